This design comes from an exercise in tuning for small area and a short achievable clock period on the open sky130 flow, not from production work. RTL that was checked went through simulation tests only; none was proved equivalent to the original. Runs are listed by start time; runs that overlapped did not see each other's results, and the first one shown may already differ from the original design. The series may have gaps, and a smaller design here may also do less where the tests do not look. For run 16, only the layout was checked, not whether the RTL still works.

==> flow/constraint.sdc <==
create_clock -name core_clock -period 18.0 [get_ports {clk}]
set_input_delay 3.6000 -clock core_clock [delete_from_list [all_inputs] [get_ports {clk}]]
set_output_delay 3.6000 -clock core_clock [all_outputs]
set_load 0.01 [all_outputs]
==> flow/config.mk <==
export PLATFORM = sky130hd
export DESIGN_NAME = FirSymmetry
export DESIGN_NICKNAME = FirSymmetry
export VERILOG_FILES = /design/flow/design.v
export SDC_FILE = /design/flow/constraint.sdc
export NUM_CORES = 4
export LEC_CHECK = 0
export CAP_MARGIN = 20
export CORE_MARGIN = 2
export CORE_UTILIZATION = 40
export SLEW_MARGIN = 20
export SYNTH_HIERARCHICAL = 1
==> flow/run.sh <==
#!/bin/bash
# synth_recipe.tcl (not shown) runs the flow's synth.tcl, then flattens the netlist and writes it again
# the make line also repeats each setting of config.mk as NAME=value (left out here)
make -C /OpenROAD-flow-scripts/flow DESIGN_CONFIG=/design/flow/config.mk WORK_HOME=/design/flow/orfs CLKGATE_MAP_FILE= SYNTH_SCRIPT=/design/flow/synth_recipe.tcl finish
==> flow/design.v <==
module FirSymmetry (
  input               io_input_valid,
  output              io_input_ready,
  input      [7:0]    io_input_payload,
  output              io_output_valid,
  input               io_output_ready,
  output     [21:0]   io_output_payload,
  input               clk,
  input               reset
);
  reg [871:0] win;
  reg [17:0] y;
  reg [6:0] run;
  reg full;
  wire s1;
  wire c2;
  wire s3;
  wire c4;
  wire s5;
  wire c6;
  wire s7;
  wire c8;
  wire s9;
  wire c10;
  wire s11;
  wire c12;
  wire s13;
  wire c14;
  wire s15;
  wire c16;
  wire s17;
  wire c18;
  wire s19;
  wire c20;
  wire s21;
  wire c22;
  wire s23;
  wire c24;
  wire s25;
  wire c26;
  wire s27;
  wire c28;
  wire s29;
  wire c30;
  wire s31;
  wire c32;
  wire s33;
  wire c34;
  wire s35;
  wire c36;
  wire s37;
  wire c38;
  wire s39;
  wire c40;
  wire s41;
  wire c42;
  wire s43;
  wire c44;
  wire s45;
  wire c46;
  wire s47;
  wire c48;
  wire s49;
  wire c50;
  wire s51;
  wire c52;
  wire s53;
  wire c54;
  wire s55;
  wire c56;
  wire s57;
  wire c58;
  wire s59;
  wire c60;
  wire s61;
  wire c62;
  wire s63;
  wire c64;
  wire s65;
  wire c66;
  wire s67;
  wire c68;
  wire s69;
  wire c70;
  wire s71;
  wire c72;
  wire s73;
  wire c74;
  wire s75;
  wire c76;
  wire s77;
  wire c78;
  wire s79;
  wire c80;
  wire s81;
  wire c82;
  wire s83;
  wire c84;
  wire s85;
  wire c86;
  wire s87;
  wire c88;
  wire s89;
  wire c90;
  wire s91;
  wire c92;
  wire s93;
  wire c94;
  wire s95;
  wire c96;
  wire s97;
  wire c98;
  wire s99;
  wire c100;
  wire s101;
  wire c102;
  wire s103;
  wire c104;
  wire s105;
  wire c106;
  wire s107;
  wire c108;
  wire s109;
  wire c110;
  wire s111;
  wire c112;
  wire s113;
  wire c114;
  wire s115;
  wire c116;
  wire s117;
  wire c118;
  wire s119;
  wire c120;
  wire s121;
  wire c122;
  wire s123;
  wire c124;
  wire s125;
  wire c126;
  wire s127;
  wire c128;
  wire s129;
  wire c130;
  wire s131;
  wire c132;
  wire s133;
  wire c134;
  wire s135;
  wire c136;
  wire s137;
  wire c138;
  wire s139;
  wire c140;
  wire s141;
  wire c142;
  wire s143;
  wire c144;
  wire s145;
  wire c146;
  wire s147;
  wire c148;
  wire s149;
  wire c150;
  wire s151;
  wire c152;
  wire s153;
  wire c154;
  wire s155;
  wire c156;
  wire s157;
  wire c158;
  wire s159;
  wire c160;
  wire s161;
  wire c162;
  wire s163;
  wire c164;
  wire s165;
  wire c166;
  wire s167;
  wire c168;
  wire s169;
  wire c170;
  wire s171;
  wire c172;
  wire s173;
  wire c174;
  wire s175;
  wire c176;
  wire s177;
  wire c178;
  wire s179;
  wire c180;
  wire s181;
  wire c182;
  wire s183;
  wire c184;
  wire s185;
  wire c186;
  wire s187;
  wire c188;
  wire s189;
  wire c190;
  wire s191;
  wire c192;
  wire s193;
  wire c194;
  wire s195;
  wire c196;
  wire s197;
  wire c198;
  wire s199;
  wire c200;
  wire s201;
  wire c202;
  wire s203;
  wire c204;
  wire s205;
  wire c206;
  wire s207;
  wire c208;
  wire s209;
  wire c210;
  wire s211;
  wire c212;
  wire s213;
  wire c214;
  wire s215;
  wire c216;
  wire s217;
  wire c218;
  wire s219;
  wire c220;
  wire s221;
  wire c222;
  wire s223;
  wire c224;
  wire s225;
  wire c226;
  wire s227;
  wire c228;
  wire s229;
  wire c230;
  wire s231;
  wire c232;
  wire s233;
  wire c234;
  wire s235;
  wire c236;
  wire s237;
  wire c238;
  wire s239;
  wire c240;
  wire s241;
  wire c242;
  wire s243;
  wire c244;
  wire s245;
  wire c246;
  wire s247;
  wire c248;
  wire s249;
  wire c250;
  wire s251;
  wire c252;
  wire s253;
  wire c254;
  wire s255;
  wire c256;
  wire s257;
  wire c258;
  wire s259;
  wire c260;
  wire s261;
  wire c262;
  wire s263;
  wire c264;
  wire s265;
  wire c266;
  wire s267;
  wire c268;
  wire s269;
  wire c270;
  wire s271;
  wire c272;
  wire s273;
  wire c274;
  wire s275;
  wire c276;
  wire s277;
  wire c278;
  wire s279;
  wire c280;
  wire s281;
  wire c282;
  wire s283;
  wire c284;
  wire s285;
  wire c286;
  wire s287;
  wire c288;
  wire s289;
  wire c290;
  wire s291;
  wire c292;
  wire s293;
  wire c294;
  wire s295;
  wire c296;
  wire s297;
  wire c298;
  wire s299;
  wire c300;
  wire s301;
  wire c302;
  wire s303;
  wire c304;
  wire s305;
  wire c306;
  wire s307;
  wire c308;
  wire s309;
  wire c310;
  wire s311;
  wire c312;
  wire s313;
  wire c314;
  wire s315;
  wire c316;
  wire s317;
  wire c318;
  wire s319;
  wire c320;
  wire s321;
  wire c322;
  wire s323;
  wire c324;
  wire s325;
  wire c326;
  wire s327;
  wire c328;
  wire s329;
  wire c330;
  wire s331;
  wire c332;
  wire s333;
  wire c334;
  wire s335;
  wire c336;
  wire s337;
  wire c338;
  wire s339;
  wire c340;
  wire s341;
  wire c342;
  wire s343;
  wire c344;
  wire s345;
  wire c346;
  wire s347;
  wire c348;
  wire s349;
  wire c350;
  wire s351;
  wire c352;
  wire s353;
  wire c354;
  wire s355;
  wire c356;
  wire s357;
  wire c358;
  wire s359;
  wire c360;
  wire s361;
  wire c362;
  wire s363;
  wire c364;
  wire s365;
  wire c366;
  wire s367;
  wire c368;
  wire s369;
  wire c370;
  wire s371;
  wire c372;
  wire s373;
  wire c374;
  wire s375;
  wire c376;
  wire s377;
  wire c378;
  wire s379;
  wire c380;
  wire s381;
  wire c382;
  wire s383;
  wire c384;
  wire s385;
  wire c386;
  wire s387;
  wire c388;
  wire s389;
  wire c390;
  wire s391;
  wire c392;
  wire s393;
  wire c394;
  wire s395;
  wire c396;
  wire s397;
  wire c398;
  wire s399;
  wire c400;
  wire s401;
  wire c402;
  wire s403;
  wire c404;
  wire s405;
  wire c406;
  wire s407;
  wire c408;
  wire s409;
  wire c410;
  wire s411;
  wire c412;
  wire s413;
  wire c414;
  wire s415;
  wire c416;
  wire s417;
  wire c418;
  wire s419;
  wire c420;
  wire s421;
  wire c422;
  wire s423;
  wire c424;
  wire s425;
  wire c426;
  wire s427;
  wire c428;
  wire s429;
  wire c430;
  wire s431;
  wire c432;
  wire s433;
  wire c434;
  wire s435;
  wire c436;
  wire s437;
  wire c438;
  wire s439;
  wire c440;
  wire s441;
  wire c442;
  wire s443;
  wire c444;
  wire s445;
  wire c446;
  wire s447;
  wire c448;
  wire s449;
  wire c450;
  wire s451;
  wire c452;
  wire s453;
  wire c454;
  wire s455;
  wire c456;
  wire s457;
  wire c458;
  wire s459;
  wire c460;
  wire s461;
  wire c462;
  wire s463;
  wire c464;
  wire s465;
  wire c466;
  wire s467;
  wire c468;
  wire s469;
  wire c470;
  wire s471;
  wire c472;
  wire s473;
  wire c474;
  wire s475;
  wire c476;
  wire s477;
  wire c478;
  wire s479;
  wire c480;
  wire s481;
  wire c482;
  wire s483;
  wire c484;
  wire s485;
  wire c486;
  wire s487;
  wire c488;
  wire s489;
  wire c490;
  wire s491;
  wire c492;
  wire s493;
  wire c494;
  wire s495;
  wire c496;
  wire s497;
  wire c498;
  wire s499;
  wire c500;
  wire s501;
  wire c502;
  wire s503;
  wire c504;
  wire s505;
  wire c506;
  wire s507;
  wire c508;
  wire s509;
  wire c510;
  wire s511;
  wire c512;
  wire s513;
  wire c514;
  wire s515;
  wire c516;
  wire s517;
  wire c518;
  wire s519;
  wire c520;
  wire s521;
  wire c522;
  wire s523;
  wire c524;
  wire s525;
  wire c526;
  wire s527;
  wire c528;
  wire s529;
  wire c530;
  wire s531;
  wire c532;
  wire s533;
  wire c534;
  wire s535;
  wire c536;
  wire s537;
  wire c538;
  wire s539;
  wire c540;
  wire s541;
  wire c542;
  wire s543;
  wire c544;
  wire s545;
  wire c546;
  wire s547;
  wire c548;
  wire s549;
  wire c550;
  wire s551;
  wire c552;
  wire s553;
  wire c554;
  wire s555;
  wire c556;
  wire s557;
  wire c558;
  wire s559;
  wire c560;
  wire s561;
  wire c562;
  wire s563;
  wire c564;
  wire s565;
  wire c566;
  wire s567;
  wire c568;
  wire s569;
  wire c570;
  wire s571;
  wire c572;
  wire s573;
  wire c574;
  wire s575;
  wire c576;
  wire s577;
  wire c578;
  wire s579;
  wire c580;
  wire s581;
  wire c582;
  wire s583;
  wire c584;
  wire s585;
  wire c586;
  wire s587;
  wire c588;
  wire s589;
  wire c590;
  wire s591;
  wire c592;
  wire s593;
  wire c594;
  wire s595;
  wire c596;
  wire s597;
  wire c598;
  wire s599;
  wire c600;
  wire s601;
  wire c602;
  wire s603;
  wire c604;
  wire s605;
  wire c606;
  wire s607;
  wire c608;
  wire s609;
  wire c610;
  wire s611;
  wire c612;
  wire s613;
  wire c614;
  wire s615;
  wire c616;
  wire s617;
  wire c618;
  wire s619;
  wire c620;
  wire s621;
  wire c622;
  wire s623;
  wire c624;
  wire s625;
  wire c626;
  wire s627;
  wire c628;
  wire s629;
  wire c630;
  wire s631;
  wire c632;
  wire s633;
  wire c634;
  wire s635;
  wire c636;
  wire s637;
  wire c638;
  wire s639;
  wire c640;
  wire s641;
  wire c642;
  wire s643;
  wire c644;
  wire s645;
  wire c646;
  wire s647;
  wire c648;
  wire s649;
  wire c650;
  wire s651;
  wire c652;
  wire s653;
  wire c654;
  wire s655;
  wire c656;
  wire s657;
  wire c658;
  wire s659;
  wire c660;
  wire s661;
  wire c662;
  wire s663;
  wire c664;
  wire s665;
  wire c666;
  wire s667;
  wire c668;
  wire s669;
  wire c670;
  wire s671;
  wire c672;
  wire s673;
  wire c674;
  wire s675;
  wire c676;
  wire s677;
  wire c678;
  wire s679;
  wire c680;
  wire s681;
  wire c682;
  wire s683;
  wire c684;
  wire s685;
  wire c686;
  wire s687;
  wire c688;
  wire s689;
  wire c690;
  wire s691;
  wire c692;
  wire s693;
  wire c694;
  wire s695;
  wire c696;
  wire s697;
  wire c698;
  wire s699;
  wire c700;
  wire s701;
  wire c702;
  wire s703;
  wire c704;
  wire s705;
  wire c706;
  wire s707;
  wire c708;
  wire s709;
  wire c710;
  wire s711;
  wire c712;
  wire s713;
  wire c714;
  wire s715;
  wire c716;
  wire s717;
  wire c718;
  wire s719;
  wire c720;
  wire s721;
  wire c722;
  wire s723;
  wire c724;
  wire s725;
  wire c726;
  wire s727;
  wire c728;
  wire s729;
  wire c730;
  wire s731;
  wire c732;
  wire s733;
  wire c734;
  wire s735;
  wire c736;
  wire s737;
  wire c738;
  wire s739;
  wire c740;
  wire s741;
  wire c742;
  wire s743;
  wire c744;
  wire s745;
  wire c746;
  wire s747;
  wire c748;
  wire s749;
  wire c750;
  wire s751;
  wire c752;
  wire s753;
  wire c754;
  wire s755;
  wire c756;
  wire s757;
  wire c758;
  wire s759;
  wire c760;
  wire s761;
  wire c762;
  wire s763;
  wire c764;
  wire s765;
  wire c766;
  wire s767;
  wire c768;
  wire s769;
  wire c770;
  wire s771;
  wire c772;
  wire s773;
  wire c774;
  wire s775;
  wire c776;
  wire s777;
  wire c778;
  wire s779;
  wire c780;
  wire s781;
  wire c782;
  wire s783;
  wire c784;
  wire s785;
  wire c786;
  wire s787;
  wire c788;
  wire s789;
  wire c790;
  wire s791;
  wire c792;
  wire s793;
  wire c794;
  wire s795;
  wire c796;
  wire s797;
  wire c798;
  wire s799;
  wire c800;
  wire s801;
  wire c802;
  wire s803;
  wire c804;
  wire s805;
  wire c806;
  wire s807;
  wire c808;
  wire s809;
  wire c810;
  wire s811;
  wire c812;
  wire s813;
  wire c814;
  wire s815;
  wire c816;
  wire s817;
  wire c818;
  wire s819;
  wire c820;
  wire s821;
  wire c822;
  wire s823;
  wire c824;
  wire s825;
  wire c826;
  wire s827;
  wire c828;
  wire s829;
  wire c830;
  wire s831;
  wire c832;
  wire s833;
  wire c834;
  wire s835;
  wire c836;
  wire s837;
  wire c838;
  wire s839;
  wire c840;
  wire s841;
  wire c842;
  wire s843;
  wire c844;
  wire s845;
  wire c846;
  wire s847;
  wire c848;
  wire s849;
  wire c850;
  wire s851;
  wire c852;
  wire s853;
  wire c854;
  wire s855;
  wire c856;
  wire s857;
  wire c858;
  wire s859;
  wire c860;
  wire s861;
  wire c862;
  wire s863;
  wire c864;
  wire s865;
  wire c866;
  wire s867;
  wire c868;
  wire s869;
  wire c870;
  wire s871;
  wire c872;
  wire s873;
  wire c874;
  wire s875;
  wire c876;
  wire s877;
  wire c878;
  wire s879;
  wire c880;
  wire s881;
  wire c882;
  wire s883;
  wire c884;
  wire s885;
  wire c886;
  wire s887;
  wire c888;
  wire s889;
  wire c890;
  wire s891;
  wire c892;
  wire s893;
  wire c894;
  wire s895;
  wire c896;
  wire s897;
  wire c898;
  wire s899;
  wire c900;
  wire s901;
  wire c902;
  wire s903;
  wire c904;
  wire s905;
  wire c906;
  wire s907;
  wire c908;
  wire s909;
  wire c910;
  wire s911;
  wire c912;
  wire s913;
  wire c914;
  wire s915;
  wire c916;
  wire s917;
  wire c918;
  wire s919;
  wire c920;
  wire s921;
  wire c922;
  wire s923;
  wire c924;
  wire s925;
  wire c926;
  wire s927;
  wire c928;
  wire s929;
  wire c930;
  wire s931;
  wire c932;
  wire s933;
  wire c934;
  wire s935;
  wire c936;
  wire s937;
  wire c938;
  wire s939;
  wire c940;
  wire s941;
  wire c942;
  wire s943;
  wire c944;
  wire s945;
  wire c946;
  wire s947;
  wire c948;
  wire s949;
  wire c950;
  wire s951;
  wire c952;
  wire s953;
  wire c954;
  wire s955;
  wire c956;
  wire s957;
  wire c958;
  wire s959;
  wire c960;
  wire s961;
  wire c962;
  wire s963;
  wire c964;
  wire s965;
  wire c966;
  wire s967;
  wire c968;
  wire s969;
  wire c970;
  wire s971;
  wire c972;
  wire s973;
  wire c974;
  wire s975;
  wire c976;
  wire s977;
  wire c978;
  wire s979;
  wire c980;
  wire s981;
  wire c982;
  wire s983;
  wire c984;
  wire s985;
  wire c986;
  wire s987;
  wire c988;
  wire s989;
  wire c990;
  wire s991;
  wire c992;
  wire n993;
  wire n994;
  wire n995;
  wire n996;
  wire n997;
  wire n998;
  wire n999;
  wire n1000;
  wire n1001;
  wire n1002;
  wire n1003;
  wire n1004;
  wire n1005;
  wire n1006;
  wire n1007;
  wire n1008;
  wire n1009;
  wire n1010;
  wire n1011;
  wire n1012;
  wire n1013;
  wire n1014;
  wire n1015;
  wire n1016;
  wire n1017;
  wire n1018;
  wire n1019;
  wire n1020;
  wire n1021;
  wire n1022;
  wire n1023;
  wire n1024;
  wire n1025;
  wire s1026;
  wire c1027;
  wire s1028;
  wire c1029;
  wire s1030;
  wire c1031;
  wire s1032;
  wire c1033;
  wire s1034;
  wire c1035;
  wire s1036;
  wire c1037;
  wire s1038;
  wire c1039;
  wire s1040;
  wire c1041;
  wire s1042;
  wire c1043;
  wire s1044;
  wire c1045;
  wire s1046;
  wire c1047;
  wire s1048;
  wire c1049;
  wire s1050;
  wire c1051;
  wire s1052;
  wire c1053;
  wire s1054;
  wire c1055;
  wire s1056;
  wire c1057;
  wire s1058;
  wire c1059;
  wire s1060;
  wire c1061;
  wire s1062;
  wire c1063;
  wire s1064;
  wire c1065;
  wire s1066;
  wire c1067;
  wire s1068;
  wire c1069;
  wire s1070;
  wire c1071;
  wire s1072;
  wire c1073;
  wire s1074;
  wire c1075;
  wire s1076;
  wire c1077;
  wire s1078;
  wire c1079;
  wire s1080;
  wire c1081;
  wire s1082;
  wire c1083;
  wire s1084;
  wire c1085;
  wire s1086;
  wire c1087;
  wire s1088;
  wire c1089;
  wire s1090;
  wire c1091;
  wire s1092;
  wire c1093;
  wire s1094;
  wire c1095;
  wire s1096;
  wire c1097;
  wire s1098;
  wire c1099;
  wire s1100;
  wire c1101;
  wire s1102;
  wire c1103;
  wire s1104;
  wire c1105;
  wire s1106;
  wire c1107;
  wire s1108;
  wire c1109;
  wire s1110;
  wire c1111;
  wire s1112;
  wire c1113;
  wire s1114;
  wire c1115;
  wire s1116;
  wire c1117;
  wire s1118;
  wire c1119;
  wire s1120;
  wire c1121;
  wire s1122;
  wire c1123;
  wire s1124;
  wire c1125;
  wire s1126;
  wire c1127;
  wire s1128;
  wire c1129;
  wire s1130;
  wire c1131;
  wire s1132;
  wire c1133;
  wire s1134;
  wire c1135;
  wire s1136;
  wire c1137;
  wire s1138;
  wire c1139;
  wire s1140;
  wire c1141;
  wire s1142;
  wire c1143;
  wire s1144;
  wire c1145;
  wire s1146;
  wire c1147;
  wire s1148;
  wire c1149;
  wire s1150;
  wire c1151;
  wire s1152;
  wire c1153;
  wire s1154;
  wire c1155;
  wire s1156;
  wire c1157;
  wire s1158;
  wire c1159;
  wire s1160;
  wire c1161;
  wire s1162;
  wire c1163;
  wire s1164;
  wire c1165;
  wire s1166;
  wire c1167;
  wire s1168;
  wire c1169;
  wire s1170;
  wire c1171;
  wire s1172;
  wire c1173;
  wire s1174;
  wire c1175;
  wire s1176;
  wire c1177;
  wire s1178;
  wire c1179;
  wire s1180;
  wire c1181;
  wire s1182;
  wire c1183;
  wire s1184;
  wire c1185;
  wire s1186;
  wire c1187;
  wire s1188;
  wire c1189;
  wire s1190;
  wire c1191;
  wire s1192;
  wire c1193;
  wire s1194;
  wire c1195;
  wire s1196;
  wire c1197;
  wire s1198;
  wire c1199;
  wire s1200;
  wire c1201;
  wire s1202;
  wire c1203;
  wire s1204;
  wire c1205;
  wire s1206;
  wire c1207;
  wire s1208;
  wire c1209;
  wire s1210;
  wire c1211;
  wire s1212;
  wire c1213;
  wire s1214;
  wire c1215;
  wire s1216;
  wire c1217;
  wire s1218;
  wire c1219;
  wire s1220;
  wire c1221;
  wire s1222;
  wire c1223;
  wire s1224;
  wire c1225;
  wire s1226;
  wire c1227;
  wire s1228;
  wire c1229;
  wire s1230;
  wire c1231;
  wire s1232;
  wire c1233;
  wire s1234;
  wire c1235;
  wire s1236;
  wire c1237;
  wire s1238;
  wire c1239;
  wire s1240;
  wire c1241;
  wire s1242;
  wire c1243;
  wire s1244;
  wire c1245;
  wire s1246;
  wire c1247;
  wire s1248;
  wire c1249;
  wire s1250;
  wire c1251;
  wire s1252;
  wire c1253;
  wire s1254;
  wire c1255;
  wire s1256;
  wire c1257;
  wire s1258;
  wire c1259;
  wire s1260;
  wire c1261;
  wire s1262;
  wire c1263;
  wire s1264;
  wire c1265;
  wire s1266;
  wire c1267;
  wire s1268;
  wire c1269;
  wire s1270;
  wire c1271;
  wire s1272;
  wire c1273;
  wire s1274;
  wire c1275;
  wire s1276;
  wire c1277;
  wire s1278;
  wire c1279;
  wire s1280;
  wire c1281;
  wire s1282;
  wire c1283;
  wire s1284;
  wire c1285;
  wire s1286;
  wire c1287;
  wire s1288;
  wire c1289;
  wire s1290;
  wire c1291;
  wire s1292;
  wire c1293;
  wire s1294;
  wire c1295;
  wire s1296;
  wire c1297;
  wire s1298;
  wire c1299;
  wire s1300;
  wire c1301;
  wire s1302;
  wire c1303;
  wire s1304;
  wire c1305;
  wire s1306;
  wire c1307;
  wire s1308;
  wire c1309;
  wire s1310;
  wire c1311;
  wire s1312;
  wire c1313;
  wire s1314;
  wire c1315;
  wire s1316;
  wire c1317;
  wire s1318;
  wire c1319;
  wire s1320;
  wire c1321;
  wire s1322;
  wire c1323;
  wire s1324;
  wire c1325;
  wire s1326;
  wire c1327;
  wire s1328;
  wire c1329;
  wire s1330;
  wire c1331;
  wire s1332;
  wire c1333;
  wire s1334;
  wire c1335;
  wire s1336;
  wire c1337;
  wire s1338;
  wire c1339;
  wire s1340;
  wire c1341;
  wire s1342;
  wire c1343;
  wire s1344;
  wire c1345;
  wire s1346;
  wire c1347;
  wire s1348;
  wire c1349;
  wire s1350;
  wire c1351;
  wire s1352;
  wire c1353;
  wire s1354;
  wire c1355;
  wire s1356;
  wire c1357;
  wire s1358;
  wire c1359;
  wire s1360;
  wire c1361;
  wire s1362;
  wire c1363;
  wire s1364;
  wire c1365;
  wire s1366;
  wire c1367;
  wire s1368;
  wire c1369;
  wire s1370;
  wire c1371;
  wire s1372;
  wire c1373;
  wire s1374;
  wire c1375;
  wire s1376;
  wire c1377;
  wire s1378;
  wire c1379;
  wire s1380;
  wire c1381;
  wire s1382;
  wire c1383;
  wire s1384;
  wire c1385;
  wire s1386;
  wire c1387;
  wire s1388;
  wire c1389;
  wire s1390;
  wire c1391;
  wire s1392;
  wire c1393;
  wire s1394;
  wire c1395;
  wire s1396;
  wire c1397;
  wire s1398;
  wire c1399;
  wire s1400;
  wire c1401;
  wire s1402;
  wire c1403;
  wire s1404;
  wire c1405;
  wire s1406;
  wire c1407;
  wire s1408;
  wire c1409;
  wire s1410;
  wire c1411;
  wire s1412;
  wire c1413;
  wire s1414;
  wire c1415;
  wire s1416;
  wire c1417;
  wire s1418;
  wire c1419;
  wire s1420;
  wire c1421;
  wire s1422;
  wire c1423;
  wire s1424;
  wire c1425;
  wire s1426;
  wire c1427;
  wire s1428;
  wire c1429;
  wire s1430;
  wire c1431;
  wire s1432;
  wire c1433;
  wire s1434;
  wire c1435;
  wire s1436;
  wire c1437;
  wire s1438;
  wire c1439;
  wire s1440;
  wire c1441;
  wire s1442;
  wire c1443;
  wire s1444;
  wire c1445;
  wire s1446;
  wire c1447;
  wire s1448;
  wire c1449;
  wire s1450;
  wire c1451;
  wire s1452;
  wire c1453;
  wire s1454;
  wire c1455;
  wire s1456;
  wire c1457;
  wire s1458;
  wire c1459;
  wire s1460;
  wire c1461;
  wire s1462;
  wire c1463;
  wire s1464;
  wire c1465;
  wire s1466;
  wire c1467;
  wire s1468;
  wire c1469;
  wire s1470;
  wire c1471;
  wire s1472;
  wire c1473;
  wire s1474;
  wire c1475;
  wire s1476;
  wire c1477;
  wire s1478;
  wire c1479;
  wire s1480;
  wire c1481;
  wire s1482;
  wire c1483;
  wire s1484;
  wire c1485;
  wire s1486;
  wire c1487;
  wire s1488;
  wire c1489;
  wire s1490;
  wire c1491;
  wire s1492;
  wire c1493;
  wire s1494;
  wire c1495;
  wire s1496;
  wire c1497;
  wire s1498;
  wire c1499;
  wire s1500;
  wire c1501;
  wire s1502;
  wire c1503;
  wire s1504;
  wire c1505;
  wire s1506;
  wire c1507;
  wire s1508;
  wire c1509;
  wire s1510;
  wire c1511;
  wire s1512;
  wire c1513;
  wire s1514;
  wire c1515;
  wire s1516;
  wire c1517;
  wire s1518;
  wire c1519;
  wire s1520;
  wire c1521;
  wire s1522;
  wire c1523;
  wire s1524;
  wire c1525;
  wire s1526;
  wire c1527;
  wire s1528;
  wire c1529;
  wire s1530;
  wire c1531;
  wire s1532;
  wire c1533;
  wire s1534;
  wire c1535;
  wire s1536;
  wire c1537;
  wire s1538;
  wire c1539;
  wire s1540;
  wire c1541;
  wire s1542;
  wire c1543;
  wire s1544;
  wire c1545;
  wire s1546;
  wire c1547;
  wire s1548;
  wire c1549;
  wire s1550;
  wire c1551;
  wire s1552;
  wire c1553;
  wire s1554;
  wire c1555;
  wire s1556;
  wire c1557;
  wire s1558;
  wire c1559;
  wire s1560;
  wire c1561;
  wire s1562;
  wire c1563;
  wire s1564;
  wire c1565;
  wire s1566;
  wire c1567;
  wire s1568;
  wire c1569;
  wire s1570;
  wire c1571;
  wire s1572;
  wire c1573;
  wire s1574;
  wire c1575;
  wire s1576;
  wire c1577;
  wire s1578;
  wire c1579;
  wire s1580;
  wire c1581;
  wire s1582;
  wire c1583;
  wire s1584;
  wire c1585;
  wire s1586;
  wire c1587;
  wire s1588;
  wire c1589;
  wire s1590;
  wire c1591;
  wire s1592;
  wire c1593;
  wire s1594;
  wire c1595;
  wire s1596;
  wire c1597;
  wire s1598;
  wire c1599;
  wire s1600;
  wire c1601;
  wire s1602;
  wire c1603;
  wire s1604;
  wire c1605;
  wire s1606;
  wire c1607;
  wire s1608;
  wire c1609;
  wire s1610;
  wire c1611;
  wire s1612;
  wire c1613;
  wire s1614;
  wire c1615;
  wire s1616;
  wire c1617;
  wire s1618;
  wire c1619;
  wire s1620;
  wire c1621;
  wire s1622;
  wire c1623;
  wire s1624;
  wire c1625;
  wire s1626;
  wire c1627;
  wire s1628;
  wire c1629;
  wire s1630;
  wire c1631;
  wire s1632;
  wire c1633;
  wire s1634;
  wire c1635;
  wire s1636;
  wire c1637;
  wire s1638;
  wire c1639;
  wire s1640;
  wire c1641;
  wire s1642;
  wire c1643;
  wire s1644;
  wire c1645;
  wire s1646;
  wire c1647;
  wire s1648;
  wire c1649;
  wire s1650;
  wire c1651;
  wire s1652;
  wire c1653;
  wire s1654;
  wire c1655;
  wire s1656;
  wire c1657;
  wire s1658;
  wire c1659;
  wire s1660;
  wire c1661;
  wire s1662;
  wire c1663;
  wire s1664;
  wire c1665;
  wire s1666;
  wire c1667;
  wire s1668;
  wire c1669;
  wire s1670;
  wire c1671;
  wire s1672;
  wire c1673;
  wire s1674;
  wire c1675;
  wire s1676;
  wire c1677;
  wire s1678;
  wire c1679;
  wire s1680;
  wire c1681;
  wire s1682;
  wire c1683;
  wire s1684;
  wire c1685;
  wire s1686;
  wire c1687;
  wire s1688;
  wire c1689;
  wire s1690;
  wire c1691;
  wire s1692;
  wire c1693;
  wire s1694;
  wire c1695;
  wire s1696;
  wire c1697;
  wire s1698;
  wire c1699;
  wire s1700;
  wire c1701;
  wire s1702;
  wire c1703;
  wire s1704;
  wire c1705;
  wire s1706;
  wire c1707;
  wire s1708;
  wire c1709;
  wire s1710;
  wire c1711;
  wire s1712;
  wire c1713;
  wire s1714;
  wire c1715;
  wire s1716;
  wire c1717;
  wire s1718;
  wire c1719;
  wire s1720;
  wire c1721;
  wire s1722;
  wire c1723;
  wire s1724;
  wire c1725;
  wire s1726;
  wire c1727;
  wire s1728;
  wire c1729;
  wire s1730;
  wire c1731;
  wire s1732;
  wire c1733;
  wire s1734;
  wire c1735;
  wire s1736;
  wire c1737;
  wire s1738;
  wire c1739;
  wire s1740;
  wire c1741;
  wire s1742;
  wire c1743;
  wire s1744;
  wire c1745;
  wire s1746;
  wire c1747;
  wire s1748;
  wire c1749;
  wire s1750;
  wire c1751;
  wire s1752;
  wire c1753;
  wire s1754;
  wire c1755;
  wire s1756;
  wire c1757;
  wire s1758;
  wire c1759;
  wire s1760;
  wire c1761;
  wire s1762;
  wire c1763;
  wire s1764;
  wire c1765;
  wire s1766;
  wire c1767;
  wire s1768;
  wire c1769;
  wire s1770;
  wire c1771;
  wire s1772;
  wire c1773;
  wire s1774;
  wire c1775;
  wire s1776;
  wire c1777;
  wire s1778;
  wire c1779;
  wire s1780;
  wire c1781;
  wire s1782;
  wire c1783;
  wire s1784;
  wire c1785;
  wire s1786;
  wire c1787;
  wire s1788;
  wire c1789;
  wire s1790;
  wire c1791;
  wire s1792;
  wire c1793;
  wire s1794;
  wire c1795;
  wire s1796;
  wire c1797;
  wire s1798;
  wire c1799;
  wire s1800;
  wire c1801;
  wire s1802;
  wire c1803;
  wire s1804;
  wire c1805;
  wire s1806;
  wire c1807;
  wire s1808;
  wire c1809;
  wire s1810;
  wire c1811;
  wire s1812;
  wire c1813;
  wire s1814;
  wire c1815;
  wire s1816;
  wire c1817;
  wire s1818;
  wire c1819;
  wire s1820;
  wire c1821;
  wire s1822;
  wire c1823;
  wire s1824;
  wire c1825;
  wire s1826;
  wire c1827;
  wire s1828;
  wire c1829;
  wire s1830;
  wire c1831;
  wire s1832;
  wire c1833;
  wire s1834;
  wire c1835;
  wire s1836;
  wire c1837;
  wire s1838;
  wire c1839;
  wire s1840;
  wire c1841;
  wire s1842;
  wire c1843;
  wire s1844;
  wire c1845;
  wire s1846;
  wire c1847;
  wire s1848;
  wire c1849;
  wire s1850;
  wire c1851;
  wire s1852;
  wire c1853;
  wire s1854;
  wire c1855;
  wire s1856;
  wire c1857;
  wire s1858;
  wire c1859;
  wire s1860;
  wire c1861;
  wire s1862;
  wire c1863;
  wire s1864;
  wire c1865;
  wire s1866;
  wire c1867;
  wire s1868;
  wire c1869;
  wire s1870;
  wire c1871;
  wire s1872;
  wire c1873;
  wire s1874;
  wire c1875;
  wire s1876;
  wire c1877;
  wire s1878;
  wire c1879;
  wire s1880;
  wire c1881;
  wire s1882;
  wire c1883;
  wire s1884;
  wire c1885;
  wire s1886;
  wire c1887;
  wire s1888;
  wire c1889;
  wire s1890;
  wire c1891;
  wire s1892;
  wire c1893;
  wire s1894;
  wire c1895;
  wire s1896;
  wire c1897;
  wire s1898;
  wire c1899;
  wire s1900;
  wire c1901;
  wire s1902;
  wire c1903;
  wire s1904;
  wire c1905;
  wire s1906;
  wire c1907;
  wire s1908;
  wire c1909;
  wire s1910;
  wire c1911;
  wire s1912;
  wire c1913;
  wire s1914;
  wire c1915;
  wire s1916;
  wire c1917;
  wire s1918;
  wire c1919;
  wire s1920;
  wire c1921;
  wire s1922;
  wire c1923;
  wire s1924;
  wire c1925;
  wire s1926;
  wire c1927;
  wire s1928;
  wire c1929;
  wire s1930;
  wire c1931;
  wire s1932;
  wire c1933;
  wire s1934;
  wire c1935;
  wire s1936;
  wire c1937;
  wire s1938;
  wire c1939;
  wire s1940;
  wire c1941;
  wire s1942;
  wire c1943;
  wire s1944;
  wire c1945;
  wire s1946;
  wire c1947;
  wire s1948;
  wire c1949;
  wire s1950;
  wire c1951;
  wire s1952;
  wire c1953;
  wire s1954;
  wire c1955;
  wire s1956;
  wire c1957;
  wire s1958;
  wire c1959;
  wire s1960;
  wire c1961;
  wire s1962;
  wire c1963;
  wire s1964;
  wire c1965;
  wire s1966;
  wire c1967;
  wire s1968;
  wire c1969;
  wire s1970;
  wire c1971;
  wire s1972;
  wire c1973;
  wire s1974;
  wire c1975;
  wire s1976;
  wire c1977;
  wire s1978;
  wire c1979;
  wire s1980;
  wire c1981;
  wire s1982;
  wire c1983;
  wire s1984;
  wire c1985;
  wire s1986;
  wire c1987;
  wire s1988;
  wire c1989;
  wire s1990;
  wire c1991;
  wire s1992;
  wire c1993;
  wire s1994;
  wire c1995;
  wire s1996;
  wire c1997;
  wire s1998;
  wire c1999;
  wire s2000;
  wire c2001;
  wire s2002;
  wire c2003;
  wire s2004;
  wire c2005;
  wire s2006;
  wire c2007;
  wire s2008;
  wire c2009;
  wire s2010;
  wire c2011;
  wire s2012;
  wire c2013;
  wire s2014;
  wire c2015;
  wire s2016;
  wire c2017;
  wire s2018;
  wire c2019;
  wire s2020;
  wire c2021;
  wire s2022;
  wire c2023;
  wire s2024;
  wire c2025;
  wire s2026;
  wire c2027;
  wire s2028;
  wire c2029;
  wire s2030;
  wire c2031;
  wire s2032;
  wire c2033;
  wire s2034;
  wire c2035;
  wire s2036;
  wire c2037;
  wire s2038;
  wire c2039;
  wire s2040;
  wire c2041;
  wire s2042;
  wire c2043;
  wire s2044;
  wire c2045;
  wire s2046;
  wire c2047;
  wire s2048;
  wire c2049;
  wire s2050;
  wire c2051;
  wire s2052;
  wire c2053;
  wire s2054;
  wire c2055;
  wire s2056;
  wire c2057;
  wire s2058;
  wire c2059;
  wire s2060;
  wire c2061;
  wire s2062;
  wire c2063;
  wire s2064;
  wire c2065;
  wire s2066;
  wire c2067;
  wire s2068;
  wire c2069;
  wire s2070;
  wire c2071;
  wire s2072;
  wire c2073;
  wire s2074;
  wire c2075;
  wire s2076;
  wire c2077;
  wire s2078;
  wire c2079;
  wire s2080;
  wire c2081;
  wire s2082;
  wire c2083;
  wire s2084;
  wire c2085;
  wire s2086;
  wire c2087;
  wire s2088;
  wire c2089;
  wire s2090;
  wire c2091;
  wire s2092;
  wire c2093;
  wire s2094;
  wire c2095;
  wire s2096;
  wire c2097;
  wire s2098;
  wire c2099;
  wire s2100;
  wire c2101;
  wire s2102;
  wire c2103;
  wire s2104;
  wire c2105;
  wire s2106;
  wire c2107;
  wire s2108;
  wire c2109;
  wire s2110;
  wire c2111;
  wire s2112;
  wire c2113;
  wire s2114;
  wire c2115;
  wire s2116;
  wire c2117;
  wire s2118;
  wire c2119;
  wire s2120;
  wire c2121;
  wire s2122;
  wire c2123;
  wire s2124;
  wire c2125;
  wire s2126;
  wire c2127;
  wire s2128;
  wire c2129;
  wire s2130;
  wire c2131;
  wire s2132;
  wire c2133;
  wire s2134;
  wire c2135;
  wire s2136;
  wire c2137;
  wire s2138;
  wire c2139;
  wire s2140;
  wire c2141;
  wire s2142;
  wire c2143;
  wire s2144;
  wire c2145;
  wire s2146;
  wire c2147;
  wire s2148;
  wire c2149;
  wire s2150;
  wire c2151;
  wire s2152;
  wire c2153;
  wire s2154;
  wire c2155;
  wire s2156;
  wire c2157;
  wire s2158;
  wire c2159;
  wire s2160;
  wire c2161;
  wire s2162;
  wire c2163;
  wire s2164;
  wire c2165;
  wire s2166;
  wire c2167;
  wire s2168;
  wire c2169;
  wire s2170;
  wire c2171;
  wire s2172;
  wire c2173;
  wire s2174;
  wire c2175;
  wire s2176;
  wire c2177;
  wire s2178;
  wire c2179;
  wire s2180;
  wire c2181;
  wire s2182;
  wire c2183;
  wire s2184;
  wire c2185;
  wire s2186;
  wire c2187;
  wire s2188;
  wire c2189;
  wire s2190;
  wire c2191;
  wire s2192;
  wire c2193;
  wire s2194;
  wire c2195;
  wire s2196;
  wire c2197;
  wire s2198;
  wire c2199;
  wire s2200;
  wire c2201;
  wire s2202;
  wire c2203;
  reg [35:0] sc;
  wire [17:0] y_next;
  wire s2204;
  wire c2205;
  wire s2206;
  wire c2207;
  wire s2208;
  wire c2209;
  wire s2210;
  wire c2211;
  wire s2212;
  wire c2213;
  wire s2214;
  wire c2215;
  wire s2216;
  wire c2217;
  wire s2218;
  wire c2219;
  wire s2220;
  wire c2221;
  wire s2222;
  wire c2223;
  wire s2224;
  wire c2225;
  wire s2226;
  wire c2227;
  wire s2228;
  wire c2229;
  wire s2230;
  wire c2231;
  wire s2232;
  wire c2233;
  wire s2234;
  wire c2235;
  wire s2236;
  wire c2237;
  wire s2238;
  wire c2239;
  fa u_s1 (.a(win[104]), .b(win[112]), .c(win[120]), .s(s1), .co(c2));
  fa u_s3 (.a(win[192]), .b(win[248]), .c(win[256]), .s(s3), .co(c4));
  fa u_s5 (.a(win[272]), .b(win[288]), .c(win[304]), .s(s5), .co(c6));
  fa u_s7 (.a(win[320]), .b(win[416]), .c(win[440]), .s(s7), .co(c8));
  fa u_s9 (.a(win[528]), .b(win[552]), .c(win[648]), .s(s9), .co(c10));
  fa u_s11 (.a(win[664]), .b(win[680]), .c(win[696]), .s(s11), .co(c12));
  fa u_s13 (.a(win[712]), .b(win[720]), .c(win[776]), .s(s13), .co(c14));
  fa u_s15 (.a(win[848]), .b(win[856]), .c(win[864]), .s(s15), .co(c16));
  fa u_s17 (.a(s1), .b(s3), .c(s5), .s(s17), .co(c18));
  fa u_s19 (.a(s7), .b(s9), .c(s11), .s(s19), .co(c20));
  fa u_s21 (.a(s13), .b(s15), .c(s17), .s(s21), .co(c22));
  fa u_s23 (.a(win[105]), .b(win[113]), .c(win[121]), .s(s23), .co(c24));
  fa u_s25 (.a(win[193]), .b(win[200]), .c(win[208]), .s(s25), .co(c26));
  fa u_s27 (.a(win[216]), .b(win[224]), .c(win[249]), .s(s27), .co(c28));
  fa u_s29 (.a(win[257]), .b(win[273]), .c(win[289]), .s(s29), .co(c30));
  fa u_s31 (.a(win[305]), .b(win[321]), .c(win[328]), .s(s31), .co(c32));
  fa u_s33 (.a(win[417]), .b(win[441]), .c(win[464]), .s(s33), .co(c34));
  fa u_s35 (.a(win[504]), .b(win[529]), .c(win[553]), .s(s35), .co(c36));
  fa u_s37 (.a(win[640]), .b(win[649]), .c(win[665]), .s(s37), .co(c38));
  fa u_s39 (.a(win[681]), .b(win[697]), .c(win[713]), .s(s39), .co(c40));
  fa u_s41 (.a(win[721]), .b(win[744]), .c(win[752]), .s(s41), .co(c42));
  fa u_s43 (.a(win[760]), .b(win[768]), .c(win[777]), .s(s43), .co(c44));
  fa u_s45 (.a(win[849]), .b(win[857]), .c(win[865]), .s(s45), .co(c46));
  fa u_s47 (.a(c2), .b(c4), .c(c6), .s(s47), .co(c48));
  fa u_s49 (.a(c8), .b(c10), .c(c12), .s(s49), .co(c50));
  fa u_s51 (.a(c14), .b(c16), .c(s23), .s(s51), .co(c52));
  fa u_s53 (.a(s25), .b(s27), .c(s29), .s(s53), .co(c54));
  fa u_s55 (.a(s31), .b(s33), .c(s35), .s(s55), .co(c56));
  fa u_s57 (.a(s37), .b(s39), .c(s41), .s(s57), .co(c58));
  fa u_s59 (.a(s43), .b(s45), .c(c18), .s(s59), .co(c60));
  fa u_s61 (.a(c20), .b(s47), .c(s49), .s(s61), .co(c62));
  fa u_s63 (.a(s51), .b(s53), .c(s55), .s(s63), .co(c64));
  fa u_s65 (.a(s57), .b(c22), .c(s59), .s(s65), .co(c66));
  ha u_s67 (.a(s61), .b(s63), .s(s67), .co(c68));
  fa u_s69 (.a(win[106]), .b(win[114]), .c(win[122]), .s(s69), .co(c70));
  fa u_s71 (.a(win[194]), .b(win[201]), .c(win[209]), .s(s71), .co(c72));
  fa u_s73 (.a(win[217]), .b(win[225]), .c(win[250]), .s(s73), .co(c74));
  fa u_s75 (.a(win[258]), .b(win[274]), .c(win[290]), .s(s75), .co(c76));
  fa u_s77 (.a(win[296]), .b(win[306]), .c(win[304]), .s(s77), .co(c78));
  fa u_s79 (.a(win[322]), .b(win[320]), .c(win[329]), .s(s79), .co(c80));
  fa u_s81 (.a(win[418]), .b(win[432]), .c(win[442]), .s(s81), .co(c82));
  fa u_s83 (.a(win[440]), .b(win[448]), .c(win[456]), .s(s83), .co(c84));
  fa u_s85 (.a(win[465]), .b(win[505]), .c(win[512]), .s(s85), .co(c86));
  fa u_s87 (.a(win[520]), .b(win[530]), .c(win[528]), .s(s87), .co(c88));
  fa u_s89 (.a(win[536]), .b(win[554]), .c(win[641]), .s(s89), .co(c90));
  fa u_s91 (.a(win[650]), .b(win[648]), .c(win[666]), .s(s91), .co(c92));
  fa u_s93 (.a(win[664]), .b(win[672]), .c(win[682]), .s(s93), .co(c94));
  fa u_s95 (.a(win[698]), .b(win[714]), .c(win[722]), .s(s95), .co(c96));
  fa u_s97 (.a(win[745]), .b(win[753]), .c(win[761]), .s(s97), .co(c98));
  fa u_s99 (.a(win[769]), .b(win[778]), .c(win[850]), .s(s99), .co(c100));
  fa u_s101 (.a(win[858]), .b(win[866]), .c(c24), .s(s101), .co(c102));
  fa u_s103 (.a(c26), .b(c28), .c(c30), .s(s103), .co(c104));
  fa u_s105 (.a(c32), .b(c34), .c(c36), .s(s105), .co(c106));
  fa u_s107 (.a(c38), .b(c40), .c(c42), .s(s107), .co(c108));
  fa u_s109 (.a(c44), .b(c46), .c(s69), .s(s109), .co(c110));
  fa u_s111 (.a(s71), .b(s73), .c(s75), .s(s111), .co(c112));
  fa u_s113 (.a(s77), .b(s79), .c(s81), .s(s113), .co(c114));
  fa u_s115 (.a(s83), .b(s85), .c(s87), .s(s115), .co(c116));
  fa u_s117 (.a(s89), .b(s91), .c(s93), .s(s117), .co(c118));
  fa u_s119 (.a(s95), .b(s97), .c(s99), .s(s119), .co(c120));
  fa u_s121 (.a(c48), .b(c50), .c(c52), .s(s121), .co(c122));
  fa u_s123 (.a(c54), .b(c56), .c(c58), .s(s123), .co(c124));
  fa u_s125 (.a(s101), .b(s103), .c(s105), .s(s125), .co(c126));
  fa u_s127 (.a(s107), .b(s109), .c(s111), .s(s127), .co(c128));
  fa u_s129 (.a(s113), .b(s115), .c(s117), .s(s129), .co(c130));
  fa u_s131 (.a(s119), .b(c60), .c(c62), .s(s131), .co(c132));
  fa u_s133 (.a(c64), .b(s121), .c(s123), .s(s133), .co(c134));
  fa u_s135 (.a(s125), .b(s127), .c(s129), .s(s135), .co(c136));
  fa u_s137 (.a(c68), .b(s131), .c(c66), .s(s137), .co(c138));
  ha u_s139 (.a(s133), .b(s135), .s(s139), .co(c140));
  fa u_s141 (.a(win[107]), .b(win[115]), .c(win[123]), .s(s141), .co(c142));
  fa u_s143 (.a(win[195]), .b(win[202]), .c(win[210]), .s(s143), .co(c144));
  fa u_s145 (.a(win[218]), .b(win[226]), .c(win[251]), .s(s145), .co(c146));
  fa u_s147 (.a(win[259]), .b(win[275]), .c(win[291]), .s(s147), .co(c148));
  fa u_s149 (.a(win[297]), .b(win[307]), .c(win[305]), .s(s149), .co(c150));
  fa u_s151 (.a(win[312]), .b(win[323]), .c(win[321]), .s(s151), .co(c152));
  fa u_s153 (.a(win[330]), .b(win[392]), .c(win[419]), .s(s153), .co(c154));
  fa u_s155 (.a(win[433]), .b(win[443]), .c(win[441]), .s(s155), .co(c156));
  fa u_s157 (.a(win[449]), .b(win[457]), .c(win[466]), .s(s157), .co(c158));
  fa u_s159 (.a(win[506]), .b(win[513]), .c(win[521]), .s(s159), .co(c160));
  fa u_s161 (.a(win[531]), .b(win[529]), .c(win[537]), .s(s161), .co(c162));
  fa u_s163 (.a(win[555]), .b(win[576]), .c(win[642]), .s(s163), .co(c164));
  fa u_s165 (.a(win[651]), .b(win[649]), .c(win[656]), .s(s165), .co(c166));
  fa u_s167 (.a(win[667]), .b(win[665]), .c(win[673]), .s(s167), .co(c168));
  fa u_s169 (.a(win[683]), .b(win[699]), .c(win[715]), .s(s169), .co(c170));
  fa u_s171 (.a(win[723]), .b(win[746]), .c(win[754]), .s(s171), .co(c172));
  fa u_s173 (.a(win[762]), .b(win[770]), .c(win[779]), .s(s173), .co(c174));
  fa u_s175 (.a(win[851]), .b(win[859]), .c(win[867]), .s(s175), .co(c176));
  fa u_s177 (.a(c70), .b(c72), .c(c74), .s(s177), .co(c178));
  fa u_s179 (.a(c76), .b(c78), .c(c80), .s(s179), .co(c180));
  fa u_s181 (.a(c82), .b(c84), .c(c86), .s(s181), .co(c182));
  fa u_s183 (.a(c88), .b(c90), .c(c92), .s(s183), .co(c184));
  fa u_s185 (.a(c94), .b(c96), .c(c98), .s(s185), .co(c186));
  fa u_s187 (.a(c100), .b(s141), .c(s143), .s(s187), .co(c188));
  fa u_s189 (.a(s145), .b(s147), .c(s149), .s(s189), .co(c190));
  fa u_s191 (.a(s151), .b(s153), .c(s155), .s(s191), .co(c192));
  fa u_s193 (.a(s157), .b(s159), .c(s161), .s(s193), .co(c194));
  fa u_s195 (.a(s163), .b(s165), .c(s167), .s(s195), .co(c196));
  fa u_s197 (.a(s169), .b(s171), .c(s173), .s(s197), .co(c198));
  fa u_s199 (.a(s175), .b(c102), .c(c104), .s(s199), .co(c200));
  fa u_s201 (.a(c106), .b(c108), .c(c110), .s(s201), .co(c202));
  fa u_s203 (.a(c112), .b(c114), .c(c116), .s(s203), .co(c204));
  fa u_s205 (.a(c118), .b(c120), .c(s177), .s(s205), .co(c206));
  fa u_s207 (.a(s179), .b(s181), .c(s183), .s(s207), .co(c208));
  fa u_s209 (.a(s185), .b(s187), .c(s189), .s(s209), .co(c210));
  fa u_s211 (.a(s191), .b(s193), .c(s195), .s(s211), .co(c212));
  fa u_s213 (.a(s197), .b(c122), .c(c124), .s(s213), .co(c214));
  fa u_s215 (.a(c126), .b(s199), .c(c128), .s(s215), .co(c216));
  fa u_s217 (.a(c130), .b(s201), .c(s203), .s(s217), .co(c218));
  fa u_s219 (.a(s205), .b(s207), .c(s209), .s(s219), .co(c220));
  fa u_s221 (.a(s211), .b(c132), .c(s213), .s(s221), .co(c222));
  fa u_s223 (.a(c134), .b(c136), .c(s215), .s(s223), .co(c224));
  fa u_s225 (.a(s217), .b(s219), .c(c138), .s(s225), .co(c226));
  fa u_s227 (.a(c140), .b(s221), .c(s223), .s(s227), .co(c228));
  fa u_s229 (.a(win[108]), .b(win[116]), .c(win[124]), .s(s229), .co(c230));
  fa u_s231 (.a(win[196]), .b(win[203]), .c(win[211]), .s(s231), .co(c232));
  fa u_s233 (.a(win[219]), .b(win[227]), .c(win[252]), .s(s233), .co(c234));
  fa u_s235 (.a(win[260]), .b(win[276]), .c(win[292]), .s(s235), .co(c236));
  fa u_s237 (.a(win[298]), .b(win[308]), .c(win[306]), .s(s237), .co(c238));
  fa u_s239 (.a(win[313]), .b(win[324]), .c(win[322]), .s(s239), .co(c240));
  fa u_s241 (.a(win[331]), .b(win[393]), .c(win[400]), .s(s241), .co(c242));
  fa u_s243 (.a(win[408]), .b(win[420]), .c(win[416]), .s(s243), .co(c244));
  fa u_s245 (.a(win[424]), .b(win[434]), .c(win[444]), .s(s245), .co(c246));
  fa u_s247 (.a(win[442]), .b(win[450]), .c(win[458]), .s(s247), .co(c248));
  fa u_s249 (.a(win[456]), .b(win[467]), .c(win[507]), .s(s249), .co(c250));
  fa u_s251 (.a(win[514]), .b(win[512]), .c(win[522]), .s(s251), .co(c252));
  fa u_s253 (.a(win[532]), .b(win[530]), .c(win[538]), .s(s253), .co(c254));
  fa u_s255 (.a(win[544]), .b(win[556]), .c(win[552]), .s(s255), .co(c256));
  fa u_s257 (.a(win[560]), .b(win[568]), .c(win[577]), .s(s257), .co(c258));
  fa u_s259 (.a(win[643]), .b(win[652]), .c(win[650]), .s(s259), .co(c260));
  fa u_s261 (.a(win[657]), .b(win[668]), .c(win[666]), .s(s261), .co(c262));
  fa u_s263 (.a(win[674]), .b(win[684]), .c(win[700]), .s(s263), .co(c264));
  fa u_s265 (.a(win[716]), .b(win[724]), .c(win[747]), .s(s265), .co(c266));
  fa u_s267 (.a(win[755]), .b(win[763]), .c(win[771]), .s(s267), .co(c268));
  fa u_s269 (.a(win[780]), .b(win[852]), .c(win[860]), .s(s269), .co(c270));
  fa u_s271 (.a(win[868]), .b(c142), .c(c144), .s(s271), .co(c272));
  fa u_s273 (.a(c146), .b(c148), .c(c150), .s(s273), .co(c274));
  fa u_s275 (.a(c152), .b(c154), .c(c156), .s(s275), .co(c276));
  fa u_s277 (.a(c158), .b(c160), .c(c162), .s(s277), .co(c278));
  fa u_s279 (.a(c164), .b(c166), .c(c168), .s(s279), .co(c280));
  fa u_s281 (.a(c170), .b(c172), .c(c174), .s(s281), .co(c282));
  fa u_s283 (.a(c176), .b(s229), .c(s231), .s(s283), .co(c284));
  fa u_s285 (.a(s233), .b(s235), .c(s237), .s(s285), .co(c286));
  fa u_s287 (.a(s239), .b(s241), .c(s243), .s(s287), .co(c288));
  fa u_s289 (.a(s245), .b(s247), .c(s249), .s(s289), .co(c290));
  fa u_s291 (.a(s251), .b(s253), .c(s255), .s(s291), .co(c292));
  fa u_s293 (.a(s257), .b(s259), .c(s261), .s(s293), .co(c294));
  fa u_s295 (.a(s263), .b(s265), .c(s267), .s(s295), .co(c296));
  fa u_s297 (.a(s269), .b(c178), .c(c180), .s(s297), .co(c298));
  fa u_s299 (.a(c182), .b(c184), .c(c186), .s(s299), .co(c300));
  fa u_s301 (.a(c188), .b(c190), .c(c192), .s(s301), .co(c302));
  fa u_s303 (.a(c194), .b(c196), .c(c198), .s(s303), .co(c304));
  fa u_s305 (.a(s271), .b(s273), .c(s275), .s(s305), .co(c306));
  fa u_s307 (.a(s277), .b(s279), .c(s281), .s(s307), .co(c308));
  fa u_s309 (.a(s283), .b(s285), .c(s287), .s(s309), .co(c310));
  fa u_s311 (.a(s289), .b(s291), .c(s293), .s(s311), .co(c312));
  fa u_s313 (.a(s295), .b(c200), .c(c202), .s(s313), .co(c314));
  fa u_s315 (.a(c204), .b(c206), .c(c208), .s(s315), .co(c316));
  fa u_s317 (.a(s297), .b(s299), .c(c210), .s(s317), .co(c318));
  fa u_s319 (.a(c212), .b(s301), .c(s303), .s(s319), .co(c320));
  fa u_s321 (.a(s305), .b(s307), .c(s309), .s(s321), .co(c322));
  fa u_s323 (.a(s311), .b(c214), .c(s313), .s(s323), .co(c324));
  fa u_s325 (.a(s315), .b(c216), .c(c218), .s(s325), .co(c326));
  fa u_s327 (.a(c220), .b(s317), .c(s319), .s(s327), .co(c328));
  fa u_s329 (.a(s321), .b(c222), .c(c224), .s(s329), .co(c330));
  fa u_s331 (.a(s323), .b(s325), .c(s327), .s(s331), .co(c332));
  fa u_s333 (.a(c226), .b(c228), .c(s329), .s(s333), .co(c334));
  fa u_s335 (.a(win[109]), .b(win[117]), .c(win[125]), .s(s335), .co(c336));
  fa u_s337 (.a(win[197]), .b(win[204]), .c(win[212]), .s(s337), .co(c338));
  fa u_s339 (.a(win[220]), .b(win[228]), .c(win[253]), .s(s339), .co(c340));
  fa u_s341 (.a(win[261]), .b(win[277]), .c(win[293]), .s(s341), .co(c342));
  fa u_s343 (.a(win[299]), .b(win[309]), .c(win[307]), .s(s343), .co(c344));
  fa u_s345 (.a(win[314]), .b(win[325]), .c(win[323]), .s(s345), .co(c346));
  fa u_s347 (.a(win[332]), .b(win[394]), .c(win[401]), .s(s347), .co(c348));
  fa u_s349 (.a(win[409]), .b(win[421]), .c(win[417]), .s(s349), .co(c350));
  fa u_s351 (.a(win[425]), .b(win[435]), .c(win[445]), .s(s351), .co(c352));
  fa u_s353 (.a(win[443]), .b(win[451]), .c(win[459]), .s(s353), .co(c354));
  fa u_s355 (.a(win[457]), .b(win[468]), .c(win[508]), .s(s355), .co(c356));
  fa u_s357 (.a(win[515]), .b(win[513]), .c(win[523]), .s(s357), .co(c358));
  fa u_s359 (.a(win[533]), .b(win[531]), .c(win[539]), .s(s359), .co(c360));
  fa u_s361 (.a(win[545]), .b(win[557]), .c(win[553]), .s(s361), .co(c362));
  fa u_s363 (.a(win[561]), .b(win[569]), .c(win[578]), .s(s363), .co(c364));
  fa u_s365 (.a(win[644]), .b(win[653]), .c(win[651]), .s(s365), .co(c366));
  fa u_s367 (.a(win[658]), .b(win[669]), .c(win[667]), .s(s367), .co(c368));
  fa u_s369 (.a(win[675]), .b(win[685]), .c(win[701]), .s(s369), .co(c370));
  fa u_s371 (.a(win[717]), .b(win[725]), .c(win[748]), .s(s371), .co(c372));
  fa u_s373 (.a(win[756]), .b(win[764]), .c(win[772]), .s(s373), .co(c374));
  fa u_s375 (.a(win[781]), .b(win[853]), .c(win[861]), .s(s375), .co(c376));
  fa u_s377 (.a(win[869]), .b(c230), .c(c232), .s(s377), .co(c378));
  fa u_s379 (.a(c234), .b(c236), .c(c238), .s(s379), .co(c380));
  fa u_s381 (.a(c240), .b(c242), .c(c244), .s(s381), .co(c382));
  fa u_s383 (.a(c246), .b(c248), .c(c250), .s(s383), .co(c384));
  fa u_s385 (.a(c252), .b(c254), .c(c256), .s(s385), .co(c386));
  fa u_s387 (.a(c258), .b(c260), .c(c262), .s(s387), .co(c388));
  fa u_s389 (.a(c264), .b(c266), .c(c268), .s(s389), .co(c390));
  fa u_s391 (.a(c270), .b(s335), .c(s337), .s(s391), .co(c392));
  fa u_s393 (.a(s339), .b(s341), .c(s343), .s(s393), .co(c394));
  fa u_s395 (.a(s345), .b(s347), .c(s349), .s(s395), .co(c396));
  fa u_s397 (.a(s351), .b(s353), .c(s355), .s(s397), .co(c398));
  fa u_s399 (.a(s357), .b(s359), .c(s361), .s(s399), .co(c400));
  fa u_s401 (.a(s363), .b(s365), .c(s367), .s(s401), .co(c402));
  fa u_s403 (.a(s369), .b(s371), .c(s373), .s(s403), .co(c404));
  fa u_s405 (.a(s375), .b(c272), .c(c274), .s(s405), .co(c406));
  fa u_s407 (.a(c276), .b(c278), .c(c280), .s(s407), .co(c408));
  fa u_s409 (.a(c282), .b(c284), .c(c286), .s(s409), .co(c410));
  fa u_s411 (.a(c288), .b(c290), .c(c292), .s(s411), .co(c412));
  fa u_s413 (.a(c294), .b(c296), .c(s377), .s(s413), .co(c414));
  fa u_s415 (.a(s379), .b(s381), .c(s383), .s(s415), .co(c416));
  fa u_s417 (.a(s385), .b(s387), .c(s389), .s(s417), .co(c418));
  fa u_s419 (.a(s391), .b(s393), .c(s395), .s(s419), .co(c420));
  fa u_s421 (.a(s397), .b(s399), .c(s401), .s(s421), .co(c422));
  fa u_s423 (.a(s403), .b(c298), .c(c300), .s(s423), .co(c424));
  fa u_s425 (.a(c302), .b(c304), .c(c306), .s(s425), .co(c426));
  fa u_s427 (.a(c308), .b(s405), .c(s407), .s(s427), .co(c428));
  fa u_s429 (.a(c310), .b(c312), .c(s409), .s(s429), .co(c430));
  fa u_s431 (.a(s411), .b(s413), .c(s415), .s(s431), .co(c432));
  fa u_s433 (.a(s417), .b(s419), .c(s421), .s(s433), .co(c434));
  fa u_s435 (.a(c314), .b(c316), .c(s423), .s(s435), .co(c436));
  fa u_s437 (.a(s425), .b(s427), .c(c318), .s(s437), .co(c438));
  fa u_s439 (.a(c320), .b(c322), .c(s429), .s(s439), .co(c440));
  fa u_s441 (.a(s431), .b(s433), .c(c324), .s(s441), .co(c442));
  fa u_s443 (.a(s435), .b(c326), .c(c328), .s(s443), .co(c444));
  fa u_s445 (.a(s437), .b(s439), .c(s441), .s(s445), .co(c446));
  fa u_s447 (.a(c330), .b(c332), .c(s443), .s(s447), .co(c448));
  ha u_s449 (.a(s445), .b(c334), .s(s449), .co(c450));
  fa u_s451 (.a(win[110]), .b(win[118]), .c(win[126]), .s(s451), .co(c452));
  fa u_s453 (.a(win[198]), .b(win[205]), .c(win[213]), .s(s453), .co(c454));
  fa u_s455 (.a(win[221]), .b(win[229]), .c(win[254]), .s(s455), .co(c456));
  fa u_s457 (.a(win[262]), .b(win[278]), .c(win[294]), .s(s457), .co(c458));
  fa u_s459 (.a(win[300]), .b(win[310]), .c(win[308]), .s(s459), .co(c460));
  fa u_s461 (.a(win[315]), .b(win[326]), .c(win[324]), .s(s461), .co(c462));
  fa u_s463 (.a(win[333]), .b(win[395]), .c(win[402]), .s(s463), .co(c464));
  fa u_s465 (.a(win[410]), .b(win[422]), .c(win[418]), .s(s465), .co(c466));
  fa u_s467 (.a(win[426]), .b(win[436]), .c(win[446]), .s(s467), .co(c468));
  fa u_s469 (.a(win[444]), .b(win[452]), .c(win[460]), .s(s469), .co(c470));
  fa u_s471 (.a(win[458]), .b(win[469]), .c(win[509]), .s(s471), .co(c472));
  fa u_s473 (.a(win[516]), .b(win[514]), .c(win[524]), .s(s473), .co(c474));
  fa u_s475 (.a(win[534]), .b(win[532]), .c(win[540]), .s(s475), .co(c476));
  fa u_s477 (.a(win[546]), .b(win[558]), .c(win[554]), .s(s477), .co(c478));
  fa u_s479 (.a(win[562]), .b(win[570]), .c(win[579]), .s(s479), .co(c480));
  fa u_s481 (.a(win[645]), .b(win[654]), .c(win[652]), .s(s481), .co(c482));
  fa u_s483 (.a(win[659]), .b(win[670]), .c(win[668]), .s(s483), .co(c484));
  fa u_s485 (.a(win[676]), .b(win[686]), .c(win[702]), .s(s485), .co(c486));
  fa u_s487 (.a(win[718]), .b(win[726]), .c(win[749]), .s(s487), .co(c488));
  fa u_s489 (.a(win[757]), .b(win[765]), .c(win[773]), .s(s489), .co(c490));
  fa u_s491 (.a(win[782]), .b(win[854]), .c(win[862]), .s(s491), .co(c492));
  fa u_s493 (.a(win[870]), .b(c336), .c(c338), .s(s493), .co(c494));
  fa u_s495 (.a(c340), .b(c342), .c(c344), .s(s495), .co(c496));
  fa u_s497 (.a(c346), .b(c348), .c(c350), .s(s497), .co(c498));
  fa u_s499 (.a(c352), .b(c354), .c(c356), .s(s499), .co(c500));
  fa u_s501 (.a(c358), .b(c360), .c(c362), .s(s501), .co(c502));
  fa u_s503 (.a(c364), .b(c366), .c(c368), .s(s503), .co(c504));
  fa u_s505 (.a(c370), .b(c372), .c(c374), .s(s505), .co(c506));
  fa u_s507 (.a(c376), .b(s451), .c(s453), .s(s507), .co(c508));
  fa u_s509 (.a(s455), .b(s457), .c(s459), .s(s509), .co(c510));
  fa u_s511 (.a(s461), .b(s463), .c(s465), .s(s511), .co(c512));
  fa u_s513 (.a(s467), .b(s469), .c(s471), .s(s513), .co(c514));
  fa u_s515 (.a(s473), .b(s475), .c(s477), .s(s515), .co(c516));
  fa u_s517 (.a(s479), .b(s481), .c(s483), .s(s517), .co(c518));
  fa u_s519 (.a(s485), .b(s487), .c(s489), .s(s519), .co(c520));
  fa u_s521 (.a(s491), .b(c378), .c(c380), .s(s521), .co(c522));
  fa u_s523 (.a(c382), .b(c384), .c(c386), .s(s523), .co(c524));
  fa u_s525 (.a(c388), .b(c390), .c(c392), .s(s525), .co(c526));
  fa u_s527 (.a(c394), .b(c396), .c(c398), .s(s527), .co(c528));
  fa u_s529 (.a(c400), .b(c402), .c(c404), .s(s529), .co(c530));
  fa u_s531 (.a(s493), .b(s495), .c(s497), .s(s531), .co(c532));
  fa u_s533 (.a(s499), .b(s501), .c(s503), .s(s533), .co(c534));
  fa u_s535 (.a(s505), .b(s507), .c(s509), .s(s535), .co(c536));
  fa u_s537 (.a(s511), .b(s513), .c(s515), .s(s537), .co(c538));
  fa u_s539 (.a(s517), .b(s519), .c(c406), .s(s539), .co(c540));
  fa u_s541 (.a(c408), .b(c410), .c(c412), .s(s541), .co(c542));
  fa u_s543 (.a(c414), .b(c416), .c(c418), .s(s543), .co(c544));
  fa u_s545 (.a(s521), .b(s523), .c(c420), .s(s545), .co(c546));
  fa u_s547 (.a(c422), .b(s525), .c(s527), .s(s547), .co(c548));
  fa u_s549 (.a(s529), .b(s531), .c(s533), .s(s549), .co(c550));
  fa u_s551 (.a(c424), .b(s535), .c(s537), .s(s551), .co(c552));
  fa u_s553 (.a(c426), .b(c428), .c(s539), .s(s553), .co(c554));
  fa u_s555 (.a(s541), .b(s543), .c(c430), .s(s555), .co(c556));
  fa u_s557 (.a(c432), .b(c434), .c(s545), .s(s557), .co(c558));
  fa u_s559 (.a(s547), .b(s549), .c(c436), .s(s559), .co(c560));
  fa u_s561 (.a(s551), .b(s553), .c(c438), .s(s561), .co(c562));
  fa u_s563 (.a(c440), .b(s555), .c(s557), .s(s563), .co(c564));
  fa u_s565 (.a(c442), .b(s559), .c(c444), .s(s565), .co(c566));
  fa u_s567 (.a(s561), .b(s563), .c(c446), .s(s567), .co(c568));
  fa u_s569 (.a(c448), .b(s565), .c(c450), .s(s569), .co(c570));
  fa u_s571 (.a(win[151]), .b(win[159]), .c(win[167]), .s(s571), .co(c572));
  fa u_s573 (.a(win[175]), .b(win[183]), .c(win[206]), .s(s573), .co(c574));
  fa u_s575 (.a(win[214]), .b(win[222]), .c(win[230]), .s(s575), .co(c576));
  fa u_s577 (.a(win[247]), .b(win[287]), .c(win[303]), .s(s577), .co(c578));
  fa u_s579 (.a(win[301]), .b(win[309]), .c(win[316]), .s(s579), .co(c580));
  fa u_s581 (.a(win[325]), .b(win[334]), .c(win[343]), .s(s581), .co(c582));
  fa u_s583 (.a(win[351]), .b(win[367]), .c(win[383]), .s(s583), .co(c584));
  fa u_s585 (.a(win[396]), .b(win[403]), .c(win[411]), .s(s585), .co(c586));
  fa u_s587 (.a(win[419]), .b(win[427]), .c(win[439]), .s(s587), .co(c588));
  fa u_s589 (.a(win[437]), .b(win[445]), .c(win[453]), .s(s589), .co(c590));
  fa u_s591 (.a(win[463]), .b(win[461]), .c(win[459]), .s(s591), .co(c592));
  fa u_s593 (.a(win[470]), .b(win[487]), .c(win[495]), .s(s593), .co(c594));
  fa u_s595 (.a(win[510]), .b(win[519]), .c(win[517]), .s(s595), .co(c596));
  fa u_s597 (.a(win[515]), .b(win[525]), .c(win[533]), .s(s597), .co(c598));
  fa u_s599 (.a(win[543]), .b(win[541]), .c(win[547]), .s(s599), .co(c600));
  fa u_s601 (.a(win[555]), .b(win[563]), .c(win[571]), .s(s601), .co(c602));
  fa u_s603 (.a(win[580]), .b(win[599]), .c(win[615]), .s(s603), .co(c604));
  fa u_s605 (.a(win[631]), .b(win[639]), .c(win[646]), .s(s605), .co(c606));
  fa u_s607 (.a(win[653]), .b(win[660]), .c(win[669]), .s(s607), .co(c608));
  fa u_s609 (.a(win[679]), .b(win[677]), .c(win[695]), .s(s609), .co(c610));
  fa u_s611 (.a(win[735]), .b(win[750]), .c(win[758]), .s(s611), .co(c612));
  fa u_s613 (.a(win[766]), .b(win[774]), .c(win[799]), .s(s613), .co(c614));
  fa u_s615 (.a(win[807]), .b(win[815]), .c(win[823]), .s(s615), .co(c616));
  fa u_s617 (.a(win[831]), .b(c452), .c(c454), .s(s617), .co(c618));
  fa u_s619 (.a(c456), .b(c458), .c(c460), .s(s619), .co(c620));
  fa u_s621 (.a(c462), .b(c464), .c(c466), .s(s621), .co(c622));
  fa u_s623 (.a(c468), .b(c470), .c(c472), .s(s623), .co(c624));
  fa u_s625 (.a(c474), .b(c476), .c(c478), .s(s625), .co(c626));
  fa u_s627 (.a(c480), .b(c482), .c(c484), .s(s627), .co(c628));
  fa u_s629 (.a(c486), .b(c488), .c(c490), .s(s629), .co(c630));
  fa u_s631 (.a(c492), .b(s571), .c(s573), .s(s631), .co(c632));
  fa u_s633 (.a(s575), .b(s577), .c(s579), .s(s633), .co(c634));
  fa u_s635 (.a(s581), .b(s583), .c(s585), .s(s635), .co(c636));
  fa u_s637 (.a(s587), .b(s589), .c(s591), .s(s637), .co(c638));
  fa u_s639 (.a(s593), .b(s595), .c(s597), .s(s639), .co(c640));
  fa u_s641 (.a(s599), .b(s601), .c(s603), .s(s641), .co(c642));
  fa u_s643 (.a(s605), .b(s607), .c(s609), .s(s643), .co(c644));
  fa u_s645 (.a(s611), .b(s613), .c(s615), .s(s645), .co(c646));
  fa u_s647 (.a(c494), .b(c496), .c(c498), .s(s647), .co(c648));
  fa u_s649 (.a(c500), .b(c502), .c(c504), .s(s649), .co(c650));
  fa u_s651 (.a(c506), .b(c508), .c(c510), .s(s651), .co(c652));
  fa u_s653 (.a(c512), .b(c514), .c(c516), .s(s653), .co(c654));
  fa u_s655 (.a(c518), .b(c520), .c(s617), .s(s655), .co(c656));
  fa u_s657 (.a(s619), .b(s621), .c(s623), .s(s657), .co(c658));
  fa u_s659 (.a(s625), .b(s627), .c(s629), .s(s659), .co(c660));
  fa u_s661 (.a(s631), .b(s633), .c(s635), .s(s661), .co(c662));
  fa u_s663 (.a(s637), .b(s639), .c(s641), .s(s663), .co(c664));
  fa u_s665 (.a(s643), .b(s645), .c(c522), .s(s665), .co(c666));
  fa u_s667 (.a(c524), .b(c526), .c(c528), .s(s667), .co(c668));
  fa u_s669 (.a(c530), .b(c532), .c(c534), .s(s669), .co(c670));
  fa u_s671 (.a(s647), .b(s649), .c(c536), .s(s671), .co(c672));
  fa u_s673 (.a(c538), .b(s651), .c(s653), .s(s673), .co(c674));
  fa u_s675 (.a(s655), .b(s657), .c(s659), .s(s675), .co(c676));
  fa u_s677 (.a(c540), .b(s661), .c(s663), .s(s677), .co(c678));
  fa u_s679 (.a(c542), .b(c544), .c(s665), .s(s679), .co(c680));
  fa u_s681 (.a(s667), .b(s669), .c(c546), .s(s681), .co(c682));
  fa u_s683 (.a(c548), .b(c550), .c(c552), .s(s683), .co(c684));
  fa u_s685 (.a(s671), .b(s673), .c(s675), .s(s685), .co(c686));
  fa u_s687 (.a(c554), .b(s677), .c(s679), .s(s687), .co(c688));
  fa u_s689 (.a(c556), .b(c558), .c(s681), .s(s689), .co(c690));
  fa u_s691 (.a(c560), .b(s683), .c(s685), .s(s691), .co(c692));
  fa u_s693 (.a(c562), .b(s687), .c(c564), .s(s693), .co(c694));
  fa u_s695 (.a(s689), .b(s691), .c(c566), .s(s695), .co(c696));
  fa u_s697 (.a(s693), .b(c568), .c(s695), .s(s697), .co(c698));
  fa u_s699 (.a(win[302]), .b(win[310]), .c(win[319]), .s(s699), .co(c700));
  fa u_s701 (.a(win[317]), .b(win[326]), .c(win[399]), .s(s701), .co(c702));
  fa u_s703 (.a(win[397]), .b(win[404]), .c(win[412]), .s(s703), .co(c704));
  fa u_s705 (.a(win[420]), .b(win[428]), .c(win[438]), .s(s705), .co(c706));
  fa u_s707 (.a(win[446]), .b(win[454]), .c(win[462]), .s(s707), .co(c708));
  fa u_s709 (.a(win[460]), .b(win[479]), .c(win[503]), .s(s709), .co(c710));
  fa u_s711 (.a(win[518]), .b(win[516]), .c(win[526]), .s(s711), .co(c712));
  fa u_s713 (.a(win[534]), .b(win[542]), .c(win[548]), .s(s713), .co(c714));
  fa u_s715 (.a(win[556]), .b(win[564]), .c(win[572]), .s(s715), .co(c716));
  fa u_s717 (.a(win[583]), .b(win[581]), .c(win[654]), .s(s717), .co(c718));
  fa u_s719 (.a(win[663]), .b(win[661]), .c(win[670]), .s(s719), .co(c720));
  fa u_s721 (.a(win[678]), .b(c572), .c(c574), .s(s721), .co(c722));
  fa u_s723 (.a(c576), .b(c578), .c(c580), .s(s723), .co(c724));
  fa u_s725 (.a(c582), .b(c584), .c(c586), .s(s725), .co(c726));
  fa u_s727 (.a(c588), .b(c590), .c(c592), .s(s727), .co(c728));
  fa u_s729 (.a(c594), .b(c596), .c(c598), .s(s729), .co(c730));
  fa u_s731 (.a(c600), .b(c602), .c(c604), .s(s731), .co(c732));
  fa u_s733 (.a(c606), .b(c608), .c(c610), .s(s733), .co(c734));
  fa u_s735 (.a(c612), .b(c614), .c(c616), .s(s735), .co(c736));
  fa u_s737 (.a(s699), .b(s701), .c(s703), .s(s737), .co(c738));
  fa u_s739 (.a(s705), .b(s707), .c(s709), .s(s739), .co(c740));
  fa u_s741 (.a(s711), .b(s713), .c(s715), .s(s741), .co(c742));
  fa u_s743 (.a(s717), .b(s719), .c(c618), .s(s743), .co(c744));
  fa u_s745 (.a(c620), .b(c622), .c(c624), .s(s745), .co(c746));
  fa u_s747 (.a(c626), .b(c628), .c(c630), .s(s747), .co(c748));
  fa u_s749 (.a(c632), .b(c634), .c(c636), .s(s749), .co(c750));
  fa u_s751 (.a(c638), .b(c640), .c(c642), .s(s751), .co(c752));
  fa u_s753 (.a(c644), .b(c646), .c(s721), .s(s753), .co(c754));
  fa u_s755 (.a(s723), .b(s725), .c(s727), .s(s755), .co(c756));
  fa u_s757 (.a(s729), .b(s731), .c(s733), .s(s757), .co(c758));
  fa u_s759 (.a(s735), .b(s737), .c(s739), .s(s759), .co(c760));
  fa u_s761 (.a(s741), .b(c648), .c(c650), .s(s761), .co(c762));
  fa u_s763 (.a(c652), .b(c654), .c(c656), .s(s763), .co(c764));
  fa u_s765 (.a(c658), .b(c660), .c(s743), .s(s765), .co(c766));
  fa u_s767 (.a(s745), .b(s747), .c(c662), .s(s767), .co(c768));
  fa u_s769 (.a(c664), .b(s749), .c(s751), .s(s769), .co(c770));
  fa u_s771 (.a(s753), .b(s755), .c(s757), .s(s771), .co(c772));
  fa u_s773 (.a(c666), .b(s759), .c(c668), .s(s773), .co(c774));
  fa u_s775 (.a(c670), .b(s761), .c(s763), .s(s775), .co(c776));
  fa u_s777 (.a(s765), .b(c672), .c(c674), .s(s777), .co(c778));
  fa u_s779 (.a(c676), .b(c678), .c(s767), .s(s779), .co(c780));
  fa u_s781 (.a(s769), .b(s771), .c(c680), .s(s781), .co(c782));
  fa u_s783 (.a(s773), .b(c682), .c(c684), .s(s783), .co(c784));
  fa u_s785 (.a(c686), .b(s775), .c(s777), .s(s785), .co(c786));
  fa u_s787 (.a(s779), .b(c688), .c(s781), .s(s787), .co(c788));
  fa u_s789 (.a(c690), .b(c692), .c(s783), .s(s789), .co(c790));
  fa u_s791 (.a(s785), .b(s787), .c(c694), .s(s791), .co(c792));
  fa u_s793 (.a(s789), .b(c696), .c(s791), .s(s793), .co(c794));
  fa u_s795 (.a(win[255]), .b(win[263]), .c(win[271]), .s(s795), .co(c796));
  fa u_s797 (.a(win[279]), .b(win[318]), .c(win[351]), .s(s797), .co(c798));
  fa u_s799 (.a(win[383]), .b(win[398]), .c(win[407]), .s(s799), .co(c800));
  fa u_s801 (.a(win[405]), .b(win[413]), .c(win[421]), .s(s801), .co(c802));
  fa u_s803 (.a(win[431]), .b(win[429]), .c(win[461]), .s(s803), .co(c804));
  fa u_s805 (.a(win[517]), .b(win[551]), .c(win[549]), .s(s805), .co(c806));
  fa u_s807 (.a(win[557]), .b(win[565]), .c(win[575]), .s(s807), .co(c808));
  fa u_s809 (.a(win[573]), .b(win[582]), .c(win[599]), .s(s809), .co(c810));
  fa u_s811 (.a(win[631]), .b(win[662]), .c(win[703]), .s(s811), .co(c812));
  fa u_s813 (.a(win[711]), .b(win[719]), .c(win[727]), .s(s813), .co(c814));
  fa u_s815 (.a(c700), .b(c702), .c(c704), .s(s815), .co(c816));
  fa u_s817 (.a(c706), .b(c708), .c(c710), .s(s817), .co(c818));
  fa u_s819 (.a(c712), .b(c714), .c(c716), .s(s819), .co(c820));
  fa u_s821 (.a(c718), .b(c720), .c(s795), .s(s821), .co(c822));
  fa u_s823 (.a(s797), .b(s799), .c(s801), .s(s823), .co(c824));
  fa u_s825 (.a(s803), .b(s805), .c(s807), .s(s825), .co(c826));
  fa u_s827 (.a(s809), .b(s811), .c(s813), .s(s827), .co(c828));
  fa u_s829 (.a(c722), .b(c724), .c(c726), .s(s829), .co(c830));
  fa u_s831 (.a(c728), .b(c730), .c(c732), .s(s831), .co(c832));
  fa u_s833 (.a(c734), .b(c736), .c(c738), .s(s833), .co(c834));
  fa u_s835 (.a(c740), .b(c742), .c(s815), .s(s835), .co(c836));
  fa u_s837 (.a(s817), .b(s819), .c(s821), .s(s837), .co(c838));
  fa u_s839 (.a(s823), .b(s825), .c(s827), .s(s839), .co(c840));
  fa u_s841 (.a(c744), .b(c746), .c(c748), .s(s841), .co(c842));
  fa u_s843 (.a(c750), .b(c752), .c(c754), .s(s843), .co(c844));
  fa u_s845 (.a(c756), .b(c758), .c(s829), .s(s845), .co(c846));
  fa u_s847 (.a(s831), .b(c760), .c(s833), .s(s847), .co(c848));
  fa u_s849 (.a(s835), .b(c762), .c(s837), .s(s849), .co(c850));
  fa u_s851 (.a(s839), .b(c764), .c(c766), .s(s851), .co(c852));
  fa u_s853 (.a(s841), .b(s843), .c(s845), .s(s853), .co(c854));
  fa u_s855 (.a(c768), .b(c770), .c(c772), .s(s855), .co(c856));
  fa u_s857 (.a(s847), .b(c774), .c(s849), .s(s857), .co(c858));
  fa u_s859 (.a(c776), .b(s851), .c(c778), .s(s859), .co(c860));
  fa u_s861 (.a(c780), .b(s853), .c(s855), .s(s861), .co(c862));
  fa u_s863 (.a(c782), .b(s857), .c(c784), .s(s863), .co(c864));
  fa u_s865 (.a(c786), .b(s859), .c(s861), .s(s865), .co(c866));
  fa u_s867 (.a(c788), .b(c790), .c(s863), .s(s867), .co(c868));
  fa u_s869 (.a(s865), .b(c792), .c(s867), .s(s869), .co(c870));
  fa u_s871 (.a(win[359]), .b(win[367]), .c(win[375]), .s(s871), .co(c872));
  fa u_s873 (.a(win[406]), .b(win[414]), .c(win[422]), .s(s873), .co(c874));
  fa u_s875 (.a(win[430]), .b(win[462]), .c(win[479]), .s(s875), .co(c876));
  fa u_s877 (.a(win[503]), .b(win[518]), .c(win[550]), .s(s877), .co(c878));
  fa u_s879 (.a(win[558]), .b(win[566]), .c(win[574]), .s(s879), .co(c880));
  fa u_s881 (.a(win[607]), .b(win[615]), .c(win[623]), .s(s881), .co(c882));
  fa u_s883 (.a(c796), .b(c798), .c(c800), .s(s883), .co(c884));
  fa u_s885 (.a(c802), .b(c804), .c(c806), .s(s885), .co(c886));
  fa u_s887 (.a(c808), .b(c810), .c(c812), .s(s887), .co(c888));
  fa u_s889 (.a(c814), .b(s871), .c(s873), .s(s889), .co(c890));
  fa u_s891 (.a(s875), .b(s877), .c(s879), .s(s891), .co(c892));
  fa u_s893 (.a(s881), .b(c816), .c(c818), .s(s893), .co(c894));
  fa u_s895 (.a(c820), .b(c822), .c(c824), .s(s895), .co(c896));
  fa u_s897 (.a(c826), .b(c828), .c(s883), .s(s897), .co(c898));
  fa u_s899 (.a(s885), .b(s887), .c(s889), .s(s899), .co(c900));
  fa u_s901 (.a(s891), .b(c830), .c(c832), .s(s901), .co(c902));
  fa u_s903 (.a(c834), .b(c836), .c(s893), .s(s903), .co(c904));
  fa u_s905 (.a(c838), .b(c840), .c(s895), .s(s905), .co(c906));
  fa u_s907 (.a(s897), .b(c842), .c(s899), .s(s907), .co(c908));
  fa u_s909 (.a(c844), .b(c846), .c(s901), .s(s909), .co(c910));
  fa u_s911 (.a(s903), .b(c848), .c(c850), .s(s911), .co(c912));
  fa u_s913 (.a(s905), .b(c852), .c(s907), .s(s913), .co(c914));
  fa u_s915 (.a(c854), .b(s909), .c(c856), .s(s915), .co(c916));
  fa u_s917 (.a(c858), .b(s911), .c(c860), .s(s917), .co(c918));
  fa u_s919 (.a(s913), .b(c862), .c(s915), .s(s919), .co(c920));
  fa u_s921 (.a(c864), .b(s917), .c(c866), .s(s921), .co(c922));
  fa u_s923 (.a(s919), .b(c868), .c(s921), .s(s923), .co(c924));
  fa u_s925 (.a(win[447]), .b(win[487]), .c(win[495]), .s(s925), .co(c926));
  fa u_s927 (.a(win[535]), .b(c872), .c(c874), .s(s927), .co(c928));
  fa u_s929 (.a(c876), .b(c878), .c(c880), .s(s929), .co(c930));
  fa u_s931 (.a(c882), .b(s925), .c(c884), .s(s931), .co(c932));
  fa u_s933 (.a(c886), .b(c888), .c(c890), .s(s933), .co(c934));
  fa u_s935 (.a(c892), .b(s927), .c(s929), .s(s935), .co(c936));
  fa u_s937 (.a(c894), .b(c896), .c(c898), .s(s937), .co(c938));
  fa u_s939 (.a(s931), .b(c900), .c(s933), .s(s939), .co(c940));
  fa u_s941 (.a(s935), .b(c902), .c(c904), .s(s941), .co(c942));
  fa u_s943 (.a(s937), .b(c906), .c(c908), .s(s943), .co(c944));
  fa u_s945 (.a(s939), .b(c910), .c(s941), .s(s945), .co(c946));
  fa u_s947 (.a(c912), .b(c914), .c(s943), .s(s947), .co(c948));
  fa u_s949 (.a(c916), .b(s945), .c(c918), .s(s949), .co(c950));
  fa u_s951 (.a(s947), .b(c920), .c(s949), .s(s951), .co(c952));
  ha u_s953 (.a(c922), .b(s951), .s(s953), .co(c954));
  fa u_s955 (.a(win[455]), .b(win[527]), .c(c926), .s(s955), .co(c956));
  fa u_s957 (.a(c928), .b(c930), .c(s955), .s(s957), .co(c958));
  fa u_s959 (.a(c932), .b(c934), .c(c936), .s(s959), .co(c960));
  fa u_s961 (.a(s957), .b(c938), .c(s959), .s(s961), .co(c962));
  fa u_s963 (.a(c940), .b(c942), .c(c944), .s(s963), .co(c964));
  fa u_s965 (.a(s961), .b(c946), .c(c948), .s(s965), .co(c966));
  fa u_s967 (.a(s963), .b(c950), .c(s965), .s(s967), .co(c968));
  ha u_s969 (.a(c952), .b(s967), .s(s969), .co(c970));
  fa u_s971 (.a(win[463]), .b(win[471]), .c(win[479]), .s(s971), .co(c972));
  fa u_s973 (.a(win[487]), .b(win[495]), .c(win[503]), .s(s973), .co(c974));
  fa u_s975 (.a(win[511]), .b(win[519]), .c(s971), .s(s975), .co(c976));
  fa u_s977 (.a(s973), .b(c956), .c(s975), .s(s977), .co(c978));
  fa u_s979 (.a(c958), .b(s977), .c(c960), .s(s979), .co(c980));
  fa u_s981 (.a(c962), .b(s979), .c(c964), .s(s981), .co(c982));
  fa u_s983 (.a(c966), .b(s981), .c(c968), .s(s983), .co(c984));
  fa u_s985 (.a(c972), .b(c974), .c(c976), .s(s985), .co(c986));
  fa u_s987 (.a(c978), .b(s985), .c(c980), .s(s987), .co(c988));
  ha u_s989 (.a(s987), .b(c982), .s(s989), .co(c990));
  ha u_s991 (.a(c986), .b(c988), .s(s991), .co(c992));
  assign n993 = ~s19;
  assign n994 = ~s21;
  assign n995 = ~s67;
  assign n996 = ~s65;
  assign n997 = ~s137;
  assign n998 = ~s139;
  assign n999 = ~s225;
  assign n1000 = ~s227;
  assign n1001 = ~s331;
  assign n1002 = ~s333;
  assign n1003 = ~s447;
  assign n1004 = ~s449;
  assign n1005 = ~s567;
  assign n1006 = ~s569;
  assign n1007 = ~c570;
  assign n1008 = ~s697;
  assign n1009 = ~c698;
  assign n1010 = ~s793;
  assign n1011 = ~c794;
  assign n1012 = ~s869;
  assign n1013 = ~c870;
  assign n1014 = ~s923;
  assign n1015 = ~c924;
  assign n1016 = ~s953;
  assign n1017 = ~c954;
  assign n1018 = ~s969;
  assign n1019 = ~c970;
  assign n1020 = ~s983;
  assign n1021 = ~s989;
  assign n1022 = ~c984;
  assign n1023 = ~s991;
  assign n1024 = ~c990;
  assign n1025 = ~c992;
  fa u_s1026 (.a(win[144]), .b(win[152]), .c(win[160]), .s(s1026), .co(c1027));
  fa u_s1028 (.a(win[168]), .b(win[176]), .c(win[240]), .s(s1028), .co(c1029));
  fa u_s1030 (.a(win[280]), .b(win[296]), .c(win[336]), .s(s1030), .co(c1031));
  fa u_s1032 (.a(win[344]), .b(win[360]), .c(win[376]), .s(s1032), .co(c1033));
  fa u_s1034 (.a(win[432]), .b(win[456]), .c(win[480]), .s(s1034), .co(c1035));
  fa u_s1036 (.a(win[488]), .b(win[512]), .c(win[536]), .s(s1036), .co(c1037));
  fa u_s1038 (.a(win[592]), .b(win[608]), .c(win[624]), .s(s1038), .co(c1039));
  fa u_s1040 (.a(win[632]), .b(win[672]), .c(win[688]), .s(s1040), .co(c1041));
  fa u_s1042 (.a(win[728]), .b(win[792]), .c(win[800]), .s(s1042), .co(c1043));
  fa u_s1044 (.a(win[808]), .b(win[816]), .c(win[824]), .s(s1044), .co(c1045));
  fa u_s1046 (.a(s1026), .b(s1028), .c(s1030), .s(s1046), .co(c1047));
  fa u_s1048 (.a(s1032), .b(s1034), .c(s1036), .s(s1048), .co(c1049));
  fa u_s1050 (.a(s1038), .b(s1040), .c(s1042), .s(s1050), .co(c1051));
  fa u_s1052 (.a(s1044), .b(s1046), .c(s1048), .s(s1052), .co(c1053));
  fa u_s1054 (.a(s1050), .b(n993), .c(s1052), .s(s1054), .co(c1055));
  fa u_s1056 (.a(win[145]), .b(win[153]), .c(win[161]), .s(s1056), .co(c1057));
  fa u_s1058 (.a(win[169]), .b(win[177]), .c(win[241]), .s(s1058), .co(c1059));
  fa u_s1060 (.a(win[281]), .b(win[297]), .c(win[312]), .s(s1060), .co(c1061));
  fa u_s1062 (.a(win[337]), .b(win[345]), .c(win[361]), .s(s1062), .co(c1063));
  fa u_s1064 (.a(win[377]), .b(win[392]), .c(win[433]), .s(s1064), .co(c1065));
  fa u_s1066 (.a(win[457]), .b(win[472]), .c(win[481]), .s(s1066), .co(c1067));
  fa u_s1068 (.a(win[489]), .b(win[496]), .c(win[513]), .s(s1068), .co(c1069));
  fa u_s1070 (.a(win[537]), .b(win[576]), .c(win[593]), .s(s1070), .co(c1071));
  fa u_s1072 (.a(win[609]), .b(win[625]), .c(win[633]), .s(s1072), .co(c1073));
  fa u_s1074 (.a(win[656]), .b(win[673]), .c(win[689]), .s(s1074), .co(c1075));
  fa u_s1076 (.a(win[729]), .b(win[793]), .c(win[801]), .s(s1076), .co(c1077));
  fa u_s1078 (.a(win[809]), .b(win[817]), .c(win[825]), .s(s1078), .co(c1079));
  assign s1080 = ~(c1027 ^ c1029);
  assign c1081 = c1027 | c1029;
  fa u_s1082 (.a(c1031), .b(c1033), .c(c1035), .s(s1082), .co(c1083));
  fa u_s1084 (.a(c1037), .b(c1039), .c(c1041), .s(s1084), .co(c1085));
  fa u_s1086 (.a(c1043), .b(c1045), .c(s1056), .s(s1086), .co(c1087));
  fa u_s1088 (.a(s1058), .b(s1060), .c(s1062), .s(s1088), .co(c1089));
  fa u_s1090 (.a(s1064), .b(s1066), .c(s1068), .s(s1090), .co(c1091));
  fa u_s1092 (.a(s1070), .b(s1072), .c(s1074), .s(s1092), .co(c1093));
  fa u_s1094 (.a(s1076), .b(s1078), .c(c1047), .s(s1094), .co(c1095));
  fa u_s1096 (.a(c1049), .b(c1051), .c(s1080), .s(s1096), .co(c1097));
  fa u_s1098 (.a(s1082), .b(s1084), .c(s1086), .s(s1098), .co(c1099));
  fa u_s1100 (.a(s1088), .b(s1090), .c(s1092), .s(s1100), .co(c1101));
  fa u_s1102 (.a(c1053), .b(s1094), .c(s1096), .s(s1102), .co(c1103));
  fa u_s1104 (.a(s1098), .b(s1100), .c(c1055), .s(s1104), .co(c1105));
  fa u_s1106 (.a(s1102), .b(n995), .c(n996), .s(s1106), .co(c1107));
  fa u_s1108 (.a(win[146]), .b(win[154]), .c(win[162]), .s(s1108), .co(c1109));
  fa u_s1110 (.a(win[170]), .b(win[178]), .c(win[242]), .s(s1110), .co(c1111));
  fa u_s1112 (.a(win[248]), .b(win[256]), .c(win[264]), .s(s1112), .co(c1113));
  fa u_s1114 (.a(win[272]), .b(win[282]), .c(win[298]), .s(s1114), .co(c1115));
  fa u_s1116 (.a(win[313]), .b(win[338]), .c(win[346]), .s(s1116), .co(c1117));
  fa u_s1118 (.a(win[344]), .b(win[362]), .c(win[378]), .s(s1118), .co(c1119));
  fa u_s1120 (.a(win[376]), .b(win[393]), .c(win[400]), .s(s1120), .co(c1121));
  fa u_s1122 (.a(win[424]), .b(win[434]), .c(win[458]), .s(s1122), .co(c1123));
  fa u_s1124 (.a(win[473]), .b(win[482]), .c(win[490]), .s(s1124), .co(c1125));
  fa u_s1126 (.a(win[497]), .b(win[514]), .c(win[538]), .s(s1126), .co(c1127));
  fa u_s1128 (.a(win[544]), .b(win[568]), .c(win[577]), .s(s1128), .co(c1129));
  fa u_s1130 (.a(win[594]), .b(win[592]), .c(win[610]), .s(s1130), .co(c1131));
  fa u_s1132 (.a(win[626]), .b(win[624]), .c(win[634]), .s(s1132), .co(c1133));
  fa u_s1134 (.a(win[657]), .b(win[674]), .c(win[690]), .s(s1134), .co(c1135));
  fa u_s1136 (.a(win[696]), .b(win[704]), .c(win[712]), .s(s1136), .co(c1137));
  fa u_s1138 (.a(win[720]), .b(win[730]), .c(win[794]), .s(s1138), .co(c1139));
  fa u_s1140 (.a(win[802]), .b(win[810]), .c(win[818]), .s(s1140), .co(c1141));
  fa u_s1142 (.a(win[826]), .b(c1057), .c(c1059), .s(s1142), .co(c1143));
  fa u_s1144 (.a(c1061), .b(c1063), .c(c1065), .s(s1144), .co(c1145));
  fa u_s1146 (.a(c1067), .b(c1069), .c(c1071), .s(s1146), .co(c1147));
  fa u_s1148 (.a(c1073), .b(c1075), .c(c1077), .s(s1148), .co(c1149));
  fa u_s1150 (.a(c1079), .b(s1108), .c(s1110), .s(s1150), .co(c1151));
  fa u_s1152 (.a(s1112), .b(s1114), .c(s1116), .s(s1152), .co(c1153));
  fa u_s1154 (.a(s1118), .b(s1120), .c(s1122), .s(s1154), .co(c1155));
  fa u_s1156 (.a(s1124), .b(s1126), .c(s1128), .s(s1156), .co(c1157));
  fa u_s1158 (.a(s1130), .b(s1132), .c(s1134), .s(s1158), .co(c1159));
  fa u_s1160 (.a(s1136), .b(s1138), .c(s1140), .s(s1160), .co(c1161));
  fa u_s1162 (.a(c1081), .b(c1083), .c(c1085), .s(s1162), .co(c1163));
  fa u_s1164 (.a(c1087), .b(c1089), .c(c1091), .s(s1164), .co(c1165));
  fa u_s1166 (.a(c1093), .b(s1142), .c(s1144), .s(s1166), .co(c1167));
  fa u_s1168 (.a(s1146), .b(s1148), .c(s1150), .s(s1168), .co(c1169));
  fa u_s1170 (.a(s1152), .b(s1154), .c(s1156), .s(s1170), .co(c1171));
  fa u_s1172 (.a(s1158), .b(s1160), .c(c1095), .s(s1172), .co(c1173));
  fa u_s1174 (.a(c1097), .b(s1162), .c(c1099), .s(s1174), .co(c1175));
  fa u_s1176 (.a(c1101), .b(s1164), .c(s1166), .s(s1176), .co(c1177));
  fa u_s1178 (.a(s1168), .b(s1170), .c(s1172), .s(s1178), .co(c1179));
  fa u_s1180 (.a(c1103), .b(s1174), .c(s1176), .s(s1180), .co(c1181));
  fa u_s1182 (.a(c1105), .b(s1178), .c(n997), .s(s1182), .co(c1183));
  fa u_s1184 (.a(c1107), .b(s1180), .c(n998), .s(s1184), .co(c1185));
  fa u_s1186 (.a(win[147]), .b(win[155]), .c(win[163]), .s(s1186), .co(c1187));
  fa u_s1188 (.a(win[171]), .b(win[179]), .c(win[243]), .s(s1188), .co(c1189));
  fa u_s1190 (.a(win[249]), .b(win[257]), .c(win[265]), .s(s1190), .co(c1191));
  fa u_s1192 (.a(win[273]), .b(win[283]), .c(win[299]), .s(s1192), .co(c1193));
  fa u_s1194 (.a(win[314]), .b(win[339]), .c(win[347]), .s(s1194), .co(c1195));
  fa u_s1196 (.a(win[345]), .b(win[352]), .c(win[363]), .s(s1196), .co(c1197));
  fa u_s1198 (.a(win[360]), .b(win[368]), .c(win[379]), .s(s1198), .co(c1199));
  fa u_s1200 (.a(win[377]), .b(win[394]), .c(win[401]), .s(s1200), .co(c1201));
  fa u_s1202 (.a(win[425]), .b(win[435]), .c(win[459]), .s(s1202), .co(c1203));
  fa u_s1204 (.a(win[474]), .b(win[472]), .c(win[483]), .s(s1204), .co(c1205));
  fa u_s1206 (.a(win[491]), .b(win[498]), .c(win[496]), .s(s1206), .co(c1207));
  fa u_s1208 (.a(win[515]), .b(win[539]), .c(win[545]), .s(s1208), .co(c1209));
  fa u_s1210 (.a(win[569]), .b(win[578]), .c(win[595]), .s(s1210), .co(c1211));
  fa u_s1212 (.a(win[593]), .b(win[600]), .c(win[611]), .s(s1212), .co(c1213));
  fa u_s1214 (.a(win[608]), .b(win[616]), .c(win[627]), .s(s1214), .co(c1215));
  fa u_s1216 (.a(win[625]), .b(win[635]), .c(win[658]), .s(s1216), .co(c1217));
  fa u_s1218 (.a(win[675]), .b(win[691]), .c(win[697]), .s(s1218), .co(c1219));
  fa u_s1220 (.a(win[705]), .b(win[713]), .c(win[721]), .s(s1220), .co(c1221));
  fa u_s1222 (.a(win[731]), .b(win[795]), .c(win[803]), .s(s1222), .co(c1223));
  fa u_s1224 (.a(win[811]), .b(win[819]), .c(win[827]), .s(s1224), .co(c1225));
  fa u_s1226 (.a(c1109), .b(c1111), .c(c1113), .s(s1226), .co(c1227));
  fa u_s1228 (.a(c1115), .b(c1117), .c(c1119), .s(s1228), .co(c1229));
  fa u_s1230 (.a(c1121), .b(c1123), .c(c1125), .s(s1230), .co(c1231));
  fa u_s1232 (.a(c1127), .b(c1129), .c(c1131), .s(s1232), .co(c1233));
  fa u_s1234 (.a(c1133), .b(c1135), .c(c1137), .s(s1234), .co(c1235));
  fa u_s1236 (.a(c1139), .b(c1141), .c(s1186), .s(s1236), .co(c1237));
  fa u_s1238 (.a(s1188), .b(s1190), .c(s1192), .s(s1238), .co(c1239));
  fa u_s1240 (.a(s1194), .b(s1196), .c(s1198), .s(s1240), .co(c1241));
  fa u_s1242 (.a(s1200), .b(s1202), .c(s1204), .s(s1242), .co(c1243));
  fa u_s1244 (.a(s1206), .b(s1208), .c(s1210), .s(s1244), .co(c1245));
  fa u_s1246 (.a(s1212), .b(s1214), .c(s1216), .s(s1246), .co(c1247));
  fa u_s1248 (.a(s1218), .b(s1220), .c(s1222), .s(s1248), .co(c1249));
  fa u_s1250 (.a(s1224), .b(c1143), .c(c1145), .s(s1250), .co(c1251));
  fa u_s1252 (.a(c1147), .b(c1149), .c(c1151), .s(s1252), .co(c1253));
  fa u_s1254 (.a(c1153), .b(c1155), .c(c1157), .s(s1254), .co(c1255));
  fa u_s1256 (.a(c1159), .b(c1161), .c(s1226), .s(s1256), .co(c1257));
  fa u_s1258 (.a(s1228), .b(s1230), .c(s1232), .s(s1258), .co(c1259));
  fa u_s1260 (.a(s1234), .b(s1236), .c(s1238), .s(s1260), .co(c1261));
  fa u_s1262 (.a(s1240), .b(s1242), .c(s1244), .s(s1262), .co(c1263));
  fa u_s1264 (.a(s1246), .b(s1248), .c(c1163), .s(s1264), .co(c1265));
  fa u_s1266 (.a(c1165), .b(c1167), .c(s1250), .s(s1266), .co(c1267));
  fa u_s1268 (.a(c1169), .b(c1171), .c(s1252), .s(s1268), .co(c1269));
  fa u_s1270 (.a(s1254), .b(s1256), .c(s1258), .s(s1270), .co(c1271));
  fa u_s1272 (.a(s1260), .b(s1262), .c(c1173), .s(s1272), .co(c1273));
  fa u_s1274 (.a(s1264), .b(s1266), .c(c1175), .s(s1274), .co(c1275));
  fa u_s1276 (.a(c1177), .b(s1268), .c(s1270), .s(s1276), .co(c1277));
  fa u_s1278 (.a(c1179), .b(s1272), .c(c1181), .s(s1278), .co(c1279));
  fa u_s1280 (.a(s1274), .b(s1276), .c(n999), .s(s1280), .co(c1281));
  fa u_s1282 (.a(c1183), .b(s1278), .c(c1185), .s(s1282), .co(c1283));
  ha u_s1284 (.a(n1000), .b(s1280), .s(s1284), .co(c1285));
  fa u_s1286 (.a(win[148]), .b(win[156]), .c(win[164]), .s(s1286), .co(c1287));
  fa u_s1288 (.a(win[172]), .b(win[180]), .c(win[244]), .s(s1288), .co(c1289));
  fa u_s1290 (.a(win[250]), .b(win[258]), .c(win[266]), .s(s1290), .co(c1291));
  fa u_s1292 (.a(win[274]), .b(win[284]), .c(win[300]), .s(s1292), .co(c1293));
  fa u_s1294 (.a(win[315]), .b(win[340]), .c(win[348]), .s(s1294), .co(c1295));
  fa u_s1296 (.a(win[346]), .b(win[353]), .c(win[364]), .s(s1296), .co(c1297));
  fa u_s1298 (.a(win[361]), .b(win[369]), .c(win[380]), .s(s1298), .co(c1299));
  fa u_s1300 (.a(win[378]), .b(win[395]), .c(win[402]), .s(s1300), .co(c1301));
  fa u_s1302 (.a(win[426]), .b(win[436]), .c(win[440]), .s(s1302), .co(c1303));
  fa u_s1304 (.a(win[460]), .b(win[475]), .c(win[473]), .s(s1304), .co(c1305));
  fa u_s1306 (.a(win[484]), .b(win[480]), .c(win[492]), .s(s1306), .co(c1307));
  fa u_s1308 (.a(win[488]), .b(win[499]), .c(win[497]), .s(s1308), .co(c1309));
  fa u_s1310 (.a(win[516]), .b(win[528]), .c(win[540]), .s(s1310), .co(c1311));
  fa u_s1312 (.a(win[546]), .b(win[570]), .c(win[579]), .s(s1312), .co(c1313));
  fa u_s1314 (.a(win[596]), .b(win[594]), .c(win[601]), .s(s1314), .co(c1315));
  fa u_s1316 (.a(win[612]), .b(win[609]), .c(win[617]), .s(s1316), .co(c1317));
  fa u_s1318 (.a(win[628]), .b(win[626]), .c(win[636]), .s(s1318), .co(c1319));
  fa u_s1320 (.a(win[659]), .b(win[676]), .c(win[692]), .s(s1320), .co(c1321));
  fa u_s1322 (.a(win[698]), .b(win[706]), .c(win[714]), .s(s1322), .co(c1323));
  fa u_s1324 (.a(win[722]), .b(win[732]), .c(win[796]), .s(s1324), .co(c1325));
  fa u_s1326 (.a(win[804]), .b(win[812]), .c(win[820]), .s(s1326), .co(c1327));
  fa u_s1328 (.a(win[828]), .b(c1187), .c(c1189), .s(s1328), .co(c1329));
  fa u_s1330 (.a(c1191), .b(c1193), .c(c1195), .s(s1330), .co(c1331));
  fa u_s1332 (.a(c1197), .b(c1199), .c(c1201), .s(s1332), .co(c1333));
  fa u_s1334 (.a(c1203), .b(c1205), .c(c1207), .s(s1334), .co(c1335));
  fa u_s1336 (.a(c1209), .b(c1211), .c(c1213), .s(s1336), .co(c1337));
  fa u_s1338 (.a(c1215), .b(c1217), .c(c1219), .s(s1338), .co(c1339));
  fa u_s1340 (.a(c1221), .b(c1223), .c(c1225), .s(s1340), .co(c1341));
  fa u_s1342 (.a(s1286), .b(s1288), .c(s1290), .s(s1342), .co(c1343));
  fa u_s1344 (.a(s1292), .b(s1294), .c(s1296), .s(s1344), .co(c1345));
  fa u_s1346 (.a(s1298), .b(s1300), .c(s1302), .s(s1346), .co(c1347));
  fa u_s1348 (.a(s1304), .b(s1306), .c(s1308), .s(s1348), .co(c1349));
  fa u_s1350 (.a(s1310), .b(s1312), .c(s1314), .s(s1350), .co(c1351));
  fa u_s1352 (.a(s1316), .b(s1318), .c(s1320), .s(s1352), .co(c1353));
  fa u_s1354 (.a(s1322), .b(s1324), .c(s1326), .s(s1354), .co(c1355));
  fa u_s1356 (.a(c1227), .b(c1229), .c(c1231), .s(s1356), .co(c1357));
  fa u_s1358 (.a(c1233), .b(c1235), .c(c1237), .s(s1358), .co(c1359));
  fa u_s1360 (.a(c1239), .b(c1241), .c(c1243), .s(s1360), .co(c1361));
  fa u_s1362 (.a(c1245), .b(c1247), .c(c1249), .s(s1362), .co(c1363));
  fa u_s1364 (.a(s1328), .b(s1330), .c(s1332), .s(s1364), .co(c1365));
  fa u_s1366 (.a(s1334), .b(s1336), .c(s1338), .s(s1366), .co(c1367));
  fa u_s1368 (.a(s1340), .b(s1342), .c(s1344), .s(s1368), .co(c1369));
  fa u_s1370 (.a(s1346), .b(s1348), .c(s1350), .s(s1370), .co(c1371));
  fa u_s1372 (.a(s1352), .b(s1354), .c(c1251), .s(s1372), .co(c1373));
  fa u_s1374 (.a(c1253), .b(c1255), .c(c1257), .s(s1374), .co(c1375));
  fa u_s1376 (.a(c1259), .b(s1356), .c(c1261), .s(s1376), .co(c1377));
  fa u_s1378 (.a(c1263), .b(s1358), .c(s1360), .s(s1378), .co(c1379));
  fa u_s1380 (.a(s1362), .b(s1364), .c(s1366), .s(s1380), .co(c1381));
  fa u_s1382 (.a(c1265), .b(s1368), .c(s1370), .s(s1382), .co(c1383));
  fa u_s1384 (.a(c1267), .b(s1372), .c(s1374), .s(s1384), .co(c1385));
  fa u_s1386 (.a(c1269), .b(c1271), .c(s1376), .s(s1386), .co(c1387));
  fa u_s1388 (.a(s1378), .b(s1380), .c(c1273), .s(s1388), .co(c1389));
  fa u_s1390 (.a(s1382), .b(c1275), .c(c1277), .s(s1390), .co(c1391));
  fa u_s1392 (.a(s1384), .b(s1386), .c(s1388), .s(s1392), .co(c1393));
  fa u_s1394 (.a(c1279), .b(s1390), .c(s1392), .s(s1394), .co(c1395));
  fa u_s1396 (.a(n1001), .b(c1281), .c(c1283), .s(s1396), .co(c1397));
  fa u_s1398 (.a(n1002), .b(c1285), .c(s1394), .s(s1398), .co(c1399));
  fa u_s1400 (.a(win[149]), .b(win[157]), .c(win[165]), .s(s1400), .co(c1401));
  fa u_s1402 (.a(win[173]), .b(win[181]), .c(win[245]), .s(s1402), .co(c1403));
  fa u_s1404 (.a(win[251]), .b(win[259]), .c(win[267]), .s(s1404), .co(c1405));
  fa u_s1406 (.a(win[275]), .b(win[285]), .c(win[301]), .s(s1406), .co(c1407));
  fa u_s1408 (.a(win[316]), .b(win[341]), .c(win[349]), .s(s1408), .co(c1409));
  fa u_s1410 (.a(win[347]), .b(win[354]), .c(win[365]), .s(s1410), .co(c1411));
  fa u_s1412 (.a(win[362]), .b(win[370]), .c(win[381]), .s(s1412), .co(c1413));
  fa u_s1414 (.a(win[379]), .b(win[396]), .c(win[403]), .s(s1414), .co(c1415));
  fa u_s1416 (.a(win[427]), .b(win[437]), .c(win[441]), .s(s1416), .co(c1417));
  fa u_s1418 (.a(win[448]), .b(win[461]), .c(win[476]), .s(s1418), .co(c1419));
  fa u_s1420 (.a(win[474]), .b(win[485]), .c(win[481]), .s(s1420), .co(c1421));
  fa u_s1422 (.a(win[493]), .b(win[489]), .c(win[500]), .s(s1422), .co(c1423));
  fa u_s1424 (.a(win[498]), .b(win[517]), .c(win[520]), .s(s1424), .co(c1425));
  fa u_s1426 (.a(win[529]), .b(win[541]), .c(win[547]), .s(s1426), .co(c1427));
  fa u_s1428 (.a(win[571]), .b(win[580]), .c(win[597]), .s(s1428), .co(c1429));
  fa u_s1430 (.a(win[595]), .b(win[602]), .c(win[613]), .s(s1430), .co(c1431));
  fa u_s1432 (.a(win[610]), .b(win[618]), .c(win[629]), .s(s1432), .co(c1433));
  fa u_s1434 (.a(win[627]), .b(win[637]), .c(win[660]), .s(s1434), .co(c1435));
  fa u_s1436 (.a(win[677]), .b(win[693]), .c(win[699]), .s(s1436), .co(c1437));
  fa u_s1438 (.a(win[707]), .b(win[715]), .c(win[723]), .s(s1438), .co(c1439));
  fa u_s1440 (.a(win[733]), .b(win[797]), .c(win[805]), .s(s1440), .co(c1441));
  fa u_s1442 (.a(win[813]), .b(win[821]), .c(win[829]), .s(s1442), .co(c1443));
  fa u_s1444 (.a(c1287), .b(c1289), .c(c1291), .s(s1444), .co(c1445));
  fa u_s1446 (.a(c1293), .b(c1295), .c(c1297), .s(s1446), .co(c1447));
  fa u_s1448 (.a(c1299), .b(c1301), .c(c1303), .s(s1448), .co(c1449));
  fa u_s1450 (.a(c1305), .b(c1307), .c(c1309), .s(s1450), .co(c1451));
  fa u_s1452 (.a(c1311), .b(c1313), .c(c1315), .s(s1452), .co(c1453));
  fa u_s1454 (.a(c1317), .b(c1319), .c(c1321), .s(s1454), .co(c1455));
  fa u_s1456 (.a(c1323), .b(c1325), .c(c1327), .s(s1456), .co(c1457));
  fa u_s1458 (.a(s1400), .b(s1402), .c(s1404), .s(s1458), .co(c1459));
  fa u_s1460 (.a(s1406), .b(s1408), .c(s1410), .s(s1460), .co(c1461));
  fa u_s1462 (.a(s1412), .b(s1414), .c(s1416), .s(s1462), .co(c1463));
  fa u_s1464 (.a(s1418), .b(s1420), .c(s1422), .s(s1464), .co(c1465));
  fa u_s1466 (.a(s1424), .b(s1426), .c(s1428), .s(s1466), .co(c1467));
  fa u_s1468 (.a(s1430), .b(s1432), .c(s1434), .s(s1468), .co(c1469));
  fa u_s1470 (.a(s1436), .b(s1438), .c(s1440), .s(s1470), .co(c1471));
  fa u_s1472 (.a(s1442), .b(c1329), .c(c1331), .s(s1472), .co(c1473));
  fa u_s1474 (.a(c1333), .b(c1335), .c(c1337), .s(s1474), .co(c1475));
  fa u_s1476 (.a(c1339), .b(c1341), .c(c1343), .s(s1476), .co(c1477));
  fa u_s1478 (.a(c1345), .b(c1347), .c(c1349), .s(s1478), .co(c1479));
  fa u_s1480 (.a(c1351), .b(c1353), .c(c1355), .s(s1480), .co(c1481));
  fa u_s1482 (.a(s1444), .b(s1446), .c(s1448), .s(s1482), .co(c1483));
  fa u_s1484 (.a(s1450), .b(s1452), .c(s1454), .s(s1484), .co(c1485));
  fa u_s1486 (.a(s1456), .b(s1458), .c(s1460), .s(s1486), .co(c1487));
  fa u_s1488 (.a(s1462), .b(s1464), .c(s1466), .s(s1488), .co(c1489));
  fa u_s1490 (.a(s1468), .b(s1470), .c(c1357), .s(s1490), .co(c1491));
  fa u_s1492 (.a(c1359), .b(c1361), .c(c1363), .s(s1492), .co(c1493));
  fa u_s1494 (.a(c1365), .b(c1367), .c(s1472), .s(s1494), .co(c1495));
  fa u_s1496 (.a(s1474), .b(c1369), .c(c1371), .s(s1496), .co(c1497));
  fa u_s1498 (.a(s1476), .b(s1478), .c(s1480), .s(s1498), .co(c1499));
  fa u_s1500 (.a(s1482), .b(s1484), .c(c1373), .s(s1500), .co(c1501));
  fa u_s1502 (.a(s1486), .b(s1488), .c(c1375), .s(s1502), .co(c1503));
  fa u_s1504 (.a(s1490), .b(s1492), .c(s1494), .s(s1504), .co(c1505));
  fa u_s1506 (.a(c1377), .b(c1379), .c(c1381), .s(s1506), .co(c1507));
  fa u_s1508 (.a(c1383), .b(s1496), .c(s1498), .s(s1508), .co(c1509));
  fa u_s1510 (.a(s1500), .b(c1385), .c(s1502), .s(s1510), .co(c1511));
  fa u_s1512 (.a(c1387), .b(s1504), .c(s1506), .s(s1512), .co(c1513));
  fa u_s1514 (.a(c1389), .b(s1508), .c(s1510), .s(s1514), .co(c1515));
  fa u_s1516 (.a(c1391), .b(s1512), .c(c1393), .s(s1516), .co(c1517));
  fa u_s1518 (.a(s1514), .b(c1395), .c(s1516), .s(s1518), .co(c1519));
  fa u_s1520 (.a(n1003), .b(n1004), .c(c1397), .s(s1520), .co(c1521));
  ha u_s1522 (.a(c1399), .b(s1518), .s(s1522), .co(c1523));
  fa u_s1524 (.a(win[150]), .b(win[158]), .c(win[166]), .s(s1524), .co(c1525));
  fa u_s1526 (.a(win[174]), .b(win[182]), .c(win[246]), .s(s1526), .co(c1527));
  fa u_s1528 (.a(win[252]), .b(win[260]), .c(win[268]), .s(s1528), .co(c1529));
  fa u_s1530 (.a(win[276]), .b(win[286]), .c(win[302]), .s(s1530), .co(c1531));
  fa u_s1532 (.a(win[317]), .b(win[342]), .c(win[350]), .s(s1532), .co(c1533));
  fa u_s1534 (.a(win[348]), .b(win[355]), .c(win[366]), .s(s1534), .co(c1535));
  fa u_s1536 (.a(win[363]), .b(win[371]), .c(win[382]), .s(s1536), .co(c1537));
  fa u_s1538 (.a(win[380]), .b(win[397]), .c(win[404]), .s(s1538), .co(c1539));
  fa u_s1540 (.a(win[428]), .b(win[438]), .c(win[442]), .s(s1540), .co(c1541));
  fa u_s1542 (.a(win[449]), .b(win[462]), .c(win[456]), .s(s1542), .co(c1543));
  fa u_s1544 (.a(win[464]), .b(win[477]), .c(win[475]), .s(s1544), .co(c1545));
  fa u_s1546 (.a(win[472]), .b(win[486]), .c(win[482]), .s(s1546), .co(c1547));
  fa u_s1548 (.a(win[480]), .b(win[494]), .c(win[490]), .s(s1548), .co(c1549));
  fa u_s1550 (.a(win[488]), .b(win[501]), .c(win[499]), .s(s1550), .co(c1551));
  fa u_s1552 (.a(win[496]), .b(win[504]), .c(win[518]), .s(s1552), .co(c1553));
  fa u_s1554 (.a(win[512]), .b(win[521]), .c(win[530]), .s(s1554), .co(c1555));
  fa u_s1556 (.a(win[542]), .b(win[548]), .c(win[572]), .s(s1556), .co(c1557));
  fa u_s1558 (.a(win[581]), .b(win[598]), .c(win[596]), .s(s1558), .co(c1559));
  fa u_s1560 (.a(win[603]), .b(win[614]), .c(win[611]), .s(s1560), .co(c1561));
  fa u_s1562 (.a(win[619]), .b(win[630]), .c(win[628]), .s(s1562), .co(c1563));
  fa u_s1564 (.a(win[638]), .b(win[661]), .c(win[678]), .s(s1564), .co(c1565));
  fa u_s1566 (.a(win[694]), .b(win[700]), .c(win[708]), .s(s1566), .co(c1567));
  fa u_s1568 (.a(win[716]), .b(win[724]), .c(win[734]), .s(s1568), .co(c1569));
  fa u_s1570 (.a(win[798]), .b(win[806]), .c(win[814]), .s(s1570), .co(c1571));
  fa u_s1572 (.a(win[822]), .b(win[830]), .c(c1401), .s(s1572), .co(c1573));
  fa u_s1574 (.a(c1403), .b(c1405), .c(c1407), .s(s1574), .co(c1575));
  fa u_s1576 (.a(c1409), .b(c1411), .c(c1413), .s(s1576), .co(c1577));
  fa u_s1578 (.a(c1415), .b(c1417), .c(c1419), .s(s1578), .co(c1579));
  fa u_s1580 (.a(c1421), .b(c1423), .c(c1425), .s(s1580), .co(c1581));
  fa u_s1582 (.a(c1427), .b(c1429), .c(c1431), .s(s1582), .co(c1583));
  fa u_s1584 (.a(c1433), .b(c1435), .c(c1437), .s(s1584), .co(c1585));
  fa u_s1586 (.a(c1439), .b(c1441), .c(c1443), .s(s1586), .co(c1587));
  fa u_s1588 (.a(s1524), .b(s1526), .c(s1528), .s(s1588), .co(c1589));
  fa u_s1590 (.a(s1530), .b(s1532), .c(s1534), .s(s1590), .co(c1591));
  fa u_s1592 (.a(s1536), .b(s1538), .c(s1540), .s(s1592), .co(c1593));
  fa u_s1594 (.a(s1542), .b(s1544), .c(s1546), .s(s1594), .co(c1595));
  fa u_s1596 (.a(s1548), .b(s1550), .c(s1552), .s(s1596), .co(c1597));
  fa u_s1598 (.a(s1554), .b(s1556), .c(s1558), .s(s1598), .co(c1599));
  fa u_s1600 (.a(s1560), .b(s1562), .c(s1564), .s(s1600), .co(c1601));
  fa u_s1602 (.a(s1566), .b(s1568), .c(s1570), .s(s1602), .co(c1603));
  fa u_s1604 (.a(c1445), .b(c1447), .c(c1449), .s(s1604), .co(c1605));
  fa u_s1606 (.a(c1451), .b(c1453), .c(c1455), .s(s1606), .co(c1607));
  fa u_s1608 (.a(c1457), .b(c1459), .c(c1461), .s(s1608), .co(c1609));
  fa u_s1610 (.a(c1463), .b(c1465), .c(c1467), .s(s1610), .co(c1611));
  fa u_s1612 (.a(c1469), .b(c1471), .c(s1572), .s(s1612), .co(c1613));
  fa u_s1614 (.a(s1574), .b(s1576), .c(s1578), .s(s1614), .co(c1615));
  fa u_s1616 (.a(s1580), .b(s1582), .c(s1584), .s(s1616), .co(c1617));
  fa u_s1618 (.a(s1586), .b(s1588), .c(s1590), .s(s1618), .co(c1619));
  fa u_s1620 (.a(s1592), .b(s1594), .c(s1596), .s(s1620), .co(c1621));
  fa u_s1622 (.a(s1598), .b(s1600), .c(s1602), .s(s1622), .co(c1623));
  fa u_s1624 (.a(c1473), .b(c1475), .c(c1477), .s(s1624), .co(c1625));
  fa u_s1626 (.a(c1479), .b(c1481), .c(c1483), .s(s1626), .co(c1627));
  fa u_s1628 (.a(c1485), .b(s1604), .c(s1606), .s(s1628), .co(c1629));
  fa u_s1630 (.a(c1487), .b(c1489), .c(s1608), .s(s1630), .co(c1631));
  fa u_s1632 (.a(s1610), .b(s1612), .c(s1614), .s(s1632), .co(c1633));
  fa u_s1634 (.a(s1616), .b(c1491), .c(s1618), .s(s1634), .co(c1635));
  fa u_s1636 (.a(s1620), .b(s1622), .c(c1493), .s(s1636), .co(c1637));
  fa u_s1638 (.a(c1495), .b(s1624), .c(s1626), .s(s1638), .co(c1639));
  fa u_s1640 (.a(s1628), .b(c1497), .c(c1499), .s(s1640), .co(c1641));
  fa u_s1642 (.a(c1501), .b(s1630), .c(s1632), .s(s1642), .co(c1643));
  fa u_s1644 (.a(c1503), .b(s1634), .c(c1505), .s(s1644), .co(c1645));
  fa u_s1646 (.a(s1636), .b(c1507), .c(c1509), .s(s1646), .co(c1647));
  fa u_s1648 (.a(s1638), .b(s1640), .c(s1642), .s(s1648), .co(c1649));
  fa u_s1650 (.a(c1511), .b(s1644), .c(c1513), .s(s1650), .co(c1651));
  fa u_s1652 (.a(s1646), .b(s1648), .c(c1515), .s(s1652), .co(c1653));
  fa u_s1654 (.a(s1650), .b(c1517), .c(s1652), .s(s1654), .co(c1655));
  fa u_s1656 (.a(n1005), .b(c1519), .c(c1521), .s(s1656), .co(c1657));
  fa u_s1658 (.a(n1006), .b(s1654), .c(c1523), .s(s1658), .co(c1659));
  fa u_s1660 (.a(win[111]), .b(win[119]), .c(win[127]), .s(s1660), .co(c1661));
  fa u_s1662 (.a(win[199]), .b(win[255]), .c(win[253]), .s(s1662), .co(c1663));
  fa u_s1664 (.a(win[263]), .b(win[261]), .c(win[269]), .s(s1664), .co(c1665));
  fa u_s1666 (.a(win[279]), .b(win[277]), .c(win[295]), .s(s1666), .co(c1667));
  fa u_s1668 (.a(win[311]), .b(win[318]), .c(win[327]), .s(s1668), .co(c1669));
  fa u_s1670 (.a(win[349]), .b(win[356]), .c(win[364]), .s(s1670), .co(c1671));
  fa u_s1672 (.a(win[372]), .b(win[381]), .c(win[398]), .s(s1672), .co(c1673));
  fa u_s1674 (.a(win[405]), .b(win[423]), .c(win[429]), .s(s1674), .co(c1675));
  fa u_s1676 (.a(win[447]), .b(win[443]), .c(win[450]), .s(s1676), .co(c1677));
  fa u_s1678 (.a(win[457]), .b(win[465]), .c(win[478]), .s(s1678), .co(c1679));
  fa u_s1680 (.a(win[476]), .b(win[473]), .c(win[483]), .s(s1680), .co(c1681));
  fa u_s1682 (.a(win[481]), .b(win[491]), .c(win[489]), .s(s1682), .co(c1683));
  fa u_s1684 (.a(win[502]), .b(win[500]), .c(win[497]), .s(s1684), .co(c1685));
  fa u_s1686 (.a(win[505]), .b(win[513]), .c(win[522]), .s(s1686), .co(c1687));
  fa u_s1688 (.a(win[535]), .b(win[531]), .c(win[549]), .s(s1688), .co(c1689));
  fa u_s1690 (.a(win[559]), .b(win[573]), .c(win[582]), .s(s1690), .co(c1691));
  fa u_s1692 (.a(win[597]), .b(win[604]), .c(win[612]), .s(s1692), .co(c1693));
  fa u_s1694 (.a(win[620]), .b(win[629]), .c(win[655]), .s(s1694), .co(c1695));
  fa u_s1696 (.a(win[662]), .b(win[671]), .c(win[687]), .s(s1696), .co(c1697));
  fa u_s1698 (.a(win[703]), .b(win[701]), .c(win[709]), .s(s1698), .co(c1699));
  fa u_s1700 (.a(win[719]), .b(win[717]), .c(win[727]), .s(s1700), .co(c1701));
  fa u_s1702 (.a(win[725]), .b(win[783]), .c(win[855]), .s(s1702), .co(c1703));
  fa u_s1704 (.a(win[863]), .b(win[871]), .c(c1525), .s(s1704), .co(c1705));
  fa u_s1706 (.a(c1527), .b(c1529), .c(c1531), .s(s1706), .co(c1707));
  fa u_s1708 (.a(c1533), .b(c1535), .c(c1537), .s(s1708), .co(c1709));
  fa u_s1710 (.a(c1539), .b(c1541), .c(c1543), .s(s1710), .co(c1711));
  fa u_s1712 (.a(c1545), .b(c1547), .c(c1549), .s(s1712), .co(c1713));
  fa u_s1714 (.a(c1551), .b(c1553), .c(c1555), .s(s1714), .co(c1715));
  fa u_s1716 (.a(c1557), .b(c1559), .c(c1561), .s(s1716), .co(c1717));
  fa u_s1718 (.a(c1563), .b(c1565), .c(c1567), .s(s1718), .co(c1719));
  fa u_s1720 (.a(c1569), .b(c1571), .c(s1660), .s(s1720), .co(c1721));
  fa u_s1722 (.a(s1662), .b(s1664), .c(s1666), .s(s1722), .co(c1723));
  fa u_s1724 (.a(s1668), .b(s1670), .c(s1672), .s(s1724), .co(c1725));
  fa u_s1726 (.a(s1674), .b(s1676), .c(s1678), .s(s1726), .co(c1727));
  fa u_s1728 (.a(s1680), .b(s1682), .c(s1684), .s(s1728), .co(c1729));
  fa u_s1730 (.a(s1686), .b(s1688), .c(s1690), .s(s1730), .co(c1731));
  fa u_s1732 (.a(s1692), .b(s1694), .c(s1696), .s(s1732), .co(c1733));
  fa u_s1734 (.a(s1698), .b(s1700), .c(s1702), .s(s1734), .co(c1735));
  fa u_s1736 (.a(c1573), .b(c1575), .c(c1577), .s(s1736), .co(c1737));
  fa u_s1738 (.a(c1579), .b(c1581), .c(c1583), .s(s1738), .co(c1739));
  fa u_s1740 (.a(c1585), .b(c1587), .c(c1589), .s(s1740), .co(c1741));
  fa u_s1742 (.a(c1591), .b(c1593), .c(c1595), .s(s1742), .co(c1743));
  fa u_s1744 (.a(c1597), .b(c1599), .c(c1601), .s(s1744), .co(c1745));
  fa u_s1746 (.a(c1603), .b(s1704), .c(s1706), .s(s1746), .co(c1747));
  fa u_s1748 (.a(s1708), .b(s1710), .c(s1712), .s(s1748), .co(c1749));
  fa u_s1750 (.a(s1714), .b(s1716), .c(s1718), .s(s1750), .co(c1751));
  fa u_s1752 (.a(s1720), .b(s1722), .c(s1724), .s(s1752), .co(c1753));
  fa u_s1754 (.a(s1726), .b(s1728), .c(s1730), .s(s1754), .co(c1755));
  fa u_s1756 (.a(s1732), .b(s1734), .c(c1605), .s(s1756), .co(c1757));
  fa u_s1758 (.a(c1607), .b(c1609), .c(c1611), .s(s1758), .co(c1759));
  fa u_s1760 (.a(c1613), .b(c1615), .c(c1617), .s(s1760), .co(c1761));
  fa u_s1762 (.a(s1736), .b(s1738), .c(c1619), .s(s1762), .co(c1763));
  fa u_s1764 (.a(c1621), .b(c1623), .c(s1740), .s(s1764), .co(c1765));
  fa u_s1766 (.a(s1742), .b(s1744), .c(s1746), .s(s1766), .co(c1767));
  fa u_s1768 (.a(s1748), .b(s1750), .c(s1752), .s(s1768), .co(c1769));
  fa u_s1770 (.a(s1754), .b(c1625), .c(c1627), .s(s1770), .co(c1771));
  fa u_s1772 (.a(c1629), .b(s1756), .c(s1758), .s(s1772), .co(c1773));
  fa u_s1774 (.a(s1760), .b(c1631), .c(c1633), .s(s1774), .co(c1775));
  fa u_s1776 (.a(c1635), .b(s1762), .c(s1764), .s(s1776), .co(c1777));
  fa u_s1778 (.a(s1766), .b(c1637), .c(s1768), .s(s1778), .co(c1779));
  fa u_s1780 (.a(c1639), .b(s1770), .c(c1641), .s(s1780), .co(c1781));
  fa u_s1782 (.a(c1643), .b(s1772), .c(s1774), .s(s1782), .co(c1783));
  fa u_s1784 (.a(s1776), .b(c1645), .c(s1778), .s(s1784), .co(c1785));
  fa u_s1786 (.a(c1647), .b(s1780), .c(c1649), .s(s1786), .co(c1787));
  fa u_s1788 (.a(s1782), .b(c1651), .c(s1784), .s(s1788), .co(c1789));
  fa u_s1790 (.a(s1786), .b(c1653), .c(s1788), .s(s1790), .co(c1791));
  fa u_s1792 (.a(n1007), .b(c1655), .c(n1008), .s(s1792), .co(c1793));
  fa u_s1794 (.a(s1790), .b(c1657), .c(c1659), .s(s1794), .co(c1795));
  fa u_s1796 (.a(win[207]), .b(win[215]), .c(win[223]), .s(s1796), .co(c1797));
  fa u_s1798 (.a(win[231]), .b(win[254]), .c(win[262]), .s(s1798), .co(c1799));
  fa u_s1800 (.a(win[270]), .b(win[278]), .c(win[335]), .s(s1800), .co(c1801));
  fa u_s1802 (.a(win[350]), .b(win[357]), .c(win[365]), .s(s1802), .co(c1803));
  fa u_s1804 (.a(win[373]), .b(win[382]), .c(win[406]), .s(s1804), .co(c1805));
  fa u_s1806 (.a(win[430]), .b(win[444]), .c(win[451]), .s(s1806), .co(c1807));
  fa u_s1808 (.a(win[458]), .b(win[471]), .c(win[466]), .s(s1808), .co(c1809));
  fa u_s1810 (.a(win[477]), .b(win[474]), .c(win[484]), .s(s1810), .co(c1811));
  fa u_s1812 (.a(win[482]), .b(win[492]), .c(win[490]), .s(s1812), .co(c1813));
  fa u_s1814 (.a(win[501]), .b(win[498]), .c(win[511]), .s(s1814), .co(c1815));
  fa u_s1816 (.a(win[506]), .b(win[514]), .c(win[523]), .s(s1816), .co(c1817));
  fa u_s1818 (.a(win[532]), .b(win[550]), .c(win[574]), .s(s1818), .co(c1819));
  fa u_s1820 (.a(win[598]), .b(win[605]), .c(win[613]), .s(s1820), .co(c1821));
  fa u_s1822 (.a(win[621]), .b(win[630]), .c(win[647]), .s(s1822), .co(c1823));
  fa u_s1824 (.a(win[702]), .b(win[710]), .c(win[718]), .s(s1824), .co(c1825));
  fa u_s1826 (.a(win[726]), .b(win[751]), .c(win[759]), .s(s1826), .co(c1827));
  fa u_s1828 (.a(win[767]), .b(win[775]), .c(c1661), .s(s1828), .co(c1829));
  fa u_s1830 (.a(c1663), .b(c1665), .c(c1667), .s(s1830), .co(c1831));
  fa u_s1832 (.a(c1669), .b(c1671), .c(c1673), .s(s1832), .co(c1833));
  fa u_s1834 (.a(c1675), .b(c1677), .c(c1679), .s(s1834), .co(c1835));
  fa u_s1836 (.a(c1681), .b(c1683), .c(c1685), .s(s1836), .co(c1837));
  fa u_s1838 (.a(c1687), .b(c1689), .c(c1691), .s(s1838), .co(c1839));
  fa u_s1840 (.a(c1693), .b(c1695), .c(c1697), .s(s1840), .co(c1841));
  fa u_s1842 (.a(c1699), .b(c1701), .c(c1703), .s(s1842), .co(c1843));
  fa u_s1844 (.a(s1796), .b(s1798), .c(s1800), .s(s1844), .co(c1845));
  fa u_s1846 (.a(s1802), .b(s1804), .c(s1806), .s(s1846), .co(c1847));
  fa u_s1848 (.a(s1808), .b(s1810), .c(s1812), .s(s1848), .co(c1849));
  fa u_s1850 (.a(s1814), .b(s1816), .c(s1818), .s(s1850), .co(c1851));
  fa u_s1852 (.a(s1820), .b(s1822), .c(s1824), .s(s1852), .co(c1853));
  fa u_s1854 (.a(s1826), .b(c1705), .c(c1707), .s(s1854), .co(c1855));
  fa u_s1856 (.a(c1709), .b(c1711), .c(c1713), .s(s1856), .co(c1857));
  fa u_s1858 (.a(c1715), .b(c1717), .c(c1719), .s(s1858), .co(c1859));
  fa u_s1860 (.a(c1721), .b(c1723), .c(c1725), .s(s1860), .co(c1861));
  fa u_s1862 (.a(c1727), .b(c1729), .c(c1731), .s(s1862), .co(c1863));
  fa u_s1864 (.a(c1733), .b(c1735), .c(s1828), .s(s1864), .co(c1865));
  fa u_s1866 (.a(s1830), .b(s1832), .c(s1834), .s(s1866), .co(c1867));
  fa u_s1868 (.a(s1836), .b(s1838), .c(s1840), .s(s1868), .co(c1869));
  fa u_s1870 (.a(s1842), .b(s1844), .c(s1846), .s(s1870), .co(c1871));
  fa u_s1872 (.a(s1848), .b(s1850), .c(s1852), .s(s1872), .co(c1873));
  fa u_s1874 (.a(c1737), .b(c1739), .c(c1741), .s(s1874), .co(c1875));
  fa u_s1876 (.a(c1743), .b(c1745), .c(c1747), .s(s1876), .co(c1877));
  fa u_s1878 (.a(c1749), .b(c1751), .c(s1854), .s(s1878), .co(c1879));
  fa u_s1880 (.a(s1856), .b(s1858), .c(c1753), .s(s1880), .co(c1881));
  fa u_s1882 (.a(c1755), .b(s1860), .c(s1862), .s(s1882), .co(c1883));
  fa u_s1884 (.a(s1864), .b(s1866), .c(s1868), .s(s1884), .co(c1885));
  fa u_s1886 (.a(c1757), .b(s1870), .c(s1872), .s(s1886), .co(c1887));
  fa u_s1888 (.a(c1759), .b(c1761), .c(s1874), .s(s1888), .co(c1889));
  fa u_s1890 (.a(s1876), .b(s1878), .c(c1763), .s(s1890), .co(c1891));
  fa u_s1892 (.a(c1765), .b(c1767), .c(c1769), .s(s1892), .co(c1893));
  fa u_s1894 (.a(s1880), .b(s1882), .c(s1884), .s(s1894), .co(c1895));
  fa u_s1896 (.a(c1771), .b(s1886), .c(c1773), .s(s1896), .co(c1897));
  fa u_s1898 (.a(c1775), .b(c1777), .c(s1888), .s(s1898), .co(c1899));
  fa u_s1900 (.a(s1890), .b(c1779), .c(s1892), .s(s1900), .co(c1901));
  fa u_s1902 (.a(s1894), .b(c1781), .c(s1896), .s(s1902), .co(c1903));
  fa u_s1904 (.a(c1783), .b(s1898), .c(c1785), .s(s1904), .co(c1905));
  fa u_s1906 (.a(s1900), .b(s1902), .c(c1787), .s(s1906), .co(c1907));
  fa u_s1908 (.a(c1789), .b(s1904), .c(s1906), .s(s1908), .co(c1909));
  fa u_s1910 (.a(c1791), .b(n1009), .c(s1908), .s(s1910), .co(c1911));
  fa u_s1912 (.a(n1010), .b(c1793), .c(s1910), .s(s1912), .co(c1913));
  fa u_s1914 (.a(win[303]), .b(win[311]), .c(win[327]), .s(s1914), .co(c1915));
  fa u_s1916 (.a(win[358]), .b(win[366]), .c(win[374]), .s(s1916), .co(c1917));
  fa u_s1918 (.a(win[439]), .b(win[447]), .c(win[445]), .s(s1918), .co(c1919));
  fa u_s1920 (.a(win[455]), .b(win[452]), .c(win[463]), .s(s1920), .co(c1921));
  fa u_s1922 (.a(win[459]), .b(win[467]), .c(win[478]), .s(s1922), .co(c1923));
  fa u_s1924 (.a(win[475]), .b(win[485]), .c(win[483]), .s(s1924), .co(c1925));
  fa u_s1926 (.a(win[493]), .b(win[491]), .c(win[502]), .s(s1926), .co(c1927));
  fa u_s1928 (.a(win[499]), .b(win[507]), .c(win[519]), .s(s1928), .co(c1929));
  fa u_s1930 (.a(win[515]), .b(win[527]), .c(win[524]), .s(s1930), .co(c1931));
  fa u_s1932 (.a(win[535]), .b(win[533]), .c(win[543]), .s(s1932), .co(c1933));
  fa u_s1934 (.a(win[606]), .b(win[614]), .c(win[622]), .s(s1934), .co(c1935));
  fa u_s1936 (.a(win[655]), .b(win[671]), .c(win[679]), .s(s1936), .co(c1937));
  fa u_s1938 (.a(c1797), .b(c1799), .c(c1801), .s(s1938), .co(c1939));
  fa u_s1940 (.a(c1803), .b(c1805), .c(c1807), .s(s1940), .co(c1941));
  fa u_s1942 (.a(c1809), .b(c1811), .c(c1813), .s(s1942), .co(c1943));
  fa u_s1944 (.a(c1815), .b(c1817), .c(c1819), .s(s1944), .co(c1945));
  fa u_s1946 (.a(c1821), .b(c1823), .c(c1825), .s(s1946), .co(c1947));
  fa u_s1948 (.a(c1827), .b(s1914), .c(s1916), .s(s1948), .co(c1949));
  fa u_s1950 (.a(s1918), .b(s1920), .c(s1922), .s(s1950), .co(c1951));
  fa u_s1952 (.a(s1924), .b(s1926), .c(s1928), .s(s1952), .co(c1953));
  fa u_s1954 (.a(s1930), .b(s1932), .c(s1934), .s(s1954), .co(c1955));
  fa u_s1956 (.a(s1936), .b(c1829), .c(c1831), .s(s1956), .co(c1957));
  fa u_s1958 (.a(c1833), .b(c1835), .c(c1837), .s(s1958), .co(c1959));
  fa u_s1960 (.a(c1839), .b(c1841), .c(c1843), .s(s1960), .co(c1961));
  fa u_s1962 (.a(c1845), .b(c1847), .c(c1849), .s(s1962), .co(c1963));
  fa u_s1964 (.a(c1851), .b(c1853), .c(s1938), .s(s1964), .co(c1965));
  fa u_s1966 (.a(s1940), .b(s1942), .c(s1944), .s(s1966), .co(c1967));
  fa u_s1968 (.a(s1946), .b(s1948), .c(s1950), .s(s1968), .co(c1969));
  fa u_s1970 (.a(s1952), .b(s1954), .c(c1855), .s(s1970), .co(c1971));
  fa u_s1972 (.a(c1857), .b(c1859), .c(c1861), .s(s1972), .co(c1973));
  fa u_s1974 (.a(c1863), .b(c1865), .c(c1867), .s(s1974), .co(c1975));
  fa u_s1976 (.a(c1869), .b(s1956), .c(s1958), .s(s1976), .co(c1977));
  fa u_s1978 (.a(s1960), .b(c1871), .c(c1873), .s(s1978), .co(c1979));
  fa u_s1980 (.a(s1962), .b(s1964), .c(s1966), .s(s1980), .co(c1981));
  fa u_s1982 (.a(s1968), .b(c1875), .c(c1877), .s(s1982), .co(c1983));
  fa u_s1984 (.a(c1879), .b(s1970), .c(s1972), .s(s1984), .co(c1985));
  fa u_s1986 (.a(s1974), .b(s1976), .c(c1881), .s(s1986), .co(c1987));
  fa u_s1988 (.a(c1883), .b(c1885), .c(c1887), .s(s1988), .co(c1989));
  fa u_s1990 (.a(s1978), .b(s1980), .c(c1889), .s(s1990), .co(c1991));
  fa u_s1992 (.a(s1982), .b(c1891), .c(c1893), .s(s1992), .co(c1993));
  fa u_s1994 (.a(c1895), .b(s1984), .c(s1986), .s(s1994), .co(c1995));
  fa u_s1996 (.a(s1988), .b(c1897), .c(s1990), .s(s1996), .co(c1997));
  fa u_s1998 (.a(c1899), .b(c1901), .c(s1992), .s(s1998), .co(c1999));
  fa u_s2000 (.a(s1994), .b(c1903), .c(s1996), .s(s2000), .co(c2001));
  fa u_s2002 (.a(c1905), .b(s1998), .c(c1907), .s(s2002), .co(c2003));
  fa u_s2004 (.a(s2000), .b(c1909), .c(s2002), .s(s2004), .co(c2005));
  fa u_s2006 (.a(n1011), .b(n1012), .c(c1911), .s(s2006), .co(c2007));
  ha u_s2008 (.a(s2004), .b(c1913), .s(s2008), .co(c2009));
  fa u_s2010 (.a(win[319]), .b(win[399]), .c(win[446]), .s(s2010), .co(c2011));
  fa u_s2012 (.a(win[453]), .b(win[460]), .c(win[468]), .s(s2012), .co(c2013));
  fa u_s2014 (.a(win[476]), .b(win[486]), .c(win[484]), .s(s2014), .co(c2015));
  fa u_s2016 (.a(win[494]), .b(win[492]), .c(win[500]), .s(s2016), .co(c2017));
  fa u_s2018 (.a(win[508]), .b(win[516]), .c(win[525]), .s(s2018), .co(c2019));
  fa u_s2020 (.a(win[534]), .b(win[583]), .c(win[663]), .s(s2020), .co(c2021));
  fa u_s2022 (.a(c1915), .b(c1917), .c(c1919), .s(s2022), .co(c2023));
  fa u_s2024 (.a(c1921), .b(c1923), .c(c1925), .s(s2024), .co(c2025));
  fa u_s2026 (.a(c1927), .b(c1929), .c(c1931), .s(s2026), .co(c2027));
  fa u_s2028 (.a(c1933), .b(c1935), .c(c1937), .s(s2028), .co(c2029));
  fa u_s2030 (.a(s2010), .b(s2012), .c(s2014), .s(s2030), .co(c2031));
  fa u_s2032 (.a(s2016), .b(s2018), .c(s2020), .s(s2032), .co(c2033));
  fa u_s2034 (.a(c1939), .b(c1941), .c(c1943), .s(s2034), .co(c2035));
  fa u_s2036 (.a(c1945), .b(c1947), .c(c1949), .s(s2036), .co(c2037));
  fa u_s2038 (.a(c1951), .b(c1953), .c(c1955), .s(s2038), .co(c2039));
  fa u_s2040 (.a(s2022), .b(s2024), .c(s2026), .s(s2040), .co(c2041));
  fa u_s2042 (.a(s2028), .b(s2030), .c(s2032), .s(s2042), .co(c2043));
  fa u_s2044 (.a(c1957), .b(c1959), .c(c1961), .s(s2044), .co(c2045));
  fa u_s2046 (.a(c1963), .b(c1965), .c(c1967), .s(s2046), .co(c2047));
  fa u_s2048 (.a(s2034), .b(c1969), .c(s2036), .s(s2048), .co(c2049));
  fa u_s2050 (.a(s2038), .b(s2040), .c(c1971), .s(s2050), .co(c2051));
  fa u_s2052 (.a(s2042), .b(c1973), .c(c1975), .s(s2052), .co(c2053));
  fa u_s2054 (.a(c1977), .b(s2044), .c(s2046), .s(s2054), .co(c2055));
  fa u_s2056 (.a(c1979), .b(c1981), .c(s2048), .s(s2056), .co(c2057));
  fa u_s2058 (.a(c1983), .b(s2050), .c(c1985), .s(s2058), .co(c2059));
  fa u_s2060 (.a(s2052), .b(c1987), .c(c1989), .s(s2060), .co(c2061));
  fa u_s2062 (.a(s2054), .b(s2056), .c(c1991), .s(s2062), .co(c2063));
  fa u_s2064 (.a(s2058), .b(c1993), .c(c1995), .s(s2064), .co(c2065));
  fa u_s2066 (.a(s2060), .b(c1997), .c(s2062), .s(s2066), .co(c2067));
  fa u_s2068 (.a(c1999), .b(s2064), .c(c2001), .s(s2068), .co(c2069));
  fa u_s2070 (.a(s2066), .b(c2003), .c(s2068), .s(s2070), .co(c2071));
  fa u_s2072 (.a(n1013), .b(n1014), .c(c2005), .s(s2072), .co(c2073));
  fa u_s2074 (.a(s2070), .b(c2007), .c(s2072), .s(s2074), .co(c2075));
  fa u_s2076 (.a(win[407]), .b(win[415]), .c(win[423]), .s(s2076), .co(c2077));
  fa u_s2078 (.a(win[431]), .b(win[454]), .c(win[463]), .s(s2078), .co(c2079));
  fa u_s2080 (.a(win[461]), .b(win[469]), .c(win[477]), .s(s2080), .co(c2081));
  fa u_s2082 (.a(win[485]), .b(win[493]), .c(win[501]), .s(s2082), .co(c2083));
  fa u_s2084 (.a(win[509]), .b(win[519]), .c(win[517]), .s(s2084), .co(c2085));
  fa u_s2086 (.a(win[526]), .b(win[551]), .c(win[559]), .s(s2086), .co(c2087));
  fa u_s2088 (.a(win[567]), .b(win[575]), .c(c2011), .s(s2088), .co(c2089));
  fa u_s2090 (.a(c2013), .b(c2015), .c(c2017), .s(s2090), .co(c2091));
  fa u_s2092 (.a(c2019), .b(c2021), .c(s2076), .s(s2092), .co(c2093));
  fa u_s2094 (.a(s2078), .b(s2080), .c(s2082), .s(s2094), .co(c2095));
  fa u_s2096 (.a(s2084), .b(s2086), .c(c2023), .s(s2096), .co(c2097));
  fa u_s2098 (.a(c2025), .b(c2027), .c(c2029), .s(s2098), .co(c2099));
  fa u_s2100 (.a(c2031), .b(c2033), .c(s2088), .s(s2100), .co(c2101));
  fa u_s2102 (.a(s2090), .b(s2092), .c(s2094), .s(s2102), .co(c2103));
  fa u_s2104 (.a(c2035), .b(c2037), .c(c2039), .s(s2104), .co(c2105));
  fa u_s2106 (.a(c2041), .b(s2096), .c(s2098), .s(s2106), .co(c2107));
  fa u_s2108 (.a(c2043), .b(s2100), .c(c2045), .s(s2108), .co(c2109));
  fa u_s2110 (.a(s2102), .b(c2047), .c(s2104), .s(s2110), .co(c2111));
  fa u_s2112 (.a(s2106), .b(c2049), .c(c2051), .s(s2112), .co(c2113));
  fa u_s2114 (.a(c2053), .b(s2108), .c(c2055), .s(s2114), .co(c2115));
  fa u_s2116 (.a(c2057), .b(s2110), .c(s2112), .s(s2116), .co(c2117));
  fa u_s2118 (.a(c2059), .b(s2114), .c(c2061), .s(s2118), .co(c2119));
  fa u_s2120 (.a(c2063), .b(s2116), .c(c2065), .s(s2120), .co(c2121));
  fa u_s2122 (.a(s2118), .b(c2067), .c(s2120), .s(s2122), .co(c2123));
  fa u_s2124 (.a(c2069), .b(s2122), .c(n1015), .s(s2124), .co(c2125));
  fa u_s2126 (.a(n1016), .b(c2071), .c(s2124), .s(s2126), .co(c2127));
  ha u_s2128 (.a(c2073), .b(s2126), .s(s2128), .co(c2129));
  fa u_s2130 (.a(win[462]), .b(win[470]), .c(win[478]), .s(s2130), .co(c2131));
  fa u_s2132 (.a(win[486]), .b(win[494]), .c(win[502]), .s(s2132), .co(c2133));
  fa u_s2134 (.a(win[510]), .b(win[518]), .c(c2077), .s(s2134), .co(c2135));
  fa u_s2136 (.a(c2079), .b(c2081), .c(c2083), .s(s2136), .co(c2137));
  fa u_s2138 (.a(c2085), .b(c2087), .c(s2130), .s(s2138), .co(c2139));
  fa u_s2140 (.a(s2132), .b(c2089), .c(c2091), .s(s2140), .co(c2141));
  fa u_s2142 (.a(c2093), .b(c2095), .c(s2134), .s(s2142), .co(c2143));
  fa u_s2144 (.a(s2136), .b(s2138), .c(c2097), .s(s2144), .co(c2145));
  fa u_s2146 (.a(c2099), .b(c2101), .c(s2140), .s(s2146), .co(c2147));
  fa u_s2148 (.a(c2103), .b(s2142), .c(c2105), .s(s2148), .co(c2149));
  fa u_s2150 (.a(c2107), .b(s2144), .c(s2146), .s(s2150), .co(c2151));
  fa u_s2152 (.a(c2109), .b(c2111), .c(s2148), .s(s2152), .co(c2153));
  fa u_s2154 (.a(c2113), .b(s2150), .c(c2115), .s(s2154), .co(c2155));
  fa u_s2156 (.a(s2152), .b(c2117), .c(s2154), .s(s2156), .co(c2157));
  fa u_s2158 (.a(c2119), .b(c2121), .c(s2156), .s(s2158), .co(c2159));
  fa u_s2160 (.a(c2123), .b(s2158), .c(n1017), .s(s2160), .co(c2161));
  fa u_s2162 (.a(n1018), .b(c2125), .c(s2160), .s(s2162), .co(c2163));
  ha u_s2164 (.a(c2127), .b(s2162), .s(s2164), .co(c2165));
  fa u_s2166 (.a(c2131), .b(c2133), .c(c2135), .s(s2166), .co(c2167));
  fa u_s2168 (.a(c2137), .b(c2139), .c(c2141), .s(s2168), .co(c2169));
  fa u_s2170 (.a(c2143), .b(s2166), .c(c2145), .s(s2170), .co(c2171));
  fa u_s2172 (.a(c2147), .b(s2168), .c(c2149), .s(s2172), .co(c2173));
  fa u_s2174 (.a(s2170), .b(c2151), .c(c2153), .s(s2174), .co(c2175));
  fa u_s2176 (.a(s2172), .b(c2155), .c(s2174), .s(s2176), .co(c2177));
  fa u_s2178 (.a(c2157), .b(s2176), .c(c2159), .s(s2178), .co(c2179));
  fa u_s2180 (.a(n1019), .b(n1020), .c(s2178), .s(s2180), .co(c2181));
  fa u_s2182 (.a(c2161), .b(s2180), .c(c2163), .s(s2182), .co(c2183));
  fa u_s2184 (.a(c2167), .b(c2169), .c(c2171), .s(s2184), .co(c2185));
  fa u_s2186 (.a(c2173), .b(s2184), .c(c2175), .s(s2186), .co(c2187));
  fa u_s2188 (.a(c2177), .b(s2186), .c(n1021), .s(s2188), .co(c2189));
  fa u_s2190 (.a(s2188), .b(n1022), .c(c2179), .s(s2190), .co(c2191));
  ha u_s2192 (.a(c2181), .b(s2190), .s(s2192), .co(c2193));
  fa u_s2194 (.a(c2185), .b(n1023), .c(c2187), .s(s2194), .co(c2195));
  fa u_s2196 (.a(n1024), .b(s2194), .c(c2189), .s(s2196), .co(c2197));
  ha u_s2198 (.a(s2196), .b(c2191), .s(s2198), .co(c2199));
  assign s2200 = ~(n1025 ^ c2195);
  assign c2201 = n1025 | c2195;
  ha u_s2202 (.a(s2200), .b(c2197), .s(s2202), .co(c2203));
  ha u_s2204 (.a(sc[0]), .b(sc[1]), .s(s2204), .co(c2205));
  fa u_s2206 (.a(sc[2]), .b(sc[3]), .c(c2205), .s(s2206), .co(c2207));
  fa u_s2208 (.a(sc[4]), .b(sc[5]), .c(c2207), .s(s2208), .co(c2209));
  fa u_s2210 (.a(sc[6]), .b(sc[7]), .c(c2209), .s(s2210), .co(c2211));
  fa u_s2212 (.a(sc[8]), .b(sc[9]), .c(c2211), .s(s2212), .co(c2213));
  fa u_s2214 (.a(sc[10]), .b(sc[11]), .c(c2213), .s(s2214), .co(c2215));
  fa u_s2216 (.a(sc[12]), .b(sc[13]), .c(c2215), .s(s2216), .co(c2217));
  fa u_s2218 (.a(sc[14]), .b(sc[15]), .c(c2217), .s(s2218), .co(c2219));
  fa u_s2220 (.a(sc[16]), .b(sc[17]), .c(c2219), .s(s2220), .co(c2221));
  fa u_s2222 (.a(sc[18]), .b(sc[19]), .c(c2221), .s(s2222), .co(c2223));
  fa u_s2224 (.a(sc[20]), .b(sc[21]), .c(c2223), .s(s2224), .co(c2225));
  fa u_s2226 (.a(sc[22]), .b(sc[23]), .c(c2225), .s(s2226), .co(c2227));
  fa u_s2228 (.a(sc[24]), .b(sc[25]), .c(c2227), .s(s2228), .co(c2229));
  fa u_s2230 (.a(sc[26]), .b(sc[27]), .c(c2229), .s(s2230), .co(c2231));
  fa u_s2232 (.a(sc[28]), .b(sc[29]), .c(c2231), .s(s2232), .co(c2233));
  fa u_s2234 (.a(sc[30]), .b(sc[31]), .c(c2233), .s(s2234), .co(c2235));
  fa u_s2236 (.a(sc[32]), .b(sc[33]), .c(c2235), .s(s2236), .co(c2237));
  fa u_s2238 (.a(sc[34]), .b(sc[35]), .c(c2237), .s(s2238), .co(c2239));
  assign y_next = {s2238, s2236, s2234, s2232, s2230, s2228, s2226, s2224, s2222, s2220, s2218, s2216, s2214, s2212, s2210, s2208, s2206, s2204};
  assign io_input_ready = io_output_ready;
  assign io_output_valid = io_input_valid & io_output_ready & full & ~reset;
  assign io_output_payload = {{4{y[17]}}, y};
  always @(posedge clk) begin
    if (io_output_ready) begin
      win <= {win[863:0], io_input_payload};
      sc <= {c2203, c2201, c2199, s2202, c2193, s2198, c2183, s2192, s2182, c2165, s2164, c2129, s2128, c2075, s2074, c2009, s2008, s2006, s1912, c1795, s1794, s1792, s1658, s1656, s1522, s1520, s1398, s1396, s1284, s1282, s1184, s1182, s1106, s1104, s1054, n994};
      y <= y_next;
    end
  end
  always @(posedge clk or posedge reset) begin
    if (reset) begin
      run <= 7'd0;
      full <= 1'b0;
    end else if (io_output_ready) begin
      run <= io_input_valid ? run + 7'd1 : 7'd0;
      full <= io_input_valid & (full | (run == 7'd126));
    end
  end
endmodule
module fa (input a, input b, input c, output s, output co);
  assign s = a ^ b ^ c;
  assign co = (a & b) | (a & c) | (b & c);
endmodule
module ha (input a, input b, output s, output co);
  assign s = a ^ b;
  assign co = a & b;
endmodule
==> out/metrics.cfg, run 1 <==
[status]
run_status=complete, no violations

[synth]
postSynthRegisterBits=934
main_combinational_cell_family_by_area_after_synthesis=adder cells
netlist_area_mm2=0.0504
yosys-top-cells-area=sky130_fd_sc_hd__edfxtp_1 (55%), sky130_fd_sc_hd__fa_1 (43%), sky130_fd_sc_hd__ha_1 (0.50%)
syn_avg_cell_area_um2=23.8
synth_xor_area_frac=0.000174
flip_flop_cell_with_the_highest_count_after_synthesis=sky130_fd_sc_hd__edfxtp_1
yosysSeqAreaShare=0.556
netlist.top_cell.by_area=sky130_fd_sc_hd__edfxtp_1
synthesis.yosys.warnings=7
post_synth_mux_area_share=0
yosys.area_share.adder=0.436
synth_top_area_frac=0.552
netlist_instances=2119
simple_logic_cell_fraction_of_the_synthesized_area=0.00204
synth_async_sr_flop_share=0.00857
synth_cell_type_count=24
synth_compound_gate_area_share=0.00137
number_of_enable_flip_flop_cells_after_synthesis=926
syn-num-nets=3236

[cts]
clock_path_buffers=3
h-tree-depth=3
cts_tree=done
cts-resized-gates=0
clk_pin_slew_ns=0.06
cts.repair_timing.setup_buffer_count=0
cts_made_buffers=104
cts.sinks=934
clock_latency_of_the_later_clocked_register_in_the_worst_skew_pair_ns=0.71
cts.root.buffer_cell=sky130_fd_sc_hd__clkbuf_16
cts_hold_buf=0

[worst_setup_path]
critPathKind=in2out
cp-end-kind=output pin
crit_path_top_delay_cell=sky130_fd_sc_hd__buf_4
cp_slowest_stage_delay_ns=0.72
setup.worst_path.start_class=input port
rr_worst_depth=18
data_arrival_time_of_the_worst_path_ns=5.46
timing.critical_path.cells=buf_8, buf_4, clkdlybuf4s50_1
critical_path.top_delay_family=buffers and inverters
crit_path_max_fanout=90
req_time_crit_path_ns=14.40
worstSetupPathDepth=3
worstPathBufferInverterCount=3

[placement]
port-buffer-count=35
dpl.hpwl_um=111000
placed_cells_incl_taps=3809
place.gp.congestion=0.925
dpl-instance-area_mm2=0.0528

[final_layout]
fillers=10503
final_design_area_no_fill_mm2=0.0560
layout.cells.non_filler=3999
area_delta_synth_final_pct=11.2
num_antenna_cells=0
design.final.nets=3382
layout-drive-gt1-share=0.0677

[floorplan]
fp-row-count=130
die_span_y_um=359
die-area_mm2=0.129
fp.dieW_um=359
num_ports=36
core_mm2=0.125
floorplan.initialDensity=0.402

[grt]
track_usage=0.215
grt_antenna_before_repair=2
grt_start_max_net_pins=166
grt_pass1_wl_um=188000
grt_pass1_vias=23725
grt.overflow.total=0

[route]
post-route-drc-count=0
vias_per_cell=5.13
totalWireLength_um=133000
drt_first_iter_violations=1920
drt_first_pass_iters=5
routed_wirelength_normalized_by_instance_count_um=33.2
antenna_violating_nets_remaining=0
via_total_after_detailed_routing=20513

[timing]
max-slew-margin-rel=0.275
tns_ns=0
largest_clock_skew_in_the_final_design_ns=0.0359
timing_max_transition_violations_final=0
report.final.setup_viol=0
period_minus_slack_ns=9.06
ratio_of_final_minimum_period_to_clock_period=0.503
clock.fmax_mhz=110
grt_setup_unrepaired=false
slew_at_the_pin_with_the_worst_max_slew_slack_ns=1.09
whs_ns=0.392
timing_hold_violations_final=0

[flow_run]
timing.max_cap.violations=0

[hold_path]
worstHoldPathType=reg2reg
min_path_cells=0

## modules after synthesis (local to each module, per instance)
module       cells  area, µm²
FirSymmetry   1018      28400
ha               1       12.5
fa               1       20.0
## stage by stage
stage	worst slack [ns]	utilization
after floorplan	10.26	-
after global placement	8.89	0.422
after detailed placement	8.83	0.422
after CTS	8.84	0.447
after global routing	8.76	0.447
final	8.94	0.447
## sequential cells by signal, summed over array words and instances, names as in the netlist
signal / flops
run: 7
win: 872
y: 18
sc: 36
full: 1
## path summary, 6_finish.rpt
check                                  startpoint                  to  slack (ns)
min in group asynchronous                   reset  run[0]$_DFFE_PP0P_        3.19
worst max-delay path              io_output_ready      io_input_ready        8.94
worst max register to register    sc[0]$_DFFE_PP_     y[17]$_DFFE_PP_       10.21
max in group asynchronous                   reset  run[1]$_DFFE_PP0P_       14.57
worst min-delay path            win[59]$_DFFE_PP_   win[67]$_DFFE_PP_        0.39
worst min register to register  win[59]$_DFFE_PP_   win[67]$_DFFE_PP_        0.39
## routing by layer
layer / GRT usage / wire, µm / part of all wire / vias up
met5: 0 / 0 / 0 / -
met4: 0.0817 / 5620 / 0.042 / 0
met3: 0.0334 / 6230 / 0.047 / 175
met2: 0.351 / 66600 / 0.50 / 649
met1: 0.294 / 54300 / 0.41 / 11988
li1: - / - / - / 7701
## final cells by class
cell class / instances / area (µm²) / area share
clock buffer: 131 / 2730 / 0.0488
inverter: 44 / 165 / 0.00295
clock inverter: 59 / 462 / 0.00824
sequential: 934 / 28000 / 0.500
multi-input combinational: 1135 / 22200 / 0.395
timing repair buffer: 46 / 450 / 0.00804
tap: 1650 / 2060 / 0.0368
## kinds of logic (layout without fill, tap and decap cells)
| logic type | Yosys count | after routing |
|---|---|---|
| buffers and inverters | 50 | 280 |
| flip-flops | 934 | 934 |
| adder cells (fa/ha/maj) | 1105 | 1105 |
| AND/OR/NAND/NOR | 19 | 19 |
| AO/OA/AOI/OAI | 10 | 10 |
| XOR/XNOR | 1 | 1 |
## cell usage in the layout (no fill, tap or decap), types with 2 or more instances in the layout
| cell type | count |
|---|---|
| sky130_fd_sc_hd__clkbuf_8 | 3 |
| sky130_fd_sc_hd__nand3_1 | 5 |
| sky130_fd_sc_hd__fa_1 | 1085 |
| sky130_fd_sc_hd__dfrtp_1 | 8 |
| sky130_fd_sc_hd__edfxtp_1 | 926 |
| sky130_fd_sc_hd__clkinvlp_4 | 9 |
| sky130_fd_sc_hd__nand2_1 | 5 |
| sky130_fd_sc_hd__ha_1 | 20 |
| sky130_fd_sc_hd__buf_4 | 10 |
| sky130_fd_sc_hd__inv_1 | 44 |
| sky130_fd_sc_hd__nor2_1 | 2 |
| sky130_fd_sc_hd__clkdlybuf4s50_1 | 34 |
| sky130_fd_sc_hd__clkinv_2 | 19 |
| sky130_fd_sc_hd__clkinv_1 | 20 |
| sky130_fd_sc_hd__o21ai_0 | 3 |
| sky130_fd_sc_hd__clkbuf_1 | 24 |
| sky130_fd_sc_hd__bufinv_16 | 5 |
| sky130_fd_sc_hd__inv_6 | 4 |
| sky130_fd_sc_hd__clkbuf_16 | 104 |
| sky130_fd_sc_hd__nand2b_1 | 2 |
## cells in the mapped netlist (2+ instances only)
library cell,instances
sky130_fd_sc_hd__fa_1,1085
sky130_fd_sc_hd__edfxtp_1,926
sky130_fd_sc_hd__buf_4,6
sky130_fd_sc_hd__nand3_1,5
sky130_fd_sc_hd__nor2_1,2
sky130_fd_sc_hd__o21ai_0,3
sky130_fd_sc_hd__inv_1,44
sky130_fd_sc_hd__ha_1,20
sky130_fd_sc_hd__nand2_1,5
sky130_fd_sc_hd__nand2b_1,2
sky130_fd_sc_hd__dfrtp_1,8
Power of run 1 is left out: the tool's default activity adds up to more than one toggle a clock period on the data nets, which glitch-free logic cannot reach.
==> run 2: changes to the inputs <==
--- a/flow/design.v
+++ b/flow/design.v
@@ -9,5 +9,5 @@
   input               reset
 );
-  reg [871:0] win;
+  reg [879:0] win;
   reg [17:0] y;
   reg [6:0] run;
@@ -2216,65 +2216,28 @@
   wire s2202;
   wire c2203;
-  reg [35:0] sc;
   wire [17:0] y_next;
-  wire s2204;
-  wire c2205;
-  wire s2206;
-  wire c2207;
-  wire s2208;
-  wire c2209;
-  wire s2210;
-  wire c2211;
-  wire s2212;
-  wire c2213;
-  wire s2214;
-  wire c2215;
-  wire s2216;
-  wire c2217;
-  wire s2218;
-  wire c2219;
-  wire s2220;
-  wire c2221;
-  wire s2222;
-  wire c2223;
-  wire s2224;
-  wire c2225;
-  wire s2226;
-  wire c2227;
-  wire s2228;
-  wire c2229;
-  wire s2230;
-  wire c2231;
-  wire s2232;
-  wire c2233;
-  wire s2234;
-  wire c2235;
-  wire s2236;
-  wire c2237;
-  wire s2238;
-  wire c2239;
-  fa u_s1 (.a(win[104]), .b(win[112]), .c(win[120]), .s(s1), .co(c2));
-  fa u_s3 (.a(win[192]), .b(win[248]), .c(win[256]), .s(s3), .co(c4));
-  fa u_s5 (.a(win[272]), .b(win[288]), .c(win[304]), .s(s5), .co(c6));
-  fa u_s7 (.a(win[320]), .b(win[416]), .c(win[440]), .s(s7), .co(c8));
-  fa u_s9 (.a(win[528]), .b(win[552]), .c(win[648]), .s(s9), .co(c10));
-  fa u_s11 (.a(win[664]), .b(win[680]), .c(win[696]), .s(s11), .co(c12));
-  fa u_s13 (.a(win[712]), .b(win[720]), .c(win[776]), .s(s13), .co(c14));
-  fa u_s15 (.a(win[848]), .b(win[856]), .c(win[864]), .s(s15), .co(c16));
+  fa u_s1 (.a(win[112]), .b(win[120]), .c(win[128]), .s(s1), .co(c2));
+  fa u_s3 (.a(win[200]), .b(win[256]), .c(win[264]), .s(s3), .co(c4));
+  fa u_s5 (.a(win[280]), .b(win[296]), .c(win[312]), .s(s5), .co(c6));
+  fa u_s7 (.a(win[328]), .b(win[424]), .c(win[448]), .s(s7), .co(c8));
+  fa u_s9 (.a(win[536]), .b(win[560]), .c(win[656]), .s(s9), .co(c10));
+  fa u_s11 (.a(win[672]), .b(win[688]), .c(win[704]), .s(s11), .co(c12));
+  fa u_s13 (.a(win[720]), .b(win[728]), .c(win[784]), .s(s13), .co(c14));
+  fa u_s15 (.a(win[856]), .b(win[864]), .c(win[872]), .s(s15), .co(c16));
   fa u_s17 (.a(s1), .b(s3), .c(s5), .s(s17), .co(c18));
   fa u_s19 (.a(s7), .b(s9), .c(s11), .s(s19), .co(c20));
   fa u_s21 (.a(s13), .b(s15), .c(s17), .s(s21), .co(c22));
-  fa u_s23 (.a(win[105]), .b(win[113]), .c(win[121]), .s(s23), .co(c24));
-  fa u_s25 (.a(win[193]), .b(win[200]), .c(win[208]), .s(s25), .co(c26));
-  fa u_s27 (.a(win[216]), .b(win[224]), .c(win[249]), .s(s27), .co(c28));
-  fa u_s29 (.a(win[257]), .b(win[273]), .c(win[289]), .s(s29), .co(c30));
-  fa u_s31 (.a(win[305]), .b(win[321]), .c(win[328]), .s(s31), .co(c32));
-  fa u_s33 (.a(win[417]), .b(win[441]), .c(win[464]), .s(s33), .co(c34));
-  fa u_s35 (.a(win[504]), .b(win[529]), .c(win[553]), .s(s35), .co(c36));
-  fa u_s37 (.a(win[640]), .b(win[649]), .c(win[665]), .s(s37), .co(c38));
-  fa u_s39 (.a(win[681]), .b(win[697]), .c(win[713]), .s(s39), .co(c40));
-  fa u_s41 (.a(win[721]), .b(win[744]), .c(win[752]), .s(s41), .co(c42));
-  fa u_s43 (.a(win[760]), .b(win[768]), .c(win[777]), .s(s43), .co(c44));
-  fa u_s45 (.a(win[849]), .b(win[857]), .c(win[865]), .s(s45), .co(c46));
+  fa u_s23 (.a(win[113]), .b(win[121]), .c(win[129]), .s(s23), .co(c24));
+  fa u_s25 (.a(win[201]), .b(win[208]), .c(win[216]), .s(s25), .co(c26));
+  fa u_s27 (.a(win[224]), .b(win[232]), .c(win[257]), .s(s27), .co(c28));
+  fa u_s29 (.a(win[265]), .b(win[281]), .c(win[297]), .s(s29), .co(c30));
+  fa u_s31 (.a(win[313]), .b(win[329]), .c(win[336]), .s(s31), .co(c32));
+  fa u_s33 (.a(win[425]), .b(win[449]), .c(win[472]), .s(s33), .co(c34));
+  fa u_s35 (.a(win[512]), .b(win[537]), .c(win[561]), .s(s35), .co(c36));
+  fa u_s37 (.a(win[648]), .b(win[657]), .c(win[673]), .s(s37), .co(c38));
+  fa u_s39 (.a(win[689]), .b(win[705]), .c(win[721]), .s(s39), .co(c40));
+  fa u_s41 (.a(win[729]), .b(win[752]), .c(win[760]), .s(s41), .co(c42));
+  fa u_s43 (.a(win[768]), .b(win[776]), .c(win[785]), .s(s43), .co(c44));
+  fa u_s45 (.a(win[857]), .b(win[865]), .c(win[873]), .s(s45), .co(c46));
   fa u_s47 (.a(c2), .b(c4), .c(c6), .s(s47), .co(c48));
   fa u_s49 (.a(c8), .b(c10), .c(c12), .s(s49), .co(c50));
@@ -2288,21 +2251,21 @@
   fa u_s65 (.a(s57), .b(c22), .c(s59), .s(s65), .co(c66));
   ha u_s67 (.a(s61), .b(s63), .s(s67), .co(c68));
-  fa u_s69 (.a(win[106]), .b(win[114]), .c(win[122]), .s(s69), .co(c70));
-  fa u_s71 (.a(win[194]), .b(win[201]), .c(win[209]), .s(s71), .co(c72));
-  fa u_s73 (.a(win[217]), .b(win[225]), .c(win[250]), .s(s73), .co(c74));
-  fa u_s75 (.a(win[258]), .b(win[274]), .c(win[290]), .s(s75), .co(c76));
-  fa u_s77 (.a(win[296]), .b(win[306]), .c(win[304]), .s(s77), .co(c78));
-  fa u_s79 (.a(win[322]), .b(win[320]), .c(win[329]), .s(s79), .co(c80));
-  fa u_s81 (.a(win[418]), .b(win[432]), .c(win[442]), .s(s81), .co(c82));
-  fa u_s83 (.a(win[440]), .b(win[448]), .c(win[456]), .s(s83), .co(c84));
-  fa u_s85 (.a(win[465]), .b(win[505]), .c(win[512]), .s(s85), .co(c86));
-  fa u_s87 (.a(win[520]), .b(win[530]), .c(win[528]), .s(s87), .co(c88));
-  fa u_s89 (.a(win[536]), .b(win[554]), .c(win[641]), .s(s89), .co(c90));
-  fa u_s91 (.a(win[650]), .b(win[648]), .c(win[666]), .s(s91), .co(c92));
-  fa u_s93 (.a(win[664]), .b(win[672]), .c(win[682]), .s(s93), .co(c94));
-  fa u_s95 (.a(win[698]), .b(win[714]), .c(win[722]), .s(s95), .co(c96));
-  fa u_s97 (.a(win[745]), .b(win[753]), .c(win[761]), .s(s97), .co(c98));
-  fa u_s99 (.a(win[769]), .b(win[778]), .c(win[850]), .s(s99), .co(c100));
-  fa u_s101 (.a(win[858]), .b(win[866]), .c(c24), .s(s101), .co(c102));
+  fa u_s69 (.a(win[114]), .b(win[122]), .c(win[130]), .s(s69), .co(c70));
+  fa u_s71 (.a(win[202]), .b(win[209]), .c(win[217]), .s(s71), .co(c72));
+  fa u_s73 (.a(win[225]), .b(win[233]), .c(win[258]), .s(s73), .co(c74));
+  fa u_s75 (.a(win[266]), .b(win[282]), .c(win[298]), .s(s75), .co(c76));
+  fa u_s77 (.a(win[304]), .b(win[314]), .c(win[312]), .s(s77), .co(c78));
+  fa u_s79 (.a(win[330]), .b(win[328]), .c(win[337]), .s(s79), .co(c80));
+  fa u_s81 (.a(win[426]), .b(win[440]), .c(win[450]), .s(s81), .co(c82));
+  fa u_s83 (.a(win[448]), .b(win[456]), .c(win[464]), .s(s83), .co(c84));
+  fa u_s85 (.a(win[473]), .b(win[513]), .c(win[520]), .s(s85), .co(c86));
+  fa u_s87 (.a(win[528]), .b(win[538]), .c(win[536]), .s(s87), .co(c88));
+  fa u_s89 (.a(win[544]), .b(win[562]), .c(win[649]), .s(s89), .co(c90));
+  fa u_s91 (.a(win[658]), .b(win[656]), .c(win[674]), .s(s91), .co(c92));
+  fa u_s93 (.a(win[672]), .b(win[680]), .c(win[690]), .s(s93), .co(c94));
+  fa u_s95 (.a(win[706]), .b(win[722]), .c(win[730]), .s(s95), .co(c96));
+  fa u_s97 (.a(win[753]), .b(win[761]), .c(win[769]), .s(s97), .co(c98));
+  fa u_s99 (.a(win[777]), .b(win[786]), .c(win[858]), .s(s99), .co(c100));
+  fa u_s101 (.a(win[866]), .b(win[874]), .c(c24), .s(s101), .co(c102));
   fa u_s103 (.a(c26), .b(c28), .c(c30), .s(s103), .co(c104));
   fa u_s105 (.a(c32), .b(c34), .c(c36), .s(s105), .co(c106));
@@ -2324,22 +2287,22 @@
   fa u_s137 (.a(c68), .b(s131), .c(c66), .s(s137), .co(c138));
   ha u_s139 (.a(s133), .b(s135), .s(s139), .co(c140));
-  fa u_s141 (.a(win[107]), .b(win[115]), .c(win[123]), .s(s141), .co(c142));
-  fa u_s143 (.a(win[195]), .b(win[202]), .c(win[210]), .s(s143), .co(c144));
-  fa u_s145 (.a(win[218]), .b(win[226]), .c(win[251]), .s(s145), .co(c146));
-  fa u_s147 (.a(win[259]), .b(win[275]), .c(win[291]), .s(s147), .co(c148));
-  fa u_s149 (.a(win[297]), .b(win[307]), .c(win[305]), .s(s149), .co(c150));
-  fa u_s151 (.a(win[312]), .b(win[323]), .c(win[321]), .s(s151), .co(c152));
-  fa u_s153 (.a(win[330]), .b(win[392]), .c(win[419]), .s(s153), .co(c154));
-  fa u_s155 (.a(win[433]), .b(win[443]), .c(win[441]), .s(s155), .co(c156));
-  fa u_s157 (.a(win[449]), .b(win[457]), .c(win[466]), .s(s157), .co(c158));
-  fa u_s159 (.a(win[506]), .b(win[513]), .c(win[521]), .s(s159), .co(c160));
-  fa u_s161 (.a(win[531]), .b(win[529]), .c(win[537]), .s(s161), .co(c162));
-  fa u_s163 (.a(win[555]), .b(win[576]), .c(win[642]), .s(s163), .co(c164));
-  fa u_s165 (.a(win[651]), .b(win[649]), .c(win[656]), .s(s165), .co(c166));
-  fa u_s167 (.a(win[667]), .b(win[665]), .c(win[673]), .s(s167), .co(c168));
-  fa u_s169 (.a(win[683]), .b(win[699]), .c(win[715]), .s(s169), .co(c170));
-  fa u_s171 (.a(win[723]), .b(win[746]), .c(win[754]), .s(s171), .co(c172));
-  fa u_s173 (.a(win[762]), .b(win[770]), .c(win[779]), .s(s173), .co(c174));
-  fa u_s175 (.a(win[851]), .b(win[859]), .c(win[867]), .s(s175), .co(c176));
+  fa u_s141 (.a(win[115]), .b(win[123]), .c(win[131]), .s(s141), .co(c142));
+  fa u_s143 (.a(win[203]), .b(win[210]), .c(win[218]), .s(s143), .co(c144));
+  fa u_s145 (.a(win[226]), .b(win[234]), .c(win[259]), .s(s145), .co(c146));
+  fa u_s147 (.a(win[267]), .b(win[283]), .c(win[299]), .s(s147), .co(c148));
+  fa u_s149 (.a(win[305]), .b(win[315]), .c(win[313]), .s(s149), .co(c150));
+  fa u_s151 (.a(win[320]), .b(win[331]), .c(win[329]), .s(s151), .co(c152));
+  fa u_s153 (.a(win[338]), .b(win[400]), .c(win[427]), .s(s153), .co(c154));
+  fa u_s155 (.a(win[441]), .b(win[451]), .c(win[449]), .s(s155), .co(c156));
+  fa u_s157 (.a(win[457]), .b(win[465]), .c(win[474]), .s(s157), .co(c158));
+  fa u_s159 (.a(win[514]), .b(win[521]), .c(win[529]), .s(s159), .co(c160));
+  fa u_s161 (.a(win[539]), .b(win[537]), .c(win[545]), .s(s161), .co(c162));
+  fa u_s163 (.a(win[563]), .b(win[584]), .c(win[650]), .s(s163), .co(c164));
+  fa u_s165 (.a(win[659]), .b(win[657]), .c(win[664]), .s(s165), .co(c166));
+  fa u_s167 (.a(win[675]), .b(win[673]), .c(win[681]), .s(s167), .co(c168));
+  fa u_s169 (.a(win[691]), .b(win[707]), .c(win[723]), .s(s169), .co(c170));
+  fa u_s171 (.a(win[731]), .b(win[754]), .c(win[762]), .s(s171), .co(c172));
+  fa u_s173 (.a(win[770]), .b(win[778]), .c(win[787]), .s(s173), .co(c174));
+  fa u_s175 (.a(win[859]), .b(win[867]), .c(win[875]), .s(s175), .co(c176));
   fa u_s177 (.a(c70), .b(c72), .c(c74), .s(s177), .co(c178));
   fa u_s179 (.a(c76), .b(c78), .c(c80), .s(s179), .co(c180));
@@ -2368,26 +2331,26 @@
   fa u_s225 (.a(s217), .b(s219), .c(c138), .s(s225), .co(c226));
   fa u_s227 (.a(c140), .b(s221), .c(s223), .s(s227), .co(c228));
-  fa u_s229 (.a(win[108]), .b(win[116]), .c(win[124]), .s(s229), .co(c230));
-  fa u_s231 (.a(win[196]), .b(win[203]), .c(win[211]), .s(s231), .co(c232));
-  fa u_s233 (.a(win[219]), .b(win[227]), .c(win[252]), .s(s233), .co(c234));
-  fa u_s235 (.a(win[260]), .b(win[276]), .c(win[292]), .s(s235), .co(c236));
-  fa u_s237 (.a(win[298]), .b(win[308]), .c(win[306]), .s(s237), .co(c238));
-  fa u_s239 (.a(win[313]), .b(win[324]), .c(win[322]), .s(s239), .co(c240));
-  fa u_s241 (.a(win[331]), .b(win[393]), .c(win[400]), .s(s241), .co(c242));
-  fa u_s243 (.a(win[408]), .b(win[420]), .c(win[416]), .s(s243), .co(c244));
-  fa u_s245 (.a(win[424]), .b(win[434]), .c(win[444]), .s(s245), .co(c246));
-  fa u_s247 (.a(win[442]), .b(win[450]), .c(win[458]), .s(s247), .co(c248));
-  fa u_s249 (.a(win[456]), .b(win[467]), .c(win[507]), .s(s249), .co(c250));
-  fa u_s251 (.a(win[514]), .b(win[512]), .c(win[522]), .s(s251), .co(c252));
-  fa u_s253 (.a(win[532]), .b(win[530]), .c(win[538]), .s(s253), .co(c254));
-  fa u_s255 (.a(win[544]), .b(win[556]), .c(win[552]), .s(s255), .co(c256));
-  fa u_s257 (.a(win[560]), .b(win[568]), .c(win[577]), .s(s257), .co(c258));
-  fa u_s259 (.a(win[643]), .b(win[652]), .c(win[650]), .s(s259), .co(c260));
-  fa u_s261 (.a(win[657]), .b(win[668]), .c(win[666]), .s(s261), .co(c262));
-  fa u_s263 (.a(win[674]), .b(win[684]), .c(win[700]), .s(s263), .co(c264));
-  fa u_s265 (.a(win[716]), .b(win[724]), .c(win[747]), .s(s265), .co(c266));
-  fa u_s267 (.a(win[755]), .b(win[763]), .c(win[771]), .s(s267), .co(c268));
-  fa u_s269 (.a(win[780]), .b(win[852]), .c(win[860]), .s(s269), .co(c270));
-  fa u_s271 (.a(win[868]), .b(c142), .c(c144), .s(s271), .co(c272));
+  fa u_s229 (.a(win[116]), .b(win[124]), .c(win[132]), .s(s229), .co(c230));
+  fa u_s231 (.a(win[204]), .b(win[211]), .c(win[219]), .s(s231), .co(c232));
+  fa u_s233 (.a(win[227]), .b(win[235]), .c(win[260]), .s(s233), .co(c234));
+  fa u_s235 (.a(win[268]), .b(win[284]), .c(win[300]), .s(s235), .co(c236));
+  fa u_s237 (.a(win[306]), .b(win[316]), .c(win[314]), .s(s237), .co(c238));
+  fa u_s239 (.a(win[321]), .b(win[332]), .c(win[330]), .s(s239), .co(c240));
+  fa u_s241 (.a(win[339]), .b(win[401]), .c(win[408]), .s(s241), .co(c242));
+  fa u_s243 (.a(win[416]), .b(win[428]), .c(win[424]), .s(s243), .co(c244));
+  fa u_s245 (.a(win[432]), .b(win[442]), .c(win[452]), .s(s245), .co(c246));
+  fa u_s247 (.a(win[450]), .b(win[458]), .c(win[466]), .s(s247), .co(c248));
+  fa u_s249 (.a(win[464]), .b(win[475]), .c(win[515]), .s(s249), .co(c250));
+  fa u_s251 (.a(win[522]), .b(win[520]), .c(win[530]), .s(s251), .co(c252));
+  fa u_s253 (.a(win[540]), .b(win[538]), .c(win[546]), .s(s253), .co(c254));
+  fa u_s255 (.a(win[552]), .b(win[564]), .c(win[560]), .s(s255), .co(c256));
+  fa u_s257 (.a(win[568]), .b(win[576]), .c(win[585]), .s(s257), .co(c258));
+  fa u_s259 (.a(win[651]), .b(win[660]), .c(win[658]), .s(s259), .co(c260));
+  fa u_s261 (.a(win[665]), .b(win[676]), .c(win[674]), .s(s261), .co(c262));
+  fa u_s263 (.a(win[682]), .b(win[692]), .c(win[708]), .s(s263), .co(c264));
+  fa u_s265 (.a(win[724]), .b(win[732]), .c(win[755]), .s(s265), .co(c266));
+  fa u_s267 (.a(win[763]), .b(win[771]), .c(win[779]), .s(s267), .co(c268));
+  fa u_s269 (.a(win[788]), .b(win[860]), .c(win[868]), .s(s269), .co(c270));
+  fa u_s271 (.a(win[876]), .b(c142), .c(c144), .s(s271), .co(c272));
   fa u_s273 (.a(c146), .b(c148), .c(c150), .s(s273), .co(c274));
   fa u_s275 (.a(c152), .b(c154), .c(c156), .s(s275), .co(c276));
@@ -2421,26 +2384,26 @@
   fa u_s331 (.a(s323), .b(s325), .c(s327), .s(s331), .co(c332));
   fa u_s333 (.a(c226), .b(c228), .c(s329), .s(s333), .co(c334));
-  fa u_s335 (.a(win[109]), .b(win[117]), .c(win[125]), .s(s335), .co(c336));
-  fa u_s337 (.a(win[197]), .b(win[204]), .c(win[212]), .s(s337), .co(c338));
-  fa u_s339 (.a(win[220]), .b(win[228]), .c(win[253]), .s(s339), .co(c340));
-  fa u_s341 (.a(win[261]), .b(win[277]), .c(win[293]), .s(s341), .co(c342));
-  fa u_s343 (.a(win[299]), .b(win[309]), .c(win[307]), .s(s343), .co(c344));
-  fa u_s345 (.a(win[314]), .b(win[325]), .c(win[323]), .s(s345), .co(c346));
-  fa u_s347 (.a(win[332]), .b(win[394]), .c(win[401]), .s(s347), .co(c348));
-  fa u_s349 (.a(win[409]), .b(win[421]), .c(win[417]), .s(s349), .co(c350));
-  fa u_s351 (.a(win[425]), .b(win[435]), .c(win[445]), .s(s351), .co(c352));
-  fa u_s353 (.a(win[443]), .b(win[451]), .c(win[459]), .s(s353), .co(c354));
-  fa u_s355 (.a(win[457]), .b(win[468]), .c(win[508]), .s(s355), .co(c356));
-  fa u_s357 (.a(win[515]), .b(win[513]), .c(win[523]), .s(s357), .co(c358));
-  fa u_s359 (.a(win[533]), .b(win[531]), .c(win[539]), .s(s359), .co(c360));
-  fa u_s361 (.a(win[545]), .b(win[557]), .c(win[553]), .s(s361), .co(c362));
-  fa u_s363 (.a(win[561]), .b(win[569]), .c(win[578]), .s(s363), .co(c364));
-  fa u_s365 (.a(win[644]), .b(win[653]), .c(win[651]), .s(s365), .co(c366));
-  fa u_s367 (.a(win[658]), .b(win[669]), .c(win[667]), .s(s367), .co(c368));
-  fa u_s369 (.a(win[675]), .b(win[685]), .c(win[701]), .s(s369), .co(c370));
-  fa u_s371 (.a(win[717]), .b(win[725]), .c(win[748]), .s(s371), .co(c372));
-  fa u_s373 (.a(win[756]), .b(win[764]), .c(win[772]), .s(s373), .co(c374));
-  fa u_s375 (.a(win[781]), .b(win[853]), .c(win[861]), .s(s375), .co(c376));
-  fa u_s377 (.a(win[869]), .b(c230), .c(c232), .s(s377), .co(c378));
+  fa u_s335 (.a(win[117]), .b(win[125]), .c(win[133]), .s(s335), .co(c336));
+  fa u_s337 (.a(win[205]), .b(win[212]), .c(win[220]), .s(s337), .co(c338));
+  fa u_s339 (.a(win[228]), .b(win[236]), .c(win[261]), .s(s339), .co(c340));
+  fa u_s341 (.a(win[269]), .b(win[285]), .c(win[301]), .s(s341), .co(c342));
+  fa u_s343 (.a(win[307]), .b(win[317]), .c(win[315]), .s(s343), .co(c344));
+  fa u_s345 (.a(win[322]), .b(win[333]), .c(win[331]), .s(s345), .co(c346));
+  fa u_s347 (.a(win[340]), .b(win[402]), .c(win[409]), .s(s347), .co(c348));
+  fa u_s349 (.a(win[417]), .b(win[429]), .c(win[425]), .s(s349), .co(c350));
+  fa u_s351 (.a(win[433]), .b(win[443]), .c(win[453]), .s(s351), .co(c352));
+  fa u_s353 (.a(win[451]), .b(win[459]), .c(win[467]), .s(s353), .co(c354));
+  fa u_s355 (.a(win[465]), .b(win[476]), .c(win[516]), .s(s355), .co(c356));
+  fa u_s357 (.a(win[523]), .b(win[521]), .c(win[531]), .s(s357), .co(c358));
+  fa u_s359 (.a(win[541]), .b(win[539]), .c(win[547]), .s(s359), .co(c360));
+  fa u_s361 (.a(win[553]), .b(win[565]), .c(win[561]), .s(s361), .co(c362));
+  fa u_s363 (.a(win[569]), .b(win[577]), .c(win[586]), .s(s363), .co(c364));
+  fa u_s365 (.a(win[652]), .b(win[661]), .c(win[659]), .s(s365), .co(c366));
+  fa u_s367 (.a(win[666]), .b(win[677]), .c(win[675]), .s(s367), .co(c368));
+  fa u_s369 (.a(win[683]), .b(win[693]), .c(win[709]), .s(s369), .co(c370));
+  fa u_s371 (.a(win[725]), .b(win[733]), .c(win[756]), .s(s371), .co(c372));
+  fa u_s373 (.a(win[764]), .b(win[772]), .c(win[780]), .s(s373), .co(c374));
+  fa u_s375 (.a(win[789]), .b(win[861]), .c(win[869]), .s(s375), .co(c376));
+  fa u_s377 (.a(win[877]), .b(c230), .c(c232), .s(s377), .co(c378));
   fa u_s379 (.a(c234), .b(c236), .c(c238), .s(s379), .co(c380));
   fa u_s381 (.a(c240), .b(c242), .c(c244), .s(s381), .co(c382));
@@ -2479,26 +2442,26 @@
   fa u_s447 (.a(c330), .b(c332), .c(s443), .s(s447), .co(c448));
   ha u_s449 (.a(s445), .b(c334), .s(s449), .co(c450));
-  fa u_s451 (.a(win[110]), .b(win[118]), .c(win[126]), .s(s451), .co(c452));
-  fa u_s453 (.a(win[198]), .b(win[205]), .c(win[213]), .s(s453), .co(c454));
-  fa u_s455 (.a(win[221]), .b(win[229]), .c(win[254]), .s(s455), .co(c456));
-  fa u_s457 (.a(win[262]), .b(win[278]), .c(win[294]), .s(s457), .co(c458));
-  fa u_s459 (.a(win[300]), .b(win[310]), .c(win[308]), .s(s459), .co(c460));
-  fa u_s461 (.a(win[315]), .b(win[326]), .c(win[324]), .s(s461), .co(c462));
-  fa u_s463 (.a(win[333]), .b(win[395]), .c(win[402]), .s(s463), .co(c464));
-  fa u_s465 (.a(win[410]), .b(win[422]), .c(win[418]), .s(s465), .co(c466));
-  fa u_s467 (.a(win[426]), .b(win[436]), .c(win[446]), .s(s467), .co(c468));
-  fa u_s469 (.a(win[444]), .b(win[452]), .c(win[460]), .s(s469), .co(c470));
-  fa u_s471 (.a(win[458]), .b(win[469]), .c(win[509]), .s(s471), .co(c472));
-  fa u_s473 (.a(win[516]), .b(win[514]), .c(win[524]), .s(s473), .co(c474));
-  fa u_s475 (.a(win[534]), .b(win[532]), .c(win[540]), .s(s475), .co(c476));
-  fa u_s477 (.a(win[546]), .b(win[558]), .c(win[554]), .s(s477), .co(c478));
-  fa u_s479 (.a(win[562]), .b(win[570]), .c(win[579]), .s(s479), .co(c480));
-  fa u_s481 (.a(win[645]), .b(win[654]), .c(win[652]), .s(s481), .co(c482));
-  fa u_s483 (.a(win[659]), .b(win[670]), .c(win[668]), .s(s483), .co(c484));
-  fa u_s485 (.a(win[676]), .b(win[686]), .c(win[702]), .s(s485), .co(c486));
-  fa u_s487 (.a(win[718]), .b(win[726]), .c(win[749]), .s(s487), .co(c488));
-  fa u_s489 (.a(win[757]), .b(win[765]), .c(win[773]), .s(s489), .co(c490));
-  fa u_s491 (.a(win[782]), .b(win[854]), .c(win[862]), .s(s491), .co(c492));
-  fa u_s493 (.a(win[870]), .b(c336), .c(c338), .s(s493), .co(c494));
+  fa u_s451 (.a(win[118]), .b(win[126]), .c(win[134]), .s(s451), .co(c452));
+  fa u_s453 (.a(win[206]), .b(win[213]), .c(win[221]), .s(s453), .co(c454));
+  fa u_s455 (.a(win[229]), .b(win[237]), .c(win[262]), .s(s455), .co(c456));
+  fa u_s457 (.a(win[270]), .b(win[286]), .c(win[302]), .s(s457), .co(c458));
+  fa u_s459 (.a(win[308]), .b(win[318]), .c(win[316]), .s(s459), .co(c460));
+  fa u_s461 (.a(win[323]), .b(win[334]), .c(win[332]), .s(s461), .co(c462));
+  fa u_s463 (.a(win[341]), .b(win[403]), .c(win[410]), .s(s463), .co(c464));
+  fa u_s465 (.a(win[418]), .b(win[430]), .c(win[426]), .s(s465), .co(c466));
+  fa u_s467 (.a(win[434]), .b(win[444]), .c(win[454]), .s(s467), .co(c468));
+  fa u_s469 (.a(win[452]), .b(win[460]), .c(win[468]), .s(s469), .co(c470));
+  fa u_s471 (.a(win[466]), .b(win[477]), .c(win[517]), .s(s471), .co(c472));
+  fa u_s473 (.a(win[524]), .b(win[522]), .c(win[532]), .s(s473), .co(c474));
+  fa u_s475 (.a(win[542]), .b(win[540]), .c(win[548]), .s(s475), .co(c476));
+  fa u_s477 (.a(win[554]), .b(win[566]), .c(win[562]), .s(s477), .co(c478));
+  fa u_s479 (.a(win[570]), .b(win[578]), .c(win[587]), .s(s479), .co(c480));
+  fa u_s481 (.a(win[653]), .b(win[662]), .c(win[660]), .s(s481), .co(c482));
+  fa u_s483 (.a(win[667]), .b(win[678]), .c(win[676]), .s(s483), .co(c484));
+  fa u_s485 (.a(win[684]), .b(win[694]), .c(win[710]), .s(s485), .co(c486));
+  fa u_s487 (.a(win[726]), .b(win[734]), .c(win[757]), .s(s487), .co(c488));
+  fa u_s489 (.a(win[765]), .b(win[773]), .c(win[781]), .s(s489), .co(c490));
+  fa u_s491 (.a(win[790]), .b(win[862]), .c(win[870]), .s(s491), .co(c492));
+  fa u_s493 (.a(win[878]), .b(c336), .c(c338), .s(s493), .co(c494));
   fa u_s495 (.a(c340), .b(c342), .c(c344), .s(s495), .co(c496));
   fa u_s497 (.a(c346), .b(c348), .c(c350), .s(s497), .co(c498));
@@ -2539,28 +2502,28 @@
   fa u_s567 (.a(s561), .b(s563), .c(c446), .s(s567), .co(c568));
   fa u_s569 (.a(c448), .b(s565), .c(c450), .s(s569), .co(c570));
-  fa u_s571 (.a(win[151]), .b(win[159]), .c(win[167]), .s(s571), .co(c572));
-  fa u_s573 (.a(win[175]), .b(win[183]), .c(win[206]), .s(s573), .co(c574));
-  fa u_s575 (.a(win[214]), .b(win[222]), .c(win[230]), .s(s575), .co(c576));
-  fa u_s577 (.a(win[247]), .b(win[287]), .c(win[303]), .s(s577), .co(c578));
-  fa u_s579 (.a(win[301]), .b(win[309]), .c(win[316]), .s(s579), .co(c580));
-  fa u_s581 (.a(win[325]), .b(win[334]), .c(win[343]), .s(s581), .co(c582));
-  fa u_s583 (.a(win[351]), .b(win[367]), .c(win[383]), .s(s583), .co(c584));
-  fa u_s585 (.a(win[396]), .b(win[403]), .c(win[411]), .s(s585), .co(c586));
-  fa u_s587 (.a(win[419]), .b(win[427]), .c(win[439]), .s(s587), .co(c588));
-  fa u_s589 (.a(win[437]), .b(win[445]), .c(win[453]), .s(s589), .co(c590));
-  fa u_s591 (.a(win[463]), .b(win[461]), .c(win[459]), .s(s591), .co(c592));
-  fa u_s593 (.a(win[470]), .b(win[487]), .c(win[495]), .s(s593), .co(c594));
-  fa u_s595 (.a(win[510]), .b(win[519]), .c(win[517]), .s(s595), .co(c596));
-  fa u_s597 (.a(win[515]), .b(win[525]), .c(win[533]), .s(s597), .co(c598));
-  fa u_s599 (.a(win[543]), .b(win[541]), .c(win[547]), .s(s599), .co(c600));
-  fa u_s601 (.a(win[555]), .b(win[563]), .c(win[571]), .s(s601), .co(c602));
-  fa u_s603 (.a(win[580]), .b(win[599]), .c(win[615]), .s(s603), .co(c604));
-  fa u_s605 (.a(win[631]), .b(win[639]), .c(win[646]), .s(s605), .co(c606));
-  fa u_s607 (.a(win[653]), .b(win[660]), .c(win[669]), .s(s607), .co(c608));
-  fa u_s609 (.a(win[679]), .b(win[677]), .c(win[695]), .s(s609), .co(c610));
-  fa u_s611 (.a(win[735]), .b(win[750]), .c(win[758]), .s(s611), .co(c612));
-  fa u_s613 (.a(win[766]), .b(win[774]), .c(win[799]), .s(s613), .co(c614));
-  fa u_s615 (.a(win[807]), .b(win[815]), .c(win[823]), .s(s615), .co(c616));
-  fa u_s617 (.a(win[831]), .b(c452), .c(c454), .s(s617), .co(c618));
+  fa u_s571 (.a(win[159]), .b(win[167]), .c(win[175]), .s(s571), .co(c572));
+  fa u_s573 (.a(win[183]), .b(win[191]), .c(win[214]), .s(s573), .co(c574));
+  fa u_s575 (.a(win[222]), .b(win[230]), .c(win[238]), .s(s575), .co(c576));
+  fa u_s577 (.a(win[255]), .b(win[295]), .c(win[311]), .s(s577), .co(c578));
+  fa u_s579 (.a(win[309]), .b(win[317]), .c(win[324]), .s(s579), .co(c580));
+  fa u_s581 (.a(win[333]), .b(win[342]), .c(win[351]), .s(s581), .co(c582));
+  fa u_s583 (.a(win[359]), .b(win[375]), .c(win[391]), .s(s583), .co(c584));
+  fa u_s585 (.a(win[404]), .b(win[411]), .c(win[419]), .s(s585), .co(c586));
+  fa u_s587 (.a(win[427]), .b(win[435]), .c(win[447]), .s(s587), .co(c588));
+  fa u_s589 (.a(win[445]), .b(win[453]), .c(win[461]), .s(s589), .co(c590));
+  fa u_s591 (.a(win[471]), .b(win[469]), .c(win[467]), .s(s591), .co(c592));
+  fa u_s593 (.a(win[478]), .b(win[495]), .c(win[503]), .s(s593), .co(c594));
+  fa u_s595 (.a(win[518]), .b(win[527]), .c(win[525]), .s(s595), .co(c596));
+  fa u_s597 (.a(win[523]), .b(win[533]), .c(win[541]), .s(s597), .co(c598));
+  fa u_s599 (.a(win[551]), .b(win[549]), .c(win[555]), .s(s599), .co(c600));
+  fa u_s601 (.a(win[563]), .b(win[571]), .c(win[579]), .s(s601), .co(c602));
+  fa u_s603 (.a(win[588]), .b(win[607]), .c(win[623]), .s(s603), .co(c604));
+  fa u_s605 (.a(win[639]), .b(win[647]), .c(win[654]), .s(s605), .co(c606));
+  fa u_s607 (.a(win[661]), .b(win[668]), .c(win[677]), .s(s607), .co(c608));
+  fa u_s609 (.a(win[687]), .b(win[685]), .c(win[703]), .s(s609), .co(c610));
+  fa u_s611 (.a(win[743]), .b(win[758]), .c(win[766]), .s(s611), .co(c612));
+  fa u_s613 (.a(win[774]), .b(win[782]), .c(win[807]), .s(s613), .co(c614));
+  fa u_s615 (.a(win[815]), .b(win[823]), .c(win[831]), .s(s615), .co(c616));
+  fa u_s617 (.a(win[839]), .b(c452), .c(c454), .s(s617), .co(c618));
   fa u_s619 (.a(c456), .b(c458), .c(c460), .s(s619), .co(c620));
   fa u_s621 (.a(c462), .b(c464), .c(c466), .s(s621), .co(c622));
@@ -2603,16 +2566,16 @@
   fa u_s695 (.a(s689), .b(s691), .c(c566), .s(s695), .co(c696));
   fa u_s697 (.a(s693), .b(c568), .c(s695), .s(s697), .co(c698));
-  fa u_s699 (.a(win[302]), .b(win[310]), .c(win[319]), .s(s699), .co(c700));
-  fa u_s701 (.a(win[317]), .b(win[326]), .c(win[399]), .s(s701), .co(c702));
-  fa u_s703 (.a(win[397]), .b(win[404]), .c(win[412]), .s(s703), .co(c704));
-  fa u_s705 (.a(win[420]), .b(win[428]), .c(win[438]), .s(s705), .co(c706));
-  fa u_s707 (.a(win[446]), .b(win[454]), .c(win[462]), .s(s707), .co(c708));
-  fa u_s709 (.a(win[460]), .b(win[479]), .c(win[503]), .s(s709), .co(c710));
-  fa u_s711 (.a(win[518]), .b(win[516]), .c(win[526]), .s(s711), .co(c712));
-  fa u_s713 (.a(win[534]), .b(win[542]), .c(win[548]), .s(s713), .co(c714));
-  fa u_s715 (.a(win[556]), .b(win[564]), .c(win[572]), .s(s715), .co(c716));
-  fa u_s717 (.a(win[583]), .b(win[581]), .c(win[654]), .s(s717), .co(c718));
-  fa u_s719 (.a(win[663]), .b(win[661]), .c(win[670]), .s(s719), .co(c720));
-  fa u_s721 (.a(win[678]), .b(c572), .c(c574), .s(s721), .co(c722));
+  fa u_s699 (.a(win[310]), .b(win[318]), .c(win[327]), .s(s699), .co(c700));
+  fa u_s701 (.a(win[325]), .b(win[334]), .c(win[407]), .s(s701), .co(c702));
+  fa u_s703 (.a(win[405]), .b(win[412]), .c(win[420]), .s(s703), .co(c704));
+  fa u_s705 (.a(win[428]), .b(win[436]), .c(win[446]), .s(s705), .co(c706));
+  fa u_s707 (.a(win[454]), .b(win[462]), .c(win[470]), .s(s707), .co(c708));
+  fa u_s709 (.a(win[468]), .b(win[487]), .c(win[511]), .s(s709), .co(c710));
+  fa u_s711 (.a(win[526]), .b(win[524]), .c(win[534]), .s(s711), .co(c712));
+  fa u_s713 (.a(win[542]), .b(win[550]), .c(win[556]), .s(s713), .co(c714));
+  fa u_s715 (.a(win[564]), .b(win[572]), .c(win[580]), .s(s715), .co(c716));
+  fa u_s717 (.a(win[591]), .b(win[589]), .c(win[662]), .s(s717), .co(c718));
+  fa u_s719 (.a(win[671]), .b(win[669]), .c(win[678]), .s(s719), .co(c720));
+  fa u_s721 (.a(win[686]), .b(c572), .c(c574), .s(s721), .co(c722));
   fa u_s723 (.a(c576), .b(c578), .c(c580), .s(s723), .co(c724));
   fa u_s725 (.a(c582), .b(c584), .c(c586), .s(s725), .co(c726));
@@ -2651,14 +2614,14 @@
   fa u_s791 (.a(s785), .b(s787), .c(c694), .s(s791), .co(c792));
   fa u_s793 (.a(s789), .b(c696), .c(s791), .s(s793), .co(c794));
-  fa u_s795 (.a(win[255]), .b(win[263]), .c(win[271]), .s(s795), .co(c796));
-  fa u_s797 (.a(win[279]), .b(win[318]), .c(win[351]), .s(s797), .co(c798));
-  fa u_s799 (.a(win[383]), .b(win[398]), .c(win[407]), .s(s799), .co(c800));
-  fa u_s801 (.a(win[405]), .b(win[413]), .c(win[421]), .s(s801), .co(c802));
-  fa u_s803 (.a(win[431]), .b(win[429]), .c(win[461]), .s(s803), .co(c804));
-  fa u_s805 (.a(win[517]), .b(win[551]), .c(win[549]), .s(s805), .co(c806));
-  fa u_s807 (.a(win[557]), .b(win[565]), .c(win[575]), .s(s807), .co(c808));
-  fa u_s809 (.a(win[573]), .b(win[582]), .c(win[599]), .s(s809), .co(c810));
-  fa u_s811 (.a(win[631]), .b(win[662]), .c(win[703]), .s(s811), .co(c812));
-  fa u_s813 (.a(win[711]), .b(win[719]), .c(win[727]), .s(s813), .co(c814));
+  fa u_s795 (.a(win[263]), .b(win[271]), .c(win[279]), .s(s795), .co(c796));
+  fa u_s797 (.a(win[287]), .b(win[326]), .c(win[359]), .s(s797), .co(c798));
+  fa u_s799 (.a(win[391]), .b(win[406]), .c(win[415]), .s(s799), .co(c800));
+  fa u_s801 (.a(win[413]), .b(win[421]), .c(win[429]), .s(s801), .co(c802));
+  fa u_s803 (.a(win[439]), .b(win[437]), .c(win[469]), .s(s803), .co(c804));
+  fa u_s805 (.a(win[525]), .b(win[559]), .c(win[557]), .s(s805), .co(c806));
+  fa u_s807 (.a(win[565]), .b(win[573]), .c(win[583]), .s(s807), .co(c808));
+  fa u_s809 (.a(win[581]), .b(win[590]), .c(win[607]), .s(s809), .co(c810));
+  fa u_s811 (.a(win[639]), .b(win[670]), .c(win[711]), .s(s811), .co(c812));
+  fa u_s813 (.a(win[719]), .b(win[727]), .c(win[735]), .s(s813), .co(c814));
   fa u_s815 (.a(c700), .b(c702), .c(c704), .s(s815), .co(c816));
   fa u_s817 (.a(c706), .b(c708), .c(c710), .s(s817), .co(c818));
@@ -2689,10 +2652,10 @@
   fa u_s867 (.a(c788), .b(c790), .c(s863), .s(s867), .co(c868));
   fa u_s869 (.a(s865), .b(c792), .c(s867), .s(s869), .co(c870));
-  fa u_s871 (.a(win[359]), .b(win[367]), .c(win[375]), .s(s871), .co(c872));
-  fa u_s873 (.a(win[406]), .b(win[414]), .c(win[422]), .s(s873), .co(c874));
-  fa u_s875 (.a(win[430]), .b(win[462]), .c(win[479]), .s(s875), .co(c876));
-  fa u_s877 (.a(win[503]), .b(win[518]), .c(win[550]), .s(s877), .co(c878));
-  fa u_s879 (.a(win[558]), .b(win[566]), .c(win[574]), .s(s879), .co(c880));
-  fa u_s881 (.a(win[607]), .b(win[615]), .c(win[623]), .s(s881), .co(c882));
+  fa u_s871 (.a(win[367]), .b(win[375]), .c(win[383]), .s(s871), .co(c872));
+  fa u_s873 (.a(win[414]), .b(win[422]), .c(win[430]), .s(s873), .co(c874));
+  fa u_s875 (.a(win[438]), .b(win[470]), .c(win[487]), .s(s875), .co(c876));
+  fa u_s877 (.a(win[511]), .b(win[526]), .c(win[558]), .s(s877), .co(c878));
+  fa u_s879 (.a(win[566]), .b(win[574]), .c(win[582]), .s(s879), .co(c880));
+  fa u_s881 (.a(win[615]), .b(win[623]), .c(win[631]), .s(s881), .co(c882));
   fa u_s883 (.a(c796), .b(c798), .c(c800), .s(s883), .co(c884));
   fa u_s885 (.a(c802), .b(c804), .c(c806), .s(s885), .co(c886));
@@ -2716,6 +2679,6 @@
   fa u_s921 (.a(c864), .b(s917), .c(c866), .s(s921), .co(c922));
   fa u_s923 (.a(s919), .b(c868), .c(s921), .s(s923), .co(c924));
-  fa u_s925 (.a(win[447]), .b(win[487]), .c(win[495]), .s(s925), .co(c926));
-  fa u_s927 (.a(win[535]), .b(c872), .c(c874), .s(s927), .co(c928));
+  fa u_s925 (.a(win[455]), .b(win[495]), .c(win[503]), .s(s925), .co(c926));
+  fa u_s927 (.a(win[543]), .b(c872), .c(c874), .s(s927), .co(c928));
   fa u_s929 (.a(c876), .b(c878), .c(c880), .s(s929), .co(c930));
   fa u_s931 (.a(c882), .b(s925), .c(c884), .s(s931), .co(c932));
@@ -2731,5 +2694,5 @@
   fa u_s951 (.a(s947), .b(c920), .c(s949), .s(s951), .co(c952));
   ha u_s953 (.a(c922), .b(s951), .s(s953), .co(c954));
-  fa u_s955 (.a(win[455]), .b(win[527]), .c(c926), .s(s955), .co(c956));
+  fa u_s955 (.a(win[463]), .b(win[535]), .c(c926), .s(s955), .co(c956));
   fa u_s957 (.a(c928), .b(c930), .c(s955), .s(s957), .co(c958));
   fa u_s959 (.a(c932), .b(c934), .c(c936), .s(s959), .co(c960));
@@ -2739,7 +2702,7 @@
   fa u_s967 (.a(s963), .b(c950), .c(s965), .s(s967), .co(c968));
   ha u_s969 (.a(c952), .b(s967), .s(s969), .co(c970));
-  fa u_s971 (.a(win[463]), .b(win[471]), .c(win[479]), .s(s971), .co(c972));
-  fa u_s973 (.a(win[487]), .b(win[495]), .c(win[503]), .s(s973), .co(c974));
-  fa u_s975 (.a(win[511]), .b(win[519]), .c(s971), .s(s975), .co(c976));
+  fa u_s971 (.a(win[471]), .b(win[479]), .c(win[487]), .s(s971), .co(c972));
+  fa u_s973 (.a(win[495]), .b(win[503]), .c(win[511]), .s(s973), .co(c974));
+  fa u_s975 (.a(win[519]), .b(win[527]), .c(s971), .s(s975), .co(c976));
   fa u_s977 (.a(s973), .b(c956), .c(s975), .s(s977), .co(c978));
   fa u_s979 (.a(c958), .b(s977), .c(c960), .s(s979), .co(c980));
@@ -2783,14 +2746,14 @@
   assign n1024 = ~c990;
   assign n1025 = ~c992;
-  fa u_s1026 (.a(win[144]), .b(win[152]), .c(win[160]), .s(s1026), .co(c1027));
-  fa u_s1028 (.a(win[168]), .b(win[176]), .c(win[240]), .s(s1028), .co(c1029));
-  fa u_s1030 (.a(win[280]), .b(win[296]), .c(win[336]), .s(s1030), .co(c1031));
-  fa u_s1032 (.a(win[344]), .b(win[360]), .c(win[376]), .s(s1032), .co(c1033));
-  fa u_s1034 (.a(win[432]), .b(win[456]), .c(win[480]), .s(s1034), .co(c1035));
-  fa u_s1036 (.a(win[488]), .b(win[512]), .c(win[536]), .s(s1036), .co(c1037));
-  fa u_s1038 (.a(win[592]), .b(win[608]), .c(win[624]), .s(s1038), .co(c1039));
-  fa u_s1040 (.a(win[632]), .b(win[672]), .c(win[688]), .s(s1040), .co(c1041));
-  fa u_s1042 (.a(win[728]), .b(win[792]), .c(win[800]), .s(s1042), .co(c1043));
-  fa u_s1044 (.a(win[808]), .b(win[816]), .c(win[824]), .s(s1044), .co(c1045));
+  fa u_s1026 (.a(win[152]), .b(win[160]), .c(win[168]), .s(s1026), .co(c1027));
+  fa u_s1028 (.a(win[176]), .b(win[184]), .c(win[248]), .s(s1028), .co(c1029));
+  fa u_s1030 (.a(win[288]), .b(win[304]), .c(win[344]), .s(s1030), .co(c1031));
+  fa u_s1032 (.a(win[352]), .b(win[368]), .c(win[384]), .s(s1032), .co(c1033));
+  fa u_s1034 (.a(win[440]), .b(win[464]), .c(win[488]), .s(s1034), .co(c1035));
+  fa u_s1036 (.a(win[496]), .b(win[520]), .c(win[544]), .s(s1036), .co(c1037));
+  fa u_s1038 (.a(win[600]), .b(win[616]), .c(win[632]), .s(s1038), .co(c1039));
+  fa u_s1040 (.a(win[640]), .b(win[680]), .c(win[696]), .s(s1040), .co(c1041));
+  fa u_s1042 (.a(win[736]), .b(win[800]), .c(win[808]), .s(s1042), .co(c1043));
+  fa u_s1044 (.a(win[816]), .b(win[824]), .c(win[832]), .s(s1044), .co(c1045));
   fa u_s1046 (.a(s1026), .b(s1028), .c(s1030), .s(s1046), .co(c1047));
   fa u_s1048 (.a(s1032), .b(s1034), .c(s1036), .s(s1048), .co(c1049));
@@ -2798,16 +2761,16 @@
   fa u_s1052 (.a(s1044), .b(s1046), .c(s1048), .s(s1052), .co(c1053));
   fa u_s1054 (.a(s1050), .b(n993), .c(s1052), .s(s1054), .co(c1055));
-  fa u_s1056 (.a(win[145]), .b(win[153]), .c(win[161]), .s(s1056), .co(c1057));
-  fa u_s1058 (.a(win[169]), .b(win[177]), .c(win[241]), .s(s1058), .co(c1059));
-  fa u_s1060 (.a(win[281]), .b(win[297]), .c(win[312]), .s(s1060), .co(c1061));
-  fa u_s1062 (.a(win[337]), .b(win[345]), .c(win[361]), .s(s1062), .co(c1063));
-  fa u_s1064 (.a(win[377]), .b(win[392]), .c(win[433]), .s(s1064), .co(c1065));
-  fa u_s1066 (.a(win[457]), .b(win[472]), .c(win[481]), .s(s1066), .co(c1067));
-  fa u_s1068 (.a(win[489]), .b(win[496]), .c(win[513]), .s(s1068), .co(c1069));
-  fa u_s1070 (.a(win[537]), .b(win[576]), .c(win[593]), .s(s1070), .co(c1071));
-  fa u_s1072 (.a(win[609]), .b(win[625]), .c(win[633]), .s(s1072), .co(c1073));
-  fa u_s1074 (.a(win[656]), .b(win[673]), .c(win[689]), .s(s1074), .co(c1075));
-  fa u_s1076 (.a(win[729]), .b(win[793]), .c(win[801]), .s(s1076), .co(c1077));
-  fa u_s1078 (.a(win[809]), .b(win[817]), .c(win[825]), .s(s1078), .co(c1079));
+  fa u_s1056 (.a(win[153]), .b(win[161]), .c(win[169]), .s(s1056), .co(c1057));
+  fa u_s1058 (.a(win[177]), .b(win[185]), .c(win[249]), .s(s1058), .co(c1059));
+  fa u_s1060 (.a(win[289]), .b(win[305]), .c(win[320]), .s(s1060), .co(c1061));
+  fa u_s1062 (.a(win[345]), .b(win[353]), .c(win[369]), .s(s1062), .co(c1063));
+  fa u_s1064 (.a(win[385]), .b(win[400]), .c(win[441]), .s(s1064), .co(c1065));
+  fa u_s1066 (.a(win[465]), .b(win[480]), .c(win[489]), .s(s1066), .co(c1067));
+  fa u_s1068 (.a(win[497]), .b(win[504]), .c(win[521]), .s(s1068), .co(c1069));
+  fa u_s1070 (.a(win[545]), .b(win[584]), .c(win[601]), .s(s1070), .co(c1071));
+  fa u_s1072 (.a(win[617]), .b(win[633]), .c(win[641]), .s(s1072), .co(c1073));
+  fa u_s1074 (.a(win[664]), .b(win[681]), .c(win[697]), .s(s1074), .co(c1075));
+  fa u_s1076 (.a(win[737]), .b(win[801]), .c(win[809]), .s(s1076), .co(c1077));
+  fa u_s1078 (.a(win[817]), .b(win[825]), .c(win[833]), .s(s1078), .co(c1079));
   assign s1080 = ~(c1027 ^ c1029);
   assign c1081 = c1027 | c1029;
@@ -2825,22 +2788,22 @@
   fa u_s1104 (.a(s1098), .b(s1100), .c(c1055), .s(s1104), .co(c1105));
   fa u_s1106 (.a(s1102), .b(n995), .c(n996), .s(s1106), .co(c1107));
-  fa u_s1108 (.a(win[146]), .b(win[154]), .c(win[162]), .s(s1108), .co(c1109));
-  fa u_s1110 (.a(win[170]), .b(win[178]), .c(win[242]), .s(s1110), .co(c1111));
-  fa u_s1112 (.a(win[248]), .b(win[256]), .c(win[264]), .s(s1112), .co(c1113));
-  fa u_s1114 (.a(win[272]), .b(win[282]), .c(win[298]), .s(s1114), .co(c1115));
-  fa u_s1116 (.a(win[313]), .b(win[338]), .c(win[346]), .s(s1116), .co(c1117));
-  fa u_s1118 (.a(win[344]), .b(win[362]), .c(win[378]), .s(s1118), .co(c1119));
-  fa u_s1120 (.a(win[376]), .b(win[393]), .c(win[400]), .s(s1120), .co(c1121));
-  fa u_s1122 (.a(win[424]), .b(win[434]), .c(win[458]), .s(s1122), .co(c1123));
-  fa u_s1124 (.a(win[473]), .b(win[482]), .c(win[490]), .s(s1124), .co(c1125));
-  fa u_s1126 (.a(win[497]), .b(win[514]), .c(win[538]), .s(s1126), .co(c1127));
-  fa u_s1128 (.a(win[544]), .b(win[568]), .c(win[577]), .s(s1128), .co(c1129));
-  fa u_s1130 (.a(win[594]), .b(win[592]), .c(win[610]), .s(s1130), .co(c1131));
-  fa u_s1132 (.a(win[626]), .b(win[624]), .c(win[634]), .s(s1132), .co(c1133));
-  fa u_s1134 (.a(win[657]), .b(win[674]), .c(win[690]), .s(s1134), .co(c1135));
-  fa u_s1136 (.a(win[696]), .b(win[704]), .c(win[712]), .s(s1136), .co(c1137));
-  fa u_s1138 (.a(win[720]), .b(win[730]), .c(win[794]), .s(s1138), .co(c1139));
-  fa u_s1140 (.a(win[802]), .b(win[810]), .c(win[818]), .s(s1140), .co(c1141));
-  fa u_s1142 (.a(win[826]), .b(c1057), .c(c1059), .s(s1142), .co(c1143));
+  fa u_s1108 (.a(win[154]), .b(win[162]), .c(win[170]), .s(s1108), .co(c1109));
+  fa u_s1110 (.a(win[178]), .b(win[186]), .c(win[250]), .s(s1110), .co(c1111));
+  fa u_s1112 (.a(win[256]), .b(win[264]), .c(win[272]), .s(s1112), .co(c1113));
+  fa u_s1114 (.a(win[280]), .b(win[290]), .c(win[306]), .s(s1114), .co(c1115));
+  fa u_s1116 (.a(win[321]), .b(win[346]), .c(win[354]), .s(s1116), .co(c1117));
+  fa u_s1118 (.a(win[352]), .b(win[370]), .c(win[386]), .s(s1118), .co(c1119));
+  fa u_s1120 (.a(win[384]), .b(win[401]), .c(win[408]), .s(s1120), .co(c1121));
+  fa u_s1122 (.a(win[432]), .b(win[442]), .c(win[466]), .s(s1122), .co(c1123));
+  fa u_s1124 (.a(win[481]), .b(win[490]), .c(win[498]), .s(s1124), .co(c1125));
+  fa u_s1126 (.a(win[505]), .b(win[522]), .c(win[546]), .s(s1126), .co(c1127));
+  fa u_s1128 (.a(win[552]), .b(win[576]), .c(win[585]), .s(s1128), .co(c1129));
+  fa u_s1130 (.a(win[602]), .b(win[600]), .c(win[618]), .s(s1130), .co(c1131));
+  fa u_s1132 (.a(win[634]), .b(win[632]), .c(win[642]), .s(s1132), .co(c1133));
+  fa u_s1134 (.a(win[665]), .b(win[682]), .c(win[698]), .s(s1134), .co(c1135));
+  fa u_s1136 (.a(win[704]), .b(win[712]), .c(win[720]), .s(s1136), .co(c1137));
+  fa u_s1138 (.a(win[728]), .b(win[738]), .c(win[802]), .s(s1138), .co(c1139));
+  fa u_s1140 (.a(win[810]), .b(win[818]), .c(win[826]), .s(s1140), .co(c1141));
+  fa u_s1142 (.a(win[834]), .b(c1057), .c(c1059), .s(s1142), .co(c1143));
   fa u_s1144 (.a(c1061), .b(c1063), .c(c1065), .s(s1144), .co(c1145));
   fa u_s1146 (.a(c1067), .b(c1069), .c(c1071), .s(s1146), .co(c1147));
@@ -2864,24 +2827,24 @@
   fa u_s1182 (.a(c1105), .b(s1178), .c(n997), .s(s1182), .co(c1183));
   fa u_s1184 (.a(c1107), .b(s1180), .c(n998), .s(s1184), .co(c1185));
-  fa u_s1186 (.a(win[147]), .b(win[155]), .c(win[163]), .s(s1186), .co(c1187));
-  fa u_s1188 (.a(win[171]), .b(win[179]), .c(win[243]), .s(s1188), .co(c1189));
-  fa u_s1190 (.a(win[249]), .b(win[257]), .c(win[265]), .s(s1190), .co(c1191));
-  fa u_s1192 (.a(win[273]), .b(win[283]), .c(win[299]), .s(s1192), .co(c1193));
-  fa u_s1194 (.a(win[314]), .b(win[339]), .c(win[347]), .s(s1194), .co(c1195));
-  fa u_s1196 (.a(win[345]), .b(win[352]), .c(win[363]), .s(s1196), .co(c1197));
-  fa u_s1198 (.a(win[360]), .b(win[368]), .c(win[379]), .s(s1198), .co(c1199));
-  fa u_s1200 (.a(win[377]), .b(win[394]), .c(win[401]), .s(s1200), .co(c1201));
-  fa u_s1202 (.a(win[425]), .b(win[435]), .c(win[459]), .s(s1202), .co(c1203));
-  fa u_s1204 (.a(win[474]), .b(win[472]), .c(win[483]), .s(s1204), .co(c1205));
-  fa u_s1206 (.a(win[491]), .b(win[498]), .c(win[496]), .s(s1206), .co(c1207));
-  fa u_s1208 (.a(win[515]), .b(win[539]), .c(win[545]), .s(s1208), .co(c1209));
-  fa u_s1210 (.a(win[569]), .b(win[578]), .c(win[595]), .s(s1210), .co(c1211));
-  fa u_s1212 (.a(win[593]), .b(win[600]), .c(win[611]), .s(s1212), .co(c1213));
-  fa u_s1214 (.a(win[608]), .b(win[616]), .c(win[627]), .s(s1214), .co(c1215));
-  fa u_s1216 (.a(win[625]), .b(win[635]), .c(win[658]), .s(s1216), .co(c1217));
-  fa u_s1218 (.a(win[675]), .b(win[691]), .c(win[697]), .s(s1218), .co(c1219));
-  fa u_s1220 (.a(win[705]), .b(win[713]), .c(win[721]), .s(s1220), .co(c1221));
-  fa u_s1222 (.a(win[731]), .b(win[795]), .c(win[803]), .s(s1222), .co(c1223));
-  fa u_s1224 (.a(win[811]), .b(win[819]), .c(win[827]), .s(s1224), .co(c1225));
+  fa u_s1186 (.a(win[155]), .b(win[163]), .c(win[171]), .s(s1186), .co(c1187));
+  fa u_s1188 (.a(win[179]), .b(win[187]), .c(win[251]), .s(s1188), .co(c1189));
+  fa u_s1190 (.a(win[257]), .b(win[265]), .c(win[273]), .s(s1190), .co(c1191));
+  fa u_s1192 (.a(win[281]), .b(win[291]), .c(win[307]), .s(s1192), .co(c1193));
+  fa u_s1194 (.a(win[322]), .b(win[347]), .c(win[355]), .s(s1194), .co(c1195));
+  fa u_s1196 (.a(win[353]), .b(win[360]), .c(win[371]), .s(s1196), .co(c1197));
+  fa u_s1198 (.a(win[368]), .b(win[376]), .c(win[387]), .s(s1198), .co(c1199));
+  fa u_s1200 (.a(win[385]), .b(win[402]), .c(win[409]), .s(s1200), .co(c1201));
+  fa u_s1202 (.a(win[433]), .b(win[443]), .c(win[467]), .s(s1202), .co(c1203));
+  fa u_s1204 (.a(win[482]), .b(win[480]), .c(win[491]), .s(s1204), .co(c1205));
+  fa u_s1206 (.a(win[499]), .b(win[506]), .c(win[504]), .s(s1206), .co(c1207));
+  fa u_s1208 (.a(win[523]), .b(win[547]), .c(win[553]), .s(s1208), .co(c1209));
+  fa u_s1210 (.a(win[577]), .b(win[586]), .c(win[603]), .s(s1210), .co(c1211));
+  fa u_s1212 (.a(win[601]), .b(win[608]), .c(win[619]), .s(s1212), .co(c1213));
+  fa u_s1214 (.a(win[616]), .b(win[624]), .c(win[635]), .s(s1214), .co(c1215));
+  fa u_s1216 (.a(win[633]), .b(win[643]), .c(win[666]), .s(s1216), .co(c1217));
+  fa u_s1218 (.a(win[683]), .b(win[699]), .c(win[705]), .s(s1218), .co(c1219));
+  fa u_s1220 (.a(win[713]), .b(win[721]), .c(win[729]), .s(s1220), .co(c1221));
+  fa u_s1222 (.a(win[739]), .b(win[803]), .c(win[811]), .s(s1222), .co(c1223));
+  fa u_s1224 (.a(win[819]), .b(win[827]), .c(win[835]), .s(s1224), .co(c1225));
   fa u_s1226 (.a(c1109), .b(c1111), .c(c1113), .s(s1226), .co(c1227));
   fa u_s1228 (.a(c1115), .b(c1117), .c(c1119), .s(s1228), .co(c1229));
@@ -2914,26 +2877,26 @@
   fa u_s1282 (.a(c1183), .b(s1278), .c(c1185), .s(s1282), .co(c1283));
   ha u_s1284 (.a(n1000), .b(s1280), .s(s1284), .co(c1285));
-  fa u_s1286 (.a(win[148]), .b(win[156]), .c(win[164]), .s(s1286), .co(c1287));
-  fa u_s1288 (.a(win[172]), .b(win[180]), .c(win[244]), .s(s1288), .co(c1289));
-  fa u_s1290 (.a(win[250]), .b(win[258]), .c(win[266]), .s(s1290), .co(c1291));
-  fa u_s1292 (.a(win[274]), .b(win[284]), .c(win[300]), .s(s1292), .co(c1293));
-  fa u_s1294 (.a(win[315]), .b(win[340]), .c(win[348]), .s(s1294), .co(c1295));
-  fa u_s1296 (.a(win[346]), .b(win[353]), .c(win[364]), .s(s1296), .co(c1297));
-  fa u_s1298 (.a(win[361]), .b(win[369]), .c(win[380]), .s(s1298), .co(c1299));
-  fa u_s1300 (.a(win[378]), .b(win[395]), .c(win[402]), .s(s1300), .co(c1301));
-  fa u_s1302 (.a(win[426]), .b(win[436]), .c(win[440]), .s(s1302), .co(c1303));
-  fa u_s1304 (.a(win[460]), .b(win[475]), .c(win[473]), .s(s1304), .co(c1305));
-  fa u_s1306 (.a(win[484]), .b(win[480]), .c(win[492]), .s(s1306), .co(c1307));
-  fa u_s1308 (.a(win[488]), .b(win[499]), .c(win[497]), .s(s1308), .co(c1309));
-  fa u_s1310 (.a(win[516]), .b(win[528]), .c(win[540]), .s(s1310), .co(c1311));
-  fa u_s1312 (.a(win[546]), .b(win[570]), .c(win[579]), .s(s1312), .co(c1313));
-  fa u_s1314 (.a(win[596]), .b(win[594]), .c(win[601]), .s(s1314), .co(c1315));
-  fa u_s1316 (.a(win[612]), .b(win[609]), .c(win[617]), .s(s1316), .co(c1317));
-  fa u_s1318 (.a(win[628]), .b(win[626]), .c(win[636]), .s(s1318), .co(c1319));
-  fa u_s1320 (.a(win[659]), .b(win[676]), .c(win[692]), .s(s1320), .co(c1321));
-  fa u_s1322 (.a(win[698]), .b(win[706]), .c(win[714]), .s(s1322), .co(c1323));
-  fa u_s1324 (.a(win[722]), .b(win[732]), .c(win[796]), .s(s1324), .co(c1325));
-  fa u_s1326 (.a(win[804]), .b(win[812]), .c(win[820]), .s(s1326), .co(c1327));
-  fa u_s1328 (.a(win[828]), .b(c1187), .c(c1189), .s(s1328), .co(c1329));
+  fa u_s1286 (.a(win[156]), .b(win[164]), .c(win[172]), .s(s1286), .co(c1287));
+  fa u_s1288 (.a(win[180]), .b(win[188]), .c(win[252]), .s(s1288), .co(c1289));
+  fa u_s1290 (.a(win[258]), .b(win[266]), .c(win[274]), .s(s1290), .co(c1291));
+  fa u_s1292 (.a(win[282]), .b(win[292]), .c(win[308]), .s(s1292), .co(c1293));
+  fa u_s1294 (.a(win[323]), .b(win[348]), .c(win[356]), .s(s1294), .co(c1295));
+  fa u_s1296 (.a(win[354]), .b(win[361]), .c(win[372]), .s(s1296), .co(c1297));
+  fa u_s1298 (.a(win[369]), .b(win[377]), .c(win[388]), .s(s1298), .co(c1299));
+  fa u_s1300 (.a(win[386]), .b(win[403]), .c(win[410]), .s(s1300), .co(c1301));
+  fa u_s1302 (.a(win[434]), .b(win[444]), .c(win[448]), .s(s1302), .co(c1303));
+  fa u_s1304 (.a(win[468]), .b(win[483]), .c(win[481]), .s(s1304), .co(c1305));
+  fa u_s1306 (.a(win[492]), .b(win[488]), .c(win[500]), .s(s1306), .co(c1307));
+  fa u_s1308 (.a(win[496]), .b(win[507]), .c(win[505]), .s(s1308), .co(c1309));
+  fa u_s1310 (.a(win[524]), .b(win[536]), .c(win[548]), .s(s1310), .co(c1311));
+  fa u_s1312 (.a(win[554]), .b(win[578]), .c(win[587]), .s(s1312), .co(c1313));
+  fa u_s1314 (.a(win[604]), .b(win[602]), .c(win[609]), .s(s1314), .co(c1315));
+  fa u_s1316 (.a(win[620]), .b(win[617]), .c(win[625]), .s(s1316), .co(c1317));
+  fa u_s1318 (.a(win[636]), .b(win[634]), .c(win[644]), .s(s1318), .co(c1319));
+  fa u_s1320 (.a(win[667]), .b(win[684]), .c(win[700]), .s(s1320), .co(c1321));
+  fa u_s1322 (.a(win[706]), .b(win[714]), .c(win[722]), .s(s1322), .co(c1323));
+  fa u_s1324 (.a(win[730]), .b(win[740]), .c(win[804]), .s(s1324), .co(c1325));
+  fa u_s1326 (.a(win[812]), .b(win[820]), .c(win[828]), .s(s1326), .co(c1327));
+  fa u_s1328 (.a(win[836]), .b(c1187), .c(c1189), .s(s1328), .co(c1329));
   fa u_s1330 (.a(c1191), .b(c1193), .c(c1195), .s(s1330), .co(c1331));
   fa u_s1332 (.a(c1197), .b(c1199), .c(c1201), .s(s1332), .co(c1333));
@@ -2971,26 +2934,26 @@
   fa u_s1396 (.a(n1001), .b(c1281), .c(c1283), .s(s1396), .co(c1397));
   fa u_s1398 (.a(n1002), .b(c1285), .c(s1394), .s(s1398), .co(c1399));
-  fa u_s1400 (.a(win[149]), .b(win[157]), .c(win[165]), .s(s1400), .co(c1401));
-  fa u_s1402 (.a(win[173]), .b(win[181]), .c(win[245]), .s(s1402), .co(c1403));
-  fa u_s1404 (.a(win[251]), .b(win[259]), .c(win[267]), .s(s1404), .co(c1405));
-  fa u_s1406 (.a(win[275]), .b(win[285]), .c(win[301]), .s(s1406), .co(c1407));
-  fa u_s1408 (.a(win[316]), .b(win[341]), .c(win[349]), .s(s1408), .co(c1409));
-  fa u_s1410 (.a(win[347]), .b(win[354]), .c(win[365]), .s(s1410), .co(c1411));
-  fa u_s1412 (.a(win[362]), .b(win[370]), .c(win[381]), .s(s1412), .co(c1413));
-  fa u_s1414 (.a(win[379]), .b(win[396]), .c(win[403]), .s(s1414), .co(c1415));
-  fa u_s1416 (.a(win[427]), .b(win[437]), .c(win[441]), .s(s1416), .co(c1417));
-  fa u_s1418 (.a(win[448]), .b(win[461]), .c(win[476]), .s(s1418), .co(c1419));
-  fa u_s1420 (.a(win[474]), .b(win[485]), .c(win[481]), .s(s1420), .co(c1421));
-  fa u_s1422 (.a(win[493]), .b(win[489]), .c(win[500]), .s(s1422), .co(c1423));
-  fa u_s1424 (.a(win[498]), .b(win[517]), .c(win[520]), .s(s1424), .co(c1425));
-  fa u_s1426 (.a(win[529]), .b(win[541]), .c(win[547]), .s(s1426), .co(c1427));
-  fa u_s1428 (.a(win[571]), .b(win[580]), .c(win[597]), .s(s1428), .co(c1429));
-  fa u_s1430 (.a(win[595]), .b(win[602]), .c(win[613]), .s(s1430), .co(c1431));
-  fa u_s1432 (.a(win[610]), .b(win[618]), .c(win[629]), .s(s1432), .co(c1433));
-  fa u_s1434 (.a(win[627]), .b(win[637]), .c(win[660]), .s(s1434), .co(c1435));
-  fa u_s1436 (.a(win[677]), .b(win[693]), .c(win[699]), .s(s1436), .co(c1437));
-  fa u_s1438 (.a(win[707]), .b(win[715]), .c(win[723]), .s(s1438), .co(c1439));
-  fa u_s1440 (.a(win[733]), .b(win[797]), .c(win[805]), .s(s1440), .co(c1441));
-  fa u_s1442 (.a(win[813]), .b(win[821]), .c(win[829]), .s(s1442), .co(c1443));
+  fa u_s1400 (.a(win[157]), .b(win[165]), .c(win[173]), .s(s1400), .co(c1401));
+  fa u_s1402 (.a(win[181]), .b(win[189]), .c(win[253]), .s(s1402), .co(c1403));
+  fa u_s1404 (.a(win[259]), .b(win[267]), .c(win[275]), .s(s1404), .co(c1405));
+  fa u_s1406 (.a(win[283]), .b(win[293]), .c(win[309]), .s(s1406), .co(c1407));
+  fa u_s1408 (.a(win[324]), .b(win[349]), .c(win[357]), .s(s1408), .co(c1409));
+  fa u_s1410 (.a(win[355]), .b(win[362]), .c(win[373]), .s(s1410), .co(c1411));
+  fa u_s1412 (.a(win[370]), .b(win[378]), .c(win[389]), .s(s1412), .co(c1413));
+  fa u_s1414 (.a(win[387]), .b(win[404]), .c(win[411]), .s(s1414), .co(c1415));
+  fa u_s1416 (.a(win[435]), .b(win[445]), .c(win[449]), .s(s1416), .co(c1417));
+  fa u_s1418 (.a(win[456]), .b(win[469]), .c(win[484]), .s(s1418), .co(c1419));
+  fa u_s1420 (.a(win[482]), .b(win[493]), .c(win[489]), .s(s1420), .co(c1421));
+  fa u_s1422 (.a(win[501]), .b(win[497]), .c(win[508]), .s(s1422), .co(c1423));
+  fa u_s1424 (.a(win[506]), .b(win[525]), .c(win[528]), .s(s1424), .co(c1425));
+  fa u_s1426 (.a(win[537]), .b(win[549]), .c(win[555]), .s(s1426), .co(c1427));
+  fa u_s1428 (.a(win[579]), .b(win[588]), .c(win[605]), .s(s1428), .co(c1429));
+  fa u_s1430 (.a(win[603]), .b(win[610]), .c(win[621]), .s(s1430), .co(c1431));
+  fa u_s1432 (.a(win[618]), .b(win[626]), .c(win[637]), .s(s1432), .co(c1433));
+  fa u_s1434 (.a(win[635]), .b(win[645]), .c(win[668]), .s(s1434), .co(c1435));
+  fa u_s1436 (.a(win[685]), .b(win[701]), .c(win[707]), .s(s1436), .co(c1437));
+  fa u_s1438 (.a(win[715]), .b(win[723]), .c(win[731]), .s(s1438), .co(c1439));
+  fa u_s1440 (.a(win[741]), .b(win[805]), .c(win[813]), .s(s1440), .co(c1441));
+  fa u_s1442 (.a(win[821]), .b(win[829]), .c(win[837]), .s(s1442), .co(c1443));
   fa u_s1444 (.a(c1287), .b(c1289), .c(c1291), .s(s1444), .co(c1445));
   fa u_s1446 (.a(c1293), .b(c1295), .c(c1297), .s(s1446), .co(c1447));
@@ -3033,29 +2996,29 @@
   fa u_s1520 (.a(n1003), .b(n1004), .c(c1397), .s(s1520), .co(c1521));
   ha u_s1522 (.a(c1399), .b(s1518), .s(s1522), .co(c1523));
-  fa u_s1524 (.a(win[150]), .b(win[158]), .c(win[166]), .s(s1524), .co(c1525));
-  fa u_s1526 (.a(win[174]), .b(win[182]), .c(win[246]), .s(s1526), .co(c1527));
-  fa u_s1528 (.a(win[252]), .b(win[260]), .c(win[268]), .s(s1528), .co(c1529));
-  fa u_s1530 (.a(win[276]), .b(win[286]), .c(win[302]), .s(s1530), .co(c1531));
-  fa u_s1532 (.a(win[317]), .b(win[342]), .c(win[350]), .s(s1532), .co(c1533));
-  fa u_s1534 (.a(win[348]), .b(win[355]), .c(win[366]), .s(s1534), .co(c1535));
-  fa u_s1536 (.a(win[363]), .b(win[371]), .c(win[382]), .s(s1536), .co(c1537));
-  fa u_s1538 (.a(win[380]), .b(win[397]), .c(win[404]), .s(s1538), .co(c1539));
-  fa u_s1540 (.a(win[428]), .b(win[438]), .c(win[442]), .s(s1540), .co(c1541));
-  fa u_s1542 (.a(win[449]), .b(win[462]), .c(win[456]), .s(s1542), .co(c1543));
-  fa u_s1544 (.a(win[464]), .b(win[477]), .c(win[475]), .s(s1544), .co(c1545));
-  fa u_s1546 (.a(win[472]), .b(win[486]), .c(win[482]), .s(s1546), .co(c1547));
-  fa u_s1548 (.a(win[480]), .b(win[494]), .c(win[490]), .s(s1548), .co(c1549));
-  fa u_s1550 (.a(win[488]), .b(win[501]), .c(win[499]), .s(s1550), .co(c1551));
-  fa u_s1552 (.a(win[496]), .b(win[504]), .c(win[518]), .s(s1552), .co(c1553));
-  fa u_s1554 (.a(win[512]), .b(win[521]), .c(win[530]), .s(s1554), .co(c1555));
-  fa u_s1556 (.a(win[542]), .b(win[548]), .c(win[572]), .s(s1556), .co(c1557));
-  fa u_s1558 (.a(win[581]), .b(win[598]), .c(win[596]), .s(s1558), .co(c1559));
-  fa u_s1560 (.a(win[603]), .b(win[614]), .c(win[611]), .s(s1560), .co(c1561));
-  fa u_s1562 (.a(win[619]), .b(win[630]), .c(win[628]), .s(s1562), .co(c1563));
-  fa u_s1564 (.a(win[638]), .b(win[661]), .c(win[678]), .s(s1564), .co(c1565));
-  fa u_s1566 (.a(win[694]), .b(win[700]), .c(win[708]), .s(s1566), .co(c1567));
-  fa u_s1568 (.a(win[716]), .b(win[724]), .c(win[734]), .s(s1568), .co(c1569));
-  fa u_s1570 (.a(win[798]), .b(win[806]), .c(win[814]), .s(s1570), .co(c1571));
-  fa u_s1572 (.a(win[822]), .b(win[830]), .c(c1401), .s(s1572), .co(c1573));
+  fa u_s1524 (.a(win[158]), .b(win[166]), .c(win[174]), .s(s1524), .co(c1525));
+  fa u_s1526 (.a(win[182]), .b(win[190]), .c(win[254]), .s(s1526), .co(c1527));
+  fa u_s1528 (.a(win[260]), .b(win[268]), .c(win[276]), .s(s1528), .co(c1529));
+  fa u_s1530 (.a(win[284]), .b(win[294]), .c(win[310]), .s(s1530), .co(c1531));
+  fa u_s1532 (.a(win[325]), .b(win[350]), .c(win[358]), .s(s1532), .co(c1533));
+  fa u_s1534 (.a(win[356]), .b(win[363]), .c(win[374]), .s(s1534), .co(c1535));
+  fa u_s1536 (.a(win[371]), .b(win[379]), .c(win[390]), .s(s1536), .co(c1537));
+  fa u_s1538 (.a(win[388]), .b(win[405]), .c(win[412]), .s(s1538), .co(c1539));
+  fa u_s1540 (.a(win[436]), .b(win[446]), .c(win[450]), .s(s1540), .co(c1541));
+  fa u_s1542 (.a(win[457]), .b(win[470]), .c(win[464]), .s(s1542), .co(c1543));
+  fa u_s1544 (.a(win[472]), .b(win[485]), .c(win[483]), .s(s1544), .co(c1545));
+  fa u_s1546 (.a(win[480]), .b(win[494]), .c(win[490]), .s(s1546), .co(c1547));
+  fa u_s1548 (.a(win[488]), .b(win[502]), .c(win[498]), .s(s1548), .co(c1549));
+  fa u_s1550 (.a(win[496]), .b(win[509]), .c(win[507]), .s(s1550), .co(c1551));
+  fa u_s1552 (.a(win[504]), .b(win[512]), .c(win[526]), .s(s1552), .co(c1553));
+  fa u_s1554 (.a(win[520]), .b(win[529]), .c(win[538]), .s(s1554), .co(c1555));
+  fa u_s1556 (.a(win[550]), .b(win[556]), .c(win[580]), .s(s1556), .co(c1557));
+  fa u_s1558 (.a(win[589]), .b(win[606]), .c(win[604]), .s(s1558), .co(c1559));
+  fa u_s1560 (.a(win[611]), .b(win[622]), .c(win[619]), .s(s1560), .co(c1561));
+  fa u_s1562 (.a(win[627]), .b(win[638]), .c(win[636]), .s(s1562), .co(c1563));
+  fa u_s1564 (.a(win[646]), .b(win[669]), .c(win[686]), .s(s1564), .co(c1565));
+  fa u_s1566 (.a(win[702]), .b(win[708]), .c(win[716]), .s(s1566), .co(c1567));
+  fa u_s1568 (.a(win[724]), .b(win[732]), .c(win[742]), .s(s1568), .co(c1569));
+  fa u_s1570 (.a(win[806]), .b(win[814]), .c(win[822]), .s(s1570), .co(c1571));
+  fa u_s1572 (.a(win[830]), .b(win[838]), .c(c1401), .s(s1572), .co(c1573));
   fa u_s1574 (.a(c1403), .b(c1405), .c(c1407), .s(s1574), .co(c1575));
   fa u_s1576 (.a(c1409), .b(c1411), .c(c1413), .s(s1576), .co(c1577));
@@ -3101,27 +3064,27 @@
   fa u_s1656 (.a(n1005), .b(c1519), .c(c1521), .s(s1656), .co(c1657));
   fa u_s1658 (.a(n1006), .b(s1654), .c(c1523), .s(s1658), .co(c1659));
-  fa u_s1660 (.a(win[111]), .b(win[119]), .c(win[127]), .s(s1660), .co(c1661));
-  fa u_s1662 (.a(win[199]), .b(win[255]), .c(win[253]), .s(s1662), .co(c1663));
-  fa u_s1664 (.a(win[263]), .b(win[261]), .c(win[269]), .s(s1664), .co(c1665));
-  fa u_s1666 (.a(win[279]), .b(win[277]), .c(win[295]), .s(s1666), .co(c1667));
-  fa u_s1668 (.a(win[311]), .b(win[318]), .c(win[327]), .s(s1668), .co(c1669));
-  fa u_s1670 (.a(win[349]), .b(win[356]), .c(win[364]), .s(s1670), .co(c1671));
-  fa u_s1672 (.a(win[372]), .b(win[381]), .c(win[398]), .s(s1672), .co(c1673));
-  fa u_s1674 (.a(win[405]), .b(win[423]), .c(win[429]), .s(s1674), .co(c1675));
-  fa u_s1676 (.a(win[447]), .b(win[443]), .c(win[450]), .s(s1676), .co(c1677));
-  fa u_s1678 (.a(win[457]), .b(win[465]), .c(win[478]), .s(s1678), .co(c1679));
-  fa u_s1680 (.a(win[476]), .b(win[473]), .c(win[483]), .s(s1680), .co(c1681));
-  fa u_s1682 (.a(win[481]), .b(win[491]), .c(win[489]), .s(s1682), .co(c1683));
-  fa u_s1684 (.a(win[502]), .b(win[500]), .c(win[497]), .s(s1684), .co(c1685));
-  fa u_s1686 (.a(win[505]), .b(win[513]), .c(win[522]), .s(s1686), .co(c1687));
-  fa u_s1688 (.a(win[535]), .b(win[531]), .c(win[549]), .s(s1688), .co(c1689));
-  fa u_s1690 (.a(win[559]), .b(win[573]), .c(win[582]), .s(s1690), .co(c1691));
-  fa u_s1692 (.a(win[597]), .b(win[604]), .c(win[612]), .s(s1692), .co(c1693));
-  fa u_s1694 (.a(win[620]), .b(win[629]), .c(win[655]), .s(s1694), .co(c1695));
-  fa u_s1696 (.a(win[662]), .b(win[671]), .c(win[687]), .s(s1696), .co(c1697));
-  fa u_s1698 (.a(win[703]), .b(win[701]), .c(win[709]), .s(s1698), .co(c1699));
-  fa u_s1700 (.a(win[719]), .b(win[717]), .c(win[727]), .s(s1700), .co(c1701));
-  fa u_s1702 (.a(win[725]), .b(win[783]), .c(win[855]), .s(s1702), .co(c1703));
-  fa u_s1704 (.a(win[863]), .b(win[871]), .c(c1525), .s(s1704), .co(c1705));
+  fa u_s1660 (.a(win[119]), .b(win[127]), .c(win[135]), .s(s1660), .co(c1661));
+  fa u_s1662 (.a(win[207]), .b(win[263]), .c(win[261]), .s(s1662), .co(c1663));
+  fa u_s1664 (.a(win[271]), .b(win[269]), .c(win[277]), .s(s1664), .co(c1665));
+  fa u_s1666 (.a(win[287]), .b(win[285]), .c(win[303]), .s(s1666), .co(c1667));
+  fa u_s1668 (.a(win[319]), .b(win[326]), .c(win[335]), .s(s1668), .co(c1669));
+  fa u_s1670 (.a(win[357]), .b(win[364]), .c(win[372]), .s(s1670), .co(c1671));
+  fa u_s1672 (.a(win[380]), .b(win[389]), .c(win[406]), .s(s1672), .co(c1673));
+  fa u_s1674 (.a(win[413]), .b(win[431]), .c(win[437]), .s(s1674), .co(c1675));
+  fa u_s1676 (.a(win[455]), .b(win[451]), .c(win[458]), .s(s1676), .co(c1677));
+  fa u_s1678 (.a(win[465]), .b(win[473]), .c(win[486]), .s(s1678), .co(c1679));
+  fa u_s1680 (.a(win[484]), .b(win[481]), .c(win[491]), .s(s1680), .co(c1681));
+  fa u_s1682 (.a(win[489]), .b(win[499]), .c(win[497]), .s(s1682), .co(c1683));
+  fa u_s1684 (.a(win[510]), .b(win[508]), .c(win[505]), .s(s1684), .co(c1685));
+  fa u_s1686 (.a(win[513]), .b(win[521]), .c(win[530]), .s(s1686), .co(c1687));
+  fa u_s1688 (.a(win[543]), .b(win[539]), .c(win[557]), .s(s1688), .co(c1689));
+  fa u_s1690 (.a(win[567]), .b(win[581]), .c(win[590]), .s(s1690), .co(c1691));
+  fa u_s1692 (.a(win[605]), .b(win[612]), .c(win[620]), .s(s1692), .co(c1693));
+  fa u_s1694 (.a(win[628]), .b(win[637]), .c(win[663]), .s(s1694), .co(c1695));
+  fa u_s1696 (.a(win[670]), .b(win[679]), .c(win[695]), .s(s1696), .co(c1697));
+  fa u_s1698 (.a(win[711]), .b(win[709]), .c(win[717]), .s(s1698), .co(c1699));
+  fa u_s1700 (.a(win[727]), .b(win[725]), .c(win[735]), .s(s1700), .co(c1701));
+  fa u_s1702 (.a(win[733]), .b(win[791]), .c(win[863]), .s(s1702), .co(c1703));
+  fa u_s1704 (.a(win[871]), .b(win[879]), .c(c1525), .s(s1704), .co(c1705));
   fa u_s1706 (.a(c1527), .b(c1529), .c(c1531), .s(s1706), .co(c1707));
   fa u_s1708 (.a(c1533), .b(c1535), .c(c1537), .s(s1708), .co(c1709));
@@ -3169,21 +3132,21 @@
   fa u_s1792 (.a(n1007), .b(c1655), .c(n1008), .s(s1792), .co(c1793));
   fa u_s1794 (.a(s1790), .b(c1657), .c(c1659), .s(s1794), .co(c1795));
-  fa u_s1796 (.a(win[207]), .b(win[215]), .c(win[223]), .s(s1796), .co(c1797));
-  fa u_s1798 (.a(win[231]), .b(win[254]), .c(win[262]), .s(s1798), .co(c1799));
-  fa u_s1800 (.a(win[270]), .b(win[278]), .c(win[335]), .s(s1800), .co(c1801));
-  fa u_s1802 (.a(win[350]), .b(win[357]), .c(win[365]), .s(s1802), .co(c1803));
-  fa u_s1804 (.a(win[373]), .b(win[382]), .c(win[406]), .s(s1804), .co(c1805));
-  fa u_s1806 (.a(win[430]), .b(win[444]), .c(win[451]), .s(s1806), .co(c1807));
-  fa u_s1808 (.a(win[458]), .b(win[471]), .c(win[466]), .s(s1808), .co(c1809));
-  fa u_s1810 (.a(win[477]), .b(win[474]), .c(win[484]), .s(s1810), .co(c1811));
-  fa u_s1812 (.a(win[482]), .b(win[492]), .c(win[490]), .s(s1812), .co(c1813));
-  fa u_s1814 (.a(win[501]), .b(win[498]), .c(win[511]), .s(s1814), .co(c1815));
-  fa u_s1816 (.a(win[506]), .b(win[514]), .c(win[523]), .s(s1816), .co(c1817));
-  fa u_s1818 (.a(win[532]), .b(win[550]), .c(win[574]), .s(s1818), .co(c1819));
-  fa u_s1820 (.a(win[598]), .b(win[605]), .c(win[613]), .s(s1820), .co(c1821));
-  fa u_s1822 (.a(win[621]), .b(win[630]), .c(win[647]), .s(s1822), .co(c1823));
-  fa u_s1824 (.a(win[702]), .b(win[710]), .c(win[718]), .s(s1824), .co(c1825));
-  fa u_s1826 (.a(win[726]), .b(win[751]), .c(win[759]), .s(s1826), .co(c1827));
-  fa u_s1828 (.a(win[767]), .b(win[775]), .c(c1661), .s(s1828), .co(c1829));
+  fa u_s1796 (.a(win[215]), .b(win[223]), .c(win[231]), .s(s1796), .co(c1797));
+  fa u_s1798 (.a(win[239]), .b(win[262]), .c(win[270]), .s(s1798), .co(c1799));
+  fa u_s1800 (.a(win[278]), .b(win[286]), .c(win[343]), .s(s1800), .co(c1801));
+  fa u_s1802 (.a(win[358]), .b(win[365]), .c(win[373]), .s(s1802), .co(c1803));
+  fa u_s1804 (.a(win[381]), .b(win[390]), .c(win[414]), .s(s1804), .co(c1805));
+  fa u_s1806 (.a(win[438]), .b(win[452]), .c(win[459]), .s(s1806), .co(c1807));
+  fa u_s1808 (.a(win[466]), .b(win[479]), .c(win[474]), .s(s1808), .co(c1809));
+  fa u_s1810 (.a(win[485]), .b(win[482]), .c(win[492]), .s(s1810), .co(c1811));
+  fa u_s1812 (.a(win[490]), .b(win[500]), .c(win[498]), .s(s1812), .co(c1813));
+  fa u_s1814 (.a(win[509]), .b(win[506]), .c(win[519]), .s(s1814), .co(c1815));
+  fa u_s1816 (.a(win[514]), .b(win[522]), .c(win[531]), .s(s1816), .co(c1817));
+  fa u_s1818 (.a(win[540]), .b(win[558]), .c(win[582]), .s(s1818), .co(c1819));
+  fa u_s1820 (.a(win[606]), .b(win[613]), .c(win[621]), .s(s1820), .co(c1821));
+  fa u_s1822 (.a(win[629]), .b(win[638]), .c(win[655]), .s(s1822), .co(c1823));
+  fa u_s1824 (.a(win[710]), .b(win[718]), .c(win[726]), .s(s1824), .co(c1825));
+  fa u_s1826 (.a(win[734]), .b(win[759]), .c(win[767]), .s(s1826), .co(c1827));
+  fa u_s1828 (.a(win[775]), .b(win[783]), .c(c1661), .s(s1828), .co(c1829));
   fa u_s1830 (.a(c1663), .b(c1665), .c(c1667), .s(s1830), .co(c1831));
   fa u_s1832 (.a(c1669), .b(c1671), .c(c1673), .s(s1832), .co(c1833));
@@ -3228,16 +3191,16 @@
   fa u_s1910 (.a(c1791), .b(n1009), .c(s1908), .s(s1910), .co(c1911));
   fa u_s1912 (.a(n1010), .b(c1793), .c(s1910), .s(s1912), .co(c1913));
-  fa u_s1914 (.a(win[303]), .b(win[311]), .c(win[327]), .s(s1914), .co(c1915));
-  fa u_s1916 (.a(win[358]), .b(win[366]), .c(win[374]), .s(s1916), .co(c1917));
-  fa u_s1918 (.a(win[439]), .b(win[447]), .c(win[445]), .s(s1918), .co(c1919));
-  fa u_s1920 (.a(win[455]), .b(win[452]), .c(win[463]), .s(s1920), .co(c1921));
-  fa u_s1922 (.a(win[459]), .b(win[467]), .c(win[478]), .s(s1922), .co(c1923));
-  fa u_s1924 (.a(win[475]), .b(win[485]), .c(win[483]), .s(s1924), .co(c1925));
-  fa u_s1926 (.a(win[493]), .b(win[491]), .c(win[502]), .s(s1926), .co(c1927));
-  fa u_s1928 (.a(win[499]), .b(win[507]), .c(win[519]), .s(s1928), .co(c1929));
-  fa u_s1930 (.a(win[515]), .b(win[527]), .c(win[524]), .s(s1930), .co(c1931));
-  fa u_s1932 (.a(win[535]), .b(win[533]), .c(win[543]), .s(s1932), .co(c1933));
-  fa u_s1934 (.a(win[606]), .b(win[614]), .c(win[622]), .s(s1934), .co(c1935));
-  fa u_s1936 (.a(win[655]), .b(win[671]), .c(win[679]), .s(s1936), .co(c1937));
+  fa u_s1914 (.a(win[311]), .b(win[319]), .c(win[335]), .s(s1914), .co(c1915));
+  fa u_s1916 (.a(win[366]), .b(win[374]), .c(win[382]), .s(s1916), .co(c1917));
+  fa u_s1918 (.a(win[447]), .b(win[455]), .c(win[453]), .s(s1918), .co(c1919));
+  fa u_s1920 (.a(win[463]), .b(win[460]), .c(win[471]), .s(s1920), .co(c1921));
+  fa u_s1922 (.a(win[467]), .b(win[475]), .c(win[486]), .s(s1922), .co(c1923));
+  fa u_s1924 (.a(win[483]), .b(win[493]), .c(win[491]), .s(s1924), .co(c1925));
+  fa u_s1926 (.a(win[501]), .b(win[499]), .c(win[510]), .s(s1926), .co(c1927));
+  fa u_s1928 (.a(win[507]), .b(win[515]), .c(win[527]), .s(s1928), .co(c1929));
+  fa u_s1930 (.a(win[523]), .b(win[535]), .c(win[532]), .s(s1930), .co(c1931));
+  fa u_s1932 (.a(win[543]), .b(win[541]), .c(win[551]), .s(s1932), .co(c1933));
+  fa u_s1934 (.a(win[614]), .b(win[622]), .c(win[630]), .s(s1934), .co(c1935));
+  fa u_s1936 (.a(win[663]), .b(win[679]), .c(win[687]), .s(s1936), .co(c1937));
   fa u_s1938 (.a(c1797), .b(c1799), .c(c1801), .s(s1938), .co(c1939));
   fa u_s1940 (.a(c1803), .b(c1805), .c(c1807), .s(s1940), .co(c1941));
@@ -3276,10 +3239,10 @@
   fa u_s2006 (.a(n1011), .b(n1012), .c(c1911), .s(s2006), .co(c2007));
   ha u_s2008 (.a(s2004), .b(c1913), .s(s2008), .co(c2009));
-  fa u_s2010 (.a(win[319]), .b(win[399]), .c(win[446]), .s(s2010), .co(c2011));
-  fa u_s2012 (.a(win[453]), .b(win[460]), .c(win[468]), .s(s2012), .co(c2013));
-  fa u_s2014 (.a(win[476]), .b(win[486]), .c(win[484]), .s(s2014), .co(c2015));
-  fa u_s2016 (.a(win[494]), .b(win[492]), .c(win[500]), .s(s2016), .co(c2017));
-  fa u_s2018 (.a(win[508]), .b(win[516]), .c(win[525]), .s(s2018), .co(c2019));
-  fa u_s2020 (.a(win[534]), .b(win[583]), .c(win[663]), .s(s2020), .co(c2021));
+  fa u_s2010 (.a(win[327]), .b(win[407]), .c(win[454]), .s(s2010), .co(c2011));
+  fa u_s2012 (.a(win[461]), .b(win[468]), .c(win[476]), .s(s2012), .co(c2013));
+  fa u_s2014 (.a(win[484]), .b(win[494]), .c(win[492]), .s(s2014), .co(c2015));
+  fa u_s2016 (.a(win[502]), .b(win[500]), .c(win[508]), .s(s2016), .co(c2017));
+  fa u_s2018 (.a(win[516]), .b(win[524]), .c(win[533]), .s(s2018), .co(c2019));
+  fa u_s2020 (.a(win[542]), .b(win[591]), .c(win[671]), .s(s2020), .co(c2021));
   fa u_s2022 (.a(c1915), .b(c1917), .c(c1919), .s(s2022), .co(c2023));
   fa u_s2024 (.a(c1921), .b(c1923), .c(c1925), .s(s2024), .co(c2025));
@@ -3309,11 +3272,11 @@
   fa u_s2072 (.a(n1013), .b(n1014), .c(c2005), .s(s2072), .co(c2073));
   fa u_s2074 (.a(s2070), .b(c2007), .c(s2072), .s(s2074), .co(c2075));
-  fa u_s2076 (.a(win[407]), .b(win[415]), .c(win[423]), .s(s2076), .co(c2077));
-  fa u_s2078 (.a(win[431]), .b(win[454]), .c(win[463]), .s(s2078), .co(c2079));
-  fa u_s2080 (.a(win[461]), .b(win[469]), .c(win[477]), .s(s2080), .co(c2081));
-  fa u_s2082 (.a(win[485]), .b(win[493]), .c(win[501]), .s(s2082), .co(c2083));
-  fa u_s2084 (.a(win[509]), .b(win[519]), .c(win[517]), .s(s2084), .co(c2085));
-  fa u_s2086 (.a(win[526]), .b(win[551]), .c(win[559]), .s(s2086), .co(c2087));
-  fa u_s2088 (.a(win[567]), .b(win[575]), .c(c2011), .s(s2088), .co(c2089));
+  fa u_s2076 (.a(win[415]), .b(win[423]), .c(win[431]), .s(s2076), .co(c2077));
+  fa u_s2078 (.a(win[439]), .b(win[462]), .c(win[471]), .s(s2078), .co(c2079));
+  fa u_s2080 (.a(win[469]), .b(win[477]), .c(win[485]), .s(s2080), .co(c2081));
+  fa u_s2082 (.a(win[493]), .b(win[501]), .c(win[509]), .s(s2082), .co(c2083));
+  fa u_s2084 (.a(win[517]), .b(win[527]), .c(win[525]), .s(s2084), .co(c2085));
+  fa u_s2086 (.a(win[534]), .b(win[559]), .c(win[567]), .s(s2086), .co(c2087));
+  fa u_s2088 (.a(win[575]), .b(win[583]), .c(c2011), .s(s2088), .co(c2089));
   fa u_s2090 (.a(c2013), .b(c2015), .c(c2017), .s(s2090), .co(c2091));
   fa u_s2092 (.a(c2019), .b(c2021), .c(s2076), .s(s2092), .co(c2093));
@@ -3336,7 +3299,7 @@
   fa u_s2126 (.a(n1016), .b(c2071), .c(s2124), .s(s2126), .co(c2127));
   ha u_s2128 (.a(c2073), .b(s2126), .s(s2128), .co(c2129));
-  fa u_s2130 (.a(win[462]), .b(win[470]), .c(win[478]), .s(s2130), .co(c2131));
-  fa u_s2132 (.a(win[486]), .b(win[494]), .c(win[502]), .s(s2132), .co(c2133));
-  fa u_s2134 (.a(win[510]), .b(win[518]), .c(c2077), .s(s2134), .co(c2135));
+  fa u_s2130 (.a(win[470]), .b(win[478]), .c(win[486]), .s(s2130), .co(c2131));
+  fa u_s2132 (.a(win[494]), .b(win[502]), .c(win[510]), .s(s2132), .co(c2133));
+  fa u_s2134 (.a(win[518]), .b(win[526]), .c(c2077), .s(s2134), .co(c2135));
   fa u_s2136 (.a(c2079), .b(c2081), .c(c2083), .s(s2136), .co(c2137));
   fa u_s2138 (.a(c2085), .b(c2087), .c(s2130), .s(s2138), .co(c2139));
@@ -3374,23 +3337,5 @@
   assign c2201 = n1025 | c2195;
   ha u_s2202 (.a(s2200), .b(c2197), .s(s2202), .co(c2203));
-  ha u_s2204 (.a(sc[0]), .b(sc[1]), .s(s2204), .co(c2205));
-  fa u_s2206 (.a(sc[2]), .b(sc[3]), .c(c2205), .s(s2206), .co(c2207));
-  fa u_s2208 (.a(sc[4]), .b(sc[5]), .c(c2207), .s(s2208), .co(c2209));
-  fa u_s2210 (.a(sc[6]), .b(sc[7]), .c(c2209), .s(s2210), .co(c2211));
-  fa u_s2212 (.a(sc[8]), .b(sc[9]), .c(c2211), .s(s2212), .co(c2213));
-  fa u_s2214 (.a(sc[10]), .b(sc[11]), .c(c2213), .s(s2214), .co(c2215));
-  fa u_s2216 (.a(sc[12]), .b(sc[13]), .c(c2215), .s(s2216), .co(c2217));
-  fa u_s2218 (.a(sc[14]), .b(sc[15]), .c(c2217), .s(s2218), .co(c2219));
-  fa u_s2220 (.a(sc[16]), .b(sc[17]), .c(c2219), .s(s2220), .co(c2221));
-  fa u_s2222 (.a(sc[18]), .b(sc[19]), .c(c2221), .s(s2222), .co(c2223));
-  fa u_s2224 (.a(sc[20]), .b(sc[21]), .c(c2223), .s(s2224), .co(c2225));
-  fa u_s2226 (.a(sc[22]), .b(sc[23]), .c(c2225), .s(s2226), .co(c2227));
-  fa u_s2228 (.a(sc[24]), .b(sc[25]), .c(c2227), .s(s2228), .co(c2229));
-  fa u_s2230 (.a(sc[26]), .b(sc[27]), .c(c2229), .s(s2230), .co(c2231));
-  fa u_s2232 (.a(sc[28]), .b(sc[29]), .c(c2231), .s(s2232), .co(c2233));
-  fa u_s2234 (.a(sc[30]), .b(sc[31]), .c(c2233), .s(s2234), .co(c2235));
-  fa u_s2236 (.a(sc[32]), .b(sc[33]), .c(c2235), .s(s2236), .co(c2237));
-  fa u_s2238 (.a(sc[34]), .b(sc[35]), .c(c2237), .s(s2238), .co(c2239));
-  assign y_next = {s2238, s2236, s2234, s2232, s2230, s2228, s2226, s2224, s2222, s2220, s2218, s2216, s2214, s2212, s2210, s2208, s2206, s2204};
+  assign y_next = {c2201, s2202, s2198, s2192, c2165, c2129, c2075, c2009, s2006, c1795, s1792, s1656, s1520, s1396, s1282, s1182, s1104, n994} + {c2203, c2199, c2193, c2183, s2182, s2164, s2128, s2074, s2008, s1912, s1794, s1658, s1522, s1398, s1284, s1184, s1106, s1054};
   assign io_input_ready = io_output_ready;
   assign io_output_valid = io_input_valid & io_output_ready & full & ~reset;
@@ -3398,6 +3343,5 @@
   always @(posedge clk) begin
     if (io_output_ready) begin
-      win <= {win[863:0], io_input_payload};
-      sc <= {c2203, c2201, c2199, s2202, c2193, s2198, c2183, s2192, s2182, c2165, s2164, c2129, s2128, c2075, s2074, c2009, s2008, s2006, s1912, c1795, s1794, s1792, s1658, s1656, s1522, s1520, s1398, s1396, s1284, s1282, s1184, s1182, s1106, s1104, s1054, n994};
+      win <= {win[871:0], io_input_payload};
       y <= y_next;
     end
==> out/metrics.cfg, run 2 <==
[synth]
synth_async_sr_flop_share=0.00883
synth_most_common_cell=sky130_fd_sc_hd__fa_1
netlist_instances=2193
number_of_enable_flip_flop_cells_after_synthesis=898
post_synth_most_frequent_cells=sky130_fd_sc_hd__fa_1 (1069), sky130_fd_sc_hd__edfxtp_1 (898), sky130_fd_sc_hd__inv_1 (52)
postSynthRegisterBits=906
synth_cell_type_count=43
synthesis.yosys.warnings=7
synth_top_area_frac=0.539
yosysSeqAreaShare=0.543
syn-num-nets=3310
netlist.top_cell.by_area=sky130_fd_sc_hd__edfxtp_1
syn_avg_cell_area_um2=22.8
flip_flop_cell_with_the_highest_count_after_synthesis=sky130_fd_sc_hd__edfxtp_1
netlist_area_mm2=0.0500
yosys-top-cells-area=sky130_fd_sc_hd__edfxtp_1 (54%), sky130_fd_sc_hd__fa_1 (43%), sky130_fd_sc_hd__ha_1 (0.90%)

[floorplan]
fp-row-count=129
die_span_y_um=358
floorplan.initialDensity=0.403
num_ports=36
core_mm2=0.124
fp.dieW_um=358
die-area_mm2=0.128

[cts]
cts.repair_timing.setup_buffer_count=0
cts_made_buffers=98
h-tree-depth=3
cts-resized-gates=0
clk_pin_slew_ns=0.06
clock_latency_of_the_later_clocked_register_in_the_worst_skew_pair_ns=0.73
cts_tree=done
cts.root.buffer_cell=sky130_fd_sc_hd__clkbuf_16
cts_hold_buf=0
clock_path_buffers=3
cts.sinks=906

[timing]
largest_clock_skew_in_the_final_design_ns=0.0370
grt_setup_unrepaired=false
ratio_of_final_minimum_period_to_clock_period=0.496
whs_ns=0.413
period_minus_slack_ns=8.92
timing_max_transition_violations_final=0
max-slew-margin-rel=0.247
report.final.setup_viol=0
clock.fmax_mhz=112
tns_ns=0
slew_at_the_pin_with_the_worst_max_slew_slack_ns=1.13
timing_hold_violations_final=0

[placement]
placed_cells_incl_taps=3866
port-buffer-count=35
place.gp.congestion=0.970
dpl.hpwl_um=113000

[grt]
grt.overflow.total=0
grt_start_max_net_pins=192
grt_pass1_wl_um=192000
grt_antenna_before_repair=3
track_usage=0.223
grt_pass1_vias=24358

[worst_setup_path]
critPathKind=in2out
setup.worst_path.start_class=input port
data_arrival_time_of_the_worst_path_ns=5.32
req_time_crit_path_ns=14.40
crit_path_max_fanout=8
cp-end-kind=output pin

[route]
post-route-drc-count=0
vias_per_cell=5.22
via_total_after_detailed_routing=21091
drt_first_iter_violations=2169
drt_first_pass_iters=6
antenna_violating_nets_remaining=0
routed_wirelength_normalized_by_instance_count_um=33.5
totalWireLength_um=135000

[final_layout]
design.final.nets=3447
register_area_mm2=0.0272
mostFrequentLayoutCell=sky130_fd_sc_hd__fa_1
top_register=win
largest_reg_flops=880
layout_common_cells=sky130_fd_sc_hd__fa_1 (1069), sky130_fd_sc_hd__edfxtp_1 (898), sky130_fd_sc_hd__clkbuf_16 (99)
multi_input_comb_area_mm2=0.0226
layout-drive-gt1-share=0.0656
share_of_the_core_filled_with_cells=0.449
area_delta_synth_final_pct=11.2
fillers=10488
reg_top3=win x880, y x18, run x7
num_antenna_cells=0
layout.cells.non_filler=4044

[hold_path]
worstHoldPathType=reg2reg

[flow_run]
timing.max_cap.violations=0

[status]
run_status=complete, no violations

[run 2: cell count changes in the layout (fill, tap and decap cells not counted), sizes merged, moves of 5 or more]
cell and delta:
xnor2 +7, nand2 +13, clkinv +5, ha +16
a21oi +12, o21ai +12, fa -16, nor2 +6
edfxtp -28, xor2 +5, clkbuf -15, inv +6
[run 2: Yosys stat by module, one instance, submodules excluded]
module | cells | area, µm² | times used | flops+latches
FirSymmetry | 1110 | 28400 | 1 | 906
fa | 1 | 20.0 | 1068 | 0
ha | 1 | 12.5 | 15 | 0
[run 2: path summary, 6_finish.rpt]
path / from / to / slack (ns) / depth (start not counted)
min: win[32]$_DFFE_PP_ / win[40]$_DFFE_PP_ / 0.41 / 0
min in group asynchronous: reset / run[1]$_DFFE_PP0P_ / 3.17 / 2
min reg2reg: win[32]$_DFFE_PP_ / win[40]$_DFFE_PP_ / 0.41 / 0
max: io_input_valid / io_output_valid / 9.08 / 4
max in group asynchronous: reset / run[5]$_DFFE_PP0P_ / 14.59 / 2
max reg2reg: win[496]$_DFFE_PP_ / y[17]$_DFFE_PP_ / 9.34 / 20
[run 2: area by class of cell]
type / instances / share of cell area
sequential: 906 / 0.489
multi-input combinational: 1228 / 0.407
clock buffer: 116 / 0.0457
tap: 1637 / 0.0368
clock inverter: 61 / 0.00995
timing repair buffer: 44 / 0.00871
inverter: 52 / 0.00351
[run 2: worst max-delay path, stage by stage]
cell,delay (ns)
sky130_fd_sc_hd__clkdlybuf4s50_1,0.64
sky130_fd_sc_hd__nand2_1,0.19
sky130_fd_sc_hd__nor3b_1,0.30
sky130_fd_sc_hd__clkdlybuf4s50_1,0.59
[run 2: logic make-up (layout without fill, tap and decap cells)]
group	after synthesis	count (layout)	share of synthesized area
flops	906	906	0.543
compound gates	60	60	0.00791
fa+ha+maj	1105	1105	0.437
buf+inv	59	273	0.00480
xor+xnor	13	13	0.00228
simple gates	50	50	0.00488
[run 2: stage by stage]
step	instance area, µm²	setup slack (ns)
2_1_floorplan	50000	10.08
3_3_place_gp	52500	9.23
3_5_place_dp	52500	9.10
4_1_cts	55600	9.08
5_1_grt	55600	9.00
6_report	55600	9.08
[run 2: metal layers]
layer / GRT usage / vias to the layer above / share of wire
met1: 0.310 / 12201 / 0.41
met2: 0.360 / 752 / 0.50
met5: 0 / - / 0
met3: 0.0351 / 175 / 0.053
met4: 0.0812 / 0 / 0.040
li1: - / 7963 / -
Power of run 2 is left out for the same reason.
==> run 3: too many edits to list; what changed since run 2 <==
flow/design.v: 3366 -> 3029 lines; modules unchanged: 2
  FirSymmetry: edited, 3358 -> 3021 lines, shown in part
==> module FirSymmetry, changes in run 3, first 117 of 2422 lines <==
@@ -9,5 +9,5 @@
   input               reset
 );
-  reg [879:0] win;
+  reg [871:0] win;
   reg [17:0] y;
   reg [6:0] run;
@@ -999,10 +999,10 @@
   wire s985;
   wire c986;
-  wire s987;
-  wire c988;
-  wire s989;
-  wire c990;
-  wire s991;
-  wire c992;
+  wire n987;
+  wire n988;
+  wire n989;
+  wire n990;
+  wire n991;
+  wire n992;
   wire n993;
   wire n994;
@@ -1030,12 +1030,12 @@
   wire n1016;
   wire n1017;
-  wire n1018;
-  wire n1019;
-  wire n1020;
-  wire n1021;
-  wire n1022;
-  wire n1023;
-  wire n1024;
-  wire n1025;
+  wire s1018;
+  wire c1019;
+  wire s1020;
+  wire c1021;
+  wire s1022;
+  wire c1023;
+  wire s1024;
+  wire c1025;
   wire s1026;
   wire c1027;
@@ -1986,1356 +1986,1018 @@
   wire s1972;
   wire c1973;
-  wire s1974;
-  wire c1975;
-  wire s1976;
-  wire c1977;
-  wire s1978;
-  wire c1979;
-  wire s1980;
-  wire c1981;
-  wire s1982;
-  wire c1983;
-  wire s1984;
-  wire c1985;
-  wire s1986;
-  wire c1987;
-  wire s1988;
-  wire c1989;
-  wire s1990;
-  wire c1991;
-  wire s1992;
-  wire c1993;
-  wire s1994;
-  wire c1995;
-  wire s1996;
-  wire c1997;
-  wire s1998;
-  wire c1999;
-  wire s2000;
-  wire c2001;
-  wire s2002;
-  wire c2003;
-  wire s2004;
-  wire c2005;
-  wire s2006;
-  wire c2007;
-  wire s2008;
-  wire c2009;
-  wire s2010;
-  wire c2011;
-  wire s2012;
-  wire c2013;
-  wire s2014;
-  wire c2015;
-  wire s2016;
-  wire c2017;
-  wire s2018;
-  wire c2019;
-  wire s2020;
-  wire c2021;
-  wire s2022;
-  wire c2023;
-  wire s2024;
-  wire c2025;
-  wire s2026;
-  wire c2027;
-  wire s2028;
-  wire c2029;
-  wire s2030;
-  wire c2031;
-  wire s2032;
-  wire c2033;
-  wire s2034;
-  wire c2035;
-  wire s2036;
-  wire c2037;
-  wire s2038;
-  wire c2039;
-  wire s2040;
-  wire c2041;
-  wire s2042;
==> out/metrics.cfg, run 3 <==
[synth]
post_synth_most_frequent_cells=sky130_fd_sc_hd__fa_1 (940), sky130_fd_sc_hd__edfxtp_1 (926), sky130_fd_sc_hd__inv_1 (82)
syn_avg_cell_area_um2=22.7
yosysSeqAreaShare=0.576
synth_most_common_cell=sky130_fd_sc_hd__fa_1
netlist_instances=2148
post_synth_mux_area_share=0.000411
synth_xor_area_frac=0.00267
synth_compound_gate_area_share=0.00800
simple_logic_cell_fraction_of_the_synthesized_area=0.00599
main_combinational_cell_family_by_area_after_synthesis=adder cells
synth_cell_type_count=45
syn-num-nets=3151
netlist_area_mm2=0.0487
number_of_enable_flip_flop_cells_after_synthesis=926
postSynthRegisterBits=934
netlist.top_cell.by_area=sky130_fd_sc_hd__edfxtp_1
synthesis.yosys.warnings=7
flip_flop_cell_with_the_highest_count_after_synthesis=sky130_fd_sc_hd__edfxtp_1
synth_top_area_frac=0.571
yosys-top-cells-area=sky130_fd_sc_hd__edfxtp_1 (57%), sky130_fd_sc_hd__fa_1 (39%), sky130_fd_sc_hd__ha_1 (1.3%)
yosys.area_share.adder=0.400
synth_async_sr_flop_share=0.00857

[worst_setup_path]
worstPathBufferInverterCount=2
data_arrival_time_of_the_worst_path_ns=5.17
cp-end-kind=output pin
crit_path_top_delay_cell=sky130_fd_sc_hd__clkdlybuf4s50_1
crit_path_max_fanout=80
critical_path.top_delay_family=buffers and inverters
worstSetupPathDepth=4
critPathKind=in2out
cp_slowest_stage_delay_ns=0.57
req_time_crit_path_ns=14.40
setup.worst_path.start_class=input port
timing.critical_path.cells=buf_8, nand2_1, nor3b_1, clkdlybuf4s50_1
rr_worst_depth=14

[placement]
port-buffer-count=35
place.gp.congestion=0.920
dpl-instance-area_mm2=0.0511
dpl.hpwl_um=99900
placed_cells_incl_taps=3797

[timing]
clock.fmax_mhz=114
timing_max_transition_violations_final=0
period_minus_slack_ns=8.77
slew_at_the_pin_with_the_worst_max_slew_slack_ns=1.08
report.final.setup_viol=0
max-slew-margin-rel=0.279
largest_clock_skew_in_the_final_design_ns=0.0353
tns_ns=0
ratio_of_final_minimum_period_to_clock_period=0.487
grt_setup_unrepaired=false
timing_hold_violations_final=0

[route]
post-route-drc-count=0
totalWireLength_um=122000
vias_per_cell=5.04
drt_first_pass_iters=5
routed_wirelength_normalized_by_instance_count_um=30.6
antenna_violating_nets_remaining=0
via_total_after_detailed_routing=20058
drt_first_iter_violations=1982

[cts]
cts.root.buffer_cell=sky130_fd_sc_hd__clkbuf_16
cts.repair_timing.setup_buffer_count=0
cts_made_buffers=100
cts_tree=done
cts.sinks=934
h-tree-depth=3
clock_latency_of_the_later_clocked_register_in_the_worst_skew_pair_ns=0.70
clk_pin_slew_ns=0.06
clock_path_buffers=3
cts-resized-gates=0
cts_hold_buf=0

[hold_path]
min_path_cells=0
worstHoldPathType=reg2reg

[floorplan]
fp-row-count=127
core_mm2=0.120
num_ports=36
die-area_mm2=0.124
floorplan.initialDensity=0.405
die_span_y_um=353
fp.dieW_um=353

[final_layout]
num_antenna_cells=0
layout.cells.non_filler=3976
top_register=win
largest_reg_flops=872
layout-drive-gt1-share=0.0639
mostFrequentLayoutCell=sky130_fd_sc_hd__fa_1
design.final.nets=3290
fillers=10064
final_design_area_no_fill_mm2=0.0542
layout_common_cells=sky130_fd_sc_hd__fa_1 (940), sky130_fd_sc_hd__edfxtp_1 (926), sky130_fd_sc_hd__clkbuf_16 (103)
reg_top3=win x872, sc x36, y x18
area_delta_synth_final_pct=11.3
share_of_the_core_filled_with_cells=0.450

[flow_run]
timing.max_cap.violations=0

[grt]
grt_pass1_wl_um=174000
grt.overflow.total=0
track_usage=0.203
grt_pass1_vias=22872
grt_antenna_before_repair=3
grt_start_max_net_pins=185

[status]
run_status=complete, no violations

run 3: cell types whose count changed after synthesis, sizes merged, moves of 3 or more:
cell and delta:
a21oi +6, and2 -3, edfxtp +28, fa -129, ha +15, inv +30, nand4 +3, nor3 +3
o22ai +3, o31a +3, o31ai -3, xnor2 +3
run 3: cells by family after synthesis:
kind of cell	after synthesis
muxes	2
AOI/OAI and AO/OA	60
adders and majority gates	991
buffers and inverters	91
DFF	934
xor gates and xnor gates	14
and+or+nand+nor	56
run 3: per-stage QoR:
step / setup WS, ns / hold slack, ns
floorplan: 10.42 / 0.400
detailed placement: 9.24 / 0.405
global route: 9.11 / 0.419
CTS: 9.23 / 0.400
global placement: 9.23 / 0.401
finish: 9.23 / 0.405
run 3: area by class of cell:
class                           count  area [µm²]  area share
Inverter                           82         308     0.00568
Clock buffer                      122        2650      0.0489
Tap cell                         1612        2020      0.0372
Clock inverter                     57         445     0.00822
Multi-Input combinational cell   1123       20300       0.375
Timing Repair Buffer               46         454     0.00838
Sequential cell                   934       28000       0.517
run 3: layer usage:
layer	wire length, µm	global-route usage	vias to the layer above
met4	5540	0.0808	0
met5	0	0	-
li1	-	-	7861
met1	50000	0.278	11340
met3	7180	0.0436	178
met2	58800	0.319	679
run 3: worst register-to-register path: stages (launching register included):
cell                       delay [ns]
sky130_fd_sc_hd__edfxtp_1        0.75
sky130_fd_sc_hd__fa_1            0.57
sky130_fd_sc_hd__fa_1            0.46
sky130_fd_sc_hd__fa_1            0.43
sky130_fd_sc_hd__fa_1            0.45
sky130_fd_sc_hd__fa_1            0.46
sky130_fd_sc_hd__fa_1            0.52
sky130_fd_sc_hd__fa_1            0.44
sky130_fd_sc_hd__fa_1            0.40
sky130_fd_sc_hd__fa_1            0.46
sky130_fd_sc_hd__fa_1            0.48
sky130_fd_sc_hd__inv_1           0.12
sky130_fd_sc_hd__fa_1            0.44
sky130_fd_sc_hd__fa_1            0.39
sky130_fd_sc_hd__fa_1            0.43
run 3: final timing paths:
kind	to	slack (ns)	start
max in group asynchronous	run[0]$_DFFE_PP0P_	14.57	reset
min	win[592]$_DFFE_PP_	0.41	win[584]$_DFFE_PP_
min reg2reg	win[592]$_DFFE_PP_	0.41	win[584]$_DFFE_PP_
max reg2reg	sc[23]$_DFFE_PP_	10.95	win[514]$_DFFE_PP_
min in group asynchronous	run[6]$_DFFE_PP0P_	3.20	reset
max	io_output_valid	9.23	io_output_ready
run 3: modules after synthesis (local to each module, per instance):
module	copies in the design	flip-flops and latches
FirSymmetry	1	934
ha	23	0
fa	939	0
Power of run 3 is left out for the same reason.
==> run 4: changes to the inputs <==
==> flow/flow/run.sh (new file) <==
#!/bin/bash
# Standard ORFS layout, but with fast port buffers (buf_2 on every input and
# output port instead of the default the resizer picks).
set -euo pipefail
export BUFFER_PORTS_ARGS="-buffer_cell sky130_fd_sc_hd__buf_2"
bash standard.sh finish > standard.log 2>&1
==> flow/standard.sh (new file) <==
#!/bin/bash
# synth_recipe.tcl (not shown) runs the flow's synth.tcl, then flattens the netlist and writes it again
# the make line also repeats each setting of config.mk as NAME=value (left out here)
make -C /OpenROAD-flow-scripts/flow DESIGN_CONFIG=/design/flow/config.mk WORK_HOME=/design/flow/orfs CLKGATE_MAP_FILE= SYNTH_SCRIPT=/design/flow/synth_recipe.tcl "${@:-finish}"
removed: flow/run.sh
==> out/metrics.cfg, run 4 <==
[worst_setup_path]
timing.critical_path.cells=buf_8, nand2_1, nor3b_1, buf_2
cp-end-kind=output pin
worstPathBufferInverterCount=2
crit_path_max_fanout=74
setup.reg_to_reg.worst_slack_ns=11.01
cp_slowest_stage_delay_ns=0.39
setup.worst_path.start_class=input port
critPathKind=in2out
req_time_crit_path_ns=14.40
worstReg2RegStart=win[514]$_DFFE_PP_
rr_worst_depth=14
critical_path.top_delay_family=buffers and inverters
crit_path_top_delay_cell=sky130_fd_sc_hd__buf_8
worst_r2r_endpoint=sc[23]$_DFFE_PP_
data_arrival_time_of_the_worst_path_ns=4.69

[synth]
synth_cell_type_count=45
number_of_enable_flip_flop_cells_after_synthesis=926
synth_async_sr_flop_share=0.00857
post_synth_most_frequent_cells=sky130_fd_sc_hd__fa_1 (940), sky130_fd_sc_hd__edfxtp_1 (926), sky130_fd_sc_hd__inv_1 (82)
syn-num-nets=3151
synth_most_common_cell=sky130_fd_sc_hd__fa_1
netlist_area_mm2=0.0487
syn_avg_cell_area_um2=22.7
synth_top_area_frac=0.571
postSynthRegisterBits=934
netlist.top_cell.by_area=sky130_fd_sc_hd__edfxtp_1
netlist_instances=2148
yosys-top-cells-area=sky130_fd_sc_hd__edfxtp_1 (57%), sky130_fd_sc_hd__fa_1 (39%), sky130_fd_sc_hd__ha_1 (1.3%)
synthesis.yosys.warnings=7
flip_flop_cell_with_the_highest_count_after_synthesis=sky130_fd_sc_hd__edfxtp_1
yosysSeqAreaShare=0.576

[grt]
grt_pass1_wl_um=174000
grt_antenna_before_repair=2
grt_start_max_net_pins=171
grt_pass1_vias=23040
grt.overflow.total=0
track_usage=0.201

[cts]
clk_pin_slew_ns=0.06
clock_latency_of_the_later_clocked_register_in_the_worst_skew_pair_ns=0.70
cts_tree=done
cts_made_buffers=100
cts.root.buffer_cell=sky130_fd_sc_hd__clkbuf_16
cts.sinks=934
clock_path_buffers=3
h-tree-depth=3
cts_hold_buf=0
cts.repair_timing.setup_buffer_count=0
cts-resized-gates=0

[final_layout]
mostFrequentLayoutCell=sky130_fd_sc_hd__fa_1
design.final.nets=3287
largest_reg_flops=872
num_antenna_cells=0
reg_top3=win x872, sc x36, y x18
area_delta_synth_final_pct=11.2
fillers=10156
top_register=win
layout-drive-gt1-share=0.0817
layout.cells.non_filler=3974
layout_common_cells=sky130_fd_sc_hd__fa_1 (940), sky130_fd_sc_hd__edfxtp_1 (926), sky130_fd_sc_hd__clkbuf_16 (101)

[timing]
ratio_of_final_minimum_period_to_clock_period=0.460
largest_clock_skew_in_the_final_design_ns=0.0311
period_minus_slack_ns=8.29
timing_max_transition_violations_final=0
report.final.setup_viol=0
layout_setup_ws_ns=9.71
grt_setup_unrepaired=false
timing_hold_violations_final=0
slew_at_the_pin_with_the_worst_max_slew_slack_ns=1.07
tns_ns=0
whs_ns=0.405
max-slew-margin-rel=0.284
clock.fmax_mhz=121

[placement]
placed_cells_incl_taps=3794
dp_slack_ns=9.68
dpl.hpwl_um=98900
place.gp.congestion=0.923
port-buffer-count=35

[hold_path]
min_path_cells=0
worstHoldPathType=reg2reg
worstHoldStart=win[43]$_DFFE_PP_
min_delay_worst_endpoint=win[51]$_DFFE_PP_

[floorplan]
floorplan.initialDensity=0.405
num_ports=36
fp-row-count=127
die_span_y_um=353
core_mm2=0.120
fp.dieW_um=353
die-area_mm2=0.124

[route]
via_total_after_detailed_routing=20178
vias_per_cell=5.08
routed_wirelength_normalized_by_instance_count_um=30.4
post-route-drc-count=0
drt_first_pass_iters=7
drt_first_iter_violations=2084
antenna_violating_nets_remaining=0
totalWireLength_um=121000

[flow_run]
timing.max_cap.violations=0

[status]
run_status=complete, no violations

[run 4: metal layers]
layer  wire, µm  up-vias  global-route usage
met3       5830      142              0.0310
met5          0        -                   0
met2      60700      581               0.329
met4       2990        0              0.0498
li1           -     7858                   -
met1      51400    11597               0.286
[run 4: how the worst max path moves through the flow]
stage / cells past startpoint / startpoint / to
final: 4 / io_output_ready / io_output_valid
after global routing: 4 / io_output_ready / io_output_valid
after CTS: 4 / io_output_ready / io_output_valid
after detailed placement: 4 / io_output_ready / io_output_valid
after global placement: 4 / io_output_ready / io_output_valid
after floorplan: 2 / io_input_valid / io_output_valid
[run 4: cell type report]
type                       count  area [µm²]  share of cell area
clock buffer                 125        2640              0.0487
clock inverter                55         566              0.0105
inverter                      82         308             0.00569
multi-input combinational   1123       20300               0.375
sequential                   934       28000               0.518
tap                         1612        2020              0.0373
timing repair buffer          43         283             0.00523
[run 4: cells by family (layout without fill, tap and decap cells)]
family / after synthesis / after routing / synth area share
flops: 934 / 934 / 0.576
xor+xnor: 14 / 14 / 0.00267
simple gates: 56 / 56 / 0.00599
fa+ha+maj: 991 / 991 / 0.400
buf+inv: 91 / 305 / 0.00756
mux: 2 / 2 / 0.000411
compound gates: 60 / 60 / 0.00800
[run 4: worst register-to-register path, stage by stage, from the launching register on]
cell	delay [ns]
sky130_fd_sc_hd__edfxtp_1	0.69
sky130_fd_sc_hd__fa_1	0.55
sky130_fd_sc_hd__fa_1	0.46
sky130_fd_sc_hd__fa_1	0.44
sky130_fd_sc_hd__fa_1	0.45
sky130_fd_sc_hd__fa_1	0.48
sky130_fd_sc_hd__fa_1	0.52
sky130_fd_sc_hd__fa_1	0.44
sky130_fd_sc_hd__fa_1	0.39
sky130_fd_sc_hd__fa_1	0.46
sky130_fd_sc_hd__fa_1	0.47
sky130_fd_sc_hd__inv_1	0.11
sky130_fd_sc_hd__fa_1	0.42
sky130_fd_sc_hd__fa_1	0.39
sky130_fd_sc_hd__fa_1	0.44
[run 4: through the flow]
stage | util | cell area [µm²]
finish | 0.450 | 54100
global route | 0.450 | 54100
CTS | 0.450 | 54100
detailed placement | 0.423 | 50900
global placement | 0.423 | 50900
floorplan | - | 48700
[run 4: per-module statistics from Yosys, one instance, submodules excluded]
module       flip-flops and latches  cell area [µm²]  cells inside
fa                                0             20.0             1
FirSymmetry                     934            29600          1186
ha                                0             12.5             1
Power of run 4 is left out for the same reason.
==> run 5: changes to the inputs <==
--- a/flow/config.mk
+++ b/flow/config.mk
@@ -8,5 +8,7 @@
 export CAP_MARGIN = 20
 export CORE_MARGIN = 2
-export CORE_UTILIZATION = 40
+export CORE_UTILIZATION = 60
+export CTS_BUF_LIST = sky130_fd_sc_hd__clkbuf_8
+export CTS_CLUSTER_SIZE = 20
 export SLEW_MARGIN = 20
 export SYNTH_HIERARCHICAL = 1
==> out/metrics.cfg, run 5 <==
[timing]
largest_clock_skew_in_the_final_design_ns=0.0366
period_minus_slack_ns=8.77
max-slew-margin-rel=0.287
grt_setup_unrepaired=false
slew_at_the_pin_with_the_worst_max_slew_slack_ns=1.07
timing_hold_violations_final=0
timing_max_transition_violations_final=0
ratio_of_final_minimum_period_to_clock_period=0.487
clock.fmax_mhz=114
report.final.setup_viol=0
tns_ns=0

[synth]
synth_xor_area_frac=0.00267
syn_avg_cell_area_um2=22.7
post_synth_mux_area_share=0.000411
main_combinational_cell_family_by_area_after_synthesis=adder cells
synth_async_sr_flop_share=0.00857
netlist_instances=2148
synth_compound_gate_area_share=0.00800
netlist_area_mm2=0.0487
number_of_enable_flip_flop_cells_after_synthesis=926
synthesis.yosys.warnings=7
yosys.area_share.adder=0.400
netlist.top_cell.by_area=sky130_fd_sc_hd__edfxtp_1
yosys-top-cells-area=sky130_fd_sc_hd__edfxtp_1 (57%), sky130_fd_sc_hd__fa_1 (39%), sky130_fd_sc_hd__ha_1 (1.3%)
synth_most_common_cell=sky130_fd_sc_hd__fa_1
syn-num-nets=3151
flip_flop_cell_with_the_highest_count_after_synthesis=sky130_fd_sc_hd__edfxtp_1
synth_cell_type_count=45
postSynthRegisterBits=934
simple_logic_cell_fraction_of_the_synthesized_area=0.00599
post_synth_most_frequent_cells=sky130_fd_sc_hd__fa_1 (940), sky130_fd_sc_hd__edfxtp_1 (926), sky130_fd_sc_hd__inv_1 (82)
synth_top_area_frac=0.571
yosysSeqAreaShare=0.576

[final_layout]
design.final.nets=3346
top_register=win
largest_reg_flops=872
fillers=5297
share_of_the_core_filled_with_cells=0.659
layout.cells.non_filler=3514
mostFrequentLayoutCell=sky130_fd_sc_hd__fa_1
area_delta_synth_final_pct=8.92
layout_common_cells=sky130_fd_sc_hd__fa_1 (940), sky130_fd_sc_hd__edfxtp_1 (926), sky130_fd_sc_hd__clkbuf_8 (159)
reg_top3=win x872, sc x36, y x18
final_design_area_no_fill_mm2=0.0530
layout-drive-gt1-share=0.0962

[flow_run]
timing.max_cap.violations=0

[worst_setup_path]
setup.reg_to_reg.worst_slack_ns=10.95
crit_path_max_fanout=89
endpoint=io_input_ready
setup.worst_path.start_class=input port
critical_path.startpoint=io_output_ready
critPathKind=in2out
req_time_crit_path_ns=14.40
rr_worst_depth=14
data_arrival_time_of_the_worst_path_ns=5.17
cp-end-kind=output pin
worst_r2r_endpoint=sc[23]$_DFFE_PP_
worstReg2RegStart=win[457]$_DFFE_PP_

[cts]
cts_made_buffers=155
cts_tree=done
cts.repair_timing.setup_buffer_count=0
cts-resized-gates=0
cts_hold_buf=0
clk_pin_slew_ns=0.06
cts.root.buffer_cell=sky130_fd_sc_hd__clkbuf_8
clock_latency_of_the_later_clocked_register_in_the_worst_skew_pair_ns=0.83
clock_path_buffers=3
cts.sinks=934
h-tree-depth=4

[grt]
grt_pass1_wl_um=170000
grt_antenna_before_repair=3
track_usage=0.307
grt.overflow.total=0
grt_pass1_vias=23124
grt_start_max_net_pins=90

[route]
drt_first_pass_iters=5
totalWireLength_um=120000
post-route-drc-count=0
vias_per_cell=5.87
antenna_violating_nets_remaining=0
routed_wirelength_normalized_by_instance_count_um=34.1
drt_first_iter_violations=1951
via_total_after_detailed_routing=20637

[floorplan]
die_span_y_um=289
floorplan.initialDensity=0.605
die-area_mm2=0.0834
fp.dieW_um=289
fp-row-count=104
num_ports=36
core_mm2=0.0804

[placement]
placed_cells_incl_taps=3246
dpl.hpwl_um=98000
port-buffer-count=35
dpl-instance-area_mm2=0.0502
place.gp.congestion=0.931

[status]
run_status=complete, no violations

[hold_path]
worstHoldPathType=reg2reg

run 5: area by class of cell:
class,count,area [µm²],area share
antenna,1,2.50,0.0000472
sequential,934,28000,0.528
clock inverter,108,606,0.0114
clock buffer,159,2190,0.0413
tap,1060,1330,0.0250
inverter,82,308,0.00581
multi-input combinational,1123,20300,0.383
timing repair buffer,47,279,0.00526
run 5: metal layers:
layer  track usage  routed length (µm)
met1         0.429               47100
met2         0.496               60800
met3        0.0480                6800
met4         0.128                5230
met5             0                   0
run 5: cells by family (layout without fill, tap and decap cells):
| family | Yosys count | in the layout |
|---|---|---|
| simple gates | 56 | 56 |
| mux | 2 | 2 |
| other cells | 0 | 1 |
| buf+inv | 91 | 396 |
| fa+ha+maj | 991 | 991 |
| flops | 934 | 934 |
| xor+xnor | 14 | 14 |
| compound gates | 60 | 60 |
run 5: Yosys stat by module, one instance, submodules excluded:
module / cells inside / flops+latches
FirSymmetry: 1186 / 934
fa: 1 / 0
ha: 1 / 0
run 5: how the worst min path moves through the flow:
stage | cells after the start | slack, ns | from | end
floorplan | 0 | 0.40 | win[92]$_DFFE_PP_ | win[100]$_DFFE_PP_
global placement | 0 | 0.40 | win[66]$_DFFE_PP_ | win[74]$_DFFE_PP_
detailed placement | 0 | 0.40 | win[133]$_DFFE_PP_ | win[141]$_DFFE_PP_
CTS | 0 | 0.38 | win[128]$_DFFE_PP_ | win[136]$_DFFE_PP_
global route | 0 | 0.39 | win[128]$_DFFE_PP_ | win[136]$_DFFE_PP_
finish | 0 | 0.39 | win[128]$_DFFE_PP_ | win[136]$_DFFE_PP_
run 5: worst max-delay path, cell delays in order:
cell and delay [ns]:
sky130_fd_sc_hd__buf_8 0.40, sky130_fd_sc_hd__buf_4 0.84, sky130_fd_sc_hd__buf_2 0.27
run 5: through the flow:
stage          hold WS (ns)  setup slack [ns]
2_1_floorplan         0.400             10.42
3_3_place_gp          0.400              9.24
3_5_place_dp          0.405              9.14
6_report              0.390              9.23
5_1_grt               0.394              9.04
4_1_cts               0.379              9.18
Power of run 5 is left out for the same reason.
==> run 6: changes to the inputs <==
==> flow/flow/run.sh (replaced) <==
#!/bin/bash
# Standard ORFS layout with three changes to how the control paths are laid out:
#  - every port buffer is a buf_2 (the resizer's default pick is a slow delay buffer),
#  - the five control pins (valid/ready/reset) are placed next to each other,
#  - before detailed placement, the shift-enable buffer tree under io_output_ready
#    is moved behind one extra buffer, so the port buffer only drives
#    io_input_ready's buffer, the io_output_valid gate and that tree buffer.
# Each step's full output is in standard.log (and ORFS's own logs under orfs/logs).
set -euo pipefail
HERE=$(pwd)
export BUFFER_PORTS_ARGS="-buffer_cell sky130_fd_sc_hd__buf_2"
export PRE_IO_PLACEMENT_TCL=$HERE/flow/io_pins.tcl
export PRE_DETAIL_PLACE_TCL=$HERE/flow/io_fix.tcl
bash standard.sh finish > standard.log 2>&1
==> flow/flow/io_fix.tcl (new file) <==
# Isolate the io_output_ready port buffer from the shift-enable buffer tree.
set block [ord::get_db_block]
proc driver_inst_of_net {net} {
  foreach it [$net getITerms] {
    if {[$it isOutputSignal]} { return [$it getInst] }
  }
  return ""
}
proc port_load_inst {port} {
  set bt [[ord::get_db_block] findBTerm $port]
  set net [$bt getNet]
  foreach it [$net getITerms] { return [$it getInst] }
}
proc port_driver_inst {port} {
  set bt [[ord::get_db_block] findBTerm $port]
  return [driver_inst_of_net [$bt getNet]]
}
set ibuf [port_load_inst io_output_ready]
set onet ""
foreach it [$ibuf getITerms] {
  if {[$it isOutputSignal]} { set onet [$it getNet] }
}
# cells in the fan-in of the io_output_valid and io_input_ready port buffers
set keep {}
foreach p {io_output_valid io_input_ready} {
  set ob [port_driver_inst $p]
  lappend keep [$ob getName]
  # walk back two levels of logic from the output buffer
  set frontier [list $ob]
  for {set lvl 0} {$lvl < 3} {incr lvl} {
    set next {}
    foreach inst $frontier {
      foreach it [$inst getITerms] {
        if {[$it isInputSignal]} {
          set n [$it getNet]
          if {$n eq "NULL" || $n eq ""} continue
          set d [driver_inst_of_net $n]
          if {$d ne "" && [$d getName] ne [$ibuf getName]} {
            lappend next $d
            lappend keep [$d getName]
          }
        }
      }
    }
    set frontier $next
  }
}
set loads {}
foreach it [$onet getITerms] {
  if {[$it isInputSignal]} {
    set inst [$it getInst]
    if {[lsearch -exact $keep [$inst getName]] < 0} {
      lappend loads "[$inst getName]/[[$it getMTerm] getName]"
    }
  }
}
puts "io_fix: [$ibuf getName] drives [llength [$onet getITerms]] pins; moving [llength $loads] behind a new buffer"
if {[llength $loads] > 0} {
  insert_buffer -buffer_cell sky130_fd_sc_hd__buf_12 -net [$onet getName] -load_pins $loads -buffer_name en_tree_root
}
==> flow/flow/io_pins.tcl (new file) <==
# keep the control pins together so the valid/ready paths stay short
set_io_pin_constraint -group -order -pin_names {io_input_valid reset io_output_valid io_input_ready io_output_ready}
--- a/flow/config.mk
+++ b/flow/config.mk
@@ -8,7 +8,5 @@
 export CAP_MARGIN = 20
 export CORE_MARGIN = 2
-export CORE_UTILIZATION = 60
-export CTS_BUF_LIST = sky130_fd_sc_hd__clkbuf_8
-export CTS_CLUSTER_SIZE = 20
+export CORE_UTILIZATION = 40
 export SLEW_MARGIN = 20
 export SYNTH_HIERARCHICAL = 1
==> out/metrics.cfg, run 6 <==
[floorplan]
floorplan.initialDensity=0.405
fp-row-count=127
die_span_y_um=353
fp.dieW_um=353
num_ports=36

[synth]
yosys-top-cells-area=sky130_fd_sc_hd__edfxtp_1 (57%), sky130_fd_sc_hd__fa_1 (39%), sky130_fd_sc_hd__ha_1 (1.3%)
flip_flop_cell_with_the_highest_count_after_synthesis=sky130_fd_sc_hd__edfxtp_1
synth_most_common_cell=sky130_fd_sc_hd__fa_1
number_of_enable_flip_flop_cells_after_synthesis=926
synth_cell_type_count=45
syn_avg_cell_area_um2=22.7
yosysSeqAreaShare=0.576
synth_async_sr_flop_share=0.00857
netlist_instances=2148
syn-num-nets=3151
postSynthRegisterBits=934
netlist.top_cell.by_area=sky130_fd_sc_hd__edfxtp_1
post_synth_most_frequent_cells=sky130_fd_sc_hd__fa_1 (940), sky130_fd_sc_hd__edfxtp_1 (926), sky130_fd_sc_hd__inv_1 (82)
netlist_area_mm2=0.0487
synthesis.yosys.warnings=7
synth_top_area_frac=0.571

[placement]
port-buffer-count=35
place.gp.congestion=0.922

[status]
toolErrorMsg=[ERROR STA-0132] pin 'win\\[353\\]$_DFFE_PP_/DE' not found.
failing_step=detailed placement
run_status=aborted with a tool error

## run 6: cell counts after synthesis
Identical to the previous run, type by type.
## run 6: worst min-delay path by stage
stage                   cells past startpoint         startpoint                 end
after floorplan                             0  win[92]$_DFFE_PP_  win[100]$_DFFE_PP_
after global placement                      0  win[33]$_DFFE_PP_   win[41]$_DFFE_PP_
## run 6: kinds of logic after synthesis
logic type,synth area share
adder cells (fa/ha/maj),0.400
multiplexers,0.000411
XOR/XNOR,0.00267
flip-flops,0.576
buffers and inverters,0.00756
AO/OA/AOI/OAI,0.00800
AND/OR/NAND/NOR,0.00599
## run 6: per-stage QoR
stage	hold WS, ns	cell area (µm²)	worst slack (ns)	instances
after global placement	0.400	50900	9.50	3796
after floorplan	0.400	48700	10.42	2148
## run 6: Yosys stat by module (local to each module, per instance)
module       cell area [µm²]  flip-flops and latches  copies in the design
fa                      20.0                       0                   939
ha                      12.5                       0                    23
FirSymmetry            29600                     934                     1
==> run 7: changes to the inputs <==
==> flow/flow/io_fix.tcl (replaced) <==
# Runs before detailed placement (PRE_DETAIL_PLACE_TCL), after the resizer has
# buffered the design.  It shortens the combinational port-to-port paths
# (io_output_ready -> io_input_ready, and the valid/ready/reset -> io_output_valid
# gate), which the flow leaves slow because they meet the 18 ns clock easily:
#  - the io_output_ready port buffer keeps only the loads on those paths; the
#    shift-enable buffer tree is moved behind one new buffer,
#  - the gates on those paths get drive strength 2, their port buffers buf_4.
set db [ord::get_db]
set block [ord::get_db_block]

proc driver_of_net {net} {
  foreach it [$net getITerms] {
    if {[$it isOutputSignal]} { return [$it getInst] }
  }
  return ""
}
proc is_seq {inst} {
  return [[$inst getMaster] isSequential]
}
proc port_net {port} {
  return [[[ord::get_db_block] findBTerm $port] getNet]
}
proc out_net {inst} {
  foreach it [$inst getITerms] {
    if {[$it isOutputSignal]} { return [$it getNet] }
  }
  return ""
}
proc upsize {inst cell} {
  set m [[ord::get_db] findMaster $cell]
  if {$m eq "NULL" || $m eq ""} { return }
  if {[[$inst getMaster] getName] eq $cell} { return }
  puts "io_fix: [$inst getName] [[$inst getMaster] getName] -> $cell"
  replace_cell [get_cells [$inst getName]] $cell
}

# port buffers
set inbuf {}
foreach p {io_input_valid io_output_ready reset} {
  foreach it [[port_net $p] getITerms] { dict set inbuf $p [$it getInst] }
}
set outbuf {}
foreach p {io_output_valid io_input_ready} {
  dict set outbuf $p [driver_of_net [port_net $p]]
}
set portbufs {}
foreach {p i} $inbuf { lappend portbufs [$i getName] }
foreach {p i} $outbuf { lappend portbufs [$i getName] }

# combinational cells between the port buffers and the two outputs
set keep {}
foreach {p ob} $outbuf {
  set frontier [list $ob]
  for {set lvl 0} {$lvl < 4} {incr lvl} {
    set next {}
    foreach inst $frontier {
      if {[lsearch -exact $portbufs [$inst getName]] >= 0 && $inst ne $ob} continue
      foreach it [$inst getITerms] {
        if {![$it isInputSignal]} continue
        set n [$it getNet]
        if {$n eq "NULL" || $n eq ""} continue
        set d [driver_of_net $n]
        if {$d eq "" || [is_seq $d]} continue
        if {[lsearch -exact $keep [$d getName]] < 0} {
          lappend keep [$d getName]
          lappend next $d
        }
      }
    }
    set frontier $next
  }
}
puts "io_fix: control path cells: $keep"

# isolate the shift-enable tree
set ibuf [dict get $inbuf io_output_ready]
set onet [out_net $ibuf]
set loads {}
set nkeep 0
foreach pin [get_pins -of_objects [get_nets [$onet getName]]] {
  if {[get_property $pin direction] ne "input"} continue
  set iname [get_full_name [get_cells -of_objects $pin]]
  if {[lsearch -exact $keep $iname] < 0 && [lsearch -exact $portbufs $iname] < 0} {
    lappend loads $pin
  } else {
    incr nkeep
  }
}
puts "io_fix: [$ibuf getName] keeps $nkeep loads, [llength $loads] move behind en_tree_root"
if {[llength $loads] > 0} {
  insert_buffer -buffer_cell sky130_fd_sc_hd__buf_12 -net [get_nets [$onet getName]] \
    -load_pins $loads -buffer_name en_tree_root
}

# sizes
foreach name $keep {
  set inst [$block findInst $name]
  if {[lsearch -exact $portbufs $name] >= 0} continue
  set mname [[$inst getMaster] getName]
  if {[regexp {^(sky130_fd_sc_hd__\w+?)_(0|1)$} $mname -> base]} {
    upsize $inst ${base}_2
  }
}
foreach p {io_input_valid reset} { upsize [dict get $inbuf $p] sky130_fd_sc_hd__buf_4 }
foreach p {io_output_valid io_input_ready} { upsize [dict get $outbuf $p] sky130_fd_sc_hd__buf_4 }
==> out/metrics.cfg, run 7 <==
[status]
run_status=complete, no violations

[timing]
largest_clock_skew_in_the_final_design_ns=0.0301
report.final.setup_viol=0
grt_setup_unrepaired=false
period_minus_slack_ns=7.74
ratio_of_final_minimum_period_to_clock_period=0.430
tns_ns=0
max-slew-margin-rel=0.301
slew_at_the_pin_with_the_worst_max_slew_slack_ns=1.05
clock.fmax_mhz=129
timing_hold_violations_final=0
timing_max_transition_violations_final=0

[synth]
synth_most_common_cell=sky130_fd_sc_hd__fa_1
synth_cell_type_count=45
yosys-top-cells-area=sky130_fd_sc_hd__edfxtp_1 (57%), sky130_fd_sc_hd__fa_1 (39%), sky130_fd_sc_hd__ha_1 (1.3%)
syn_avg_cell_area_um2=22.7
number_of_enable_flip_flop_cells_after_synthesis=926
syn-num-nets=3151
post_synth_most_frequent_cells=sky130_fd_sc_hd__fa_1 (940), sky130_fd_sc_hd__edfxtp_1 (926), sky130_fd_sc_hd__inv_1 (82)
synth_top_area_frac=0.571
netlist_instances=2148
yosysSeqAreaShare=0.576
netlist.top_cell.by_area=sky130_fd_sc_hd__edfxtp_1
synth_async_sr_flop_share=0.00857
flip_flop_cell_with_the_highest_count_after_synthesis=sky130_fd_sc_hd__edfxtp_1
synthesis.yosys.warnings=7
netlist_area_mm2=0.0487
postSynthRegisterBits=934

[cts]
clock_latency_of_the_later_clocked_register_in_the_worst_skew_pair_ns=0.70
clock_path_buffers=3
cts_made_buffers=100
cts.root.buffer_cell=sky130_fd_sc_hd__clkbuf_16
cts_tree=done
cts_hold_buf=0
cts-resized-gates=0
h-tree-depth=3
clk_pin_slew_ns=0.06
cts.repair_timing.setup_buffer_count=0
cts.sinks=934

[route]
drt_first_pass_iters=5
post-route-drc-count=0
antenna_violating_nets_remaining=0
via_total_after_detailed_routing=20124
totalWireLength_um=123000
vias_per_cell=5.05
routed_wirelength_normalized_by_instance_count_um=31.0
drt_first_iter_violations=2150

[final_layout]
area_delta_synth_final_pct=11.8
final_design_area_no_fill_mm2=0.0544
num_antenna_cells=0
mostFrequentLayoutCell=sky130_fd_sc_hd__fa_1
layout_common_cells=sky130_fd_sc_hd__fa_1 (940), sky130_fd_sc_hd__edfxtp_1 (926), sky130_fd_sc_hd__clkbuf_16 (102)
reg_top3=win x872, sc x36, y x18
top_register=win
layout-drive-gt1-share=0.0864
largest_reg_flops=872
design.final.nets=3290

[worst_setup_path]
worstReg2RegStart=win[459]$_DFFE_PP_
setup.reg_to_reg.worst_slack_ns=10.98
critPathKind=in2out
worst_r2r_endpoint=sc[27]$_DFFE_PP_
critical_path.top_delay_family=buffers and inverters
cp_slowest_stage_delay_ns=0.19
crit_path_top_delay_cell=sky130_fd_sc_hd__nor3b_2
req_time_crit_path_ns=14.40
timing.critical_path.cells=buf_4, nand2_2, nor3b_2, buf_4
crit_path_frequent_cell=sky130_fd_sc_hd__buf_4
setup.worst_path.start_class=input port
crit_path_max_fanout=6
rr_worst_depth=14
cp-end-kind=output pin
data_arrival_time_of_the_worst_path_ns=4.14
worstPathBufferInverterCount=2

[grt]
grt.overflow.total=0
grt_pass1_wl_um=178000
grt_pass1_vias=23130
grt_start_max_net_pins=166
grt_antenna_before_repair=2
track_usage=0.206

[hold_path]
worstHoldStart=win[846]$_DFFE_PP_
min_path_cells=0
min_delay_worst_endpoint=win[854]$_DFFE_PP_
worstHoldPathType=reg2reg

[placement]
port-buffer-count=35
dpl-instance-area_mm2=0.0509
place.gp.congestion=0.922
dpl.hpwl_um=101000

[floorplan]
num_ports=36
die_span_y_um=353
fp.dieW_um=353
floorplan.initialDensity=0.405
core_mm2=0.120
fp-row-count=127
die-area_mm2=0.124

[flow_run]
timing.max_cap.violations=0

run 7: cell counts after synthesis:
Identical to the previous run, type by type.
run 7: through the flow:
| step | hold slack, ns | instances | util | setup slack (ns) |
|---|---|---|---|---|
| floorplan | 0.400 | 2148 | - | 10.42 |
| global placement | 0.400 | 3796 | 0.423 | 9.50 |
| detailed placement | 0.405 | 3797 | 0.423 | 10.25 |
| CTS | 0.414 | 3985 | 0.452 | 10.24 |
| global route | 0.417 | 3985 | 0.452 | 10.22 |
| finish | 0.413 | 3985 | 0.452 | 10.26 |
run 7: cell type report:
| class | count | area [µm²] |
|---|---|---|
| Sequential cell | 934 | 28000 |
| Inverter | 82 | 308 |
| Tap cell | 1612 | 2020 |
| Clock inverter | 71 | 853 |
| Clock buffer | 117 | 2610 |
| Fill cell | 10067 | 65900 |
| Multi-Input combinational cell | 1123 | 20300 |
| Timing Repair Buffer | 46 | 303 |
run 7: cell families (layout without fill, tap and decap cells):
family / Yosys count / after routing / share of synthesized area
compound gates: 60 / 60 / 0.00800
fa+ha+maj: 991 / 991 / 0.400
buf+inv: 91 / 316 / 0.00756
simple gates: 56 / 56 / 0.00599
flops: 934 / 934 / 0.576
mux: 2 / 2 / 0.000411
xor+xnor: 14 / 14 / 0.00267
run 7: worst max-delay path by stage:
| stage | from | end | cells after the start |
|---|---|---|---|
| global placement | io_output_ready | io_output_valid | 4 |
| global route | io_input_valid | io_output_valid | 4 |
| CTS | io_input_valid | io_output_valid | 4 |
| floorplan | io_input_valid | io_output_valid | 2 |
| finish | io_input_valid | io_output_valid | 4 |
| detailed placement | io_input_valid | io_output_valid | 4 |
run 7: routing by layer:
metal	track usage	vias to the layer above	share of wire
li1	-	7881	-
met1	0.292	11491	0.42
met2	0.337	622	0.50
met3	0.0356	130	0.052
met4	0.0485	0	0.023
met5	0	-	0
run 7: modules after synthesis (local to each module, per instance):
module,cells inside,times used
fa,1,939
ha,1,23
FirSymmetry,1186,1
Power of run 7 is left out for the same reason.
==> run 8: changes to the inputs <==
--- a/flow/config.mk
+++ b/flow/config.mk
@@ -9,4 +9,7 @@
 export CORE_MARGIN = 2
 export CORE_UTILIZATION = 40
+export CTS_BUF_LIST = sky130_fd_sc_hd__clkbuf_16
+export CTS_CLUSTER_DIAMETER = 150
+export CTS_CLUSTER_SIZE = 26
 export SLEW_MARGIN = 20
 export SYNTH_HIERARCHICAL = 1
==> out/metrics.cfg, run 8 <==
[status]
run_status=complete, no violations

[floorplan]
num_ports=36
core_mm2=0.120
fp.dieW_um=353
fp-row-count=127
die-area_mm2=0.124
die_span_y_um=353
floorplan.initialDensity=0.405

[cts]
h-tree-depth=2
clk_pin_slew_ns=0.11
cts-resized-gates=0
cts_hold_buf=0
cts_tree=done
clock_latency_of_the_later_clocked_register_in_the_worst_skew_pair_ns=0.66
clock_path_buffers=3
cts_made_buffers=41
cts.sinks=934
cts.root.buffer_cell=sky130_fd_sc_hd__clkbuf_16
cts.repair_timing.setup_buffer_count=0

[worst_setup_path]
data_arrival_time_of_the_worst_path_ns=4.14
cp-end-kind=output pin
crit_path_max_fanout=6
worstReg2RegStart=win[459]$_DFFE_PP_
rr_worst_depth=14
critical_path.startpoint=io_input_valid
req_time_crit_path_ns=14.40
setup.worst_path.start_class=input port
critPathKind=in2out

[route]
vias_per_cell=5.12
drt_first_pass_iters=5
routed_wirelength_normalized_by_instance_count_um=31.7
totalWireLength_um=122000
post-route-drc-count=0
drt_first_iter_violations=2282
via_total_after_detailed_routing=19665
antenna_violating_nets_remaining=0

[synth]
synth_cell_type_count=45
flip_flop_cell_with_the_highest_count_after_synthesis=sky130_fd_sc_hd__edfxtp_1
syn_avg_cell_area_um2=22.7
synth_async_sr_flop_share=0.00857
postSynthRegisterBits=934
netlist_area_mm2=0.0487
post_synth_most_frequent_cells=sky130_fd_sc_hd__fa_1 (940), sky130_fd_sc_hd__edfxtp_1 (926), sky130_fd_sc_hd__inv_1 (82)
synth_top_area_frac=0.571
syn-num-nets=3151
yosys-top-cells-area=sky130_fd_sc_hd__edfxtp_1 (57%), sky130_fd_sc_hd__fa_1 (39%), sky130_fd_sc_hd__ha_1 (1.3%)
netlist_instances=2148
number_of_enable_flip_flop_cells_after_synthesis=926
netlist.top_cell.by_area=sky130_fd_sc_hd__edfxtp_1
synthesis.yosys.warnings=7
yosysSeqAreaShare=0.576
synth_most_common_cell=sky130_fd_sc_hd__fa_1

[timing]
report.final.setup_viol=0
slew_at_the_pin_with_the_worst_max_slew_slack_ns=1.06
ratio_of_final_minimum_period_to_clock_period=0.430
period_minus_slack_ns=7.74
tns_ns=0
largest_clock_skew_in_the_final_design_ns=0.0419
grt_setup_unrepaired=false
max-slew-margin-rel=0.292
timing_hold_violations_final=0
clock.fmax_mhz=129
timing_max_transition_violations_final=0

[final_layout]
mostFrequentLayoutCell=sky130_fd_sc_hd__fa_1
largest_reg_flops=872
num_antenna_cells=0
top_register=win
reg_top3=win x872, sc x36, y x18
layout_common_cells=sky130_fd_sc_hd__fa_1 (940), sky130_fd_sc_hd__edfxtp_1 (926), sky130_fd_sc_hd__inv_1 (82)
design.final.nets=3231
fillers=10244
area_delta_synth_final_pct=6.90
layout-drive-gt1-share=0.0444

[placement]
port-buffer-count=35
place.gp.congestion=0.922
dpl.hpwl_um=101000

[hold_path]
worstHoldStart=win[584]$_DFFE_PP_
worstHoldPathType=reg2reg
min_path_cells=0

[grt]
grt_pass1_vias=22446
grt.overflow.total=0
track_usage=0.203
grt_antenna_before_repair=2
grt_start_max_net_pins=166
grt_pass1_wl_um=175000

[flow_run]
timing.max_cap.violations=0

[run 8: final timing paths]
kind / slack [ns] / endpoint
max: 10.26 / io_output_valid
min: 0.41 / win[592]$_DFFE_PP_
max reg2reg: 11.03 / sc[27]$_DFFE_PP_
min reg2reg: 0.41 / win[592]$_DFFE_PP_
max in group asynchronous: 14.88 / run[0]$_DFFE_PP0P_
min in group asynchronous: 2.89 / run[6]$_DFFE_PP0P_
[run 8: layout make-up]
type	count	area, µm²	area share
Sequential cell	934	28000	0.538
Multi-Input combinational cell	1123	20300	0.390
Tap cell	1612	2020	0.0388
Clock inverter	2	12.5	0.000241
Clock buffer	43	1080	0.0207
Timing Repair Buffer	46	303	0.00582
Inverter	82	308	0.00592
[run 8: per-layer routing]
metal	vias to the layer above	share of wire	GRT usage
met3	81	0.049	0.0255
met4	0	0.016	0.0360
met1	11364	0.42	0.291
li1	7656	-	-
met2	564	0.51	0.339
met5	-	0	0
[run 8: modules after synthesis, one instance, submodules excluded]
module | cells | flops+latches | times used | cell area, µm²
FirSymmetry | 1186 | 934 | 1 | 29600
fa | 1 | 0 | 939 | 20.0
ha | 1 | 0 | 23 | 12.5
[run 8: logic make-up (layout without fill, tap and decap cells)]
kind of cell / Yosys count / count (layout) / synth area share
AO/OA/AOI/OAI: 60 / 60 / 0.00800
multiplexers: 2 / 2 / 0.000411
buffers and inverters: 91 / 173 / 0.00756
XOR/XNOR: 14 / 14 / 0.00267
adder cells (fa/ha/maj): 991 / 991 / 0.400
flip-flops: 934 / 934 / 0.576
AND/OR/NAND/NOR: 56 / 56 / 0.00599
[run 8: per-stage QoR]
step / setup WS [ns] / std cells / hold slack [ns] / util / area (µm²)
3_5_place_dp: 10.25 / 3797 / 0.405 / 0.423 / 50900
5_1_grt: 10.22 / 3842 / 0.423 / 0.432 / 52000
4_1_cts: 10.24 / 3842 / 0.410 / 0.432 / 52000
3_3_place_gp: 9.50 / 3796 / 0.400 / 0.423 / 50900
2_1_floorplan: 10.42 / 2148 / 0.400 / - / 48700
6_report: 10.26 / 3842 / 0.415 / 0.432 / 52000
[run 8: worst max-delay path, stage by stage]
cell	delay (ns)
sky130_fd_sc_hd__buf_4	0.12
sky130_fd_sc_hd__nand2_2	0.08
sky130_fd_sc_hd__nor3b_2	0.19
sky130_fd_sc_hd__buf_4	0.15
Power of run 8 is left out for the same reason.
==> run 9: changes to the inputs <==
--- a/flow/config.mk
+++ b/flow/config.mk
@@ -10,6 +10,6 @@
 export CORE_UTILIZATION = 40
 export CTS_BUF_LIST = sky130_fd_sc_hd__clkbuf_16
-export CTS_CLUSTER_DIAMETER = 150
-export CTS_CLUSTER_SIZE = 26
+export CTS_CLUSTER_DIAMETER = 120
+export CTS_CLUSTER_SIZE = 22
 export SLEW_MARGIN = 20
 export SYNTH_HIERARCHICAL = 1
==> out/metrics.cfg, run 9 <==
[status]
run_status=complete, no violations

[cts]
clock_path_buffers=3
cts-resized-gates=0
h-tree-depth=2
cts_tree=done
cts_hold_buf=0
cts.sinks=934
cts.repair_timing.setup_buffer_count=0
cts.root.buffer_cell=sky130_fd_sc_hd__clkbuf_16
clk_pin_slew_ns=0.09
cts_made_buffers=48
clock_latency_of_the_later_clocked_register_in_the_worst_skew_pair_ns=0.67

[final_layout]
final_design_area_no_fill_mm2=0.0522
top_register=win
num_antenna_cells=0
mostFrequentLayoutCell=sky130_fd_sc_hd__fa_1
largest_reg_flops=872
layout_common_cells=sky130_fd_sc_hd__fa_1 (940), sky130_fd_sc_hd__edfxtp_1 (926), sky130_fd_sc_hd__inv_1 (89)
design.final.nets=3238
share_of_the_core_filled_with_cells=0.434
layout-drive-gt1-share=0.0481
area_delta_synth_final_pct=7.30
reg_top3=win x872, sc x36, y x18

[synth]
syn-num-nets=3151
synth_cell_type_count=45
synth_async_sr_flop_share=0.00857
postSynthRegisterBits=934
main_combinational_cell_family_by_area_after_synthesis=adder cells
post_synth_mux_area_share=0.000411
synthesis.yosys.warnings=7
synth_xor_area_frac=0.00267
synth_top_area_frac=0.571
yosys-top-cells-area=sky130_fd_sc_hd__edfxtp_1 (57%), sky130_fd_sc_hd__fa_1 (39%), sky130_fd_sc_hd__ha_1 (1.3%)
syn_avg_cell_area_um2=22.7
netlist_area_mm2=0.0487
simple_logic_cell_fraction_of_the_synthesized_area=0.00599
yosys.area_share.adder=0.400
flip_flop_cell_with_the_highest_count_after_synthesis=sky130_fd_sc_hd__edfxtp_1
synth_compound_gate_area_share=0.00800
post_synth_most_frequent_cells=sky130_fd_sc_hd__fa_1 (940), sky130_fd_sc_hd__edfxtp_1 (926), sky130_fd_sc_hd__inv_1 (82)
synth_most_common_cell=sky130_fd_sc_hd__fa_1
netlist.top_cell.by_area=sky130_fd_sc_hd__edfxtp_1
yosysSeqAreaShare=0.576
netlist_instances=2148
number_of_enable_flip_flop_cells_after_synthesis=926

[placement]
place.gp.congestion=0.922
dp_slack_ns=10.25
dpl-instance-area_mm2=0.0509
dpl.hpwl_um=101000
port-buffer-count=35

[timing]
ratio_of_final_minimum_period_to_clock_period=0.430
layout_setup_ws_ns=10.26
grt_setup_unrepaired=false
timing_max_transition_violations_final=0
period_minus_slack_ns=7.74
clock.fmax_mhz=129
largest_clock_skew_in_the_final_design_ns=0.0314
timing_hold_violations_final=0
tns_ns=0
max-slew-margin-rel=0.302
report.final.setup_viol=0
slew_at_the_pin_with_the_worst_max_slew_slack_ns=1.05

[worst_setup_path]
cp-end-kind=output pin
req_time_crit_path_ns=14.40
critPathKind=in2out
crit_path_max_fanout=6
data_arrival_time_of_the_worst_path_ns=4.14
setup.worst_path.start_class=input port
rr_worst_depth=14

[grt]
grt.overflow.total=0
grt_pass1_wl_um=175000
grt_start_max_net_pins=166
track_usage=0.203
grt_antenna_before_repair=1
grt_pass1_vias=22502

[floorplan]
fp.dieW_um=353
num_ports=36
fp-row-count=127
floorplan.initialDensity=0.405
core_mm2=0.120
die-area_mm2=0.124
die_span_y_um=353

[hold_path]
worstHoldPathType=reg2reg
min_path_cells=0

[route]
antenna_violating_nets_remaining=0
via_total_after_detailed_routing=19763
post-route-drc-count=0
totalWireLength_um=122000
routed_wirelength_normalized_by_instance_count_um=31.6
drt_first_pass_iters=5
vias_per_cell=5.12
drt_first_iter_violations=2233

[flow_run]
timing.max_cap.violations=0

## run 9: cell counts after synthesis
No cell type changed its count.
## run 9: metrics by stage
step	instances	hold slack (ns)
2_1_floorplan	2148	0.400
3_3_place_gp	3796	0.400
3_5_place_dp	3797	0.405
4_1_cts	3857	0.422
5_1_grt	3857	0.421
6_report	3857	0.419
## run 9: cell families after synthesis
| group | count (synthesis) |
|---|---|
| adder cells (fa/ha/maj) | 991 |
| flip-flops | 934 |
| buffers and inverters | 91 |
| AO/OA/AOI/OAI | 60 |
| AND/OR/NAND/NOR | 56 |
| XOR/XNOR | 14 |
| multiplexers | 2 |
## run 9: worst paths after layout
check / from / end / slack, ns
hold reg to reg: win[48]$_DFFE_PP_ / win[56]$_DFFE_PP_ / 0.42
max in group asynchronous: reset / full$_DFFE_PP0P_ / 14.89
setup / recovery: io_input_valid / io_output_valid / 10.26
hold / removal: win[48]$_DFFE_PP_ / win[56]$_DFFE_PP_ / 0.42
min in group asynchronous: reset / run[5]$_DFFE_PP0P_ / 2.88
setup reg to reg: win[459]$_DFFE_PP_ / sc[27]$_DFFE_PP_ / 10.99
## run 9: layout make-up
class                           instances  area [µm²]
Fill cell                           10208       68100
Sequential cell                       934       28000
Multi-Input combinational cell       1123       20300
Tap cell                             1612        2020
Clock buffer                           49        1230
Inverter                               82         308
Timing Repair Buffer                   46         303
Clock inverter                         11        60.1
## run 9: per-module statistics from Yosys (local to each module, per instance)
| module | flip-flops and latches | cell area (µm²) |
|---|---|---|
| FirSymmetry | 934 | 29600 |
| fa | 0 | 20.0 |
| ha | 0 | 12.5 |
## run 9: per-layer routing
| metal | global-route usage | vias to the layer above | wire length (µm) |
|---|---|---|---|
| li1 | - | 7689 | - |
| met1 | 0.290 | 11345 | 51400 |
| met2 | 0.336 | 628 | 61500 |
| met3 | 0.0311 | 101 | 6540 |
| met4 | 0.0408 | 0 | 2570 |
| met5 | 0 | - | 0 |
## run 9: worst max-delay path: stages
cell                      delay (ns)
sky130_fd_sc_hd__buf_4          0.12
sky130_fd_sc_hd__nand2_2        0.08
sky130_fd_sc_hd__nor3b_2        0.19
sky130_fd_sc_hd__buf_4          0.15
Power of run 9 is left out for the same reason.
## Run 10: large edit since run 9, in outline
flow/design.v: 3029 -> 2790 lines; modules unchanged: 2
  FirSymmetry: edited, 3021 -> 2782 lines, shown in part
==> module FirSymmetry, changes in run 10, first 126 of 2150 lines <==
@@ -925,109 +925,109 @@
   wire s911;
   wire c912;
-  wire s913;
-  wire c914;
-  wire s915;
-  wire c916;
-  wire s917;
-  wire c918;
-  wire s919;
-  wire c920;
-  wire s921;
-  wire c922;
-  wire s923;
-  wire c924;
-  wire s925;
-  wire c926;
-  wire s927;
-  wire c928;
-  wire s929;
-  wire c930;
-  wire s931;
-  wire c932;
-  wire s933;
-  wire c934;
-  wire s935;
-  wire c936;
-  wire s937;
-  wire c938;
-  wire s939;
-  wire c940;
-  wire s941;
-  wire c942;
-  wire s943;
-  wire c944;
-  wire s945;
-  wire c946;
-  wire s947;
-  wire c948;
-  wire s949;
-  wire c950;
-  wire s951;
-  wire c952;
-  wire s953;
-  wire c954;
-  wire s955;
-  wire c956;
-  wire s957;
-  wire c958;
-  wire s959;
-  wire c960;
-  wire s961;
-  wire c962;
-  wire s963;
-  wire c964;
-  wire s965;
-  wire c966;
-  wire s967;
-  wire c968;
-  wire s969;
-  wire c970;
-  wire s971;
-  wire c972;
-  wire s973;
-  wire c974;
-  wire s975;
-  wire c976;
-  wire s977;
-  wire c978;
-  wire s979;
-  wire c980;
-  wire s981;
-  wire c982;
-  wire s983;
-  wire c984;
-  wire s985;
-  wire c986;
-  wire n987;
-  wire n988;
-  wire n989;
-  wire n990;
-  wire n991;
-  wire n992;
-  wire n993;
-  wire n994;
-  wire n995;
-  wire n996;
-  wire n997;
-  wire n998;
-  wire n999;
-  wire n1000;
-  wire n1001;
-  wire n1002;
-  wire n1003;
-  wire n1004;
-  wire n1005;
-  wire n1006;
-  wire n1007;
-  wire n1008;
-  wire n1009;
-  wire n1010;
-  wire n1011;
-  wire n1012;
-  wire n1013;
-  wire n1014;
-  wire n1015;
-  wire n1016;
-  wire n1017;
+  wire n913;
+  wire n914;
+  wire n915;
+  wire n916;
+  wire n917;
+  wire n918;
+  wire n919;
+  wire n920;
+  wire n921;
+  wire n922;
+  wire n923;
+  wire n924;
+  wire n925;
+  wire n926;
+  wire n927;
+  wire n928;
+  wire n929;
+  wire n930;
==> out/metrics.cfg, run 10 <==
[status]
run_status=complete, no violations

[final_layout]
design.final.nets=3074
layout_common_cells=sky130_fd_sc_hd__edfxtp_1 (924), sky130_fd_sc_hd__fa_1 (833), sky130_fd_sc_hd__inv_1 (105)
reg_top3=win x872, sc x34, y x18
top_register=win
area_delta_synth_final_pct=7.49
fillers=9871
num_antenna_cells=0
layout-drive-gt1-share=0.0516
largest_reg_flops=872
mostFrequentLayoutCell=sky130_fd_sc_hd__edfxtp_1

[timing]
max-slew-margin-rel=0.320
timing_hold_violations_final=0
ratio_of_final_minimum_period_to_clock_period=0.430
tns_ns=0
report.final.setup_viol=0
timing_max_transition_violations_final=0
clock.fmax_mhz=129
grt_setup_unrepaired=false
largest_clock_skew_in_the_final_design_ns=0.0512
period_minus_slack_ns=7.73
slew_at_the_pin_with_the_worst_max_slew_slack_ns=1.02

[cts]
cts_made_buffers=49
clock_latency_of_the_later_clocked_register_in_the_worst_skew_pair_ns=0.67
cts_hold_buf=0
h-tree-depth=2
clk_pin_slew_ns=0.08
cts.sinks=932
cts_tree=done
cts.repair_timing.setup_buffer_count=0
cts.root.buffer_cell=sky130_fd_sc_hd__clkbuf_16
cts-resized-gates=0
clock_path_buffers=3

[route]
via_total_after_detailed_routing=18600
drt_first_iter_violations=1957
totalWireLength_um=98100
drt_first_pass_iters=5
antenna_violating_nets_remaining=0
routed_wirelength_normalized_by_instance_count_um=26.5
vias_per_cell=5.04
post-route-drc-count=0

[synth]
syn_avg_cell_area_um2=22.5
number_of_enable_flip_flop_cells_after_synthesis=924
synth_top_area_frac=0.594
yosysSeqAreaShare=0.598
flip_flop_cell_with_the_highest_count_after_synthesis=sky130_fd_sc_hd__edfxtp_1
yosys-top-cells-area=sky130_fd_sc_hd__edfxtp_1 (59%), sky130_fd_sc_hd__fa_1 (36%), sky130_fd_sc_hd__ha_1 (1.8%)
netlist_instances=2076
synth_cell_type_count=46
synth_async_sr_flop_share=0.00858
synthesis.yosys.warnings=7
postSynthRegisterBits=932
syn-num-nets=2987
synth_most_common_cell=sky130_fd_sc_hd__edfxtp_1
post_synth_most_frequent_cells=sky130_fd_sc_hd__edfxtp_1 (924), sky130_fd_sc_hd__fa_1 (833), sky130_fd_sc_hd__inv_1 (104)
netlist.top_cell.by_area=sky130_fd_sc_hd__edfxtp_1
netlist_area_mm2=0.0467

[placement]
dpl.hpwl_um=78100
place.gp.congestion=0.894
port-buffer-count=35

[worst_setup_path]
data_arrival_time_of_the_worst_path_ns=4.13
setup.worst_path.start_class=input port
crit_path_max_fanout=6
cp-end-kind=output pin
req_time_crit_path_ns=14.40
critPathKind=in2out

[floorplan]
floorplan.initialDensity=0.403
core_mm2=0.116
num_ports=36
fp-row-count=125
die-area_mm2=0.120
fp.dieW_um=346
die_span_y_um=346

[grt]
grt_pass1_wl_um=145000
grt_pass1_vias=21425
grt.overflow.total=0
grt_antenna_before_repair=2
track_usage=0.168
grt_start_max_net_pins=204

[flow_run]
timing.max_cap.violations=0

[hold_path]
worstHoldPathType=reg2reg

run 10: cell count changes after synthesis, sizes merged:
cell	before	now
edfxtp	926	924
fa	940	833
ha	51	66
inv	82	104
run 10: routing by layer:
metal,vias to the layer above,track usage,routed length (µm)
met5,-,0,0
met4,0,0.0330,1630
met3,87,0.0300,5100
met2,456,0.268,47800
met1,10605,0.245,43600
li1,7452,-,-
run 10: critical path: stages:
cell,delay [ns]
sky130_fd_sc_hd__buf_4,0.12
sky130_fd_sc_hd__nand2_2,0.08
sky130_fd_sc_hd__nor3b_2,0.18
sky130_fd_sc_hd__buf_4,0.15
run 10: layout make-up:
cell class	count	area (µm²)	share of cell area
Clock buffer	49	1230	0.0244
Inverter	104	390	0.00777
Timing Repair Buffer	45	328	0.00652
Tap cell	1524	1910	0.0379
Multi-Input combinational cell	1031	18400	0.365
Sequential cell	932	27900	0.556
Clock inverter	9	91.3	0.00182
run 10: final timing paths:
check / start / end / slack, ns / cells past startpoint
setup / recovery: io_input_valid / io_output_valid / 10.27 / 4
hold / removal: win[99]$_DFFE_PP_ / win[107]$_DFFE_PP_ / 0.39 / 0
setup reg to reg: win[715]$_DFFE_PP_ / sc[27]$_DFFE_PP_ / 10.51 / 15
hold reg to reg: win[99]$_DFFE_PP_ / win[107]$_DFFE_PP_ / 0.39 / 0
max in group asynchronous: reset / run[2]$_DFFE_PP0P_ / 14.87 / 2
min in group asynchronous: reset / run[5]$_DFFE_PP0P_ / 2.90 / 2
run 10: modules after synthesis, one instance, submodules excluded:
module,area [µm²],flip-flops and latches,times used
fa,20.0,0,832
FirSymmetry,29600,932,1
ha,12.5,0,37
run 10: logic make-up (layout without fill, tap and decap cells):
family	count (synthesis)	in the layout	synth area share
xor+xnor	14	14	0.00278
mux	2	2	0.000428
buf+inv	113	207	0.00963
compound gates	60	60	0.00838
simple gates	56	56	0.00661
fa+ha+maj	899	899	0.374
flops	932	932	0.598
run 10: per-stage QoR:
stage	worst slack [ns]	cells	hold WS (ns)	util	area [µm²]
finish	10.27	3694	0.390	0.433	50200
global route	10.21	3694	0.399	0.433	50200
CTS	10.24	3693	0.383	0.433	50200
detailed placement	10.25	3635	0.405	0.421	48900
global placement	9.47	3634	0.401	0.421	48900
floorplan	10.42	2076	0.400	-	46700
Power of run 10 is left out for the same reason.
==> run 11: changes to the inputs <==
--- a/flow/config.mk
+++ b/flow/config.mk
@@ -8,5 +8,5 @@
 export CAP_MARGIN = 20
 export CORE_MARGIN = 2
-export CORE_UTILIZATION = 40
+export CORE_UTILIZATION = 55
 export CTS_BUF_LIST = sky130_fd_sc_hd__clkbuf_16
 export CTS_CLUSTER_DIAMETER = 120
==> out/metrics.cfg, run 11 <==
[route]
antenna_violating_nets_remaining=0
vias_per_cell=5.54
via_total_after_detailed_routing=18348
totalWireLength_um=95500
routed_wirelength_normalized_by_instance_count_um=28.8
post-route-drc-count=0
drt_first_pass_iters=5
drt_first_iter_violations=1596

[flow_run]
timing.max_cap.violations=0

[final_layout]
num_antenna_cells=0
design.final.nets=3076
area_delta_synth_final_pct=6.48
top_register=win
reg_top3=win x872, sc x34, y x18
layout-drive-gt1-share=0.0528
largest_reg_flops=872
layout_common_cells=sky130_fd_sc_hd__edfxtp_1 (924), sky130_fd_sc_hd__fa_1 (833), sky130_fd_sc_hd__inv_1 (112)
final_design_area_no_fill_mm2=0.0498
mostFrequentLayoutCell=sky130_fd_sc_hd__edfxtp_1
fillers=6084

[synth]
postSynthRegisterBits=932
synth_async_sr_flop_share=0.00858
synth_most_common_cell=sky130_fd_sc_hd__edfxtp_1
flip_flop_cell_with_the_highest_count_after_synthesis=sky130_fd_sc_hd__edfxtp_1
syn-num-nets=2987
post_synth_most_frequent_cells=sky130_fd_sc_hd__edfxtp_1 (924), sky130_fd_sc_hd__fa_1 (833), sky130_fd_sc_hd__inv_1 (104)
number_of_enable_flip_flop_cells_after_synthesis=924
yosys-top-cells-area=sky130_fd_sc_hd__edfxtp_1 (59%), sky130_fd_sc_hd__fa_1 (36%), sky130_fd_sc_hd__ha_1 (1.8%)
synth_top_area_frac=0.594
synthesis.yosys.warnings=7
netlist_instances=2076
netlist_area_mm2=0.0467
yosysSeqAreaShare=0.598
netlist.top_cell.by_area=sky130_fd_sc_hd__edfxtp_1
synth_cell_type_count=46
syn_avg_cell_area_um2=22.5

[worst_setup_path]
rr_worst_depth=15
req_time_crit_path_ns=18.27
data_arrival_time_of_the_worst_path_ns=8.35
setup.reg_to_reg.worst_slack_ns=10.34
worstReg2RegStart=win[716]$_DFFE_PP_
worst_r2r_endpoint=sc[27]$_DFFE_PP_
critPathKind=in2reg
cp-end-kind=flip-flop
setup.worst_path.start_class=input port
crit_path_max_fanout=134

[placement]
port-buffer-count=35
place.gp.congestion=0.883
dpl-instance-area_mm2=0.0484
dpl.hpwl_um=77200

[hold_path]
worstHoldStart=win[521]$_DFFE_PP_
min_delay_worst_endpoint=win[529]$_DFFE_PP_
min_path_cells=0
worstHoldPathType=reg2reg

[grt]
track_usage=0.232
grt_pass1_vias=20887
grt_antenna_before_repair=1
grt.overflow.total=0
grt_start_max_net_pins=135
grt_pass1_wl_um=141000

[floorplan]
die_span_y_um=296
die-area_mm2=0.0873
fp.dieW_um=296
floorplan.initialDensity=0.557
fp-row-count=106
core_mm2=0.0840
num_ports=36

[cts]
clock_path_buffers=3
cts.root.buffer_cell=sky130_fd_sc_hd__clkbuf_16
clock_latency_of_the_later_clocked_register_in_the_worst_skew_pair_ns=0.65
h-tree-depth=2
cts-resized-gates=0
clk_pin_slew_ns=0.09
cts_hold_buf=0
cts_made_buffers=49
cts.repair_timing.setup_buffer_count=0
cts.sinks=932
cts_tree=done

[timing]
tns_ns=0
ratio_of_final_minimum_period_to_clock_period=0.449
largest_clock_skew_in_the_final_design_ns=0.0481
clock.fmax_mhz=124
slew_at_the_pin_with_the_worst_max_slew_slack_ns=0.997
timing_max_transition_violations_final=0
period_minus_slack_ns=8.08
grt_setup_unrepaired=false
report.final.setup_viol=0
max-slew-margin-rel=0.335
timing_hold_violations_final=0

[status]
run_status=complete, no violations

## run 11: cell types whose count changed in the layout (fill, tap and decap cells not counted), moves of 2 or more
cell                       change
sky130_fd_sc_hd__inv_1         +7
sky130_fd_sc_hd__buf_4         +4
sky130_fd_sc_hd__clkinv_8      -2
sky130_fd_sc_hd__inv_8         +2
sky130_fd_sc_hd__buf_12        -2
## run 11: critical path: stages
cell and delay (ns):
sky130_fd_sc_hd__buf_8 0.09, sky130_fd_sc_hd__buf_12 0.50, sky130_fd_sc_hd__buf_4 0.75, sky130_fd_sc_hd__buf_4 0.81
sky130_fd_sc_hd__buf_4 0.83, sky130_fd_sc_hd__buf_4 0.79, sky130_fd_sc_hd__buf_6 0.71
## run 11: per-module statistics from Yosys, one instance, submodules excluded
module | times used | flip-flops and latches | cells
FirSymmetry | 1 | 932 | 1207
fa | 832 | 0 | 1
ha | 37 | 0 | 1
## run 11: worst max-delay path by stage
stage | depth (start not counted) | start | to
after CTS | 7 | io_output_ready | win[258]$_DFFE_PP_
final | 7 | io_output_ready | win[258]$_DFFE_PP_
after floorplan | 2 | io_input_valid | io_output_valid
after global routing | 7 | io_output_ready | win[258]$_DFFE_PP_
after detailed placement | 7 | io_output_ready | win[217]$_DFFE_PP_
after global placement | 6 | io_output_ready | win[392]$_DFFE_PP_
## run 11: kinds of logic (layout without fill, tap and decap cells)
group           after synthesis  count (layout)  share of synthesized area
buf+inv                     113             216                    0.00963
flops                       932             932                      0.598
fa+ha+maj                   899             899                      0.374
simple gates                 56              56                    0.00661
xor+xnor                     14              14                    0.00278
mux                           2               2                   0.000428
compound gates               60              60                    0.00838
## run 11: area by class of cell
class / instances / area, µm² / area share
multi-input combinational: 1031 / 18400 / 0.369
tap: 1134 / 1420 / 0.0285
sequential: 932 / 27900 / 0.561
timing repair buffer: 47 / 302 / 0.00606
clock buffer: 49 / 1230 / 0.0246
clock inverter: 16 / 134 / 0.00269
inverter: 104 / 390 / 0.00784
## run 11: per-layer routing
metal / routed length [µm] / global-route usage / up-vias
li1: - / - / 7459
met1: 41400 / 0.346 / 10365
met2: 47100 / 0.373 / 437
met3: 5340 / 0.0400 / 87
met4: 1630 / 0.0428 / 0
met5: 0 / 0 / -
## run 11: per-stage QoR
| stage | utilization | setup WS [ns] | std cells | hold WS (ns) |
|---|---|---|---|---|
| 2_1_floorplan | - | 10.42 | 2076 | 0.400 |
| 3_3_place_gp | 0.576 | 9.04 | 3247 | 0.400 |
| 3_5_place_dp | 0.577 | 8.88 | 3248 | 0.405 |
| 4_1_cts | 0.593 | 9.63 | 3313 | 0.406 |
| 5_1_grt | 0.593 | 9.51 | 3313 | 0.421 |
| 6_report | 0.593 | 9.92 | 3313 | 0.409 |
Power of run 11 is left out for the same reason.
==> run 12: changes to the inputs <==
--- a/flow/config.mk
+++ b/flow/config.mk
@@ -8,8 +8,8 @@
 export CAP_MARGIN = 20
 export CORE_MARGIN = 2
-export CORE_UTILIZATION = 55
+export CORE_UTILIZATION = 40
 export CTS_BUF_LIST = sky130_fd_sc_hd__clkbuf_16
-export CTS_CLUSTER_DIAMETER = 120
-export CTS_CLUSTER_SIZE = 22
+export CTS_CLUSTER_DIAMETER = 100
+export CTS_CLUSTER_SIZE = 25
 export SLEW_MARGIN = 20
 export SYNTH_HIERARCHICAL = 1
==> out/metrics.cfg, run 12 <==
[synth]
postSynthRegisterBits=932
syn_avg_cell_area_um2=22.5
synth_async_sr_flop_share=0.00858
synth_most_common_cell=sky130_fd_sc_hd__edfxtp_1
syn-num-nets=2987
synthesis.yosys.warnings=7
post_synth_most_frequent_cells=sky130_fd_sc_hd__edfxtp_1 (924), sky130_fd_sc_hd__fa_1 (833), sky130_fd_sc_hd__inv_1 (104)
flip_flop_cell_with_the_highest_count_after_synthesis=sky130_fd_sc_hd__edfxtp_1
synth_cell_type_count=46
yosys-top-cells-area=sky130_fd_sc_hd__edfxtp_1 (59%), sky130_fd_sc_hd__fa_1 (36%), sky130_fd_sc_hd__ha_1 (1.8%)
number_of_enable_flip_flop_cells_after_synthesis=924
netlist_instances=2076
synth_top_area_frac=0.594
netlist.top_cell.by_area=sky130_fd_sc_hd__edfxtp_1
yosysSeqAreaShare=0.598
netlist_area_mm2=0.0467

[timing]
clock.fmax_mhz=129
timing_max_transition_violations_final=0
grt_setup_unrepaired=false
max-slew-margin-rel=0.332
timing_hold_violations_final=0
layout_setup_ws_ns=10.27
period_minus_slack_ns=7.73
largest_clock_skew_in_the_final_design_ns=0.0378
ratio_of_final_minimum_period_to_clock_period=0.429
tns_ns=0
report.final.setup_viol=0
slew_at_the_pin_with_the_worst_max_slew_slack_ns=1.00

[route]
totalWireLength_um=98300
via_total_after_detailed_routing=18561
drt_first_iter_violations=1835
antenna_violating_nets_remaining=0
drt_first_pass_iters=5
post-route-drc-count=0
routed_wirelength_normalized_by_instance_count_um=26.6
vias_per_cell=5.02

[cts]
cts.repair_timing.setup_buffer_count=0
cts_made_buffers=47
cts_hold_buf=0
cts.sinks=932
cts-resized-gates=0
cts_tree=done
h-tree-depth=2
cts.root.buffer_cell=sky130_fd_sc_hd__clkbuf_16
clk_pin_slew_ns=0.09
clock_path_buffers=3
clock_latency_of_the_later_clocked_register_in_the_worst_skew_pair_ns=0.68

[worst_setup_path]
req_time_crit_path_ns=14.40
critical_path.startpoint=io_input_valid
worstReg2RegStart=win[717]$_DFFE_PP_
crit_path_max_fanout=6
data_arrival_time_of_the_worst_path_ns=4.13
cp-end-kind=output pin
critPathKind=in2out
setup.worst_path.start_class=input port

[hold_path]
worstHoldPathType=reg2reg
worstHoldStart=win[75]$_DFFE_PP_

[flow_run]
timing.max_cap.violations=0

[final_layout]
area_delta_synth_final_pct=7.70
mostFrequentLayoutCell=sky130_fd_sc_hd__edfxtp_1
top_register=win
largest_reg_flops=872
num_antenna_cells=0
layout_common_cells=sky130_fd_sc_hd__edfxtp_1 (924), sky130_fd_sc_hd__fa_1 (833), sky130_fd_sc_hd__inv_1 (106)
design.final.nets=3072
layout-drive-gt1-share=0.0538
reg_top3=win x872, sc x34, y x18

[placement]
dpl.hpwl_um=78100
port-buffer-count=35
dp_slack_ns=10.25
place.gp.congestion=0.894

[status]
run_status=complete, no violations

[grt]
grt_antenna_before_repair=1
track_usage=0.169
grt_start_max_net_pins=204
grt_pass1_vias=21369
grt.overflow.total=0
grt_pass1_wl_um=145000

[floorplan]
num_ports=36
fp-row-count=125
fp.dieW_um=346
die_span_y_um=346
die-area_mm2=0.120
core_mm2=0.116
floorplan.initialDensity=0.403

[run 12: cell types whose count changed in the layout (fill, tap and decap cells not counted), moves of 2 or more]
cell	change
sky130_fd_sc_hd__buf_12	+2
sky130_fd_sc_hd__inv_12	+2
sky130_fd_sc_hd__clkinv_8	+2
sky130_fd_sc_hd__bufinv_16	+2
sky130_fd_sc_hd__inv_1	-6
sky130_fd_sc_hd__buf_4	-4
[run 12: kinds of logic (layout without fill, tap and decap cells)]
| kind of cell | Yosys count | in the layout | share of synthesized area |
|---|---|---|---|
| compound gates | 60 | 60 | 0.00838 |
| xor+xnor | 14 | 14 | 0.00278 |
| fa+ha+maj | 899 | 899 | 0.374 |
| buf+inv | 113 | 213 | 0.00963 |
| flops | 932 | 932 | 0.598 |
| mux | 2 | 2 | 0.000428 |
| simple gates | 56 | 56 | 0.00661 |
[run 12: critical path: stages]
cell                      delay (ns)
sky130_fd_sc_hd__buf_4          0.12
sky130_fd_sc_hd__nand2_2        0.08
sky130_fd_sc_hd__nor3b_2        0.18
sky130_fd_sc_hd__buf_4          0.15
[run 12: stage by stage]
step,instance area (µm²),cells,hold slack (ns),util
after floorplan,46700,2076,0.400,-
after global placement,48900,3634,0.401,0.421
after detailed placement,48900,3635,0.405,0.421
after CTS,50300,3699,0.399,0.434
after global routing,50400,3700,0.402,0.434
final,50400,3700,0.399,0.434
[run 12: layer usage]
metal | vias to the layer above | wire (µm) | track usage
li1 | 7460 | - | -
met1 | 10547 | 43200 | 0.246
met2 | 474 | 47600 | 0.267
met3 | 80 | 5770 | 0.0333
met4 | 0 | 1630 | 0.0314
met5 | - | 0 | 0
[run 12: path summary, 6_finish.rpt]
| path | to | cells past startpoint | slack [ns] |
|---|---|---|---|
| setup / recovery | io_output_valid | 4 | 10.27 |
| hold / removal | win[83]$_DFFE_PP_ | 0 | 0.40 |
| setup reg to reg | sc[27]$_DFFE_PP_ | 15 | 10.46 |
| hold reg to reg | win[83]$_DFFE_PP_ | 0 | 0.40 |
| max in group asynchronous | run[2]$_DFFE_PP0P_ | 2 | 14.88 |
| min in group asynchronous | run[5]$_DFFE_PP0P_ | 2 | 2.88 |
[run 12: area by class of cell]
cell class	count	area (µm²)
inverters	104	390
repair buffers	45	328
clock buffers	48	1200
fillers	9866	65700
well taps	1524	1910
flip-flops and latches	932	27900
clock inverters	16	218
multi-input cells	1031	18400
[run 12: per-module statistics from Yosys, one instance, submodules excluded]
module	flip-flops and latches	area, µm²
ha	0	12.5
FirSymmetry	932	29600
fa	0	20.0
Power of run 12 is left out for the same reason.
==> run 13: changes to the inputs <==
--- a/flow/config.mk
+++ b/flow/config.mk
@@ -9,7 +9,7 @@
 export CORE_MARGIN = 2
 export CORE_UTILIZATION = 40
-export CTS_BUF_LIST = sky130_fd_sc_hd__clkbuf_16
-export CTS_CLUSTER_DIAMETER = 100
-export CTS_CLUSTER_SIZE = 25
+export CTS_BUF_LIST = sky130_fd_sc_hd__clkbuf_16 sky130_fd_sc_hd__clkbuf_8
+export CTS_CLUSTER_DIAMETER = 80
+export CTS_CLUSTER_SIZE = 30
 export SLEW_MARGIN = 20
 export SYNTH_HIERARCHICAL = 1
==> out/metrics.cfg, run 13 <==
[synth]
syn_avg_cell_area_um2=22.5
synthesis.yosys.warnings=7
synth_top_area_frac=0.594
postSynthRegisterBits=932
netlist_instances=2076
yosys.area_share.adder=0.374
flip_flop_cell_with_the_highest_count_after_synthesis=sky130_fd_sc_hd__edfxtp_1
simple_logic_cell_fraction_of_the_synthesized_area=0.00661
yosysSeqAreaShare=0.598
synth_cell_type_count=46
yosys-top-cells-area=sky130_fd_sc_hd__edfxtp_1 (59%), sky130_fd_sc_hd__fa_1 (36%), sky130_fd_sc_hd__ha_1 (1.8%)
post_synth_most_frequent_cells=sky130_fd_sc_hd__edfxtp_1 (924), sky130_fd_sc_hd__fa_1 (833), sky130_fd_sc_hd__inv_1 (104)
syn-num-nets=2987
netlist.top_cell.by_area=sky130_fd_sc_hd__edfxtp_1
main_combinational_cell_family_by_area_after_synthesis=adder cells
synth_compound_gate_area_share=0.00838
post_synth_mux_area_share=0.000428
number_of_enable_flip_flop_cells_after_synthesis=924
synth_most_common_cell=sky130_fd_sc_hd__edfxtp_1
synth_xor_area_frac=0.00278
synth_async_sr_flop_share=0.00858
netlist_area_mm2=0.0467

[status]
run_status=complete, no violations

[grt]
grt.overflow.total=0
track_usage=0.169
grt_antenna_before_repair=2
grt_pass1_wl_um=146000
grt_start_max_net_pins=204
grt_pass1_vias=21391

[cts]
cts.root.buffer_cell=sky130_fd_sc_hd__clkbuf_16
clock_path_buffers=3
clock_latency_of_the_later_clocked_register_in_the_worst_skew_pair_ns=0.68
clk_pin_slew_ns=0.11
cts.sinks=932
cts_tree=done
cts_hold_buf=0
cts.repair_timing.setup_buffer_count=0
h-tree-depth=2
cts-resized-gates=0
cts_made_buffers=48

[hold_path]
min_delay_worst_endpoint=win[42]$_DFFE_PP_
min_path_cells=0
worstHoldStart=win[34]$_DFFE_PP_
worstHoldPathType=reg2reg

[worst_setup_path]
rr_worst_depth=15
setup.worst_path.start_class=input port
crit_path_max_fanout=6
cp_slowest_stage_delay_ns=0.18
data_arrival_time_of_the_worst_path_ns=4.13
cp-end-kind=output pin
worstReg2RegStart=win[715]$_DFFE_PP_
timing.critical_path.cells=buf_4, nand2_2, nor3b_2, buf_4
setup.reg_to_reg.worst_slack_ns=10.46
critical_path.top_delay_family=buffers and inverters
critPathKind=in2out
worst_r2r_endpoint=sc[27]$_DFFE_PP_
worstPathBufferInverterCount=2
crit_path_top_delay_cell=sky130_fd_sc_hd__nor3b_2
req_time_crit_path_ns=14.40
crit_path_frequent_cell=sky130_fd_sc_hd__buf_4

[timing]
ratio_of_final_minimum_period_to_clock_period=0.430
report.final.setup_viol=0
max-slew-margin-rel=0.295
tns_ns=0
largest_clock_skew_in_the_final_design_ns=0.0380
whs_ns=0.402
clock.fmax_mhz=129
layout_setup_ws_ns=10.27
period_minus_slack_ns=7.73
slew_at_the_pin_with_the_worst_max_slew_slack_ns=1.06
timing_max_transition_violations_final=0
grt_setup_unrepaired=false
timing_hold_violations_final=0

[route]
antenna_violating_nets_remaining=0
totalWireLength_um=98500
drt_first_iter_violations=2032
via_total_after_detailed_routing=18666
routed_wirelength_normalized_by_instance_count_um=26.5
vias_per_cell=5.02
post-route-drc-count=0
drt_first_pass_iters=5

[placement]
dp_slack_ns=10.25
dpl-instance-area_mm2=0.0489
port-buffer-count=35
place.gp.congestion=0.894
dpl.hpwl_um=78100

[floorplan]
fp-row-count=125
num_ports=36
fp.dieW_um=346
die-area_mm2=0.120
floorplan.initialDensity=0.403
die_span_y_um=346
core_mm2=0.116

[final_layout]
largest_reg_flops=872
multi_input_comb_area_mm2=0.0184
register_area_mm2=0.0279
top_register=win
num_antenna_cells=0
final_design_area_no_fill_mm2=0.0507
layout-drive-gt1-share=0.0612
design.final.nets=3073
area_delta_synth_final_pct=8.37
fillers=9831
reg_top3=win x872, sc x34, y x18
mostFrequentLayoutCell=sky130_fd_sc_hd__edfxtp_1
layout_common_cells=sky130_fd_sc_hd__edfxtp_1 (924), sky130_fd_sc_hd__fa_1 (833), sky130_fd_sc_hd__inv_1 (105)

[flow_run]
timing.max_cap.violations=0

==> run 13: cell types whose count changed in the layout (fill, tap and decap cells not counted) <==
| cell | previous run | this run |
|---|---|---|
| sky130_fd_sc_hd__inv_8 | 1 | 4 |
| sky130_fd_sc_hd__clkinv_1 | 1 | 0 |
| sky130_fd_sc_hd__inv_6 | 1 | 5 |
| sky130_fd_sc_hd__inv_16 | 2 | 5 |
| sky130_fd_sc_hd__clkinv_8 | 2 | 6 |
| sky130_fd_sc_hd__clkinv_2 | 1 | 0 |
| sky130_fd_sc_hd__clkbuf_16 | 48 | 49 |
| sky130_fd_sc_hd__inv_1 | 106 | 105 |
| sky130_fd_sc_hd__inv_12 | 2 | 1 |
| sky130_fd_sc_hd__clkinv_16 | 0 | 4 |
==> run 13: layer usage <==
metal,wire (µm),global-route usage,vias up
met5,0,0,-
met4,1660,0.0332,0
met3,5350,0.0296,77
met2,47900,0.268,431
met1,43600,0.248,10686
li1,-,-,7472
==> run 13: worst max-delay path by stage <==
stage / startpoint / cells past startpoint / endpoint / slack, ns
final: io_input_valid / 4 / io_output_valid / 10.27
after CTS: io_input_valid / 4 / io_output_valid / 10.24
after global placement: io_output_ready / 4 / io_output_valid / 9.47
after global routing: win[716]$_DFFE_PP_ / 15 / sc[27]$_DFFE_PP_ / 10.21
after detailed placement: io_input_valid / 4 / io_output_valid / 10.25
after floorplan: io_input_valid / 2 / io_output_valid / 10.42
==> run 13: area by class of cell <==
class | instances | area share
multi-input cells | 1031 | 0.362
flip-flops and latches | 932 | 0.552
inverters | 104 | 0.00771
well taps | 1524 | 0.0376
clock inverters | 30 | 0.00993
repair buffers | 45 | 0.00647
clock buffers | 49 | 0.0242
==> run 13: Yosys stat by module, one instance, submodules excluded <==
module / copies in the design / cell area [µm²]
FirSymmetry: 1 / 29600
ha: 37 / 12.5
fa: 832 / 20.0
==> run 13: cells by family (layout without fill, tap and decap cells) <==
logic type	Yosys count	in the layout
flip-flops	932	932
adder cells (fa/ha/maj)	899	899
buffers and inverters	113	228
AO/OA/AOI/OAI	60	60
AND/OR/NAND/NOR	56	56
XOR/XNOR	14	14
multiplexers	2	2
==> run 13: metrics by stage <==
step                 util  std cells
floorplan               -       2076
CTS                 0.436       3714
global placement    0.421       3634
global route        0.437       3715
finish              0.437       3715
detailed placement  0.421       3635
==> run 13: worst reg2reg max path, stage by stage (launching register included) <==
cell                       delay, ns
sky130_fd_sc_hd__edfxtp_1       0.60
sky130_fd_sc_hd__fa_1           0.58
sky130_fd_sc_hd__fa_1           0.48
sky130_fd_sc_hd__fa_1           0.52
sky130_fd_sc_hd__fa_1           0.48
sky130_fd_sc_hd__fa_1           0.44
sky130_fd_sc_hd__fa_1           0.49
sky130_fd_sc_hd__fa_1           0.50
sky130_fd_sc_hd__fa_1           0.46
sky130_fd_sc_hd__fa_1           0.46
sky130_fd_sc_hd__fa_1           0.40
sky130_fd_sc_hd__fa_1           0.40
sky130_fd_sc_hd__fa_1           0.49
sky130_fd_sc_hd__inv_1          0.05
sky130_fd_sc_hd__fa_1           0.50
sky130_fd_sc_hd__fa_1           0.41
Power of run 13 is left out for the same reason.
==> run 14: changes to the inputs <==
==> flow/flow/io_pins.tcl (replaced) <==
# keep the control pins together, in the middle of the left edge, so the
# valid/ready paths stay short and the shift-enable tree starts near the centre
set die [[ord::get_db_block] getDieArea]
set dbu [[ord::get_db_tech] getDbUnitsPerMicron]
set ymid [expr {([$die yMin] + [$die yMax]) / 2.0 / $dbu}]
set y0 [expr {int($ymid - 15)}]
set y1 [expr {int($ymid + 15)}]
set_io_pin_constraint -group -order -region left:$y0-$y1 \
  -pin_names {io_input_valid reset io_output_valid io_input_ready io_output_ready}
--- a/flow/config.mk
+++ b/flow/config.mk
@@ -9,7 +9,7 @@
 export CORE_MARGIN = 2
 export CORE_UTILIZATION = 40
-export CTS_BUF_LIST = sky130_fd_sc_hd__clkbuf_16 sky130_fd_sc_hd__clkbuf_8
-export CTS_CLUSTER_DIAMETER = 80
-export CTS_CLUSTER_SIZE = 30
+export CTS_BUF_LIST = sky130_fd_sc_hd__clkbuf_16
+export CTS_CLUSTER_DIAMETER = 120
+export CTS_CLUSTER_SIZE = 22
 export SLEW_MARGIN = 20
 export SYNTH_HIERARCHICAL = 1
==> out/metrics.cfg, run 14 <==
[status]
run_status=complete, no violations

[worst_setup_path]
crit_path_max_fanout=6
critPathKind=in2out
cp-end-kind=output pin
data_arrival_time_of_the_worst_path_ns=4.13
req_time_crit_path_ns=14.40
setup.worst_path.start_class=input port

[synth]
yosys-top-cells-area=sky130_fd_sc_hd__edfxtp_1 (59%), sky130_fd_sc_hd__fa_1 (36%), sky130_fd_sc_hd__ha_1 (1.8%)
netlist_area_mm2=0.0467
post_synth_most_frequent_cells=sky130_fd_sc_hd__edfxtp_1 (924), sky130_fd_sc_hd__fa_1 (833), sky130_fd_sc_hd__inv_1 (104)
syn-num-nets=2987
synth_most_common_cell=sky130_fd_sc_hd__edfxtp_1
synth_xor_area_frac=0.00278
syn_avg_cell_area_um2=22.5
netlist_instances=2076
synth_cell_type_count=46
synth_top_area_frac=0.594
yosysSeqAreaShare=0.598
post_synth_mux_area_share=0.000428
simple_logic_cell_fraction_of_the_synthesized_area=0.00661
synth_async_sr_flop_share=0.00858
number_of_enable_flip_flop_cells_after_synthesis=924
flip_flop_cell_with_the_highest_count_after_synthesis=sky130_fd_sc_hd__edfxtp_1
main_combinational_cell_family_by_area_after_synthesis=adder cells
synthesis.yosys.warnings=7
netlist.top_cell.by_area=sky130_fd_sc_hd__edfxtp_1
yosys.area_share.adder=0.374
synth_compound_gate_area_share=0.00838
postSynthRegisterBits=932

[timing]
timing_hold_violations_final=0
max-slew-margin-rel=0.176
largest_clock_skew_in_the_final_design_ns=0.0455
grt_setup_unrepaired=false
period_minus_slack_ns=7.73
clock.fmax_mhz=129
slew_at_the_pin_with_the_worst_max_slew_slack_ns=1.24
ratio_of_final_minimum_period_to_clock_period=0.429
timing_max_transition_violations_final=0
tns_ns=0
report.final.setup_viol=0

[final_layout]
layout-drive-gt1-share=0.0517
layout.cells.non_filler=3709
fillers=9878
num_antenna_cells=0
mostFrequentLayoutCell=sky130_fd_sc_hd__edfxtp_1
reg_top3=win x872, sc x34, y x18
top_register=win
design.final.nets=3074
layout_common_cells=sky130_fd_sc_hd__edfxtp_1 (924), sky130_fd_sc_hd__fa_1 (833), sky130_fd_sc_hd__inv_1 (120)
largest_reg_flops=872
area_delta_synth_final_pct=7.70

[route]
drt_first_pass_iters=5
vias_per_cell=5.01
drt_first_iter_violations=1508
routed_wirelength_normalized_by_instance_count_um=26.5
antenna_violating_nets_remaining=0
totalWireLength_um=98100
post-route-drc-count=0
via_total_after_detailed_routing=18578

[cts]
clock_latency_of_the_later_clocked_register_in_the_worst_skew_pair_ns=0.67
cts.root.buffer_cell=sky130_fd_sc_hd__clkbuf_16
clock_path_buffers=3
cts_hold_buf=0
h-tree-depth=2
cts_made_buffers=49
cts-resized-gates=0
clk_pin_slew_ns=0.10
cts.repair_timing.setup_buffer_count=0
cts.sinks=932
cts_tree=done

[grt]
grt_antenna_before_repair=0
grt.overflow.total=0
grt_start_max_net_pins=196
track_usage=0.168
grt_pass1_vias=21436
grt_pass1_wl_um=146000

[placement]
placed_cells_incl_taps=3635
dpl.hpwl_um=78000
port-buffer-count=35
place.gp.congestion=0.872

[floorplan]
floorplan.initialDensity=0.403
num_ports=36
core_mm2=0.116
die-area_mm2=0.120
fp-row-count=125
die_span_y_um=346
fp.dieW_um=346

[hold_path]
worstHoldPathType=reg2reg

[flow_run]
timing.max_cap.violations=0

## run 14: cell count changes in the layout (fill, tap and decap cells not counted)
cell / delta
sky130_fd_sc_hd__bufinv_16: -1
sky130_fd_sc_hd__clkbuf_16: +2
sky130_fd_sc_hd__clkinv_16: -4
sky130_fd_sc_hd__clkinv_8: -5
sky130_fd_sc_hd__inv_1: +15
sky130_fd_sc_hd__inv_12: -1
sky130_fd_sc_hd__inv_16: -5
sky130_fd_sc_hd__inv_6: -4
sky130_fd_sc_hd__inv_8: -3
## run 14: routing by layer
layer	vias up	part of all wire	track usage
li1	7469	-	-
met1	10662	0.46	0.251
met2	368	0.49	0.273
met3	79	0.033	0.0188
met4	0	0.012	0.0283
met5	-	0	0
## run 14: through the flow
| step | instance area (µm²) | setup WS [ns] | util | hold slack (ns) |
|---|---|---|---|---|
| final | 50400 | 10.27 | 0.434 | 0.410 |
| after detailed placement | 48900 | 9.76 | 0.421 | 0.405 |
| after CTS | 50300 | 10.24 | 0.434 | 0.399 |
| after global placement | 48900 | 9.50 | 0.421 | 0.401 |
| after global routing | 50400 | 10.11 | 0.434 | 0.422 |
| after floorplan | 46700 | 10.42 | - | 0.400 |
## run 14: critical path, stage by stage
cell                      delay [ns]
sky130_fd_sc_hd__buf_4          0.12
sky130_fd_sc_hd__nand2_2        0.08
sky130_fd_sc_hd__nor3b_2        0.18
sky130_fd_sc_hd__buf_4          0.15
## run 14: final cells by class
class	count	area (µm²)	area share
clock buffer	51	1280	0.0253
multi-input combinational	1031	18400	0.365
sequential	932	27900	0.555
clock inverter	22	143	0.00283
timing repair buffer	45	328	0.00651
inverter	104	390	0.00775
tap	1524	1910	0.0379
## run 14: path summary, 6_finish.rpt
| kind | start | slack [ns] | to | cells past startpoint |
|---|---|---|---|---|
| max | io_input_valid | 10.27 | io_output_valid | 4 |
| min | win[271]$_DFFE_PP_ | 0.41 | win[279]$_DFFE_PP_ | 0 |
| max reg2reg | win[716]$_DFFE_PP_ | 10.49 | sc[27]$_DFFE_PP_ | 15 |
| min reg2reg | win[271]$_DFFE_PP_ | 0.41 | win[279]$_DFFE_PP_ | 0 |
| max in group asynchronous | reset | 14.85 | run[5]$_DFFE_PP0P_ | 2 |
| min in group asynchronous | reset | 2.91 | full$_DFFE_PP0P_ | 2 |
## run 14: cells by family after synthesis
| family | after synthesis |
|---|---|
| AO/OA/AOI/OAI | 60 |
| adder cells (fa/ha/maj) | 899 |
| buffers and inverters | 113 |
| AND/OR/NAND/NOR | 56 |
| flip-flops | 932 |
| XOR/XNOR | 14 |
| multiplexers | 2 |
## run 14: Yosys stat by module, one instance, submodules excluded
module,cells inside,flops+latches,cell area (µm²),times used
fa,1,0,20.0,832
FirSymmetry,1207,932,29600,1
ha,1,0,12.5,37
Power of run 14 is left out for the same reason.
==> run 15: changes to the inputs <==
--- a/flow/config.mk
+++ b/flow/config.mk
@@ -8,8 +8,8 @@
 export CAP_MARGIN = 20
 export CORE_MARGIN = 2
-export CORE_UTILIZATION = 40
+export CORE_UTILIZATION = 55
 export CTS_BUF_LIST = sky130_fd_sc_hd__clkbuf_16
 export CTS_CLUSTER_DIAMETER = 120
-export CTS_CLUSTER_SIZE = 22
+export CTS_CLUSTER_SIZE = 25
 export SLEW_MARGIN = 20
 export SYNTH_HIERARCHICAL = 1
==> out/metrics.cfg, run 15 <==
[status]
run_status=complete, no violations

[synth]
simple_logic_cell_fraction_of_the_synthesized_area=0.00661
synth_top_area_frac=0.594
main_combinational_cell_family_by_area_after_synthesis=adder cells
syn_avg_cell_area_um2=22.5
yosysSeqAreaShare=0.598
yosys.area_share.adder=0.374
synth_async_sr_flop_share=0.00858
number_of_enable_flip_flop_cells_after_synthesis=924
post_synth_most_frequent_cells=sky130_fd_sc_hd__edfxtp_1 (924), sky130_fd_sc_hd__fa_1 (833), sky130_fd_sc_hd__inv_1 (104)
syn-num-nets=2987
netlist_area_mm2=0.0467
synthesis.yosys.warnings=7
flip_flop_cell_with_the_highest_count_after_synthesis=sky130_fd_sc_hd__edfxtp_1
netlist_instances=2076
yosys-top-cells-area=sky130_fd_sc_hd__edfxtp_1 (59%), sky130_fd_sc_hd__fa_1 (36%), sky130_fd_sc_hd__ha_1 (1.8%)
postSynthRegisterBits=932
post_synth_mux_area_share=0.000428
synth_cell_type_count=46
netlist.top_cell.by_area=sky130_fd_sc_hd__edfxtp_1
synth_most_common_cell=sky130_fd_sc_hd__edfxtp_1
synth_compound_gate_area_share=0.00838
synth_xor_area_frac=0.00278

[worst_setup_path]
data_arrival_time_of_the_worst_path_ns=4.15
cp-end-kind=output pin
worstReg2RegStart=win[717]$_DFFE_PP_
setup.worst_path.start_class=input port
crit_path_max_fanout=6
critPathKind=in2out
critical_path.startpoint=io_input_valid
req_time_crit_path_ns=14.40

[timing]
timing_hold_violations_final=0
clock.fmax_mhz=129
grt_setup_unrepaired=false
period_minus_slack_ns=7.75
whs_ns=0.415
tns_ns=0
timing_max_transition_violations_final=0
ratio_of_final_minimum_period_to_clock_period=0.431
slew_at_the_pin_with_the_worst_max_slew_slack_ns=1.07
largest_clock_skew_in_the_final_design_ns=0.0615
max-slew-margin-rel=0.285
report.final.setup_viol=0

[final_layout]
reg_top3=win x872, sc x34, y x18
fillers=6087
final_design_area_no_fill_mm2=0.0497
design.final.nets=3070
layout-drive-gt1-share=0.0502
mostFrequentLayoutCell=sky130_fd_sc_hd__edfxtp_1
top_register=win
largest_reg_flops=872
layout_common_cells=sky130_fd_sc_hd__edfxtp_1 (924), sky130_fd_sc_hd__fa_1 (833), sky130_fd_sc_hd__inv_1 (110)
share_of_the_core_filled_with_cells=0.592
num_antenna_cells=0
area_delta_synth_final_pct=6.28

[floorplan]
core_mm2=0.0840
fp.dieW_um=296
die-area_mm2=0.0873
die_span_y_um=296
fp-row-count=106
num_ports=36
floorplan.initialDensity=0.557

[grt]
grt_start_max_net_pins=203
top_usage_layer=met2
grt_antenna_before_repair=1
grt_use_met3=0.0477
grt_pass1_vias=20791
track_usage=0.233
grt_use_met1=0.340
grt_pass1_wl_um=141000
grt.overflow.total=0
globalRouteMet2Util=0.374

[hold_path]
worstHoldStart=win[189]$_DFFE_PP_
worstHoldPathType=reg2reg

[cts]
h-tree-depth=2
cts-resized-gates=0
clock_latency_of_the_later_clocked_register_in_the_worst_skew_pair_ns=0.66
cts_tree=done
cts_hold_buf=0
cts.sinks=932
clk_pin_slew_ns=0.10
cts.repair_timing.setup_buffer_count=0
cts.root.buffer_cell=sky130_fd_sc_hd__clkbuf_16
clock_path_buffers=3
cts_made_buffers=44

[route]
antenna_violating_nets_remaining=0
routed_wirelength_normalized_by_instance_count_um=29.1
drt_first_pass_iters=5
totalWireLength_um=96300
vias_per_cell=5.51
drt_first_iter_violations=1604
via_total_after_detailed_routing=18213
post-route-drc-count=0

[placement]
place.gp.congestion=0.867
dpl-instance-area_mm2=0.0484
dpl.hpwl_um=77300
port-buffer-count=35

[flow_run]
timing.max_cap.violations=0

run 15: routing by layer:
metal	routed length, µm	part of all wire	up-vias
li1	-	-	7446
met1	41300	0.43	10277
met2	47600	0.49	405
met3	5640	0.059	83
met4	1670	0.017	2
met5	10	0.00010	-
run 15: final cells by class:
type,instances,area (µm²),share of cell area
flip-flops and latches,932,27900,0.562
multi-input cells,1031,18400,0.370
well taps,1134,1420,0.0286
clock buffers,44,1100,0.0222
inverters,104,390,0.00786
repair buffers,46,327,0.00657
clock inverters,14,144,0.00290
run 15: per-module statistics from Yosys (local to each module, per instance):
module       cells inside  cell area (µm²)  times used
FirSymmetry          1207            29600           1
fa                      1             20.0         832
ha                      1             12.5          37
run 15: cell families (layout without fill, tap and decap cells):
family,count (synthesis),count (layout)
compound gates,60,60
fa+ha+maj,899,899
mux,2,2
simple gates,56,56
buf+inv,113,208
xor+xnor,14,14
flops,932,932
run 15: worst paths after layout:
| check | endpoint | slack [ns] | cells past startpoint |
|---|---|---|---|
| setup / recovery | io_output_valid | 10.25 | 4 |
| max in group asynchronous | run[4]$_DFFE_PP0P_ | 14.84 | 2 |
| setup reg to reg | sc[27]$_DFFE_PP_ | 10.40 | 15 |
| hold / removal | win[197]$_DFFE_PP_ | 0.42 | 0 |
| min in group asynchronous | full$_DFFE_PP0P_ | 2.92 | 2 |
| hold reg to reg | win[197]$_DFFE_PP_ | 0.42 | 0 |
run 15: stage by stage:
stage | instances | worst slack, ns
final | 3305 | 10.25
after global routing | 3305 | 10.18
after CTS | 3304 | 10.27
after detailed placement | 3246 | 10.28
after global placement | 3245 | 9.46
after floorplan | 2076 | 10.42
run 15: critical path, cell delays in order:
cell	delay, ns
sky130_fd_sc_hd__buf_4	0.11
sky130_fd_sc_hd__nand2_2	0.08
sky130_fd_sc_hd__nor3b_2	0.20
sky130_fd_sc_hd__buf_4	0.16
Power of run 15 is left out for the same reason.
==> run 16: too many edits to list; what changed since run 15 <==
flow/design.v: 2790 -> 2802 lines; modules unchanged: 2
  FirSymmetry: edited, 2782 -> 2794 lines, shown in part
==> module FirSymmetry, changes in run 16, first 127 of 3206 lines <==
@@ -873,34 +873,34 @@
   wire s859;
   wire c860;
-  wire s861;
-  wire c862;
-  wire s863;
-  wire c864;
-  wire s865;
-  wire c866;
-  wire s867;
-  wire c868;
-  wire s869;
-  wire c870;
-  wire s871;
-  wire c872;
-  wire s873;
-  wire c874;
-  wire s875;
-  wire c876;
-  wire s877;
-  wire c878;
-  wire s879;
-  wire c880;
-  wire s881;
-  wire c882;
-  wire s883;
-  wire c884;
-  wire s885;
-  wire c886;
-  wire s887;
-  wire c888;
-  wire s889;
-  wire c890;
+  wire n861;
+  wire n862;
+  wire n863;
+  wire n864;
+  wire n865;
+  wire n866;
+  wire n867;
+  wire n868;
+  wire n869;
+  wire n870;
+  wire n871;
+  wire n872;
+  wire n873;
+  wire n874;
+  wire n875;
+  wire n876;
+  wire n877;
+  wire n878;
+  wire n879;
+  wire n880;
+  wire n881;
+  wire n882;
+  wire n883;
+  wire n884;
+  wire n885;
+  wire n886;
+  wire n887;
+  wire n888;
+  wire n889;
+  wire n890;
   wire s891;
   wire c892;
@@ -925,649 +925,649 @@
   wire s911;
   wire c912;
-  wire n913;
-  wire n914;
-  wire n915;
-  wire n916;
-  wire n917;
-  wire n918;
-  wire n919;
-  wire n920;
-  wire n921;
-  wire n922;
-  wire n923;
-  wire n924;
-  wire n925;
-  wire n926;
-  wire n927;
-  wire n928;
-  wire n929;
-  wire n930;
-  wire n931;
-  wire n932;
-  wire n933;
-  wire n934;
-  wire n935;
-  wire n936;
-  wire n937;
-  wire n938;
-  wire n939;
-  wire n940;
-  wire n941;
-  wire n942;
-  wire n943;
-  wire s944;
-  wire c945;
-  wire s946;
-  wire c947;
-  wire s948;
-  wire c949;
-  wire s950;
-  wire c951;
-  wire s952;
-  wire c953;
-  wire s954;
-  wire c955;
-  wire s956;
-  wire c957;
-  wire s958;
-  wire c959;
-  wire s960;
-  wire c961;
-  wire s962;
-  wire c963;
-  wire s964;
-  wire c965;
-  wire s966;
-  wire c967;
-  wire s968;
-  wire c969;
-  wire s970;
-  wire c971;
==> out/metrics.cfg, run 16 <==
[worst_setup_path]
critPathKind=in2out
worstPathBufferInverterCount=2
timing.critical_path.cells=buf_4, nand2_2, nor3b_2, buf_4
cp-end-kind=output pin
cp_slowest_stage_delay_ns=0.17
critical_path.top_delay_family=buffers and inverters
req_time_crit_path_ns=14.40
data_arrival_time_of_the_worst_path_ns=4.11
crit_path_frequent_cell=sky130_fd_sc_hd__buf_4
setup.worst_path.start_class=input port
crit_path_max_fanout=6
crit_path_top_delay_cell=sky130_fd_sc_hd__nor3b_2

[route]
vias_per_cell=5.55
post-route-drc-count=0
routed_wirelength_normalized_by_instance_count_um=30.3
via_total_after_detailed_routing=18416
drt_first_iter_violations=1719
antenna_violating_nets_remaining=0
drt_first_pass_iters=5
totalWireLength_um=101000

[cts]
cts-resized-gates=0
cts.root.buffer_cell=sky130_fd_sc_hd__clkbuf_16
cts_tree=done
cts_made_buffers=43
clock_latency_of_the_later_clocked_register_in_the_worst_skew_pair_ns=0.64
cts.repair_timing.setup_buffer_count=0
cts_hold_buf=0
clk_pin_slew_ns=0.10
h-tree-depth=2
cts.sinks=931
clock_path_buffers=3

[floorplan]
die-area_mm2=0.0871
floorplan.initialDensity=0.556
die_span_y_um=295
fp-row-count=106
num_ports=36
fp.dieW_um=295
core_mm2=0.0838

[timing]
report.final.setup_viol=0
max-slew-margin-rel=0.301
period_minus_slack_ns=7.71
timing_max_transition_violations_final=0
largest_clock_skew_in_the_final_design_ns=0.0261
clock.fmax_mhz=130
ratio_of_final_minimum_period_to_clock_period=0.428
grt_setup_unrepaired=false
slew_at_the_pin_with_the_worst_max_slew_slack_ns=1.05
tns_ns=0
timing_hold_violations_final=0

[synth]
postSynthRegisterBits=931
synth_most_common_cell=sky130_fd_sc_hd__edfxtp_1
post_synth_most_frequent_cells=sky130_fd_sc_hd__edfxtp_1 (923), sky130_fd_sc_hd__fa_1 (825), sky130_fd_sc_hd__inv_1 (105)
syn-num-nets=2984
number_of_enable_flip_flop_cells_after_synthesis=923
yosysSeqAreaShare=0.599
synthesis.yosys.warnings=7
synth_cell_type_count=49
netlist.top_cell.by_area=sky130_fd_sc_hd__edfxtp_1
yosys-top-cells-area=sky130_fd_sc_hd__edfxtp_1 (59%), sky130_fd_sc_hd__fa_1 (35%), sky130_fd_sc_hd__ha_1 (2.0%)
netlist_area_mm2=0.0466
synth_top_area_frac=0.594
syn_avg_cell_area_um2=22.5
netlist_instances=2074
synth_async_sr_flop_share=0.00859
flip_flop_cell_with_the_highest_count_after_synthesis=sky130_fd_sc_hd__edfxtp_1

[final_layout]
layout_common_cells=sky130_fd_sc_hd__edfxtp_1 (923), sky130_fd_sc_hd__fa_1 (825), sky130_fd_sc_hd__inv_1 (126)
mostFrequentLayoutCell=sky130_fd_sc_hd__edfxtp_1
reg_top3=win x872, sc x33, y x18
design.final.nets=3067
fillers=6055
top_register=win
largest_reg_flops=872
layout-drive-gt1-share=0.0490
area_delta_synth_final_pct=6.33

[grt]
grt_pass1_vias=20847
grt_pass1_wl_um=145000
grt_use_met3=0.0374
grt_use_met1=0.372
grt.overflow.total=0
track_usage=0.243
grt_start_max_net_pins=91
top_usage_layer=met2
grt_antenna_before_repair=2
globalRouteMet2Util=0.381

[flow_run]
timing.max_cap.violations=0

[placement]
port-buffer-count=35
dpl.hpwl_um=81700
place.gp.congestion=0.873

[hold_path]
worstHoldPathType=reg2reg

[status]
run_status=complete, no violations

run 16: final cells by class:
cell class | count | area, µm² | area share
clock inverter | 28 | 206 | 0.00416
clock buffer | 43 | 1080 | 0.0217
timing repair buffer | 48 | 305 | 0.00616
inverter | 105 | 394 | 0.00795
tap | 1134 | 1420 | 0.0286
multi-input combinational | 1028 | 18300 | 0.368
antenna | 1 | 2.50 | 0.0000505
sequential | 931 | 27900 | 0.563
run 16: path summary, 6_finish.rpt:
| path | slack, ns | startpoint | cells past startpoint | to |
|---|---|---|---|---|
| min | 0.42 | win[781]$_DFFE_PP_ | 0 | win[789]$_DFFE_PP_ |
| max | 10.29 | io_input_valid | 4 | io_output_valid |
| min in group asynchronous | 2.94 | reset | 2 | run[1]$_DFFE_PP0P_ |
| min reg2reg | 0.42 | win[781]$_DFFE_PP_ | 0 | win[789]$_DFFE_PP_ |
| max in group asynchronous | 14.83 | reset | 2 | run[0]$_DFFE_PP0P_ |
| max reg2reg | 10.31 | win[540]$_DFFE_PP_ | 15 | sc[23]$_DFFE_PP_ |
run 16: layer usage:
layer,up-vias,routed length [µm]
met5,-,0
met4,0,2000
met3,82,5520
met2,491,48500
met1,10391,44500
li1,7452,-
run 16: cell families after synthesis:
family                     Yosys count  synth area share
AOI/OAI and AO/OA                   62           0.00899
muxes                                3          0.000671
and+or+nand+nor                     51           0.00563
buffers and inverters              115           0.00982
adders and majority gates          898             0.374
DFF                                931             0.599
xor gates and xnor gates            14           0.00263
run 16: Yosys stat by module (local to each module, per instance):
module	copies in the design	cell area, µm²	cells inside	flops+latches
FirSymmetry	1	29600	1205	931
ha	45	12.5	1	0
fa	824	20.0	1	0
run 16: stage by stage:
stage          std cells  area (µm²)  hold slack, ns   util  setup slack, ns
3_3_place_gp        3245       48300           0.400  0.576             9.61
3_5_place_dp        3246       48300           0.405  0.576             9.79
6_report            3318       49600           0.417  0.592            10.29
5_1_grt             3317       49600           0.422  0.592            10.13
4_1_cts             3317       49600           0.420  0.592            10.28
2_1_floorplan       2074       46600           0.400      -            10.42
Power of run 16 is left out for the same reason.

what the ideal ports hide:
In the flow no input, the clock included, has a driving cell. The finished layouts below were timed again as built, in two steps.
Step 1 sets driving cells, clkbuf_16 on the clock port and buf_2 on the other inputs (assumed; they add their load-dependent delay and slew).
Step 2 moves the port delays by t, midway between the first and last clock arrival at a register: inputs arrive t later, outputs are due t later. That takes back most of the time a late clock gives input paths.
a / b / c = ideal ports / drivers / drivers and shift; a / b = the first two.
run	t (ns)	setup slack, ns	worst setup path at the end	clock arrival spread, ns
run 1	0.763	8.937 / 8.885 / 8.885	input to output	0.039 / 0.038
run 2	0.788	9.081 / 9.056 / 9.056	input to output	0.043 / 0.043
run 3	0.756	9.227 / 9.177 / 9.177	input to output	0.041 / 0.041
run 4	0.757	9.711 / 9.662 / 9.662	input to output	0.036 / 0.036
run 5	0.885	9.227 / 9.167 / 9.167	input to output	0.044 / 0.043
run 7	0.754	10.260 / 10.229 / 10.229	input to output	0.033 / 0.033
run 8	0.713	10.257 / 10.232 / 10.232	input to output	0.053 / 0.053
run 9	0.728	10.256 / 10.226 / 10.226	input to output	0.038 / 0.039
run 10	0.714	10.268 / 10.242 / 10.242	input to output	0.054 / 0.054
run 11	0.693	9.920 / 9.940 / 9.247	input to register	0.050 / 0.049
run 12	0.721	10.270 / 10.244 / 10.244	input to output	0.056 / 0.056
run 13	0.724	10.266 / 10.240 / 10.240	input to output	0.059 / 0.059
run 14	0.714	10.271 / 10.243 / 9.799	input to register	0.049 / 0.049
run 15	0.688	10.247 / 10.219 / 10.219	input to output	0.063 / 0.063
run 16	0.685	10.291 / 10.253 / 9.832	input to register	0.026 / 0.026
After both steps setup and hold are still met in every run listed. For run 11, which loses most, drivers alone change the setup slack by +0.020 ns; drivers and shift together by -0.673 ns.
